Context: an optimization exercise on an open-source flow, tuned for small area and a short achievable clock period. The choices shown serve that exercise and are no tape-out recipe. At most, simulation tests tie the RTL to the original design; equivalence was not proved. Order is by start time. A run may have started before the one above it ended, and the first run may already hold edits. The series may have gaps, and a smaller design here may also do less where the tests do not look. Only the layout flow was run in runs 2 to 8, 10, 11, 13 to 15, 17, 18, 29, 33 to 35, 41 to 44 and 46 to 48; the RTL was not checked for function there.

<file path="flow/design.v">
module m_addr (
        i_A,
        i_B,
        o_C
    );
    parameter N = 16;
    input [N-1:0] i_A, i_B;
    output [N-1:0] o_C;
    assign o_C = {1'b0,i_A} + {1'b0,i_B};
endmodule
module qtwosComp(
        a,
        b
    );
	parameter Q = 15;
	parameter N = 32;
    input [N-2:0] a;
    output [2*N-1:0] b;
	reg [2*N-1:0] data;
	reg [2*N-1:0] flip;
	reg [2*N-1:0] out;
	assign b = out;
	always @(*)
	begin
		data = a;		 
	end
	always @(*)
	begin
		flip = ~a;
	end
	always @(*)
	begin
		out = flip + 1;
	end
endmodule
module qmult(
        a,
        b,
        c
    );
	parameter Q = 15;
	parameter N = 32;
    input [N-1:0] a;
    input [N-1:0] b;
    output [N-1:0] c;
	wire [2*N-1:0] a_ext;
	wire [2*N-1:0] b_ext;
	wire [2*N-1:0] r_ext;
	reg [2*N-1:0] a_mult;
	reg [2*N-1:0] b_mult;
	reg [2*N-1:0] result;
	reg [N-1:0] retVal;
    qtwosComp #(Q,N) comp_a (a[(N-2):0], a_ext);
	qtwosComp #(Q,N) comp_b (b[(N-2):0], b_ext);
	qtwosComp #(Q,N) comp_r (result[N-2+Q:Q], r_ext);
	assign c = retVal;
	always @(*)
	begin
		if(a[N-1] == 1)
			a_mult = a_ext;
		else
			a_mult = a;
		if(b[N-1] == 1)
			b_mult = b_ext;
		else
			b_mult = b;		
	end 
	always @(*)
	begin
		result = a_mult * b_mult;
	end
	always @(*)
	begin		
		if((a[N-1] == 1 && b[N-1] == 0) || (a[N-1] == 0 && b[N-1] == 1)) begin
			retVal[N-1] = 1;
			retVal[N-2:0] = r_ext[N-2:0];
		end
		else begin
			retVal[N-1] = 0;
			retVal[N-2:0] = result[N-2+Q:Q];
		end
	end
endmodule
module m_mult (
        i_A,
        i_B,
        o_C
    );
    parameter N = 16;
    parameter Q = 10;
    input [N-1:0] i_A, i_B;
    output [N-1:0] o_C;
    qmult #(.Q(Q), .N(N)) MULT (
        i_A,
        i_B,
        o_C
    );
endmodule
module mult_piped (
        clk,
        a_in,
        b_in,
        y_out
    );
    parameter N = 16;
    parameter NUM_PIPE_REGS = 2;
    input           clk;     
    input [N-1:0]   a_in, b_in;
    output [N-1:0]  y_out;
    wire [N-1:0]    mult_out;
    assign y_out = mult_out;
    m_mult MULT (
        a_in,
        b_in,
        mult_out
    );
endmodule
module neuron_Tn_mult (
        clk,
        i_input,
        i_synapses,
        o_mult_out
    );
    parameter N = 16;
    parameter Tn = 16;
    input                   clk;
    input [((N*Tn) - 1):0]  i_input;
    input [((N*Tn) - 1):0]  i_synapses;
    output [((N*Tn) - 1):0] o_mult_out;
    genvar i;
    generate
        for(i=0; i<Tn; i=i+1) begin : mult
            mult_piped MULT_PIPE (
                clk,
                i_input[ ((i+1)*N) - 1 : (i*N) ],
                i_synapses[ ((i+1)*N) - 1 : (i*N) ],
                o_mult_out[ ((i+1)*N) - 1 : (i*N) ]
            );
        end
    endgenerate
endmodule  
module nfu_1_pipe_slice (
        clk,
        i_inputs,
        i_synapses,
        o_results    
    );
    parameter N = 16;
    parameter Tn = 1;
    parameter Ti = 16;
    input clk;
    input [((N*Ti) - 1):0] i_inputs;
    input [((N*Ti*Tn) - 1):0] i_synapses;
    output [((N*Ti*Tn) - 1):0] o_results;
    reg [N*Ti - 1:0] i_reg [1:0];
    reg [N*Tn*Ti - 1:0] s_reg [1:0];
    always @(posedge clk) begin
        i_reg[0] <= i_inputs;
        i_reg[1] <= i_reg[0];
        s_reg[0] <= i_synapses;
        s_reg[1] <= s_reg[0];
    end
    genvar i;
    generate
        for(i=0; i<Tn; i=i+1) begin : Tnmult
            neuron_Tn_mult #(.N(N), .Tn(Ti)) M (
                clk,
                i_reg[1],
                s_reg[1][ (i+1)*Tn*Ti*N - 1 : (i*Tn*Ti*N) ],
                o_results [ (i+1)*Tn*Ti*N - 1 : (i*Tn*Ti*N) ]
            );
        end
    endgenerate
endmodule  
module Tn_adder_max_tree_pipe (
        clk,
        i_nfu1,          
        i_nbout,         
        i_op,
        o_results
    );
    parameter N     = 16;
    parameter Tn    = 1;
    parameter Ti    = 16;
    parameter N_OPS = 1;
    input                           clk;
    input [N_OPS-1:0]               i_op;
    input [(N*Ti)-1:0]           i_nfu1;    
    input [N-1:0]                   i_nbout;      
    output [N-1:0]                  o_results;
    wire [ (Ti*N/2)-1 : 0 ]        level_0_addr_out;     
    wire [ (Ti*N/4)-1 : 0 ]        level_1_addr_out;     
    wire [ (Ti*N/8)-1 : 0 ]        level_2_addr_out;     
    wire [ (Ti*N/16)-1 : 0 ]       level_3_addr_out;     
    wire [ (Ti*N/2)-1 : 0 ]        level_0_max_out;     
    wire [ (Ti*N/4)-1 : 0 ]        level_1_max_out;     
    wire [ (Ti*N/8)-1 : 0 ]        level_2_max_out;     
    wire [ (Ti*N/16)-1 : 0 ]       level_3_max_out;     
    wire [ (N-1) : 0 ]              partial_sum_out;  
    wire [ (N-1) : 0 ]              partial_max_out;  
    reg [ (Ti*N/4)-1 : 0 ]         level_1_reg;     
    wire [ (Ti*N/4)-1 : 0 ]        op_to_reg;
    assign o_results = (i_op) ? (partial_max_out) : (partial_sum_out);
    assign op_to_reg = (i_op) ? (level_1_max_out) : (level_1_addr_out);
    always @(posedge clk) begin
        level_1_reg <= op_to_reg;
    end
    adder_array #(.W(8), .N(16)) L0_A (i_nfu1, level_0_addr_out);
    adder_array #(.W(4), .N(16)) L1_A (level_0_addr_out, level_1_addr_out);  
    adder_array #(.W(2), .N(16)) L2_A (level_1_reg, level_2_addr_out);  
    adder_array #(.W(1), .N(16)) L3_A (level_2_addr_out, level_3_addr_out); 
    m_addr L4_A (level_3_addr_out, i_nbout, partial_sum_out);
    max_array #(.W(8), .N(16)) L0_M (i_nfu1, level_0_max_out);
    max_array #(.W(4), .N(16)) L1_M (level_0_max_out, level_1_max_out);  
    max_array #(.W(2), .N(16)) L2_M (level_1_reg, level_2_max_out);  
    max_array #(.W(1), .N(16)) L3_M (level_2_max_out, level_3_max_out); 
    max_op L4_M (level_3_max_out, i_nbout, partial_max_out);
endmodule 
module adder_array (
        i_vals,
        o_res
    );
    parameter W = 8;
    parameter N = 16;
    input   [(2*W*N) - 1 : 0] i_vals;
    output  [(W*N) - 1 : 0]   o_res;
    genvar j;
    generate
        for(j=0; j<W; j=j+1) begin : adder_array
            m_addr ADD_ARRAY (
                    i_vals  [ ((2*j)+1)*N - 1 : (2*j)*N       ],
                    i_vals  [ ((2*j)+2)*N - 1 : ((2*j)+1)*N   ],
                    o_res   [ (j+1)*N - 1     : j*N           ]
            );
        end
    endgenerate
endmodule
module max_array(
        i_vals,
        o_res
    );
    parameter W = 8;
    parameter N = 16;
    input   [(2*W*N) - 1 : 0] i_vals;
    output  [(W*N) - 1 : 0]   o_res;
    genvar j;
    generate
        for(j=0; j<W; j=j+1) begin : adder_array
            max_op MAX_ARRAY (
                    i_vals  [ ((2*j)+1)*N - 1 : (2*j)*N     ],
                    i_vals  [ ((2*j)+2)*N - 1 : ((2*j)+1)*N ],
                    o_res   [ (j+1)*N - 1     : j*N         ]
            ); 
        end
    endgenerate
endmodule
module max_op (
        i_A,
        i_B,
        o_C
    );
    parameter N = 16;
    input   [N-1:0]     i_A, i_B;
    output  [N-1:0]     o_C;
    assign o_C = (i_A > i_B) ? (i_A) : (i_B);
endmodule    
module nfu_2_pipe_vMAX_slice (
        clk,
        i_nfu1_out,
        i_nbout,
        i_op,
        o_nfu2_out
    );
    parameter N     = 16;
    parameter Tn    = 1;
    parameter Ti    = 16;
    parameter N_OPS = 1;
    input clk;
    input [N_OPS-1:0]               i_op;
    input [ ((N*Tn*Ti) - 1) : 0 ]   i_nfu1_out;
    input [ ((N*Tn) - 1) : 0 ]      i_nbout;
    output [ ((N*Tn) - 1) : 0 ]     o_nfu2_out;
    genvar i;
    generate
        for(i=0; i<Tn; i=i+1) begin : ADDER_MAX_TREES
            Tn_adder_max_tree_pipe T (
                clk,
                i_nfu1_out[ ((i+1)*Ti*N) - 1 : (i*Ti*N) ],
                i_nbout   [ ((i+1)*N) - 1    : (i*N) ],
                i_op,
                o_nfu2_out[ ((i+1)*N) - 1    : (i*N) ]
            );
        end
    endgenerate
endmodule  
module top_diannao_node_vMAX (
        clk,                     
        i_inputs,                
        i_synapses,              
        i_op,                    
        i_nbout,                 
        i_load,
        o_to_edram
    );
    parameter N             = 16;
    parameter Tn            = 1;
    parameter Ti            = 16;
    parameter ADDR_WIDTH    = 6;
    parameter N_OPS         = 1;
    input                       clk;
    input [((N*Ti) - 1):0]      i_inputs;
    input [((N*Tn*Ti) - 1):0]   i_synapses;
    input                       i_load;
    input [N_OPS-1:0]           i_op;                    
    input [((N*Tn) - 1):0]     i_nbout;
    output [((N*Tn) - 1):0]     o_to_edram;
    wire [((N*Tn*Ti) - 1):0]    nfu1_out;
    wire [ (N*Tn) - 1 : 0 ]     nfu2_out;
    reg [((N*Ti*Tn) - 1):0]     nfu1_nfu2_pipe_reg;
    reg [ (N*Tn) - 1 : 0 ]      nfu2_nfu3_pipe_reg;
    assign o_to_edram       = nfu2_nfu3_pipe_reg;
    nfu_1_pipe_slice n1( 
        clk, 
        i_inputs,   
        i_synapses,  
        nfu1_out     
    );
    nfu_2_pipe_vMAX_slice n2(
        clk, 
        nfu1_nfu2_pipe_reg,  
        nfu2_nfu3_pipe_reg,  
        i_op,
        nfu2_out  
    );
    always @(posedge clk) begin
        nfu1_nfu2_pipe_reg      <= nfu1_out;
        if (i_load) 
          nfu2_nfu3_pipe_reg      <= nfu2_out;
        else
          nfu2_nfu3_pipe_reg      <= i_nbout;
    end
endmodule
</file>
<file path="flow/run.sh">
#!/bin/bash
# synth_recipe.tcl (not shown) runs the flow's synth.tcl, then flattens the netlist and writes it again
# the make line also repeats each setting of config.mk as NAME=value (left out here)
make -C /OpenROAD-flow-scripts/flow DESIGN_CONFIG=/design/flow/config.mk WORK_HOME=/design/flow/orfs CLKGATE_MAP_FILE= SYNTH_SCRIPT=/design/flow/synth_recipe.tcl finish
</file>
<file path="flow/config.mk">
export PLATFORM = sky130hd
export DESIGN_NAME = top_diannao_node_vMAX
export DESIGN_NICKNAME = top_diannao_node_vMAX
export VERILOG_FILES = /design/flow/design.v
export SDC_FILE = /design/flow/constraint.sdc
export NUM_CORES = 8
export LEC_CHECK = 0
export CAP_MARGIN = 20
export CORE_MARGIN = 2
export CORE_UTILIZATION = 40
export SLEW_MARGIN = 20
</file>
<file path="flow/constraint.sdc">
create_clock -name core_clock -period 12.0 [get_ports {clk}]
set_input_delay 2.4000 -clock core_clock [delete_from_list [all_inputs] [get_ports {clk}]]
set_output_delay 2.4000 -clock core_clock [all_outputs]
set_load 0.01 [all_outputs]
</file>
==> reports/qor.yml, run 1 <==
outcome: "complete, no violations"
arrival_ns: 10.61
min_to: "n1.i_reg[1][71]$_DFF_P_"
h-tree-depth: 4
async_flop_share_pct: 0
portBuffers: 546
holdCritPathClass: "reg2reg"
wl_um: 586500
die-area_um2: 527400
syn_inst: 23460
dpl_cell_area_um2: 224700
crit_fanout: 15
seq_area_um2: 27390
grt_pass1_wl_um: 930600
cts_sinks: 1360
postCtsHoldBufs: 0
grt-ovfl-total: 0
hold_start: "n1.i_reg[0][71]$_DFF_P_"
die_y_um: 726.3
synth_ff_type: "dfxtp_1"
antenna_found_initial: 29
grt_max_degree: 51
maxSlewHeadroom_pct: 17.44
syn_nets: 29660
layout_commonest_cell: "inv_1"
cts_buffers: 165
clock_latency_ns: 0.92
drc: 0
avgViaCountPerCell: 4.941
max-cap-violations: 0
final_cell_mix: "inv_1, fa_1, nand2_1, nor2_1, ha_1"
period_share_pct: 81.85
worst_slack_ns: 2.178
pre_cts_slack_ns: 2.307
grt_pass1_vias: 163900
ios: 547
fill_cells: 50780
area_growth_pct: 10.51
worstMarginPinSlew_ns: 1.234
tritoncts: "built"
drt-initial-drc-count: 9409
critPathLaunchType: "flop"
rows: 265
clkTransAtPathRegs_ns: 0.06
reg2reg_from: "n1.s_reg[1][32]$_DFF_P_"
multi_input_area_um2: 158200
fin_area_um2: 230600
tns_ns: 0
post-dp-hpwl_um: 489000
synth_edf_count: 16
post_cts_resized: 0
clock_skew_ns: 0.05175
drt.antenna.violating_nets: 0
timing.rr.end: "nfu1_nfu2_pipe_reg[46]$_DFF_P_"
ys_top_cells_by_area: "fa_1, dfxtp_1, ha_1, inv_1, xnor2_1"
root_buffer: "clkbuf_16"
core-area_um2: 520200
fin_nets: 30250
max_freq_mhz: 101.8
globalplace.congestion: 0.9574
yosysTopAreaCellShare_pct: 37.19
hold_violations: 0
finalSetupViolations: 0
first_pass_iters: 6
avgSynthCellArea_um2: 8.893
reg2reg_slack_ns: 2.18
drv_slew: 0
synth_top_area_cell: "fa_1"
period_needed_ns: 9.822
ys_ff_latch: 1360
synth_area_um2: 208700
r2r_cells: 27
grt_setup_unrepaired: "no"
wire_per_inst_um: 18.83
vias: 153900
grt_use_total_pct: 22.51
required_ns: 12.79
synth_cell_types: 105
drive_above_1_share_pct: 4.382
cts_setup_buffers: 0
cts_max_path_buffers: 4
start_util_pct: 40.11
yosysWarningCount: 9
critical_path_class: "reg2reg"
fp.dieW_um: 726.3
hold_depth: 0
cp-end-kind: "flop"
synth_seq_area_share_pct: 13.12
## layout make-up
| cell class | instances | area share [%] |
|---|---|---|
| multi-input combinational | 15780 | 68.59 |
| sequential | 1360 | 11.88 |
| inverter | 5708 | 9.292 |
| timing repair buffer | 1040 | 3.977 |
| tap | 6942 | 3.767 |
| clock buffer | 206 | 1.962 |
| clock inverter | 91 | 0.5122 |
| antenna | 19 | 0.02062 |
## per-stage QoR
step	hold slack, ns	util (%)	std cells
CTS	0.2910	44.28	31130
global route	0.3086	44.32	31140
finish	0.3017	44.32	31150
floorplan	0.3096	-	23460
detailed placement	0.3121	43.18	30830
global placement	0.3109	43.17	30830
## cells in the mapped netlist (all sizes together), types with 12 or more instances
master	count
o22ai	27
o21bai	12
a31oi	57
nor2	2213
and2	389
edfxtp	16
o31a	38
nand3b	15
clkbuf	591
dfxtp	1344
mux2i	194
o221ai	19
o41ai	61
or3b	12
a21oi	333
mux2	64
or3	99
nor2b	85
o211ai	20
ha	1788
or2	76
nor4	45
a41oi	19
a21boi	25
a31o	16
o31ai	153
fa	3876
o21a	138
xor2	529
buf	20
a21o	150
nand4	74
inv	5698
o21ai	436
a211oi	28
and4	19
nand3	128
nor3	116
nand2	2730
or4	68
a221oi	12
nor3b	29
nand2b	130
xnor2	1383
and3	38
## metal layers
metal	up-vias	routed length, um	global-route usage, %
met2	4611	280600	38.24
met5	-	34	0
li1	71090	-	-
met1	77180	241900	29.01
met3	1019	35700	2.805
met4	4	28300	9.304
## logic make-up (layout without fill, tap and decap cells)
family / count (synthesis) / count (layout) / synth area share, %
buf+inv: 6319 / 7045 / 11.37
other cells: 0 / 19 / 0
mux: 258 / 258 / 1.280
compound gates: 1645 / 1645 / 5.199
flops: 1360 / 1360 / 13.12
xor+xnor: 1922 / 1922 / 8.161
fa+ha+maj: 5664 / 5664 / 47.91
simple gates: 6294 / 6294 / 12.96
## worst max-delay path by stage
stage / end / startpoint / depth (start not counted)
after floorplan: nfu1_nfu2_pipe_reg[206]$_DFF_P_ / n1.i_reg[1][192]$_DFF_P_ / 33
after global placement: nfu1_nfu2_pipe_reg[141]$_DFF_P_ / n1.i_reg[1][128]$_DFF_P_ / 28
after detailed placement: nfu1_nfu2_pipe_reg[141]$_DFF_P_ / n1.i_reg[1][128]$_DFF_P_ / 28
after CTS: nfu1_nfu2_pipe_reg[141]$_DFF_P_ / n1.i_reg[1][128]$_DFF_P_ / 28
after global routing: nfu1_nfu2_pipe_reg[142]$_DFF_P_ / n1.i_reg[1][128]$_DFF_P_ / 29
final: nfu1_nfu2_pipe_reg[46]$_DFF_P_ / n1.s_reg[1][32]$_DFF_P_ / 27
## worst max-delay path: stages, from the launching register on
cell and delay [ns]:
dfxtp_1 0.85, clkinv_1 0.62, ha_1 0.44, nand2b_1 0.19, xnor2_1 0.85, nand2_1 0.17
fa_1 0.54, fa_1 0.53, fa_1 0.52, fa_1 0.52, inv_1 0.05, ha_1 0.28
fa_1 0.48, inv_1 0.05, fa_1 0.47, inv_1 0.04, ha_1 0.33, a21o_1 0.24
a21o_1 0.21, nand3b_1 0.18, o221a_2 0.31, o31a_1 0.27, o21ai_1 0.24, a21boi_0 0.19
or3_1 0.36, or3_1 0.32, a31oi_1 0.20, xor2_1 0.27
Power of run 1 is not shown: default switching activity piles up to over one toggle a cycle in this logic, so the estimate is an artifact.
--- run 2: outline of the changes from run 1 ---
flow/design.v: 342 -> 891 lines; modules unchanged: 0
  nfu_mul_cs: new, 791 lines, shown in part
  nfu_sum4: new, 13 lines
  nfu_max4: new, 19 lines
  top_diannao_node_vMAX: edited, 47 -> 68 lines, not shown
  removed: m_addr, qtwosComp, qmult, m_mult, mult_piped, neuron_Tn_mult, nfu_1_pipe_slice, Tn_adder_max_tree_pipe, adder_array, max_array, max_op, nfu_2_pipe_vMAX_slice
==> module nfu_mul_cs as of run 2, first 87 of 791 lines <==
module nfu_mul_cs (
    input  [14:0] A,
    input  [14:0] B,
    input         s,
    output [14:0] h0,
    output [14:0] h1
);
    wire one0;
    wire two0;
    wire neg0;
    wire pp1;
    wire pp2;
    wire pp3;
    wire pp4;
    wire pp5;
    wire pp6;
    wire pp7;
    wire pp8;
    wire pp9;
    wire pp10;
    wire pp11;
    wire pp12;
    wire pp13;
    wire pp14;
    wire pp15;
    wire pp16;
    wire sn17;
    wire one1;
    wire two1;
    wire neg1;
    wire pp18;
    wire pp19;
    wire pp20;
    wire pp21;
    wire pp22;
    wire pp23;
    wire pp24;
    wire pp25;
    wire pp26;
    wire pp27;
    wire pp28;
    wire pp29;
    wire pp30;
    wire pp31;
    wire pp32;
    wire pp33;
    wire sn34;
    wire one2;
    wire two2;
    wire neg2;
    wire pp35;
    wire pp36;
    wire pp37;
    wire pp38;
    wire pp39;
    wire pp40;
    wire pp41;
    wire pp42;
    wire pp43;
    wire pp44;
    wire pp45;
    wire pp46;
    wire pp47;
    wire pp48;
    wire pp49;
    wire pp50;
    wire sn51;
    wire one3;
    wire two3;
    wire neg3;
    wire pp52;
    wire pp53;
    wire pp54;
    wire pp55;
    wire pp56;
    wire pp57;
    wire pp58;
    wire pp59;
    wire pp60;
    wire pp61;
    wire pp62;
    wire pp63;
    wire pp64;
    wire pp65;
    wire pp66;
    wire pp67;
    wire sn68;
==> module nfu_sum4 as of run 2 <==
module nfu_sum4 (
    input  [15:0] a,
    input  [15:0] b,
    input  [15:0] c,
    input  [15:0] d,
    output [15:0] y
);
    wire [15:0] s1 = a ^ b ^ c;
    wire [15:0] c1 = {(a[14:0] & b[14:0]) | (a[14:0] & c[14:0]) | (b[14:0] & c[14:0]), 1'b0};
    wire [15:0] s2 = s1 ^ c1 ^ d;
    wire [15:0] c2 = {(s1[14:0] & c1[14:0]) | (s1[14:0] & d[14:0]) | (c1[14:0] & d[14:0]), 1'b0};
    assign y = s2 + c2;
endmodule
==> module nfu_max4 as of run 2 <==
module nfu_max4 (
    input  [15:0] a,
    input  [15:0] b,
    input  [15:0] c,
    input  [15:0] d,
    output [15:0] y
);
    wire ab = a > b;
    wire ac = a > c;
    wire ad = a > d;
    wire bc = b > c;
    wire bd = b > d;
    wire cd = c > d;
    wire sa = ab & ac & ad;
    wire sb = ~ab & bc & bd;
    wire sc = ~ac & ~bc & cd;
    wire sd = ~ad & ~bd & ~cd;
    assign y = ({16{sa}} & a) | ({16{sb}} & b) | ({16{sc}} & c) | ({16{sd}} & d);
endmodule
==> reports/qor.yml, run 2 <==
period_needed_ns: 6.040
die-area_um2: 427900
root_buffer: "clkbuf_16"
tns_ns: 0
period_share_pct: 50.34
drt-initial-drc-count: 15720
synth_cell_types: 116
critPathLaunch: "cs0[135]$_DFF_P_"
critical_path_class: "reg2reg"
yosysWarningCount: 1
grt_max_degree: 90
grt_use_total_pct: 23.94
finalSetupViolations: 0
cts_max_path_buffers: 4
synth_most_common_cell: "nand2_1"
clock_skew_ns: 0.04575
cts_sinks: 1168
clkTransAtPathRegs_ns: 0.06
post_cts_resized: 0
async_flop_share_pct: 0
yosysTopAreaCellShare_pct: 19.24
drv_slew: 0
portBuffers: 546
ys_ff_latch: 1168
max-cap-violations: 0
hold_start: "sgn1[15]$_DFF_P_"
synthTopCellsByCount: "nand2_1, inv_1, a21oi_1, fa_1, clkbuf_1"
grt_pass1_wl_um: 823500
ios: 547
reg2reg_from: "cs0[135]$_DFF_P_"
first_pass_iters: 6
utilization_pct: 43.52
fin_nets: 24740
max_freq_mhz: 165.6
core-area_um2: 420500
hold_violations: 0
drive_above_1_share_pct: 4.117
grt-ovfl-total: 0
synth_seq_area_share_pct: 13.93
synth_edf_count: 16
grt_pass1_vias: 139900
ys_top_cells_by_area: "fa_1, dfxtp_1, ha_1, a21oi_1, nand2_1"
syn_inst: 21880
antenna_found_initial: 23
seq_area_um2: 23650
reg2reg_slack_ns: 5.96
die_y_um: 654.1
arrival_ns: 6.81
start_util_pct: 40.21
area_growth_pct: 8.237
synth_area_um2: 169100
fin_area_um2: 183000
multi_input_area_um2: 129700
required_ns: 12.77
cts_buffers: 161
dpl_cell_area_um2: 177300
post-dp-hpwl_um: 392500
avgViaCountPerCell: 5.681
rows: 238
critPathLaunchType: "flop"
worstMarginPinSlew_ns: 1.179
cts_setup_buffers: 0
vias: 152300
outcome: "complete, no violations"
wl_um: 528700
syn_nets: 25590
synth_top_area_cell: "fa_1"
avgSynthCellArea_um2: 7.726
postCtsHoldBufs: 0
synth_ff_type: "dfxtp_1"
fp.dieW_um: 654.1
fill_cells: 42310
globalplace.congestion: 0.9300
drc: 0
maxSlewHeadroom_pct: 21.27
wire_per_inst_um: 19.73
tritoncts: "built"
grt_setup_unrepaired: "no"
drt.antenna.violating_nets: 0
layout_commonest_cell: "nand2_1"
holdCritPathClass: "reg2reg"
h-tree-depth: 4
crit_fanout: 16
cp-end-kind: "flop"
clock_latency_ns: 0.91
final_cell_mix: "nand2_1, inv_1, a21oi_1, fa_1, ha_1"
[run 2: cell count changes after synthesis, moves of 635 or more]
cell | before | now
a21oi_1 | 333 | 1970
a22oi_1 | 10 | 645
clkbuf_1 | 591 | 1584
fa_1 | 3876 | 1625
inv_1 | 5697 | 2174
nor2_1 | 2212 | 1383
o21ai_0 | 387 | 1532
xnor2_1 | 1380 | 493
[run 2: cell type report]
cell class	count	area share (%)
tap	5640	3.857
timing repair buffer	970	4.722
clock inverter	83	0.5710
antenna	6	0.008205
inverter	2227	4.568
clock buffer	208	2.475
multi-input combinational	16500	70.87
sequential	1168	12.92
[run 2: final timing paths]
kind	endpoint	cells past startpoint
max	grp_max[43]$_DFF_P_	23
min	sgn2[15]$_DFF_P_	0
min reg2reg	sgn2[15]$_DFF_P_	0
max reg2reg	grp_max[43]$_DFF_P_	23
[run 2: per-layer routing]
layer	global-route usage, %	vias to the layer above	part of all wire [%]
met1	34.03	72870	45
li1	-	73380	-
met3	2.864	688	6.9
met4	6.342	4	2.8
met5	0	-	0.0044
met2	38.23	5317	45
[run 2: cells by family (layout without fill, tap and decap cells)]
group	after synthesis	count (layout)	share of synthesized area, %
compound gates	6628	6628	24.54
xor+xnor	826	826	4.301
fa+ha+maj	3706	3706	33.87
buf+inv	4216	3488	9.400
flops	1168	1168	13.93
mux	31	31	0.1865
other cells	0	6	0
simple gates	5307	5307	13.78
[run 2: worst max-delay path, cell delays in order, from the launching register on]
cell and delay (ns):
dfxtp_1 0.30, ha_1 0.22, fa_1 0.41, a21o_1 0.19
a221oi_1 0.40, a21oi_1 0.20, a21o_1 0.22, a21oi_1 0.14
o21bai_1 0.07, a21o_1 0.20, a21o_1 0.18, a21oi_1 0.17
xnor2_1 0.24, inv_1 0.23, ha_1 0.36, nor4bb_1 0.52
nand2_1 0.14, nor2_1 0.10, o21ai_0 0.10, o211ai_1 0.12
o21ai_1 0.13, nor3_2 0.90, a22oi_1 0.22, o211ai_1 0.16
[run 2: through the flow]
step	std cells	setup slack, ns	hold slack [ns]
6_report	26800	5.960	0.5691
5_1_grt	26800	5.467	0.5931
4_1_cts	26790	5.941	0.5770
3_5_place_dp	26500	5.989	0.5678
3_3_place_gp	26500	6.121	0.5663
2_1_floorplan	21880	7.040	0.4637
Power of run 2 is not shown: the default activity estimate is doubtful for this run.
==> run 3, diff against run 2 <==
--- a/flow/config.mk
+++ b/flow/config.mk
@@ -6,6 +6,8 @@
 export NUM_CORES = 8
 export LEC_CHECK = 0
+export ABC_CLOCK_PERIOD_IN_PS = 3000
 export CAP_MARGIN = 20
 export CORE_MARGIN = 2
 export CORE_UTILIZATION = 40
+export SETUP_SLACK_MARGIN = 5
 export SLEW_MARGIN = 20
==> reports/qor.yml, run 3 <==
fin_area_um2: 183000
clkTransAtPathRegs_ns: 0.06
grt_pass1_vias: 139900
wire_per_inst_um: 19.73
cts_buffers: 161
drt-initial-drc-count: 15720
drt.antenna.violating_nets: 0
grt_pass1_wl_um: 823500
crit_family: "compound AO/OA/AOI/OAI gates"
grt_max_degree: 90
critPathMostFrequentCell: "a21o_1"
post-dp-hpwl_um: 392500
async_flop_share_pct: 0
syn_inst: 21880
portBuffers: 546
synth_area_um2: 169100
arrival_ns: 6.81
core-area_um2: 420500
drv_slew: 0
crit_chain: "ha_1, fa_1, a21o_1, a221oi_1, a21oi_1, a21o_1, a21oi_1, o21bai_1, a21o_1, a21o_1, a21oi_1, xnor2_1, inv_1, ha_1, nor4bb_1, nand2_1, nor2_1, o21ai_0, o211ai_1, o21ai_1, nor3_2, a22oi_1, o211ai_1"
utilization_pct: 43.52
layout_commonest_cell: "nand2_1"
avgViaCountPerCell: 5.681
first_pass_iters: 6
seq_area_um2: 23650
tritoncts: "built"
reg2reg_slack_ns: 5.96
root_buffer: "clkbuf_16"
clock_skew_ns: 0.04575
h-tree-depth: 4
r2r_cells: 23
fp.dieW_um: 654.1
antenna_found_initial: 23
synth_edf_count: 16
clock_latency_ns: 0.91
rows: 238
synth_top_area_cell: "fa_1"
start_util_pct: 40.21
area_growth_pct: 8.237
hold_start: "sgn1[15]$_DFF_P_"
synth_seq_area_share_pct: 13.93
die-area_um2: 427900
vias: 152300
timing.rr.end: "grp_max[43]$_DFF_P_"
critPathLaunch: "cs0[135]$_DFF_P_"
cts_setup_buffers: 0
synth_cell_types: 116
postCtsHoldBufs: 0
critPathCapture: "grp_max[43]$_DFF_P_"
cp_slowest_cell: "nor3_2"
drive_above_1_share_pct: 4.117
ys_top_cells_by_area: "fa_1, dfxtp_1, ha_1, a21oi_1, nand2_1"
die_y_um: 654.1
grt_setup_unrepaired: "no"
worstMarginPinSlew_ns: 1.179
yosysTopAreaCellShare_pct: 19.24
tns_ns: 0
synthTopCellsByCount: "nand2_1, inv_1, a21oi_1, fa_1, clkbuf_1"
required_ns: 12.77
period_needed_ns: 6.040
maxSlewHeadroom_pct: 21.27
syn_nets: 25590
crit_cells: 23
ios: 547
grt-ovfl-total: 0
avgSynthCellArea_um2: 7.726
wl_um: 528700
fin_nets: 24740
max_freq_mhz: 165.6
cp-end-kind: "flop"
drc: 0
critical_path_class: "reg2reg"
crit_fanout: 16
post_cts_resized: 0
reg2reg_from: "cs0[135]$_DFF_P_"
max-cap-violations: 0
multi_input_area_um2: 129700
slowest_delay_ns: 0.90
final_cell_mix: "nand2_1, inv_1, a21oi_1, fa_1, ha_1"
synth_ff_type: "dfxtp_1"
period_share_pct: 50.34
synth_most_common_cell: "nand2_1"
outcome: "complete, no violations"
globalplace.congestion: 0.9300
cts_max_path_buffers: 4
worst-path-buf-inv: 1
hold_violations: 0
yosysWarningCount: 1
whs_ns: 0.5691
ys_ff_latch: 1168
finalSetupViolations: 0
grt_use_total_pct: 23.94
fill_cells: 42310
cts_sinks: 1168
dpl_cell_area_um2: 177300
critPathLaunchType: "flop"
holdCritPathClass: "reg2reg"
run 3: cell families after synthesis:
family / after synthesis / share of synthesized area, %
compound gates: 6628 / 24.54
xor+xnor: 826 / 4.301
fa+ha+maj: 3706 / 33.87
mux: 31 / 0.1865
flops: 1168 / 13.93
simple gates: 5307 / 13.78
buf+inv: 4216 / 9.400
run 3: area by class of cell:
cell class / count / area share (%)
multi-input combinational: 16500 / 70.87
sequential: 1168 / 12.92
timing repair buffer: 970 / 4.722
inverter: 2227 / 4.568
tap: 5640 / 3.857
clock buffer: 208 / 2.475
clock inverter: 83 / 0.5710
antenna: 6 / 0.008205
run 3: worst register-to-register path: cells and delay by family, from the launching register on:
kind            cells  cell delay [ns]
compound gates     14             2.50
simple gates        4             1.66
fa+ha+maj           3             0.99
flops               1             0.30
xor+xnor            1             0.24
buf+inv             1             0.24
run 3: through the flow:
| step | instances | worst slack, ns |
|---|---|---|
| CTS | 26790 | 5.941 |
| global placement | 26500 | 6.121 |
| floorplan | 21880 | 7.040 |
| detailed placement | 26500 | 5.989 |
| finish | 26800 | 5.960 |
| global route | 26800 | 5.467 |
run 3: layer usage:
metal,vias up,global-route usage (%),routed length (um)
li1,73380,-,-
met5,-,0,23
met4,4,6.342,14670
met1,72870,34.03,237200
met2,5317,38.23,240100
met3,688,2.864,36680
run 3: how the worst min path moves through the flow:
stage / end / slack, ns / cells past startpoint
5_1_grt: sgn2[4]$_DFF_P_ / 0.59 / 1
6_report: sgn2[15]$_DFF_P_ / 0.57 / 0
3_3_place_gp: sgn2[4]$_DFF_P_ / 0.57 / 1
2_1_floorplan: red_max[0]$_DFF_P_ / 0.46 / 2
4_1_cts: sgn2[4]$_DFF_P_ / 0.58 / 1
3_5_place_dp: sgn2[4]$_DFF_P_ / 0.57 / 1
Power of run 3 is not shown: the default activity estimate is doubtful for this run.
==> run 4, diff against run 3 <==
--- a/flow/config.mk
+++ b/flow/config.mk
@@ -6,8 +6,7 @@
 export NUM_CORES = 8
 export LEC_CHECK = 0
-export ABC_CLOCK_PERIOD_IN_PS = 3000
-export CAP_MARGIN = 20
+export CAP_MARGIN = 80
 export CORE_MARGIN = 2
 export CORE_UTILIZATION = 40
 export SETUP_SLACK_MARGIN = 5
-export SLEW_MARGIN = 20
+export SLEW_MARGIN = 80
==> reports/qor.yml, run 4 <==
outcome: "complete, no violations"
cts_sinks: 1168
synth_cell_types: 116
wl_um: 540200
dpl.cell_count: 27100
ys_top_cells_by_area: "fa_1, dfxtp_1, ha_1, a21oi_1, nand2_1"
maxSlewHeadroom_pct: 76.08
synth_edf_count: 16
grt_pass1_vias: 144900
grt-ovfl-total: 0
crit_fanout: 4
syn_inst: 21880
yosysWarningCount: 1
ios: 547
finalSetupViolations: 0
drive_above_1_share_pct: 13.19
die-area_um2: 427900
clock_skew_ns: 0.05120
cts_buffers: 160
post-dp-hpwl_um: 411200
synth_ff_type: "dfxtp_1"
root_buffer: "clkbuf_16"
grt_max_degree: 52
globalplace.congestion: 0.9300
ys_ff_latch: 1168
holdCritPathClass: "reg2reg"
slowest_delay_ns: 0.44
period_needed_ns: 6.248
drv_slew: 0
core-area_um2: 420500
instances_no_fill: 27500
drt.antenna.violating_nets: 0
avgSynthCellArea_um2: 7.726
synthTopCellsByCount: "nand2_1, inv_1, a21oi_1, fa_1, clkbuf_1"
arrival_ns: 7.05
drc: 0
h-tree-depth: 4
wire_per_inst_um: 19.65
portBuffers: 546
fill_cells: 40230
worstMarginPinSlew_ns: 0.3551
fin_nets: 25430
drt-initial-drc-count: 14600
max-cap-violations: 0
final_cell_mix: "nand2_1, inv_1, a21oi_1, fa_1, ha_1"
grt_pass1_wl_um: 844000
antenna_found_initial: 22
syn_nets: 25590
critPathMostFrequentCell: "buf_1"
async_flop_share_pct: 0
rows: 238
critical_path_class: "reg2reg"
clkTransAtPathRegs_ns: 0.06
tns_ns: 0
dpl_cell_area_um2: 192500
required_ns: 12.80
post_cts_resized: 0
period_share_pct: 52.07
start_util_pct: 40.21
die_y_um: 654.1
synth_top_area_cell: "fa_1"
critPathLaunchType: "flop"
clock_latency_ns: 0.91
cp-end-kind: "flop"
postCtsHoldBufs: 0
area_growth_pct: 19.10
synth_seq_area_share_pct: 13.93
synth_area_um2: 169100
fp.dieW_um: 654.1
layout_commonest_cell: "nand2_1"
yosysTopAreaCellShare_pct: 19.24
cp_slowest_cell: "or3b_1"
hold_violations: 0
cts_max_path_buffers: 4
avgViaCountPerCell: 5.690
grt_use_total_pct: 24.46
tritoncts: "built"
grt_setup_unrepaired: "no"
fin_area_um2: 201300
cts_setup_buffers: 0
first_pass_iters: 8
vias: 156500
max_freq_mhz: 160.0
synth_most_common_cell: "nand2_1"
utilization_pct: 47.89
run 4: metal layers:
layer | vias to the layer above | track usage [%] | part of all wire (%)
met5 | - | 0 | 0.013
met4 | 8 | 7.198 | 3.3
met3 | 846 | 3.061 | 6.8
met2 | 5304 | 39.18 | 46
met1 | 75480 | 34.35 | 44
li1 | 74830 | - | -
run 4: worst paths after layout:
| path | depth (start not counted) | slack [ns] | from | endpoint |
|---|---|---|---|---|
| setup / recovery | 29 | 5.75 | cs0[15]$_DFF_P_ | grp_max[1]$_DFF_P_ |
| hold reg to reg | 0 | 0.46 | sgn1[15]$_DFF_P_ | sgn2[15]$_DFF_P_ |
| setup reg to reg | 29 | 5.75 | cs0[15]$_DFF_P_ | grp_max[1]$_DFF_P_ |
| hold / removal | 0 | 0.46 | sgn1[15]$_DFF_P_ | sgn2[15]$_DFF_P_ |
run 4: layout make-up:
type,instances,area (um^2),share of cell area [%]
multi-input cells,16500,137800,68.42
flip-flops and latches,1168,24370,12.10
repair buffers,1660,17950,8.915
inverters,2227,8598,4.270
well taps,5640,7057,3.505
clock buffers,201,4539,2.254
clock inverters,93,1060,0.5263
diodes,9,22.52,0.01119
run 4: logic make-up after synthesis:
family / after synthesis / synth area share (%)
mux: 31 / 0.1865
simple gates: 5307 / 13.78
compound gates: 6628 / 24.54
flops: 1168 / 13.93
buf+inv: 4216 / 9.400
fa+ha+maj: 3706 / 33.87
xor+xnor: 826 / 4.301
run 4: through the flow:
step / hold WS [ns] / worst slack, ns
floorplan: 0.4637 / 7.040
global placement: 0.5663 / 6.121
detailed placement: 0.4616 / 5.890
CTS: 0.4654 / 5.864
global route: 0.4730 / 5.466
finish: 0.4569 / 5.752
run 4: worst max-delay path, delay by kind of cell, from the launching register on:
family / cells / cell delay (ns)
and+or+nand+nor: 6 / 1.34
AOI/OAI and AO/OA: 12 / 2.06
adders and majority gates: 3 / 0.92
buffers and inverters: 7 / 1.38
xor gates and xnor gates: 1 / 0.12
DFF: 1 / 0.30
Power of run 4 is not shown: the default activity estimate is doubtful for this run.
==> run 5, diff against run 4 <==
--- a/flow/config.mk
+++ b/flow/config.mk
@@ -6,4 +6,5 @@
 export NUM_CORES = 8
 export LEC_CHECK = 0
+export ABC_AREA = 1
 export CAP_MARGIN = 80
 export CORE_MARGIN = 2
==> reports/qor.yml, run 5 <==
vias: 113600
critical_path_class: "reg2reg"
postCtsHoldBufs: 0
seq_area_um2: 24180
clkTransAtPathRegs_ns: 0.07
crit_chain: "ha_1, clkinv_1, nor4_2, clkdlybuf4s50_1, nand2_1, nor2_1, a211oi_2, xnor2_2, clkdlybuf4s15_2, inv_1, ha_1, nor4_2, clkdlybuf4s50_1, nand4_1, nor4_4, inv_1, nand2_1, nand3_1, buf_4, nor3_1, nor2_1, nand2_1"
cp-end-kind: "flop"
synth_most_common_cell: "inv_1"
yosysWarningCount: 1
hold_depth: 0
yosysTopAreaCellShare_pct: 23.22
synth_edf_count: 16
hold_violations: 0
ys_top_cells_by_area: "fa_1, dfxtp_1, ha_1, xor2_1, inv_1"
period_needed_ns: 4.957
slowest_delay_ns: 0.55
synth_top_area_cell: "fa_1"
syn_nets: 20270
tritoncts: "built"
globalplace.congestion: 0.9520
post-dp-hpwl_um: 331800
max_freq_mhz: 201.8
cts_setup_buffers: 0
worstMarginPinSlew_ns: 0.3455
final_cell_mix: "inv_1, xor2_1, o22ai_1, fa_1, nand2_1"
synth_seq_area_share_pct: 16.80
drive_above_1_share_pct: 12.57
cts_buffers: 161
arrival_ns: 5.78
ys_ff_latch: 1168
rows: 217
max-cap-violations: 0
antenna_found_initial: 21
ios: 547
drc: 0
wire_per_inst_um: 19.15
cp_slowest_cell: "clkdlybuf4s50_1"
r2r_cells: 22
async_flop_share_pct: 0
avgViaCountPerCell: 5.242
grt_setup_unrepaired: "no"
die_y_um: 595.8
post_cts_resized: 0
grt_pass1_wl_um: 654600
synth_ff_type: "dfxtp_1"
outcome: "complete, no violations"
required_ns: 12.82
grt_use_total_pct: 23.18
first_pass_iters: 6
syn_inst: 16560
drv_slew: 0
layout_commonest_cell: "inv_1"
grt_max_degree: 32
drt.antenna.violating_nets: 0
die-area_um2: 355000
root_buffer: "clkbuf_16"
clock_skew_ns: 0.06543
grt_pass1_vias: 114300
avgSynthCellArea_um2: 8.459
h-tree-depth: 4
wl_um: 415200
area_growth_pct: 16.29
critPathLaunchType: "flop"
fin_nets: 20650
maxSlewHeadroom_pct: 76.88
synth_cell_types: 60
critPathMostFrequentCell: "nand2_1"
core-area_um2: 348900
tns_ns: 0
finalSetupViolations: 0
fill_cells: 33750
start_util_pct: 40.16
period_share_pct: 41.30
multi_input_area_um2: 106900
synth_area_um2: 140100
grt-ovfl-total: 0
fp.dieW_um: 595.8
clock_latency_ns: 0.93
synthTopCellsByCount: "inv_1, xor2_1, o22ai_1, fa_1, nand2_1"
crit_fanout: 10
portBuffers: 546
drt-initial-drc-count: 9023
cts_sinks: 1168
holdCritPathClass: "reg2reg"
cts_max_path_buffers: 4
[run 5: final timing paths]
kind                          to             from  slack [ns]
max          grp_max[16]$_DFF_P_  cs0[72]$_DFF_P_        7.04
max reg2reg  grp_max[16]$_DFF_P_  cs0[72]$_DFF_P_        7.04
min reg2reg      sgn2[1]$_DFF_P_  sgn1[1]$_DFF_P_        0.44
min              sgn2[1]$_DFF_P_  sgn1[1]$_DFF_P_        0.44
[run 5: cell type report]
class / instances / area share [%]
multi-input cells: 11430 / 65.64
clock inverters: 90 / 0.6297
repair buffers: 886 / 4.615
flip-flops and latches: 1168 / 14.84
clock buffers: 205 / 2.752
inverters: 3286 / 7.980
well taps: 4599 / 3.532
diodes: 7 / 0.01075
[run 5: cell families (layout without fill, tap and decap cells)]
logic type      Yosys count  count (layout)  share of synthesized area (%)
compound gates         3002            3002                          12.86
xor+xnor               2039            2039                          12.75
fa+ha+maj              3180            3180                          37.11
buf+inv                3962            4467                          10.68
flops                  1168            1168                          16.80
mux                       5               5                        0.03929
other cells               0               7                              0
simple gates           3207            3207                          9.759
[run 5: layer usage]
layer / global-route usage, % / vias to the layer above / wire (um)
li1: - / 54130 / -
met1: 31.60 / 54770 / 181200
met2: 37.42 / 4036 / 189800
met3: 3.535 / 644 / 29020
met4: 7.800 / 20 / 15060
met5: 0 / - / 134
[run 5: through the flow]
stage | hold slack, ns | std cells | area [um^2] | setup slack, ns | utilization, %
finish | 0.4445 | 21670 | 162900 | 7.043 | 46.70
global route | 0.4585 | 21670 | 162900 | 6.714 | 46.70
CTS | 0.4531 | 21640 | 161600 | 7.055 | 46.30
detailed placement | 0.4590 | 21340 | 156000 | 7.039 | 44.72
global placement | 0.5670 | 21150 | 149500 | 6.824 | 42.86
floorplan | 0.4733 | 16560 | 140100 | 7.583 | -
[run 5: worst max-delay path, delay by kind of cell, from the launching register on]
family | cells | cell delay, ns
buf+inv | 7 | 2.03
xor+xnor | 1 | 0.14
flops | 1 | 0.30
fa+ha+maj | 2 | 0.62
simple gates | 11 | 1.75
compound gates | 1 | 0.06
Power of run 5 is not shown: default switching activity piles up to over one toggle a cycle in this logic, so the estimate is an artifact.
==> run 6: too many edits to list; what changed since run 5 <==
flow/design.v: 891 -> 1028 lines; modules unchanged: 0
  nfu_booth_enc: new, 19 lines, not shown
  nfu_mul_cs: edited, 791 -> 896 lines, shown in part
  nfu_sum4: edited, 13 -> 15 lines
  nfu_max4: edited, 19 -> 11 lines
  top_diannao_node_vMAX: edited, 68 -> 87 lines, not shown
==> module nfu_mul_cs, changes in run 6, first 60 of 1411 lines <==
@@ -1,12 +1,12 @@
 module nfu_mul_cs (
     input  [14:0] A,
-    input  [14:0] B,
+    input  [7:0]  one,
+    input  [7:0]  two,
+    input  [7:0]  neg,
+    input  [8:0]  ext,
     input         s,
     output [14:0] h0,
     output [14:0] h1
 );
-    wire one0;
-    wire two0;
-    wire neg0;
     wire pp1;
     wire pp2;
@@ -25,8 +25,5 @@
     wire pp15;
     wire pp16;
-    wire sn17;
-    wire one1;
-    wire two1;
-    wire neg1;
+    wire pp17;
     wire pp18;
     wire pp19;
@@ -45,8 +42,5 @@
     wire pp32;
     wire pp33;
-    wire sn34;
-    wire one2;
-    wire two2;
-    wire neg2;
+    wire pp34;
     wire pp35;
     wire pp36;
@@ -65,8 +59,5 @@
     wire pp49;
     wire pp50;
-    wire sn51;
-    wire one3;
-    wire two3;
-    wire neg3;
+    wire pp51;
     wire pp52;
     wire pp53;
@@ -85,8 +76,5 @@
     wire pp66;
     wire pp67;
-    wire sn68;
-    wire one4;
-    wire two4;
-    wire neg4;
+    wire pp68;
     wire pp69;
     wire pp70;
@@ -105,8 +93,5 @@
     wire pp83;
     wire pp84;
==> module nfu_sum4 as of run 6 <==
module nfu_sum4 (
    input  [15:0] a,
    input  [15:0] b,
    input  [15:0] c,
    input  [15:0] d,
    output [15:0] y
);
    wire [15:0] x1 = a ^ b;
    wire [15:0] s1 = x1 ^ c;
    wire [15:0] c1 = {(a[14:0] & b[14:0]) | (c[14:0] & x1[14:0]), 1'b0};
    wire [15:0] x2 = s1 ^ c1;
    wire [15:0] s2 = x2 ^ d;
    wire [15:0] c2 = {(s1[14:0] & c1[14:0]) | (d[14:0] & x2[14:0]), 1'b0};
    assign y = s2 + c2;
endmodule
==> module nfu_max4 as of run 6 <==
module nfu_max4 (
    input  [15:0] a,
    input  [15:0] b,
    input  [15:0] c,
    input  [15:0] d,
    output [15:0] y
);
    wire [15:0] m0 = (a > b) ? a : b;
    wire [15:0] m1 = (c > d) ? c : d;
    assign y = (m0 > m1) ? m0 : m1;
endmodule
removed: flow/run.sh
==> flow/flow/run.sh (new file) <==
#!/bin/bash
set -euo pipefail
bash standard.sh SETUP_SLACK_MARGIN=8 finish > standard.log 2>&1
==> flow/standard.sh (new file) <==
#!/bin/bash
# synth_recipe.tcl (not shown) runs the flow's synth.tcl, then flattens the netlist and writes it again
# the make line also repeats each setting of config.mk as NAME=value (left out here)
make -C /OpenROAD-flow-scripts/flow DESIGN_CONFIG=/design/flow/config.mk WORK_HOME=/design/flow/orfs CLKGATE_MAP_FILE= SYNTH_SCRIPT=/design/flow/synth_recipe.tcl "${@:-finish}"
==> reports/qor.yml, run 6 <==
outcome: "complete, no violations"
die_y_um: 583.8
cts_sinks: 1296
tns_ns: 0
clock_latency_ns: 0.91
crit_family: "simple AND/OR/NAND/NOR gates"
syn_inst: 15180
maxSlewHeadroom_pct: 74.73
synth_most_common_cell: "inv_1"
wl_met3_um: 32170
synthTopCellsByCount: "inv_1, xor2_1, o22ai_1, fa_1, nand2_1"
fp.dieW_um: 583.8
holdCritPathClass: "reg2reg"
postCtsHoldBufs: 0
dr.max_layer_used: "met5"
cp-end-kind: "flop"
drc: 0
dpl_cell_area_um2: 149300
worst-path-buf-inv: 8
hold_violations: 0
synth_edf_count: 16
period_needed_ns: 5.121
layout_commonest_cell: "inv_1"
tritoncts: "built"
crit_fanout: 8
core-area_um2: 334000
ys_top_cells_by_area: "fa_1, dfxtp_1, xor2_1, ha_1, o22ai_1"
fill_cells: 30850
portBuffers: 546
finalSetupViolations: 0
cp_slowest_cell: "or4_4"
area_growth_pct: 23.30
fin_area_um2: 165800
worstMarginPinSlew_ns: 0.3765
yosysWarningCount: 1
drt.antenna.violating_nets: 0
dpl.cell_count: 19590
max_freq_mhz: 195.3
die-area_um2: 340800
utilization_pct: 49.64
antenna_found_initial: 11
yosysTopAreaCellShare_pct: 24.31
fin_nets: 19280
clkTransAtPathRegs_ns: 0.07
drt-initial-drc-count: 8944
synth_cell_types: 63
cts_buffers: 164
synth_top_area_cell: "fa_1"
clock_skew_ns: 0.05647
drive_above_1_share_pct: 21.18
grt_pass1_wl_um: 636500
ios: 547
grt_pass1_vias: 109000
wl_um: 413600
wire_per_inst_um: 20.23
period_share_pct: 42.68
route.met2.wl_um: 187500
synth_seq_area_share_pct: 19.42
instances_no_fill: 20440
rows: 212
arrival_ns: 5.91
grt_setup_unrepaired: "yes"
post-dp-hpwl_um: 316800
globalplace.congestion: 0.9355
grt_max_degree: 48
ys_ff_latch: 1296
final_cell_mix: "inv_1, xor2_1, o22ai_1, fa_1, nand2_1"
critical_path_class: "reg2reg"
synth_area_um2: 134500
grt_use_total_pct: 23.67
critPathLaunchType: "flop"
root_buffer: "clkbuf_16"
start_util_pct: 40.26
h-tree-depth: 4
async_flop_share_pct: 0
required_ns: 12.79
grt-ovfl-total: 0
cts_max_path_buffers: 4
first_pass_iters: 8
vias: 108500
slowest_delay_ns: 0.55
wl_met1_um: 181900
avgViaCountPerCell: 5.306
max-cap-violations: 0
avgSynthCellArea_um2: 8.859
syn_nets: 18540
drv_slew: 0
synth_ff_type: "dfxtp_1"
-- run 6: logic make-up (layout without fill, tap and decap cells) --
| logic type | after synthesis | in the layout | share of synthesized area [%] |
|---|---|---|---|
| other cells | 0 | 2 | 0 |
| xor+xnor | 2171 | 2171 | 14.14 |
| simple gates | 2484 | 2494 | 7.904 |
| buf+inv | 3572 | 4441 | 10.03 |
| flops | 1296 | 1296 | 19.42 |
| mux | 97 | 97 | 0.8115 |
| compound gates | 2726 | 2726 | 12.24 |
| fa+ha+maj | 2830 | 2830 | 35.45 |
-- run 6: layer usage --
layer	vias to the layer above	track usage [%]
li1	50440	-
met1	53080	33.43
met2	4252	37.46
met3	696	3.834
met4	4	6.109
met5	-	0
-- run 6: worst paths after layout --
path	from	to	slack [ns]	depth (start not counted)
max reg2reg	cs0[75]$_DFF_P_	grp_max[24]$_DFF_P_	6.88	31
max	cs0[75]$_DFF_P_	grp_max[24]$_DFF_P_	6.88	31
min reg2reg	sgn1[13]$_DFF_P_	sgn2[13]$_DFF_P_	0.46	0
min	sgn1[13]$_DFF_P_	sgn2[13]$_DFF_P_	0.46	0
-- run 6: metrics by stage --
stage	hold slack (ns)	setup slack [ns]
after floorplan	0.5084	7.277
after global placement	0.5854	5.917
after detailed placement	0.4616	5.770
after CTS	0.4602	6.882
after global routing	0.4683	6.645
final	0.4582	6.879
-- run 6: repair_timing --
item / 4_1_cts / 5_1_grt
endpoints found under the setup margin: 129 / 131
cloned: 17 / 6
buffers inserted: 298 / 216
pin swaps: 306 / 301
gates resized for setup: 738 / 742
-- run 6: layout make-up --
class / instances / area [um^2] / share of cell area (%)
clock inverters: 90 / 1036 / 0.6249
flip-flops and latches: 1296 / 26780 / 16.16
clock buffers: 212 / 4592 / 2.770
inverters: 2904 / 12110 / 7.303
well taps: 4387 / 5489 / 3.311
repair inverters: 7 / 62.56 / 0.03774
diodes: 2 / 5.005 / 0.003019
multi-input cells: 10320 / 104800 / 63.22
repair buffers: 1228 / 10900 / 6.573
Power of run 6 is left out for the same reason.
==> run 7, diff against run 6 <==
--- a/flow/design.v
+++ b/flow/design.v
@@ -914,10 +914,11 @@
     assign h1 = {s440, s431, s420, s408, s394, s379, s362, s344, s324, s304, s284, s264, s247, s230, low[10]};
 endmodule
-module nfu_sum4 (
+module nfu_csa4 (
     input  [15:0] a,
     input  [15:0] b,
     input  [15:0] c,
     input  [15:0] d,
-    output [15:0] y
+    output [15:0] y0,
+    output [15:0] y1
 );
     wire [15:0] x1 = a ^ b;
@@ -925,7 +926,6 @@
     wire [15:0] c1 = {(a[14:0] & b[14:0]) | (c[14:0] & x1[14:0]), 1'b0};
     wire [15:0] x2 = s1 ^ c1;
-    wire [15:0] s2 = x2 ^ d;
-    wire [15:0] c2 = {(s1[14:0] & c1[14:0]) | (d[14:0] & x2[14:0]), 1'b0};
-    assign y = s2 + c2;
+    assign y0 = x2 ^ d;
+    assign y1 = {(s1[14:0] & c1[14:0]) | (d[14:0] & x2[14:0]), 1'b0};
 endmodule
 module nfu_max4 (
@@ -936,7 +936,15 @@
     output [15:0] y
 );
-    wire [15:0] m0 = (a > b) ? a : b;
-    wire [15:0] m1 = (c > d) ? c : d;
-    assign y = (m0 > m1) ? m0 : m1;
+    wire ab = a > b;
+    wire ac = a > c;
+    wire ad = a > d;
+    wire bc = b > c;
+    wire bd = b > d;
+    wire cd = c > d;
+    wire sa = ab & ac & ad;
+    wire sb = ~ab & bc & bd;
+    wire sc = ~ac & ~bc & cd;
+    wire sd = ~ad & ~bd & ~cd;
+    assign y = ({16{sa}} & a) | ({16{sb}} & b) | ({16{sc}} & c) | ({16{sd}} & d);
 endmodule
 module top_diannao_node_vMAX (
@@ -961,11 +969,11 @@
     reg  [239:0] cs0, cs1;
     reg  [15:0]  sgn2;
-    reg  [63:0]  grp_sum, grp_max;
-    reg  [15:0]  red_sum, red_max;
+    reg  [63:0]  gsum0, gsum1, gmax;
+    reg  [15:0]  rsum0, rsum1, rmax;
     reg  [15:0]  out_reg;
     assign o_to_edram = out_reg;
     wire [239:0] h0, h1;
     wire [255:0] prod;
-    wire [63:0]  grp_sum_d, grp_max_d;
+    wire [63:0]  gsum0_d, gsum1_d, gmax_d;
     genvar j, k;
     generate
@@ -981,13 +989,11 @@
             );
             always @(posedge clk) begin
-                one1[8*j +: 8] <= one0;
-                two1[8*j +: 8] <= two0;
-                neg1[8*j +: 8] <= neg0;
-            end
-            assign ext1 = -{neg1[8*j+4], 1'b0, neg1[8*j+3], 1'b0, neg1[8*j+2], 1'b0, neg1[8*j+1], 1'b0, neg1[8*j]};
-            always @(posedge clk) begin
                 mag_a[15*j +: 15] <= i_inputs[16*j +: 15];
                 sgn1[j]           <= i_inputs[16*j+15] ^ i_synapses[16*j+15];
+                one1[8*j +: 8]    <= one0;
+                two1[8*j +: 8]    <= two0;
+                neg1[8*j +: 8]    <= neg0;
             end
+            assign ext1 = -{neg1[8*j+4], 1'b0, neg1[8*j+3], 1'b0, neg1[8*j+2], 1'b0, neg1[8*j+1], 1'b0, neg1[8*j]};
             nfu_mul_cs MUL (
                 .A   (mag_a[15*j +: 15]),
@@ -1003,16 +1009,26 @@
         end
         for (k = 0; k < 4; k = k + 1) begin : grp
-            nfu_sum4 GS (prod[64*k +: 16], prod[64*k+16 +: 16], prod[64*k+32 +: 16], prod[64*k+48 +: 16], grp_sum_d[16*k +: 16]);
-            nfu_max4 GM (prod[64*k +: 16], prod[64*k+16 +: 16], prod[64*k+32 +: 16], prod[64*k+48 +: 16], grp_max_d[16*k +: 16]);
+            nfu_csa4 GS (prod[64*k +: 16], prod[64*k+16 +: 16], prod[64*k+32 +: 16], prod[64*k+48 +: 16],
+                         gsum0_d[16*k +: 16], gsum1_d[16*k +: 16]);
+            nfu_max4 GM (prod[64*k +: 16], prod[64*k+16 +: 16], prod[64*k+32 +: 16], prod[64*k+48 +: 16],
+                         gmax_d[16*k +: 16]);
         end
     endgenerate
-    wire [15:0] ss, sm, ms, mm;
-    nfu_sum4 SS (grp_sum[15:0], grp_sum[31:16], grp_sum[47:32], grp_sum[63:48], ss);
-    nfu_max4 SM (grp_sum[15:0], grp_sum[31:16], grp_sum[47:32], grp_sum[63:48], sm);
-    nfu_sum4 MS (grp_max[15:0], grp_max[31:16], grp_max[47:32], grp_max[63:48], ms);
-    nfu_max4 MM (grp_max[15:0], grp_max[31:16], grp_max[47:32], grp_max[63:48], mm);
-    wire        take = red_max > out_reg;
-    wire [15:0] fin_sum = red_sum + out_reg;
-    wire [15:0] fin_max = ({16{take}} & red_max) | ({16{~take}} & out_reg);
+    wire [63:0] gsum;
+    assign gsum[15:0]  = gsum0[15:0]  + gsum1[15:0];
+    assign gsum[31:16] = gsum0[31:16] + gsum1[31:16];
+    assign gsum[47:32] = gsum0[47:32] + gsum1[47:32];
+    assign gsum[63:48] = gsum0[63:48] + gsum1[63:48];
+    wire [15:0] ss0, ss1, sm, ms0, ms1, mm;
+    nfu_csa4 SS (gsum[15:0], gsum[31:16], gsum[47:32], gsum[63:48], ss0, ss1);
+    nfu_max4 SM (gsum[15:0], gsum[31:16], gsum[47:32], gsum[63:48], sm);
+    nfu_csa4 MS (gmax[15:0], gmax[31:16], gmax[47:32], gmax[63:48], ms0, ms1);
+    nfu_max4 MM (gmax[15:0], gmax[31:16], gmax[47:32], gmax[63:48], mm);
+    wire [15:0] fx  = rsum0 ^ rsum1;
+    wire [15:0] fs  = fx ^ out_reg;
+    wire [15:0] fc  = {(rsum0[14:0] & rsum1[14:0]) | (out_reg[14:0] & fx[14:0]), 1'b0};
+    wire [15:0] fin_sum = fs + fc;
+    wire        take = rmax > out_reg;
+    wire [15:0] fin_max = ({16{take}} & rmax) | ({16{~take}} & out_reg);
     wire [15:0] fin     = i_op[0] ? fin_max : fin_sum;
     always @(posedge clk) begin
@@ -1020,8 +1036,10 @@
         cs1     <= h1;
         sgn2    <= sgn1;
-        grp_sum <= grp_sum_d;
-        grp_max <= grp_max_d;
-        red_sum <= i_op[0] ? ms : ss;
-        red_max <= i_op[0] ? mm : sm;
+        gsum0   <= gsum0_d;
+        gsum1   <= gsum1_d;
+        gmax    <= gmax_d;
+        rsum0   <= i_op[0] ? ms0 : ss0;
+        rsum1   <= i_op[0] ? ms1 : ss1;
+        rmax    <= i_op[0] ? mm : sm;
         out_reg <= i_load ? fin : i_nbout;
     end
==> flow/run.sh (new file) <==
#!/bin/bash
# synth_recipe.tcl (not shown) runs the flow's synth.tcl, then flattens the netlist and writes it again
# the make line also repeats each setting of config.mk as NAME=value (left out here)
make -C /OpenROAD-flow-scripts/flow DESIGN_CONFIG=/design/flow/config.mk WORK_HOME=/design/flow/orfs CLKGATE_MAP_FILE= SYNTH_SCRIPT=/design/flow/synth_recipe.tcl finish
removed: flow/flow/run.sh
removed: flow/standard.sh
==> reports/qor.yml, run 7 <==
outcome: "complete, no violations"
synth_seq_area_share_pct: 19.45
synth_area_um2: 141900
reg2reg_from: "cs1[165]$_DFF_P_"
max_freq_mhz: 202.4
root_buffer: "clkbuf_16"
die-area_um2: 359500
finalSetupViolations: 0
hold_violations: 0
cts_max_path_buffers: 4
synth_cell_types: 74
grt_pass1_vias: 113400
synth_top_area_cell: "fa_1"
drc: 0
grt-ovfl-total: 0
post-dp-hpwl_um: 346800
critPathLaunchType: "flop"
ys_top_cells_by_area: "fa_1, dfxtp_1, ha_1, xor2_1, o22ai_1"
crit_fanout: 9
tritoncts: "built"
portBuffers: 546
avgSynthCellArea_um2: 8.858
yosysTopAreaCellShare_pct: 23.01
cp-end-kind: "flop"
globalplace.congestion: 0.9623
min_to: "sgn2[7]$_DFF_P_"
grt_max_degree: 36
first_pass_iters: 8
antenna_found_initial: 38
tns_ns: 0
synthTopCellsByCount: "inv_1, xor2_1, o22ai_1, fa_1, ha_1"
cts_buffers: 176
wire_per_inst_um: 20.62
clkTransAtPathRegs_ns: 0.07
arrival_ns: 5.75
vias: 112500
max-cap-violations: 0
ios: 547
grt_setup_unrepaired: "no"
wl_um: 437900
reg2reg_slack_ns: 7.06
final_cell_mix: "inv_1, xor2_1, o22ai_1, fa_1, ha_1"
drt-initial-drc-count: 9094
maxSlewHeadroom_pct: 78.24
cts_sinks: 1371
period_needed_ns: 4.941
hold_start: "sgn1[7]$_DFF_P_"
fin_nets: 19940
critical_path_class: "reg2reg"
worstMarginPinSlew_ns: 0.3260
syn_inst: 16020
async_flop_share_pct: 0
drt.antenna.violating_nets: 0
grt_use_total_pct: 24.13
die_y_um: 599.6
synth_ff_type: "dfxtp_1"
cts_setup_buffers: 0
cp_slowest_cell: "fa_4"
clock_skew_ns: 0.04797
core-area_um2: 353000
r2r_cells: 25
slowest_delay_ns: 0.48
yosysWarningCount: 1
timing.rr.end: "gmax[47]$_DFF_P_"
ys_ff_latch: 1371
synth_most_common_cell: "inv_1"
area_growth_pct: 16.02
h-tree-depth: 4
drive_above_1_share_pct: 13.42
syn_nets: 19610
clock_latency_ns: 0.91
post_cts_resized: 0
postCtsHoldBufs: 0
fp.dieW_um: 599.6
start_util_pct: 40.20
critPathMostFrequentCell: "nand3_1"
avgViaCountPerCell: 5.295
rows: 218
holdCritPathClass: "reg2reg"
period_share_pct: 41.17
hold_depth: 0
drv_slew: 0
synth_edf_count: 16
required_ns: 12.81
layout_commonest_cell: "inv_1"
grt_pass1_wl_um: 676700
## run 7: cell types whose count changed after synthesis, sizes merged, moves of 61 or more
cell	before	now
dfxtp	1280	1355
nand4	89	228
nor2	396	700
o21ai	284	223
inv	2820	2908
ha	1197	1432
## run 7: final cells by class
class / instances / area (um^2)
repair buffers: 806 / 7046
clock buffers: 224 / 4892
flip-flops and latches: 1371 / 28120
fillers: 33880 / 188300
well taps: 4730 / 5918
multi-input cells: 11010 / 105500
inverters: 2988 / 12060
clock inverters: 100 / 1117
diodes: 12 / 30.03
## run 7: worst max-delay path by stage
stage | startpoint | cells past startpoint | end
after floorplan | cs0[180]$_DFF_P_ | 22 | gmax[62]$_DFF_P_
after global placement | cs0[180]$_DFF_P_ | 20 | gmax[52]$_DFF_P_
after detailed placement | cs1[165]$_DFF_P_ | 25 | gmax[33]$_DFF_P_
after CTS | cs1[165]$_DFF_P_ | 25 | gmax[47]$_DFF_P_
after global routing | cs1[165]$_DFF_P_ | 25 | gmax[47]$_DFF_P_
final | cs1[165]$_DFF_P_ | 25 | gmax[47]$_DFF_P_
## run 7: kinds of logic after synthesis
kind of cell             after synthesis  share of synthesized area, %
buffers and inverters               3642                         9.722
adder cells (fa/ha/maj)             3063                         35.64
AND/OR/NAND/NOR                     2901                         8.887
AO/OA/AOI/OAI                       2785                         12.10
XOR/XNOR                            2160                         13.43
flip-flops                          1371                         19.45
multiplexers                          98                        0.7759
## run 7: per-stage QoR
step,std cells,hold WS (ns),utilization (%),area [um^2],worst slack [ns]
after floorplan,16020,0.4810,-,141900,8.030
after global placement,20700,0.5699,42.83,151200,7.073
after detailed placement,20890,0.4540,44.72,157800,7.127
after CTS,21220,0.4355,46.42,163800,7.098
after global routing,21240,0.4454,46.64,164600,6.711
final,21240,0.4399,46.65,164600,7.059
## run 7: critical path, delay by kind of cell (launching register included)
kind	cells	cell delay (ns)
and+or+nand+nor	11	1.63
buffers and inverters	5	1.03
adders and majority gates	3	0.95
AOI/OAI and AO/OA	5	0.65
DFF	1	0.36
xor gates and xnor gates	1	0.22
## run 7: per-layer routing
metal	up-vias	GRT usage, %	wire length [um]
li1	52670	-	-
met1	54580	31.45	180300
met5	-	0	105
met3	917	3.191	28670
met2	4280	39.97	206300
met4	16	10.61	22570
Power of run 7 is left out for the same reason.
==> run 8, diff against run 7 <==
==> flow/flow/run.sh (new file) <==
#!/bin/bash
set -euo pipefail
bash standard.sh SETUP_SLACK_MARGIN=8.2 finish > standard.log 2>&1
==> flow/standard.sh (new file) <==
#!/bin/bash
# synth_recipe.tcl (not shown) runs the flow's synth.tcl, then flattens the netlist and writes it again
# the make line also repeats each setting of config.mk as NAME=value (left out here)
make -C /OpenROAD-flow-scripts/flow DESIGN_CONFIG=/design/flow/config.mk WORK_HOME=/design/flow/orfs CLKGATE_MAP_FILE= SYNTH_SCRIPT=/design/flow/synth_recipe.tcl "${@:-finish}"
removed: flow/run.sh
==> reports/qor.yml, run 8 <==
synth_most_common_cell: "inv_1"
synth_xor_area_share_pct: 13.43
required_ns: 9.60
grt_max_degree: 36
reg2reg_slack_ns: 7.97
final_cell_mix: "inv_1, xor2_1, o22ai_1, fa_1, nand2_1"
outcome: "complete, no violations"
grt_pass1_vias: 116100
period_share_pct: 34.00
synth_area_um2: 141900
drive_above_1_share_pct: 19.10
clock_skew_ns: 0.06820
holdCritPathClass: "reg2reg"
worstMarginPinSlew_ns: 0.3417
ios: 547
ys_ff_latch: 1371
first_pass_iters: 7
drv_slew: 0
reg2reg_from: "cs1[75]$_DFF_P_"
critPathLaunchType: "flop"
cts_sinks: 1371
hold_depth: 0
grt_use_total_pct: 24.27
r2r_cells: 21
synth_simple_gate_area_share_pct: 8.887
crit_fanout: 2
core-area_um2: 353000
antenna_found_initial: 16
synth_fa_ha_area_share_pct: 35.64
fin_nets: 20250
synthTopCellsByCount: "inv_1, xor2_1, o22ai_1, fa_1, ha_1"
layout_commonest_cell: "inv_1"
synth_top_family_by_area: "adder cells"
syn_nets: 19610
cp-end-kind: "output pin"
portBuffers: 546
period_needed_ns: 4.080
utilization_pct: 48.68
grt_setup_unrepaired: "yes"
clkTransAtPathRegs_ns: 0.06
postCtsHoldBufs: 0
arrival_ns: 1.68
synth_compound_area_share_pct: 12.10
finalSetupViolations: 0
vias: 114900
fp.dieW_um: 599.6
start_util_pct: 40.20
avgViaCountPerCell: 5.337
hold_start: "sgn1[8]$_DFF_P_"
synth_seq_area_share_pct: 19.45
rows: 218
async_flop_share_pct: 0
min_to: "sgn2[8]$_DFF_P_"
instances_no_fill: 21530
syn_inst: 16020
globalplace.congestion: 0.9770
timing.rr.end: "gmax[24]$_DFF_P_"
tns_ns: 0
cts_buffers: 171
area_growth_pct: 21.09
root_buffer: "clkbuf_16"
synth_edf_count: 16
tritoncts: "built"
drc: 0
wire_per_inst_um: 20.68
synth_cell_types: 74
die_y_um: 599.6
critical_path_class: "reg2out"
post-dp-hpwl_um: 343300
h-tree-depth: 4
yosysTopAreaCellShare_pct: 23.01
drt-initial-drc-count: 9588
wl_um: 445200
synth_ff_type: "dfxtp_1"
dpl.cell_count: 20890
die-area_um2: 359500
grt-ovfl-total: 0
synth_top_area_cell: "fa_1"
max-cap-violations: 0
ys_top_cells_by_area: "fa_1, dfxtp_1, ha_1, xor2_1, o22ai_1"
hold_violations: 0
yosysWarningCount: 1
maxSlewHeadroom_pct: 77.08
muxShareOfSynthArea_pct: 0.7759
max_freq_mhz: 245.1
avgSynthCellArea_um2: 8.858
cts_max_path_buffers: 4
grt_pass1_wl_um: 683700
drt.antenna.violating_nets: 0
clock_latency_ns: 0.93
## run 8: timing repair
item / in CTS / in global routing
resized for setup: 558 / 534
setup endpoints to repair: 96 / 99
pin swaps: 260 / 369
gates cloned: 11 / 2
setup buffers: 185 / 117
## run 8: stage by stage
step / instance area (um^2) / hold slack, ns / setup slack [ns]
after global placement: 151200 / 0.5887 / 6.543
after floorplan: 141900 / 0.4810 / 8.212
after global routing: 171800 / 0.4013 / 7.760
after CTS: 167800 / 0.4366 / 7.861
after detailed placement: 157800 / 0.4606 / 6.682
final: 171800 / 0.4013 / 7.920
## run 8: worst max-delay path by stage
stage | start | to | slack [ns] | cells after the start
2_1_floorplan | lane[10].MUL.neg[4]$_DFF_P_ | cs1[158]$_DFF_P_ | 8.21 | 10
3_3_place_gp | i_op[0] | flop | 6.54 | 5
3_5_place_dp | cs0[60]$_DFF_P_ | gmax[30]$_DFF_P_ | 6.68 | 26
4_1_cts | flop | o_to_edram[14] | 7.86 | 2
5_1_grt | cs0[64]$_DFF_P_ | gmax[27]$_DFF_P_ | 7.76 | 23
6_report | flop | o_to_edram[14] | 7.92 | 2
## run 8: routing by layer
| layer | track usage, % | part of all wire (%) | vias to the layer above |
|---|---|---|---|
| li1 | - | - | 53280 |
| met1 | 31.06 | 40 | 56090 |
| met2 | 40.52 | 47 | 4540 |
| met3 | 3.283 | 6.9 | 973 |
| met4 | 11.40 | 5.4 | 22 |
| met5 | 0 | 0.029 | - |
## run 8: layout make-up
| class | instances | area (um^2) |
|---|---|---|
| multi-input cells | 11020 | 109800 |
| repair buffers | 1105 | 9836 |
| repair inverters | 1 | 7.507 |
| clock buffers | 206 | 4646 |
| well taps | 4730 | 5918 |
| inverters | 2988 | 12140 |
| clock inverters | 107 | 1296 |
| diodes | 5 | 12.51 |
| flip-flops and latches | 1371 | 28200 |
| fillers | 33170 | 181100 |
## run 8: cell families (layout without fill, tap and decap cells)
kind of cell / count (synthesis) / count (layout)
compound gates: 2785 / 2785
xor+xnor: 2160 / 2160
fa+ha+maj: 3063 / 3063
buf+inv: 3642 / 4407
flops: 1371 / 1371
mux: 98 / 98
other cells: 0 / 5
simple gates: 2901 / 2910
## run 8: worst max-delay path: stages, from the launching register on
cell	delay [ns]
edfxtp_1	0.46
buf_6	0.18
buf_6	0.12
Power of run 8 is left out for the same reason.
==> run 9, diff against run 8 <==
--- a/flow/design.v
+++ b/flow/design.v
@@ -914,11 +914,10 @@
     assign h1 = {s440, s431, s420, s408, s394, s379, s362, s344, s324, s304, s284, s264, s247, s230, low[10]};
 endmodule
-module nfu_csa4 (
+module nfu_sum4 (
     input  [15:0] a,
     input  [15:0] b,
     input  [15:0] c,
     input  [15:0] d,
-    output [15:0] y0,
-    output [15:0] y1
+    output [15:0] y
 );
     wire [15:0] x1 = a ^ b;
@@ -926,6 +925,7 @@
     wire [15:0] c1 = {(a[14:0] & b[14:0]) | (c[14:0] & x1[14:0]), 1'b0};
     wire [15:0] x2 = s1 ^ c1;
-    assign y0 = x2 ^ d;
-    assign y1 = {(s1[14:0] & c1[14:0]) | (d[14:0] & x2[14:0]), 1'b0};
+    wire [15:0] s2 = x2 ^ d;
+    wire [15:0] c2 = {(s1[14:0] & c1[14:0]) | (d[14:0] & x2[14:0]), 1'b0};
+    assign y = s2 + c2;
 endmodule
 module nfu_max4 (
@@ -969,11 +969,11 @@
     reg  [239:0] cs0, cs1;
     reg  [15:0]  sgn2;
-    reg  [63:0]  gsum0, gsum1, gmax;
-    reg  [15:0]  rsum0, rsum1, rmax;
+    reg  [63:0]  grp_sum, grp_max;
+    reg  [15:0]  red_sum, red_max;
     reg  [15:0]  out_reg;
     assign o_to_edram = out_reg;
     wire [239:0] h0, h1;
     wire [255:0] prod;
-    wire [63:0]  gsum0_d, gsum1_d, gmax_d;
+    wire [63:0]  grp_sum_d, grp_max_d;
     genvar j, k;
     generate
@@ -989,11 +989,13 @@
             );
             always @(posedge clk) begin
+                one1[8*j +: 8] <= one0;
+                two1[8*j +: 8] <= two0;
+                neg1[8*j +: 8] <= neg0;
+            end
+            assign ext1 = -{neg1[8*j+4], 1'b0, neg1[8*j+3], 1'b0, neg1[8*j+2], 1'b0, neg1[8*j+1], 1'b0, neg1[8*j]};
+            always @(posedge clk) begin
                 mag_a[15*j +: 15] <= i_inputs[16*j +: 15];
                 sgn1[j]           <= i_inputs[16*j+15] ^ i_synapses[16*j+15];
-                one1[8*j +: 8]    <= one0;
-                two1[8*j +: 8]    <= two0;
-                neg1[8*j +: 8]    <= neg0;
             end
-            assign ext1 = -{neg1[8*j+4], 1'b0, neg1[8*j+3], 1'b0, neg1[8*j+2], 1'b0, neg1[8*j+1], 1'b0, neg1[8*j]};
             nfu_mul_cs MUL (
                 .A   (mag_a[15*j +: 15]),
@@ -1009,26 +1011,16 @@
         end
         for (k = 0; k < 4; k = k + 1) begin : grp
-            nfu_csa4 GS (prod[64*k +: 16], prod[64*k+16 +: 16], prod[64*k+32 +: 16], prod[64*k+48 +: 16],
-                         gsum0_d[16*k +: 16], gsum1_d[16*k +: 16]);
-            nfu_max4 GM (prod[64*k +: 16], prod[64*k+16 +: 16], prod[64*k+32 +: 16], prod[64*k+48 +: 16],
-                         gmax_d[16*k +: 16]);
+            nfu_sum4 GS (prod[64*k +: 16], prod[64*k+16 +: 16], prod[64*k+32 +: 16], prod[64*k+48 +: 16], grp_sum_d[16*k +: 16]);
+            nfu_max4 GM (prod[64*k +: 16], prod[64*k+16 +: 16], prod[64*k+32 +: 16], prod[64*k+48 +: 16], grp_max_d[16*k +: 16]);
         end
     endgenerate
-    wire [63:0] gsum;
-    assign gsum[15:0]  = gsum0[15:0]  + gsum1[15:0];
-    assign gsum[31:16] = gsum0[31:16] + gsum1[31:16];
-    assign gsum[47:32] = gsum0[47:32] + gsum1[47:32];
-    assign gsum[63:48] = gsum0[63:48] + gsum1[63:48];
-    wire [15:0] ss0, ss1, sm, ms0, ms1, mm;
-    nfu_csa4 SS (gsum[15:0], gsum[31:16], gsum[47:32], gsum[63:48], ss0, ss1);
-    nfu_max4 SM (gsum[15:0], gsum[31:16], gsum[47:32], gsum[63:48], sm);
-    nfu_csa4 MS (gmax[15:0], gmax[31:16], gmax[47:32], gmax[63:48], ms0, ms1);
-    nfu_max4 MM (gmax[15:0], gmax[31:16], gmax[47:32], gmax[63:48], mm);
-    wire [15:0] fx  = rsum0 ^ rsum1;
-    wire [15:0] fs  = fx ^ out_reg;
-    wire [15:0] fc  = {(rsum0[14:0] & rsum1[14:0]) | (out_reg[14:0] & fx[14:0]), 1'b0};
-    wire [15:0] fin_sum = fs + fc;
-    wire        take = rmax > out_reg;
-    wire [15:0] fin_max = ({16{take}} & rmax) | ({16{~take}} & out_reg);
+    wire [15:0] ss, sm, ms, mm;
+    nfu_sum4 SS (grp_sum[15:0], grp_sum[31:16], grp_sum[47:32], grp_sum[63:48], ss);
+    nfu_max4 SM (grp_sum[15:0], grp_sum[31:16], grp_sum[47:32], grp_sum[63:48], sm);
+    nfu_sum4 MS (grp_max[15:0], grp_max[31:16], grp_max[47:32], grp_max[63:48], ms);
+    nfu_max4 MM (grp_max[15:0], grp_max[31:16], grp_max[47:32], grp_max[63:48], mm);
+    wire        take = red_max > out_reg;
+    wire [15:0] fin_sum = red_sum + out_reg;
+    wire [15:0] fin_max = ({16{take}} & red_max) | ({16{~take}} & out_reg);
     wire [15:0] fin     = i_op[0] ? fin_max : fin_sum;
     always @(posedge clk) begin
@@ -1036,10 +1028,8 @@
         cs1     <= h1;
         sgn2    <= sgn1;
-        gsum0   <= gsum0_d;
-        gsum1   <= gsum1_d;
-        gmax    <= gmax_d;
-        rsum0   <= i_op[0] ? ms0 : ss0;
-        rsum1   <= i_op[0] ? ms1 : ss1;
-        rmax    <= i_op[0] ? mm : sm;
+        grp_sum <= grp_sum_d;
+        grp_max <= grp_max_d;
+        red_sum <= i_op[0] ? ms : ss;
+        red_max <= i_op[0] ? mm : sm;
         out_reg <= i_load ? fin : i_nbout;
     end
==> flow/run.sh (new file) <==
#!/bin/bash
# synth_recipe.tcl (not shown) runs the flow's synth.tcl, then flattens the netlist and writes it again
# the make line also repeats each setting of config.mk as NAME=value (left out here)
make -C /OpenROAD-flow-scripts/flow DESIGN_CONFIG=/design/flow/config.mk WORK_HOME=/design/flow/orfs CLKGATE_MAP_FILE= SYNTH_SCRIPT=/design/flow/synth_recipe.tcl finish
removed: flow/flow/run.sh
removed: flow/standard.sh
==> reports/qor.yml, run 9 <==
outcome: "complete, no violations"
synth_simple_gate_area_share_pct: 9.588
crit_fanout: 4
slowest_delay_ns: 0.61
cts_buffers: 167
tns_ns: 0
yosysTopAreaCellShare_pct: 23.02
muxShareOfSynthArea_pct: 0.7708
cp_slowest_cell: "fa_1"
period_share_pct: 40.15
max-cap-violations: 0
synth_area_um2: 141500
root_buffer: "clkbuf_16"
postCtsHoldBufs: 0
grt_setup_unrepaired: "no"
seq_area_um2: 26700
max_freq_mhz: 207.6
globalplace.congestion: 0.9440
instances_no_fill: 21480
grt_use_total_pct: 23.70
drv_slew: 0
start_util_pct: 40.17
synth_xor_area_share_pct: 13.24
vias: 113500
avgSynthCellArea_um2: 8.671
cts_sinks: 1296
antenna_found_initial: 27
final_cell_mix: "inv_1, xor2_1, o22ai_1, fa_1, nand2_1"
clock_skew_ns: 0.06928
maxSlewHeadroom_pct: 77.84
synth_seq_area_share_pct: 18.44
core-area_um2: 352400
post_cts_resized: 0
worst-path-buf-inv: 5
first_pass_iters: 6
synth_top_family_by_area: "adder cells"
holdCritPathClass: "reg2reg"
cp-end-kind: "flop"
die_y_um: 598.9
critical_path_class: "reg2reg"
worstMarginPinSlew_ns: 0.3306
period_needed_ns: 4.818
synth_ff_type: "dfxtp_1"
synthTopCellsByCount: "inv_1, xor2_1, o22ai_1, nand2_1, fa_1"
synth_most_common_cell: "inv_1"
fp.dieW_um: 598.9
yosysWarningCount: 1
fin_nets: 20220
synth_top_area_cell: "fa_1"
area_growth_pct: 14.92
h-tree-depth: 4
critPathMostFrequentCell: "nand2_1"
portBuffers: 546
clock_latency_ns: 0.92
layout_commonest_cell: "inv_1"
critPathLaunchType: "flop"
synth_edf_count: 16
multi_input_area_um2: 105000
avgViaCountPerCell: 5.283
dpl_cell_area_um2: 155800
wl_um: 430600
drc: 0
cts_setup_buffers: 0
synth_compound_area_share_pct: 11.95
async_flop_share_pct: 0
rows: 218
arrival_ns: 5.64
fin_area_um2: 162700
synth_fa_ha_area_share_pct: 35.97
tritoncts: "built"
wire_per_inst_um: 20.05
dpl.cell_count: 21140
drive_above_1_share_pct: 12.14
drt.antenna.violating_nets: 0
finalSetupViolations: 0
grt-ovfl-total: 0
required_ns: 12.82
hold_violations: 0
syn_nets: 19950
post-dp-hpwl_um: 341200
crit_family: "adder cells"
fill_cells: 34230
ys_top_cells_by_area: "fa_1, dfxtp_1, ha_1, xor2_1, inv_1"
die-area_um2: 358600
crit_chain: "ha_2, inv_1, fa_1, inv_1, fa_1, inv_1, fa_1, inv_1, ha_1, inv_1, fa_1, o21ai_1, nand2_1, o211ai_1, nand2_1, nand2_1, a21oi_1, o21ai_0, nand2_1, nand2_1, nand2_1, a21oi_1, xor2_1"
drt-initial-drc-count: 9900
grt_max_degree: 38
synth_cell_types: 59
grt_pass1_wl_um: 666900
syn_inst: 16330
ys_ff_latch: 1296
clkTransAtPathRegs_ns: 0.07
ios: 547
cts_max_path_buffers: 4
grt_pass1_vias: 112800
[run 9: stage by stage]
stage               utilization, %  hold WS [ns]  setup slack, ns
detailed placement           44.20        0.4557            7.257
global route                 46.15        0.4330            6.863
CTS                          45.89        0.4231            7.208
global placement             42.80        0.5047            6.853
finish                       46.16        0.4318            7.182
floorplan                        -        0.4830            7.752
[run 9: final timing paths]
path | from | endpoint | slack, ns | cells past startpoint
worst max-delay path | cs0[90]$_DFF_P_ | grp_sum[31]$_DFF_P_ | 7.18 | 23
worst min-delay path | sgn1[0]$_DFF_P_ | sgn2[0]$_DFF_P_ | 0.43 | 0
worst max register to register | cs0[90]$_DFF_P_ | grp_sum[31]$_DFF_P_ | 7.18 | 23
worst min register to register | sgn1[0]$_DFF_P_ | sgn2[0]$_DFF_P_ | 0.43 | 0
[run 9: area by class of cell]
cell class / count / share of cell area (%)
antenna: 20 / 0.03077
clock buffer: 217 / 2.983
clock inverter: 89 / 0.6753
inverter: 3088 / 7.641
multi-input combinational: 11280 / 64.56
sequential: 1296 / 16.42
tap: 4730 / 3.638
timing repair buffer: 756 / 4.056
[run 9: kinds of logic (layout without fill, tap and decap cells)]
kind of cell             Yosys count  in the layout
XOR/XNOR                        2139           2139
adder cells (fa/ha/maj)         3093           3093
multiplexers                      97             97
flip-flops                      1296           1296
other                              0             20
AND/OR/NAND/NOR                 3172           3172
buffers and inverters           3747           4150
AO/OA/AOI/OAI                   2781           2781
[run 9: routing by layer]
| metal | routed length, um | GRT usage [%] | vias up |
|---|---|---|---|
| li1 | - | - | 53520 |
| met1 | 191100 | 33.38 | 54870 |
| met2 | 192100 | 37.01 | 4363 |
| met3 | 32640 | 3.763 | 696 |
| met4 | 14710 | 7.647 | 10 |
| met5 | 60 | 0 | - |
Power of run 9 is left out for the same reason.
==> run 10, diff against run 9 <==
==> flow/design.v: back to that of run 7 <==
==> flow/flow/run.sh (new file) <==
#!/bin/bash
# Standard ORFS layout (standard.sh, standard synthesis unchanged), with
# extra settings for timing repair, clock tree and port buffers.
set -euo pipefail
bash standard.sh SETUP_SLACK_MARGIN=8.2 CTS_CLUSTER_SIZE=30 CTS_CLUSTER_DIAMETER=80 finish > standard.log 2>&1
==> flow/standard.sh (new file) <==
#!/bin/bash
# synth_recipe.tcl (not shown) runs the flow's synth.tcl, then flattens the netlist and writes it again
# the make line also repeats each setting of config.mk as NAME=value (left out here)
make -C /OpenROAD-flow-scripts/flow DESIGN_CONFIG=/design/flow/config.mk WORK_HOME=/design/flow/orfs CLKGATE_MAP_FILE= SYNTH_SCRIPT=/design/flow/synth_recipe.tcl "${@:-finish}"
removed: flow/run.sh
==> reports/qor.yml, run 10 <==
rows: 218
grt_pass1_vias: 115200
ios: 547
die_y_um: 599.6
synth_most_common_cell: "inv_1"
tns_ns: 0
synth_ff_type: "dfxtp_1"
synthTopCellsByCount: "inv_1, xor2_1, o22ai_1, fa_1, ha_1"
start_util_pct: 40.20
timing.rr.end: "gmax[24]$_DFF_P_"
critical_path_class: "reg2out"
synth_top_area_cell: "fa_1"
outcome: "complete, no violations"
grtUsageMet2_pct: 40.35
hold_depth: 0
whs_ns: 0.3996
worst_slack_ns: 7.878
grt_pass1_wl_um: 678600
maxSlewHeadroom_pct: 64.32
avgSynthCellArea_um2: 8.858
pre_cts_slack_ns: 6.682
syn_inst: 16020
cts_buffers: 117
holdCritPathClass: "reg2reg"
max-cap-violations: 0
grtUsageMet1_pct: 31.00
h-tree-depth: 3
drt-initial-drc-count: 9567
grt_max_degree: 36
required_ns: 9.60
die-area_um2: 359500
layout_commonest_cell: "inv_1"
arrival_ns: 1.72
worstMarginPinSlew_ns: 0.5332
yosysWarningCount: 1
grt-ovfl-total: 0
period_needed_ns: 4.122
reg2reg_slack_ns: 8.00
final_cell_mix: "inv_1, xor2_1, o22ai_1, fa_1, nand2_1"
utilization_pct: 48.55
antenna_found_initial: 16
globalplace.congestion: 0.9770
grt-busiest-layer: "met2"
fill_cells: 33240
tritoncts: "built"
clock_skew_ns: 0.08131
ys_top_cells_by_area: "fa_1, dfxtp_1, ha_1, xor2_1, o22ai_1"
syn_nets: 19610
fp.dieW_um: 599.6
grt_setup_unrepaired: "yes"
portBuffers: 546
grt_use_total_pct: 24.07
yosysTopAreaCellShare_pct: 23.01
min_to: "sgn2[8]$_DFF_P_"
finalSetupViolations: 0
wl_um: 442700
r2r_cells: 23
avgViaCountPerCell: 5.345
drive_above_1_share_pct: 19.35
synth_area_um2: 141900
root_buffer: "clkbuf_16"
hold_violations: 0
drc: 0
grt_use_met3_pct: 2.980
cts_max_path_buffers: 4
fin_nets: 20220
synth_cell_types: 74
post-dp-hpwl_um: 343300
reg2reg_from: "cs1[75]$_DFF_P_"
area_growth_pct: 20.76
async_flop_share_pct: 0
max_freq_mhz: 242.6
synth_seq_area_share_pct: 19.45
clock_latency_ns: 0.95
cp-end-kind: "output pin"
clkTransAtPathRegs_ns: 0.10
wire_per_inst_um: 20.63
postCtsHoldBufs: 0
drt.antenna.violating_nets: 0
hold_start: "sgn1[8]$_DFF_P_"
core-area_um2: 353000
vias: 114700
cts_sinks: 1371
crit_fanout: 2
first_pass_iters: 9
ys_ff_latch: 1371
drv_slew: 0
critPathLaunchType: "flop"
synth_edf_count: 16
period_share_pct: 34.35
## run 10: cell count changes after synthesis, sizes merged, moves of 45 or more
cell	change
nand2	-258
inv	-97
dfxtp	+75
xor2	+73
nand4	-66
nand3	+57
xnor2	-52
a21oi	-47
a21o	+45
## run 10: cell families after synthesis
family | synth area share [%]
compound gates | 12.10
fa+ha+maj | 35.64
simple gates | 8.887
buf+inv | 9.722
flops | 19.45
mux | 0.7759
xor+xnor | 13.43
## run 10: worst max-delay path by stage
stage | from | endpoint | slack, ns
global placement | i_op[0] | flop | 6.54
detailed placement | cs0[60]$_DFF_P_ | gmax[30]$_DFF_P_ | 6.68
global route | cs0[68]$_DFF_P_ | gmax[27]$_DFF_P_ | 7.83
finish | flop | o_to_edram[14] | 7.88
floorplan | lane[10].MUL.neg[4]$_DFF_P_ | cs1[158]$_DFF_P_ | 8.21
CTS | flop | o_to_edram[14] | 7.81
## run 10: worst max-delay path, stage by stage (launching register included)
cell	delay [ns]
edfxtp_1	0.47
buf_6	0.18
buf_6	0.12
## run 10: stage by stage
step           cell area [um^2]  instances
6_report                 171400      21460
5_1_grt                  171400      21460
4_1_cts                  166700      21300
3_5_place_dp             157800      20890
3_3_place_gp             151200      20690
2_1_floorplan            141900      16020
## run 10: metal layers
layer  wire length (um)  up-vias
met4              24090       22
li1                   -    53190
met2             210200     4499
met5                133        -
met1             179300    55990
met3              28940     1009
## run 10: repair_timing
item	in CTS	in global routing
resized for setup	567	644
setup buffers	189	142
setup endpoints to repair	96	102
cloned	10	6
pin swaps	266	397
## run 10: area by class of cell
| type | instances | area, um^2 | area share (%) |
|---|---|---|---|
| Antenna cell | 5 | 12.51 | 0.007301 |
| Sequential cell | 1371 | 28230 | 16.47 |
| Clock buffer | 121 | 2985 | 1.742 |
| Clock inverter | 95 | 1759 | 1.027 |
| Tap cell | 4730 | 5918 | 3.453 |
| Multi-Input combinational cell | 11020 | 110300 | 64.35 |
| Timing Repair inverter | 2 | 16.27 | 0.009492 |
| Inverter | 2988 | 12150 | 7.091 |
| Timing Repair Buffer | 1132 | 10030 | 5.853 |
Power of run 10 is left out for the same reason.
==> run 11, diff against run 10 <==
==> flow/flow/run.sh (replaced) <==
#!/bin/bash
# Standard ORFS layout (standard.sh, standard synthesis unchanged), with
# extra settings for timing repair, clock tree and port buffers.
set -euo pipefail
bash standard.sh SETUP_SLACK_MARGIN=8.2 "BUFFER_PORTS_ARGS=-buffer_cell sky130_fd_sc_hd__buf_1" finish > standard.log 2>&1
==> reports/qor.yml, run 11 <==
synth_top_area_cell: "fa_1"
avgViaCountPerCell: 5.313
yosysWarningCount: 1
area_growth_pct: 18.59
first_pass_iters: 9
whs_ns: 0.4251
hold_violations: 0
synth_cell_types: 74
clock_skew_ns: 0.09706
grt_max_degree: 33
synth_top_family_by_area: "adder cells"
post-dp-hpwl_um: 343600
holdCritPathClass: "reg2reg"
outcome: "complete, no violations"
start_util_pct: 40.20
arrival_ns: 5.12
maxSlewHeadroom_pct: 77.12
synth_compound_area_share_pct: 12.10
cts_buffers: 169
root_buffer: "clkbuf_16"
pre_cts_slack_ns: 6.256
period_needed_ns: 4.316
syn_inst: 16020
worstMarginPinSlew_ns: 0.3429
critPathLaunchType: "flop"
wl_um: 443800
synth_seq_area_share_pct: 19.45
fill_cells: 33360
drc: 0
synth_most_common_cell: "inv_1"
slowest_delay_ns: 0.32
core-area_um2: 353000
async_flop_share_pct: 0
worst-path-buf-inv: 7
h-tree-depth: 4
clock_latency_ns: 0.95
syn_nets: 19610
max_freq_mhz: 231.7
die_y_um: 599.6
tritoncts: "built"
drt.antenna.violating_nets: 0
r2r_cells: 28
required_ns: 12.81
grt_setup_unrepaired: "yes"
grt-ovfl-total: 0
cts_max_path_buffers: 4
period_share_pct: 35.97
utilization_pct: 47.68
drv_slew: 0
synth_edf_count: 16
max-cap-violations: 0
drt-initial-drc-count: 9593
wire_per_inst_um: 20.62
synth_simple_gate_area_share_pct: 8.887
finalSetupViolations: 0
synth_area_um2: 141900
rows: 218
cp-end-kind: "flop"
muxShareOfSynthArea_pct: 0.7759
crit_family: "compound AO/OA/AOI/OAI gates"
synth_xor_area_share_pct: 13.43
hold_depth: 0
synth_fa_ha_area_share_pct: 35.64
globalplace.congestion: 0.9624
worst_slack_ns: 7.684
grt_use_total_pct: 24.21
crit_fanout: 5
clkTransAtPathRegs_ns: 0.06
crit_cells: 28
yosysTopAreaCellShare_pct: 23.01
avgSynthCellArea_um2: 8.858
ys_ff_latch: 1371
ys_top_cells_by_area: "fa_1, dfxtp_1, ha_1, xor2_1, o22ai_1"
portBuffers: 546
cts_sinks: 1371
synth_ff_type: "dfxtp_1"
fin_nets: 20240
antenna_found_initial: 25
final_cell_mix: "inv_1, xor2_1, o22ai_1, fa_1, ha_1"
tns_ns: 0
die-area_um2: 359500
layout_commonest_cell: "inv_1"
synthTopCellsByCount: "inv_1, xor2_1, o22ai_1, fa_1, ha_1"
drive_above_1_share_pct: 18.78
vias: 114400
cp_slowest_cell: "dfxtp_1"
fp.dieW_um: 599.6
grt_pass1_wl_um: 680500
ios: 547
grt_pass1_vias: 114800
critical_path_class: "reg2reg"
-- run 11: path summary, 6_finish.rpt --
kind | start | end | slack, ns
min reg2reg | sgn1[8]$_DFF_P_ | sgn2[8]$_DFF_P_ | 0.43
max | cs0[81]$_DFF_P_ | gmax[22]$_DFF_P_ | 7.68
min | sgn1[8]$_DFF_P_ | sgn2[8]$_DFF_P_ | 0.43
max reg2reg | cs0[81]$_DFF_P_ | gmax[22]$_DFF_P_ | 7.68
-- run 11: timing repair --
item | CTS | global route
pin swaps | 253 | 348
hold buffers | 0 | 0
resized for setup | 507 | 531
gates cloned | 7 | 4
endpoints found under the setup margin | 96 | 101
buffers inserted | 170 | 123
-- run 11: cell families (layout without fill, tap and decap cells) --
kind of cell             count (synthesis)  in the layout
buffers and inverters                 3642           4401
adder cells (fa/ha/maj)               3063           3063
AND/OR/NAND/NOR                       2901           2909
AO/OA/AOI/OAI                         2785           2785
XOR/XNOR                              2160           2160
flip-flops                            1371           1371
multiplexers                            98             98
other                                    0              7
-- run 11: metrics by stage --
| stage | cell area, um^2 | instances |
|---|---|---|
| 5_1_grt | 168300 | 21520 |
| 4_1_cts | 164100 | 21370 |
| 3_3_place_gp | 147800 | 20700 |
| 3_5_place_dp | 154800 | 20890 |
| 6_report | 168300 | 21520 |
| 2_1_floorplan | 141900 | 16020 |
-- run 11: worst register-to-register path: cells and delay by family (launching register included) --
family                     cells  cell delay (ns)
DFF                            1             0.32
and+or+nand+nor               11             1.03
buffers and inverters          7             1.14
adders and majority gates      2             0.55
AOI/OAI and AO/OA              8             1.21
-- run 11: cell type report --
type	count	area, um^2	area share, %
Antenna cell	7	17.52	0.01041
Sequential cell	1371	28190	16.75
Clock buffer	228	4895	2.909
Multi-Input combinational cell	11020	109600	65.11
Inverter	2988	12140	7.211
Tap cell	4730	5918	3.517
Timing Repair Buffer	1102	6626	3.938
Timing Repair inverter	1	7.507	0.004461
Clock inverter	82	924.6	0.5495
-- run 11: layer usage --
layer | global-route usage, % | wire length (um) | up-vias
li1 | - | - | 53280
met1 | 30.88 | 178900 | 55670
met2 | 40.33 | 210100 | 4429
met3 | 3.373 | 29810 | 965
met4 | 11.62 | 24950 | 18
met5 | 0 | 108 | -
Power of run 11 is left out for the same reason.
--- run 12: outline of the changes from run 11 ---
flow/design.v: 1046 -> 1076 lines; modules unchanged: 2
  nfu_mul_cs: edited, 896 -> 892 lines, shown in part
  nfu_gt16: new, 27 lines, not shown
  nfu_max4: edited, 19 -> 20 lines
  top_diannao_node_vMAX: edited, 97 -> 103 lines, not shown
==> module nfu_mul_cs, changes in run 12, first 80 of 1164 lines <==
@@ -7,5 +7,6 @@
     input         s,
     output [14:0] h0,
-    output [14:0] h1
+    output [14:0] h1,
+    output        ci
 );
     wire pp1;
@@ -145,7 +146,7 @@
     wire s135;
     wire c136;
-    wire x137;
-    wire s138;
-    wire c139;
+    wire s137;
+    wire c138;
+    wire x139;
     wire s140;
     wire c141;
@@ -153,7 +154,7 @@
     wire s143;
     wire c144;
-    wire x145;
-    wire s146;
-    wire c147;
+    wire s145;
+    wire c146;
+    wire x147;
     wire s148;
     wire c149;
@@ -161,98 +162,98 @@
     wire s151;
     wire c152;
-    wire x153;
-    wire s154;
-    wire c155;
-    wire x156;
-    wire s157;
-    wire c158;
+    wire s153;
+    wire c154;
+    wire x155;
+    wire s156;
+    wire c157;
+    wire x158;
     wire s159;
     wire c160;
-    wire x161;
-    wire s162;
-    wire c163;
-    wire x164;
-    wire s165;
-    wire c166;
-    wire x167;
-    wire s168;
-    wire c169;
-    wire s170;
-    wire c171;
-    wire x172;
-    wire s173;
-    wire c174;
-    wire x175;
-    wire s176;
-    wire c177;
-    wire x178;
-    wire s179;
-    wire c180;
-    wire x181;
-    wire s182;
-    wire c183;
-    wire s184;
-    wire c185;
-    wire x186;
+    wire s161;
+    wire c162;
+    wire x163;
+    wire s164;
+    wire c165;
+    wire x166;
+    wire s167;
==> module nfu_max4 as of run 12 <==
module nfu_max4 (
    input  [15:0] a,
    input  [15:0] b,
    input  [15:0] c,
    input  [15:0] d,
    output [15:0] y
);
    wire ab, ac, ad, bc, bd, cd;
    nfu_gt16 C0 (a, b, ab);
    nfu_gt16 C1 (a, c, ac);
    nfu_gt16 C2 (a, d, ad);
    nfu_gt16 C3 (b, c, bc);
    nfu_gt16 C4 (b, d, bd);
    nfu_gt16 C5 (c, d, cd);
    wire sa = ab & ac & ad;
    wire sb = ~ab & bc & bd;
    wire sc = ~ac & ~bc & cd;
    wire sd = ~ad & ~bd & ~cd;
    assign y = ({16{sa}} & a) | ({16{sb}} & b) | ({16{sc}} & c) | ({16{sd}} & d);
endmodule
==> flow/flow/run.sh (replaced) <==
#!/bin/bash
# Standard ORFS layout (standard.sh, standard synthesis unchanged), with
# extra settings for timing repair, clock tree and port buffers.
set -euo pipefail
bash standard.sh SETUP_SLACK_MARGIN=8.3 CTS_CLUSTER_SIZE=30 CTS_CLUSTER_DIAMETER=80 "BUFFER_PORTS_ARGS=-buffer_cell sky130_fd_sc_hd__buf_1" finish > standard.log 2>&1
==> reports/qor.yml, run 12 <==
antenna_found_initial: 45
grt_setup_unrepaired: "yes"
first_pass_iters: 6
postCtsHoldBufs: 0
synth_xor_area_share_pct: 11.93
finalSetupViolations: 0
clock_skew_ns: 0.06524
fin_nets: 21860
grt-ovfl-total: 0
synth_edf_count: 16
clkTransAtPathRegs_ns: 0.09
grt_pass1_vias: 120500
crit_family: "flip-flops"
required_ns: 9.60
grt_max_degree: 38
cp_slowest_cell: "edfxtp_1"
ios: 547
h-tree-depth: 3
grt_use_total_pct: 23.92
fin_area_um2: 162400
outcome: "complete, no violations"
yosysTopAreaCellShare_pct: 21.77
die_y_um: 610.3
min_to: "sgn2[15]$_DFF_P_"
avgViaCountPerCell: 5.257
max-cap-violations: 0
hold_start: "sgn1[15]$_DFF_P_"
root_buffer: "clkbuf_16"
post-dp-hpwl_um: 366200
reg2reg_slack_ns: 8.31
r2r_cells: 23
synth_ff_type: "dfxtp_1"
seq_area_um2: 28500
syn_inst: 18600
layout_commonest_cell: "inv_1"
dpl_cell_area_um2: 156400
crit_fanout: 2
tns_ns: 0
synth_compound_area_share_pct: 11.19
wl_um: 453200
holdCritPathClass: "reg2reg"
cts_sinks: 1387
drv_slew: 0
synth_area_um2: 147000
syn_nets: 21750
hold_violations: 0
grt_pass1_wl_um: 705600
ys_ff_latch: 1387
utilization_pct: 44.38
critical_path_class: "reg2out"
synth_most_common_cell: "inv_1"
multi_input_area_um2: 105200
wire_per_inst_um: 19.17
synth_top_area_cell: "fa_1"
drive_above_1_share_pct: 10.35
cts_max_path_buffers: 4
drc: 0
portBuffers: 546
cts_buffers: 116
core-area_um2: 365800
worst-path-buf-inv: 1
critPathLaunchType: "flop"
slowest_delay_ns: 0.49
crit_chain: "buf_1"
rows: 222
synthTopCellsByCount: "inv_1, nand2_1, xor2_1, o22ai_1, fa_1"
area_growth_pct: 10.44
clock_latency_ns: 0.94
synth_top_family_by_area: "adder cells"
synth_simple_gate_area_share_pct: 15.23
avgSynthCellArea_um2: 7.905
final_cell_mix: "inv_1, nand2_1, xor2_1, o22ai_1, fa_1"
synth_cell_types: 64
synth_seq_area_share_pct: 18.99
yosysWarningCount: 1
cp-end-kind: "output pin"
arrival_ns: 1.56
instances_no_fill: 23640
fp.dieW_um: 610.3
drt-initial-drc-count: 11040
synth_fa_ha_area_share_pct: 30.45
worstMarginPinSlew_ns: 0.3125
ys_top_cells_by_area: "fa_1, dfxtp_1, xor2_1, inv_1, ha_1"
fill_cells: 36540
async_flop_share_pct: 0
die-area_um2: 372400
dpl.cell_count: 23350
hold_depth: 0
period_needed_ns: 3.961
period_share_pct: 33.01
vias: 124200
max_freq_mhz: 252.5
muxShareOfSynthArea_pct: 0.7761
tritoncts: "built"
maxSlewHeadroom_pct: 78.75
globalplace.congestion: 0.9625
drt.antenna.violating_nets: 0
start_util_pct: 40.19
-- run 12: cell types whose count changed in the layout (fill, tap and decap cells not counted), moves of 111 or more --
cell	previous run	this run
nand2_1	1261	3018
ha_1	1266	962
inv_1	2244	3070
nand3_1	249	770
ha_4	131	5
nand3_2	121	10
buf_4	351	64
o21ai_0	132	265
nor2_1	587	927
-- run 12: per-stage QoR --
| step | setup WS (ns) | hold WS (ns) |
|---|---|---|
| after global placement | 7.619 | 0.5971 |
| after CTS | 7.965 | 0.4435 |
| after detailed placement | 8.243 | 0.4551 |
| after floorplan | 8.304 | 0.4980 |
| final | 8.039 | 0.4392 |
| after global routing | 7.975 | 0.4522 |
-- run 12: kinds of logic (layout without fill, tap and decap cells) --
kind of cell	after synthesis	count (layout)
AND/OR/NAND/NOR	5332	5334
buffers and inverters	4433	4640
AO/OA/AOI/OAI	2736	2736
adder cells (fa/ha/maj)	2619	2619
XOR/XNOR	1989	1989
flip-flops	1387	1387
multiplexers	102	102
other	0	12
-- run 12: worst max path at each step --
stage	start	to	slack, ns	cells past startpoint
after detailed placement	flop	flop	8.24	20
after floorplan	lane[11].MUL.neg[2]$_DFF_P_	csc[11]$_DFF_P_	8.30	15
after CTS	flop	o_to_edram[8]	7.96	1
after global placement	cs0[60]$_DFF_P_	gmax[20]$_DFF_P_	7.62	16
after global routing	flop	o_to_edram[12]	7.97	1
final	flop	o_to_edram[11]	8.04	1
-- run 12: worst register-to-register path, stage by stage, from the launching register on --
cell and delay, ns:
edfxtp_1 0.42, buf_4 0.16, buf_6 0.10, buf_6 0.11, fa_1 0.53, ha_2 0.17, inv_1 0.05, fa_2 0.33
inv_2 0.08, a31oi_2 0.10, nor2_2 0.14, nor2_1 0.05, o21bai_1 0.19, inv_1 0.08, o21ai_2 0.19, inv_2 0.07
o21ai_4 0.17, inv_1 0.06, o21ai_2 0.13, nor2_1 0.05, nor2_1 0.09, nand2_1 0.08, nand2_1 0.07, nand2_1 0.04
-- run 12: routing by layer --
layer  GRT usage [%]  up-vias  part of all wire, %
met4           7.839       30                  3.7
li1                -    59090                    -
met5               0        -                0.036
met1           33.08    60030                   44
met3           3.211      691                  7.0
met2           38.46     4405                   45
-- run 12: timing repair --
action,4_1_cts,5_1_grt
resized for setup,25,87
setup buffers,15,27
setup endpoints to repair,30,83
pin swaps,0,23
cloned,0,2
-- run 12: final cells by class --
cell class / instances / area share (%)
inverter: 3713 / 9.040
multi-input combinational: 12780 / 64.78
antenna: 12 / 0.01849
sequential: 1387 / 17.55
clock buffer: 119 / 1.821
timing repair buffer: 713 / 2.096
tap: 4816 / 3.711
clock inverter: 95 / 0.9848
Power of run 12 is left out for the same reason.
==> run 13, diff against run 12 <==
--- a/flow/design.v
+++ b/flow/design.v
@@ -952,4 +952,33 @@
     assign y1 = {(s1[14:0] & c1[14:0]) | (d[14:0] & x2[14:0]), 1'b0};
 endmodule
+module nfu_cmp4 (
+    input  [15:0] a,
+    input  [15:0] b,
+    input  [15:0] c,
+    input  [15:0] d,
+    output [5:0]  g
+);
+    nfu_gt16 C0 (a, b, g[0]);
+    nfu_gt16 C1 (a, c, g[1]);
+    nfu_gt16 C2 (a, d, g[2]);
+    nfu_gt16 C3 (b, c, g[3]);
+    nfu_gt16 C4 (b, d, g[4]);
+    nfu_gt16 C5 (c, d, g[5]);
+endmodule
+module nfu_sel4 (
+    input  [15:0] a,
+    input  [15:0] b,
+    input  [15:0] c,
+    input  [15:0] d,
+    input  [5:0]  g,
+    output [15:0] y
+);
+    wire ab = g[0], ac = g[1], ad = g[2], bc = g[3], bd = g[4], cd = g[5];
+    wire sa = ab & ac & ad;
+    wire sb = ~ab & bc & bd;
+    wire sc = ~ac & ~bc & cd;
+    wire sd = ~ad & ~bd & ~cd;
+    assign y = ({16{sa}} & a) | ({16{sb}} & b) | ({16{sc}} & c) | ({16{sd}} & d);
+endmodule
 module nfu_max4 (
     input  [15:0] a,
@@ -994,5 +1023,7 @@
     reg  [15:0]  csc;
     reg  [15:0]  sgn2;
-    reg  [63:0]  gsum0, gsum1, gmax;
+    reg  [255:0] prod3;
+    reg  [23:0]  gcmp;
+    reg  [63:0]  gsum;
     reg  [15:0]  rsum0, rsum1, rmax;
     reg  [15:0]  out_reg;
@@ -1001,5 +1032,7 @@
     wire [15:0]  hc;
     wire [255:0] prod;
-    wire [63:0]  gsum0_d, gsum1_d, gmax_d;
+    wire [63:0]  gsum0_d, gsum1_d, gsum_d;
+    wire [23:0]  gcmp_d;
+    wire [63:0]  gmax;
     genvar j, k;
     generate
@@ -1039,13 +1072,11 @@
             nfu_csa4 GS (prod[64*k +: 16], prod[64*k+16 +: 16], prod[64*k+32 +: 16], prod[64*k+48 +: 16],
                          gsum0_d[16*k +: 16], gsum1_d[16*k +: 16]);
-            nfu_max4 GM (prod[64*k +: 16], prod[64*k+16 +: 16], prod[64*k+32 +: 16], prod[64*k+48 +: 16],
-                         gmax_d[16*k +: 16]);
+            assign gsum_d[16*k +: 16] = gsum0_d[16*k +: 16] + gsum1_d[16*k +: 16];
+            nfu_cmp4 GC (prod[64*k +: 16], prod[64*k+16 +: 16], prod[64*k+32 +: 16], prod[64*k+48 +: 16],
+                         gcmp_d[6*k +: 6]);
+            nfu_sel4 GM (prod3[64*k +: 16], prod3[64*k+16 +: 16], prod3[64*k+32 +: 16], prod3[64*k+48 +: 16],
+                         gcmp[6*k +: 6], gmax[16*k +: 16]);
         end
     endgenerate
-    wire [63:0] gsum;
-    assign gsum[15:0]  = gsum0[15:0]  + gsum1[15:0];
-    assign gsum[31:16] = gsum0[31:16] + gsum1[31:16];
-    assign gsum[47:32] = gsum0[47:32] + gsum1[47:32];
-    assign gsum[63:48] = gsum0[63:48] + gsum1[63:48];
     wire [15:0] ss0, ss1, sm, ms0, ms1, mm;
     nfu_csa4 SS (gsum[15:0], gsum[31:16], gsum[47:32], gsum[63:48], ss0, ss1);
@@ -1066,7 +1097,7 @@
         csc     <= hc;
         sgn2    <= sgn1;
-        gsum0   <= gsum0_d;
-        gsum1   <= gsum1_d;
-        gmax    <= gmax_d;
+        prod3   <= prod;
+        gcmp    <= gcmp_d;
+        gsum    <= gsum_d;
         rsum0   <= i_op[0] ? ms0 : ss0;
         rsum1   <= i_op[0] ? ms1 : ss1;
==> reports/qor.yml, run 13 <==
outcome: "complete, no violations"
drv_slew: 0
tns_ns: 0
synth_top_area_cell: "fa_1"
seq_area_um2: 31710
grt_pass1_wl_um: 689600
max_freq_mhz: 232.3
root_buffer: "clkbuf_16"
avgSynthCellArea_um2: 8.438
rows: 221
timing.rr.end: "gsum[63]$_DFF_P_"
drive_above_1_share_pct: 16.16
clock_latency_ns: 0.91
drt-initial-drc-count: 9891
critical_path_class: "reg2reg"
slowest_delay_ns: 0.53
clock_skew_ns: 0.06557
cts_max_path_buffers: 4
arrival_ns: 5.08
start_util_pct: 40.14
largest_reg_flops: 256
synth_edf_count: 16
hold_depth: 0
whs_ns: 0.4145
grt_use_total_pct: 23.75
grt_pass1_vias: 117900
postCtsHoldBufs: 0
required_ns: 12.78
maxSlewHeadroom_pct: 75.96
synth_area_um2: 145200
multi_input_area_um2: 106000
crit_family: "adder cells"
drc: 0
post-dp-hpwl_um: 351900
max-cap-violations: 0
grt_setup_unrepaired: "yes"
reg2reg_slack_ns: 7.70
hold_violations: 0
period_share_pct: 35.87
finalSetupViolations: 0
synth_most_common_cell: "inv_1"
first_pass_iters: 6
core-area_um2: 361700
route.met2.wl_um: 206600
yosysTopAreaCellShare_pct: 22.05
globalplace.congestion: 0.9659
antenna_found_initial: 24
fin_nets: 20880
dpl_cell_area_um2: 158400
wl_met3_um: 31250
syn_nets: 20350
grt_max_degree: 54
drt.antenna.violating_nets: 0
wire_per_inst_um: 19.61
avgViaCountPerCell: 5.241
h-tree-depth: 4
vias: 118700
synth_ff_type: "dfxtp_1"
die_y_um: 606.4
grt-ovfl-total: 0
die-area_um2: 367800
fill_cells: 34890
syn_inst: 17200
period_needed_ns: 4.304
dr.max_layer_used: "met5"
cp_slowest_cell: "fa_1"
reg2reg_from: "cs1[180]$_DFF_P_"
wl_um: 443900
yosysWarningCount: 1
critPathMostFrequentCell: "nand2_2"
ys_top_cells_by_area: "fa_1, dfxtp_1, xor2_1, inv_1, ha_1"
fin_area_um2: 169500
synth_seq_area_share_pct: 21.39
area_growth_pct: 16.73
regMostFlops: "prod3"
final_cell_mix: "inv_1, xor2_1, o22ai_1, nand2_1, fa_1"
ios: 547
critPathLaunchType: "flop"
worstMarginPinSlew_ns: 0.3607
synth_cell_types: 67
tritoncts: "built"
cts_sinks: 1543
wl_met1_um: 190700
layout_commonest_cell: "inv_1"
async_flop_share_pct: 0
cts_buffers: 134
r2r_cells: 25
clkTransAtPathRegs_ns: 0.09
synthTopCellsByCount: "inv_1, xor2_1, nand2_1, o22ai_1, fa_1"
hold_start: "sgn1[9]$_DFF_P_"
crit_fanout: 3
worst-path-buf-inv: 5
holdCritPathClass: "reg2reg"
portBuffers: 546
min_to: "sgn2[9]$_DFF_P_"
fp.dieW_um: 606.4
critPathLaunch: "cs1[180]$_DFF_P_"
ys_ff_latch: 1543
cp-end-kind: "flop"
## run 13: cell count changes after synthesis, sizes merged, moves of 34 or more
cell,change
a31oi,+52
nor2,-178
xnor2,+66
dfxtp,+156
nand3,-241
nor3,+34
o21ai,+142
a21oi,+42
xor2,+135
inv,-174
nand2,-1420
nand4,-110
## run 13: routing by layer
metal	up-vias	global-route usage (%)
met2	4307	39.11
li1	55850	-
met3	704	3.382
met4	12	7.458
met1	57790	32.12
met5	-	0
## run 13: kinds of logic after synthesis
family                   count (synthesis)  share of synthesized area (%)
buffers and inverters                 4258                          11.13
XOR/XNOR                              2190                          13.21
multiplexers                            96                         0.7447
adder cells (fa/ha/maj)               2618                          30.83
AO/OA/AOI/OAI                         3102                          12.83
flip-flops                            1543                          21.39
AND/OR/NAND/NOR                       3397                          9.870
## run 13: area by class of cell
| cell class | count | area share (%) |
|---|---|---|
| clock inverters | 96 | 0.8801 |
| diodes | 9 | 0.01329 |
| repair buffers | 1111 | 3.924 |
| multi-input cells | 11400 | 62.57 |
| flip-flops and latches | 1543 | 18.71 |
| well taps | 4794 | 3.540 |
| clock buffers | 147 | 2.082 |
| inverters | 3539 | 8.280 |
## run 13: worst max-delay path by stage
stage	endpoint	slack (ns)	cells past startpoint
4_1_cts	gsum[15]$_DFF_P_	7.74	24
6_report	gsum[63]$_DFF_P_	7.70	25
3_5_place_dp	gsum[15]$_DFF_P_	7.27	25
5_1_grt	gsum[31]$_DFF_P_	7.52	22
3_3_place_gp	gsum[15]$_DFF_P_	7.19	20
2_1_floorplan	gsum[31]$_DFF_P_	7.90	22
## run 13: per-stage QoR
stage          cells  utilization [%]  setup slack, ns
2_1_floorplan  17200                -            7.897
3_3_place_gp   21870            41.87            7.190
3_5_place_dp   22080            43.81            7.270
4_1_cts        22500            46.04            7.744
5_1_grt        22640            46.85            7.524
6_report       22640            46.85            7.696
## run 13: repair_timing
action                     4_1_cts  5_1_grt
setup buffers                  179      107
cloned                           0        1
pin swaps                      196      190
setup endpoints to repair       64       76
resized for setup              416      281
Power of run 13 is left out for the same reason.
## Run 14: large edit since run 13, in outline
flow/design.v: 1107 -> 740 lines; modules unchanged: 0
  nfu_fa: new, 5 lines
  nfu_ha: new, 4 lines
  top_diannao_node_vMAX: edited, 105 -> 731 lines, shown in part
  removed: nfu_booth_enc, nfu_mul_cs, nfu_gt16, nfu_csa4, nfu_cmp4, nfu_sel4, nfu_max4
==> module nfu_fa as of run 14 <==
module nfu_fa (input a, input b, input c, output s, output co);
    wire x = a ^ b;
    assign s = x ^ c;
    assign co = (a & b) | (c & x);
endmodule
==> module nfu_ha as of run 14 <==
module nfu_ha (input a, input b, output s, output co);
    assign s = a ^ b;
    assign co = a & b;
endmodule
==> module top_diannao_node_vMAX, changes in run 14, first 52 of 773 lines <==
@@ -15,34 +15,81 @@
     input           i_load;
     output [15:0]   o_to_edram;
+    function gt16;
+        input [15:0] a, b;
+        reg [15:0] g0, l0;
+        reg [7:0] g1, l1;
+        reg [3:0] g2, l2;
+        reg [1:0] g3, l3;
+        integer i;
+        begin
+            g0 = a & ~b;
+            l0 = ~a & b;
+            for (i = 0; i < 8; i = i + 1) begin
+                g1[i] = g0[2*i+1] | (~l0[2*i+1] & g0[2*i]);
+                l1[i] = l0[2*i+1] | (~g0[2*i+1] & l0[2*i]);
+            end
+            for (i = 0; i < 4; i = i + 1) begin
+                g2[i] = g1[2*i+1] | (~l1[2*i+1] & g1[2*i]);
+                l2[i] = l1[2*i+1] | (~g1[2*i+1] & l1[2*i]);
+            end
+            for (i = 0; i < 2; i = i + 1) begin
+                g3[i] = g2[2*i+1] | (~l2[2*i+1] & g2[2*i]);
+                l3[i] = l2[2*i+1] | (~g2[2*i+1] & l2[2*i]);
+            end
+            gt16 = g3[1] | (~l3[1] & g3[0]);
+        end
+    endfunction
+    function [15:0] max4;
+        input [15:0] a, b, c, d;
+        reg ab, ac, ad, bc, bd, cd;
+        begin
+            ab = gt16(a, b);
+            ac = gt16(a, c);
+            ad = gt16(a, d);
+            bc = gt16(b, c);
+            bd = gt16(b, d);
+            cd = gt16(c, d);
+            max4 = ({16{ab & ac & ad}} & a) | ({16{~ab & bc & bd}} & b) |
+                   ({16{~ac & ~bc & cd}} & c) | ({16{~ad & ~bd & ~cd}} & d);
+        end
+    endfunction
+    function [31:0] csa4;
+        input [15:0] a, b, c, d;
+        reg [15:0] x1, s1, c1, x2;
+        begin
+            x1 = a ^ b;
+            s1 = x1 ^ c;
+            c1 = {(a[14:0] & b[14:0]) | (c[14:0] & x1[14:0]), 1'b0};
+            x2 = s1 ^ c1;
+            csa4 = {(s1[14:0] & c1[14:0]) | (d[14:0] & x2[14:0]), 1'b0, x2 ^ d};
+        end
--- a/flow/config.mk
+++ b/flow/config.mk
@@ -12,2 +12,3 @@
 export SETUP_SLACK_MARGIN = 5
 export SLEW_MARGIN = 80
+export SYNTH_HIERARCHICAL = 1
==> reports/qor.yml, run 14 <==
maxSlewHeadroom_pct: 77.05
route.met2.wl_um: 200000
reg2reg_slack_ns: 8.41
cts_buffers: 110
slowest_delay_ns: 0.52
drt.antenna.violating_nets: 0
cp-end-kind: "output pin"
critPathLaunchType: "flop"
ys_top_cells_by_area: "fa_1, dfxtp_1, xor2_1, o22ai_1, nand2_1"
cp_slowest_cell: "edfxtp_1"
synth_seq_area_share_pct: 20.24
drt-initial-drc-count: 9938
postCtsHoldBufs: 0
finalSetupViolations: 0
start_util_pct: 40.19
ys_ff_latch: 1387
outcome: "complete, no violations"
cts_sinks: 1387
drive_above_1_share_pct: 11.94
wire_per_inst_um: 20.42
area_growth_pct: 11.79
drv_slew: 0
vias: 115400
arrival_ns: 1.61
die_y_um: 591.3
first_pass_iters: 9
antenna_found_initial: 18
die-area_um2: 349600
max-cap-violations: 0
crit_fanout: 2
critPathLaunch: "out_reg[14]$_DFFE_PP_"
synth_cell_types: 64
crit_cells: 1
clock_skew_ns: 0.08438
critical_path_class: "reg2out"
synth_ff_type: "dfxtp_1"
synthTopCellsByCount: "nand2_1, inv_1, xor2_1, o22ai_1, fa_1"
crit_family: "flip-flops"
portBuffers: 546
clkTransAtPathRegs_ns: 0.10
wl_met3_um: 28220
hold_depth: 0
hold_violations: 0
globalplace.congestion: 0.9607
synth_area_um2: 138000
rows: 215
hold_start: "sgn1[2]$_DFF_P_"
tns_ns: 0
reg2reg_from: "cs0[9]$_DFF_P_"
grt_use_total_pct: 24.43
worstMarginPinSlew_ns: 0.3443
ios: 547
final_cell_mix: "nand2_1, o22ai_1, xor2_1, fa_1, inv_1"
period_needed_ns: 4.009
fp.dieW_um: 591.3
worst-path-buf-inv: 1
syn_inst: 16460
h-tree-depth: 3
grt_pass1_wl_um: 672800
wl_um: 435200
async_flop_share_pct: 0
layout_commonest_cell: "nand2_1"
synth_most_common_cell: "nand2_1"
max_freq_mhz: 249.5
grt-ovfl-total: 0
yosysTopAreaCellShare_pct: 23.90
yosysWarningCount: 7
cts_max_path_buffers: 4
dr.max_layer_used: "met5"
fin_nets: 19650
syn_nets: 19450
avgViaCountPerCell: 5.415
post-dp-hpwl_um: 351700
avgSynthCellArea_um2: 8.380
crit_chain: "buf_1"
timing.rr.end: "gmax[9]$_DFF_P_"
required_ns: 9.60
wl_met1_um: 191000
synth_top_area_cell: "fa_1"
grt_pass1_vias: 112800
grt_max_degree: 41
root_buffer: "clkbuf_16"
r2r_cells: 19
clock_latency_ns: 0.95
synth_edf_count: 16
tritoncts: "built"
period_share_pct: 33.41
core-area_um2: 343300
drc: 0
holdCritPathClass: "reg2reg"
grt_setup_unrepaired: "yes"
min_to: "sgn2[2]$_DFF_P_"
## run 14: routing by layer
| metal | up-vias | global-route usage (%) |
|---|---|---|
| met5 | - | 0 |
| met4 | 12 | 8.228 |
| met3 | 593 | 2.981 |
| met2 | 4049 | 39.44 |
| met1 | 56350 | 33.83 |
| li1 | 54420 | - |
## run 14: kinds of logic after synthesis
family / Yosys count / synth area share (%)
AND/OR/NAND/NOR: 5140 / 15.65
AO/OA/AOI/OAI: 2815 / 12.39
adder cells (fa/ha/maj): 2458 / 31.25
XOR/XNOR: 1919 / 12.30
flip-flops: 1387 / 20.24
buffers and inverters: 2641 / 7.331
multiplexers: 102 / 0.8271
## run 14: layout make-up
class                      instances  area (um^2)
sequential                      1387        28480
tap                             4557         5702
timing repair buffer             830         4607
multi-input combinational      12440       103400
inverter                        1899         7679
clock inverter                    81         1459
antenna                            7        17.52
clock buffer                     120         2893
fill                           33870       189000
## run 14: worst max path at each step
stage,to,slack (ns)
floorplan,out_reg[0]$_DFFE_PP_,8.35
global placement,out_reg[7]$_DFFE_PP_,7.66
detailed placement,out_reg[0]$_DFFE_PP_,7.65
CTS,o_to_edram[14],7.96
global route,o_to_edram[14],7.95
finish,o_to_edram[14],7.99
## run 14: what timing repair did
action / in CTS / in global routing
resized for setup: 53 / 125
buffers inserted: 17 / 17
cloned: 1 / 2
setup endpoints to repair: 62 / 98
pin swaps: 1 / 15
## run 14: Yosys stat by module (local to each module, per instance)
module,flip-flops and latches,cells inside,copies in the design
nfu_fa,0,1,1472
nfu_ha,0,1,272
top_diannao_node_vMAX,1387,14720,1
## run 14: metrics by stage
stage               instances  cell area [um^2]  utilization [%]  hold WS (ns)  worst slack [ns]
finish                  21320            154200            44.93        0.4095             7.991
global route            21320            154200            44.93        0.4136             7.947
CTS                     21260            152600            44.45        0.4166             7.955
detailed placement      21040            147900            43.10        0.4368             7.649
global placement        20860            143000            41.66        0.5877             7.660
floorplan               16460            138000                -        0.5105             8.350
Power of run 14 is left out for the same reason.
==> run 15: too many edits to list; what changed since run 14 <==
flow/design.v: 740 -> 1024 lines; modules unchanged: 0
  top_diannao_node_vMAX: edited, 731 -> 1024 lines, shown in part
  removed: nfu_fa, nfu_ha
==> module top_diannao_node_vMAX, changes in run 15, first 75 of 876 lines <==
@@ -227,54 +227,54 @@
             wire s124;
             wire c125;
-            wire s126;
-            wire c127;
-            wire s128;
-            wire c129;
-            wire s130;
-            wire c131;
+            wire x126;
+            wire s127;
+            wire c128;
+            wire s129;
+            wire c130;
+            wire x131;
             wire s132;
             wire c133;
             wire s134;
             wire c135;
-            wire s136;
-            wire c137;
-            wire s138;
-            wire c139;
-            wire s140;
-            wire c141;
+            wire x136;
+            wire s137;
+            wire c138;
+            wire s139;
+            wire c140;
+            wire x141;
             wire s142;
             wire c143;
-            wire s144;
-            wire c145;
-            wire s146;
-            wire c147;
+            wire x144;
+            wire s145;
+            wire c146;
+            wire x147;
             wire s148;
             wire c149;
-            wire s150;
-            wire c151;
-            wire s152;
-            wire c153;
+            wire x150;
+            wire s151;
+            wire c152;
+            wire x153;
             wire s154;
             wire c155;
-            wire s156;
-            wire c157;
-            wire s158;
-            wire c159;
+            wire x156;
+            wire s157;
+            wire c158;
+            wire x159;
             wire s160;
             wire c161;
-            wire s162;
-            wire c163;
-            wire s164;
-            wire c165;
+            wire x162;
+            wire s163;
+            wire c164;
+            wire x165;
             wire s166;
             wire c167;
             wire s168;
             wire c169;
--- a/flow/config.mk
+++ b/flow/config.mk
@@ -12,3 +12,2 @@
 export SETUP_SLACK_MARGIN = 5
 export SLEW_MARGIN = 80
-export SYNTH_HIERARCHICAL = 1
==> reports/qor.yml, run 15 <==
cts_sinks: 1387
core-area_um2: 361700
arrival_ns: 1.51
ios: 547
fp.dieW_um: 606.2
clock_latency_ns: 0.94
area_growth_pct: 11.32
drt.antenna.violating_nets: 0
synth_top_area_cell: "fa_1"
reg2reg_from: "cs0[91]$_DFF_P_"
synth_ff_type: "dfxtp_1"
wire_per_inst_um: 20.08
grt_max_degree: 31
layout_commonest_cell: "inv_1"
cp_slowest_cell: "edfxtp_1"
fin_nets: 21660
final_cell_mix: "inv_1, nand2_1, xor2_1, o22ai_1, fa_1"
grt_use_total_pct: 25.44
holdCritPathClass: "reg2reg"
cts_max_path_buffers: 4
yosysWarningCount: 1
maxSlewHeadroom_pct: 76.73
fill_cells: 36460
avgViaCountPerCell: 5.273
clock_skew_ns: 0.05580
ys_top_cells_by_area: "fa_1, dfxtp_1, xor2_1, inv_1, nand2_1"
min_to: "sgn2[5]$_DFF_P_"
rows: 221
critPathLaunchType: "flop"
synthTopCellsByCount: "inv_1, nand2_1, xor2_1, o22ai_1, fa_1"
grt_pass1_vias: 121500
hold_start: "sgn1[5]$_DFF_P_"
synth_most_common_cell: "inv_1"
synth_cell_types: 60
tns_ns: 0
crit_chain: "clkbuf_2"
synth_edf_count: 16
hold_violations: 0
grt_pass1_wl_um: 729400
avgSynthCellArea_um2: 7.822
finalSetupViolations: 0
grt_setup_unrepaired: "yes"
post-dp-hpwl_um: 384600
ys_ff_latch: 1387
wl_um: 474400
hold_depth: 0
outcome: "complete, no violations"
critical_path_class: "reg2out"
root_buffer: "clkbuf_16"
grt-ovfl-total: 0
globalplace.congestion: 1.028
crit_family: "flip-flops"
async_flop_share_pct: 0
clkTransAtPathRegs_ns: 0.09
max_freq_mhz: 256.1
drc: 0
postCtsHoldBufs: 0
cp-end-kind: "output pin"
worst-path-buf-inv: 1
cts_buffers: 119
reg2reg_slack_ns: 8.48
max-cap-violations: 0
yosysTopAreaCellShare_pct: 22.07
drt-initial-drc-count: 11240
portBuffers: 546
start_util_pct: 40.10
period_needed_ns: 3.905
syn_inst: 18540
drive_above_1_share_pct: 10.73
die_y_um: 606.2
crit_fanout: 2
tritoncts: "built"
h-tree-depth: 3
timing.rr.end: "gmax[21]$_DFF_P_"
synth_seq_area_share_pct: 19.26
vias: 124600
r2r_cells: 22
first_pass_iters: 6
drv_slew: 0
die-area_um2: 367400
worstMarginPinSlew_ns: 0.3486
slowest_delay_ns: 0.42
antenna_found_initial: 22
syn_nets: 21480
synth_area_um2: 145000
required_ns: 9.60
period_share_pct: 32.54
[run 15: cell types whose count changed after synthesis, moves of 38 or more]
cell and change:
inv_1 +1720, nand2_1 +265, xor2_1 +86, nand4_1 +81, inv_2 +49, fa_1 -48, nand2_2 -44, nor2_1 +40
clkinv_1 +38
[run 15: cells by family after synthesis]
kind of cell	count (synthesis)	synth area share, %
xor+xnor	2005	12.18
simple gates	5439	15.57
mux	102	0.7868
fa+ha+maj	2412	29.08
flops	1387	19.26
buf+inv	4405	11.49
compound gates	2791	11.65
[run 15: how the worst max path moves through the flow]
stage                               start                    to  slack [ns]  cells after the start
CTS                  out_reg[2]$_DFFE_PP_         o_to_edram[2]        7.99                      1
finish               out_reg[2]$_DFFE_PP_         o_to_edram[2]        8.09                      1
floorplan                          i_load  out_reg[6]$_DFFE_PP_        8.35                      7
global placement         cs0[135]$_DFF_P_      gmax[46]$_DFF_P_        7.55                     18
global route        out_reg[12]$_DFFE_PP_        o_to_edram[12]        8.02                      1
detailed placement                i_op[0]       rmax[5]$_DFF_P_        8.05                      9
[run 15: layout make-up]
cell class	instances	area (um^2)	share of cell area, %
flip-flops and latches	1387	28490	17.65
diodes	9	22.52	0.01395
clock inverters	98	1663	1.030
multi-input cells	12750	104000	64.40
clock buffers	122	3032	1.878
repair buffers	760	3646	2.258
well taps	4794	5998	3.715
inverters	3706	14630	9.060
[run 15: metrics by stage]
step	setup slack, ns	area [um^2]	cells	hold slack [ns]	utilization (%)
finish	8.095	161400	23630	0.4414	44.64
global route	8.024	161400	23620	0.4476	44.64
CTS	7.994	160400	23590	0.4391	44.34
detailed placement	8.052	155500	23350	0.4573	42.99
global placement	7.545	150700	23220	0.5812	41.66
floorplan	8.348	145000	18540	0.4964	-
[run 15: repair_timing]
action,CTS,global route
buffers inserted,18,17
endpoints found under the setup margin,45,97
resized for setup,13,101
pin swaps,1,14
[run 15: routing by layer]
layer	global-route usage (%)	wire, um	share of wire [%]	up-vias
met5	0	58	0.012	-
met4	10.13	21540	4.5	8
met1	33.62	199000	42	60190
li1	-	-	-	59050
met2	42.21	221500	47	4564
met3	3.072	32310	6.8	763
Power of run 15 is left out for the same reason.
==> run 16, diff against run 15 <==
==> flow/design.v: back to that of run 12 <==
==> flow/flow/run.sh (replaced) <==
#!/bin/bash
# The standard layout (standard.sh: the standard synthesis and ORFS steps,
# unchanged), with a larger setup margin for timing repair, a clock tree with
# larger sink clusters and plain buffers on the ports.  The make output goes to
# standard.log; each ORFS step logs to orfs/logs/.
set -euo pipefail
bash standard.sh SETUP_SLACK_MARGIN=8.3 CTS_CLUSTER_SIZE=30 CTS_CLUSTER_DIAMETER=80 "BUFFER_PORTS_ARGS=-buffer_cell sky130_fd_sc_hd__buf_1" finish > standard.log 2>&1
==> reports/qor.yml, run 16 <==
cp-end-kind: "output pin"
outcome: "complete, no violations"
synth_most_common_cell: "inv_1"
antenna_found_initial: 45
crit_family: "flip-flops"
postCtsHoldBufs: 0
tritoncts: "built"
wl_um: 453200
max-cap-violations: 0
multi_input_area_um2: 105200
grt-ovfl-total: 0
ys_top_cells_by_area: "fa_1, dfxtp_1, xor2_1, inv_1, ha_1"
arrival_ns: 1.56
h-tree-depth: 3
critical_path_class: "reg2out"
maxSlewHeadroom_pct: 78.75
worst-path-buf-inv: 1
drt-initial-drc-count: 11040
post-dp-hpwl_um: 366200
fp.dieW_um: 610.3
core-area_um2: 365800
synth_edf_count: 16
fin_area_um2: 162400
clock_latency_ns: 0.94
ys_ff_latch: 1387
cts_sinks: 1387
async_flop_share_pct: 0
drv_slew: 0
rows: 222
avgViaCountPerCell: 5.257
final_cell_mix: "inv_1, nand2_1, xor2_1, o22ai_1, fa_1"
critPathLaunchType: "flop"
portBuffers: 546
cp_slowest_cell: "edfxtp_1"
required_ns: 9.60
die-area_um2: 372400
avgSynthCellArea_um2: 7.905
grt_use_total_pct: 23.92
synth_area_um2: 147000
drt.antenna.violating_nets: 0
dpl_cell_area_um2: 156400
first_pass_iters: 6
root_buffer: "clkbuf_16"
vias: 124200
grt_setup_unrepaired: "yes"
grt_max_degree: 38
drive_above_1_share_pct: 10.35
fill_cells: 36540
globalplace.congestion: 0.9625
worstMarginPinSlew_ns: 0.3125
synth_top_area_cell: "fa_1"
hold_violations: 0
crit_chain: "buf_1"
layout_commonest_cell: "inv_1"
max_freq_mhz: 252.5
area_growth_pct: 10.44
fin_nets: 21860
grt_pass1_vias: 120500
period_share_pct: 33.01
drc: 0
yosysTopAreaCellShare_pct: 21.77
synth_seq_area_share_pct: 18.99
die_y_um: 610.3
seq_area_um2: 28500
synth_ff_type: "dfxtp_1"
syn_inst: 18600
clkTransAtPathRegs_ns: 0.09
start_util_pct: 40.19
slowest_delay_ns: 0.49
whs_ns: 0.4392
finalSetupViolations: 0
synth_cell_types: 64
clock_skew_ns: 0.06524
syn_nets: 21750
yosysWarningCount: 1
cts_max_path_buffers: 4
period_needed_ns: 3.961
tns_ns: 0
ios: 547
cts_buffers: 116
grt_pass1_wl_um: 705600
crit_fanout: 2
synthTopCellsByCount: "inv_1, nand2_1, xor2_1, o22ai_1, fa_1"
holdCritPathClass: "reg2reg"
wire_per_inst_um: 19.17
-- run 16: through the flow --
| step | utilization, % | setup WS (ns) | std cells |
|---|---|---|---|
| floorplan | - | 8.304 | 18600 |
| global placement | 41.65 | 7.619 | 23260 |
| detailed placement | 42.75 | 8.243 | 23350 |
| CTS | 44.04 | 7.965 | 23570 |
| global route | 44.38 | 7.975 | 23630 |
| finish | 44.38 | 8.039 | 23640 |
-- run 16: final timing paths --
path,startpoint,end,slack (ns),depth (start not counted)
setup / recovery,flop,o_to_edram[11],8.04,1
hold / removal,sgn1[15]$_DFF_P_,sgn2[15]$_DFF_P_,0.44,0
setup reg to reg,flop,flop,8.31,23
hold reg to reg,sgn1[15]$_DFF_P_,sgn2[15]$_DFF_P_,0.44,0
-- run 16: repair_timing --
item                                    in CTS  in global routing
gates cloned                                 0                  2
endpoints found under the setup margin      30                 83
buffers inserted                            15                 27
resized for setup                           25                 87
pin swaps                                    0                 23
-- run 16: kinds of logic (layout without fill, tap and decap cells) --
group | count (synthesis) | after routing | share of synthesized area (%)
AND/OR/NAND/NOR | 5332 | 5334 | 15.23
buffers and inverters | 4433 | 4640 | 11.43
AO/OA/AOI/OAI | 2736 | 2736 | 11.19
adder cells (fa/ha/maj) | 2619 | 2619 | 30.45
XOR/XNOR | 1989 | 1989 | 11.93
flip-flops | 1387 | 1387 | 18.99
multiplexers | 102 | 102 | 0.7761
other | 0 | 12 | 0
-- run 16: area by class of cell --
class / count / share of cell area, %
timing repair buffer: 713 / 2.096
tap: 4816 / 3.711
sequential: 1387 / 17.55
clock buffer: 119 / 1.821
clock inverter: 95 / 0.9848
multi-input combinational: 12780 / 64.78
inverter: 3713 / 9.040
antenna: 12 / 0.01849
-- run 16: per-layer routing --
layer  track usage, %  wire length [um]
met5                0               161
met4            7.839             16630
met3            3.211             31570
met2            38.46            206100
met1            33.08            198700
Power of run 16 is left out for the same reason.
==> run 17: too many edits to list; what changed since run 16 <==
flow/design.v: 1076 -> 744 lines; modules unchanged: 0
  nfu_fa: new, 5 lines
  nfu_ha: new, 4 lines
  top_diannao_node_vMAX: edited, 103 -> 735 lines, shown in part
  removed: nfu_booth_enc, nfu_mul_cs, nfu_gt16, nfu_csa4, nfu_max4
==> module nfu_fa as of run 17 <==
module nfu_fa (input a, input b, input c, output s, output co);
    wire x = a ^ b;
    assign s = x ^ c;
    assign co = (a & b) | (c & x);
endmodule
==> module nfu_ha as of run 17 <==
module nfu_ha (input a, input b, output s, output co);
    assign s = a ^ b;
    assign co = a & b;
endmodule
==> module top_diannao_node_vMAX, changes in run 17, first 44 of 777 lines <==
@@ -15,30 +15,82 @@
     input           i_load;
     output [15:0]   o_to_edram;
+    function gt16;
+        input [15:0] a, b;
+        reg [15:0] g0, l0;
+        reg [7:0] g1, l1;
+        reg [3:0] g2, l2;
+        reg [1:0] g3, l3;
+        integer i;
+        begin
+            g0 = a & ~b;
+            l0 = ~a & b;
+            for (i = 0; i < 8; i = i + 1) begin
+                g1[i] = g0[2*i+1] | (~l0[2*i+1] & g0[2*i]);
+                l1[i] = l0[2*i+1] | (~g0[2*i+1] & l0[2*i]);
+            end
+            for (i = 0; i < 4; i = i + 1) begin
+                g2[i] = g1[2*i+1] | (~l1[2*i+1] & g1[2*i]);
+                l2[i] = l1[2*i+1] | (~g1[2*i+1] & l1[2*i]);
+            end
+            for (i = 0; i < 2; i = i + 1) begin
+                g3[i] = g2[2*i+1] | (~l2[2*i+1] & g2[2*i]);
+                l3[i] = l2[2*i+1] | (~g2[2*i+1] & l2[2*i]);
+            end
+            gt16 = g3[1] | (~l3[1] & g3[0]);
+        end
+    endfunction
+    function [15:0] max4;
+        input [15:0] a, b, c, d;
+        reg ab, ac, ad, bc, bd, cd;
+        begin
+            ab = gt16(a, b);
+            ac = gt16(a, c);
+            ad = gt16(a, d);
+            bc = gt16(b, c);
+            bd = gt16(b, d);
+            cd = gt16(c, d);
+            max4 = ({16{ab & ac & ad}} & a) | ({16{~ab & bc & bd}} & b) |
+                   ({16{~ac & ~bc & cd}} & c) | ({16{~ad & ~bd & ~cd}} & d);
+        end
+    endfunction
+    function [31:0] csa4;
+        input [15:0] a, b, c, d;
==> flow/flow/run.sh (replaced) <==
#!/bin/bash
# Standard ORFS layout (standard.sh, standard synthesis unchanged), with
# extra settings for timing repair, clock tree and port buffers.
set -euo pipefail
bash standard.sh SETUP_SLACK_MARGIN=8.3 CTS_CLUSTER_SIZE=30 CTS_CLUSTER_DIAMETER=80 "BUFFER_PORTS_ARGS=-buffer_cell sky130_fd_sc_hd__buf_1" finish > standard.log 2>&1
--- a/flow/config.mk
+++ b/flow/config.mk
@@ -12,2 +12,3 @@
 export SETUP_SLACK_MARGIN = 5
 export SLEW_MARGIN = 80
+export SYNTH_HIERARCHICAL = 1
==> reports/qor.yml, run 17 <==
yosysWarningCount: 7
holdCritPathClass: "reg2reg"
rows: 216
required_ns: 9.60
arrival_ns: 1.52
grt_max_degree: 45
syn_nets: 19680
post-dp-hpwl_um: 341600
crit_fanout: 1
critPathLaunch: "out_copy[1]$_DFF_P_"
worst-path-buf-inv: 1
grt_setup_unrepaired: "yes"
vias: 116400
globalplace.congestion: 0.9746
ys_ff_latch: 1403
period_share_pct: 32.68
drt.antenna.violating_nets: 0
antenna_found_initial: 9
slowest_delay_ns: 0.44
wl_um: 426700
cp_slowest_cell: "dfxtp_4"
drt-initial-drc-count: 9307
max-cap-violations: 0
yosysTopAreaCellShare_pct: 23.72
grt_use_total_pct: 23.82
async_flop_share_pct: 0
synth_ff_type: "dfxtp_1"
root_buffer: "clkbuf_16"
synth_most_common_cell: "nand2_1"
fin_nets: 19900
cts_buffers: 116
fp.dieW_um: 593.5
synth_cell_types: 65
ys_top_cells_by_area: "fa_1, dfxtp_1, xor2_1, nand2_1, o22ai_1"
synth_seq_area_share_pct: 20.32
avgViaCountPerCell: 5.394
critPathCapture: "o_to_edram[1]"
clock_latency_ns: 0.96
layout_commonest_cell: "nand2_1"
synthTopCellsByCount: "nand2_1, inv_1, xor2_1, o22ai_1, fa_1"
start_util_pct: 40.19
syn_inst: 16690
clock_skew_ns: 0.06821
avgSynthCellArea_um2: 8.327
finalSetupViolations: 0
grt_pass1_wl_um: 671800
worstMarginPinSlew_ns: 0.3316
max_freq_mhz: 255.0
cp-end-kind: "output pin"
h-tree-depth: 3
tns_ns: 0
crit_cells: 1
reg2reg_slack_ns: 8.48
grt-ovfl-total: 0
portBuffers: 546
cts_sinks: 1403
critPathLaunchType: "flop"
hold_violations: 0
grt_pass1_vias: 115300
period_needed_ns: 3.922
timing.rr.end: "gmax[33]$_DFF_P_"
maxSlewHeadroom_pct: 77.86
whs_ns: 0.4179
ios: 547
drive_above_1_share_pct: 11.99
drv_slew: 0
wire_per_inst_um: 19.77
drc: 0
crit_family: "flip-flops"
die_y_um: 593.5
tritoncts: "built"
synth_top_area_cell: "fa_1"
outcome: "complete, no violations"
core-area_um2: 345900
crit_chain: "buf_6"
synth_area_um2: 139000
first_pass_iters: 9
reg2reg_from: "cs1[142]$_DFF_P_"
critical_path_class: "reg2out"
final_cell_mix: "nand2_1, o22ai_1, xor2_1, fa_1, inv_1"
cts_max_path_buffers: 4
synth_edf_count: 16
die-area_um2: 352300
area_growth_pct: 12.13
r2r_cells: 23
clkTransAtPathRegs_ns: 0.09
## run 17: logic make-up (layout without fill, tap and decap cells)
kind of cell | Yosys count | count (layout) | synth area share (%)
DFF | 1403 | 1403 | 20.32
muxes | 102 | 102 | 0.8208
other | 0 | 6 | 0
and+or+nand+nor | 5243 | 5244 | 15.82
buffers and inverters | 2744 | 3053 | 7.544
xor gates and xnor gates | 1927 | 1927 | 12.22
adders and majority gates | 2458 | 2458 | 31.02
AOI/OAI and AO/OA | 2817 | 2817 | 12.26
## run 17: how the worst min path moves through the flow
stage / from / endpoint / slack, ns / cells past startpoint
detailed placement: sgn1[8]$_DFF_P_ / sgn2[8]$_DFF_P_ / 0.46 / 0
CTS: sgn1[9]$_DFF_P_ / sgn2[9]$_DFF_P_ / 0.46 / 0
global placement: out_reg[1]$_DFFE_PP_ / out_copy[1]$_DFF_P_ / 0.60 / 2
floorplan: sgn2[15]$_DFF_P_ / gmax[63]$_DFF_P_ / 0.50 / 2
global route: sgn1[9]$_DFF_P_ / sgn2[9]$_DFF_P_ / 0.43 / 0
finish: sgn1[9]$_DFF_P_ / sgn2[9]$_DFF_P_ / 0.42 / 0
## run 17: repair_timing
| action | in CTS | in global routing |
|---|---|---|
| gates cloned | 0 | 1 |
| endpoints found under the setup margin | 49 | 99 |
| hold buffers | 0 | 0 |
| pin swaps | 6 | 29 |
| setup buffers | 8 | 38 |
| hold endpoints to repair | 0 | 0 |
| gates resized for setup | 110 | 123 |
## run 17: cell type report
type	instances	area (um^2)
Fill cell	34090	190100
Multi-Input combinational cell	12550	104000
Sequential cell	1403	28850
Inverter	1992	8050
Tap cell	4578	5728
Timing Repair Buffer	848	4668
Clock buffer	119	2935
Clock inverter	94	1607
Antenna cell	6	15.01
## run 17: through the flow
stage	setup WS, ns	std cells	utilization (%)	area (um^2)
6_report	8.078	21590	45.06	155900
5_1_grt	8.022	21590	45.06	155900
4_1_cts	8.007	21510	44.60	154300
3_5_place_dp	7.722	21280	43.16	149300
3_3_place_gp	7.848	21100	41.63	144000
2_1_floorplan	8.447	16690	-	139000
## run 17: per-module statistics from Yosys (local to each module, per instance)
module,times used,cell area [um^2],cells inside,flip-flops and latches
nfu_ha,272,12.51,1,0
top_diannao_node_vMAX,1,106100,14950,1403
nfu_fa,1472,20.02,1,0
## run 17: per-layer routing
layer	vias to the layer above	GRT usage [%]	share of wire [%]
li1	55080	-	-
met1	56770	31.92	43
met2	3915	39.47	47
met3	676	2.642	5.8
met4	8	8.992	4.2
met5	-	0	0.016
Power of run 17 is left out for the same reason.
==> run 18, diff against run 17 <==
--- a/flow/design.v
+++ b/flow/design.v
@@ -63,4 +63,13 @@
         end
     endfunction
+    function [15:0] max4t;
+        input [15:0] a, b, c, d;
+        reg [15:0] m0, m1;
+        begin
+            m0 = gt16(a, b) ? a : b;
+            m1 = gt16(c, d) ? c : d;
+            max4t = gt16(m0, m1) ? m0 : m1;
+        end
+    endfunction
     function [31:0] csa4;
         input [15:0] a, b, c, d;
@@ -74,13 +83,86 @@
         end
     endfunction
+    function [29:0] add15_pre;
+        input [14:0] a, b;
+        input        cin;
+        reg [14:0] g, p, G1;
+        integer i;
+        begin
+            g = a & b;
+            p = a ^ b;
+            G1[0] = g[0] | (p[0] & cin);
+            for (i = 1; i < 15; i = i + 1)
+                G1[i] = g[i] | (p[i] & g[i-1]);
+            add15_pre = {G1, p};
+        end
+    endfunction
+    function [14:0] add15_post;
+        input [14:0] G1, p;
+        input        cin;
+        reg [15:0] G, P, Gn, Pn;
+        integer k, d;
+        begin
+            G = {G1, cin};
+            P = {p[14:1] & p[13:0], 1'b0, 1'b0};
+            for (d = 2; d < 16; d = d * 2) begin
+                for (k = 0; k < 16; k = k + 1) begin
+                    if (k >= d) begin
+                        Gn[k] = G[k] | (P[k] & G[k-d]);
+                        Pn[k] = P[k] & P[k-d];
+                    end else begin
+                        Gn[k] = G[k];
+                        Pn[k] = P[k];
+                    end
+                end
+                G = Gn;
+                P = Pn;
+            end
+            add15_post = p ^ G[14:0];
+        end
+    endfunction
+    function [31:0] add16_pre;
+        input [15:0] a, b;
+        reg [15:0] g, p, G1;
+        integer i;
+        begin
+            g = a & b;
+            p = a ^ b;
+            G1[0] = g[0];
+            for (i = 1; i < 16; i = i + 1)
+                G1[i] = g[i] | (p[i] & g[i-1]);
+            add16_pre = {G1, p};
+        end
+    endfunction
+    function [15:0] add16_post;
+        input [15:0] G1, p;
+        reg [15:0] G, P, Gn, Pn;
+        integer k, d;
+        begin
+            G = G1;
+            P = {p[15:1] & p[14:0], 1'b0};
+            for (d = 2; d < 16; d = d * 2) begin
+                for (k = 0; k < 16; k = k + 1) begin
+                    if (k >= d) begin
+                        Gn[k] = G[k] | (P[k] & G[k-d]);
+                        Pn[k] = P[k] & P[k-d];
+                    end else begin
+                        Gn[k] = G[k];
+                        Pn[k] = P[k];
+                    end
+                end
+                G = Gn;
+                P = Pn;
+            end
+            add16_post = p ^ {G[14:0], 1'b0};
+        end
+    endfunction
     reg  [239:0] mag_a;
     reg  [127:0] one1, two1;
     reg  [111:0] neg1;
     reg  [15:0]  sgn1;
-    reg  [239:0] cs0, cs1;
-    reg  [15:0]  csc;
+    reg  [239:0] pg_g, pg_p;     
+    reg  [15:0]  pg_c;
     reg  [15:0]  sgn2;
-    reg  [63:0]  gsum0, gmax;
-    reg  [59:0]  gsum1;       
+    reg  [63:0]  gs_g, gs_p, gmax;    
     reg  [15:0]  rsum0, rmax;
     reg  [15:1]  rsum1;
@@ -88,5 +170,5 @@
     reg  [15:0]  out_copy;    
     assign o_to_edram = out_copy;
-    wire [239:0] h0_all, h1_all;
+    wire [479:0] pre_all;
     wire [15:0]  ci_all;
     wire [255:0] prod;
@@ -692,12 +774,10 @@
             assign h0 = {s336, s334, s332, s330, s328, s326, s324, s322, s320, s318, s316, s314, s312, s310, s308};
             assign h1 = {c335, c333, c331, c329, c327, c325, c323, c321, c319, c317, c315, c313, c311, c309, c307};
-            assign h0_all[15*j +: 15] = h0;
-            assign h1_all[15*j +: 15] = h1;
+            assign pre_all[30*j +: 30] = add15_pre(h0, h1, ci);
             assign ci_all[j] = ci;
-            wire [15:0] psum = {cs0[15*j +: 15], 1'b1} + {cs1[15*j +: 15], csc[j]};
-            assign prod[16*j +: 16] = {sgn2[j], psum[15:1]};
+            assign prod[16*j +: 16] = {sgn2[j], add15_post(pg_g[15*j +: 15], pg_p[15*j +: 15], pg_c[j])};
         end
     endgenerate
-    wire [63:0] gsum0_d, gsum1_d, gmax_d;
+    wire [63:0] gsum0_d, gsum1_d, gs_g_d, gs_p_d, gmax_d;
     generate
         for (k = 0; k < 4; k = k + 1) begin : grp
@@ -707,15 +787,16 @@
             wire [15:0] p3 = prod[64*k+48 +: 16];
             assign {gsum1_d[16*k +: 16], gsum0_d[16*k +: 16]} = csa4(p0, p1, p2, p3);
-            assign gmax_d[16*k +: 16] = max4(p0, p1, p2, p3);
+            assign {gs_g_d[16*k +: 16], gs_p_d[16*k +: 16]} = add16_pre(gsum0_d[16*k +: 16], gsum1_d[16*k +: 16]);
+            assign gmax_d[16*k +: 16] = max4t(p0, p1, p2, p3);
         end
     endgenerate
-    wire [15:0] gs0 = gsum0[15:0]  + {gsum1[14:0],  1'b0};
-    wire [15:0] gs1 = gsum0[31:16] + {gsum1[29:15], 1'b0};
-    wire [15:0] gs2 = gsum0[47:32] + {gsum1[44:30], 1'b0};
-    wire [15:0] gs3 = gsum0[63:48] + {gsum1[59:45], 1'b0};
+    wire [15:0] gs0 = add16_post(gs_g[15:0],  gs_p[15:0]);
+    wire [15:0] gs1 = add16_post(gs_g[31:16], gs_p[31:16]);
+    wire [15:0] gs2 = add16_post(gs_g[47:32], gs_p[47:32]);
+    wire [15:0] gs3 = add16_post(gs_g[63:48], gs_p[63:48]);
     wire [31:0] ss = csa4(gs0, gs1, gs2, gs3);
     wire [15:0] sm = max4(gs0, gs1, gs2, gs3);
     wire [31:0] ms = csa4(gmax[15:0], gmax[31:16], gmax[47:32], gmax[63:48]);
-    wire [15:0] mm = max4(gmax[15:0], gmax[31:16], gmax[47:32], gmax[63:48]);
+    wire [15:0] mm = max4t(gmax[15:0], gmax[31:16], gmax[47:32], gmax[63:48]);
     wire [15:0] rs1 = {rsum1, 1'b0};
     wire [15:0] fx  = rsum0 ^ rs1;
@@ -728,11 +809,17 @@
     wire [15:0] fin_max_c = ({16{take}} & rmax) | ({16{~take}} & out_reg);
     wire [15:0] fin_c     = i_op[0] ? fin_max_c : fin_sum;
+    generate
+        for (j = 0; j < 16; j = j + 1) begin : pgreg
+            always @(posedge clk) begin
+                pg_p[15*j +: 15] <= pre_all[30*j +: 15];
+                pg_g[15*j +: 15] <= pre_all[30*j+15 +: 15];
+            end
+        end
+    endgenerate
     always @(posedge clk) begin
-        cs0     <= h0_all;
-        cs1     <= h1_all;
-        csc     <= ci_all;
+        pg_c    <= ci_all;
         sgn2    <= sgn1;
-        gsum0   <= gsum0_d;
-        gsum1   <= {gsum1_d[63:49], gsum1_d[47:33], gsum1_d[31:17], gsum1_d[15:1]};
+        gs_g    <= gs_g_d;
+        gs_p    <= gs_p_d;
         gmax    <= gmax_d;
         rsum0   <= i_op[0] ? ms[15:0]  : ss[15:0];
==> flow/flow/run.sh (replaced) <==
#!/bin/bash
# Standard ORFS layout (standard.sh, standard synthesis unchanged), with
# extra settings for timing repair, clock tree and port buffers.
set -euo pipefail
bash standard.sh SETUP_SLACK_MARGIN=8.4 CTS_CLUSTER_SIZE=30 CTS_CLUSTER_DIAMETER=80 "BUFFER_PORTS_ARGS=-buffer_cell sky130_fd_sc_hd__buf_1" finish > standard.log 2>&1
==> reports/qor.yml, run 18 <==
synth_most_common_cell: "nand2_1"
synth_ff_type: "dfxtp_1"
crit_fanout: 1
min_to: "sgn2[1]$_DFF_P_"
crit_family: "flip-flops"
cp_slowest_cell: "dfxtp_4"
ios: 547
post-dp-hpwl_um: 320800
critPathLaunchType: "flop"
dr.max_layer_used: "met5"
crit_cells: 1
grt_pass1_vias: 109000
maxSlewHeadroom_pct: 77.06
wl_met1_um: 179000
max-cap-violations: 0
avgViaCountPerCell: 5.269
die_y_um: 583.1
utilization_pct: 47.75
slowest_delay_ns: 0.44
drv_slew: 0
cts_buffers: 117
syn_nets: 18640
tns_ns: 0
area_growth_pct: 18.79
hold_violations: 0
worstMarginPinSlew_ns: 0.3442
outcome: "complete, no violations"
synth_top_family_by_area: "adder cells"
die-area_um2: 340000
synthTopCellsByCount: "nand2_1, inv_1, xor2_1, o22ai_1, fa_1"
fin_nets: 19200
drive_above_1_share_pct: 18.78
cts_sinks: 1383
hold_start: "sgn1[1]$_DFF_P_"
synth_xor_area_share_pct: 13.54
route.met2.wl_um: 191300
cp-end-kind: "output pin"
rows: 212
cts_max_path_buffers: 4
r2r_cells: 29
clock_latency_ns: 0.94
avgSynthCellArea_um2: 8.564
critical_path_class: "reg2out"
async_flop_share_pct: 0
finalSetupViolations: 0
synth_fa_ha_area_share_pct: 32.07
grt_pass1_wl_um: 638400
tritoncts: "built"
yosysWarningCount: 7
globalplace.congestion: 0.9434
synth_area_um2: 134100
clock_skew_ns: 0.06026
synth_edf_count: 16
final_cell_mix: "nand2_1, xor2_1, o22ai_1, fa_1, inv_1"
ys_ff_latch: 1383
synth_simple_gate_area_share_pct: 12.91
root_buffer: "clkbuf_16"
synth_top_area_cell: "fa_1"
timing.rr.end: "gmax[63]$_DFF_P_"
yosysTopAreaCellShare_pct: 24.73
antenna_found_initial: 28
required_ns: 9.60
reg2reg_from: "pg_p[182]$_DFF_P_"
reg2reg_slack_ns: 8.10
clkTransAtPathRegs_ns: 0.10
layout_commonest_cell: "nand2_1"
period_share_pct: 32.56
max_freq_mhz: 255.9
drc: 0
period_needed_ns: 3.907
grt_setup_unrepaired: "yes"
core-area_um2: 333700
arrival_ns: 1.51
worst-path-buf-inv: 1
synth_seq_area_share_pct: 20.76
wire_per_inst_um: 19.72
muxShareOfSynthArea_pct: 0.8209
grt_max_degree: 41
syn_inst: 15660
synth_compound_area_share_pct: 11.61
crit_chain: "buf_6"
ys_top_cells_by_area: "fa_1, dfxtp_1, xor2_1, o22ai_1, nand2_1"
grt-ovfl-total: 0
start_util_pct: 40.20
wl_um: 408700
holdCritPathClass: "reg2reg"
fp.dieW_um: 583.1
portBuffers: 546
grt_use_total_pct: 23.62
vias: 109200
wl_met3_um: 24860
h-tree-depth: 3
synth_cell_types: 57
drt-initial-drc-count: 8362
hold_depth: 0
drt.antenna.violating_nets: 0
first_pass_iters: 5
[run 18: cell count changes after synthesis, sizes merged, moves of 31 or more]
| cell | change |
|---|---|
| nand2 | -338 |
| nor2 | -327 |
| a21oi | -276 |
| inv | +190 |
| nand3 | -177 |
| nand4 | -159 |
| xor2 | +116 |
| o22ai | -33 |
| nor3 | -31 |
[run 18: area by class of cell]
cell class	instances	area, um^2
multi-input cells	11370	103700
well taps	4387	5489
repair buffers	1176	7805
clock buffers	121	2985
flip-flops and latches	1383	28810
diodes	10	25.02
clock inverters	95	1738
fillers	31650	174400
inverters	2175	8826
[run 18: cells by family (layout without fill, tap and decap cells)]
logic type / count (synthesis) / in the layout
AOI/OAI and AO/OA: 2522 / 2522
xor gates and xnor gates: 2070 / 2070
adders and majority gates: 2444 / 2444
buffers and inverters: 2924 / 3567
DFF: 1383 / 1383
muxes: 98 / 98
other: 0 / 10
and+or+nand+nor: 4220 / 4238
[run 18: per-module statistics from Yosys, one instance, submodules excluded]
| module | area [um^2] | times used | flip-flops and latches | cells inside |
|---|---|---|---|---|
| nfu_fa | 20.02 | 1472 | 0 | 1 |
| nfu_ha | 12.51 | 272 | 0 | 1 |
| top_diannao_node_vMAX | 101300 | 1 | 1383 | 13920 |
[run 18: repair_timing]
action,4_1_cts,5_1_grt
resized for setup,775,605
setup buffers,270,142
endpoints found under the setup margin,116,214
cloned,21,0
hold buffers,0,0
pin swaps,260,298
[run 18: worst max path at each step]
stage | end | slack [ns] | start
2_1_floorplan | pg_g[121]$_DFF_P_ | 8.45 | neg1[56]$_DFF_P_
3_3_place_gp | gmax[7]$_DFF_P_ | 6.94 | pg_p[1]$_DFF_P_
6_report | o_to_edram[8] | 8.09 | out_copy[8]$_DFF_P_
3_5_place_dp | gmax[1]$_DFF_P_ | 7.27 | pg_p[17]$_DFF_P_
4_1_cts | o_to_edram[6] | 8.02 | out_copy[6]$_DFF_P_
5_1_grt | gmax[63]$_DFF_P_ | 7.88 | pg_p[182]$_DFF_P_
[run 18: stage by stage]
stage / setup WS (ns) / instances / hold slack, ns / cell area [um^2]
6_report: 8.093 / 20720 / 0.4681 / 159300
3_5_place_dp: 7.267 / 20030 / 0.4632 / 145400
4_1_cts: 8.019 / 20530 / 0.4727 / 155200
3_3_place_gp: 6.942 / 19870 / 0.5885 / 138900
5_1_grt: 7.880 / 20710 / 0.4773 / 159300
2_1_floorplan: 8.445 / 15660 / 0.4961 / 134100
[run 18: routing by layer]
metal	track usage [%]	vias up
met3	3.332	625
met5	0	-
met2	38.70	3385
li1	-	51570
met4	6.799	16
met1	32.38	53570
Power of run 18 is left out for the same reason.
## Run 19: large edit since run 18, in outline
flow/design.v: 831 -> 750 lines; modules unchanged: 2
  top_diannao_node_vMAX: edited, 822 -> 741 lines, shown in part
==> module top_diannao_node_vMAX as of run 19, first 59 of 741 lines <==
module top_diannao_node_vMAX (
        clk,
        i_inputs,
        i_synapses,
        i_op,
        i_nbout,
        i_load,
        o_to_edram
    );
    input           clk;
    input  [255:0]  i_inputs;
    input  [255:0]  i_synapses;
    input  [0:0]    i_op;
    input  [15:0]   i_nbout;
    input           i_load;
    output [15:0]   o_to_edram;
    function gt16;
        input [15:0] a, b;
        reg [15:0] g0, l0;
        reg [7:0] g1, l1;
        reg [3:0] g2, l2;
        reg [1:0] g3, l3;
        integer i;
        begin
            g0 = a & ~b;
            l0 = ~a & b;
            for (i = 0; i < 8; i = i + 1) begin
                g1[i] = g0[2*i+1] | (~l0[2*i+1] & g0[2*i]);
                l1[i] = l0[2*i+1] | (~g0[2*i+1] & l0[2*i]);
            end
            for (i = 0; i < 4; i = i + 1) begin
                g2[i] = g1[2*i+1] | (~l1[2*i+1] & g1[2*i]);
                l2[i] = l1[2*i+1] | (~g1[2*i+1] & l1[2*i]);
            end
            for (i = 0; i < 2; i = i + 1) begin
                g3[i] = g2[2*i+1] | (~l2[2*i+1] & g2[2*i]);
                l3[i] = l2[2*i+1] | (~g2[2*i+1] & l2[2*i]);
            end
            gt16 = g3[1] | (~l3[1] & g3[0]);
        end
    endfunction
    function [15:0] max4;
        input [15:0] a, b, c, d;
        reg ab, ac, ad, bc, bd, cd;
        begin
            ab = gt16(a, b);
            ac = gt16(a, c);
            ad = gt16(a, d);
            bc = gt16(b, c);
            bd = gt16(b, d);
            cd = gt16(c, d);
            max4 = ({16{ab & ac & ad}} & a) | ({16{~ab & bc & bd}} & b) |
                   ({16{~ac & ~bc & cd}} & c) | ({16{~ad & ~bd & ~cd}} & d);
        end
    endfunction
    function [15:0] max4t;
        input [15:0] a, b, c, d;
        reg [15:0] m0, m1;
        begin
==> flow/flow/run.sh (replaced) <==
#!/bin/bash
# Standard ORFS layout (standard.sh, standard synthesis unchanged), with
# extra settings for timing repair, clock tree and port buffers.
set -euo pipefail
bash standard.sh SETUP_SLACK_MARGIN=8.15 CTS_CLUSTER_SIZE=30 CTS_CLUSTER_DIAMETER=80 "BUFFER_PORTS_ARGS=-buffer_cell sky130_fd_sc_hd__buf_1" finish > standard.log 2>&1
==> reports/qor.yml, run 19 <==
globalplace.congestion: 0.9480
ys_ff_latch: 1275
period_needed_ns: 3.793
cts_max_path_buffers: 4
drt-initial-drc-count: 9396
synth_compound_area_share_pct: 13.23
cp_slowest_cell: "dfxtp_4"
grt_use_total_pct: 23.04
start_util_pct: 40.14
maxSlewHeadroom_pct: 78.35
antenna_found_initial: 11
root_buffer: "clkbuf_16"
postCtsHoldBufs: 0
muxShareOfSynthArea_pct: 0.05240
synth_area_um2: 133700
h-tree-depth: 3
cp-end-kind: "output pin"
layout_commonest_cell: "nand2_1"
wire_per_inst_um: 18.91
tritoncts: "built"
synth_ff_type: "dfxtp_1"
rows: 212
arrival_ns: 1.39
first_pass_iters: 7
wl_um: 396300
grt-ovfl-total: 0
yosysWarningCount: 7
drv_slew: 0
clkTransAtPathRegs_ns: 0.09
synth_simple_gate_area_share_pct: 15.82
cts_buffers: 111
synth_seq_area_share_pct: 19.21
fill_cells: 32410
synth_top_family_by_area: "adder cells"
holdCritPathClass: "reg2reg"
syn_nets: 19140
max-cap-violations: 0
synthTopCellsByCount: "nand2_1, xor2_1, o22ai_1, inv_1, fa_1"
crit_fanout: 1
area_growth_pct: 13.58
drc: 0
fp.dieW_um: 582.2
worst-path-buf-inv: 1
syn_inst: 16160
required_ns: 9.60
async_flop_share_pct: 0
worstMarginPinSlew_ns: 0.3248
grt_pass1_wl_um: 630000
slowest_delay_ns: 0.38
period_share_pct: 31.61
die_y_um: 582.2
die-area_um2: 339000
portBuffers: 546
outcome: "complete, no violations"
critical_path_class: "reg2out"
synth_edf_count: 16
crit_family: "flip-flops"
grt_max_degree: 34
final_cell_mix: "nand2_1, o22ai_1, xor2_1, fa_1, inv_1"
crit_chain: "buf_6"
avgSynthCellArea_um2: 8.277
ys_top_cells_by_area: "fa_1, dfxtp_1, xor2_1, nand2_1, o22ai_1"
drt.antenna.violating_nets: 0
yosysTopAreaCellShare_pct: 24.66
max_freq_mhz: 263.7
fin_nets: 19470
drive_above_1_share_pct: 11.15
clock_skew_ns: 0.04787
synth_fa_ha_area_share_pct: 32.24
hold_violations: 0
ios: 547
cts_sinks: 1275
synth_cell_types: 64
grt_setup_unrepaired: "yes"
core-area_um2: 333200
grt_pass1_vias: 111300
synth_xor_area_share_pct: 12.37
avgViaCountPerCell: 5.404
synth_most_common_cell: "nand2_1"
synth_top_area_cell: "fa_1"
tns_ns: 0
critPathLaunchType: "flop"
clock_latency_ns: 0.91
vias: 113300
finalSetupViolations: 0
post-dp-hpwl_um: 315600
-- run 19: cell types whose count changed in the layout (fill, tap and decap cells not counted), sizes merged, moves of 126 or more --
cell | previous run | this run
buf | 1152 | 907
a21oi | 219 | 556
nor2 | 665 | 1025
inv | 2158 | 1705
xor2 | 1932 | 1792
nand3 | 653 | 779
nand2 | 2732 | 2966
-- run 19: worst paths after layout --
check / slack, ns / cells after the start / startpoint / to
max: 8.21 / 1 / out_copy[13]$_DFF_P_ / o_to_edram[13]
min: 0.46 / 0 / sgn1[1]$_DFF_P_ / sgn2[1]$_DFF_P_
max reg2reg: 8.31 / 21 / gsum0[1]$_DFF_P_ / rmax[0]$_DFF_P_
min reg2reg: 0.46 / 0 / sgn1[1]$_DFF_P_ / sgn2[1]$_DFF_P_
-- run 19: cells by family after synthesis --
logic type,after synthesis
xor+xnor,1881
simple gates,5102
fa+ha+maj,2458
mux,7
flops,1275
buf+inv,2481
compound gates,2952
-- run 19: layout make-up --
cell class              instances  area [um^2]  share of cell area, %
diodes                          6        15.01               0.009885
flip-flops and latches       1275        26040                  17.15
well taps                    4387         5489                  3.614
multi-input cells           12400       103400                  68.09
clock inverters                89         1546                  1.018
inverters                    1746         7083                  4.663
clock buffers                 116         2839                  1.869
repair buffers                942         5456                  3.592
-- run 19: per-stage QoR --
stage          utilization, %  area [um^2]  std cells  hold slack, ns  setup WS (ns)
2_1_floorplan               -       133700      16160          0.5030          8.266
3_3_place_gp            41.81       139300      20480          0.5758          6.906
3_5_place_dp            43.84       146100      20710          0.4587          8.011
4_1_cts                 45.21       150600      20910          0.4608          8.078
5_1_grt                 45.59       151900      20960          0.4537          8.130
6_report                45.59       151900      20960          0.4577          8.207
-- run 19: metal layers --
metal  global-route usage, %  wire length (um)
met1                   31.86            174800
met2                   37.30            182600
met3                   2.949             25490
met5                       0                10
met4                   7.381             13490
-- run 19: repair_timing --
action,CTS,global route
resized for setup,60,78
gates cloned,1,1
buffers inserted,1,23
pin swaps,3,11
endpoints found under the setup margin,49,83
-- run 19: modules after synthesis, one instance, submodules excluded --
module	copies in the design	area [um^2]	cells
top_diannao_node_vMAX	1	100900	14410
nfu_fa	1472	20.02	1
nfu_ha	272	12.51	1
Power of run 19 is left out for the same reason.
==> run 20, diff against run 19 <==
--- a/flow/config.mk
+++ b/flow/config.mk
@@ -7,8 +7,8 @@
 export LEC_CHECK = 0
 export ABC_AREA = 1
-export CAP_MARGIN = 80
+export CAP_MARGIN = 40
 export CORE_MARGIN = 2
 export CORE_UTILIZATION = 40
 export SETUP_SLACK_MARGIN = 5
-export SLEW_MARGIN = 80
+export SLEW_MARGIN = 40
 export SYNTH_HIERARCHICAL = 1
==> reports/qor.yml, run 20 <==
cp_slowest_cell: "dfxtp_4"
avgViaCountPerCell: 5.416
fin_nets: 19260
required_ns: 9.60
instances_no_fill: 20750
clkTransAtPathRegs_ns: 0.08
grt_max_degree: 61
synth_ff_type: "dfxtp_1"
tns_ns: 0
maxSlewHeadroom_pct: 39.83
max_freq_mhz: 263.9
ys_ff_latch: 1275
postCtsHoldBufs: 0
clock_skew_ns: 0.05036
clock_latency_ns: 0.90
worst-path-buf-inv: 1
cts_buffers: 109
globalplace.congestion: 0.9480
ys_top_cells_by_area: "fa_1, dfxtp_1, xor2_1, nand2_1, o22ai_1"
fin_area_um2: 145900
h-tree-depth: 3
grt_pass1_vias: 109700
drt-initial-drc-count: 9092
dpl_cell_area_um2: 139600
critPathLaunch: "out_copy[13]$_DFF_P_"
worstMarginPinSlew_ns: 0.8995
root_buffer: "clkbuf_16"
crit_family: "flip-flops"
cts_max_path_buffers: 4
hold_start: "out_reg[0]$_DFFE_PP_"
synth_top_area_cell: "fa_1"
vias: 112400
tritoncts: "built"
cts_sinks: 1275
synth_area_um2: 133700
cp-end-kind: "output pin"
wl_um: 395000
grt_use_total_pct: 22.92
drc: 0
r2r_cells: 8
core-area_um2: 333200
finalSetupViolations: 0
hold_violations: 0
reg2reg_from: "mag_b[150]$_DFF_P_"
hold_depth: 2
yosysTopAreaCellShare_pct: 24.66
outcome: "complete, no violations"
reg2reg_slack_ns: 8.27
die_y_um: 582.2
synthTopCellsByCount: "nand2_1, xor2_1, o22ai_1, inv_1, fa_1"
period_needed_ns: 3.790
critical_path_class: "reg2out"
crit_chain: "buf_6"
holdCritPathClass: "reg2reg"
period_share_pct: 31.58
drv_slew: 0
timing.rr.end: "cs0[155]$_DFF_P_"
start_util_pct: 40.14
syn_inst: 16160
yosysWarningCount: 7
max-cap-violations: 0
ios: 547
layout_commonest_cell: "nand2_1"
antenna_found_initial: 12
avgSynthCellArea_um2: 8.277
dpl.cell_count: 20480
syn_nets: 19140
worst_slack_ns: 8.210
post-dp-hpwl_um: 309200
grt_setup_unrepaired: "no"
crit_fanout: 1
die-area_um2: 339000
synth_most_common_cell: "nand2_1"
synth_cell_types: 64
wire_per_inst_um: 19.03
slowest_delay_ns: 0.37
synth_seq_area_share_pct: 19.21
drt.antenna.violating_nets: 0
drive_above_1_share_pct: 4.786
grt_pass1_wl_um: 626000
async_flop_share_pct: 0
first_pass_iters: 8
grt-ovfl-total: 0
critPathLaunchType: "flop"
rows: 212
arrival_ns: 1.39
fp.dieW_um: 582.2
fill_cells: 33130
synth_edf_count: 16
pre_cts_slack_ns: 7.314
final_cell_mix: "nand2_1, xor2_1, o22ai_1, inv_1, fa_1"
area_growth_pct: 9.106
portBuffers: 546
min_to: "out_copy[0]$_DFF_P_"
-- run 20: stage by stage --
| stage | util, % | hold slack (ns) |
|---|---|---|
| floorplan | - | 0.5030 |
| global placement | 41.81 | 0.5758 |
| detailed placement | 41.91 | 0.5856 |
| CTS | 43.34 | 0.6041 |
| global route | 43.79 | 0.6670 |
| finish | 43.79 | 0.6177 |
-- run 20: per-layer routing --
| metal | up-vias | routed length [um] | GRT usage, % |
|---|---|---|---|
| li1 | 53460 | - | - |
| met1 | 54610 | 175000 | 31.87 |
| met2 | 3793 | 180500 | 36.86 |
| met3 | 537 | 25910 | 2.947 |
| met4 | 6 | 13540 | 7.355 |
| met5 | - | 29 | 0 |
-- run 20: worst min-delay path, cell delays in order, from the launching register on --
cell and delay, ns:
edfxtp_1 0.41, o21ai_0 0.11, nand2_1 0.07
-- run 20: how the worst max path moves through the flow --
stage | cells past startpoint | to
floorplan | 5 | out_reg[0]$_DFFE_PP_
finish | 1 | o_to_edram[13]
CTS | 1 | o_to_edram[11]
global route | 20 | rmax[4]$_DFF_P_
global placement | 4 | out_reg[1]$_DFFE_PP_
detailed placement | 4 | out_reg[3]$_DFFE_PP_
-- run 20: modules after synthesis, one instance, submodules excluded --
module	times used	cells inside	cell area, um^2
nfu_fa	1472	1	20.02
top_diannao_node_vMAX	1	14410	100900
nfu_ha	272	1	12.51
-- run 20: cell families after synthesis --
logic type / count (synthesis) / synth area share [%]
muxes: 7 / 0.05240
xor gates and xnor gates: 1881 / 12.37
AOI/OAI and AO/OA: 2952 / 13.23
and+or+nand+nor: 5102 / 15.82
DFF: 1275 / 19.21
adders and majority gates: 2458 / 32.24
buffers and inverters: 2481 / 7.075
-- run 20: what timing repair did --
action,in CTS,in global routing
resized for setup,98,253
gates cloned,2,2
buffers inserted,13,50
endpoints found under the setup margin,122,291
pin swaps,5,17
-- run 20: final cells by class --
class | instances | area (um^2) | area share, %
diodes | 6 | 15.01 | 0.01029
clock buffers | 116 | 2805 | 1.923
clock inverters | 84 | 1410 | 0.9665
inverters | 1746 | 6576 | 4.507
multi-input cells | 12400 | 99980 | 68.53
flip-flops and latches | 1275 | 25870 | 17.73
well taps | 4387 | 5489 | 3.762
repair buffers | 734 | 3750 | 2.570
repair inverters | 1 | 5.005 | 0.003430
Power of run 20 is left out for the same reason.
==> run 21, diff against run 20 <==
==> flow/flow/run.sh (replaced) <==
#!/bin/bash
# Standard ORFS layout (standard.sh, standard synthesis unchanged), with
# extra settings for timing repair, clock tree and port buffers.
set -euo pipefail
bash standard.sh SETUP_SLACK_MARGIN=8.2 CTS_CLUSTER_SIZE=30 CTS_CLUSTER_DIAMETER=80 "BUFFER_PORTS_ARGS=-buffer_cell sky130_fd_sc_hd__buf_1" finish > standard.log 2>&1
--- a/flow/config.mk
+++ b/flow/config.mk
@@ -7,8 +7,8 @@
 export LEC_CHECK = 0
 export ABC_AREA = 1
-export CAP_MARGIN = 40
+export CAP_MARGIN = 20
 export CORE_MARGIN = 2
 export CORE_UTILIZATION = 40
 export SETUP_SLACK_MARGIN = 5
-export SLEW_MARGIN = 40
+export SLEW_MARGIN = 20
 export SYNTH_HIERARCHICAL = 1
==> reports/qor.yml, run 21 <==
crit_fanout: 1
synth_area_um2: 133700
hold_start: "out_reg[0]$_DFFE_PP_"
drt-initial-drc-count: 9023
maxSlewHeadroom_pct: 27.93
drt.antenna.violating_nets: 0
reg2reg_from: "mag_b[202]$_DFF_P_"
crit_chain: "buf_6"
cp_slowest_cell: "dfxtp_2"
first_pass_iters: 7
clock_latency_ns: 0.91
hold_violations: 0
r2r_cells: 10
core-area_um2: 333200
grtUsageMet1_pct: 31.80
drive_above_1_share_pct: 5.046
grt-busiest-layer: "met2"
fp.dieW_um: 582.2
antenna_found_initial: 11
critical_path_class: "reg2out"
finalSetupViolations: 0
final_cell_mix: "nand2_1, xor2_1, o22ai_1, fa_1, inv_1"
grtUsageMet2_pct: 36.92
holdCritPathClass: "reg2reg"
postCtsHoldBufs: 0
pre_cts_slack_ns: 6.891
min_to: "out_copy[0]$_DFF_P_"
clock_skew_ns: 0.05420
rows: 212
synth_top_area_cell: "fa_1"
cts_sinks: 1275
synth_ff_type: "dfxtp_1"
drc: 0
ios: 547
yosysTopAreaCellShare_pct: 24.66
grt-ovfl-total: 0
period_share_pct: 31.62
fin_nets: 19270
ys_ff_latch: 1275
portBuffers: 546
synthTopCellsByCount: "nand2_1, xor2_1, o22ai_1, inv_1, fa_1"
synth_cell_types: 64
async_flop_share_pct: 0
die_y_um: 582.2
root_buffer: "clkbuf_16"
syn_inst: 16160
timing.rr.end: "cs0[200]$_DFF_P_"
grt_max_degree: 61
worst_slack_ns: 8.206
layout_commonest_cell: "nand2_1"
worstMarginPinSlew_ns: 1.077
worst-path-buf-inv: 1
outcome: "complete, no violations"
ys_top_cells_by_area: "fa_1, dfxtp_1, xor2_1, nand2_1, o22ai_1"
wl_um: 395200
slowest_delay_ns: 0.38
area_growth_pct: 9.328
grt_pass1_vias: 109700
post-dp-hpwl_um: 309300
synth_edf_count: 16
grt_setup_unrepaired: "yes"
reg2reg_slack_ns: 8.32
drv_slew: 0
required_ns: 9.60
syn_nets: 19140
arrival_ns: 1.39
period_needed_ns: 3.794
h-tree-depth: 3
cts_max_path_buffers: 4
max-cap-violations: 0
globalplace.congestion: 0.9480
synth_most_common_cell: "nand2_1"
tns_ns: 0
max_freq_mhz: 263.6
tritoncts: "built"
hold_depth: 2
start_util_pct: 40.14
wire_per_inst_um: 19.03
die-area_um2: 339000
cts_buffers: 111
grt_pass1_wl_um: 624600
crit_family: "flip-flops"
yosysWarningCount: 7
synth_seq_area_share_pct: 19.21
avgSynthCellArea_um2: 8.277
avgViaCountPerCell: 5.403
crit_cells: 1
cp-end-kind: "output pin"
critPathLaunchType: "flop"
grt_use_total_pct: 22.87
clkTransAtPathRegs_ns: 0.09
vias: 112200
grt_use_met3_pct: 2.904
## run 21: cell families after synthesis
kind of cell	Yosys count	share of synthesized area, %
muxes	7	0.05240
xor gates and xnor gates	1881	12.37
adders and majority gates	2458	32.24
buffers and inverters	2481	7.075
DFF	1275	19.21
AOI/OAI and AO/OA	2952	13.23
and+or+nand+nor	5102	15.82
## run 21: metrics by stage
step | utilization [%] | hold slack, ns | instances | area (um^2)
floorplan | - | 0.5030 | 16160 | 133700
global placement | 41.81 | 0.5758 | 20480 | 139300
detailed placement | 41.83 | 0.5943 | 20480 | 139400
CTS | 43.44 | 0.6026 | 20710 | 144700
global route | 43.88 | 0.6635 | 20760 | 146200
finish | 43.88 | 0.6142 | 20760 | 146200
## run 21: how the worst max path moves through the flow
stage,start,end
finish,out_copy[12]$_DFF_P_,o_to_edram[12]
global route,cs0[81]$_DFF_P_,gmax[31]$_DFF_P_
CTS,mag_b[200]$_DFF_P_,csc[13]$_DFF_P_
detailed placement,i_op[0],out_reg[3]$_DFFE_PP_
global placement,i_op[0],out_reg[1]$_DFFE_PP_
floorplan,i_op[0],out_reg[0]$_DFFE_PP_
## run 21: final cells by class
class	instances	area, um^2
fill	33100	187000
multi-input combinational	12400	99960
sequential	1275	25870
inverter	1746	6593
tap	4387	5489
timing repair buffer	742	3844
clock buffer	116	2828
clock inverter	88	1597
antenna	6	15.01
timing repair inverter	1	5.005
## run 21: per-layer routing
metal  vias to the layer above  wire, um
li1                      53470         -
met5                         -        10
met4                         2     13100
met3                       496     25410
met1                     54510    175700
met2                      3716    180900
## run 21: what timing repair did
item / 4_1_cts / 5_1_grt
hold endpoints to repair: 0 / 0
pin swaps: 9 / 16
buffers inserted: 21 / 46
gates cloned: 2 / 2
gates resized for setup: 197 / 295
endpoints found under the setup margin: 570 / 400
## run 21: per-module statistics from Yosys (local to each module, per instance)
module,flops+latches,copies in the design,area [um^2],cells
nfu_fa,0,1472,20.02,1
nfu_ha,0,272,12.51,1
top_diannao_node_vMAX,1275,1,100900,14410
Power of run 21 is left out for the same reason.
==> run 22, diff against run 21 <==
==> flow/flow/run.sh (replaced) <==
#!/bin/bash
# Standard ORFS layout (standard.sh, standard synthesis unchanged), with
# extra settings for timing repair, clock tree and port buffers.
set -euo pipefail
bash standard.sh SETUP_SLACK_MARGIN=8.2 CTS_CLUSTER_SIZE=30 CTS_CLUSTER_DIAMETER=80 "BUFFER_PORTS_ARGS=-buffer_cell sky130_fd_sc_hd__buf_1" PRE_DETAIL_PLACE_TCL=$PWD/flow/move_outcopy.tcl finish > standard.log 2>&1
==> flow/flow/move_outcopy.tcl (new file) <==
# Run before detailed placement (PRE_DETAIL_PLACE_TCL): put each flip-flop
# whose only load is an output port's buffer next to that buffer, so the
# register-to-output wire is short.  Detailed placement then legalizes.
set block [ord::get_db_block]
set moved 0
foreach inst [$block getInsts] {
  set master [[$inst getMaster] getName]
  if {![string match "sky130_fd_sc_hd__df*" $master]} { continue }
  foreach iterm [$inst getITerms] {
    if {![$iterm isOutputSignal]} { continue }
    set net [$iterm getNet]
    if {$net == "NULL"} { continue }
    set loads {}
    foreach it2 [$net getITerms] {
      if {[$it2 getInst] != $inst} { lappend loads [$it2 getInst] }
    }
    if {[llength $loads] != 1 || [llength [$net getBTerms]] != 0} { continue }
    set buf [lindex $loads 0]
    # the load must be a buffer that drives an output port
    set drives_port 0
    foreach it3 [$buf getITerms] {
      if {[$it3 isOutputSignal] && [$it3 getNet] != "NULL" && [llength [[$it3 getNet] getBTerms]] > 0} { set drives_port 1 }
    }
    if {!$drives_port} { continue }
    set loc [$buf getLocation]
    $inst setLocation [lindex $loc 0] [lindex $loc 1]
    incr moved
  }
}
puts "move_outcopy: moved $moved flip-flops next to their output buffers"
--- a/flow/config.mk
+++ b/flow/config.mk
@@ -7,8 +7,8 @@
 export LEC_CHECK = 0
 export ABC_AREA = 1
-export CAP_MARGIN = 20
+export CAP_MARGIN = 40
 export CORE_MARGIN = 2
 export CORE_UTILIZATION = 40
 export SETUP_SLACK_MARGIN = 5
-export SLEW_MARGIN = 20
+export SLEW_MARGIN = 40
 export SYNTH_HIERARCHICAL = 1
==> reports/qor.yml, run 22 <==
outcome: "complete, no violations"
globalplace.congestion: 0.9480
fp.dieW_um: 582.2
clock_skew_ns: 0.03992
area_growth_pct: 9.424
synth_most_common_cell: "nand2_1"
vias: 112500
final_cell_mix: "nand2_1, xor2_1, o22ai_1, fa_1, inv_1"
cts_buffers: 113
avgSynthCellArea_um2: 8.277
max_freq_mhz: 266.8
synth_seq_area_share_pct: 19.21
synth_area_um2: 133700
holdCritPathClass: "reg2reg"
synthTopCellsByCount: "nand2_1, xor2_1, o22ai_1, inv_1, fa_1"
fin_nets: 19270
synth_ff_type: "dfxtp_1"
h-tree-depth: 3
clock_latency_ns: 0.90
clkTransAtPathRegs_ns: 0.09
syn_inst: 16160
synth_edf_count: 16
layout_commonest_cell: "nand2_1"
drc: 0
grt_max_degree: 61
grt_pass1_wl_um: 625600
root_buffer: "clkbuf_16"
worstMarginPinSlew_ns: 0.8763
synth_top_area_cell: "fa_1"
wire_per_inst_um: 19.05
wl_um: 395600
tritoncts: "built"
critical_path_class: "reg2out"
slowest_delay_ns: 0.32
drive_above_1_share_pct: 5.141
synth_fa_ha_area_share_pct: 32.24
tns_ns: 0
rows: 212
period_share_pct: 31.23
ys_ff_latch: 1275
core-area_um2: 333200
grt_pass1_vias: 109700
synth_xor_area_share_pct: 12.37
synth_top_family_by_area: "adder cells"
cp-end-kind: "output pin"
critPathLaunchType: "flop"
first_pass_iters: 6
cp_slowest_cell: "dfxtp_1"
yosysTopAreaCellShare_pct: 24.66
muxShareOfSynthArea_pct: 0.05240
die-area_um2: 339000
grt-ovfl-total: 0
period_needed_ns: 3.748
max-cap-violations: 0
ios: 547
post-dp-hpwl_um: 308900
finalSetupViolations: 0
avgViaCountPerCell: 5.415
hold_violations: 0
die_y_um: 582.2
worst-path-buf-inv: 1
crit_chain: "buf_2"
fin_area_um2: 146300
ys_top_cells_by_area: "fa_1, dfxtp_1, xor2_1, nand2_1, o22ai_1"
required_ns: 9.60
synth_compound_area_share_pct: 13.23
cts_max_path_buffers: 4
arrival_ns: 1.35
crit_family: "flip-flops"
async_flop_share_pct: 0
grt_setup_unrepaired: "yes"
yosysWarningCount: 7
drt-initial-drc-count: 9332
dpl_cell_area_um2: 139600
synth_cell_types: 64
instances_no_fill: 20770
drt.antenna.violating_nets: 0
antenna_found_initial: 17
dpl.cell_count: 20480
grt_use_total_pct: 22.92
start_util_pct: 40.14
drv_slew: 0
synth_simple_gate_area_share_pct: 15.82
crit_fanout: 1
portBuffers: 546
maxSlewHeadroom_pct: 41.38
postCtsHoldBufs: 0
cts_sinks: 1275
syn_nets: 19140
## run 22: modules after synthesis (local to each module, per instance)
module	cell area, um^2	cells	flops+latches	copies in the design
top_diannao_node_vMAX	100900	14410	1275	1
nfu_fa	20.02	1	0	1472
nfu_ha	12.51	1	0	272
## run 22: cell type report
type                    instances  area, um^2
fillers                     33120      186800
multi-input cells           12400      100100
flip-flops and latches       1275       25830
inverters                    1746        6595
well taps                    4387        5489
repair buffers                743        3787
clock buffers                 119        2913
clock inverters                90        1569
diodes                          5       12.51
repair inverters                1       5.005
## run 22: what timing repair did
item	4_1_cts	5_1_grt
endpoints found under the setup margin	157	358
pin swaps	6	27
gates cloned	2	2
setup buffers	15	57
gates resized for setup	91	294
hold endpoints to repair	0	0
## run 22: through the flow
step | setup slack (ns) | hold slack, ns | utilization [%]
after global placement | 6.906 | 0.5758 | 41.81
final | 8.252 | 0.6389 | 43.92
after detailed placement | 7.304 | 0.6325 | 41.91
after floorplan | 8.266 | 0.5030 | -
after global routing | 8.162 | 0.6824 | 43.92
after CTS | 8.156 | 0.6427 | 43.42
## run 22: path summary, 6_finish.rpt
kind	startpoint	endpoint	slack [ns]	depth (start not counted)
worst max-delay path	out_copy[13]$_DFF_P_	o_to_edram[13]	8.25	1
worst min-delay path	sgn1[3]$_DFF_P_	sgn2[3]$_DFF_P_	0.64	0
worst max register to register	mag_b[170]$_DFF_P_	cs0[173]$_DFF_P_	8.33	10
worst min register to register	sgn1[3]$_DFF_P_	sgn2[3]$_DFF_P_	0.64	0
## run 22: layer usage
layer / track usage (%) / vias up / wire length [um]
met5: 0 / - / 34
met4: 6.872 / 6 / 12840
met3: 2.792 / 531 / 24970
met2: 37.17 / 3785 / 181800
met1: 31.88 / 54650 / 175900
li1: - / 53500 / -
## run 22: cell families after synthesis
| family | Yosys count |
|---|---|
| mux | 7 |
| flops | 1275 |
| xor+xnor | 1881 |
| buf+inv | 2481 |
| simple gates | 5102 |
| fa+ha+maj | 2458 |
| compound gates | 2952 |
Power of run 22 is left out for the same reason.
==> run 23, diff against run 22 <==
==> flow/flow/run.sh (replaced) <==
#!/bin/bash
# The standard layout (standard.sh: the standard synthesis and ORFS steps,
# unchanged), with a larger setup margin for timing repair, a clock tree with
# larger sink clusters and plain buffers on the ports.  The make output goes to
# standard.log; each ORFS step logs to orfs/logs/.
set -euo pipefail
bash standard.sh SETUP_SLACK_MARGIN=8.15 CTS_CLUSTER_SIZE=30 CTS_CLUSTER_DIAMETER=80 "BUFFER_PORTS_ARGS=-buffer_cell sky130_fd_sc_hd__buf_1" finish > standard.log 2>&1
removed: flow/flow/move_outcopy.tcl
==> reports/qor.yml, run 23 <==
crit_chain: "buf_6"
grt_use_total_pct: 22.92
period_needed_ns: 3.790
layout_commonest_cell: "nand2_1"
critical_path_class: "reg2out"
cts_buffers: 109
whs_ns: 0.6177
ios: 547
worstMarginPinSlew_ns: 0.8995
cp_slowest_cell: "dfxtp_4"
syn_nets: 19140
crit_family: "flip-flops"
cp-end-kind: "output pin"
yosysWarningCount: 7
portBuffers: 546
grt_pass1_vias: 109700
die_y_um: 582.2
synth_seq_area_share_pct: 19.21
globalplace.congestion: 0.9480
holdCritPathClass: "reg2reg"
clkTransAtPathRegs_ns: 0.08
hold_start: "out_reg[0]$_DFFE_PP_"
min_to: "out_copy[0]$_DFF_P_"
critPathLaunchType: "flop"
wl_um: 395000
tns_ns: 0
outcome: "complete, no violations"
pre_cts_slack_ns: 7.314
worst-path-buf-inv: 1
slowest_delay_ns: 0.37
max_freq_mhz: 263.9
dpl.cell_count: 20480
synthTopCellsByCount: "nand2_1, xor2_1, o22ai_1, inv_1, fa_1"
reg2reg_slack_ns: 8.27
synth_most_common_cell: "nand2_1"
grt_max_degree: 61
wire_per_inst_um: 19.03
start_util_pct: 40.14
critPathLaunch: "out_copy[13]$_DFF_P_"
period_share_pct: 31.58
ys_top_cells_by_area: "fa_1, dfxtp_1, xor2_1, nand2_1, o22ai_1"
post-dp-hpwl_um: 309200
synth_top_area_cell: "fa_1"
antenna_found_initial: 12
synth_cell_types: 64
hold_violations: 0
reg2reg_from: "mag_b[150]$_DFF_P_"
hold_depth: 2
grt-ovfl-total: 0
core-area_um2: 333200
clock_latency_ns: 0.90
async_flop_share_pct: 0
yosysTopAreaCellShare_pct: 24.66
rows: 212
crit_fanout: 1
root_buffer: "clkbuf_16"
fin_nets: 19260
avgViaCountPerCell: 5.416
r2r_cells: 8
instances_no_fill: 20750
drt.antenna.violating_nets: 0
ys_ff_latch: 1275
synth_area_um2: 133700
finalSetupViolations: 0
vias: 112400
cts_sinks: 1275
worst_slack_ns: 8.210
cts_max_path_buffers: 4
required_ns: 9.60
timing.rr.end: "cs0[155]$_DFF_P_"
arrival_ns: 1.39
final_cell_mix: "nand2_1, xor2_1, o22ai_1, inv_1, fa_1"
maxSlewHeadroom_pct: 39.83
syn_inst: 16160
fp.dieW_um: 582.2
clock_skew_ns: 0.05036
area_growth_pct: 9.106
drive_above_1_share_pct: 4.786
tritoncts: "built"
max-cap-violations: 0
synth_edf_count: 16
drv_slew: 0
drt-initial-drc-count: 9092
drc: 0
grt_pass1_wl_um: 626000
die-area_um2: 339000
h-tree-depth: 3
synth_ff_type: "dfxtp_1"
grt_setup_unrepaired: "no"
avgSynthCellArea_um2: 8.277
first_pass_iters: 8
-- run 23: cell count changes in the layout (fill, tap and decap cells not counted), sizes merged --
cell and delta:
buf -9, inv +6, bufinv -5, clkinvlp -4
clkbuf -3, clkinv -3, diode +1
-- run 23: kinds of logic after synthesis --
group           synth area share [%]
simple gates                   15.82
buf+inv                        7.075
mux                          0.05240
flops                          19.21
compound gates                 13.23
fa+ha+maj                      32.24
xor+xnor                       12.37
-- run 23: routing by layer --
metal  track usage (%)  part of all wire, %  vias up
met5                 0               0.0073        -
met4             7.355                  3.4        6
met3             2.947                  6.6      537
met2             36.86                   46     3793
met1             31.87                   44    54610
li1                  -                    -    53460
-- run 23: worst max-delay path by stage --
stage                                 to  slack (ns)  cells after the start
CTS                       o_to_edram[11]        8.11                      1
finish                    o_to_edram[13]        8.21                      1
floorplan           out_reg[0]$_DFFE_PP_        8.27                      5
global route             rmax[4]$_DFF_P_        8.10                     20
detailed placement  out_reg[3]$_DFFE_PP_        7.31                      4
global placement    out_reg[1]$_DFFE_PP_        6.91                      4
-- run 23: repair_timing --
action | 4_1_cts | 5_1_grt
buffers inserted | 13 | 50
pin swaps | 5 | 17
setup endpoints to repair | 122 | 291
cloned | 2 | 2
hold buffers | 0 | 0
resized for setup | 98 | 253
-- run 23: Yosys stat by module, one instance, submodules excluded --
module | area, um^2 | cells | times used | flip-flops and latches
top_diannao_node_vMAX | 100900 | 14410 | 1 | 1275
nfu_fa | 20.02 | 1 | 1472 | 0
nfu_ha | 12.51 | 1 | 272 | 0
-- run 23: per-stage QoR --
step / instance area [um^2] / util (%)
after CTS: 144400 / 43.34
after floorplan: 133700 / -
after detailed placement: 139600 / 41.91
final: 145900 / 43.79
after global routing: 145900 / 43.79
after global placement: 139300 / 41.81
-- run 23: layout make-up --
type / instances / area, um^2
clock inverter: 84 / 1410
sequential: 1275 / 25870
timing repair inverter: 1 / 5.005
fill: 33130 / 187300
tap: 4387 / 5489
multi-input combinational: 12400 / 99980
antenna: 6 / 15.01
inverter: 1746 / 6576
timing repair buffer: 734 / 3750
clock buffer: 116 / 2805
Power of run 23 is left out for the same reason.
==> run 24, diff against run 23 <==
==> flow/flow/run.sh (replaced) <==
#!/bin/bash
# Standard ORFS layout (standard.sh, standard synthesis unchanged), with
# extra settings for timing repair, clock tree and port buffers.
set -euo pipefail
bash standard.sh SETUP_SLACK_MARGIN=8.5 CTS_CLUSTER_SIZE=30 CTS_CLUSTER_DIAMETER=80 "BUFFER_PORTS_ARGS=-buffer_cell sky130_fd_sc_hd__buf_1" finish > standard.log 2>&1
--- a/flow/config.mk
+++ b/flow/config.mk
@@ -7,8 +7,8 @@
 export LEC_CHECK = 0
 export ABC_AREA = 1
-export CAP_MARGIN = 40
+export CAP_MARGIN = 20
 export CORE_MARGIN = 2
 export CORE_UTILIZATION = 40
 export SETUP_SLACK_MARGIN = 5
-export SLEW_MARGIN = 40
+export SLEW_MARGIN = 20
 export SYNTH_HIERARCHICAL = 1
==> reports/qor.yml, run 24 <==
drc: 0
utilization_pct: 45.98
worstMarginPinSlew_ns: 0.9212
hold_violations: 0
max-cap-violations: 0
clkTransAtPathRegs_ns: 0.09
avgViaCountPerCell: 5.436
multi_input_area_um2: 102700
ys_ff_latch: 1275
whs_ns: 0.6141
clock_latency_ns: 0.91
post-dp-hpwl_um: 310900
critPathLaunchType: "flop"
grt_max_degree: 64
ys_top_cells_by_area: "fa_1, dfxtp_1, xor2_1, nand2_1, o22ai_1"
drive_above_1_share_pct: 10.53
synthTopCellsByCount: "nand2_1, xor2_1, o22ai_1, inv_1, fa_1"
synth_cell_types: 64
synth_most_common_cell: "nand2_1"
grt-ovfl-total: 0
async_flop_share_pct: 0
period_needed_ns: 3.771
syn_inst: 16160
synth_edf_count: 16
rows: 212
grt_use_total_pct: 23.11
start_util_pct: 40.14
holdCritPathClass: "reg2reg"
grt_pass1_wl_um: 630900
yosysTopAreaCellShare_pct: 24.66
synth_area_um2: 133700
layout_commonest_cell: "nand2_1"
tns_ns: 0
drt-initial-drc-count: 9247
seq_area_um2: 25980
cts_max_path_buffers: 4
area_growth_pct: 14.54
antenna_found_initial: 9
synth_ff_type: "dfxtp_1"
die-area_um2: 339000
required_ns: 9.60
avgSynthCellArea_um2: 8.277
portBuffers: 546
crit_family: "flip-flops"
cts_sinks: 1275
arrival_ns: 1.37
wire_per_inst_um: 19.43
vias: 114900
grt_setup_unrepaired: "yes"
final_cell_mix: "nand2_1, xor2_1, o22ai_1, fa_1, inv_1"
ios: 547
crit_fanout: 1
max_freq_mhz: 265.2
h-tree-depth: 3
core-area_um2: 333200
critPathLaunch: "out_copy[13]$_DFF_P_"
crit_chain: "buf_6"
syn_nets: 19140
yosysWarningCount: 7
drt.antenna.violating_nets: 0
first_pass_iters: 8
reg2reg_from: "mag_b[142]$_DFF_P_"
drv_slew: 0
globalplace.congestion: 0.9506
cp-end-kind: "output pin"
clock_skew_ns: 0.05203
root_buffer: "clkbuf_16"
synth_top_area_cell: "fa_1"
hold_start: "out_reg[0]$_DFFE_PP_"
slowest_delay_ns: 0.37
postCtsHoldBufs: 0
cp_slowest_cell: "dfxtp_4"
wl_um: 410800
tritoncts: "built"
finalSetupViolations: 0
period_share_pct: 31.43
fp.dieW_um: 582.2
fin_nets: 19650
synth_seq_area_share_pct: 19.21
worst-path-buf-inv: 1
grt_pass1_vias: 111000
maxSlewHeadroom_pct: 38.43
fill_cells: 32770
critical_path_class: "reg2out"
cts_buffers: 107
die_y_um: 582.2
outcome: "complete, no violations"
run 24: cell counts after synthesis:
No cell type changed its count.
run 24: metal layers:
layer	track usage (%)	wire length (um)	vias up	share of wire [%]
met3	2.794	25430	594	6.2
met5	0	37	-	0.0090
li1	-	-	54320	-
met4	7.577	14790	6	3.6
met1	32.03	181100	56080	44
met2	37.36	189500	3938	46
run 24: per-module statistics from Yosys (local to each module, per instance):
module / copies in the design / flip-flops and latches / cells / area [um^2]
top_diannao_node_vMAX: 1 / 1275 / 14410 / 100900
nfu_ha: 272 / 0 / 1 / 12.51
nfu_fa: 1472 / 0 / 1 / 20.02
run 24: path summary, 6_finish.rpt:
path / end / slack [ns] / depth (start not counted)
setup reg to reg: cs0[146]$_DFF_P_ / 8.56 / 10
setup / recovery: o_to_edram[13] / 8.23 / 1
hold / removal: out_copy[0]$_DFF_P_ / 0.61 / 2
hold reg to reg: out_copy[0]$_DFF_P_ / 0.61 / 2
run 24: metrics by stage:
step	cells	instance area [um^2]	setup slack (ns)
5_1_grt	21140	153200	8.185
4_1_cts	20800	146500	8.148
3_5_place_dp	20490	139400	7.424
3_3_place_gp	20490	139400	7.353
6_report	21150	153200	8.229
2_1_floorplan	16160	133800	8.513
run 24: what timing repair did:
item,4_1_cts,5_1_grt
setup buffers,108,295
pin swaps,49,214
gates resized for setup,558,901
cloned,4,47
endpoints found under the setup margin,587,440
run 24: layout make-up:
| type | count | share of cell area (%) |
|---|---|---|
| timing repair buffer | 1117 | 5.291 |
| inverter | 1746 | 4.410 |
| clock buffer | 113 | 1.783 |
| sequential | 1275 | 16.96 |
| clock inverter | 84 | 0.8879 |
| tap | 4387 | 3.584 |
| multi-input combinational | 12410 | 67.04 |
| antenna | 4 | 0.006535 |
| timing repair inverter | 7 | 0.03431 |
run 24: logic make-up (layout without fill, tap and decap cells):
group	Yosys count	count (layout)	synth area share (%)
fa+ha+maj	2458	2458	32.24
other cells	0	4	0
simple gates	5102	5106	15.82
compound gates	2952	2960	13.23
xor+xnor	1881	1881	12.37
flops	1275	1275	19.21
buf+inv	2481	3067	7.075
mux	7	7	0.05240
Power of run 24 is left out for the same reason.
==> run 25, diff against run 24 <==
==> flow/flow/run.sh (replaced) <==
#!/bin/bash
# Standard ORFS layout (standard.sh, standard synthesis unchanged), with
# extra settings for timing repair, clock tree and port buffers.
set -euo pipefail
bash standard.sh SETUP_SLACK_MARGIN=8.2 CTS_CLUSTER_SIZE=30 CTS_CLUSTER_DIAMETER=80 "BUFFER_PORTS_ARGS=-buffer_cell sky130_fd_sc_hd__buf_1" finish > standard.log 2>&1
--- a/flow/config.mk
+++ b/flow/config.mk
@@ -9,5 +9,5 @@
 export CAP_MARGIN = 20
 export CORE_MARGIN = 2
-export CORE_UTILIZATION = 40
+export CORE_UTILIZATION = 55
 export SETUP_SLACK_MARGIN = 5
 export SLEW_MARGIN = 20
==> reports/qor.yml, run 25 <==
ys_top_cells_by_area: "fa_1, dfxtp_1, xor2_1, nand2_1, o22ai_1"
holdCritPathClass: "reg2reg"
slowest_delay_ns: 0.40
core-area_um2: 242500
reg2reg_slack_ns: 8.33
crit_chain: "buf_2"
utilization_pct: 59.51
r2r_cells: 10
grt_use_total_pct: 30.43
worstMarginPinSlew_ns: 1.058
cp_slowest_cell: "dfxtp_2"
hold_depth: 0
h-tree-depth: 3
syn_nets: 19140
synth_most_common_cell: "nand2_1"
yosysTopAreaCellShare_pct: 24.66
critPathLaunchType: "flop"
clock_latency_ns: 0.82
die_y_um: 497.1
synth_cell_types: 64
syn_inst: 16160
synth_edf_count: 16
async_flop_share_pct: 0
max_freq_mhz: 266.2
ys_ff_latch: 1275
area_growth_pct: 7.931
cts_sinks: 1275
clkTransAtPathRegs_ns: 0.09
period_needed_ns: 3.757
synth_area_um2: 133700
max-cap-violations: 0
period_share_pct: 31.31
grt-ovfl-total: 0
cts_setup_buffers: 15
drt-initial-drc-count: 9629
globalplace.congestion: 0.9810
drc: 0
arrival_ns: 1.36
wire_per_inst_um: 19.45
outcome: "complete, no violations"
cts_max_path_buffers: 3
synth_top_area_cell: "fa_1"
synthTopCellsByCount: "nand2_1, xor2_1, o22ai_1, inv_1, fa_1"
synth_ff_type: "dfxtp_1"
maxSlewHeadroom_pct: 29.46
required_ns: 9.60
postCtsHoldBufs: 0
rows: 181
drv_slew: 0
crit_fanout: 1
tritoncts: "built"
tns_ns: 0
post-dp-hpwl_um: 298300
cts_buffers: 102
clock_skew_ns: 0.04196
hold_violations: 0
grt_pass1_wl_um: 608900
root_buffer: "clkbuf_16"
vias: 111700
first_pass_iters: 7
worst-path-buf-inv: 1
yosysWarningCount: 7
min_to: "sgn2[2]$_DFF_P_"
layout_commonest_cell: "nand2_1"
cp-end-kind: "output pin"
grt_max_degree: 63
avgViaCountPerCell: 5.708
ios: 547
portBuffers: 546
hold_start: "sgn1[2]$_DFF_P_"
fill_cells: 22310
final_cell_mix: "nand2_1, xor2_1, o22ai_1, fa_1, inv_1"
post_cts_resized: 159
grt_setup_unrepaired: "yes"
start_util_pct: 55.13
die-area_um2: 247100
drive_above_1_share_pct: 4.943
fin_nets: 19270
finalSetupViolations: 0
timing.rr.end: "cs0[217]$_DFF_P_"
synth_seq_area_share_pct: 19.21
fp.dieW_um: 497.1
crit_family: "flip-flops"
antenna_found_initial: 13
avgSynthCellArea_um2: 8.277
reg2reg_from: "mag_b[219]$_DFF_P_"
drt.antenna.violating_nets: 0
grt_pass1_vias: 108000
critical_path_class: "reg2out"
wl_um: 380700
run 25: cell types whose count changed in the layout (fill, tap and decap cells not counted), sizes merged:
cell      delta
buf        -335
clkinvlp    -39
clkbuf      -33
inv         +24
a21oi        -8
clkinv       +4
bufinv       +2
diode        -1
nand2        -1
nand3        -1
run 25: cell families after synthesis:
kind of cell | share of synthesized area (%)
DFF | 19.21
xor gates and xnor gates | 12.37
adders and majority gates | 32.24
muxes | 0.05240
buffers and inverters | 7.075
and+or+nand+nor | 15.82
AOI/OAI and AO/OA | 13.23
run 25: worst max path at each step:
| stage | start | end | slack, ns | cells past startpoint |
|---|---|---|---|---|
| after floorplan | i_op[0] | out_reg[0]$_DFFE_PP_ | 8.27 | 5 |
| after global placement | mag_b[78]$_DFF_P_ | cs0[80]$_DFF_P_ | 7.45 | 8 |
| after detailed placement | mag_b[78]$_DFF_P_ | csc[5]$_DFF_P_ | 7.41 | 12 |
| after CTS | out_copy[15]$_DFF_P_ | o_to_edram[15] | 8.20 | 1 |
| after global routing | cs0[135]$_DFF_P_ | gmax[45]$_DFF_P_ | 8.17 | 19 |
| final | out_copy[11]$_DFF_P_ | o_to_edram[11] | 8.24 | 1 |
run 25: cell type report:
class | instances | area [um^2] | share of cell area, %
inverters | 1746 | 6580 | 4.559
diodes | 3 | 7.507 | 0.005201
flip-flops and latches | 1275 | 25840 | 17.91
multi-input cells | 12400 | 99980 | 69.27
well taps | 3202 | 4006 | 2.776
clock buffers | 111 | 2713 | 1.879
clock inverters | 82 | 1358 | 0.9406
repair buffers | 751 | 3839 | 2.660
run 25: per-stage QoR:
step / hold slack [ns] / std cells / area (um^2) / setup slack, ns
floorplan: 0.5030 / 16160 / 133700 / 8.266
global placement: 0.5946 / 19310 / 137900 / 7.452
detailed placement: 0.6111 / 19310 / 137900 / 7.407
CTS: 0.6326 / 19510 / 142800 / 8.201
global route: 0.6571 / 19570 / 144300 / 8.167
finish: 0.6318 / 19570 / 144300 / 8.243
run 25: routing by layer:
layer | part of all wire (%) | GRT usage [%]
met4 | 3.4 | 9.252
met1 | 44 | 42.99
met5 | 0.0087 | 0
met2 | 46 | 48.92
met3 | 6.1 | 3.684
run 25: per-module statistics from Yosys (local to each module, per instance):
module | cell area (um^2) | flip-flops and latches | cells inside | times used
nfu_ha | 12.51 | 0 | 1 | 272
nfu_fa | 20.02 | 0 | 1 | 1472
top_diannao_node_vMAX | 100900 | 1275 | 14410 | 1
Power of run 25 is left out for the same reason.
==> run 26, diff against run 25 <==
==> flow/flow/run.sh (replaced) <==
#!/bin/bash
# Standard ORFS layout (standard.sh, standard synthesis unchanged), with
# extra settings for timing repair, clock tree and port buffers.
set -euo pipefail
bash standard.sh SETUP_SLACK_MARGIN=8.2 MATCH_CELL_FOOTPRINT=0 CTS_CLUSTER_SIZE=30 CTS_CLUSTER_DIAMETER=80 "BUFFER_PORTS_ARGS=-buffer_cell sky130_fd_sc_hd__buf_1" finish > standard.log 2>&1
--- a/flow/config.mk
+++ b/flow/config.mk
@@ -9,5 +9,5 @@
 export CAP_MARGIN = 20
 export CORE_MARGIN = 2
-export CORE_UTILIZATION = 55
+export CORE_UTILIZATION = 40
 export SETUP_SLACK_MARGIN = 5
 export SLEW_MARGIN = 20
==> reports/qor.yml, run 26 <==
avgViaCountPerCell: 5.403
outcome: "complete, no violations"
die-area_um2: 339000
portBuffers: 546
drv_slew: 0
hold_violations: 0
grt_pass1_vias: 109700
critPathLaunchType: "flop"
h-tree-depth: 3
root_buffer: "clkbuf_16"
avgSynthCellArea_um2: 8.277
yosysWarningCount: 7
syn_inst: 16160
finalSetupViolations: 0
clock_latency_ns: 0.91
instances_no_fill: 20760
drive_above_1_share_pct: 5.046
final_cell_mix: "nand2_1, xor2_1, o22ai_1, fa_1, inv_1"
cts_buffers: 111
cts_sinks: 1275
clkTransAtPathRegs_ns: 0.09
synth_ff_type: "dfxtp_1"
fill_cells: 33100
grt_use_total_pct: 22.87
postCtsHoldBufs: 0
wire_per_inst_um: 19.03
synth_most_common_cell: "nand2_1"
syn_nets: 19140
ios: 547
core-area_um2: 333200
ys_top_cells_by_area: "fa_1, dfxtp_1, xor2_1, nand2_1, o22ai_1"
fp.dieW_um: 582.2
max-cap-violations: 0
synth_cell_types: 64
route.met2.wl_um: 180900
die_y_um: 582.2
cp_slowest_cell: "dfxtp_2"
dpl.cell_count: 20480
wl_um: 395200
ys_ff_latch: 1275
fin_nets: 19270
arrival_ns: 1.39
synth_top_area_cell: "fa_1"
dr.max_layer_used: "met5"
synthTopCellsByCount: "nand2_1, xor2_1, o22ai_1, inv_1, fa_1"
async_flop_share_pct: 0
synth_area_um2: 133700
antenna_found_initial: 11
drt.antenna.violating_nets: 0
wl_met3_um: 25410
crit_fanout: 1
slowest_delay_ns: 0.38
period_needed_ns: 3.794
crit_chain: "buf_6"
tns_ns: 0
max_freq_mhz: 263.6
start_util_pct: 40.14
cts_max_path_buffers: 4
holdCritPathClass: "reg2reg"
first_pass_iters: 7
grt_pass1_wl_um: 624600
drc: 0
post-dp-hpwl_um: 309300
wl_met1_um: 175700
worstMarginPinSlew_ns: 1.077
synth_seq_area_share_pct: 19.21
grt_setup_unrepaired: "yes"
cp-end-kind: "output pin"
synth_edf_count: 16
drt-initial-drc-count: 9023
required_ns: 9.60
layout_commonest_cell: "nand2_1"
grt-ovfl-total: 0
worst-path-buf-inv: 1
yosysTopAreaCellShare_pct: 24.66
tritoncts: "built"
crit_family: "flip-flops"
vias: 112200
period_share_pct: 31.62
critical_path_class: "reg2out"
maxSlewHeadroom_pct: 27.93
area_growth_pct: 9.328
globalplace.congestion: 0.9480
clock_skew_ns: 0.05420
seq_area_um2: 25870
rows: 212
multi_input_area_um2: 99960
grt_max_degree: 61
-- run 26: modules after synthesis, one instance, submodules excluded --
| module | times used | cells inside | flip-flops and latches | area [um^2] |
|---|---|---|---|---|
| top_diannao_node_vMAX | 1 | 14410 | 1275 | 100900 |
| nfu_fa | 1472 | 1 | 0 | 20.02 |
| nfu_ha | 272 | 1 | 0 | 12.51 |
-- run 26: final timing paths --
check	slack, ns	startpoint	depth (start not counted)	endpoint
max	8.21	out_copy[12]$_DFF_P_	1	o_to_edram[12]
min	0.61	out_reg[0]$_DFFE_PP_	2	out_copy[0]$_DFF_P_
max reg2reg	8.32	mag_b[202]$_DFF_P_	10	cs0[200]$_DFF_P_
min reg2reg	0.61	out_reg[0]$_DFFE_PP_	2	out_copy[0]$_DFF_P_
-- run 26: metal layers --
metal,vias to the layer above,track usage (%)
met1,54510,31.80
li1,53470,-
met2,3716,36.92
met5,-,0
met4,2,7.118
met3,496,2.904
-- run 26: repair_timing --
item                                    CTS  global route
resized for setup                       213           296
endpoints found under the setup margin  570           416
pin swaps                                 9            16
buffers inserted                         21            46
gates cloned                              2             2
-- run 26: logic make-up after synthesis --
logic type      Yosys count  share of synthesized area (%)
simple gates           5102                          15.82
compound gates         2952                          13.23
buf+inv                2481                          7.075
fa+ha+maj              2458                          32.24
xor+xnor               1881                          12.37
flops                  1275                          19.21
mux                       7                        0.05240
-- run 26: area by class of cell --
class | instances | share of cell area (%)
antenna | 6 | 0.01027
clock buffer | 116 | 1.934
clock inverter | 88 | 1.092
inverter | 1746 | 4.509
multi-input combinational | 12400 | 68.37
sequential | 1275 | 17.70
tap | 4387 | 3.755
timing repair buffer | 742 | 2.629
timing repair inverter | 1 | 0.003423
-- run 26: worst register-to-register path, stage by stage, from the launching register on --
cell and delay (ns):
dfxtp_1 0.34, buf_6 0.25, nor2_1 0.11, nor2_1 0.27, clkinvlp_4 0.30, o22ai_1 0.24, xor2_1 0.22, fa_1 0.48
fa_1 0.43, fa_1 0.52, fa_1 0.40
-- run 26: through the flow --
stage                     util (%)  hold slack (ns)  setup WS, ns  area [um^2]
after global routing         43.88           0.6635         8.156       146200
final                        43.88           0.6142         8.206       146200
after floorplan                  -           0.5030         8.266       133700
after global placement       41.81           0.5758         6.906       139300
after CTS                    43.44           0.6026         8.080       144700
after detailed placement     41.83           0.5943         6.891       139400
Power of run 26 is left out for the same reason.
==> run 27, diff against run 26 <==
==> flow/flow/run.sh (replaced) <==
#!/bin/bash
# Standard ORFS layout (standard.sh, standard synthesis unchanged), with
# extra settings for timing repair, clock tree and port buffers.
set -euo pipefail
bash standard.sh SETUP_SLACK_MARGIN=7.9 CTS_CLUSTER_SIZE=30 CTS_CLUSTER_DIAMETER=80 "BUFFER_PORTS_ARGS=-buffer_cell sky130_fd_sc_hd__buf_1" finish > standard.log 2>&1
==> reports/qor.yml, run 27 <==
synth_xor_area_share_pct: 12.37
postCtsHoldBufs: 0
synth_most_common_cell: "nand2_1"
portBuffers: 546
clock_skew_ns: 0.05560
root_buffer: "clkbuf_16"
cp-end-kind: "flop"
grt_pass1_wl_um: 623200
drt-initial-drc-count: 9098
yosysTopAreaCellShare_pct: 24.66
synth_seq_area_share_pct: 19.21
tritoncts: "built"
muxShareOfSynthArea_pct: 0.05240
period_needed_ns: 3.998
area_growth_pct: 8.097
finalSetupViolations: 0
holdCritPathClass: "reg2reg"
start_util_pct: 40.14
avgSynthCellArea_um2: 8.277
timing.rr.end: "rmax[10]$_DFF_P_"
vias: 111900
final_cell_mix: "nand2_1, xor2_1, o22ai_1, inv_1, fa_1"
synth_simple_gate_area_share_pct: 15.82
crit_fanout: 8
hold_violations: 0
clkTransAtPathRegs_ns: 0.10
grt-ovfl-total: 0
avgViaCountPerCell: 5.403
wl_um: 393600
core-area_um2: 333200
cts_sinks: 1275
synth_ff_type: "dfxtp_1"
post-dp-hpwl_um: 309300
layout_commonest_cell: "nand2_1"
arrival_ns: 4.79
ys_ff_latch: 1275
maxSlewHeadroom_pct: 26.53
yosysWarningCount: 7
synth_compound_area_share_pct: 13.23
antenna_found_initial: 11
reg2reg_from: "gsum0[1]$_DFF_P_"
die-area_um2: 339000
fp.dieW_um: 582.2
seq_area_um2: 25730
grt_use_total_pct: 22.83
wire_per_inst_um: 19.00
r2r_cells: 22
fill_cells: 33220
synth_fa_ha_area_share_pct: 32.24
reg2reg_slack_ns: 8.00
outcome: "complete, no violations"
cts_buffers: 111
drive_above_1_share_pct: 3.473
synthTopCellsByCount: "nand2_1, xor2_1, o22ai_1, inv_1, fa_1"
globalplace.congestion: 0.9480
period_share_pct: 33.32
hold_depth: 2
grt_setup_unrepaired: "yes"
drc: 0
critical_path_class: "reg2reg"
synth_cell_types: 64
synth_area_um2: 133700
ys_top_cells_by_area: "fa_1, dfxtp_1, xor2_1, nand2_1, o22ai_1"
rows: 212
synth_edf_count: 16
fin_nets: 19220
synth_top_family_by_area: "adder cells"
cts_max_path_buffers: 4
async_flop_share_pct: 0
drt.antenna.violating_nets: 0
first_pass_iters: 7
hold_start: "out_reg[0]$_DFFE_PP_"
grt_pass1_vias: 109200
critPathLaunchType: "flop"
worstMarginPinSlew_ns: 1.102
required_ns: 12.79
syn_inst: 16160
max-cap-violations: 0
die_y_um: 582.2
h-tree-depth: 3
grt_max_degree: 61
syn_nets: 19140
synth_top_area_cell: "fa_1"
tns_ns: 0
multi_input_area_um2: 99060
drv_slew: 0
ios: 547
max_freq_mhz: 250.1
min_to: "out_copy[0]$_DFF_P_"
clock_latency_ns: 0.92
-- run 27: timing repair --
action	4_1_cts	5_1_grt
endpoints found under the setup margin	416	204
pin swaps	0	8
buffers inserted	0	21
hold endpoints to repair	0	0
gates cloned	0	2
gates resized for setup	65	60
-- run 27: per-module statistics from Yosys (local to each module, per instance) --
| module | times used | cell area (um^2) | cells | flops+latches |
|---|---|---|---|---|
| nfu_ha | 272 | 12.51 | 1 | 0 |
| top_diannao_node_vMAX | 1 | 100900 | 14410 | 1275 |
| nfu_fa | 1472 | 20.02 | 1 | 0 |
-- run 27: cell type report --
class	count	share of cell area [%]
repair buffers	698	2.270
inverters	1746	4.536
clock buffers	116	1.956
flip-flops and latches	1275	17.80
well taps	4387	3.797
multi-input cells	12400	68.53
clock inverters	88	1.104
diodes	6	0.01039
-- run 27: logic make-up after synthesis --
logic type | Yosys count
simple gates | 5102
compound gates | 2952
buf+inv | 2481
fa+ha+maj | 2458
xor+xnor | 1881
flops | 1275
mux | 7
-- run 27: routing by layer --
layer	wire (um)	global-route usage [%]
met5	10	0
met4	12210	6.710
met3	25320	2.798
met2	180500	36.99
met1	175600	31.84
-- run 27: worst max-delay path by stage --
stage                                end         startpoint  cells past startpoint  slack (ns)
finish                  rmax[10]$_DFF_P_   gsum0[1]$_DFF_P_                     22        8.00
global route            rmax[12]$_DFF_P_   gsum0[1]$_DFF_P_                     21        7.86
CTS                      cs0[53]$_DFF_P_  mag_b[50]$_DFF_P_                     10        7.90
detailed placement  out_reg[3]$_DFFE_PP_            i_op[0]                      4        6.89
global placement    out_reg[1]$_DFFE_PP_            i_op[0]                      4        6.91
floorplan           out_reg[0]$_DFFE_PP_            i_op[0]                      5        8.27
-- run 27: metrics by stage --
stage                     std cells  cell area (um^2)  worst slack, ns  hold slack, ns  util, %
final                         20720            144600            8.002          0.6142    43.39
after global routing          20720            144500            7.857          0.6682    43.39
after CTS                     20690            144000            7.901          0.6113    43.22
after detailed placement      20480            139400            6.891          0.5943    41.83
after global placement        20480            139300            6.906          0.5758    41.81
after floorplan               16160            133700            8.266          0.5030        -
-- run 27: worst max-delay path, stage by stage, from the launching register on --
cell and delay, ns:
dfxtp_1 0.32, ha_1 0.25, fa_1 0.43, nand3_1 0.11
nand2_1 0.10, nand2_1 0.09, nand2_2 0.13, xnor2_2 0.33
ha_1 0.24, inv_1 0.05, a21oi_1 0.12, inv_1 0.06
o21ai_0 0.19, o21a_1 0.19, nand3b_1 0.15, inv_1 0.05
nand2_1 0.19, nand3_4 0.20, buf_4 0.19, nand4_1 0.06
nand2_1 0.08, o21ai_1 0.25, nand2_1 0.11
Power of run 27 is left out for the same reason.
==> run 28, diff against run 27 <==
==> flow/flow/run.sh (replaced) <==
#!/bin/bash
# Standard ORFS layout (standard.sh, standard synthesis unchanged), with
# extra settings for timing repair, clock tree and port buffers.
set -euo pipefail
bash standard.sh SETUP_SLACK_MARGIN=8.2 CTS_CLUSTER_SIZE=30 CTS_CLUSTER_DIAMETER=80 "BUFFER_PORTS_ARGS=-buffer_cell sky130_fd_sc_hd__buf_1" finish > standard.log 2>&1
--- a/flow/config.mk
+++ b/flow/config.mk
@@ -7,8 +7,8 @@
 export LEC_CHECK = 0
 export ABC_AREA = 1
-export CAP_MARGIN = 20
+export CAP_MARGIN = 10
 export CORE_MARGIN = 2
 export CORE_UTILIZATION = 40
 export SETUP_SLACK_MARGIN = 5
-export SLEW_MARGIN = 20
+export SLEW_MARGIN = 10
 export SYNTH_HIERARCHICAL = 1
==> reports/qor.yml, run 28 <==
ys_top_cells_by_area: "fa_1, dfxtp_1, xor2_1, nand2_1, o22ai_1"
clkTransAtPathRegs_ns: 0.08
drv_slew: 0
synth_most_common_cell: "nand2_1"
max-cap-violations: 0
required_ns: 9.60
holdCritPathClass: "reg2reg"
fin_nets: 19270
synth_area_um2: 133700
synth_ff_type: "dfxtp_1"
grt_use_total_pct: 22.91
max_freq_mhz: 263.5
root_buffer: "clkbuf_16"
synth_seq_area_share_pct: 19.21
wire_per_inst_um: 19.04
cts_sinks: 1275
reg2reg_from: "mag_b[71]$_DFF_P_"
synth_edf_count: 16
die-area_um2: 339000
cts_max_path_buffers: 4
rows: 212
synth_top_area_cell: "fa_1"
fill_cells: 33150
timing.rr.end: "cs0[66]$_DFF_P_"
core-area_um2: 333200
final_cell_mix: "nand2_1, xor2_1, o22ai_1, fa_1, inv_1"
reg2reg_slack_ns: 8.33
avgViaCountPerCell: 5.408
area_growth_pct: 9.467
synth_cell_types: 64
die_y_um: 582.2
arrival_ns: 1.39
postCtsHoldBufs: 0
drt.antenna.violating_nets: 0
period_needed_ns: 3.795
yosysWarningCount: 7
hold_start: "rmax[5]$_DFF_P_"
r2r_cells: 8
drt-initial-drc-count: 9214
synthTopCellsByCount: "nand2_1, xor2_1, o22ai_1, inv_1, fa_1"
h-tree-depth: 3
vias: 112300
critPathLaunchType: "flop"
worst-path-buf-inv: 1
clock_latency_ns: 0.92
fp.dieW_um: 582.2
clock_skew_ns: 0.06130
layout_commonest_cell: "nand2_1"
start_util_pct: 40.14
hold_depth: 4
cts_buffers: 113
grt_pass1_vias: 110000
wl_um: 395300
min_to: "out_copy[5]$_DFF_P_"
maxSlewHeadroom_pct: 26.11
drc: 0
syn_inst: 16160
avgSynthCellArea_um2: 8.277
tns_ns: 0
tritoncts: "built"
slowest_delay_ns: 0.37
ios: 547
grt_max_degree: 61
period_share_pct: 31.62
post-dp-hpwl_um: 309000
crit_fanout: 1
cp-end-kind: "output pin"
first_pass_iters: 7
crit_chain: "buf_6"
globalplace.congestion: 0.9480
yosysTopAreaCellShare_pct: 24.66
async_flop_share_pct: 0
crit_family: "flip-flops"
syn_nets: 19140
worstMarginPinSlew_ns: 1.108
critical_path_class: "reg2out"
grt_pass1_wl_um: 625200
cp_slowest_cell: "dfxtp_4"
grt_setup_unrepaired: "yes"
outcome: "complete, no violations"
drive_above_1_share_pct: 5.142
hold_violations: 0
ys_ff_latch: 1275
grt-ovfl-total: 0
antenna_found_initial: 12
portBuffers: 546
finalSetupViolations: 0
run 28: cell counts after synthesis:
Identical to the previous run, type by type.
run 28: worst max path at each step:
stage	start	end	slack [ns]	cells past startpoint
after CTS	mag_b[185]$_DFF_P_	csc[12]$_DFF_P_	8.07	12
final	out_copy[11]$_DFF_P_	o_to_edram[11]	8.21	1
after floorplan	i_op[0]	out_reg[0]$_DFFE_PP_	8.27	5
after global placement	i_op[0]	out_reg[1]$_DFFE_PP_	6.91	4
after global routing	out_copy[11]$_DFF_P_	o_to_edram[11]	8.14	1
after detailed placement	i_op[0]	out_reg[2]$_DFFE_PP_	6.89	4
run 28: layer usage:
metal,track usage (%),part of all wire (%),vias up
met5,0,0.0025,-
met4,7.058,3.3,2
met3,3.306,6.7,521
met2,36.91,46,3774
met1,31.67,44,54520
li1,-,-,53500
run 28: repair_timing:
item	in CTS	in global routing
buffers inserted	15	56
resized for setup	203	321
endpoints found under the setup margin	577	396
pin swaps	8	21
cloned	2	3
hold endpoints to repair	0	0
run 28: layout make-up:
type | instances | area, um^2 | share of cell area (%)
inverter | 1746 | 6594 | 4.504
timing repair buffer | 742 | 3852 | 2.632
multi-input combinational | 12400 | 100100 | 68.35
clock inverter | 92 | 1610 | 1.100
timing repair inverter | 2 | 10.01 | 0.006838
sequential | 1275 | 25880 | 17.68
antenna | 6 | 15.01 | 0.01026
tap | 4387 | 5489 | 3.750
clock buffer | 116 | 2882 | 1.968
run 28: per-stage QoR:
step	utilization (%)	setup slack [ns]	cell area, um^2	cells	hold WS, ns
2_1_floorplan	-	8.266	133700	16160	0.5030
3_3_place_gp	41.81	6.906	139300	20480	0.5758
3_5_place_dp	41.81	6.893	139300	20480	0.5745
4_1_cts	43.43	8.070	144700	20700	0.6016
5_1_grt	43.94	8.139	146400	20770	0.6676
6_report	43.94	8.205	146400	20770	0.5998
run 28: per-module statistics from Yosys, one instance, submodules excluded:
module / flops+latches / copies in the design / cells / area, um^2
nfu_ha: 0 / 272 / 1 / 12.51
nfu_fa: 0 / 1472 / 1 / 20.02
top_diannao_node_vMAX: 1275 / 1 / 14410 / 100900
run 28: logic make-up (layout without fill, tap and decap cells):
family / Yosys count / count (layout) / synth area share [%]
other cells: 0 / 6 / 0
buf+inv: 2481 / 2698 / 7.075
mux: 7 / 7 / 0.05240
compound gates: 2952 / 2952 / 13.23
simple gates: 5102 / 5105 / 15.82
fa+ha+maj: 2458 / 2458 / 32.24
flops: 1275 / 1275 / 19.21
xor+xnor: 1881 / 1881 / 12.37
Power of run 28 is left out for the same reason.
==> run 29, diff against run 28 <==
--- a/flow/design.v
+++ b/flow/design.v
@@ -86,5 +86,6 @@
     reg  [239:0] mag_b;
     reg  [15:0]  sgn1;
-    reg  [239:0] cs0, cs1;
+    reg  [239:0] cs0;
+    reg  [223:0] cs1;         
     reg  [15:0]  csc;
     reg  [15:0]  sgn2;
@@ -96,7 +97,8 @@
     reg  [15:0]  out_copy;    
     assign o_to_edram = out_copy;
-    wire [239:0] h0_all, h1_all;
+    wire [239:0] h0_all;
     wire [15:0]  ci_all;
     wire [255:0] prod;
+    wire [223:0] h1_lo;
     genvar j, k;
     generate
@@ -696,10 +698,10 @@
             wire g70 = g74 | (p74 & g30);
             assign ci = g98 | (p98 & g70);
-            assign h0 = {s336, s334, s332, s330, s328, s326, s324, s322, s320, s318, s316, s314, s312, s310, s308};
-            assign h1 = {c335, c333, c331, c329, c327, c325, c323, c321, c319, c317, c315, c313, c311, c309, c307};
+            assign h0 = {s336 ^ c335, s334, s332, s330, s328, s326, s324, s322, s320, s318, s316, s314, s312, s310, s308};
+            assign h1 = {1'b0, c333, c331, c329, c327, c325, c323, c321, c319, c317, c315, c313, c311, c309, c307};
             assign h0_all[15*j +: 15] = h0;
-            assign h1_all[15*j +: 15] = h1;
+            assign h1_lo[14*j +: 14] = h1[13:0];
             assign ci_all[j] = ci;
-            wire [15:0] psum = {cs0[15*j +: 15], 1'b1} + {cs1[15*j +: 15], csc[j]};
+            wire [15:0] psum = {cs0[15*j +: 15], 1'b1} + {1'b0, cs1[14*j +: 14], csc[j]};
             assign prod[16*j +: 16] = {sgn2[j], psum[15:1]};
         end
@@ -736,5 +738,5 @@
     always @(posedge clk) begin
         cs0     <= h0_all;
-        cs1     <= h1_all;
+        cs1     <= h1_lo;
         csc     <= ci_all;
         sgn2    <= sgn1;
--- a/flow/config.mk
+++ b/flow/config.mk
@@ -7,8 +7,8 @@
 export LEC_CHECK = 0
 export ABC_AREA = 1
-export CAP_MARGIN = 10
+export CAP_MARGIN = 20
 export CORE_MARGIN = 2
 export CORE_UTILIZATION = 40
 export SETUP_SLACK_MARGIN = 5
-export SLEW_MARGIN = 10
+export SLEW_MARGIN = 20
 export SYNTH_HIERARCHICAL = 1
==> reports/qor.yml, run 29 <==
final_cell_mix: "nand2_1, xor2_1, o22ai_1, fa_1, inv_1"
cts_buffers: 108
layout_commonest_cell: "nand2_1"
critPathLaunchType: "flop"
die_y_um: 581.9
synth_cell_types: 63
tns_ns: 0
avgSynthCellArea_um2: 8.275
period_share_pct: 31.95
grt_setup_unrepaired: "yes"
critical_path_class: "reg2out"
wire_per_inst_um: 20.06
grt_pass1_wl_um: 650100
syn_inst: 16140
reg2reg_slack_ns: 8.32
grt-busiest-layer: "met2"
holdCritPathClass: "reg2reg"
synth_area_um2: 133600
drive_above_1_share_pct: 5.082
clkTransAtPathRegs_ns: 0.10
synth_ff_type: "dfxtp_1"
wl_um: 416100
finalSetupViolations: 0
drt.antenna.violating_nets: 0
grt_pass1_vias: 109900
max-cap-violations: 0
grt_max_degree: 65
grt_use_met3_pct: 3.885
required_ns: 9.60
crit_fanout: 1
cts_max_path_buffers: 4
grtUsageMet1_pct: 36.10
tritoncts: "built"
ys_ff_latch: 1259
postCtsHoldBufs: 0
ys_top_cells_by_area: "fa_1, dfxtp_1, xor2_1, nand2_1, o22ai_1"
synthTopCellsByCount: "nand2_1, xor2_1, o22ai_1, fa_1, inv_1"
synth_seq_area_share_pct: 18.99
yosysTopAreaCellShare_pct: 24.68
grt_use_total_pct: 24.09
portBuffers: 546
first_pass_iters: 6
synth_most_common_cell: "nand2_1"
die-area_um2: 338600
root_buffer: "clkbuf_16"
rows: 212
grt-ovfl-total: 0
area_growth_pct: 9.336
instances_no_fill: 20740
fin_nets: 19250
period_needed_ns: 3.834
outcome: "complete, no violations"
grtUsageMet2_pct: 36.13
clock_latency_ns: 0.92
async_flop_share_pct: 0
ios: 547
h-tree-depth: 3
dpl.cell_count: 20480
slowest_delay_ns: 0.41
cts_sinks: 1259
cp-end-kind: "output pin"
maxSlewHeadroom_pct: 33.61
core-area_um2: 332900
syn_nets: 19130
hold_violations: 0
crit_family: "flip-flops"
drt-initial-drc-count: 10160
start_util_pct: 40.13
arrival_ns: 1.43
avgViaCountPerCell: 5.456
drc: 0
clock_skew_ns: 0.05773
drv_slew: 0
worst-path-buf-inv: 1
max_freq_mhz: 260.8
antenna_found_initial: 18
cp_slowest_cell: "dfxtp_4"
synth_edf_count: 16
fp.dieW_um: 581.9
yosysWarningCount: 7
post-dp-hpwl_um: 328300
worstMarginPinSlew_ns: 0.9959
crit_chain: "buf_6"
vias: 113200
synth_top_area_cell: "fa_1"
globalplace.congestion: 0.9834
run 29: cells by family after synthesis:
logic type,count (synthesis),share of synthesized area [%]
simple gates,5136,16.07
fa+ha+maj,2458,32.28
compound gates,2940,13.21
flops,1259,18.99
mux,6,0.04496
xor+xnor,1880,12.37
buf+inv,2464,7.039
run 29: metrics by stage:
stage / hold WS [ns] / util (%) / worst slack [ns] / area, um^2
4_1_cts: 0.5914 / 43.41 / 8.084 / 144500
2_1_floorplan: 0.5030 / - / 8.284 / 133600
3_3_place_gp: 0.5900 / 41.85 / 7.262 / 139300
5_1_grt: 0.6194 / 43.87 / 8.090 / 146100
6_report: 0.6003 / 43.88 / 8.166 / 146100
3_5_place_dp: 0.5682 / 41.86 / 7.245 / 139400
run 29: per-layer routing:
metal | part of all wire, % | wire length (um)
met1 | 47 | 196200
met2 | 43 | 177700
met3 | 8.0 | 33120
met4 | 2.2 | 9056
met5 | 0.012 | 49
run 29: cell type report:
type / instances / area [um^2]
Fill cell: 33090 / 186800
Multi-Input combinational cell: 12420 / 100100
Sequential cell: 1259 / 25530
Inverter: 1720 / 6486
Tap cell: 4387 / 5489
Timing Repair Buffer: 755 / 4025
Clock buffer: 115 / 2801
Clock inverter: 83 / 1574
Antenna cell: 5 / 12.51
run 29: Yosys stat by module, one instance, submodules excluded:
| module | cells inside | flip-flops and latches | times used | area, um^2 |
|---|---|---|---|---|
| nfu_ha | 1 | 0 | 272 | 12.51 |
| nfu_fa | 1 | 0 | 1472 | 20.02 |
| top_diannao_node_vMAX | 14400 | 1259 | 1 | 100700 |
run 29: worst paths after layout:
check / start / endpoint / cells after the start
min reg2reg: out_reg[10]$_DFFE_PP_ / out_copy[10]$_DFF_P_ / 2
max: out_copy[10]$_DFF_P_ / o_to_edram[10] / 1
min: out_reg[10]$_DFFE_PP_ / out_copy[10]$_DFF_P_ / 2
max reg2reg: mag_b[37]$_DFF_P_ / cs0[38]$_DFF_P_ / 10
run 29: what timing repair did:
| action | in CTS | in global routing |
|---|---|---|
| pin swaps | 5 | 19 |
| endpoints found under the setup margin | 556 | 372 |
| gates cloned | 0 | 1 |
| hold endpoints to repair | 0 | 0 |
| buffers inserted | 13 | 45 |
| gates resized for setup | 195 | 288 |
Power of run 29 is left out for the same reason.
==> run 30, diff against run 29 <==
--- a/flow/design.v
+++ b/flow/design.v
@@ -86,6 +86,5 @@
     reg  [239:0] mag_b;
     reg  [15:0]  sgn1;
-    reg  [239:0] cs0;
-    reg  [223:0] cs1;         
+    reg  [239:0] cs0, cs1;
     reg  [15:0]  csc;
     reg  [15:0]  sgn2;
@@ -97,8 +96,7 @@
     reg  [15:0]  out_copy;    
     assign o_to_edram = out_copy;
-    wire [239:0] h0_all;
+    wire [239:0] h0_all, h1_all;
     wire [15:0]  ci_all;
     wire [255:0] prod;
-    wire [223:0] h1_lo;
     genvar j, k;
     generate
@@ -698,10 +696,10 @@
             wire g70 = g74 | (p74 & g30);
             assign ci = g98 | (p98 & g70);
-            assign h0 = {s336 ^ c335, s334, s332, s330, s328, s326, s324, s322, s320, s318, s316, s314, s312, s310, s308};
-            assign h1 = {1'b0, c333, c331, c329, c327, c325, c323, c321, c319, c317, c315, c313, c311, c309, c307};
+            assign h0 = {s336, s334, s332, s330, s328, s326, s324, s322, s320, s318, s316, s314, s312, s310, s308};
+            assign h1 = {c335, c333, c331, c329, c327, c325, c323, c321, c319, c317, c315, c313, c311, c309, c307};
             assign h0_all[15*j +: 15] = h0;
-            assign h1_lo[14*j +: 14] = h1[13:0];
+            assign h1_all[15*j +: 15] = h1;
             assign ci_all[j] = ci;
-            wire [15:0] psum = {cs0[15*j +: 15], 1'b1} + {1'b0, cs1[14*j +: 14], csc[j]};
+            wire [15:0] psum = {cs0[15*j +: 15], 1'b1} + {cs1[15*j +: 15], csc[j]};
             assign prod[16*j +: 16] = {sgn2[j], psum[15:1]};
         end
@@ -738,5 +736,5 @@
     always @(posedge clk) begin
         cs0     <= h0_all;
-        cs1     <= h1_lo;
+        cs1     <= h1_all;
         csc     <= ci_all;
         sgn2    <= sgn1;
==> flow/flow/run.sh (replaced) <==
#!/bin/bash
# Standard ORFS layout (standard.sh, standard synthesis unchanged), with
# extra settings for timing repair, clock tree and port buffers.
set -euo pipefail
bash standard.sh SETUP_SLACK_MARGIN=8.2 "CTS_ARGS=-sink_clustering_enable -repair_clock_nets -sink_clustering_size 30 -sink_clustering_max_diameter 80 -dont_use_dummy_load" "BUFFER_PORTS_ARGS=-buffer_cell sky130_fd_sc_hd__buf_1" finish > standard.log 2>&1
--- a/flow/config.mk
+++ b/flow/config.mk
@@ -7,8 +7,8 @@
 export LEC_CHECK = 0
 export ABC_AREA = 1
-export CAP_MARGIN = 20
+export CAP_MARGIN = 10
 export CORE_MARGIN = 2
 export CORE_UTILIZATION = 40
 export SETUP_SLACK_MARGIN = 5
-export SLEW_MARGIN = 20
+export SLEW_MARGIN = 10
 export SYNTH_HIERARCHICAL = 1
==> reports/qor.yml, run 30 <==
outcome: "complete, no violations"
layout_commonest_cell: "nand2_1"
synth_ff_type: "dfxtp_1"
portBuffers: 546
hold_violations: 0
ys_ff_latch: 1275
grt_use_total_pct: 22.86
cts_buffers: 113
holdCritPathClass: "reg2reg"
ios: 547
synth_cell_types: 64
cp-end-kind: "output pin"
ys_top_cells_by_area: "fa_1, dfxtp_1, xor2_1, nand2_1, o22ai_1"
post-dp-hpwl_um: 309000
critical_path_class: "reg2out"
drv_slew: 0
cts_setup_buffers: 19
avgViaCountPerCell: 5.430
die-area_um2: 339000
drive_above_1_share_pct: 4.684
max_freq_mhz: 265.1
final_cell_mix: "nand2_1, xor2_1, o22ai_1, fa_1, inv_1"
synth_most_common_cell: "nand2_1"
clkTransAtPathRegs_ns: 0.08
post_cts_resized: 207
fin_nets: 19280
vias: 112300
first_pass_iters: 8
clock_skew_ns: 0.09922
pre_cts_slack_ns: 6.893
slowest_delay_ns: 0.36
drt.antenna.violating_nets: 0
critPathLaunchType: "flop"
tns_ns: 0
seq_area_um2: 25880
clock_latency_ns: 0.91
worst_slack_ns: 8.228
finalSetupViolations: 0
avgSynthCellArea_um2: 8.277
worstMarginPinSlew_ns: 1.073
root_buffer: "clkbuf_16"
drc: 0
fp.dieW_um: 582.2
async_flop_share_pct: 0
start_util_pct: 40.14
h-tree-depth: 3
grt_setup_unrepaired: "yes"
rows: 212
yosysWarningCount: 7
crit_family: "flip-flops"
grt_max_degree: 61
synthTopCellsByCount: "nand2_1, xor2_1, o22ai_1, inv_1, fa_1"
wire_per_inst_um: 19.12
required_ns: 9.60
period_share_pct: 31.43
cts_sinks: 1275
multi_input_area_um2: 100100
max-cap-violations: 0
maxSlewHeadroom_pct: 28.45
postCtsHoldBufs: 0
cts_max_path_buffers: 4
crit_chain: "buf_6"
drt-initial-drc-count: 9262
synth_area_um2: 133700
die_y_um: 582.2
cp_slowest_cell: "dfxtp_4"
crit_fanout: 1
grt-ovfl-total: 0
wl_um: 395400
globalplace.congestion: 0.9480
fill_cells: 33290
tritoncts: "built"
period_needed_ns: 3.772
synth_top_area_cell: "fa_1"
antenna_found_initial: 12
arrival_ns: 1.37
yosysTopAreaCellShare_pct: 24.66
syn_inst: 16160
grt_pass1_wl_um: 623800
core-area_um2: 333200
syn_nets: 19140
synth_edf_count: 16
synth_seq_area_share_pct: 19.21
grt_pass1_vias: 109700
worst-path-buf-inv: 1
area_growth_pct: 8.346
## run 30: cell types whose count changed after synthesis, sizes merged, moves of 6 or more
cell / delta
nor2: +88
dfxtp: +16
nand2: -49
o21ai: +29
nand4: -53
nor3: +6
nand3: -27
a21oi: -12
inv: +24
## run 30: kinds of logic (layout without fill, tap and decap cells)
kind of cell,Yosys count,after routing,share of synthesized area (%)
multiplexers,7,7,0.05240
XOR/XNOR,1881,1881,12.37
adder cells (fa/ha/maj),2458,2458,32.24
buffers and inverters,2481,2611,7.075
other,0,6,0
AO/OA/AOI/OAI,2952,2952,13.23
flip-flops,1275,1275,19.21
AND/OR/NAND/NOR,5102,5105,15.82
## run 30: tightest hold or removal path: stages (launching register included)
cell,delay (ns)
dfxtp_1,0.31
inv_1,0.08
a21oi_1,0.07
o21ai_0,0.07
nand2_1,0.04
## run 30: per-module statistics from Yosys (local to each module, per instance)
module | copies in the design | flops+latches | cell area [um^2] | cells
nfu_fa | 1472 | 0 | 20.02 | 1
top_diannao_node_vMAX | 1 | 1275 | 100900 | 14410
nfu_ha | 272 | 0 | 12.51 | 1
## run 30: worst paths after layout
check                  startpoint                  end  slack (ns)  cells after the start
max          out_copy[11]$_DFF_P_       o_to_edram[11]        8.23                      1
min reg2reg       rmax[5]$_DFF_P_  out_copy[5]$_DFF_P_        0.58                      4
min               rmax[5]$_DFF_P_  out_copy[5]$_DFF_P_        0.58                      4
max reg2reg     mag_b[80]$_DFF_P_      cs0[85]$_DFF_P_        8.35                     11
## run 30: area by class of cell
type | instances | share of cell area [%]
multi-input cells | 12400 | 69.10
well taps | 4387 | 3.789
repair buffers | 751 | 2.734
clock buffers | 113 | 1.952
diodes | 6 | 0.01036
repair inverters | 1 | 0.003454
flip-flops and latches | 1275 | 17.86
inverters | 1746 | 4.554
## run 30: routing by layer
metal / up-vias / track usage, % / wire length (um)
met2: 3714 / 36.95 / 181500
met5: - / 0 / 10
met1: 54690 / 31.56 / 175000
li1: 53400 / - / -
met4: 2 / 6.872 / 12780
met3: 505 / 3.334 / 26090
## run 30: through the flow
| stage | hold WS, ns | instances | instance area [um^2] | util [%] |
|---|---|---|---|---|
| 2_1_floorplan | 0.5030 | 16160 | 133700 | - |
| 3_3_place_gp | 0.5758 | 20480 | 139300 | 41.81 |
| 3_5_place_dp | 0.5745 | 20480 | 139300 | 41.81 |
| 4_1_cts | 0.5771 | 20610 | 143100 | 42.95 |
| 5_1_grt | 0.6509 | 20680 | 144900 | 43.49 |
| 6_report | 0.5769 | 20680 | 144900 | 43.49 |
Power of run 30 is left out for the same reason.
==> run 31, diff against run 30 <==
==> flow/flow/run.sh (replaced) <==
#!/bin/bash
# Standard ORFS layout (standard.sh, standard synthesis unchanged), with
# extra settings for timing repair, clock tree and port buffers.
set -euo pipefail
bash standard.sh SETUP_SLACK_MARGIN=8.3 "CTS_ARGS=-sink_clustering_enable -repair_clock_nets -sink_clustering_size 30 -sink_clustering_max_diameter 80 -dont_use_dummy_load" "BUFFER_PORTS_ARGS=-buffer_cell sky130_fd_sc_hd__buf_1" finish > standard.log 2>&1
==> reports/qor.yml, run 31 <==
period_needed_ns: 3.752
arrival_ns: 1.35
max_freq_mhz: 266.5
synth_ff_type: "dfxtp_1"
period_share_pct: 31.27
outcome: "complete, no violations"
layout_commonest_cell: "nand2_1"
syn_nets: 19140
crit_fanout: 1
fp.dieW_um: 582.2
critical_path_class: "reg2out"
fill_cells: 33240
synth_area_um2: 133700
grt_max_degree: 63
yosysTopAreaCellShare_pct: 24.66
synth_cell_types: 64
synth_edf_count: 16
final_cell_mix: "nand2_1, xor2_1, o22ai_1, fa_1, inv_1"
critPathLaunchType: "flop"
tns_ns: 0
drt.antenna.violating_nets: 0
crit_family: "flip-flops"
fin_nets: 19360
hold_start: "sgn2[14]$_DFF_P_"
grt_pass1_vias: 109300
cts_sinks: 1275
drive_above_1_share_pct: 5.876
start_util_pct: 40.14
wire_per_inst_um: 19.07
area_growth_pct: 9.231
finalSetupViolations: 0
rows: 212
h-tree-depth: 3
cts_max_path_buffers: 4
drv_slew: 0
clock_latency_ns: 0.93
synthTopCellsByCount: "nand2_1, xor2_1, o22ai_1, inv_1, fa_1"
die-area_um2: 339000
crit_chain: "buf_6"
max-cap-violations: 0
first_pass_iters: 7
dpl_cell_area_um2: 139400
globalplace.congestion: 0.9625
tritoncts: "built"
cts_buffers: 112
yosysWarningCount: 7
ys_top_cells_by_area: "fa_1, dfxtp_1, xor2_1, nand2_1, o22ai_1"
clock_skew_ns: 0.1132
drt-initial-drc-count: 9181
grt_use_total_pct: 22.82
required_ns: 9.60
holdCritPathClass: "reg2reg"
slowest_delay_ns: 0.37
whs_ns: 0.5809
cp_slowest_cell: "dfxtp_2"
portBuffers: 546
core-area_um2: 333200
vias: 112400
reg2reg_from: "gsum0[17]$_DFF_P_"
ios: 547
clkTransAtPathRegs_ns: 0.08
hold_violations: 0
drc: 0
avgSynthCellArea_um2: 8.277
hold_depth: 2
maxSlewHeadroom_pct: 40.48
synth_top_area_cell: "fa_1"
post-dp-hpwl_um: 308300
min_to: "gmax[63]$_DFF_P_"
timing.rr.end: "rmax[1]$_DFF_P_"
worst-path-buf-inv: 1
avgViaCountPerCell: 5.412
r2r_cells: 19
root_buffer: "clkbuf_16"
wl_um: 396000
grt_pass1_wl_um: 622000
async_flop_share_pct: 0
synth_seq_area_share_pct: 19.21
reg2reg_slack_ns: 8.34
ys_ff_latch: 1275
syn_inst: 16160
grt-ovfl-total: 0
worstMarginPinSlew_ns: 0.8898
cp-end-kind: "output pin"
die_y_um: 582.2
antenna_found_initial: 15
fin_area_um2: 146100
grt_setup_unrepaired: "yes"
synth_most_common_cell: "nand2_1"
run 31: cell types whose count changed in the layout (fill, tap and decap cells not counted), moves of 11 or more:
cell | before | now
inv_2 | 35 | 65
inv_1 | 1633 | 1593
nor2_1 | 999 | 986
nand2_1 | 2851 | 2826
dfxtp_4 | 46 | 33
buf_6 | 37 | 48
dfxtp_2 | 15 | 26
xor2_1 | 1747 | 1736
nand2_2 | 94 | 109
buf_4 | 168 | 220
nor2_2 | 10 | 23
run 31: per-module statistics from Yosys, one instance, submodules excluded:
module                 area, um^2  cells  flip-flops and latches
top_diannao_node_vMAX      100900  14410                    1275
nfu_fa                      20.02      1                       0
nfu_ha                      12.51      1                       0
run 31: layer usage:
metal	wire (um)	GRT usage, %	up-vias
met1	176500	31.83	54460
met3	24390	2.875	540
met4	14060	7.232	16
met5	101	0	-
met2	180900	36.65	3799
li1	-	-	53550
run 31: area by class of cell:
cell class | instances | area [um^2] | share of cell area, %
multi-input cells | 12410 | 100500 | 68.82
flip-flops and latches | 1275 | 25840 | 17.69
inverters | 1746 | 6630 | 4.539
well taps | 4387 | 5489 | 3.758
repair buffers | 830 | 4762 | 3.260
clock buffers | 112 | 2803 | 1.919
repair inverters | 2 | 12.51 | 0.008566
diodes | 2 | 5.005 | 0.003426
run 31: stage by stage:
stage	std cells	setup slack [ns]	util [%]
finish	20760	8.248	43.84
floorplan	16160	8.350	-
global placement	20490	7.223	41.83
CTS	20630	8.150	43.09
detailed placement	20490	7.185	41.83
global route	20760	8.165	43.84
run 31: logic make-up after synthesis:
kind of cell               count (synthesis)  share of synthesized area [%]
xor gates and xnor gates                1881                          12.37
AOI/OAI and AO/OA                       2952                          13.23
and+or+nand+nor                         5102                          15.82
buffers and inverters                   2481                          7.075
muxes                                      7                        0.05240
adders and majority gates               2458                          32.24
DFF                                     1275                          19.21
run 31: what timing repair did:
item	in CTS	in global routing
resized for setup	292	411
pin swaps	11	61
hold endpoints to repair	0	0
setup buffers	30	119
endpoints found under the setup margin	579	449
hold buffers	0	0
gates cloned	3	5
run 31: worst max-delay path by stage:
stage                   startpoint              endpoint  slack (ns)  depth (start not counted)
6_report       out_copy[4]$_DFF_P_         o_to_edram[4]        8.25                          1
5_1_grt        out_copy[7]$_DFF_P_         o_to_edram[7]        8.17                          1
4_1_cts        out_copy[1]$_DFF_P_         o_to_edram[1]        8.15                          1
3_5_place_dp               i_op[0]  out_reg[3]$_DFFE_PP_        7.18                          4
3_3_place_gp               i_op[0]  out_reg[1]$_DFFE_PP_        7.22                          4
2_1_floorplan    mag_b[82]$_DFF_P_       cs0[81]$_DFF_P_        8.35                         10
Power of run 31 is left out for the same reason.
==> run 32, diff against run 31 <==
==> flow/flow/run.sh (replaced) <==
#!/bin/bash
# The standard layout (standard.sh: the standard synthesis and ORFS steps,
# unchanged), with a larger setup margin for timing repair, a clock tree with
# larger sink clusters and plain buffers on the ports.  The make output goes to
# standard.log; each ORFS step logs to orfs/logs/.
set -euo pipefail
bash standard.sh SETUP_SLACK_MARGIN=8.2 "CTS_ARGS=-sink_clustering_enable -repair_clock_nets -sink_clustering_size 30 -sink_clustering_max_diameter 80 -dont_use_dummy_load" "BUFFER_PORTS_ARGS=-buffer_cell sky130_fd_sc_hd__buf_1" finish > standard.log 2>&1
==> reports/qor.yml, run 32 <==
outcome: "complete, no violations"
synth_ff_type: "dfxtp_1"
worst-path-buf-inv: 1
clkTransAtPathRegs_ns: 0.08
cp_slowest_cell: "dfxtp_4"
final_cell_mix: "nand2_1, xor2_1, o22ai_1, fa_1, inv_1"
yosysTopAreaCellShare_pct: 24.66
globalplace.congestion: 0.9480
wl_um: 395400
timing.rr.end: "cs0[85]$_DFF_P_"
layout_commonest_cell: "nand2_1"
post-dp-hpwl_um: 309000
synth_seq_area_share_pct: 19.21
first_pass_iters: 8
grt-ovfl-total: 0
start_util_pct: 40.14
synthTopCellsByCount: "nand2_1, xor2_1, o22ai_1, inv_1, fa_1"
synth_cell_types: 64
critPathCapture: "o_to_edram[11]"
max-cap-violations: 0
clock_skew_ns: 0.09922
avgSynthCellArea_um2: 8.277
drt.antenna.violating_nets: 0
arrival_ns: 1.37
postCtsHoldBufs: 0
crit_cells: 1
syn_inst: 16160
cts_sinks: 1275
critPathLaunchType: "flop"
reg2reg_from: "mag_b[80]$_DFF_P_"
syn_nets: 19140
reg2reg_slack_ns: 8.35
finalSetupViolations: 0
synth_area_um2: 133700
crit_fanout: 1
grt_setup_unrepaired: "yes"
synth_most_common_cell: "nand2_1"
cp-end-kind: "output pin"
grt_max_degree: 61
instances_no_fill: 20680
portBuffers: 546
dpl_cell_area_um2: 139300
slowest_delay_ns: 0.36
wire_per_inst_um: 19.12
antenna_found_initial: 12
drc: 0
fp.dieW_um: 582.2
tns_ns: 0
avgViaCountPerCell: 5.430
rows: 212
grt_use_total_pct: 22.86
root_buffer: "clkbuf_16"
required_ns: 9.60
dpl.cell_count: 20480
ys_ff_latch: 1275
h-tree-depth: 3
die_y_um: 582.2
die-area_um2: 339000
core-area_um2: 333200
cts_buffers: 113
whs_ns: 0.5769
drv_slew: 0
cts_max_path_buffers: 4
synth_top_area_cell: "fa_1"
drive_above_1_share_pct: 4.684
worstMarginPinSlew_ns: 1.073
critical_path_class: "reg2out"
r2r_cells: 11
yosysWarningCount: 7
fin_area_um2: 144900
area_growth_pct: 8.346
period_needed_ns: 3.772
tritoncts: "built"
period_share_pct: 31.43
holdCritPathClass: "reg2reg"
hold_depth: 4
grt_pass1_wl_um: 623800
maxSlewHeadroom_pct: 28.45
grt_pass1_vias: 109700
synth_edf_count: 16
crit_family: "flip-flops"
max_freq_mhz: 265.1
async_flop_share_pct: 0
vias: 112300
crit_chain: "buf_6"
clock_latency_ns: 0.91
fin_nets: 19280
hold_violations: 0
ys_top_cells_by_area: "fa_1, dfxtp_1, xor2_1, nand2_1, o22ai_1"
critPathLaunch: "out_copy[11]$_DFF_P_"
drt-initial-drc-count: 9262
ios: 547
[run 32: worst min path at each step]
stage,start,to
global placement,out_reg[0]$_DFFE_PP_,out_copy[0]$_DFF_P_
global route,rmax[5]$_DFF_P_,out_reg[5]$_DFFE_PP_
finish,rmax[5]$_DFF_P_,out_copy[5]$_DFF_P_
CTS,rmax[5]$_DFF_P_,out_copy[5]$_DFF_P_
detailed placement,out_reg[0]$_DFFE_PP_,out_copy[0]$_DFF_P_
floorplan,out_reg[0]$_DFFE_PP_,out_copy[0]$_DFF_P_
[run 32: layout make-up]
class / count / area, um^2
Inverter: 1746 / 6598
Sequential cell: 1275 / 25880
Timing Repair Buffer: 751 / 3961
Fill cell: 33290 / 188300
Tap cell: 4387 / 5489
Antenna cell: 6 / 15.01
Timing Repair inverter: 1 / 5.005
Multi-Input combinational cell: 12400 / 100100
Clock buffer: 113 / 2828
[run 32: logic make-up (layout without fill, tap and decap cells)]
logic type,count (synthesis),count (layout),synth area share [%]
and+or+nand+nor,5102,5105,15.82
other,0,6,0
adders and majority gates,2458,2458,32.24
AOI/OAI and AO/OA,2952,2952,13.23
xor gates and xnor gates,1881,1881,12.37
muxes,7,7,0.05240
buffers and inverters,2481,2611,7.075
DFF,1275,1275,19.21
[run 32: metal layers]
layer | share of wire (%) | GRT usage [%] | vias to the layer above
li1 | - | - | 53400
met1 | 44 | 31.56 | 54690
met2 | 46 | 36.95 | 3714
met3 | 6.6 | 3.334 | 505
met4 | 3.2 | 6.872 | 2
met5 | 0.0025 | 0 | -
[run 32: per-module statistics from Yosys (local to each module, per instance)]
module                 cells inside  copies in the design
top_diannao_node_vMAX         14410                     1
nfu_ha                            1                   272
nfu_fa                            1                  1472
[run 32: repair_timing]
action / in CTS / in global routing
cloned: 2 / 2
pin swaps: 10 / 21
endpoints found under the setup margin: 578 / 380
gates resized for setup: 207 / 329
setup buffers: 19 / 61
[run 32: stage by stage]
| stage | setup slack, ns | utilization [%] |
|---|---|---|
| after global routing | 8.152 | 43.49 |
| after floorplan | 8.266 | - |
| after CTS | 8.074 | 42.95 |
| after detailed placement | 6.893 | 41.81 |
| final | 8.228 | 43.49 |
| after global placement | 6.906 | 41.81 |
Power of run 32 is left out for the same reason.
==> run 33, diff against run 32 <==
--- a/flow/design.v
+++ b/flow/design.v
@@ -26,25 +26,23 @@
     function gt16;
         input [15:0] a, b;
-        reg [15:0] g0, l0;
-        reg [7:0] g1, l1;
-        reg [3:0] g2, l2;
-        reg [1:0] g3, l3;
-        integer i;
+        reg [15:0] G, P, Gn, Pn;
+        integer i, d;
         begin
-            g0 = a & ~b;
-            l0 = ~a & b;
-            for (i = 0; i < 8; i = i + 1) begin
-                g1[i] = g0[2*i+1] | (~l0[2*i+1] & g0[2*i]);
-                l1[i] = l0[2*i+1] | (~g0[2*i+1] & l0[2*i]);
+            G = a & ~b;
+            P = a | ~b;
+            for (d = 1; d < 16; d = d * 2) begin
+                for (i = 0; i < 16; i = i + 1) begin
+                    if (i % (2*d) == 2*d-1) begin
+                        Gn[i] = G[i] | (P[i] & G[i-d]);
+                        Pn[i] = P[i] & P[i-d];
+                    end else begin
+                        Gn[i] = G[i];
+                        Pn[i] = P[i];
+                    end
+                end
+                G = Gn;
+                P = Pn;
             end
-            for (i = 0; i < 4; i = i + 1) begin
-                g2[i] = g1[2*i+1] | (~l1[2*i+1] & g1[2*i]);
-                l2[i] = l1[2*i+1] | (~g1[2*i+1] & l1[2*i]);
-            end
-            for (i = 0; i < 2; i = i + 1) begin
-                g3[i] = g2[2*i+1] | (~l2[2*i+1] & g2[2*i]);
-                l3[i] = l2[2*i+1] | (~g2[2*i+1] & l2[2*i]);
-            end
-            gt16 = g3[1] | (~l3[1] & g3[0]);
+            gt16 = G[15];
         end
     endfunction
==> flow/flow/run.sh (replaced) <==
#!/bin/bash
# Standard ORFS layout (standard.sh, standard synthesis unchanged), with
# extra settings for timing repair, clock tree and port buffers.
set -euo pipefail
bash standard.sh SETUP_SLACK_MARGIN=8.2 "CTS_ARGS=-sink_clustering_enable -repair_clock_nets -sink_clustering_size 30 -sink_clustering_max_diameter 80 -dont_use_dummy_load" "BUFFER_PORTS_ARGS=-buffer_cell sky130_fd_sc_hd__buf_1" finish > standard.log 2>&1
==> reports/qor.yml, run 33 <==
holdCritPathClass: "reg2reg"
grt_use_total_pct: 23.46
async_flop_share_pct: 0
vias: 111900
root_buffer: "clkbuf_16"
period_share_pct: 31.79
synth_seq_area_share_pct: 19.28
fin_nets: 19080
crit_family: "flip-flops"
core-area_um2: 330800
grt_pass1_wl_um: 635200
final_cell_mix: "nand2_1, xor2_1, o22ai_1, fa_1, inv_1"
drt.antenna.violating_nets: 0
worst-path-buf-inv: 1
ys_ff_latch: 1275
clock_skew_ns: 0.1097
tns_ns: 0
slowest_delay_ns: 0.41
first_pass_iters: 13
drc: 0
synth_fa_ha_area_share_pct: 32.57
avgViaCountPerCell: 5.473
wl_um: 404500
crit_chain: "buf_6"
synth_area_um2: 133200
synth_most_common_cell: "nand2_1"
drive_above_1_share_pct: 4.857
clkTransAtPathRegs_ns: 0.10
ios: 547
cp-end-kind: "output pin"
yosysTopAreaCellShare_pct: 25.00
h-tree-depth: 3
hold_violations: 0
synthTopCellsByCount: "nand2_1, xor2_1, o22ai_1, fa_1, inv_1"
maxSlewHeadroom_pct: 32.08
max-cap-violations: 0
required_ns: 9.60
synth_simple_gate_area_share_pct: 16.18
grt_max_degree: 71
cts_sinks: 1275
synth_compound_area_share_pct: 12.72
cp_slowest_cell: "dfxtp_4"
muxShareOfSynthArea_pct: 0.01503
ys_top_cells_by_area: "fa_1, dfxtp_1, xor2_1, nand2_1, o22ai_1"
synth_edf_count: 16
tritoncts: "built"
die_y_um: 581.0
period_needed_ns: 3.814
arrival_ns: 1.41
drt-initial-drc-count: 9548
rows: 211
drv_slew: 0
synth_top_area_cell: "fa_1"
worstMarginPinSlew_ns: 1.019
clock_latency_ns: 0.91
die-area_um2: 337600
fp.dieW_um: 581.0
max_freq_mhz: 262.2
grt_pass1_vias: 108900
synth_top_family_by_area: "adder cells"
start_util_pct: 40.26
globalplace.congestion: 0.9590
wire_per_inst_um: 19.77
syn_inst: 15940
area_growth_pct: 8.186
cts_max_path_buffers: 4
critPathLaunchType: "flop"
crit_fanout: 1
post-dp-hpwl_um: 317400
grt-ovfl-total: 0
outcome: "complete, no violations"
syn_nets: 18940
synth_ff_type: "dfxtp_1"
portBuffers: 546
antenna_found_initial: 29
finalSetupViolations: 0
layout_commonest_cell: "nand2_1"
critical_path_class: "reg2out"
grt_setup_unrepaired: "yes"
avgSynthCellArea_um2: 8.353
yosysWarningCount: 7
synth_xor_area_share_pct: 12.38
synth_cell_types: 63
cts_buffers: 110
## run 33: cell type report
type / count / area, um^2
clock buffer: 110 / 2753
tap: 4366 / 5463
antenna: 9 / 22.52
multi-input combinational: 12280 / 99610
sequential: 1275 / 25860
timing repair buffer: 766 / 4135
inverter: 1651 / 6251
fill: 33050 / 186700
## run 33: Yosys stat by module, one instance, submodules excluded
module                 area (um^2)  flip-flops and latches  cells inside  times used
nfu_fa                       20.02                       0             1        1472
nfu_ha                       12.51                       0             1         272
top_diannao_node_vMAX       100300                    1275         14200           1
## run 33: through the flow
stage                     hold WS [ns]  setup WS (ns)  cells  util [%]  instance area, um^2
after floorplan                 0.4800          8.344  15940         -               133200
after global placement          0.5491          6.872  20240     41.92               138700
after detailed placement        0.5539          6.828  20240     41.92               138700
after CTS                       0.5902          7.923  20360     42.99               142200
after global routing            0.6374          8.048  20450     43.55               144100
final                           0.5854          8.186  20460     43.56               144100
## run 33: final timing paths
path	start	to	slack, ns	cells after the start
worst max-delay path	out_copy[7]$_DFF_P_	o_to_edram[7]	8.19	1
worst min-delay path	out_reg[0]$_DFFE_PP_	out_copy[0]$_DFF_P_	0.59	2
worst max register to register	mag_b[80]$_DFF_P_	csc[5]$_DFF_P_	8.26	13
worst min register to register	out_reg[0]$_DFFE_PP_	out_copy[0]$_DFF_P_	0.59	2
## run 33: cell families after synthesis
group                      Yosys count
muxes                                2
buffers and inverters             2390
and+or+nand+nor                   5101
AOI/OAI and AO/OA                 2845
DFF                               1275
adders and majority gates         2469
xor gates and xnor gates          1862
## run 33: repair_timing
item	in CTS	in global routing
pin swaps	2	26
setup buffers	14	85
endpoints found under the setup margin	516	351
hold buffers	0	0
resized for setup	183	281
## run 33: layer usage
layer	GRT usage [%]	share of wire [%]
met1	33.88	46
met2	36.89	45
met3	2.926	6.7
met4	6.065	2.8
met5	0	0.020
Power of run 33 is left out for the same reason.
==> run 34, diff against run 33 <==
--- a/flow/design.v
+++ b/flow/design.v
@@ -70,4 +70,40 @@
         end
     endfunction
+    function [31:0] add16_pre;
+        input [15:0] a, b;
+        reg [15:0] g, p, G1;
+        integer i;
+        begin
+            g = a & b;
+            p = a ^ b;
+            G1[0] = g[0];
+            for (i = 1; i < 16; i = i + 1)
+                G1[i] = g[i] | (p[i] & g[i-1]);
+            add16_pre = {G1, p};
+        end
+    endfunction
+    function [15:0] add16_post;
+        input [15:0] G1, p;
+        reg [15:0] G, P, Gn, Pn;
+        integer k, d;
+        begin
+            G = G1;
+            P = {p[15:1] & p[14:0], 1'b0};
+            for (d = 2; d < 16; d = d * 2) begin
+                for (k = 0; k < 16; k = k + 1) begin
+                    if (k >= d) begin
+                        Gn[k] = G[k] | (P[k] & G[k-d]);
+                        Pn[k] = P[k] & P[k-d];
+                    end else begin
+                        Gn[k] = G[k];
+                        Pn[k] = P[k];
+                    end
+                end
+                G = Gn;
+                P = Pn;
+            end
+            add16_post = p ^ {G[14:0], 1'b0};
+        end
+    endfunction
     function [31:0] csa4;
         input [15:0] a, b, c, d;
@@ -87,6 +123,6 @@
     reg  [15:0]  csc;
     reg  [15:0]  sgn2;
-    reg  [63:0]  gsum0, gmax;
-    reg  [59:0]  gsum1;       
+    reg  [63:0]  gs_p, gmax;    
+    reg  [59:0]  gs_g;          
     reg  [15:0]  rsum0, rmax;
     reg  [15:1]  rsum1;
@@ -703,5 +739,5 @@
         end
     endgenerate
-    wire [63:0] gsum0_d, gsum1_d, gmax_d;
+    wire [63:0] gsum0_d, gsum1_d, gs_g_d, gs_p_d, gmax_d;
     generate
         for (k = 0; k < 4; k = k + 1) begin : grp
@@ -711,13 +747,14 @@
             wire [15:0] p3 = prod[64*k+48 +: 16];
             assign {gsum1_d[16*k +: 16], gsum0_d[16*k +: 16]} = csa4(p0, p1, p2, p3);
+            assign {gs_g_d[16*k +: 16], gs_p_d[16*k +: 16]} = add16_pre(gsum0_d[16*k +: 16], gsum1_d[16*k +: 16]);
             assign gmax_d[16*k +: 16] = max4(p0, p1, p2, p3);
         end
     endgenerate
-    wire [15:0] gs0 = gsum0[15:0]  + {gsum1[14:0],  1'b0};
-    wire [15:0] gs1 = gsum0[31:16] + {gsum1[29:15], 1'b0};
-    wire [15:0] gs2 = gsum0[47:32] + {gsum1[44:30], 1'b0};
-    wire [15:0] gs3 = gsum0[63:48] + {gsum1[59:45], 1'b0};
+    wire [15:0] gs0 = add16_post({gs_g[14:0],  1'b0}, gs_p[15:0]);
+    wire [15:0] gs1 = add16_post({gs_g[29:15], 1'b0}, gs_p[31:16]);
+    wire [15:0] gs2 = add16_post({gs_g[44:30], 1'b0}, gs_p[47:32]);
+    wire [15:0] gs3 = add16_post({gs_g[59:45], 1'b0}, gs_p[63:48]);
     wire [31:0] ss = csa4(gs0, gs1, gs2, gs3);
-    wire [15:0] sm = max4(gs0, gs1, gs2, gs3);
+    wire [15:0] sm = max4t(gs0, gs1, gs2, gs3);
     wire [31:0] ms = csa4(gmax[15:0], gmax[31:16], gmax[47:32], gmax[63:48]);
     wire [15:0] mm = max4t(gmax[15:0], gmax[31:16], gmax[47:32], gmax[63:48]);
@@ -737,6 +774,6 @@
         csc     <= ci_all;
         sgn2    <= sgn1;
-        gsum0   <= gsum0_d;
-        gsum1   <= {gsum1_d[63:49], gsum1_d[47:33], gsum1_d[31:17], gsum1_d[15:1]};
+        gs_p    <= gs_p_d;
+        gs_g    <= {gs_g_d[63:49], gs_g_d[47:33], gs_g_d[31:17], gs_g_d[15:1]};
         gmax    <= gmax_d;
         rsum0   <= i_op[0] ? ms[15:0]  : ss[15:0];
==> reports/qor.yml, run 34 <==
ys_top_cells_by_area: "fa_1, dfxtp_1, xor2_1, o22ai_1, ha_1"
synth_cell_types: 63
synth_ff_type: "dfxtp_1"
tritoncts: "built"
synth_top_area_cell: "fa_1"
synth_seq_area_share_pct: 19.93
async_flop_share_pct: 0
critPathLaunchType: "flop"
yosysWarningCount: 7
holdCritPathClass: "reg2reg"
avgSynthCellArea_um2: 8.801
die_y_um: 570.7
critPathLaunch: "out_copy[4]$_DFF_P_"
post-dp-hpwl_um: 292500
crit_fanout: 1
cts_sinks: 1271
drt-initial-drc-count: 9171
drt.antenna.violating_nets: 0
drv_slew: 0
hold_violations: 0
arrival_ns: 1.37
cts_max_path_buffers: 4
worstMarginPinSlew_ns: 1.004
crit_family: "flip-flops"
ios: 547
root_buffer: "clkbuf_16"
first_pass_iters: 6
period_share_pct: 31.40
globalplace.congestion: 0.9344
yosysTopAreaCellShare_pct: 26.04
portBuffers: 546
final_cell_mix: "o22ai_1, xor2_1, fa_1, nand2_1, inv_1"
syn_nets: 17600
clock_latency_ns: 0.90
finalSetupViolations: 0
layout_commonest_cell: "o22ai_1"
slowest_delay_ns: 0.34
grt_use_total_pct: 22.66
hold_start: "sgn2[10]$_DFF_P_"
grt-ovfl-total: 0
cp_slowest_cell: "dfxtp_2"
grt_max_degree: 61
grt_pass1_vias: 101400
cp-end-kind: "output pin"
h-tree-depth: 3
synthTopCellsByCount: "xor2_1, o22ai_1, nand2_1, fa_1, inv_1"
wl_um: 377900
drive_above_1_share_pct: 8.394
cts_buffers: 114
drc: 0
outcome: "complete, no violations"
start_util_pct: 40.10
period_needed_ns: 3.767
die-area_um2: 325700
fp.dieW_um: 570.7
antenna_found_initial: 19
maxSlewHeadroom_pct: 33.09
core-area_um2: 320400
grt_setup_unrepaired: "yes"
avgViaCountPerCell: 5.425
fill_cells: 31160
vias: 104200
max-cap-violations: 0
ys_ff_latch: 1271
synth_most_common_cell: "xor2_1"
clkTransAtPathRegs_ns: 0.10
clock_skew_ns: 0.1186
syn_inst: 14600
required_ns: 9.60
fin_nets: 17910
critical_path_class: "reg2out"
synth_edf_count: 16
area_growth_pct: 11.60
worst-path-buf-inv: 1
wire_per_inst_um: 19.67
tns_ns: 0
postCtsHoldBufs: 0
rows: 208
grt_pass1_wl_um: 589600
reg2reg_from: "gs_p[3]$_DFF_P_"
max_freq_mhz: 265.4
synth_area_um2: 128500
crit_chain: "buf_6"
[run 34: metal layers]
layer | routed length [um] | part of all wire [%] | track usage, %
met2 | 167100 | 44 | 34.78
met5 | 85 | 0.022 | 0
met3 | 26920 | 7.1 | 3.337
met4 | 9405 | 2.5 | 5.524
met1 | 174400 | 46 | 33.28
[run 34: area by class of cell]
| type | count | area (um^2) | area share, % |
|---|---|---|---|
| well taps | 4305 | 5386 | 3.757 |
| inverters | 1691 | 6421 | 4.479 |
| flip-flops and latches | 1271 | 25780 | 17.98 |
| multi-input cells | 10910 | 97560 | 68.05 |
| clock buffers | 114 | 2853 | 1.990 |
| diodes | 5 | 12.51 | 0.008727 |
| repair inverters | 2 | 15.01 | 0.01047 |
| repair buffers | 917 | 5339 | 3.724 |
[run 34: what timing repair did]
action	CTS	global route
resized for setup	337	664
endpoints found under the setup margin	572	445
hold endpoints to repair	0	0
buffers inserted	76	128
pin swaps	37	174
gates cloned	5	5
[run 34: modules after synthesis (local to each module, per instance)]
module,copies in the design,flip-flops and latches,area (um^2)
nfu_fa,1472,0,20.02
nfu_ha,272,0,12.51
top_diannao_node_vMAX,1,1271,95600
[run 34: cells by family (layout without fill, tap and decap cells)]
logic type / after synthesis / count (layout) / share of synthesized area, %
compound gates: 3001 / 3001 / 14.05
xor+xnor: 1985 / 1985 / 13.53
fa+ha+maj: 2476 / 2476 / 33.86
buf+inv: 2424 / 2724 / 7.159
flops: 1271 / 1271 / 19.93
mux: 4 / 4 / 0.03117
other cells: 0 / 5 / 0
simple gates: 3436 / 3443 / 11.43
[run 34: worst paths after layout]
check | endpoint | slack, ns | cells after the start
setup / recovery | o_to_edram[4] | 8.23 | 1
hold / removal | gmax[47]$_DFF_P_ | 0.59 | 2
setup reg to reg | rmax[6]$_DFF_P_ | 8.25 | 28
hold reg to reg | gmax[47]$_DFF_P_ | 0.59 | 2
[run 34: through the flow]
step / setup WS, ns / util (%) / hold WS, ns / area, um^2 / instances
2_1_floorplan: 8.349 / - / 0.4748 / 128500 / 14600
3_3_place_gp: 6.959 / 41.92 / 0.6276 / 134300 / 18880
6_report: 8.233 / 44.75 / 0.5949 / 143400 / 19210
4_1_cts: 8.132 / 43.51 / 0.5953 / 139400 / 19080
5_1_grt: 8.035 / 44.75 / 0.6013 / 143400 / 19210
3_5_place_dp: 6.982 / 41.92 / 0.6258 / 134300 / 18880
Power of run 34 is left out for the same reason.
==> run 35, diff against run 34 <==
==> flow/design.v: back to that of run 29 <==
==> reports/qor.yml, run 35 <==
grt_setup_unrepaired: "yes"
core-area_um2: 332900
rows: 212
cp_slowest_cell: "dfxtp_4"
multi_input_area_um2: 100100
first_pass_iters: 6
grt_pass1_wl_um: 649300
finalSetupViolations: 0
clock_skew_ns: 0.1160
die_y_um: 581.9
worstMarginPinSlew_ns: 1.135
critical_path_class: "reg2out"
synth_top_area_cell: "fa_1"
slowest_delay_ns: 0.40
synth_area_um2: 133600
tritoncts: "built"
max-cap-violations: 0
post-dp-hpwl_um: 328600
avgViaCountPerCell: 5.481
crit_fanout: 1
cts_sinks: 1259
required_ns: 9.60
instances_no_fill: 20670
pre_cts_slack_ns: 7.245
drive_above_1_share_pct: 4.645
fin_nets: 19270
grt_max_degree: 65
cts_buffers: 107
synth_cell_types: 63
globalplace.congestion: 0.9834
dpl.cell_count: 20480
crit_chain: "buf_6"
vias: 113300
grt_pass1_vias: 109900
outcome: "complete, no violations"
yosysWarningCount: 7
start_util_pct: 40.13
synth_edf_count: 16
arrival_ns: 1.39
crit_family: "flip-flops"
async_flop_share_pct: 0
period_share_pct: 31.61
die-area_um2: 338600
drc: 0
syn_nets: 19130
period_needed_ns: 3.793
worst-path-buf-inv: 1
synth_most_common_cell: "nand2_1"
antenna_found_initial: 15
portBuffers: 546
cp-end-kind: "output pin"
yosysTopAreaCellShare_pct: 24.68
grt_use_total_pct: 24.06
clock_latency_ns: 0.91
synth_ff_type: "dfxtp_1"
worst_slack_ns: 8.207
fp.dieW_um: 581.9
layout_commonest_cell: "nand2_1"
drt-initial-drc-count: 9970
h-tree-depth: 3
postCtsHoldBufs: 0
drv_slew: 0
grt-ovfl-total: 0
tns_ns: 0
max_freq_mhz: 263.6
drt.antenna.violating_nets: 0
ys_ff_latch: 1259
cts_max_path_buffers: 4
hold_violations: 0
ios: 547
clkTransAtPathRegs_ns: 0.09
synthTopCellsByCount: "nand2_1, xor2_1, o22ai_1, fa_1, inv_1"
critPathLaunchType: "flop"
holdCritPathClass: "reg2reg"
syn_inst: 16140
avgSynthCellArea_um2: 8.275
root_buffer: "clkbuf_16"
wire_per_inst_um: 20.15
wl_um: 416400
synth_seq_area_share_pct: 18.99
fill_cells: 33250
seq_area_um2: 25540
ys_top_cells_by_area: "fa_1, dfxtp_1, xor2_1, nand2_1, o22ai_1"
area_growth_pct: 8.123
maxSlewHeadroom_pct: 23.79
final_cell_mix: "nand2_1, xor2_1, o22ai_1, fa_1, inv_1"
## run 35: changes by cell type after synthesis, moves of 43 or more
cell,previous run,this run
o21ai_0,404,357
nand3_1,594,801
xor2_1,1875,1787
nor2_1,728,919
a21oi_1,512,557
nand4_1,190,233
nand2_1,1723,2975
## run 35: metal layers
layer	GRT usage, %	vias to the layer above	share of wire (%)
li1	-	53500	-
met1	36.09	55270	47
met2	36.09	4056	43
met3	3.826	450	7.8
met4	5.228	8	2.1
met5	0	-	0.012
## run 35: Yosys stat by module (local to each module, per instance)
module | cells inside | area [um^2]
top_diannao_node_vMAX | 14400 | 100700
nfu_fa | 1 | 20.02
nfu_ha | 1 | 12.51
## run 35: final timing paths
kind,startpoint,end,slack (ns),cells past startpoint
setup / recovery,out_copy[3]$_DFF_P_,o_to_edram[3],8.21,1
setup reg to reg,cs0[135]$_DFF_P_,gmax[39]$_DFF_P_,8.31,20
hold reg to reg,sgn1[14]$_DFF_P_,sgn2[14]$_DFF_P_,0.60,0
hold / removal,sgn1[14]$_DFF_P_,sgn2[14]$_DFF_P_,0.60,0
## run 35: final cells by class
cell class,count,area share [%]
Timing Repair Buffer,765,2.845
Clock buffer,107,1.854
Inverter,1720,4.499
Multi-Input combinational cell,12420,69.32
Tap cell,4387,3.800
Sequential cell,1259,17.68
Antenna cell,4,0.006930
## run 35: per-stage QoR
step                instance area [um^2]  utilization, %  hold WS (ns)
detailed placement                139300           41.85        0.5690
floorplan                         133600               -        0.5030
global route                      144400           43.39        0.6288
global placement                  139300           41.85        0.5900
finish                            144400           43.39        0.5964
CTS                               142900           42.91        0.5967
## run 35: cell families after synthesis
kind of cell / synth area share (%)
AO/OA/AOI/OAI: 13.21
XOR/XNOR: 12.37
adder cells (fa/ha/maj): 32.28
buffers and inverters: 7.039
flip-flops: 18.99
multiplexers: 0.04496
AND/OR/NAND/NOR: 16.07
## run 35: timing repair
action,CTS,global route
endpoints found under the setup margin,562,363
pin swaps,6,21
gates cloned,1,4
hold endpoints to repair,0,0
gates resized for setup,210,284
buffers inserted,16,53
## run 35: worst register-to-register path: stages, from the launching register on
cell	delay [ns]
dfxtp_1	0.32
fa_1	0.49
nand3_1	0.10
nand2_1	0.16
nand2_1	0.10
nand2_1	0.10
nand2_1	0.08
nand2_1	0.31
xnor2_4	0.41
ha_1	0.21
inv_1	0.05
a21oi_1	0.13
o21ai_0	0.13
a21oi_1	0.18
nand2_1	0.07
o211ai_1	0.10
buf_4	0.27
nor2_4	0.05
buf_4	0.18
nand3_1	0.07
nand4_1	0.11
Power of run 35 is left out for the same reason.
==> run 36, diff against run 35 <==
--- a/flow/design.v
+++ b/flow/design.v
@@ -86,6 +86,5 @@
     reg  [239:0] mag_b;
     reg  [15:0]  sgn1;
-    reg  [239:0] cs0;
-    reg  [223:0] cs1;         
+    reg  [239:0] cs0, cs1;
     reg  [15:0]  csc;
     reg  [15:0]  sgn2;
@@ -97,8 +96,7 @@
     reg  [15:0]  out_copy;    
     assign o_to_edram = out_copy;
-    wire [239:0] h0_all;
+    wire [239:0] h0_all, h1_all;
     wire [15:0]  ci_all;
     wire [255:0] prod;
-    wire [223:0] h1_lo;
     genvar j, k;
     generate
@@ -698,10 +696,10 @@
             wire g70 = g74 | (p74 & g30);
             assign ci = g98 | (p98 & g70);
-            assign h0 = {s336 ^ c335, s334, s332, s330, s328, s326, s324, s322, s320, s318, s316, s314, s312, s310, s308};
-            assign h1 = {1'b0, c333, c331, c329, c327, c325, c323, c321, c319, c317, c315, c313, c311, c309, c307};
+            assign h0 = {s336, s334, s332, s330, s328, s326, s324, s322, s320, s318, s316, s314, s312, s310, s308};
+            assign h1 = {c335, c333, c331, c329, c327, c325, c323, c321, c319, c317, c315, c313, c311, c309, c307};
             assign h0_all[15*j +: 15] = h0;
-            assign h1_lo[14*j +: 14] = h1[13:0];
+            assign h1_all[15*j +: 15] = h1;
             assign ci_all[j] = ci;
-            wire [15:0] psum = {cs0[15*j +: 15], 1'b1} + {1'b0, cs1[14*j +: 14], csc[j]};
+            wire [15:0] psum = {cs0[15*j +: 15], 1'b1} + {cs1[15*j +: 15], csc[j]};
             assign prod[16*j +: 16] = {sgn2[j], psum[15:1]};
         end
@@ -738,5 +736,5 @@
     always @(posedge clk) begin
         cs0     <= h0_all;
-        cs1     <= h1_lo;
+        cs1     <= h1_all;
         csc     <= ci_all;
         sgn2    <= sgn1;
==> flow/flow/run.sh (replaced) <==
#!/bin/bash
# Standard ORFS layout (standard.sh, standard synthesis unchanged), with
# extra settings for timing repair, clock tree and port buffers.
set -euo pipefail
bash standard.sh SETUP_SLACK_MARGIN=8.2 "CTS_ARGS=-sink_clustering_enable -repair_clock_nets -sink_clustering_size 30 -sink_clustering_max_diameter 80 -dont_use_dummy_load -distance_between_buffers 300" "BUFFER_PORTS_ARGS=-buffer_cell sky130_fd_sc_hd__buf_1" finish > standard.log 2>&1
==> reports/qor.yml, run 36 <==
outcome: "complete, no violations"
syn_nets: 19140
drt-initial-drc-count: 9178
h-tree-depth: 3
clock_latency_ns: 0.81
worstMarginPinSlew_ns: 1.123
final_cell_mix: "nand2_1, xor2_1, o22ai_1, fa_1, inv_1"
drc: 0
multi_input_area_um2: 100100
area_growth_pct: 8.167
vias: 112200
wire_per_inst_um: 19.09
wl_um: 394800
seq_area_um2: 25850
arrival_ns: 1.30
globalplace.congestion: 0.9480
ios: 547
maxSlewHeadroom_pct: 25.15
grt_pass1_wl_um: 623500
synth_most_common_cell: "nand2_1"
synth_top_area_cell: "fa_1"
async_flop_share_pct: 0
grt_setup_unrepaired: "yes"
antenna_found_initial: 13
yosysTopAreaCellShare_pct: 24.66
holdCritPathClass: "reg2reg"
postCtsHoldBufs: 0
max-cap-violations: 0
grt-ovfl-total: 0
drt.antenna.violating_nets: 0
grt_max_degree: 61
grt_use_total_pct: 22.86
synthTopCellsByCount: "nand2_1, xor2_1, o22ai_1, inv_1, fa_1"
max_freq_mhz: 270.3
worst-path-buf-inv: 1
synth_simple_gate_area_share_pct: 15.82
crit_family: "flip-flops"
slowest_delay_ns: 0.38
fill_cells: 33300
required_ns: 9.60
synth_seq_area_share_pct: 19.21
cp-end-kind: "output pin"
synth_xor_area_share_pct: 12.37
ys_top_cells_by_area: "fa_1, dfxtp_1, xor2_1, nand2_1, o22ai_1"
synth_area_um2: 133700
cp_slowest_cell: "dfxtp_2"
instances_no_fill: 20680
crit_fanout: 1
critPathLaunch: "out_copy[13]$_DFF_P_"
critPathLaunchType: "flop"
tns_ns: 0
ys_ff_latch: 1275
die_y_um: 582.2
period_share_pct: 30.83
crit_chain: "buf_2"
root_buffer: "clkbuf_16"
rows: 212
synth_edf_count: 16
muxShareOfSynthArea_pct: 0.05240
grt_pass1_vias: 109600
cts_buffers: 109
hold_start: "rmax[5]$_DFF_P_"
layout_commonest_cell: "nand2_1"
finalSetupViolations: 0
portBuffers: 546
synth_top_family_by_area: "adder cells"
clkTransAtPathRegs_ns: 0.08
drive_above_1_share_pct: 4.636
synth_ff_type: "dfxtp_1"
hold_violations: 0
synth_compound_area_share_pct: 13.23
fp.dieW_um: 582.2
avgSynthCellArea_um2: 8.277
die-area_um2: 339000
worst_slack_ns: 8.300
avgViaCountPerCell: 5.423
start_util_pct: 40.14
reg2reg_from: "mag_b[71]$_DFF_P_"
cts_max_path_buffers: 3
pre_cts_slack_ns: 6.893
cts_sinks: 1275
drv_slew: 0
synth_fa_ha_area_share_pct: 32.24
yosysWarningCount: 7
tritoncts: "built"
clock_skew_ns: 0.1002
synth_cell_types: 64
core-area_um2: 333200
dpl.cell_count: 20480
critical_path_class: "reg2out"
first_pass_iters: 7
period_needed_ns: 3.700
syn_inst: 16160
fin_nets: 19280
post-dp-hpwl_um: 309000
-- run 36: layer usage --
| layer | routed length, um | part of all wire [%] | vias to the layer above | GRT usage (%) |
|---|---|---|---|---|
| met1 | 174600 | 44 | 54500 | 31.59 |
| met2 | 181300 | 46 | 3722 | 36.98 |
| met4 | 12830 | 3.3 | 2 | 6.843 |
| met5 | 10 | 0.0025 | - | 0 |
| met3 | 26080 | 6.6 | 499 | 3.236 |
| li1 | - | - | 53430 | - |
-- run 36: final cells by class --
| class | count | share of cell area, % |
|---|---|---|
| Antenna cell | 7 | 0.01211 |
| Clock buffer | 109 | 1.886 |
| Inverter | 1746 | 4.561 |
| Multi-Input combinational cell | 12400 | 69.20 |
| Sequential cell | 1275 | 17.87 |
| Tap cell | 4387 | 3.795 |
| Timing Repair Buffer | 753 | 2.670 |
| Timing Repair inverter | 1 | 0.005190 |
-- run 36: worst paths after layout --
check / to / slack (ns) / cells after the start
worst min-delay path: out_copy[5]$_DFF_P_ / 0.58 / 4
worst min register to register: out_copy[5]$_DFF_P_ / 0.58 / 4
worst max register to register: cs0[66]$_DFF_P_ / 8.32 / 8
worst max-delay path: o_to_edram[13] / 8.30 / 1
-- run 36: repair_timing --
action | in CTS | in global routing
setup buffers | 19 | 63
pin swaps | 9 | 19
cloned | 2 | 2
setup endpoints to repair | 578 | 369
resized for setup | 174 | 330
-- run 36: tightest hold or removal path, stage by stage, from the launching register on --
cell,delay (ns)
dfxtp_1,0.31
inv_1,0.09
a21oi_1,0.07
o21ai_0,0.07
nand2_1,0.05
-- run 36: modules after synthesis, one instance, submodules excluded --
module,times used,flops+latches
nfu_fa,1472,0
top_diannao_node_vMAX,1,1275
nfu_ha,272,0
-- run 36: kinds of logic (layout without fill, tap and decap cells) --
group / Yosys count / count (layout)
AOI/OAI and AO/OA: 2952 / 2952
muxes: 7 / 7
buffers and inverters: 2481 / 2609
and+or+nand+nor: 5102 / 5105
other: 0 / 7
xor gates and xnor gates: 1881 / 1881
DFF: 1275 / 1275
adders and majority gates: 2458 / 2458
-- run 36: stage by stage --
stage / hold slack [ns] / util (%) / area (um^2)
2_1_floorplan: 0.5030 / - / 133700
6_report: 0.5837 / 43.42 / 144600
3_3_place_gp: 0.5758 / 41.81 / 139300
3_5_place_dp: 0.5745 / 41.81 / 139300
5_1_grt: 0.6507 / 43.41 / 144600
4_1_cts: 0.5786 / 42.88 / 142800
Power of run 36 is left out for the same reason.
==> run 37, diff against run 36 <==
==> flow/flow/run.sh (replaced) <==
#!/bin/bash
# Standard ORFS layout (standard.sh, standard synthesis unchanged), with
# extra settings for timing repair, clock tree and port buffers.
set -euo pipefail
bash standard.sh SETUP_SLACK_MARGIN=8.3 "CTS_ARGS=-sink_clustering_enable -repair_clock_nets -sink_clustering_size 30 -sink_clustering_max_diameter 80 -dont_use_dummy_load -distance_between_buffers 300" "BUFFER_PORTS_ARGS=-buffer_cell sky130_fd_sc_hd__buf_1" finish > standard.log 2>&1
==> reports/qor.yml, run 37 <==
tritoncts: "built"
wl_met1_um: 176200
clkTransAtPathRegs_ns: 0.08
cts_max_path_buffers: 3
h-tree-depth: 3
timing.rr.end: "cs0[216]$_DFF_P_"
avgViaCountPerCell: 5.409
period_needed_ns: 3.667
antenna_found_initial: 16
core-area_um2: 333200
ys_ff_latch: 1275
wl_met3_um: 24850
hold_violations: 0
tns_ns: 0
avgSynthCellArea_um2: 8.277
wire_per_inst_um: 19.10
fp.dieW_um: 582.2
portBuffers: 546
period_share_pct: 30.56
drt.antenna.violating_nets: 0
crit_family: "flip-flops"
async_flop_share_pct: 0
drive_above_1_share_pct: 5.727
cp_slowest_cell: "dfxtp_4"
yosysWarningCount: 7
grt_pass1_vias: 109300
min_to: "gmax[63]$_DFF_P_"
synthTopCellsByCount: "nand2_1, xor2_1, o22ai_1, inv_1, fa_1"
syn_nets: 19140
holdCritPathClass: "reg2reg"
area_growth_pct: 9.093
vias: 112200
synth_ff_type: "dfxtp_1"
wl_um: 396200
worst-path-buf-inv: 1
synth_most_common_cell: "nand2_1"
synth_cell_types: 64
synth_edf_count: 16
reg2reg_from: "mag_b[215]$_DFF_P_"
postCtsHoldBufs: 0
slowest_delay_ns: 0.37
layout_commonest_cell: "nand2_1"
final_cell_mix: "nand2_1, xor2_1, o22ai_1, fa_1, inv_1"
critical_path_class: "reg2out"
max_freq_mhz: 272.7
fin_nets: 19350
drt-initial-drc-count: 9320
grt-ovfl-total: 0
hold_depth: 2
cp-end-kind: "output pin"
clock_latency_ns: 0.84
ios: 547
route.met2.wl_um: 181800
synth_seq_area_share_pct: 19.21
rows: 212
grt_pass1_wl_um: 621900
crit_fanout: 1
clock_skew_ns: 0.1158
maxSlewHeadroom_pct: 38.93
hold_start: "sgn2[14]$_DFF_P_"
post-dp-hpwl_um: 308300
die_y_um: 582.2
root_buffer: "clkbuf_16"
whs_ns: 0.5816
grt_max_degree: 63
synth_area_um2: 133700
crit_chain: "buf_6"
die-area_um2: 339000
start_util_pct: 40.14
grt_setup_unrepaired: "yes"
drc: 0
first_pass_iters: 8
synth_top_area_cell: "fa_1"
arrival_ns: 1.27
globalplace.congestion: 0.9625
drv_slew: 0
outcome: "complete, no violations"
required_ns: 9.60
grt_use_total_pct: 22.82
ys_top_cells_by_area: "fa_1, dfxtp_1, xor2_1, nand2_1, o22ai_1"
worstMarginPinSlew_ns: 0.9130
cts_sinks: 1275
r2r_cells: 10
finalSetupViolations: 0
yosysTopAreaCellShare_pct: 24.66
dr.max_layer_used: "met5"
cts_buffers: 108
critPathLaunchType: "flop"
syn_inst: 16160
max-cap-violations: 0
reg2reg_slack_ns: 8.42
-- run 37: cell counts after synthesis --
Identical to the previous run, type by type.
-- run 37: cell families (layout without fill, tap and decap cells) --
kind of cell | Yosys count | count (layout) | share of synthesized area [%]
compound gates | 2952 | 2954 | 13.23
xor+xnor | 1881 | 1881 | 12.37
fa+ha+maj | 2458 | 2458 | 32.24
buf+inv | 2481 | 2679 | 7.075
flops | 1275 | 1275 | 19.21
mux | 7 | 7 | 0.05240
other cells | 0 | 2 | 0
simple gates | 5102 | 5106 | 15.82
-- run 37: cell type report --
class	instances	area [um^2]
fill	33260	187300
tap	4387	5489
timing repair inverter	2	12.51
inverter	1746	6634
timing repair buffer	823	4727
multi-input combinational	12410	100500
clock buffer	108	2703
antenna	2	5.005
sequential	1275	25840
-- run 37: worst max path at each step --
| stage | slack, ns | cells past startpoint | startpoint | endpoint |
|---|---|---|---|---|
| global placement | 7.22 | 4 | i_op[0] | out_reg[1]$_DFFE_PP_ |
| global route | 8.25 | 20 | cs0[136]$_DFF_P_ | gmax[47]$_DFF_P_ |
| floorplan | 8.35 | 10 | mag_b[82]$_DFF_P_ | cs0[81]$_DFF_P_ |
| finish | 8.33 | 1 | out_copy[1]$_DFF_P_ | o_to_edram[1] |
| detailed placement | 7.18 | 4 | i_op[0] | out_reg[3]$_DFFE_PP_ |
| CTS | 8.19 | 12 | mag_b[183]$_DFF_P_ | csc[12]$_DFF_P_ |
-- run 37: per-stage QoR --
step / cell area [um^2] / std cells / worst slack (ns) / util (%)
3_3_place_gp: 139400 / 20490 / 7.223 / 41.83
6_report: 145900 / 20750 / 8.333 / 43.79
3_5_place_dp: 139400 / 20490 / 7.185 / 41.83
4_1_cts: 143500 / 20630 / 8.192 / 43.06
2_1_floorplan: 133700 / 16160 / 8.350 / -
5_1_grt: 145900 / 20750 / 8.250 / 43.79
-- run 37: Yosys stat by module, one instance, submodules excluded --
module,cells inside,flops+latches,times used
nfu_ha,1,0,272
top_diannao_node_vMAX,14410,1275,1
nfu_fa,1,0,1472
-- run 37: what timing repair did --
item,4_1_cts,5_1_grt
resized for setup,292,396
pin swaps,11,57
buffers inserted,27,115
setup endpoints to repair,579,440
gates cloned,4,4
-- run 37: routing by layer --
metal	global-route usage, %	up-vias
met5	0	-
met4	7.017	16
met3	2.907	512
met2	36.73	3799
met1	31.83	54400
li1	-	53500
Power of run 37 is left out for the same reason.
==> run 38, diff against run 37 <==
==> flow/flow/run.sh (replaced) <==
#!/bin/bash
# Standard ORFS layout (standard.sh, standard synthesis unchanged), with
# extra settings for timing repair, clock tree and port buffers.
set -euo pipefail
bash standard.sh SETUP_SLACK_MARGIN=8.4 "CTS_ARGS=-sink_clustering_enable -repair_clock_nets -sink_clustering_size 30 -sink_clustering_max_diameter 80 -dont_use_dummy_load -distance_between_buffers 300" "BUFFER_PORTS_ARGS=-buffer_cell sky130_fd_sc_hd__buf_1" finish > standard.log 2>&1
==> reports/qor.yml, run 38 <==
outcome: "complete, no violations"
drt-initial-drc-count: 9724
cts_buffers: 105
holdCritPathClass: "reg2reg"
fill_cells: 32920
core-area_um2: 333200
drv_slew: 0
wl_um: 401000
drc: 0
ios: 547
finalSetupViolations: 0
fin_nets: 19530
drive_above_1_share_pct: 8.029
arrival_ns: 1.25
synth_edf_count: 16
ys_top_cells_by_area: "fa_1, dfxtp_1, xor2_1, nand2_1, o22ai_1"
maxSlewHeadroom_pct: 44.27
start_util_pct: 40.14
critPathLaunchType: "flop"
drt.antenna.violating_nets: 0
max_freq_mhz: 274.3
fp.dieW_um: 582.2
grt_pass1_vias: 108800
yosysWarningCount: 7
period_share_pct: 30.38
h-tree-depth: 3
die_y_um: 582.2
clock_skew_ns: 0.1523
root_buffer: "clkbuf_16"
critical_path_class: "reg2out"
clock_latency_ns: 0.83
tritoncts: "built"
area_growth_pct: 11.35
cts_sinks: 1275
rows: 212
grt_max_degree: 63
required_ns: 9.60
final_cell_mix: "nand2_1, xor2_1, o22ai_1, fa_1, inv_1"
yosysTopAreaCellShare_pct: 24.66
synthTopCellsByCount: "nand2_1, xor2_1, o22ai_1, inv_1, fa_1"
reg2reg_slack_ns: 8.37
grt_use_total_pct: 22.75
syn_nets: 19140
wire_per_inst_um: 19.16
synth_area_um2: 133700
die-area_um2: 339000
avgSynthCellArea_um2: 8.277
clkTransAtPathRegs_ns: 0.07
ys_ff_latch: 1275
avgViaCountPerCell: 5.435
synth_cell_types: 64
synth_seq_area_share_pct: 19.21
worstMarginPinSlew_ns: 0.8332
first_pass_iters: 6
synth_most_common_cell: "nand2_1"
crit_fanout: 1
syn_inst: 16160
globalplace.congestion: 0.9695
period_needed_ns: 3.645
slowest_delay_ns: 0.36
worst-path-buf-inv: 1
grt_pass1_wl_um: 620900
cp_slowest_cell: "dfxtp_4"
async_flop_share_pct: 0
post-dp-hpwl_um: 307900
synth_ff_type: "dfxtp_1"
vias: 113800
grt_setup_unrepaired: "yes"
portBuffers: 546
grt-ovfl-total: 0
crit_chain: "buf_6"
tns_ns: 0
hold_violations: 0
crit_family: "flip-flops"
synth_top_area_cell: "fa_1"
cp-end-kind: "output pin"
cts_max_path_buffers: 3
antenna_found_initial: 15
max-cap-violations: 0
layout_commonest_cell: "nand2_1"
-- run 38: area by class of cell --
class / count / area (um^2) / share of cell area [%]
well taps: 4387 / 5489 / 3.686
repair inverters: 5 / 37.54 / 0.02521
flip-flops and latches: 1275 / 25870 / 17.37
diodes: 3 / 7.507 / 0.005042
repair buffers: 998 / 6614 / 4.442
clock buffers: 105 / 2628 / 1.765
inverters: 1746 / 6724 / 4.516
multi-input cells: 12410 / 101500 / 68.19
-- run 38: Yosys stat by module (local to each module, per instance) --
module                 area (um^2)  cells  times used
nfu_ha                       12.51      1         272
nfu_fa                       20.02      1        1472
top_diannao_node_vMAX       100900  14410           1
-- run 38: kinds of logic (layout without fill, tap and decap cells) --
family          count (synthesis)  in the layout  share of synthesized area [%]
simple gates                 5102           5106                          15.82
xor+xnor                     1881           1881                          12.37
buf+inv                      2481           2854                          7.075
compound gates               2952           2959                          13.23
other cells                     0              3                              0
fa+ha+maj                    2458           2458                          32.24
flops                        1275           1275                          19.21
mux                             7              7                        0.05240
-- run 38: timing repair --
action,4_1_cts,5_1_grt
setup buffers,45,261
endpoints found under the setup margin,593,416
cloned,4,22
hold buffers,0,0
gates resized for setup,416,662
pin swaps,22,110
-- run 38: layer usage --
metal	routed length [um]	global-route usage, %	up-vias	share of wire, %
met3	26830	3.055	529	6.7
met4	13120	6.663	10	3.3
met1	176300	31.74	55160	44
met2	184500	36.66	4139	46
met5	332	0	-	0.083
li1	-	-	53930	-
-- run 38: worst paths after layout --
kind	from	to	cells past startpoint
hold / removal	sgn1[8]$_DFF_P_	sgn2[8]$_DFF_P_	0
hold reg to reg	sgn1[8]$_DFF_P_	sgn2[8]$_DFF_P_	0
setup / recovery	out_copy[7]$_DFF_P_	o_to_edram[7]	1
setup reg to reg	gsum0[1]$_DFF_P_	rmax[11]$_DFF_P_	21
-- run 38: through the flow --
step           std cells  utilization (%)  setup WS (ns)  hold slack (ns)  cell area, um^2
2_1_floorplan      16160                -          8.400           0.5030           133800
3_3_place_gp       20490            41.84          7.178           0.5706           139400
3_5_place_dp       20490            41.84          7.153           0.5678           139400
4_1_cts            20640            43.20          8.255           0.6091           143900
5_1_grt            20930            44.69          8.277           0.6272           148900
6_report           20930            44.69          8.355           0.5940           148900
Power of run 38 is left out for the same reason.
==> run 39, diff against run 38 <==
==> flow/flow/run.sh (replaced) <==
#!/bin/bash
# Standard ORFS layout (standard.sh, standard synthesis unchanged), with
# extra settings for timing repair, clock tree and port buffers.
set -euo pipefail
bash standard.sh SETUP_SLACK_MARGIN=8.5 "CTS_ARGS=-sink_clustering_enable -repair_clock_nets -sink_clustering_size 30 -sink_clustering_max_diameter 80 -dont_use_dummy_load -distance_between_buffers 300" "BUFFER_PORTS_ARGS=-buffer_cell sky130_fd_sc_hd__buf_1" finish > standard.log 2>&1
==> reports/qor.yml, run 39 <==
outcome: "complete, no violations"
grt_max_degree: 64
grt_use_total_pct: 23.08
grt_pass1_wl_um: 628700
synth_seq_area_share_pct: 19.21
drive_above_1_share_pct: 10.47
async_flop_share_pct: 0
start_util_pct: 40.14
dpl.cell_count: 20490
wl_um: 412600
muxShareOfSynthArea_pct: 0.05240
clock_latency_ns: 0.80
synth_top_family_by_area: "adder cells"
grt_setup_unrepaired: "yes"
grt_pass1_vias: 110300
rows: 212
avgSynthCellArea_um2: 8.277
globalplace.congestion: 0.9506
portBuffers: 546
crit_family: "flip-flops"
antenna_found_initial: 10
synth_simple_gate_area_share_pct: 15.82
instances_no_fill: 21110
drt-initial-drc-count: 9939
drv_slew: 0
critPathCapture: "o_to_edram[5]"
cts_max_path_buffers: 3
synth_cell_types: 64
fp.dieW_um: 582.2
ys_ff_latch: 1275
syn_inst: 16160
synth_edf_count: 16
ios: 547
synthTopCellsByCount: "nand2_1, xor2_1, o22ai_1, inv_1, fa_1"
synth_xor_area_share_pct: 12.37
synth_compound_area_share_pct: 13.23
hold_violations: 0
area_growth_pct: 13.91
reg2reg_from: "mag_b[76]$_DFF_P_"
layout_commonest_cell: "nand2_1"
max_freq_mhz: 273.8
max-cap-violations: 0
die-area_um2: 339000
vias: 115400
finalSetupViolations: 0
drt.antenna.violating_nets: 0
cts_buffers: 103
wire_per_inst_um: 19.55
cts_sinks: 1275
synth_area_um2: 133700
clkTransAtPathRegs_ns: 0.07
period_share_pct: 30.44
period_needed_ns: 3.652
die_y_um: 582.2
critical_path_class: "reg2out"
crit_fanout: 1
core-area_um2: 333200
post-dp-hpwl_um: 311000
critPathLaunch: "out_copy[5]$_DFF_P_"
syn_nets: 19140
crit_chain: "buf_6"
slowest_delay_ns: 0.36
arrival_ns: 1.25
r2r_cells: 12
postCtsHoldBufs: 0
maxSlewHeadroom_pct: 39.74
worst-path-buf-inv: 1
yosysWarningCount: 7
fill_cells: 32790
first_pass_iters: 7
tritoncts: "built"
clock_skew_ns: 0.08773
reg2reg_slack_ns: 8.48
timing.rr.end: "cs0[76]$_DFF_P_"
utilization_pct: 45.72
synth_top_area_cell: "fa_1"
holdCritPathClass: "reg2reg"
worstMarginPinSlew_ns: 0.9018
avgViaCountPerCell: 5.466
grt-ovfl-total: 0
tns_ns: 0
h-tree-depth: 3
synth_most_common_cell: "nand2_1"
cp_slowest_cell: "dfxtp_4"
root_buffer: "clkbuf_16"
synth_fa_ha_area_share_pct: 32.24
critPathLaunchType: "flop"
synth_ff_type: "dfxtp_1"
crit_cells: 1
yosysTopAreaCellShare_pct: 24.66
final_cell_mix: "nand2_1, xor2_1, o22ai_1, fa_1, inv_1"
drc: 0
fin_nets: 19710
cp-end-kind: "output pin"
ys_top_cells_by_area: "fa_1, dfxtp_1, xor2_1, nand2_1, o22ai_1"
required_ns: 9.60
run 39: cell counts after synthesis:
Identical to the previous run, type by type.
run 39: worst min-delay path by stage:
| stage | startpoint | end | slack [ns] | cells after the start |
|---|---|---|---|---|
| final | rmax[5]$_DFF_P_ | out_copy[5]$_DFF_P_ | 0.61 | 4 |
| after CTS | rmax[5]$_DFF_P_ | out_copy[5]$_DFF_P_ | 0.60 | 4 |
| after floorplan | out_reg[0]$_DFFE_PP_ | out_copy[0]$_DFF_P_ | 0.50 | 2 |
| after global routing | sgn1[13]$_DFF_P_ | sgn2[13]$_DFF_P_ | 0.64 | 0 |
| after global placement | out_reg[0]$_DFFE_PP_ | out_copy[0]$_DFF_P_ | 0.60 | 2 |
| after detailed placement | rmax[5]$_DFF_P_ | out_copy[5]$_DFF_P_ | 0.60 | 4 |
run 39: per-stage QoR:
stage	setup WS (ns)	hold WS (ns)	area [um^2]
after floorplan	8.513	0.5030	133800
after global placement	7.353	0.6000	139400
after detailed placement	7.266	0.5979	139400
after CTS	8.241	0.6024	145000
after global routing	8.256	0.6420	152300
final	8.348	0.6069	152300
run 39: metal layers:
layer | vias up | global-route usage, % | share of wire, %
li1 | 54350 | - | -
met1 | 56210 | 32.06 | 44
met2 | 4247 | 37.67 | 47
met3 | 573 | 2.874 | 6.5
met4 | 8 | 6.438 | 3.2
met5 | - | 0 | 0.081
run 39: repair_timing:
item,CTS,global route
resized for setup,580,912
buffers inserted,100,346
gates cloned,5,62
pin swaps,46,238
endpoints found under the setup margin,603,413
run 39: Yosys stat by module (local to each module, per instance):
module / copies in the design / flops+latches
nfu_fa: 1472 / 0
top_diannao_node_vMAX: 1 / 1275
nfu_ha: 272 / 0
run 39: cells by family (layout without fill, tap and decap cells):
logic type               count (synthesis)  in the layout
AO/OA/AOI/OAI                         2952           2964
XOR/XNOR                              1881           1881
adder cells (fa/ha/maj)               2458           2458
buffers and inverters                 2481           3024
flip-flops                            1275           1275
multiplexers                             7              7
other                                    0              3
AND/OR/NAND/NOR                       5102           5108
run 39: area by class of cell:
class	instances	area [um^2]	area share (%)
antenna	3	7.507	0.004928
clock buffer	103	2577	1.692
timing repair buffer	1162	8544	5.609
sequential	1275	25970	17.05
tap	4387	5489	3.603
inverter	1746	6778	4.450
timing repair inverter	13	95.09	0.06243
multi-input combinational	12420	102900	67.53
Power of run 39 is left out for the same reason.
==> run 40, diff against run 39 <==
==> flow/flow/run.sh (replaced) <==
#!/bin/bash
# The standard layout (standard.sh: the standard synthesis and ORFS steps,
# unchanged), with these settings changed: a larger setup margin for timing
# repair; a clock tree with sink clusters of up to 30 flip-flops, no dummy
# loads and a longer distance between buffers; plain buf_1 cells as the port
# buffers.  The make output goes to standard.log; each ORFS step logs to
# orfs/logs/.
set -euo pipefail
bash standard.sh SETUP_SLACK_MARGIN=8.3 "CTS_ARGS=-sink_clustering_enable -repair_clock_nets -sink_clustering_size 30 -sink_clustering_max_diameter 80 -dont_use_dummy_load -distance_between_buffers 300" "BUFFER_PORTS_ARGS=-buffer_cell sky130_fd_sc_hd__buf_1" finish > standard.log 2>&1
==> reports/qor.yml, run 40 <==
vias: 112200
synth_seq_area_share_pct: 19.21
syn_inst: 16160
cts_buffers: 108
first_pass_iters: 8
synth_cell_types: 64
maxSlewHeadroom_pct: 38.93
area_growth_pct: 9.093
drt.antenna.violating_nets: 0
die_y_um: 582.2
synth_top_area_cell: "fa_1"
worst-path-buf-inv: 1
clock_latency_ns: 0.84
synth_fa_ha_area_share_pct: 32.24
cp_slowest_cell: "dfxtp_4"
arrival_ns: 1.27
outcome: "complete, no violations"
holdCritPathClass: "reg2reg"
wire_per_inst_um: 19.10
critPathLaunchType: "flop"
synth_top_family_by_area: "adder cells"
drc: 0
grt_setup_unrepaired: "yes"
synth_xor_area_share_pct: 12.37
crit_fanout: 1
drive_above_1_share_pct: 5.727
synth_simple_gate_area_share_pct: 15.82
grt_use_total_pct: 22.82
synth_compound_area_share_pct: 13.23
ys_top_cells_by_area: "fa_1, dfxtp_1, xor2_1, nand2_1, o22ai_1"
avgViaCountPerCell: 5.409
synth_area_um2: 133700
globalplace.congestion: 0.9625
h-tree-depth: 3
start_util_pct: 40.14
clkTransAtPathRegs_ns: 0.08
max_freq_mhz: 272.7
grt_max_degree: 63
hold_violations: 0
fin_nets: 19350
rows: 212
avgSynthCellArea_um2: 8.277
grt_pass1_wl_um: 621900
slowest_delay_ns: 0.37
root_buffer: "clkbuf_16"
period_needed_ns: 3.667
synthTopCellsByCount: "nand2_1, xor2_1, o22ai_1, inv_1, fa_1"
syn_nets: 19140
antenna_found_initial: 16
ys_ff_latch: 1275
core-area_um2: 333200
worstMarginPinSlew_ns: 0.9130
cts_sinks: 1275
async_flop_share_pct: 0
yosysTopAreaCellShare_pct: 24.66
tns_ns: 0
crit_family: "flip-flops"
critical_path_class: "reg2out"
postCtsHoldBufs: 0
synth_edf_count: 16
crit_chain: "buf_6"
final_cell_mix: "nand2_1, xor2_1, o22ai_1, fa_1, inv_1"
grt-ovfl-total: 0
max-cap-violations: 0
cts_max_path_buffers: 3
muxShareOfSynthArea_pct: 0.05240
post-dp-hpwl_um: 308300
grt_pass1_vias: 109300
tritoncts: "built"
die-area_um2: 339000
layout_commonest_cell: "nand2_1"
clock_skew_ns: 0.1158
utilization_pct: 43.79
synth_ff_type: "dfxtp_1"
finalSetupViolations: 0
drv_slew: 0
cp-end-kind: "output pin"
yosysWarningCount: 7
synth_most_common_cell: "nand2_1"
ios: 547
wl_um: 396200
fp.dieW_um: 582.2
drt-initial-drc-count: 9320
required_ns: 9.60
portBuffers: 546
period_share_pct: 30.56
==> run 40: cell counts after synthesis <==
Identical to the previous run, type by type.
==> run 40: path summary, 6_finish.rpt <==
check | to | startpoint | cells after the start | slack [ns]
setup / recovery | o_to_edram[1] | out_copy[1]$_DFF_P_ | 1 | 8.33
hold / removal | gmax[63]$_DFF_P_ | sgn2[14]$_DFF_P_ | 2 | 0.58
setup reg to reg | cs0[216]$_DFF_P_ | mag_b[215]$_DFF_P_ | 10 | 8.42
hold reg to reg | gmax[63]$_DFF_P_ | sgn2[14]$_DFF_P_ | 2 | 0.58
==> run 40: layout make-up <==
type                            instances  area, um^2
Multi-Input combinational cell      12410      100500
Timing Repair inverter                  2       12.51
Inverter                             1746        6634
Fill cell                           33260      187300
Timing Repair Buffer                  823        4727
Antenna cell                            2       5.005
Clock buffer                          108        2703
Sequential cell                      1275       25840
Tap cell                             4387        5489
==> run 40: Yosys stat by module, one instance, submodules excluded <==
module,times used,area (um^2),cells,flops+latches
nfu_fa,1472,20.02,1,0
top_diannao_node_vMAX,1,100900,14410,1275
nfu_ha,272,12.51,1,0
==> run 40: cell families (layout without fill, tap and decap cells) <==
family | after synthesis | after routing
fa+ha+maj | 2458 | 2458
simple gates | 5102 | 5106
buf+inv | 2481 | 2679
other cells | 0 | 2
mux | 7 | 7
compound gates | 2952 | 2954
xor+xnor | 1881 | 1881
flops | 1275 | 1275
==> run 40: metrics by stage <==
stage	instances	worst slack, ns	instance area (um^2)	hold WS [ns]
6_report	20750	8.333	145900	0.5816
4_1_cts	20630	8.192	143500	0.5892
3_3_place_gp	20490	7.223	139400	0.5726
3_5_place_dp	20490	7.185	139400	0.5699
2_1_floorplan	16160	8.350	133700	0.5030
5_1_grt	20750	8.250	145900	0.6159
==> run 40: what timing repair did <==
item                                    4_1_cts  5_1_grt
gates cloned                                  4        4
gates resized for setup                     292      396
pin swaps                                    11       57
setup buffers                                27      115
endpoints found under the setup margin      579      440
==> run 40: per-layer routing <==
layer / GRT usage, % / up-vias / wire, um
li1: - / 53500 / -
met1: 31.83 / 54400 / 176200
met2: 36.73 / 3799 / 181800
met3: 2.907 / 512 / 24850
met4: 7.017 / 16 / 13310
met5: 0 / - / 105
Power of run 40 is left out for the same reason.
==> run 41, diff against run 40 <==
==> flow/design.v: back to that of run 34 <==
==> flow/flow/run.sh (replaced) <==
#!/bin/bash
# Standard ORFS layout (standard.sh, standard synthesis unchanged), with
# extra settings for timing repair, clock tree and port buffers.
set -euo pipefail
bash standard.sh SETUP_SLACK_MARGIN=8.3 "CTS_ARGS=-sink_clustering_enable -repair_clock_nets -sink_clustering_size 30 -sink_clustering_max_diameter 80 -dont_use_dummy_load -distance_between_buffers 300" "BUFFER_PORTS_ARGS=-buffer_cell sky130_fd_sc_hd__buf_1" finish > standard.log 2>&1
==> reports/qor.yml, run 41 <==
outcome: "complete, no violations"
die-area_um2: 325700
fill_cells: 31030
die_y_um: 570.7
post-dp-hpwl_um: 292500
critPathMostFrequentCell: "nand2_2"
grt-ovfl-total: 0
synth_edf_count: 16
wl_um: 380900
async_flop_share_pct: 0
hold_violations: 0
fp.dieW_um: 570.7
synth_fa_ha_area_share_pct: 33.86
crit_family: "simple AND/OR/NAND/NOR gates"
rows: 208
avgSynthCellArea_um2: 8.801
worst_slack_ns: 8.298
ys_ff_latch: 1271
synth_top_area_cell: "fa_1"
required_ns: 12.74
critPathLaunch: "gs_p[22]$_DFF_P_"
synth_top_family_by_area: "adder cells"
cts_buffers: 110
cp-end-kind: "flop"
synth_xor_area_share_pct: 13.53
period_share_pct: 30.85
grt_pass1_wl_um: 591600
synth_area_um2: 128500
core-area_um2: 320400
cts_sinks: 1271
globalplace.congestion: 0.9344
tns_ns: 0
worstMarginPinSlew_ns: 1.093
synth_seq_area_share_pct: 19.93
ys_top_cells_by_area: "fa_1, dfxtp_1, xor2_1, o22ai_1, ha_1"
tritoncts: "built"
yosysWarningCount: 7
drt-initial-drc-count: 9493
holdCritPathClass: "reg2reg"
grt_max_degree: 61
h-tree-depth: 3
synthTopCellsByCount: "xor2_1, o22ai_1, nand2_1, fa_1, inv_1"
yosysTopAreaCellShare_pct: 26.04
synth_ff_type: "dfxtp_1"
period_needed_ns: 3.702
synth_compound_area_share_pct: 14.05
synth_most_common_cell: "xor2_1"
cts_max_path_buffers: 3
first_pass_iters: 6
fin_nets: 18020
worst-path-buf-inv: 5
drt.antenna.violating_nets: 0
drv_slew: 0
finalSetupViolations: 0
max-cap-violations: 0
max_freq_mhz: 270.1
grtUsageMet2_pct: 34.84
clock_latency_ns: 0.82
muxShareOfSynthArea_pct: 0.03117
synth_cell_types: 63
critical_path_class: "reg2reg"
clkTransAtPathRegs_ns: 0.09
crit_fanout: 8
drc: 0
synth_simple_gate_area_share_pct: 11.43
reg2reg_from: "gs_p[22]$_DFF_P_"
r2r_cells: 25
maxSlewHeadroom_pct: 26.63
grt_pass1_vias: 101900
cp_slowest_cell: "dfxtp_4"
syn_inst: 14600
grt_use_total_pct: 22.74
area_growth_pct: 13.06
critPathLaunchType: "flop"
wire_per_inst_um: 19.70
final_cell_mix: "o22ai_1, xor2_1, fa_1, nand2_1, inv_1"
clock_skew_ns: 0.1179
start_util_pct: 40.10
grt_setup_unrepaired: "yes"
reg2reg_slack_ns: 8.30
vias: 104800
pre_cts_slack_ns: 6.982
drive_above_1_share_pct: 10.12
grt-busiest-layer: "met2"
layout_commonest_cell: "o22ai_1"
avgViaCountPerCell: 5.422
grt_use_met3_pct: 3.353
antenna_found_initial: 19
root_buffer: "clkbuf_16"
portBuffers: 546
critPathCapture: "rmax[13]$_DFF_P_"
timing.rr.end: "rmax[13]$_DFF_P_"
crit_cells: 25
arrival_ns: 4.44
slowest_delay_ns: 0.39
grtUsageMet1_pct: 33.35
syn_nets: 17600
ios: 547
## run 41: stage by stage
step                      cell area, um^2  hold WS, ns  std cells  util, %
after floorplan                    128500       0.4748      14600        -
after global placement             134300       0.6276      18880    41.92
after detailed placement           134300       0.6258      18880    41.92
after CTS                          140700       0.5724      19120    43.90
after global routing               145200       0.5778      19330    45.33
final                              145200       0.5787      19330    45.34
## run 41: repair_timing
item / CTS / global route
pin swaps: 94 / 172
hold buffers: 0 / 0
gates cloned: 7 / 3
setup endpoints to repair: 607 / 492
setup buffers: 123 / 204
resized for setup: 556 / 685
## run 41: final cells by class
| cell class | count | area (um^2) | share of cell area [%] |
|---|---|---|---|
| diodes | 6 | 15.01 | 0.01034 |
| clock buffers | 110 | 2753 | 1.895 |
| inverters | 1691 | 6471 | 4.455 |
| multi-input cells | 10910 | 98400 | 67.75 |
| flip-flops and latches | 1271 | 25780 | 17.75 |
| well taps | 4305 | 5386 | 3.709 |
| repair buffers | 1039 | 6412 | 4.415 |
| repair inverters | 3 | 20.02 | 0.01378 |
## run 41: worst min path at each step
stage	startpoint	end	slack (ns)	cells past startpoint
finish	sgn2[10]$_DFF_P_	gmax[47]$_DFF_P_	0.58	2
detailed placement	out_reg[14]$_DFFE_PP_	out_copy[14]$_DFF_P_	0.63	2
global route	sgn2[10]$_DFF_P_	gmax[47]$_DFF_P_	0.58	2
floorplan	sgn2[11]$_DFF_P_	gmax[47]$_DFF_P_	0.47	2
global placement	out_reg[14]$_DFFE_PP_	out_copy[14]$_DFF_P_	0.63	2
CTS	sgn2[10]$_DFF_P_	gmax[47]$_DFF_P_	0.57	2
## run 41: per-module statistics from Yosys (local to each module, per instance)
module / area, um^2 / cells inside
nfu_fa: 20.02 / 1
nfu_ha: 12.51 / 1
top_diannao_node_vMAX: 95600 / 12850
## run 41: worst min-delay path, stage by stage, from the launching register on
cell and delay [ns]:
dfxtp_1 0.39, nand3_1 0.12, nand4_1 0.08
## run 41: per-layer routing
metal  up-vias  routed length, um
met5         -                 78
met4        12              10030
met3       463              27630
met2      3856             168000
met1     51200             175200
li1      49310                  -
## run 41: kinds of logic (layout without fill, tap and decap cells)
| kind of cell | after synthesis | count (layout) |
|---|---|---|
| compound gates | 3001 | 3001 |
| xor+xnor | 1985 | 1985 |
| fa+ha+maj | 2476 | 2476 |
| buf+inv | 2424 | 2843 |
| flops | 1271 | 1271 |
| mux | 4 | 4 |
| other cells | 0 | 6 |
| simple gates | 3436 | 3443 |
Power of run 41 is left out for the same reason.
==> run 42, diff against run 41 <==
==> flow/design.v: back to that of run 33 <==
==> reports/qor.yml, run 42 <==
outcome: "complete, no violations"
critical_path_class: "reg2out"
ios: 547
portBuffers: 546
die_y_um: 581.0
avgSynthCellArea_um2: 8.353
grt-ovfl-total: 0
drive_above_1_share_pct: 5.850
root_buffer: "clkbuf_16"
synthTopCellsByCount: "nand2_1, xor2_1, o22ai_1, fa_1, inv_1"
critPathLaunchType: "flop"
ys_ff_latch: 1275
async_flop_share_pct: 0
wl_um: 406900
arrival_ns: 1.31
holdCritPathClass: "reg2reg"
utilization_pct: 43.90
worstMarginPinSlew_ns: 0.9284
worst-path-buf-inv: 1
final_cell_mix: "nand2_1, xor2_1, o22ai_1, fa_1, inv_1"
slowest_delay_ns: 0.40
hold_violations: 0
crit_fanout: 1
synth_edf_count: 16
syn_inst: 15940
required_ns: 9.60
syn_nets: 18940
synth_seq_area_share_pct: 19.28
ys_top_cells_by_area: "fa_1, dfxtp_1, xor2_1, nand2_1, o22ai_1"
max-cap-violations: 0
clock_latency_ns: 0.82
core-area_um2: 330800
clock_skew_ns: 0.1066
max_freq_mhz: 269.5
area_growth_pct: 9.026
cts_buffers: 106
drv_slew: 0
start_util_pct: 40.26
avgViaCountPerCell: 5.478
tns_ns: 0
finalSetupViolations: 0
antenna_found_initial: 27
hold_start: "out_reg[14]$_DFFE_PP_"
first_pass_iters: 6
crit_family: "flip-flops"
maxSlewHeadroom_pct: 38.02
rows: 211
synth_ff_type: "dfxtp_1"
synth_cell_types: 63
multi_input_area_um2: 99980
synth_area_um2: 133200
cp-end-kind: "output pin"
drc: 0
drt.antenna.violating_nets: 0
fin_nets: 19160
clkTransAtPathRegs_ns: 0.10
tritoncts: "built"
h-tree-depth: 3
fill_cells: 32950
grt_use_total_pct: 23.46
fp.dieW_um: 581.0
synth_most_common_cell: "nand2_1"
grt_pass1_wl_um: 635400
reg2reg_from: "mag_b[80]$_DFF_P_"
worst_slack_ns: 8.290
synth_top_area_cell: "fa_1"
post-dp-hpwl_um: 317400
period_needed_ns: 3.710
vias: 112400
pre_cts_slack_ns: 6.828
seq_area_um2: 25860
period_share_pct: 30.92
cp_slowest_cell: "dfxtp_4"
layout_commonest_cell: "nand2_1"
crit_chain: "buf_6"
cts_sinks: 1275
wire_per_inst_um: 19.82
die-area_um2: 337600
yosysWarningCount: 7
grt_pass1_vias: 109000
globalplace.congestion: 0.9590
grt_max_degree: 71
cts_max_path_buffers: 3
yosysTopAreaCellShare_pct: 25.00
drt-initial-drc-count: 9524
critPathLaunch: "out_copy[13]$_DFF_P_"
grt_setup_unrepaired: "yes"
-- run 42: Yosys stat by module, one instance, submodules excluded --
module | flip-flops and latches | cell area, um^2
nfu_fa | 0 | 20.02
nfu_ha | 0 | 12.51
top_diannao_node_vMAX | 1275 | 100300
-- run 42: worst paths after layout --
path,to,slack [ns],cells past startpoint
max reg2reg,csc[5]$_DFF_P_,8.38,13
min reg2reg,out_copy[14]$_DFF_P_,0.59,2
max,o_to_edram[13],8.29,1
min,out_copy[14]$_DFF_P_,0.59,2
-- run 42: kinds of logic after synthesis --
group / after synthesis / synth area share (%)
simple gates: 5101 / 16.18
compound gates: 2845 / 12.72
fa+ha+maj: 2469 / 32.57
buf+inv: 2390 / 6.849
xor+xnor: 1862 / 12.38
flops: 1275 / 19.28
mux: 2 / 0.01503
-- run 42: final cells by class --
type,instances,area share (%)
inverters,1651,4.336
repair buffers,837,3.390
repair inverters,3,0.01206
clock buffers,106,1.827
multi-input cells,12280,68.85
flip-flops and latches,1275,17.81
well taps,4366,3.762
diodes,7,0.01206
-- run 42: metrics by stage --
step / hold slack, ns / instance area, um^2 / instances
after floorplan: 0.4800 / 133200 / 15940
after global placement: 0.5491 / 138700 / 20240
after detailed placement: 0.5539 / 138700 / 20240
after CTS: 0.5903 / 142500 / 20360
after global routing: 0.6375 / 145200 / 20520
final: 0.5896 / 145200 / 20530
-- run 42: metal layers --
metal | vias up | routed length (um) | GRT usage (%)
met1 | 54820 | 185700 | 33.84
met4 | 10 | 11130 | 6.091
met5 | - | 69 | 0
met2 | 4058 | 182100 | 36.86
li1 | 53010 | - | -
met3 | 547 | 27810 | 3.042
-- run 42: repair_timing --
item	CTS	global route
pin swaps	6	48
setup buffers	20	149
hold buffers	0	0
gates cloned	0	6
resized for setup	254	362
endpoints found under the setup margin	532	443
Power of run 42 is left out for the same reason.
## Run 43: large edit since run 42, in outline
flow/design.v: 748 -> 822 lines; modules unchanged: 2
  top_diannao_node_vMAX: edited, 739 -> 813 lines, shown in part
==> module top_diannao_node_vMAX, changes in run 43, first 54 of 518 lines <==
@@ -17,23 +17,25 @@
     function gt16;
         input [15:0] a, b;
-        reg [15:0] G, P, Gn, Pn;
-        integer i, d;
+        reg [15:0] g0, l0;
+        reg [7:0] g1, l1;
+        reg [3:0] g2, l2;
+        reg [1:0] g3, l3;
+        integer i;
         begin
-            G = a & ~b;
-            P = a | ~b;
-            for (d = 1; d < 16; d = d * 2) begin
-                for (i = 0; i < 16; i = i + 1) begin
-                    if (i % (2*d) == 2*d-1) begin
-                        Gn[i] = G[i] | (P[i] & G[i-d]);
-                        Pn[i] = P[i] & P[i-d];
-                    end else begin
-                        Gn[i] = G[i];
-                        Pn[i] = P[i];
-                    end
-                end
-                G = Gn;
-                P = Pn;
+            g0 = a & ~b;
+            l0 = ~a & b;
+            for (i = 0; i < 8; i = i + 1) begin
+                g1[i] = g0[2*i+1] | (~l0[2*i+1] & g0[2*i]);
+                l1[i] = l0[2*i+1] | (~g0[2*i+1] & l0[2*i]);
+            end
+            for (i = 0; i < 4; i = i + 1) begin
+                g2[i] = g1[2*i+1] | (~l1[2*i+1] & g1[2*i]);
+                l2[i] = l1[2*i+1] | (~g1[2*i+1] & l1[2*i]);
             end
-            gt16 = G[15];
+            for (i = 0; i < 2; i = i + 1) begin
+                g3[i] = g2[2*i+1] | (~l2[2*i+1] & g2[2*i]);
+                l3[i] = l2[2*i+1] | (~g2[2*i+1] & l2[2*i]);
+            end
+            gt16 = g3[1] | (~l3[1] & g3[0]);
         end
     endfunction
@@ -52,13 +54,4 @@
         end
     endfunction
-    function [15:0] max4t;
-        input [15:0] a, b, c, d;
-        reg [15:0] m0, m1;
-        begin
-            m0 = gt16(a, b) ? a : b;
-            m1 = gt16(c, d) ? c : d;
-            max4t = gt16(m0, m1) ? m0 : m1;
-        end
==> reports/qor.yml, run 43 <==
h-tree-depth: 3
crit_family: "flip-flops"
clock_latency_ns: 0.81
drv_slew: 0
grt_max_degree: 49
maxSlewHeadroom_pct: 19.74
reg2reg_slack_ns: 8.36
drive_above_1_share_pct: 5.813
outcome: "complete, no violations"
vias: 117400
crit_fanout: 1
wl_um: 427200
hold_start: "sgn1[8]$_DFF_P_"
grt_setup_unrepaired: "yes"
grt_pass1_wl_um: 661600
tritoncts: "built"
async_flop_share_pct: 0
die_y_um: 596.6
fp.dieW_um: 596.6
cts_sinks: 1383
wire_per_inst_um: 19.32
crit_chain: "buf_6"
syn_nets: 20200
grt-ovfl-total: 0
final_cell_mix: "nand2_1, inv_1, xor2_1, o22ai_1, fa_1"
cts_buffers: 108
critPathLaunchType: "flop"
required_ns: 9.60
tns_ns: 0
rows: 217
antenna_found_initial: 52
ys_top_cells_by_area: "fa_1, dfxtp_1, xor2_1, nand2_1, o22ai_1"
portBuffers: 546
ios: 547
core-area_um2: 349400
pre_cts_slack_ns: 7.402
fin_nets: 20460
finalSetupViolations: 0
area_growth_pct: 8.065
clkTransAtPathRegs_ns: 0.08
worst_slack_ns: 8.342
hold_violations: 0
cp-end-kind: "output pin"
start_util_pct: 40.19
max-cap-violations: 0
syn_inst: 17240
layout_commonest_cell: "nand2_1"
period_share_pct: 30.49
worstMarginPinSlew_ns: 1.195
fill_cells: 35080
reg2reg_from: "mag_a[55]$_DFF_P_"
drt.antenna.violating_nets: 0
post-dp-hpwl_um: 340200
clock_skew_ns: 0.1034
holdCritPathClass: "reg2reg"
synth_top_area_cell: "fa_1"
synth_cell_types: 65
globalplace.congestion: 0.9821
slowest_delay_ns: 0.40
synth_ff_type: "dfxtp_1"
drt-initial-drc-count: 10260
ys_ff_latch: 1383
drc: 0
critPathLaunch: "out_copy[10]$_DFF_P_"
root_buffer: "clkbuf_16"
synth_seq_area_share_pct: 19.83
critical_path_class: "reg2out"
grt_pass1_vias: 112300
die-area_um2: 355900
period_needed_ns: 3.658
cts_max_path_buffers: 3
max_freq_mhz: 273.3
avgViaCountPerCell: 5.309
arrival_ns: 1.26
grt_use_total_pct: 23.39
synth_edf_count: 16
avgSynthCellArea_um2: 8.145
yosysTopAreaCellShare_pct: 23.18
cp_slowest_cell: "dfxtp_4"
synth_area_um2: 140500
synth_most_common_cell: "nand2_1"
worst-path-buf-inv: 1
utilization_pct: 43.44
synthTopCellsByCount: "nand2_1, inv_1, xor2_1, o22ai_1, fa_1"
first_pass_iters: 9
yosysWarningCount: 7
run 43: layer usage:
metal | global-route usage, % | vias up | part of all wire (%)
met4 | 6.060 | 32 | 2.7
met5 | 0 | - | 0.048
met2 | 35.55 | 4270 | 43
met1 | 33.99 | 56540 | 46
met3 | 4.269 | 562 | 8.1
li1 | - | 55990 | -
run 43: path summary, 6_finish.rpt:
kind                            to  depth (start not counted)
setup / recovery    o_to_edram[10]                          1
hold / removal     sgn2[8]$_DFF_P_                          0
setup reg to reg  pg_g[50]$_DFF_P_                         11
hold reg to reg    sgn2[8]$_DFF_P_                          0
run 43: cells by family after synthesis:
kind of cell	after synthesis	share of synthesized area, %
DFF	1383	19.83
adders and majority gates	2429	30.33
and+or+nand+nor	5488	16.15
muxes	104	0.8267
xor gates and xnor gates	1994	12.52
AOI/OAI and AO/OA	2733	11.90
buffers and inverters	3113	8.452
run 43: cell type report:
class,count,area (um^2),area share [%]
multi-input combinational,12750,101100,66.59
sequential,1383,28100,18.51
inverter,2371,9223,6.076
tap,4599,5754,3.791
timing repair buffer,877,4855,3.198
clock buffer,108,2703,1.781
antenna,21,52.55,0.03462
timing repair inverter,6,30.03,0.01978
run 43: what timing repair did:
item | 4_1_cts | 5_1_grt
setup buffers | 3 | 297
cloned | 0 | 7
endpoints found under the setup margin | 271 | 292
endpoints found under the hold margin | 0 | 0
hold buffers | 0 | 0
pin swaps | 1 | 4
resized for setup | 120 | 219
run 43: per-stage QoR:
stage / instances / cell area [um^2] / hold WS [ns]
after floorplan: 17240 / 140500 / 0.5030
after global placement: 21680 / 145500 / 0.5872
after detailed placement: 21680 / 145500 / 0.5862
after CTS: 21790 / 148500 / 0.6059
after global routing: 22100 / 151800 / 0.6346
final: 22110 / 151800 / 0.6078
run 43: modules after synthesis, one instance, submodules excluded:
module | cell area, um^2 | copies in the design | cells
top_diannao_node_vMAX | 107600 | 1 | 15500
nfu_fa | 20.02 | 1472 | 1
nfu_ha | 12.51 | 272 | 1
Power of run 43 is not shown: the default activity estimate is doubtful for this run.
==> run 44, diff against run 43 <==
--- a/flow/design.v
+++ b/flow/design.v
@@ -63,4 +63,13 @@
         end
     endfunction
+    function [15:0] max4t;
+        input [15:0] a, b, c, d;
+        reg [15:0] m0, m1;
+        begin
+            m0 = gt16(a, b) ? a : b;
+            m1 = gt16(c, d) ? c : d;
+            max4t = gt16(m0, m1) ? m0 : m1;
+        end
+    endfunction
     function [31:0] csa4;
         input [15:0] a, b, c, d;
@@ -779,5 +788,5 @@
             assign {gsum1_d[16*k +: 16], gsum0_d[16*k +: 16]} = csa4(p0, p1, p2, p3);
             assign {gs_g_d[16*k +: 16], gs_p_d[16*k +: 16]} = add16_pre(gsum0_d[16*k +: 16], gsum1_d[16*k +: 16]);
-            assign gmax_d[16*k +: 16] = max4(p0, p1, p2, p3);
+            assign gmax_d[16*k +: 16] = max4t(p0, p1, p2, p3);
         end
     endgenerate
@@ -789,5 +798,5 @@
     wire [15:0] sm = max4(gs0, gs1, gs2, gs3);
     wire [31:0] ms = csa4(gmax[15:0], gmax[31:16], gmax[47:32], gmax[63:48]);
-    wire [15:0] mm = max4(gmax[15:0], gmax[31:16], gmax[47:32], gmax[63:48]);
+    wire [15:0] mm = max4t(gmax[15:0], gmax[31:16], gmax[47:32], gmax[63:48]);
     wire [15:0] rs1 = {rsum1, 1'b0};
     wire [15:0] fx  = rsum0 ^ rs1;
==> reports/qor.yml, run 44 <==
cp-end-kind: "flop"
syn_inst: 15660
cts_buffers: 113
synth_seq_area_share_pct: 20.76
grt_pass1_wl_um: 628900
grt_use_total_pct: 23.31
max-cap-violations: 0
period_needed_ns: 3.876
portBuffers: 546
root_buffer: "clkbuf_16"
area_growth_pct: 15.60
drt.antenna.violating_nets: 0
globalplace.congestion: 0.9434
clkTransAtPathRegs_ns: 0.08
grt_setup_unrepaired: "yes"
finalSetupViolations: 0
synthTopCellsByCount: "nand2_1, inv_1, xor2_1, o22ai_1, fa_1"
slowest_delay_ns: 0.37
cp_slowest_cell: "dfxtp_2"
arrival_ns: 4.51
tns_ns: 0
die_y_um: 583.1
max_freq_mhz: 258.0
crit_family: "simple AND/OR/NAND/NOR gates"
synth_top_area_cell: "fa_1"
first_pass_iters: 6
async_flop_share_pct: 0
drive_above_1_share_pct: 14.01
h-tree-depth: 3
synth_area_um2: 134100
synth_most_common_cell: "nand2_1"
cts_sinks: 1383
tritoncts: "built"
fin_nets: 19400
worst-path-buf-inv: 7
grt_pass1_vias: 106700
synth_cell_types: 57
crit_fanout: 8
layout_commonest_cell: "nand2_1"
synth_ff_type: "dfxtp_1"
wire_per_inst_um: 19.74
start_util_pct: 40.20
required_ns: 12.63
post-dp-hpwl_um: 315500
syn_nets: 18640
yosysWarningCount: 7
antenna_found_initial: 26
avgSynthCellArea_um2: 8.564
ios: 547
die-area_um2: 340000
drv_slew: 0
final_cell_mix: "nand2_1, inv_1, xor2_1, o22ai_1, fa_1"
drc: 0
clock_latency_ns: 0.85
critPathLaunchType: "flop"
ys_top_cells_by_area: "fa_1, dfxtp_1, xor2_1, o22ai_1, nand2_1"
cts_max_path_buffers: 3
grt-ovfl-total: 0
drt-initial-drc-count: 8875
holdCritPathClass: "reg2reg"
ys_ff_latch: 1383
critical_path_class: "reg2reg"
yosysTopAreaCellShare_pct: 24.73
core-area_um2: 333700
wl_um: 411100
postCtsHoldBufs: 0
maxSlewHeadroom_pct: 28.28
grt_max_degree: 74
outcome: "complete, no violations"
synth_edf_count: 16
period_share_pct: 32.30
clock_skew_ns: 0.1467
fp.dieW_um: 583.1
worstMarginPinSlew_ns: 1.074
avgViaCountPerCell: 5.299
vias: 110300
hold_violations: 0
rows: 212
run 44: kinds of logic (layout without fill, tap and decap cells):
| logic type | count (synthesis) | count (layout) | synth area share (%) |
|---|---|---|---|
| and+or+nand+nor | 4220 | 4237 | 12.91 |
| buffers and inverters | 2924 | 3673 | 8.285 |
| AOI/OAI and AO/OA | 2522 | 2522 | 11.61 |
| adders and majority gates | 2444 | 2444 | 32.07 |
| xor gates and xnor gates | 2070 | 2070 | 13.54 |
| DFF | 1383 | 1383 | 20.76 |
| muxes | 98 | 98 | 0.8209 |
| other | 0 | 10 | 0 |
run 44: per-module statistics from Yosys (local to each module, per instance):
module                 flops+latches  cells
top_diannao_node_vMAX           1383  13920
nfu_fa                             0      1
nfu_ha                             0      1
run 44: what timing repair did:
| item | 4_1_cts | 5_1_grt |
|---|---|---|
| gates resized for setup | 921 | 864 |
| pin swaps | 210 | 331 |
| cloned | 16 | 26 |
| endpoints found under the setup margin | 368 | 281 |
| setup buffers | 276 | 514 |
run 44: metrics by stage:
stage / utilization, % / cell area [um^2] / hold slack (ns) / cells / setup WS, ns
CTS: 44.20 / 147500 / 0.5958 / 20270 / 8.028
global placement: 41.62 / 138900 / 0.5885 / 19870 / 6.942
detailed placement: 41.62 / 138900 / 0.5900 / 19870 / 6.864
global route: 46.46 / 155000 / 0.6168 / 20820 / 7.909
floorplan: - / 134100 / 0.4961 / 15660 / 8.445
finish: 46.47 / 155100 / 0.5805 / 20820 / 8.124
run 44: worst paths after layout:
check,startpoint,to,slack (ns),cells past startpoint
max,pg_p[138]$_DFF_P_,gmax[32]$_DFF_P_,8.12,30
min,sgn1[4]$_DFF_P_,sgn2[4]$_DFF_P_,0.58,0
max reg2reg,pg_p[138]$_DFF_P_,gmax[32]$_DFF_P_,8.12,30
min reg2reg,sgn1[4]$_DFF_P_,sgn2[4]$_DFF_P_,0.58,0
run 44: cell type report:
cell class	count	area [um^2]
antenna	10	25.02
inverter	2175	8693
timing repair inverter	23	120.1
multi-input combinational	11370	100500
clock buffer	113	2828
sequential	1383	28350
tap	4387	5489
timing repair buffer	1362	9062
fill	32280	178600
run 44: layer usage:
layer	track usage (%)	routed length [um]
met1	32.27	179500
met2	38.20	192400
met3	3.010	26310
met4	6.233	12730
met5	0	136
Power of run 44 is left out: the tool's default activity adds up to more than one toggle a clock period on the data nets, which glitch-free logic cannot reach.
==> run 45, diff against run 44 <==
==> flow/design.v: back to that of run 19 <==
--- a/flow/config.mk
+++ b/flow/config.mk
@@ -10,4 +10,5 @@
 export CORE_MARGIN = 2
 export CORE_UTILIZATION = 40
+export PLACE_DENSITY = 0.75
 export SETUP_SLACK_MARGIN = 5
 export SLEW_MARGIN = 10
==> reports/qor.yml, run 45 <==
fin_nets: 19330
grtUsageMet2_pct: 35.32
fin_area_um2: 145700
period_needed_ns: 3.637
hold_violations: 0
drive_above_1_share_pct: 5.611
vias: 115200
period_share_pct: 30.31
avgViaCountPerCell: 5.557
maxSlewHeadroom_pct: 38.64
grt_use_total_pct: 22.22
drt-initial-drc-count: 11450
outcome: "complete, no violations"
dpl_cell_area_um2: 139200
postCtsHoldBufs: 0
grt_pass1_wl_um: 611300
grt_max_degree: 63
tritoncts: "built"
async_flop_share_pct: 0
finalSetupViolations: 0
holdCritPathClass: "reg2reg"
first_pass_iters: 7
synth_edf_count: 16
start_util_pct: 40.14
final_cell_mix: "nand2_1, xor2_1, o22ai_1, fa_1, inv_1"
critical_path_class: "reg2out"
crit_fanout: 1
yosysTopAreaCellShare_pct: 24.66
synth_cell_types: 64
ys_ff_latch: 1275
grt-ovfl-total: 0
slowest_delay_ns: 0.37
worst-path-buf-inv: 1
cts_buffers: 106
synth_top_area_cell: "fa_1"
cp-end-kind: "output pin"
required_ns: 9.60
max_freq_mhz: 274.9
die_y_um: 582.2
synth_area_um2: 133700
crit_chain: "buf_6"
syn_nets: 19140
cts_max_path_buffers: 3
synthTopCellsByCount: "nand2_1, xor2_1, o22ai_1, inv_1, fa_1"
avgSynthCellArea_um2: 8.277
rows: 212
clock_skew_ns: 0.1229
cts_sinks: 1275
ys_top_cells_by_area: "fa_1, dfxtp_1, xor2_1, nand2_1, o22ai_1"
antenna_found_initial: 21
wl_um: 389700
grt_use_met3_pct: 3.794
whs_ns: 0.5864
grtUsageMet1_pct: 30.47
fp.dieW_um: 582.2
synth_most_common_cell: "nand2_1"
h-tree-depth: 3
critPathLaunch: "out_copy[5]$_DFF_P_"
clkTransAtPathRegs_ns: 0.08
clock_latency_ns: 0.81
drc: 0
instances_no_fill: 20740
critPathLaunchType: "flop"
layout_commonest_cell: "nand2_1"
portBuffers: 546
synth_seq_area_share_pct: 19.21
yosysWarningCount: 7
syn_inst: 16160
grt_setup_unrepaired: "yes"
drv_slew: 0
max-cap-violations: 0
area_growth_pct: 8.970
ios: 547
grt_pass1_vias: 110500
cp_slowest_cell: "dfxtp_2"
drt.antenna.violating_nets: 0
die-area_um2: 339000
crit_family: "flip-flops"
tns_ns: 0
globalplace.congestion: 0.9827
reg2reg_from: "mag_b[5]$_DFF_P_"
post-dp-hpwl_um: 302000
synth_ff_type: "dfxtp_1"
arrival_ns: 1.24
core-area_um2: 333200
wire_per_inst_um: 18.79
worstMarginPinSlew_ns: 0.9173
dpl.cell_count: 20460
grt-busiest-layer: "met2"
hold_start: "sgn1[8]$_DFF_P_"
root_buffer: "clkbuf_16"
==> run 45: through the flow <==
stage / utilization (%) / setup slack, ns
after detailed placement: 41.77 / 7.237
after CTS: 43.01 / 8.270
final: 43.74 / 8.363
after global routing: 43.74 / 8.261
after global placement: 41.77 / 7.304
after floorplan: - / 8.350
==> run 45: logic make-up after synthesis <==
kind of cell / synth area share, %
muxes: 0.05240
xor gates and xnor gates: 12.37
AOI/OAI and AO/OA: 13.23
adders and majority gates: 32.24
and+or+nand+nor: 15.82
buffers and inverters: 7.075
DFF: 19.21
==> run 45: Yosys stat by module (local to each module, per instance) <==
module | times used | cell area [um^2] | flip-flops and latches | cells inside
nfu_fa | 1472 | 20.02 | 0 | 1
nfu_ha | 272 | 12.51 | 0 | 1
top_diannao_node_vMAX | 1 | 100900 | 1275 | 14410
==> run 45: path summary, 6_finish.rpt <==
path	to	slack (ns)	cells after the start
setup / recovery	o_to_edram[5]	8.36	1
hold / removal	sgn2[8]$_DFF_P_	0.59	0
setup reg to reg	cs0[5]$_DFF_P_	8.42	10
hold reg to reg	sgn2[8]$_DFF_P_	0.59	0
==> run 45: repair_timing <==
action,in CTS,in global routing
setup buffers,32,127
pin swaps,14,45
gates cloned,2,3
endpoints found under the setup margin,593,431
resized for setup,307,384
endpoints found under the hold margin,0,0
==> run 45: per-layer routing <==
layer,wire (um),vias to the layer above
li1,-,53550
met2,176600,5298
met3,33940,771
met5,133,-
met1,163600,55600
met4,15300,22
==> run 45: final cells by class <==
cell class	instances	area, um^2
Sequential cell	1275	25890
Tap cell	4387	5489
Timing Repair Buffer	813	4627
Inverter	1746	6594
Antenna cell	5	12.51
Multi-Input combinational cell	12400	100500
Clock buffer	106	2653
Fill cell	32420	187400
Power of run 45 is left out for the same reason.
==> run 46, diff against run 45 <==
--- a/flow/design.v
+++ b/flow/design.v
@@ -86,5 +86,6 @@
     reg  [239:0] mag_b;
     reg  [15:0]  sgn1;
-    reg  [239:0] cs0, cs1;
+    reg  [239:0] cs0;
+    reg  [223:0] cs1;         
     reg  [15:0]  csc;
     reg  [15:0]  sgn2;
@@ -96,7 +97,8 @@
     reg  [15:0]  out_copy;    
     assign o_to_edram = out_copy;
-    wire [239:0] h0_all, h1_all;
+    wire [239:0] h0_all;
     wire [15:0]  ci_all;
     wire [255:0] prod;
+    wire [223:0] h1_lo;
     genvar j, k;
     generate
@@ -696,10 +698,10 @@
             wire g70 = g74 | (p74 & g30);
             assign ci = g98 | (p98 & g70);
-            assign h0 = {s336, s334, s332, s330, s328, s326, s324, s322, s320, s318, s316, s314, s312, s310, s308};
-            assign h1 = {c335, c333, c331, c329, c327, c325, c323, c321, c319, c317, c315, c313, c311, c309, c307};
+            assign h0 = {s336 ^ c335, s334, s332, s330, s328, s326, s324, s322, s320, s318, s316, s314, s312, s310, s308};
+            assign h1 = {1'b0, c333, c331, c329, c327, c325, c323, c321, c319, c317, c315, c313, c311, c309, c307};
             assign h0_all[15*j +: 15] = h0;
-            assign h1_all[15*j +: 15] = h1;
+            assign h1_lo[14*j +: 14] = h1[13:0];
             assign ci_all[j] = ci;
-            wire [15:0] psum = {cs0[15*j +: 15], 1'b1} + {cs1[15*j +: 15], csc[j]};
+            wire [15:0] psum = {cs0[15*j +: 15], 1'b1} + {1'b0, cs1[14*j +: 14], csc[j]};
             assign prod[16*j +: 16] = {sgn2[j], psum[15:1]};
         end
@@ -736,5 +738,5 @@
     always @(posedge clk) begin
         cs0     <= h0_all;
-        cs1     <= h1_all;
+        cs1     <= h1_lo;
         csc     <= ci_all;
         sgn2    <= sgn1;
--- a/flow/config.mk
+++ b/flow/config.mk
@@ -10,5 +10,4 @@
 export CORE_MARGIN = 2
 export CORE_UTILIZATION = 40
-export PLACE_DENSITY = 0.75
 export SETUP_SLACK_MARGIN = 5
 export SLEW_MARGIN = 10
==> reports/qor.yml, run 46 <==
worstMarginPinSlew_ns: 0.9773
ios: 547
worst-path-buf-inv: 1
wl_met1_um: 195000
fin_nets: 19280
async_flop_share_pct: 0
tritoncts: "built"
globalplace.congestion: 1.021
cts_buffers: 106
synth_xor_area_share_pct: 12.37
synth_compound_area_share_pct: 13.21
period_share_pct: 31.17
synth_top_area_cell: "fa_1"
synth_ff_type: "dfxtp_1"
wl_um: 416300
wl_met3_um: 33890
tns_ns: 0
syn_nets: 19130
slowest_delay_ns: 0.40
period_needed_ns: 3.740
outcome: "complete, no violations"
ys_top_cells_by_area: "fa_1, dfxtp_1, xor2_1, nand2_1, o22ai_1"
vias: 113300
grt-ovfl-total: 0
hold_violations: 0
clkTransAtPathRegs_ns: 0.09
crit_family: "flip-flops"
synth_most_common_cell: "nand2_1"
antenna_found_initial: 19
ys_ff_latch: 1259
holdCritPathClass: "reg2reg"
fp.dieW_um: 581.9
clock_latency_ns: 0.82
synth_edf_count: 16
hold_start: "sgn2[10]$_DFF_P_"
cts_sinks: 1259
area_growth_pct: 8.727
synth_seq_area_share_pct: 18.99
avgSynthCellArea_um2: 8.275
fill_cells: 33140
crit_chain: "buf_6"
r2r_cells: 9
max_freq_mhz: 267.4
syn_inst: 16140
muxShareOfSynthArea_pct: 0.04496
postCtsHoldBufs: 0
dr.max_layer_used: "met4"
drt-initial-drc-count: 10170
cts_max_path_buffers: 3
max-cap-violations: 0
reg2reg_from: "mag_b[228]$_DFF_P_"
start_util_pct: 40.13
portBuffers: 546
synthTopCellsByCount: "nand2_1, xor2_1, o22ai_1, fa_1, inv_1"
grt_pass1_wl_um: 646700
post-dp-hpwl_um: 327400
pre_cts_slack_ns: 7.451
grt_setup_unrepaired: "yes"
required_ns: 9.60
drc: 0
utilization_pct: 43.63
route.met2.wl_um: 178300
crit_fanout: 1
grt_max_degree: 66
drv_slew: 0
drt.antenna.violating_nets: 0
hold_depth: 2
cp-end-kind: "output pin"
clock_skew_ns: 0.1281
arrival_ns: 1.34
synth_area_um2: 133600
die-area_um2: 338600
synth_simple_gate_area_share_pct: 16.07
avgViaCountPerCell: 5.478
reg2reg_slack_ns: 8.41
grt_pass1_vias: 109300
core-area_um2: 332900
first_pass_iters: 7
yosysWarningCount: 7
worst_slack_ns: 8.260
final_cell_mix: "nand2_1, xor2_1, o22ai_1, fa_1, inv_1"
h-tree-depth: 3
die_y_um: 581.9
critical_path_class: "reg2out"
cp_slowest_cell: "dfxtp_4"
yosysTopAreaCellShare_pct: 24.68
finalSetupViolations: 0
synth_cell_types: 63
wire_per_inst_um: 20.13
synth_fa_ha_area_share_pct: 32.28
critPathLaunchType: "flop"
grt_use_total_pct: 24.00
timing.rr.end: "cs1[215]$_DFF_P_"
root_buffer: "clkbuf_16"
rows: 212
drive_above_1_share_pct: 5.434
synth_top_family_by_area: "adder cells"
layout_commonest_cell: "nand2_1"
maxSlewHeadroom_pct: 34.62
min_to: "gmax[47]$_DFF_P_"
-- run 46: timing repair --
action / in CTS / in global routing
gates resized for setup: 290 / 399
buffers inserted: 19 / 63
setup endpoints to repair: 565 / 438
pin swaps: 11 / 27
gates cloned: 1 / 4
-- run 46: per-stage QoR --
step	cells	area, um^2	hold WS, ns
global route	20680	145200	0.5686
finish	20680	145200	0.5443
global placement	20480	139300	0.5737
CTS	20610	143200	0.5436
detailed placement	20480	139300	0.5717
floorplan	16140	133600	0.5030
-- run 46: layout make-up --
class	instances	area, um^2	area share, %
multi-input cells	12420	100600	69.28
flip-flops and latches	1259	25560	17.59
inverters	1720	6514	4.485
well taps	4387	5489	3.779
repair buffers	777	4379	3.015
clock buffers	106	2653	1.826
diodes	10	25.02	0.01723
repair inverters	1	5.005	0.003446
-- run 46: logic make-up after synthesis --
group                      count (synthesis)
and+or+nand+nor                         5136
muxes                                      6
xor gates and xnor gates                1880
AOI/OAI and AO/OA                       2940
DFF                                     1259
adders and majority gates               2458
buffers and inverters                   2464
-- run 46: worst max path at each step --
stage                                 end  slack, ns  depth (start not counted)           startpoint
after detailed placement  cs0[66]$_DFF_P_       7.45                          8    mag_b[61]$_DFF_P_
final                       o_to_edram[1]       8.26                          1  out_copy[1]$_DFF_P_
after global routing        o_to_edram[1]       8.17                          1  out_copy[1]$_DFF_P_
after global placement    cs0[67]$_DFF_P_       7.50                          8    mag_b[61]$_DFF_P_
after floorplan            csc[9]$_DFF_P_       8.34                         14   mag_b[142]$_DFF_P_
after CTS                   o_to_edram[1]       8.18                          1  out_copy[1]$_DFF_P_
-- run 46: modules after synthesis, one instance, submodules excluded --
module / cell area (um^2) / flip-flops and latches
top_diannao_node_vMAX: 100700 / 1259
nfu_ha: 12.51 / 0
nfu_fa: 20.02 / 0
-- run 46: layer usage --
metal  vias up  track usage (%)
met5         -                0
met4         0            5.146
met3       488            3.972
met2      4202            35.91
met1     55090            36.02
li1      53520                -
Power of run 46 is left out for the same reason.
==> run 47, diff against run 46 <==
--- a/flow/design.v
+++ b/flow/design.v
@@ -24,52 +24,4 @@
     input           i_load;
     output [15:0]   o_to_edram;
-    function gt16;
-        input [15:0] a, b;
-        reg [15:0] g0, l0;
-        reg [7:0] g1, l1;
-        reg [3:0] g2, l2;
-        reg [1:0] g3, l3;
-        integer i;
-        begin
-            g0 = a & ~b;
-            l0 = ~a & b;
-            for (i = 0; i < 8; i = i + 1) begin
-                g1[i] = g0[2*i+1] | (~l0[2*i+1] & g0[2*i]);
-                l1[i] = l0[2*i+1] | (~g0[2*i+1] & l0[2*i]);
-            end
-            for (i = 0; i < 4; i = i + 1) begin
-                g2[i] = g1[2*i+1] | (~l1[2*i+1] & g1[2*i]);
-                l2[i] = l1[2*i+1] | (~g1[2*i+1] & l1[2*i]);
-            end
-            for (i = 0; i < 2; i = i + 1) begin
-                g3[i] = g2[2*i+1] | (~l2[2*i+1] & g2[2*i]);
-                l3[i] = l2[2*i+1] | (~g2[2*i+1] & l2[2*i]);
-            end
-            gt16 = g3[1] | (~l3[1] & g3[0]);
-        end
-    endfunction
-    function [15:0] max4;
-        input [15:0] a, b, c, d;
-        reg ab, ac, ad, bc, bd, cd;
-        begin
-            ab = gt16(a, b);
-            ac = gt16(a, c);
-            ad = gt16(a, d);
-            bc = gt16(b, c);
-            bd = gt16(b, d);
-            cd = gt16(c, d);
-            max4 = ({16{ab & ac & ad}} & a) | ({16{~ab & bc & bd}} & b) |
-                   ({16{~ac & ~bc & cd}} & c) | ({16{~ad & ~bd & ~cd}} & d);
-        end
-    endfunction
-    function [15:0] max4t;
-        input [15:0] a, b, c, d;
-        reg [15:0] m0, m1;
-        begin
-            m0 = gt16(a, b) ? a : b;
-            m1 = gt16(c, d) ? c : d;
-            max4t = gt16(m0, m1) ? m0 : m1;
-        end
-    endfunction
     function [31:0] csa4;
         input [15:0] a, b, c, d;
@@ -86,6 +38,5 @@
     reg  [239:0] mag_b;
     reg  [15:0]  sgn1;
-    reg  [239:0] cs0;
-    reg  [223:0] cs1;         
+    reg  [239:0] cs0, cs1;
     reg  [15:0]  csc;
     reg  [15:0]  sgn2;
@@ -97,8 +48,7 @@
     reg  [15:0]  out_copy;    
     assign o_to_edram = out_copy;
-    wire [239:0] h0_all;
+    wire [239:0] h0_all, h1_all;
     wire [15:0]  ci_all;
     wire [255:0] prod;
-    wire [223:0] h1_lo;
     genvar j, k;
     generate
@@ -698,10 +648,10 @@
             wire g70 = g74 | (p74 & g30);
             assign ci = g98 | (p98 & g70);
-            assign h0 = {s336 ^ c335, s334, s332, s330, s328, s326, s324, s322, s320, s318, s316, s314, s312, s310, s308};
-            assign h1 = {1'b0, c333, c331, c329, c327, c325, c323, c321, c319, c317, c315, c313, c311, c309, c307};
+            assign h0 = {s336, s334, s332, s330, s328, s326, s324, s322, s320, s318, s316, s314, s312, s310, s308};
+            assign h1 = {c335, c333, c331, c329, c327, c325, c323, c321, c319, c317, c315, c313, c311, c309, c307};
             assign h0_all[15*j +: 15] = h0;
-            assign h1_lo[14*j +: 14] = h1[13:0];
+            assign h1_all[15*j +: 15] = h1;
             assign ci_all[j] = ci;
-            wire [15:0] psum = {cs0[15*j +: 15], 1'b1} + {1'b0, cs1[14*j +: 14], csc[j]};
+            wire [15:0] psum = {cs0[15*j +: 15], 1'b1} + {cs1[15*j +: 15], csc[j]};
             assign prod[16*j +: 16] = {sgn2[j], psum[15:1]};
         end
@@ -715,5 +665,5 @@
             wire [15:0] p3 = prod[64*k+48 +: 16];
             assign {gsum1_d[16*k +: 16], gsum0_d[16*k +: 16]} = csa4(p0, p1, p2, p3);
-            assign gmax_d[16*k +: 16] = max4(p0, p1, p2, p3);
+            nfu_max4 GM (p0, p1, p2, p3, gmax_d[16*k +: 16]);
         end
     endgenerate
@@ -723,7 +673,9 @@
     wire [15:0] gs3 = gsum0[63:48] + {gsum1[59:45], 1'b0};
     wire [31:0] ss = csa4(gs0, gs1, gs2, gs3);
-    wire [15:0] sm = max4(gs0, gs1, gs2, gs3);
+    wire [15:0] sm;
+    nfu_max4 SM (gs0, gs1, gs2, gs3, sm);
     wire [31:0] ms = csa4(gmax[15:0], gmax[31:16], gmax[47:32], gmax[63:48]);
-    wire [15:0] mm = max4t(gmax[15:0], gmax[31:16], gmax[47:32], gmax[63:48]);
+    wire [15:0] mm;
+    nfu_max4t MM (gmax[15:0], gmax[31:16], gmax[47:32], gmax[63:48], mm);
     wire [15:0] rs1 = {rsum1, 1'b0};
     wire [15:0] fx  = rsum0 ^ rs1;
@@ -731,5 +683,6 @@
     wire [15:0] fc  = {(rsum0[14:0] & rs1[14:0]) | (out_reg[14:0] & fx[14:0]), 1'b0};
     wire [15:0] fin_sum = fs + fc;
-    wire        take = gt16(rmax, out_reg);
+    wire        take;
+    nfu_gt16 FC (rmax, out_reg, take);
     wire [15:0] fin_max = take ? rmax : out_reg;
     wire [15:0] fin     = i_op[0] ? fin_max : fin_sum;
@@ -738,5 +691,5 @@
     always @(posedge clk) begin
         cs0     <= h0_all;
-        cs1     <= h1_lo;
+        cs1     <= h1_all;
         csc     <= ci_all;
         sgn2    <= sgn1;
@@ -751,2 +704,44 @@
     end
 endmodule
+module nfu_gt16 (input [15:0] a, input [15:0] b, output y);
+    reg [15:0] G, P, Gn, Pn;
+    integer i, d;
+    always @(*) begin
+        G = a & ~b;
+        P = a | ~b;
+        for (d = 1; d < 16; d = d * 2) begin
+            for (i = 0; i < 16; i = i + 1) begin
+                if (i % (2*d) == 2*d-1) begin
+                    Gn[i] = G[i] | (P[i] & G[i-d]);
+                    Pn[i] = P[i] & P[i-d];
+                end else begin
+                    Gn[i] = G[i];
+                    Pn[i] = P[i];
+                end
+            end
+            G = Gn;
+            P = Pn;
+        end
+    end
+    assign y = G[15];
+endmodule
+module nfu_max4 (input [15:0] a, input [15:0] b, input [15:0] c, input [15:0] d, output [15:0] y);
+    wire ab, ac, ad, bc, bd, cd;
+    nfu_gt16 C0 (a, b, ab);
+    nfu_gt16 C1 (a, c, ac);
+    nfu_gt16 C2 (a, d, ad);
+    nfu_gt16 C3 (b, c, bc);
+    nfu_gt16 C4 (b, d, bd);
+    nfu_gt16 C5 (c, d, cd);
+    assign y = ({16{ab & ac & ad}} & a) | ({16{~ab & bc & bd}} & b) |
+               ({16{~ac & ~bc & cd}} & c) | ({16{~ad & ~bd & ~cd}} & d);
+endmodule
+module nfu_max4t (input [15:0] a, input [15:0] b, input [15:0] c, input [15:0] d, output [15:0] y);
+    wire g0, g1, g2;
+    nfu_gt16 C0 (a, b, g0);
+    nfu_gt16 C1 (c, d, g1);
+    wire [15:0] m0 = g0 ? a : b;
+    wire [15:0] m1 = g1 ? c : d;
+    nfu_gt16 C2 (m0, m1, g2);
+    assign y = g2 ? m0 : m1;
+endmodule
==> flow/flow/run.sh (replaced) <==
#!/bin/bash
# Standard ORFS layout (standard.sh, standard synthesis unchanged), with
# extra settings for timing repair, clock tree and port buffers.
set -euo pipefail
bash standard.sh SETUP_SLACK_MARGIN=8.2 "CTS_ARGS=-sink_clustering_enable -repair_clock_nets -sink_clustering_size 30 -sink_clustering_max_diameter 80 -dont_use_dummy_load -distance_between_buffers 300" "BUFFER_PORTS_ARGS=-buffer_cell sky130_fd_sc_hd__buf_1" finish > standard.log 2>&1
==> reports/qor.yml, run 47 <==
outcome: "complete, no violations"
avgViaCountPerCell: 5.240
max-cap-violations: 0
ios: 547
clock_latency_ns: 0.82
wl_met1_um: 168300
max_freq_mhz: 265.4
cp_slowest_cell: "dfxtp_4"
crit_chain: "buf_6"
yosysTopAreaCellShare_pct: 25.73
required_ns: 9.60
grt_pass1_vias: 103200
critPathLaunchType: "flop"
holdCritPathClass: "reg2reg"
drv_slew: 0
pre_cts_slack_ns: 6.243
area_growth_pct: 10.24
avgSynthCellArea_um2: 8.479
wire_per_inst_um: 18.37
synthTopCellsByCount: "nand2_1, inv_1, xor2_1, o22ai_1, fa_1"
maxSlewHeadroom_pct: 20.17
worst-path-buf-inv: 1
postCtsHoldBufs: 0
synth_cell_types: 60
post-dp-hpwl_um: 282100
globalplace.congestion: 0.8975
drc: 0
final_cell_mix: "nand2_1, inv_1, xor2_1, o22ai_1, fa_1"
synth_most_common_cell: "nand2_1"
cts_max_path_buffers: 3
wl_um: 369100
cp-end-kind: "output pin"
vias: 105300
start_util_pct: 40.27
period_share_pct: 31.40
clkTransAtPathRegs_ns: 0.09
layout_commonest_cell: "nand2_1"
worstMarginPinSlew_ns: 1.193
period_needed_ns: 3.768
root_buffer: "clkbuf_16"
fin_area_um2: 144200
syn_inst: 15430
wl_met3_um: 21870
clock_skew_ns: 0.1112
whs_ns: 0.5726
grt_pass1_wl_um: 581800
grt-ovfl-total: 0
h-tree-depth: 3
critical_path_class: "reg2out"
antenna_found_initial: 12
synth_edf_count: 16
synth_top_area_cell: "fa_1"
hold_violations: 0
utilization_pct: 44.39
cts_buffers: 112
cts_sinks: 1275
syn_nets: 18240
tns_ns: 0
finalSetupViolations: 0
synth_area_um2: 130800
instances_no_fill: 20090
first_pass_iters: 6
arrival_ns: 1.37
route.met2.wl_um: 170400
fp.dieW_um: 575.8
drt.antenna.violating_nets: 0
grt_use_total_pct: 21.73
synth_seq_area_share_pct: 19.64
die_y_um: 575.8
crit_fanout: 1
slowest_delay_ns: 0.44
drive_above_1_share_pct: 8.081
yosysWarningCount: 8
async_flop_share_pct: 0
ys_top_cells_by_area: "fa_1, dfxtp_1, xor2_1, o22ai_1, nand2_1"
worst_slack_ns: 8.232
portBuffers: 546
core-area_um2: 324800
grt_setup_unrepaired: "yes"
fin_nets: 18580
synth_ff_type: "dfxtp_1"
tritoncts: "built"
crit_family: "flip-flops"
drt-initial-drc-count: 7606
dr.max_layer_used: "met5"
ys_ff_latch: 1275
dpl.cell_count: 19740
rows: 209
grt_max_degree: 73
die-area_um2: 331600
dpl_cell_area_um2: 136000
[run 47: cell types whose count changed after synthesis, moves of 157 or more]
cell      before   now
buf_2         36   295
clkbuf_1     602   332
ha_1         810   605
inv_1       1642  1914
nand2_1     2975  2281
nand3_1      801   423
nand4_1      233    12
nor2_1       919  1076
[run 47: repair_timing]
item	in CTS	in global routing
pin swaps	12	83
endpoints found under the hold margin	0	0
gates cloned	1	19
buffers inserted	18	197
setup endpoints to repair	486	338
gates resized for setup	217	487
[run 47: per-module statistics from Yosys, one instance, submodules excluded]
module | flip-flops and latches | cells | cell area [um^2]
nfu_fa | 0 | 1 | 20.02
nfu_ha | 0 | 1 | 12.51
nfu_gt16 | 0 | 79 | 332.8
nfu_max4 | 0 | 173 | 837.1
top_diannao_node_vMAX | 1275 | 9910 | 81400
nfu_max4t | 0 | 220 | 1011
[run 47: area by class of cell]
| type | count | area [um^2] |
|---|---|---|
| Timing Repair Buffer | 947 | 6181 |
| Inverter | 2009 | 7661 |
| Sequential cell | 1275 | 25850 |
| Timing Repair inverter | 2 | 10.01 |
| Tap cell | 4325 | 5411 |
| Fill cell | 32030 | 180600 |
| Antenna cell | 3 | 7.507 |
| Multi-Input combinational cell | 11420 | 96250 |
| Clock buffer | 112 | 2803 |
[run 47: logic make-up (layout without fill, tap and decap cells)]
family / after synthesis / count (layout) / synth area share (%)
adders and majority gates: 2286 / 2286 / 31.52
xor gates and xnor gates: 2020 / 2020 / 13.53
muxes: 10 / 10 / 0.07654
AOI/OAI and AO/OA: 2958 / 2958 / 13.57
and+or+nand+nor: 4143 / 4146 / 13.23
buffers and inverters: 2733 / 3070 / 8.441
other: 0 / 3 / 0
DFF: 1275 / 1275 / 19.64
[run 47: path summary, 6_finish.rpt]
path,to,slack [ns],depth (start not counted),start
worst max-delay path,o_to_edram[15],8.23,1,out_copy[15]$_DFF_P_
worst min register to register,sgn2[10]$_DFF_P_,0.57,1,sgn1[10]$_DFF_P_
worst min-delay path,sgn2[10]$_DFF_P_,0.57,1,sgn1[10]$_DFF_P_
worst max register to register,csc[13]$_DFF_P_,8.33,11,mag_b[198]$_DFF_P_
[run 47: metal layers]
metal | vias up | track usage (%)
li1 | 50570 | -
met3 | 386 | 3.008
met5 | - | 0
met2 | 3110 | 35.15
met1 | 51220 | 30.65
met4 | 6 | 5.102
[run 47: worst register-to-register path, cell delays in order (launching register included)]
cell and delay, ns:
dfxtp_4 0.55, nor2_1 0.15, a21oi_4 0.42, o22ai_1 0.15, xor2_1 0.22, fa_1 0.46, fa_1 0.52, fa_1 0.42
or2_2 0.30, nand3_1 0.07, a21boi_0 0.17, o21ai_0 0.10
Power of run 47 is left out for the same reason.
==> run 48, diff against run 47 <==
==> flow/flow/run.sh (replaced) <==
#!/bin/bash
# Standard ORFS layout (standard.sh, standard synthesis unchanged), with
# extra settings for timing repair, clock tree and port buffers.
set -euo pipefail
bash standard.sh SETUP_SLACK_MARGIN=8.3 "CTS_ARGS=-sink_clustering_enable -repair_clock_nets -sink_clustering_size 30 -sink_clustering_max_diameter 80 -dont_use_dummy_load -distance_between_buffers 300" "BUFFER_PORTS_ARGS=-buffer_cell sky130_fd_sc_hd__buf_1" finish > standard.log 2>&1
==> reports/qor.yml, run 48 <==
outcome: "complete, no violations"
drt-initial-drc-count: 8602
arrival_ns: 1.34
reg2reg_from: "mag_b[97]$_DFF_P_"
worst-path-buf-inv: 1
postCtsHoldBufs: 0
clkTransAtPathRegs_ns: 0.10
root_buffer: "clkbuf_16"
yosysWarningCount: 8
critPathLaunch: "out_copy[15]$_DFF_P_"
synth_edf_count: 16
dpl_cell_area_um2: 136000
synth_seq_area_share_pct: 19.64
max-cap-violations: 0
synth_fa_ha_area_share_pct: 31.52
grt_max_degree: 73
drv_slew: 0
wire_per_inst_um: 18.47
avgViaCountPerCell: 5.253
area_growth_pct: 12.52
post-dp-hpwl_um: 282400
syn_nets: 18240
cp-end-kind: "output pin"
synth_ff_type: "dfxtp_1"
rows: 209
max_freq_mhz: 267.1
tritoncts: "built"
crit_chain: "buf_6"
ios: 547
fp.dieW_um: 575.8
period_share_pct: 31.20
drc: 0
die_y_um: 575.8
synth_cell_types: 60
holdCritPathClass: "reg2reg"
cts_buffers: 110
fin_nets: 18780
grt_pass1_vias: 103000
slowest_delay_ns: 0.43
wl_um: 374800
ys_ff_latch: 1275
core-area_um2: 324800
yosysTopAreaCellShare_pct: 25.73
cts_sinks: 1275
critPathLaunchType: "flop"
ys_top_cells_by_area: "fa_1, dfxtp_1, xor2_1, o22ai_1, nand2_1"
required_ns: 9.60
critical_path_class: "reg2out"
synth_compound_area_share_pct: 13.57
synth_top_area_cell: "fa_1"
die-area_um2: 331600
worstMarginPinSlew_ns: 1.240
h-tree-depth: 3
cp_slowest_cell: "dfxtp_4"
grt_setup_unrepaired: "yes"
fin_area_um2: 147200
syn_inst: 15430
synth_simple_gate_area_share_pct: 13.23
maxSlewHeadroom_pct: 17.07
vias: 106600
finalSetupViolations: 0
grt-ovfl-total: 0
drt.antenna.violating_nets: 0
synth_xor_area_share_pct: 13.53
portBuffers: 546
first_pass_iters: 9
start_util_pct: 40.27
synth_top_family_by_area: "adder cells"
hold_violations: 0
synth_area_um2: 130800
layout_commonest_cell: "nand2_1"
period_needed_ns: 3.744
clock_latency_ns: 0.80
crit_family: "flip-flops"
avgSynthCellArea_um2: 8.479
synthTopCellsByCount: "nand2_1, inv_1, xor2_1, o22ai_1, fa_1"
drive_above_1_share_pct: 10.42
tns_ns: 0
grt_pass1_wl_um: 580000
clock_skew_ns: 0.08515
crit_fanout: 1
hold_start: "sgn1[3]$_DFF_P_"
grt_use_total_pct: 21.70
final_cell_mix: "nand2_1, inv_1, xor2_1, o22ai_1, fa_1"
globalplace.congestion: 0.8887
async_flop_share_pct: 0
cts_max_path_buffers: 3
muxShareOfSynthArea_pct: 0.07654
antenna_found_initial: 14
synth_most_common_cell: "nand2_1"
-- run 48: modules after synthesis, one instance, submodules excluded --
module,flops+latches,cells,copies in the design
nfu_fa,0,1,1472
nfu_gt16,0,79,34
nfu_ha,0,1,272
nfu_max4,0,173,5
nfu_max4t,0,220,1
top_diannao_node_vMAX,1275,9910,1
-- run 48: per-layer routing --
metal | vias to the layer above | routed length [um] | global-route usage [%] | share of wire (%)
met5 | - | 314 | 0 | 0.084
met4 | 8 | 9010 | 5.108 | 2.4
met3 | 417 | 22940 | 2.719 | 6.1
met2 | 3366 | 174200 | 35.44 | 46
met1 | 51850 | 168300 | 30.51 | 45
li1 | 50970 | - | - | -
-- run 48: area by class of cell --
cell class              count  area (um^2)
fillers                 31680       177600
multi-input cells       11420        97170
flip-flops and latches   1275        25930
repair buffers           1145         8198
inverters                2009         7681
well taps                4325         5411
clock buffers             110         2753
diodes                      5        12.51
repair inverters            2        10.01
-- run 48: cell families (layout without fill, tap and decap cells) --
kind of cell | Yosys count | in the layout
adder cells (fa/ha/maj) | 2286 | 2286
multiplexers | 10 | 10
other | 0 | 5
flip-flops | 1275 | 1275
AO/OA/AOI/OAI | 2958 | 2958
AND/OR/NAND/NOR | 4143 | 4149
buffers and inverters | 2733 | 3266
XOR/XNOR | 2020 | 2020
-- run 48: timing repair --
action | in CTS | in global routing
endpoints found under the setup margin | 545 | 365
cloned | 2 | 36
gates resized for setup | 369 | 635
pin swaps | 22 | 124
buffers inserted | 55 | 350
endpoints found under the hold margin | 0 | 0
-- run 48: worst paths after layout --
| kind | end | slack (ns) | depth (start not counted) |
|---|---|---|---|
| setup / recovery | o_to_edram[15] | 8.26 | 1 |
| hold / removal | sgn2[3]$_DFF_P_ | 0.57 | 1 |
| setup reg to reg | cs0[96]$_DFF_P_ | 8.43 | 10 |
| hold reg to reg | sgn2[3]$_DFF_P_ | 0.57 | 1 |
-- run 48: metrics by stage --
| step | utilization, % | cells | setup WS [ns] | hold WS (ns) |
|---|---|---|---|---|
| 6_report | 45.31 | 20290 | 8.256 | 0.5688 |
| 5_1_grt | 45.31 | 20290 | 8.179 | 0.5817 |
| 4_1_cts | 43.36 | 19900 | 8.152 | 0.5679 |
| 3_5_place_dp | 41.87 | 19740 | 6.550 | 0.5688 |
| 3_3_place_gp | 41.87 | 19740 | 6.585 | 0.5749 |
| 2_1_floorplan | - | 15430 | 8.378 | 0.5206 |
Power of run 48 is left out for the same reason.
==> run 49, diff against run 48 <==
==> flow/design.v: back to that of run 19 <==
==> flow/flow/run.sh (replaced) <==
#!/bin/bash
# Standard ORFS layout (standard.sh, standard synthesis unchanged), with
# extra settings for timing repair, clock tree and port buffers.
set -euo pipefail
bash standard.sh SETUP_SLACK_MARGIN=8.3 "CTS_ARGS=-sink_clustering_enable -repair_clock_nets -sink_clustering_size 25 -sink_clustering_max_diameter 70 -dont_use_dummy_load -distance_between_buffers 300" "BUFFER_PORTS_ARGS=-buffer_cell sky130_fd_sc_hd__buf_1" finish > standard.log 2>&1
==> reports/qor.yml, run 49 <==
outcome: "complete, no violations"
crit_family: "flip-flops"
layout_commonest_cell: "nand2_1"
tns_ns: 0
area_growth_pct: 9.805
reg2reg_from: "gsum1[53]$_DFF_P_"
hold_violations: 0
grt_pass1_vias: 109800
yosysWarningCount: 7
synth_xor_area_share_pct: 12.37
synth_area_um2: 133700
post-dp-hpwl_um: 308300
vias: 112400
fin_area_um2: 146800
reg2reg_slack_ns: 8.39
slowest_delay_ns: 0.37
avgViaCountPerCell: 5.412
synth_most_common_cell: "nand2_1"
critPathLaunchType: "flop"
period_share_pct: 31.20
root_buffer: "clkbuf_16"
core-area_um2: 333200
hold_start: "sgn1[12]$_DFF_P_"
cp_slowest_cell: "dfxtp_4"
synthTopCellsByCount: "nand2_1, xor2_1, o22ai_1, inv_1, fa_1"
muxShareOfSynthArea_pct: 0.05240
critical_path_class: "reg2out"
max-cap-violations: 0
first_pass_iters: 9
dpl_cell_area_um2: 139400
h-tree-depth: 4
crit_chain: "buf_6"
cts_sinks: 1275
ys_top_cells_by_area: "fa_1, dfxtp_1, xor2_1, nand2_1, o22ai_1"
globalplace.congestion: 0.9625
synth_fa_ha_area_share_pct: 32.24
r2r_cells: 20
fill_cells: 33170
avgSynthCellArea_um2: 8.277
final_cell_mix: "nand2_1, o22ai_1, xor2_1, fa_1, inv_1"
worst-path-buf-inv: 1
syn_nets: 19140
antenna_found_initial: 15
wl_um: 397700
dpl.cell_count: 20490
synth_top_area_cell: "fa_1"
rows: 212
hold_depth: 0
grt-ovfl-total: 0
period_needed_ns: 3.744
async_flop_share_pct: 0
required_ns: 9.60
wire_per_inst_um: 19.14
tritoncts: "built"
cp-end-kind: "output pin"
cts_buffers: 139
drv_slew: 0
min_to: "sgn2[12]$_DFF_P_"
timing.rr.end: "rmax[1]$_DFF_P_"
ios: 547
syn_inst: 16160
worstMarginPinSlew_ns: 1.027
yosysTopAreaCellShare_pct: 24.66
ys_ff_latch: 1275
die-area_um2: 339000
finalSetupViolations: 0
instances_no_fill: 20780
holdCritPathClass: "reg2reg"
synth_ff_type: "dfxtp_1"
synth_seq_area_share_pct: 19.21
grt_max_degree: 63
synth_top_family_by_area: "adder cells"
start_util_pct: 40.14
crit_fanout: 1
grt_setup_unrepaired: "yes"
synth_simple_gate_area_share_pct: 15.82
drc: 0
fin_nets: 19370
cts_max_path_buffers: 4
synth_cell_types: 64
synth_compound_area_share_pct: 13.23
portBuffers: 546
whs_ns: 0.5858
arrival_ns: 1.34
clkTransAtPathRegs_ns: 0.07
drt-initial-drc-count: 9029
die_y_um: 582.2
maxSlewHeadroom_pct: 31.55
drive_above_1_share_pct: 6.018
clock_latency_ns: 0.88
clock_skew_ns: 0.09518
drt.antenna.violating_nets: 0
synth_edf_count: 16
postCtsHoldBufs: 0
grt_use_total_pct: 22.90
grt_pass1_wl_um: 623700
fp.dieW_um: 582.2
max_freq_mhz: 267.1
## run 49: how the worst max path moves through the flow
stage,from,to,cells after the start
after CTS,out_copy[1]$_DFF_P_,o_to_edram[1],1
final,out_copy[1]$_DFF_P_,o_to_edram[1],1
after global placement,i_op[0],out_reg[1]$_DFFE_PP_,4
after floorplan,mag_b[82]$_DFF_P_,cs0[81]$_DFF_P_,10
after detailed placement,i_op[0],out_reg[3]$_DFFE_PP_,4
after global routing,out_copy[7]$_DFF_P_,o_to_edram[7],1
## run 49: final cells by class
type	count	area [um^2]	share of cell area, %
clock buffers	139	3478	2.369
repair inverters	3	17.52	0.01193
inverters	1746	6630	4.515
flip-flops and latches	1275	25840	17.60
well taps	4387	5489	3.738
repair buffers	813	4658	3.172
diodes	5	12.51	0.008521
multi-input cells	12410	100700	68.59
## run 49: kinds of logic after synthesis
group | Yosys count
flip-flops | 1275
buffers and inverters | 2481
XOR/XNOR | 1881
AO/OA/AOI/OAI | 2952
multiplexers | 7
AND/OR/NAND/NOR | 5102
adder cells (fa/ha/maj) | 2458
## run 49: worst reg2reg max path, stage by stage (launching register included)
cell and delay, ns:
dfxtp_1 0.31, ha_2 0.50, nand2_1 0.16, nor2_1 0.18
nand3_1 0.14, nand3_1 0.11, nand2_1 0.05, nand2_1 0.30
inv_1 0.25, nor2_1 0.13, nand2_1 0.08, nand2_1 0.07
nand3b_1 0.13, nand2_1 0.09, nand2_1 0.11, nand2_4 0.10
buf_4 0.20, nand4_1 0.11, nand2_1 0.07, o21ai_1 0.23
nand2_1 0.12
## run 49: modules after synthesis (local to each module, per instance)
module	copies in the design	flops+latches	cells	area (um^2)
nfu_fa	1472	0	1	20.02
nfu_ha	272	0	1	12.51
top_diannao_node_vMAX	1	1275	14410	100900
## run 49: repair_timing
item                       in CTS  in global routing
cloned                          2                  8
gates resized for setup       286                437
setup buffers                  33                 99
pin swaps                       9                 57
setup endpoints to repair     580                454
## run 49: routing by layer
metal	GRT usage, %	part of all wire [%]	vias to the layer above	wire (um)
li1	-	-	53600	-
met1	31.64	44	54390	175600
met2	36.68	46	3806	181600
met3	3.194	6.4	623	25540
met4	7.839	3.8	14	14920
met5	0	0.023	-	92
## run 49: per-stage QoR
| step | util (%) | setup WS, ns |
|---|---|---|
| finish | 44.07 | 8.256 |
| CTS | 43.31 | 8.178 |
| floorplan | - | 8.350 |
| detailed placement | 41.83 | 7.185 |
| global route | 44.07 | 8.204 |
| global placement | 41.83 | 7.223 |
Power of run 49 is left out for the same reason.
==> run 50, diff against run 49 <==
==> flow/flow/run.sh (replaced) <==
#!/bin/bash
# Standard ORFS layout (standard.sh, standard synthesis unchanged), with
# extra settings for timing repair, clock tree and port buffers.
set -euo pipefail
bash standard.sh SETUP_SLACK_MARGIN=8.3 "CTS_ARGS=-sink_clustering_enable -repair_clock_nets -sink_clustering_size 30 -sink_clustering_max_diameter 80 -dont_use_dummy_load -distance_between_buffers 300" "BUFFER_PORTS_ARGS=-buffer_cell sky130_fd_sc_hd__buf_1" finish > standard.log 2>&1
--- a/flow/config.mk
+++ b/flow/config.mk
@@ -7,8 +7,8 @@
 export LEC_CHECK = 0
 export ABC_AREA = 1
-export CAP_MARGIN = 10
+export CAP_MARGIN = 0
 export CORE_MARGIN = 2
 export CORE_UTILIZATION = 40
 export SETUP_SLACK_MARGIN = 5
-export SLEW_MARGIN = 10
+export SLEW_MARGIN = 0
 export SYNTH_HIERARCHICAL = 1
==> reports/qor.yml, run 50 <==
max_freq_mhz: 272.7
grt_use_total_pct: 22.82
synth_most_common_cell: "nand2_1"
synth_top_area_cell: "fa_1"
synth_seq_area_share_pct: 19.21
clock_latency_ns: 0.84
cts_max_path_buffers: 3
instances_no_fill: 20750
portBuffers: 546
async_flop_share_pct: 0
period_needed_ns: 3.667
start_util_pct: 40.14
ys_ff_latch: 1275
drt.antenna.violating_nets: 0
arrival_ns: 1.27
syn_inst: 16160
tritoncts: "built"
drc: 0
tns_ns: 0
holdCritPathClass: "reg2reg"
syn_nets: 19140
clock_skew_ns: 0.1158
fp.dieW_um: 582.2
avgViaCountPerCell: 5.409
ios: 547
max-cap-violations: 0
antenna_found_initial: 16
worst_slack_ns: 8.333
slowest_delay_ns: 0.37
r2r_cells: 10
drv_slew: 0
grt_pass1_vias: 109300
wire_per_inst_um: 19.10
maxSlewHeadroom_pct: 38.93
synth_cell_types: 64
synth_ff_type: "dfxtp_1"
critPathLaunchType: "flop"
area_growth_pct: 9.093
avgSynthCellArea_um2: 8.277
crit_chain: "buf_6"
vias: 112200
grt_setup_unrepaired: "yes"
post-dp-hpwl_um: 308300
crit_cells: 1
synth_area_um2: 133700
cts_buffers: 108
grt-ovfl-total: 0
hold_violations: 0
outcome: "complete, no violations"
critPathCapture: "o_to_edram[1]"
clkTransAtPathRegs_ns: 0.08
grt_pass1_wl_um: 621900
drive_above_1_share_pct: 5.727
cp-end-kind: "output pin"
yosysWarningCount: 7
ys_top_cells_by_area: "fa_1, dfxtp_1, xor2_1, nand2_1, o22ai_1"
worstMarginPinSlew_ns: 0.9130
timing.rr.end: "cs0[216]$_DFF_P_"
dpl.cell_count: 20490
reg2reg_from: "mag_b[215]$_DFF_P_"
cp_slowest_cell: "dfxtp_4"
critical_path_class: "reg2out"
rows: 212
crit_family: "flip-flops"
synthTopCellsByCount: "nand2_1, xor2_1, o22ai_1, inv_1, fa_1"
first_pass_iters: 8
yosysTopAreaCellShare_pct: 24.66
crit_fanout: 1
die-area_um2: 339000
globalplace.congestion: 0.9625
finalSetupViolations: 0
critPathLaunch: "out_copy[1]$_DFF_P_"
wl_um: 396200
grt_max_degree: 63
core-area_um2: 333200
layout_commonest_cell: "nand2_1"
postCtsHoldBufs: 0
final_cell_mix: "nand2_1, xor2_1, o22ai_1, fa_1, inv_1"
root_buffer: "clkbuf_16"
fin_nets: 19350
required_ns: 9.60
cts_sinks: 1275
synth_edf_count: 16
drt-initial-drc-count: 9320
reg2reg_slack_ns: 8.42
die_y_um: 582.2
pre_cts_slack_ns: 7.185
worst-path-buf-inv: 1
h-tree-depth: 3
period_share_pct: 30.56
run 50: routing by layer:
metal | global-route usage, % | vias up | routed length, um
met3 | 2.907 | 512 | 24850
met4 | 7.017 | 16 | 13310
met2 | 36.73 | 3799 | 181800
met1 | 31.83 | 54400 | 176200
li1 | - | 53500 | -
met5 | 0 | - | 105
run 50: cell type report:
cell class / count / area, um^2
tap: 4387 / 5489
fill: 33260 / 187300
timing repair buffer: 823 / 4727
clock buffer: 108 / 2703
antenna: 2 / 5.005
multi-input combinational: 12410 / 100500
inverter: 1746 / 6634
timing repair inverter: 2 / 12.51
sequential: 1275 / 25840
run 50: worst min path at each step:
| stage | start | end | slack, ns | cells after the start |
|---|---|---|---|---|
| after floorplan | out_reg[0]$_DFFE_PP_ | out_copy[0]$_DFF_P_ | 0.50 | 2 |
| after global placement | sgn1[10]$_DFF_P_ | sgn2[10]$_DFF_P_ | 0.57 | 1 |
| after detailed placement | sgn1[10]$_DFF_P_ | sgn2[10]$_DFF_P_ | 0.57 | 1 |
| after CTS | sgn2[14]$_DFF_P_ | gmax[63]$_DFF_P_ | 0.59 | 2 |
| after global routing | sgn1[6]$_DFF_P_ | sgn2[6]$_DFF_P_ | 0.62 | 1 |
| final | sgn2[14]$_DFF_P_ | gmax[63]$_DFF_P_ | 0.58 | 2 |
run 50: per-stage QoR:
stage                     hold slack, ns  cell area [um^2]  util (%)
final                             0.5816            145900     43.79
after global routing              0.6159            145900     43.79
after CTS                         0.5892            143500     43.06
after detailed placement          0.5699            139400     41.83
after global placement            0.5726            139400     41.83
after floorplan                   0.5030            133700         -
run 50: modules after synthesis, one instance, submodules excluded:
| module | times used | cells |
|---|---|---|
| nfu_fa | 1472 | 1 |
| nfu_ha | 272 | 1 |
| top_diannao_node_vMAX | 1 | 14410 |
run 50: cell families (layout without fill, tap and decap cells):
kind of cell / count (synthesis) / count (layout) / share of synthesized area (%)
compound gates: 2952 / 2954 / 13.23
xor+xnor: 1881 / 1881 / 12.37
fa+ha+maj: 2458 / 2458 / 32.24
buf+inv: 2481 / 2679 / 7.075
flops: 1275 / 1275 / 19.21
mux: 7 / 7 / 0.05240
other cells: 0 / 2 / 0
simple gates: 5102 / 5106 / 15.82
run 50: timing repair:
item,CTS,global route
gates resized for setup,292,396
setup endpoints to repair,579,440
pin swaps,11,57
gates cloned,4,4
buffers inserted,27,115
Power of run 50 is left out for the same reason.

## re-timing with driven ports
The flow's constraints put no driver on any port. The routed layouts listed below were extracted and timed again, unchanged, in two steps. Step 1 assumes that a clkbuf_16 drives the clock port and a buf_2 every other input. Step 2 also shifts input and output timing later by t, the mid clock arrival at the registers, as if the neighbouring blocks saw the same clock. a / b / c = ideal ports / drivers / drivers and shift; a / b = the first two.
run	shift t [ns]	slack for setup (ns)	clock arrival spread, ns	slew at the worst register clock pin (ns)
run 1	1.012	2.178 / 2.178 / 2.178	0.057 / 0.058	0.08 / 0.08
run 2	1.002	5.960 / 5.960 / 5.960	0.069 / 0.069	0.07 / 0.07
run 3	1.002	5.960 / 5.960 / 5.960	0.069 / 0.069	0.07 / 0.07
run 4	1.012	5.752 / 5.752 / 5.752	0.066 / 0.065	0.07 / 0.07
run 5	0.996	7.043 / 7.043 / 7.043	0.085 / 0.085	0.07 / 0.07
run 6	0.987	6.879 / 6.879 / 6.879	0.060 / 0.060	0.08 / 0.08
run 7	0.996	7.059 / 7.059 / 7.059	0.055 / 0.055	0.07 / 0.07
run 8	0.995	7.920 / 7.812 / 7.932	0.082 / 0.082	0.08 / 0.08
run 9	0.994	7.182 / 7.182 / 7.182	0.086 / 0.086	0.08 / 0.08
run 10	1.022	7.878 / 7.770 / 7.968	0.093 / 0.093	0.11 / 0.11
run 11	1.007	7.684 / 7.684 / 7.684	0.103 / 0.103	0.07 / 0.07
run 12	1.015	8.039 / 7.928 / 8.299	0.083 / 0.083	0.11 / 0.11
run 13	0.985	7.696 / 7.696 / 7.696	0.089 / 0.088	0.11 / 0.11
run 14	1.018	7.991 / 7.878 / 7.573	0.097 / 0.097	0.11 / 0.11
run 15	1.026	8.095 / 7.983 / 7.978	0.068 / 0.069	0.11 / 0.11
run 16	1.015	8.039 / 7.928 / 8.299	0.083 / 0.083	0.11 / 0.11
run 17	1.030	8.078 / 7.964 / 8.201	0.078 / 0.078	0.11 / 0.11
run 18	1.011	8.093 / 7.988 / 8.101	0.064 / 0.063	0.11 / 0.11
run 19	0.995	8.207 / 8.101 / 8.204	0.065 / 0.064	0.10 / 0.10
run 20	0.986	8.210 / 8.102 / 7.460	0.056 / 0.056	0.10 / 0.10
run 21	0.994	8.206 / 8.098 / 7.454	0.055 / 0.055	0.10 / 0.10
run 22	0.993	8.252 / 8.141 / 7.318	0.051 / 0.051	0.10 / 0.10
run 23	0.986	8.210 / 8.102 / 7.460	0.056 / 0.056	0.10 / 0.10
run 24	0.999	8.229 / 8.117 / 7.731	0.056 / 0.056	0.10 / 0.10
run 25	0.897	8.243 / 8.141 / 7.361	0.048 / 0.048	0.10 / 0.10
run 26	0.994	8.206 / 8.098 / 7.454	0.055 / 0.055	0.10 / 0.10
run 27	0.997	8.002 / 7.994 / 7.228	0.057 / 0.056	0.11 / 0.11
run 28	0.994	8.205 / 8.097 / 7.503	0.066 / 0.067	0.11 / 0.11
run 29	0.976	8.166 / 8.068 / 7.344	0.082 / 0.082	0.10 / 0.10
run 30	0.971	8.228 / 8.121 / 7.499	0.116 / 0.116	0.11 / 0.11
run 31	0.977	8.248 / 8.142 / 7.723	0.128 / 0.128	0.11 / 0.11
run 32	0.971	8.228 / 8.121 / 7.499	0.116 / 0.116	0.11 / 0.11
run 33	0.963	8.186 / 8.079 / 7.450	0.115 / 0.115	0.10 / 0.10
run 34	0.947	8.233 / 8.131 / 7.365	0.126 / 0.126	0.10 / 0.10
run 35	0.950	8.207 / 8.107 / 7.405	0.142 / 0.142	0.11 / 0.11
run 36	0.875	8.300 / 8.193 / 7.654	0.117 / 0.118	0.11 / 0.11
run 37	0.890	8.333 / 8.227 / 7.701	0.136 / 0.136	0.11 / 0.11
run 38	0.855	8.355 / 8.255 / 7.618	0.153 / 0.152	0.11 / 0.11
run 39	0.855	8.348 / 8.247 / 7.812	0.100 / 0.101	0.11 / 0.11
run 40	0.890	8.333 / 8.227 / 7.701	0.136 / 0.136	0.11 / 0.11
run 41	0.867	8.298 / 8.210 / 7.530	0.130 / 0.131	0.10 / 0.10
run 42	0.873	8.290 / 8.184 / 7.581	0.109 / 0.109	0.10 / 0.10
run 43	0.878	8.342 / 8.227 / 7.678	0.122 / 0.122	0.11 / 0.11
run 44	0.871	8.124 / 8.092 / 7.585	0.167 / 0.167	0.11 / 0.11
run 45	0.864	8.363 / 8.250 / 7.683	0.128 / 0.127	0.11 / 0.11
run 46	0.877	8.260 / 8.145 / 7.496	0.173 / 0.173	0.11 / 0.11
run 47	0.875	8.232 / 8.125 / 7.548	0.117 / 0.117	0.11 / 0.11
run 48	0.870	8.256 / 8.157 / 7.613	0.121 / 0.120	0.11 / 0.11
run 49	0.949	8.256 / 8.145 / 7.762	0.095 / 0.095	0.09 / 0.09
run 50	0.890	8.333 / 8.227 / 7.701	0.136 / 0.136	0.11 / 0.11
After both steps every run listed still meets setup and hold. For run 22, which loses most, drivers alone change the setup slack by -0.111 ns; drivers and shift together by -0.934 ns.
